Background: an optimization exercise with open tools, aiming at small area and a short achievable clock period. Do not read the settings as production practice.
RTL that was checked went through simulation tests only; none was proved equivalent to the original.
Runs are listed by start time; runs that overlapped did not see each other's results, and the first one shown may already differ from the original design.
Not every run is shown, and edits may drop behaviour that the tests do not exercise.
No functional check of the RTL was part of runs 5 to 8, 17, 21, 27, 33, 35 and 39 to 41.
Power and IR drop assume default switching activity.

==> design.v <==
`timescale 1ns/1ps
module FloatingPoint_Multiplier_Complete (
    input wire         clk,
    input wire         rst,
    input  wire [15:0] a,
    input  wire [15:0] b,
    output reg  [15:0] result,
    output reg         overflow,
    output reg         underflow
);
    reg        s1_sign_res;
    reg signed [8:0]  s1_exp_res_biased;
    reg [21:0] s1_mant_prod;
    reg        s1_is_zero;  
    reg        s2_sign_res;
    reg signed [9:0]  s2_exp_res_biased;
    reg [21:0] s2_mant_prod_norm;
    reg        s2_is_zero;
    wire sign_a, sign_b;
    wire [4:0] exp_a, exp_b;
    wire [10:0] mant_a, mant_b;
    wire is_zero_a, is_zero_b;
    assign sign_a = a[15];
    assign exp_a  = a[14:10];
    assign mant_a = {exp_a != 0, a[9:0]};  
    assign is_zero_a = (exp_a == 0) && (a[9:0] == 0);
    assign sign_b = b[15];
    assign exp_b  = b[14:10];
    assign mant_b = {exp_b != 0, b[9:0]};
    assign is_zero_b = (exp_b == 0) && (b[9:0] == 0);
    always @(posedge clk or posedge rst) begin
        if (rst) begin
            s1_sign_res <= 1'b0;
            s1_exp_res_biased <= 9'b0;
            s1_mant_prod <= 22'b0;
            s1_is_zero <= 1'b0;
        end else begin
            s1_sign_res <= sign_a ^ sign_b;
            s1_exp_res_biased <= $signed({2'b0, exp_a}) + $signed({2'b0, exp_b}) - 9'd15;
            s1_mant_prod <= mant_a * mant_b;
            s1_is_zero <= is_zero_a | is_zero_b;
        end
    end
    always @(posedge clk or posedge rst) begin
        if (rst) begin
            s2_sign_res <= 1'b0;
            s2_exp_res_biased <= 10'b0;
            s2_mant_prod_norm <= 22'b0;
            s2_is_zero <= 1'b0;
        end else begin
            s2_is_zero <= s1_is_zero;
            s2_sign_res <= s1_sign_res;
            if (s1_mant_prod[21]) begin
                s2_mant_prod_norm <= s1_mant_prod >> 1;
                s2_exp_res_biased <= s1_exp_res_biased + 1;
            end else begin
                s2_mant_prod_norm <= s1_mant_prod;
                s2_exp_res_biased <= s1_exp_res_biased;
            end
        end
    end
    wire [11:0] mant_rounded;
    wire signed [10:0]  exp_final;
    wire        round_up;
    wire lsb        = s2_mant_prod_norm[10];  
    wire guard_bit  = s2_mant_prod_norm[9];
    wire round_bit  = s2_mant_prod_norm[8];
    wire sticky_bit = |(s2_mant_prod_norm[7:0]);
    wire round_if_greater_than_half = guard_bit & (round_bit | sticky_bit);
    wire round_if_tie_to_even       = guard_bit & ~(round_bit | sticky_bit) & lsb;
    assign round_up = round_if_greater_than_half | round_if_tie_to_even;
    assign mant_rounded = {1'b0, s2_mant_prod_norm[20:10]} + round_up;
    assign exp_final = s2_exp_res_biased + $signed({1'b0, mant_rounded[11]});
    always @(posedge clk or posedge rst) begin
        if (rst) begin
            result <= 16'b0;
            overflow <= 1'b0;
            underflow <= 1'b0;
        end else begin
            if (s2_is_zero) begin
                result <= 16'b0;
                overflow <= 1'b0;
                underflow <= 1'b0;
            end
            else if (exp_final >= 31) begin
                overflow <= 1'b1;
                underflow <= 1'b0;
                result <= 16'h7F80;  
            end
            else if (exp_final <= 0) begin
                overflow <= 1'b0;
                underflow <= 1'b1;
                result <= 16'b0;  
            end
            else begin
                overflow <= 1'b0;
                underflow <= 1'b0;
                result <= {s2_sign_res, exp_final[4:0], mant_rounded[11] ? 10'b0 : mant_rounded[9:0]};
            end
        end
    end
endmodule
==> run.sh <==
#!/bin/bash
# synth_recipe.tcl (not shown) runs the flow's synth.tcl, then flattens the netlist and writes it again
# the make line also repeats each setting of config.mk as NAME=value (left out here)
make -C /OpenROAD-flow-scripts/flow DESIGN_CONFIG=/design/flow/config.mk WORK_HOME=/design/flow/orfs CLKGATE_MAP_FILE= SYNTH_SCRIPT=/design/flow/synth_recipe.tcl finish
==> config.mk <==
export PLATFORM = sky130hd
export DESIGN_NAME = FloatingPoint_Multiplier_Complete
export DESIGN_NICKNAME = FloatingPoint_Multiplier_Complete
export VERILOG_FILES = /design/flow/design.v
export SDC_FILE = /design/flow/constraint.sdc
export NUM_CORES = 4
export LEC_CHECK = 0
export CAP_MARGIN = 20
export CORE_MARGIN = 2
export CORE_UTILIZATION = 40
export SLEW_MARGIN = 20
==> constraint.sdc <==
create_clock -name core_clock -period 7.5 [get_ports {clk}]
set_input_delay 1.5000 -clock core_clock [delete_from_list [all_inputs] [get_ports {clk}]]
set_output_delay 1.5000 -clock core_clock [all_outputs]
set_load 0.01 [all_outputs]
==> summary.md, run 1 <==
| Metric | Value |
|---|---|
| Status | no timing/DRC/antenna violations |
| Most frequent cells in the layout | 127 x inv_1, 81 x fa_1, 80 x dfrtp_1, 73 x ha_1, 69 x and2_1 |
| Fraction of layout cells with a size suffix above 1 | 7.918% |
| Pwr Density | approximately 360 nW/um^2 |
| Clock Path Buffers | 2 |
| Netlist Area Pre-Place | approximately 7400 sq um |
| Yosys reg bits | 80 |
| Highest clock rate | between 100 and 150 MHz |
| Syn-to-layout area delta | 14.26% |
| DRT Pass-1 Iters | 4 |
| DIE AREA | ~20000 sq um |
| CP max FO | 4 |
| # Post-CTS Setup Buffers | 0 |
| Post-Syn Instances | 737 |
| Antenna violations before repair | 0 |
| Post-route ant nets | 0 |
| Vias per inst | 4.895 |
| DP HPWL | approximately 11000 um |
| Core ar. | 18020 sq um |
| Number of enable flip-flop cells after synthesis | 0 |
| Die width | 140.0 um |
| Per-cell routed wire length | ~14 um |
| Max Cap Viol | 0 |
| Htree depth | 3 |
| Remaining global-route overflow | 0 |
| Clock Latency Late Sink | between 0.3 and 0.4 ns |
| Fillcell total | 1738 |
| FF/Latch Area | ~2000 sq um |
| Ys Warns | 1 |
| Clock-pin slew on the worst setup and hold paths | roughly 0.060 ns |
| Syn nets | between 900 and 1000 |
| Critical path class | in -> reg |
| Vias | around 5000 |
| Commonest non-fill, non-tap cell in the layout | inv_1 |
| Synth cell types | 56 |
| Die H | between 100 and 150 um |
| Setup TNS | 0 ns |
| CTS Root Cell | clkbuf_16 |
| Gr usage total | ~15% |
| Worst hold path class | reg -> reg |
| Fin Hold WS | around 0.36 ns |
| Row cnt | 49 |
| I/O Buffers | between 50 and 60 |
| Reg2reg path depth | 11 |
| Tcrit/Tclk final | between 90% and 100% |
| Initial Util | between 40% and 50% |
| CP Capture Type | flip-flop |
| DRC | 0 |
| Worst slew margin | between 30% and 40% |
| Leak Pwr | ~4.1 nW |
| RSZ-0062 raised after global routing | false |
| Final nets | 966 |
| Number of diodes | 0 |
| # IOs | 52 |
| Clock Sinks | 80 |
| Post-cts resize count | 0 |
| Hold violation count in the final report | 0 |
| Post-synthesis sequential area ratio | a little over a quarter |
| First-pass GRT wire length | around 25000 um |
| Ys flop type | dfrtp_1 |
| DRT iter0 DRCs | 106 |
| Critical Path RT | between 7 and 8 ns |
| FFs w/ async S/R, synth | 100.0% |
| Worst VDD drop | 196.1 uV |
| Number of CTS-inserted buffers | 9 |
| CTS Hold Bufs | 0 |
| Multi-input logic area | between 4000 and 5000 sq um |
| WHS Path Cells | 0 |
| Startpoint Class | input port |
| Clock skew | 0.006512 ns |
| CTS tree | built |
| Vias in the first global route | between 5000 and 6000 |
| Slew Limit Fails | 0 |
| Largest net degree at the start of global routing | between 80 and 90 |
| Worst slew pin tran | 0.9405 ns |
| CP Data Arrival Time | between 7 and 8 ns |
| Syn avg cell area | about 10 sq um |
| Tmin final | a little over 7 ns |
| Tot Pwr | just over 3 mW |
| Final setup fails | 0 |
| GPL Wtd Cong | just under 0.9 |
| Drt total wl | roughly 14000 um |
## registers in the layout, summed over array words and instances (netlist names), 7 cells and up
register,count
result,16
s1_exp_res_biased,7
s1_mant_prod,22
s2_exp_res_biased,8
s2_mant_prod_norm,21
## worst max-delay path, stage by stage
cell and delay [ns]:
clkdlybuf4s50_1 0.42, or4_1 0.63, nor2_1 0.27, nor2b_1 0.12
fa_1 0.55, inv_1 0.06, fa_1 0.53, inv_1 0.05
fa_1 0.50, fa_1 0.55, inv_1 0.06, fa_1 0.52
inv_1 0.04, ha_1 0.30, a21oi_1 0.13, o21ai_0 0.12
a221oi_1 0.30, o31a_1 0.30, mux2i_1 0.23, o2111ai_1 0.13
## through the flow
stage	area [sq um]	setup slack [ns]	utilization, %	cells
after floorplan	7396	0.6533	-	737
after global placement	8134	0.2091	45.13	996
after detailed placement	8134	0.06374	45.13	996
after CTS	8451	0.4075	46.88	1012
after global routing	8451	0.02030	46.88	1012
final	8451	0.3854	46.88	1012
## path summary, 6_finish.rpt
check                                           start                   end  slack, ns
worst max-delay path                            b[11]      s1_mant_prod[19]       0.39
worst min-delay path                      s1_sign_res           s2_sign_res       0.36
worst max register to register  s2_mant_prod_norm[12]            result[15]       4.57
worst min register to register            s1_sign_res           s2_sign_res       0.36
max in group asynchronous                         rst            result[13]       5.11
min in group asynchronous                         rst  s2_mant_prod_norm[3]       1.78
## cell usage after synthesis, drive strengths merged, types with 6 or more instances
| cell | instances | share of area [%] |
|---|---|---|
| nor4 | 6 | 0.71 |
| o21ai | 12 | 0.86 |
| xnor2 | 22 | 2.7 |
| a21o | 8 | 0.83 |
| ha | 73 | 12 |
| nand3 | 12 | 0.88 |
| and2 | 69 | 5.8 |
| a21oi | 23 | 1.6 |
| xor2 | 15 | 1.8 |
| nand2 | 60 | 3.0 |
| nand4 | 7 | 0.59 |
| inv | 128 | 6.5 |
| nand2b | 7 | 0.59 |
| clkbuf | 25 | 1.3 |
| mux2 | 21 | 3.2 |
| nor2b | 9 | 0.76 |
| fa | 81 | 22 |
| dfrtp | 80 | 27 |
| nor2 | 26 | 1.3 |
| and3 | 7 | 0.63 |
## power breakdown
part           internal [mW]  leakage, nW  switching (mW)
clock network          0.278        0.152           0.167
registers              0.620        0.949           0.108
logic                  0.864         2.98           0.980
## per-layer routing
layer,global-route usage [%],wire (um)
met3,1.675,403
met4,4.947,147
met1,19.94,6508
met2,26.50,6866
met5,0,0
## cells by family after synthesis
logic type	synth area share (%)
mux	3.333
simple gates	15.90
fa+ha+maj	34.28
buf+inv	7.816
xor+xnor	4.483
flops	27.07
compound gates	7.122
## layout make-up
cell class / count / area share [%]
flip-flops and latches: 80 / 23.69
clock buffers: 11 / 2.991
clock inverters: 5 / 0.7551
multi-input cells: 503 / 56.99
well taps: 229 / 3.391
repair buffers: 56 / 6.485
inverters: 128 / 5.700
==> run 2: too many edits to list; what changed since run 1 <==
design.v: 102 -> 573 lines; modules unchanged: 0
  FloatingPoint_Multiplier_Complete: edited, 101 -> 572 lines, shown in part
==> module FloatingPoint_Multiplier_Complete, changes in run 2, first 50 of 650 lines <==
@@ -7,95 +7,566 @@
     output reg         overflow,
     output reg         underflow
 );
-    reg        s1_sign_res;
-    reg signed [8:0]  s1_exp_res_biased;
-    reg [21:0] s1_mant_prod;
-    reg        s1_is_zero;  
-    reg        s2_sign_res;
-    reg signed [9:0]  s2_exp_res_biased;
-    reg [21:0] s2_mant_prod_norm;
-    reg        s2_is_zero;
-    wire sign_a, sign_b;
-    wire [4:0] exp_a, exp_b;
-    wire [10:0] mant_a, mant_b;
-    wire is_zero_a, is_zero_b;
-    assign sign_a = a[15];
-    assign exp_a  = a[14:10];
-    assign mant_a = {exp_a != 0, a[9:0]};  
-    assign is_zero_a = (exp_a == 0) && (a[9:0] == 0);
-    assign sign_b = b[15];
-    assign exp_b  = b[14:10];
-    assign mant_b = {exp_b != 0, b[9:0]};
-    assign is_zero_b = (exp_b == 0) && (b[9:0] == 0);
-    always @(posedge clk or posedge rst) begin
-        if (rst) begin
-            s1_sign_res <= 1'b0;
-            s1_exp_res_biased <= 9'b0;
-            s1_mant_prod <= 22'b0;
-            s1_is_zero <= 1'b0;
-        end else begin
-            s1_sign_res <= sign_a ^ sign_b;
-            s1_exp_res_biased <= $signed({2'b0, exp_a}) + $signed({2'b0, exp_b}) - 9'd15;
-            s1_mant_prod <= mant_a * mant_b;
-            s1_is_zero <= is_zero_a | is_zero_b;
-        end
+    wire es_g0 = a[10] & b[10];
+    wire es_p0 = a[10] ^ b[10];
+    wire es_g1 = a[11] & b[11];
+    wire es_p1 = a[11] ^ b[11];
+    wire es_g2 = a[12] & b[12];
+    wire es_p2 = a[12] ^ b[12];
+    wire es_g3 = a[13] & b[13];
+    wire es_p3 = a[13] ^ b[13];
+    wire es_g4 = a[14] & b[14];
+    wire es_p4 = a[14] ^ b[14];
+    wire es_G0_1 = es_g1 | (es_p1 & es_g0);
+    wire es_P0_1 = es_p1 & es_p0;
+    wire es_G0_2 = es_g2 | (es_p2 & es_g1);
+    wire es_P0_2 = es_p2 & es_p1;
--- a/config.mk
+++ b/config.mk
@@ -5,6 +5,7 @@
 export SDC_FILE = /design/flow/constraint.sdc
 export NUM_CORES = 4
 export LEC_CHECK = 0
+export ABC_CLOCK_PERIOD_IN_PS = 2500
 export CAP_MARGIN = 20
 export CORE_MARGIN = 2
 export CORE_UTILIZATION = 40
==> run 2 against run 1 <==
  * Register-to-register slack got worse by 1.2 ns
  * First-iteration DRC count rose by 55%
  * Design area shrank 7.2%
  * Critical path depth decreased by 9
  * Setup slack improved by 3.0 ns
  * Wire length is 1.5% higher
  * Final cell count is 3.9% lower
  * Via count decreased by 3.8%
  * Utilization is 0.26 points higher
  * Power increased by 0.46%
  * Sequential power shrank 9.3%
  * Clock-buffer cell count fell by 1
==> summary.md, run 2 <==
| Metric | Value |
|---|---|
| Status | no timing/DRC/antenna violations |
| Post-route ant nets | 0 (unchanged) |
| Die width | 134.8 um (-3.7%) |
| Largest regs | result x16, r2_a x13, r2_b x13 |
| Number of enable flip-flop cells after synthesis | 0 (unchanged) |
| Ys Warns | 1 (unchanged) |
| Switching pwr | 1.397 mW (+11%) |
| Core ar. | 16640 sq um (-7.7%) |
| CP Data Arrival Time | 4.35 ns (-2.96 ns) |
| Clock Sinks | 86 (+7.5%) |
| Vias per inst | 4.900 (+0.10%) |
| Netlist Area Pre-Place | 6843 sq um (-7.5%) |
| Commonest non-fill, non-tap cell in the layout | inv_1 |
| Vias | 4768 (-3.8%) |
| Row cnt | 47 (-4.1%) |
| # Post-CTS Setup Buffers | 0 (unchanged) |
| DP HPWL | 11330 um (+0.91%) |
| Post-synthesis sequential area ratio | 26.48% (-0.59 points) |
| Largest Register | result |
| Synth area leader | fa_1 |
| Worst slack, placed | 3.197 ns (+3.133 ns) |
| Clock share of power | 15.4% (+0.7 points) |
| R2r setup slk | 3.41 ns (-1.16 ns) |
| PnR worst setup slack | 3.407 ns (+3.022 ns) |
| Final nets | 906 (-6.2%) |
| Gr usage total | 16.87% (+1.7 points) |
| Int Pwr | 1.635 mW (-7.3%) |
| Ys flop type | dfxtp_1 |
| Hold violation count in the final report | 0 (unchanged) |
| Worst slew margin | 37.26% (-0.043 points) |
| Critical Path RT | 7.76 ns (+0.07 ns) |
| Clock Latency Late Sink | 0.35 ns (+0.02 ns) |
| Slew Limit Fails | 0 (unchanged) |
| Per-cell routed wire length | 14.53 um (+5.6%) |
| Die H | 134.8 um (-3.7%) |
| Post-Syn Instances | 712 (-3.4%) |
| Startpoint Class | flip-flop |
| Syn-to-layout area delta | 14.65% |
| Tcrit/Tclk final | 54.57% (-40 points) |
| Fraction of layout cells with a size suffix above 1 | 5.312% (-2.6 points) |
| Number of diodes | 0 (unchanged) |
| DRC | 0 (unchanged) |
| Tmin final | 4.093 ns (-3.022 ns) |
| First-pass GRT wire length | 24510 um (-0.51%) |
| # IOs | 52 (unchanged) |
| Htree depth | 3 (unchanged) |
| GPL Wtd Cong | 0.8691 (-1.1%) |
| Largest net degree at the start of global routing | 23 (-72%) |
| Number of CTS-inserted buffers | 9 (unchanged) |
| Share of the synthesized area in the top cell type | 24.28% (-2.8 points) |
| Sw Share | 46.09% (+4.5 points) |
| Worst slew pin tran | 0.9411 ns (+0.0006436 ns) |
| Syn nets | 870 (-5.9%) |
| RSZ-0062 raised after global routing | false |
| Final setup fails | 0 (unchanged) |
| Worst VDD drop | 192.7 uV (-1.7%) |
| Remaining global-route overflow | 0 (unchanged) |
| Synth cell types | 68 (+21%) |
| DRT iter0 DRCs | 164 (+55%) |
| FFs w/ async S/R, synth | 20.93% (-79 points) |
| Critical path class | reg -> reg |
| Post-cts resize count | 0 (unchanged) |
| Clock skew | 0.009126 ns (+0.002613 ns) |
| Comb pwr share | 62.8% (+1.7 points) |
| Synth area leaders | fa_1 24%, dfxtp_1 20%, ha_1 7.5% |
| CP max FO | 22 (+18) |
| Highest clock rate | 244.3 MHz (+74%) |
| CTS Root Cell | clkbuf_16 |
| Worst hold path class | reg -> reg |
| CP Capture Type | flip-flop |
| Vias in the first global route | 5199 (-3.2%) |
| Clock Path Buffers | 2 (unchanged) |
| Pwr Density | 386.5 nW/um^2 (+8.2%) |
| CTS Hold Bufs | 0 (unchanged) |
| Clock-pin slew on the worst setup and hold paths | 0.06 ns (about the same) |
| Yosys reg bits | 86 (+7.5%) |
| Initial Util | 41.12% (+0.086 points) |
| Max Cap Viol | 0 (unchanged) |
| Largest register FFs | 16 (-27%) |
| Drt total wl | 14140 um (+1.5%) |
| I/O Buffers | 51 (unchanged) |
| Antenna violations before repair | 0 (unchanged) |
| Sequential group share of total power | 21.8% (-2.3 points) |
| Most frequent cells in the layout | 110 x inv_1, 83 x fa_1, 68 x and2_1, 68 x dfxtp_1, 66 x nand2_1 |
| Top-count cell post-synth | inv_1 |
| Synth cell count leaders | 110 x inv_1, 83 x fa_1, 68 x and2_1, 68 x dfxtp_1, 66 x nand2_1 |
| Leak Pwr | 3.538 nW (-13%) |
| Setup TNS | 0 ns (unchanged) |
| DRT Pass-1 Iters | 4 (unchanged) |
| DIE AREA | 18170 sq um (-7.3%) |
| CTS tree | built |
| Syn avg cell area | 9.611 sq um (-4.2%) |
-- run 2: cell types whose count changed after synthesis, moves of 5 or more --
cell / change
mux2_2: -21
nand2_1: +6
inv_1: -18
nor3_1: +6
o21ai_0: +5
a211oi_1: +5
dfxtp_1: +68
dfrtp_1: -62
ha_1: -32
-- run 2: layer usage --
metal | vias to the layer above | global-route usage (%) | share of wire, %
met5 | - | 0 | 0
met2 | 83 | 28.34 | 48
met3 | 13 | 2.665 | 2.8
li1 | 2353 | - | -
met1 | 2319 | 22.68 | 48
met4 | 0 | 4.678 | 1.1
-- run 2: stage by stage --
stage                     util (%)  area, sq um  hold slack, ns  instances  power (mW)
after floorplan                  -         6843          0.3096        712       2.123
after global placement       45.19         7521          0.3132        957       2.538
after detailed placement     45.19         7521          0.3121        957       2.560
after CTS                    47.07         7834          0.3273        973       3.043
after global routing         47.14         7845          0.3525        973       3.320
final                        47.14         7845          0.3266        973       3.032
-- run 2: final cells by class --
class,count,area (sq um)
Fill cell,1536,8797
Tap cell,220,275.3
Multi-Input combinational cell,490,4522
Sequential cell,86,1812
Clock buffer,10,239.0
Clock inverter,6,73.82
Timing Repair Buffer,51,510.5
Inverter,110,412.9
-- run 2: kinds of logic (layout without fill, tap and decap cells) --
kind of cell             Yosys count  in the layout  share of synthesized area, %
AND/OR/NAND/NOR                  229            229                         17.92
buffers and inverters            136            177                         7.607
adder cells (fa/ha/maj)          124            124                         31.78
AO/OA/AOI/OAI                     97             97                         10.81
flip-flops                        86             86                         26.48
XOR/XNOR                          36             36                         4.827
multiplexers                       4              4                        0.5851
-- run 2: path summary, 6_finish.rpt --
check	cells after the start	to	from
max reg2reg	11	result[2]	r2_a[8]
max in group asynchronous	2	result[9]	rst
min in group asynchronous	2	result[13]	rst
max	11	result[2]	r2_a[8]
min	0	r2_zero	r1_zero
min reg2reg	0	r2_zero	r1_zero
-- run 2: power groups by stage --
stage          clock network, mW  logic [mW]  registers, mW
2_1_floorplan                  0        1.46          0.663
3_3_place_gp                   0        1.87          0.670
3_5_place_dp                   0        1.89          0.673
4_1_cts                    0.482        1.90          0.663
5_1_grt                    0.496        2.15          0.675
6_report                   0.466        1.90          0.661
-- run 2: critical path, stage by stage, from the launching register on --
cell and delay (ns):
dfxtp_1 0.34, inv_1 0.06, fa_1 0.45, and2b_1 0.25, o2111ai_2 0.23, a21oi_1 0.23, o21ai_0 0.11, a21oi_1 0.74
a41oi_4 0.29, a211o_1 0.49, or3_1 0.58, a211oi_2 0.22
==> run 3, diff against run 2 <==
--- a/config.mk
+++ b/config.mk
@@ -9,4 +9,5 @@
 export CAP_MARGIN = 20
 export CORE_MARGIN = 2
 export CORE_UTILIZATION = 40
+export SETUP_SLACK_MARGIN = 4.5
 export SLEW_MARGIN = 20
==> run 3 against run 2 <==
  * Power increased by 26%
  * Utilization rose by 7.2 points
  * Global-route usage increased by 2.5 points
  * Fmax grew 26%
  * Flip-flop and latch count unchanged
  * Critical endpoint is now result[3]
  * Critical path type unchanged
  * Largest power group unchanged
  * Highest routed layer unchanged
==> summary.md, run 3 <==
| Metric | Value |
|---|---|
| Final core utilization | 54.33% (+7.2 points) |
| Synth cell count leaders | 110 x inv_1, 83 x fa_1, 68 x and2_1, 68 x dfxtp_1, 66 x nand2_1 |
| DIE AREA | 18170 sq um (unchanged) |
| Number of enable flip-flop cells after synthesis | 0 (unchanged) |
| Pwr Density | 421.0 nW/um^2 (+8.9%) |
| Post-Syn Instances | 712 (unchanged) |
| CTS tree | built |
| Slew Limit Fails | 0 (unchanged) |
| Clock Latency Late Sink | 0.35 ns (about the same) |
| Critical path class | reg -> reg |
| Die width | 134.8 um (unchanged) |
| Ys flop type | dfxtp_1 |
| # IOs | 52 (unchanged) |
| Row cnt | 47 (unchanged) |
| Comb pwr share | 71.7% (+8.9 points) |
| Leak Pwr | 3.950 nW (+12%) |
| Hold path startpoint | r1_zero |
| Fraction of layout cells with a size suffix above 1 | 27.18% (+22 points) |
| Commonest non-fill, non-tap cell in the layout | inv_1 |
| Switching pwr | 1.767 mW (+26%) |
| I/O Buffers | 51 (unchanged) |
| Post-route ant nets | 0 (unchanged) |
| Largest register FFs | 16 (unchanged) |
| Clock-pin slew on the worst setup and hold paths | 0.07 ns (about the same) |
| Per-cell routed wire length | 16.18 um (+11%) |
| Met1 wire length | 7424 um (+8.3%) |
| DRT Pass-1 Iters | 5 (+1) |
| Sequential group share of total power | 17.3% (-4.5 points) |
| Setup TNS | 0 ns (unchanged) |
| Largest Register | result |
| Most frequent cells in the layout | 97 x inv_1, 70 x fa_1, 61 x and2_1, 61 x nand2_1, 53 x buf_4 |
| Final nets | 977 (+7.8%) |
| Syn nets | 870 (unchanged) |
| Hold violation count in the final report | 0 (unchanged) |
| CP startpoint | r2_a[8] |
| Die H | 134.8 um (unchanged) |
| GPL Wtd Cong | 0.9108 (+4.8%) |
| Worst slew pin tran | 0.6753 ns (-0.2658 ns) |
| Drt total wl | 16900 um (+19%) |
| Synth cell types | 68 (unchanged) |
| Top-count cell post-synth | inv_1 |
| Ys Warns | 1 (unchanged) |
| Syn-to-layout area delta | 32.13% |
| Post-synthesis sequential area ratio | 26.48% (unchanged) |
| Final setup fails | 0 (unchanged) |
| Fin Hold WS | 0.3277 ns (+0.001170 ns) |
| Netlist Area Pre-Place | 6843 sq um (unchanged) |
| Tcrit/Tclk final | 43.17% (-11 points) |
| DP HPWL | 11700 um (+3.2%) |
| Clock Path Buffers | 2 (unchanged) |
| DRT iter0 DRCs | 302 (+84%) |
| Worst slew margin | 54.93% (+18 points) |
| CTS Root Cell | clkbuf_16 |
| Largest regs | result x16, r2_a x13, r2_b x13 |
| Max Used Layer | met4 |
| Remaining global-route overflow | 0 (unchanged) |
| Clock skew | 0.007048 ns (-0.002078 ns) |
| Number of CTS-inserted buffers | 9 (unchanged) |
| Worst hold path class | reg -> reg |
| RSZ-0062 raised after global routing | true |
| Htree depth | 3 (unchanged) |
| Met2 Wirelength | 8423 um (+25%) |
| Tmin final | 3.238 ns (-0.8555 ns) |
| Reg-to-reg startpoint | r2_a[8] |
| Yosys reg bits | 86 (unchanged) |
| Critical Path RT | 7.76 ns (about the same) |
| First-pass GRT wire length | 27880 um (+14%) |
| Max Cap Viol | 0 (unchanged) |
| CP max FO | 8 (-64%) |
| Sw Share | 46.41% (+0.33 points) |
| CTS Hold Bufs | 0 (unchanged) |
| Worst VDD drop | 252.1 uV (+31%) |
| Synth area leaders | fa_1 24%, dfxtp_1 20%, ha_1 7.5% |
| Largest net degree at the start of global routing | 19 (-17%) |
| Antenna violations before repair | 0 (unchanged) |
| Number of diodes | 0 (unchanged) |
| CP Capture Type | flip-flop |
| Clock share of power | 11.0% (-4.4 points) |
| CP Data Arrival Time | 3.50 ns (-0.85 ns) |
| Vias per inst | 5.132 (+4.7%) |
| FFs w/ async S/R, synth | 20.93% (unchanged) |
| Highest clock rate | 308.9 MHz (+26%) |
| Syn avg cell area | 9.611 sq um (unchanged) |
| Share of the synthesized area in the top cell type | 24.28% (unchanged) |
| Clock Sinks | 86 (unchanged) |
| DRC | 0 (unchanged) |
| Gr usage total | 19.36% (+2.5 points) |
| Core ar. | 16640 sq um (unchanged) |
| Int Pwr | 2.040 mW (+25%) |
| Startpoint Class | flip-flop |
| WL met3 | 819 um (+110%) |
| Status | no timing/DRC/antenna violations |
| Synth area leader | fa_1 |
| Vias in the first global route | 5568 (+7.1%) |
| Initial Util | 41.12% (unchanged) |
| Vias | 5358 (+12%) |
## run 3: kinds of logic (layout without fill, tap and decap cells)
group,count (synthesis),after routing,share of synthesized area [%]
xor gates and xnor gates,36,36,4.827
adders and majority gates,124,124,31.78
buffers and inverters,136,246,7.607
DFF,86,86,26.48
muxes,4,4,0.5851
and+or+nand+nor,229,229,17.92
AOI/OAI and AO/OA,97,99,10.81
## run 3: final cells by class
class                   instances  area [sq um]
fillers                      1425          7601
multi-input cells             492          5105
flip-flops and latches         86          1887
repair buffers                120          1089
inverters                     110         412.9
well taps                     220         275.3
clock buffers                  10         229.0
clock inverters                 6         43.79
## run 3: critical path, stage by stage (launching register included)
cell and delay, ns:
dfxtp_1 0.31, ha_1 0.32, a211oi_4 0.26, buf_4 0.18
o21ai_4 0.09, a21oi_2 0.38, xor2_4 0.18, nor3_4 0.27
a41oi_4 0.19, a211o_4 0.37, or3_4 0.41, a211oi_2 0.17
## run 3: timing repair
action,in CTS,in global routing
endpoints found under the hold margin,0,0
gates resized for setup,122,49
gates cloned,2,0
pin swaps,31,25
setup endpoints to repair,29,30
buffers inserted,56,13
## run 3: path summary, 6_finish.rpt
kind / depth (start not counted) / end / slack [ns]
worst max-delay path: 11 / result[3] / 4.26
worst min-delay path: 0 / r2_zero / 0.33
worst max register to register: 11 / result[3] / 4.26
worst min register to register: 0 / r2_zero / 0.33
max in group asynchronous: 2 / underflow / 5.52
min in group asynchronous: 2 / result[15] / 1.55
## run 3: power by group through the flow
stage	clock [mW]	sequential (mW)	combinational, mW
2_1_floorplan	0	0.664	1.52
3_3_place_gp	0	0.670	1.93
3_5_place_dp	0	0.675	1.97
4_1_cts	0.430	0.657	2.44
5_1_grt	0.449	0.674	2.98
6_report	0.418	0.660	2.73
## run 3: per-stage QoR
stage | cell area, sq um | cells | worst slack [ns] | total power, mW
finish | 9041 | 1044 | 4.262 | 3.807
global route | 9041 | 1044 | 4.150 | 4.107
floorplan | 6989 | 712 | 4.262 | 2.186
global placement | 7614 | 957 | 3.490 | 2.599
detailed placement | 7614 | 957 | 3.377 | 2.643
CTS | 8760 | 1031 | 4.227 | 3.531
## run 3: metal layers
metal / track usage [%] / vias to the layer above
met1: 25.80 / 2660
li1: - / 2507
met4: 4.386 / 0
met5: 0 / -
met3: 3.866 / 26
met2: 32.66 / 165
==> run 4, diff against run 3 <==
==> flow/run.sh (new file) <==
#!/bin/bash
# Own layout flow: the standard flow (standard.sh) with two changes:
#  - synthesis runs Yosys's synth without its generic "abc -fast" pass
#    (-noabc), so the full adders written in the RTL reach extract_fa as
#    written instead of being remapped first; everything else in
#    synth_recipe.tcl (flatten, renames, registers) is unchanged;
#  - port buffers use the buffer cell named in flow/ports.txt.
# Each tool's output is in the ORFS logs under orfs/logs; make's own output
# goes to flow.log here.
set -euo pipefail
here=$(pwd)
first=$(head -n 1 synth_recipe.tcl)
if [[ "$first" != 'proc synth {args} { yosys synth -nofsm -noshare {*}$args }' ]]; then
  echo "unexpected first line of synth_recipe.tcl: $first" >&2
  exit 1
fi
{ echo 'proc synth {args} { yosys synth -nofsm -noshare -noabc {*}$args }'; tail -n +2 synth_recipe.tcl; } > own_synth.tcl
buf=$(tr -d ' \n' < flow/ports.txt)
sed -e "s#SYNTH_SCRIPT=[^ ]*#SYNTH_SCRIPT=$here/own_synth.tcl 'BUFFER_PORTS_ARGS=-buffer_cell $buf'#" standard.sh > own_standard.sh
grep -q own_synth.tcl own_standard.sh
bash own_standard.sh > flow.log 2>&1
==> flow/ports.txt (new file) <==
sky130_fd_sc_hd__buf_1
==> standard.sh (new file) <==
#!/bin/bash
# synth_recipe.tcl (not shown) runs the flow's synth.tcl, then flattens the netlist and writes it again
# the make line also repeats each setting of config.mk as NAME=value (left out here)
make -C /OpenROAD-flow-scripts/flow DESIGN_CONFIG=/design/flow/config.mk WORK_HOME=/design/flow/orfs CLKGATE_MAP_FILE= SYNTH_SCRIPT=/design/flow/synth_recipe.tcl "${@:-finish}"
removed: run.sh
==> run 4 against run 3 <==
  * Synthesized cell count is 15% lower
  * Clock-buffer cell count unchanged
  * Fmax is 5.2% higher
  * Combinational power is 23% lower
  * Final cell count decreased by 13%
  * Largest cell class unchanged
  * Highest routed layer unchanged
==> summary.md, run 4 <==
| Metric | Value |
|---|---|
| Per-cell routed wire length | 16.51 um (+2.0%) |
| Startpoint Class | flip-flop |
| CP Cell Sequence | and2_4 > fa_1 > fa_1 > fa_1 > ha_4 > a21oi_4 > xnor2_2 > nor4_4 > a21boi_2 |
| Reg2reg path depth | 9 (-2) |
| First-pass GRT wire length | 25050 um (-10%) |
| CP Data Arrival Time | 3.36 ns (-0.14 ns) |
| Fin area | 8083 sq um (-11%) |
| Post-DP Area | 6844 sq um (-10%) |
| Hold path startpoint | r1_sign |
| Synth area leaders | fa_1 26%, dfxtp_1 21%, and2_1 12% |
| Critical path's top delay family | adder cells |
| Leak Pwr | 3.311 nW (-16%) |
| Final setup fails | 0 (unchanged) |
| DRC | 0 (unchanged) |
| Remaining global-route overflow | 0 (unchanged) |
| Vias in the first global route | 5037 (-9.5%) |
| Pwr Density | 403.1 nW/um^2 (-4.3%) |
| Worst slack, placed | 3.974 ns (+0.5977 ns) |
| Clock Latency Late Sink | 0.35 ns (about the same) |
| Synth cell types | 58 (-15%) |
| Critical path class | reg -> reg |
| CP startpoint | r1_ma[2] |
| Most frequent cells in the layout | 114 x and2_1, 71 x fa_1, 51 x buf_1, 41 x dfxtp_1, 36 x buf_4 |
| GPL Wtd Cong | 0.8352 (-8.3%) |
| Ys flop type | dfxtp_1 |
| Largest stage delay, worst path | 0.55 ns (+0.14 ns) |
| Core ar. | 15830 sq um (-4.9%) |
| Synth area leader | fa_1 |
| Fillcell total | 1420 (-0.35%) |
| Synth cell count leaders | 124 x and2_1, 83 x fa_1, 68 x dfxtp_1 |
| Worst hold path class | reg -> reg |
| Tmin final | 3.077 ns (-0.1611 ns) |
| Top-count cell post-synth | and2_1 |
| Initial Util | 40.73% (-0.39 points) |
| Reg-to-reg startpoint | r1_ma[2] |
| Clock Path Buffers | 2 (unchanged) |
| Drt total wl | 14970 um (-11%) |
| Sequential group share of total power | 20.7% (+3.4 points) |
| PnR worst setup slack | 4.423 ns (+0.1611 ns) |
| FF/Latch Area | 1888 sq um (about the same) |
| Vias per inst | 5.098 (-0.66%) |
| Clock Sinks | 86 (unchanged) |
| Number of diodes | 0 (unchanged) |
| Max Cap Viol | 0 (unchanged) |
| Syn avg cell area | 10.64 sq um (+11%) |
| Number of CTS-inserted buffers | 9 (unchanged) |
| Largest register FFs | 16 (unchanged) |
| Clock share of power | 14.9% (+3.9 points) |
| I/O Buffers | 51 (unchanged) |
| Antenna violations before repair | 0 (unchanged) |
| Die width | 130.9 um (-2.9%) |
| Worst slew margin | 58.03% (+3.1 points) |
| CTS Hold Bufs | 0 (unchanged) |
| Tcrit/Tclk final | 41.02% (-2.1 points) |
| Setup TNS | 0 ns (unchanged) |
| DRT iter0 DRCs | 217 (-28%) |
| Row cnt | 46 (-2.1%) |
| Syn nets | 764 (-12%) |
| Hold violation count in the final report | 0 (unchanged) |
| CTS tree | built |
| Slowest cell on the critical path | fa_1 |
| Critical Path RT | 7.78 ns (+0.02 ns) |
| Largest Register | result |
| Post-route ant nets | 0 (unchanged) |
| Post-Syn Instances | 606 (-15%) |
| Worst VDD drop | 211.9 uV (-16%) |
| Yosys reg bits | 86 (unchanged) |
| Syn-to-layout area delta | 25.39% |
| Share of the synthesized area in the top cell type | 25.78% (+1.5 points) |
| DP HPWL | 10530 um (-10%) |
| Post-synthesis sequential area ratio | 28.11% (+1.6 points) |
| Status | no timing/DRC/antenna violations |
| Netlist Area Pre-Place | 6446 sq um (-5.8%) |
| Gr usage total | 19.01% (-0.35 points) |
| Worst slew pin tran | 0.6288 ns (-0.04645 ns) |
| CTS Root Cell | clkbuf_16 |
| Int Pwr | 1.870 mW (-8.3%) |
| CP max FO | 7 (-1) |
| Sw Share | 42.61% (-3.8 points) |
| DIE AREA | 17150 sq um (-5.6%) |
| # IOs | 52 (unchanged) |
| FFs w/ async S/R, synth | 20.93% (unchanged) |
| Htree depth | 3 (unchanged) |
| Largest net degree at the start of global routing | 19 (unchanged) |
| Commonest non-fill, non-tap cell in the layout | and2_1 |
| WP depth | 9 (-2) |
| Switching pwr | 1.388 mW (-21%) |
| Number of enable flip-flop cells after synthesis | 0 (unchanged) |
| Highest clock rate | 325.0 MHz (+5.2%) |
| Fraction of layout cells with a size suffix above 1 | 25.90% (-1.3 points) |
| Comb pwr share | 64.3% (-7.4 points) |
| Clock-pin slew on the worst setup and hold paths | 0.07 ns (about the same) |
| Final nets | 844 (-14%) |
| RSZ-0062 raised after global routing | true |
| DRT Pass-1 Iters | 4 (-1) |
| Ys Warns | 1 (unchanged) |
| Cell repeated most along the worst path | fa_1 |
| Vias | 4624 (-14%) |
| Die H | 130.9 um (-2.9%) |
| Clock skew | 0.009089 ns (+0.002041 ns) |
| Slew Limit Fails | 0 (unchanged) |
| CP Capture Type | flip-flop |
| CP bufs+invs | 0 (-1) |
| Largest regs | result x16, r2_a x13, r2_b x13 |
| WHS Path Cells | 0 (unchanged) |
| Multi-input logic area | 4985 sq um (-2.4%) |
[run 4: power groups by stage]
stage / Combinational [mW] / Sequential (mW) / Clock [mW]
2_1_floorplan: 1.28 / 0.659 / 0
3_3_place_gp: 1.58 / 0.665 / 0
3_5_place_dp: 1.59 / 0.667 / 0
4_1_cts: 1.91 / 0.664 / 0.496
5_1_grt: 2.33 / 0.692 / 0.520
6_report: 2.10 / 0.676 / 0.487
[run 4: path summary, 6_finish.rpt]
kind | slack [ns] | endpoint
worst min-delay path | 0.33 | r2_sign
max in group asynchronous | 5.90 | result[7]
worst max-delay path | 4.42 | r2_z0
worst max register to register | 4.42 | r2_z0
min in group asynchronous | 1.19 | result[10]
worst min register to register | 0.33 | r2_sign
[run 4: layout make-up]
class | instances | area share (%)
inverters | 13 | 0.6037
multi-input cells | 480 | 61.67
clock buffers | 10 | 3.096
well taps | 216 | 3.344
repair buffers | 96 | 7.028
flip-flops and latches | 86 | 23.36
clock inverters | 6 | 0.8978
[run 4: kinds of logic (layout without fill, tap and decap cells)]
family                     after synthesis  after routing  share of synthesized area, %
adders and majority gates              124            124                         33.73
muxes                                    3              3                        0.4852
DFF                                     86             86                         28.11
AOI/OAI and AO/OA                       91             91                         10.15
buffers and inverters                   40            125                         2.446
and+or+nand+nor                        222            222                         19.64
xor gates and xnor gates                40             40                         5.435
[run 4: routing by layer]
metal | global-route usage [%] | wire length (um) | vias up
met5 | 0 | 0 | -
met2 | 32.55 | 7428 | 116
met3 | 4.072 | 772 | 13
li1 | - | - | 2189
met4 | 6.008 | 196 | 0
met1 | 24.09 | 6575 | 2306
[run 4: what timing repair did]
action / CTS / global route
pin swaps: 32 / 21
setup buffers: 36 / 9
gates resized for setup: 98 / 40
endpoints found under the setup margin: 29 / 30
[run 4: per-stage QoR]
| stage | power, mW | hold WS (ns) | utilization, % | std cells |
|---|---|---|---|---|
| final | 3.258 | 0.3293 | 51.07 | 907 |
| after global routing | 3.540 | 0.3446 | 51.07 | 907 |
| after floorplan | 1.942 | 0.3096 | - | 606 |
| after global placement | 2.249 | 0.3168 | 43.24 | 846 |
| after detailed placement | 2.260 | 0.3179 | 43.24 | 846 |
| after CTS | 3.070 | 0.3341 | 49.53 | 898 |
[run 4: worst register-to-register path: cells and delay by family (launching register included)]
kind / cells / cell delay (ns)
DFF: 1 / 0.38
and+or+nand+nor: 2 / 0.46
AOI/OAI and AO/OA: 2 / 0.25
adders and majority gates: 4 / 1.77
xor gates and xnor gates: 1 / 0.14
==> run 5: too many edits to list; what changed since run 4 <==
design.v: 573 -> 608 lines; modules unchanged: 0
  FloatingPoint_Multiplier_Complete: edited, 572 -> 607 lines, shown in part
==> module FloatingPoint_Multiplier_Complete, changes in run 5, first 40 of 824 lines <==
@@ -37,229 +37,242 @@
     wire es_s2 = es_p2 ^ es_G0_1;
     wire es_s3 = es_p3 ^ es_G1_2;
     wire es_s4 = es_p4 ^ es_G1_3;
-    reg        r1_sign, r1_zero, r1_ha, r1_hb;
+    reg        r1_sign, r1_zero, r1_ha;
     reg  [5:0] r1_es;    
-    reg  [9:0] r1_ma, r1_mb;
+    reg  [9:0] r1_ma;
+    reg  [5:0] r1_one, r1_two;    
+    reg  [4:0] r1_neg;
+    wire [12:0] yb = {2'b00, b[14:10] != 5'd0, b[9:0]};
     always @(posedge clk) begin
         r1_sign <= a[15] ^ b[15];
         r1_zero <= (a[14:0] == 15'd0) | (b[14:0] == 15'd0);
         r1_es   <= {es_G2_4, es_s4, es_s3, es_s2, es_s1, es_p0};
         r1_ha   <= a[14:10] != 5'd0;
-        r1_hb   <= b[14:10] != 5'd0;
         r1_ma   <= a[9:0];
-        r1_mb   <= b[9:0];
+        r1_one[0] <= yb[0] ^ 1'b0;
+        r1_two[0] <= (yb[1] & ~yb[0] & ~1'b0) | (~yb[1] & yb[0] & 1'b0);
+        r1_neg[0] <= yb[1];
+        r1_one[1] <= yb[2] ^ yb[1];
+        r1_two[1] <= (yb[3] & ~yb[2] & ~yb[1]) | (~yb[3] & yb[2] & yb[1]);
+        r1_neg[1] <= yb[3];
+        r1_one[2] <= yb[4] ^ yb[3];
+        r1_two[2] <= (yb[5] & ~yb[4] & ~yb[3]) | (~yb[5] & yb[4] & yb[3]);
+        r1_neg[2] <= yb[5];
+        r1_one[3] <= yb[6] ^ yb[5];
+        r1_two[3] <= (yb[7] & ~yb[6] & ~yb[5]) | (~yb[7] & yb[6] & yb[5]);
+        r1_neg[3] <= yb[7];
+        r1_one[4] <= yb[8] ^ yb[7];
+        r1_two[4] <= (yb[9] & ~yb[8] & ~yb[7]) | (~yb[9] & yb[8] & yb[7]);
+        r1_neg[4] <= yb[9];
+        r1_one[5] <= yb[10] ^ yb[9];
+        r1_two[5] <= (yb[11] & ~yb[10] & ~yb[9]) | (~yb[11] & yb[10] & yb[9]);
     end
     wire [10:0] mx = {r1_ha, r1_ma};
-    wire [10:0] my = {r1_hb, r1_mb};
==> run 5 against run 4 <==
  * Still clean on timing, DRC and antenna
  * Design area shrank 0.48%
  * Wire length shrank 0.39%
  * Largest power group unchanged
  * Clock-buffer cell count is the same
  * Die area grew 3.0%
  * Combinational power grew 29%
  * Clock skew shrank 0.0029 ns
==> summary.md, run 5 <==
| Metric | Value |
|---|---|
| Largest regs | result x16, r2_a x12, r2_b x12 |
| Clock Path Buffers | 2 (unchanged) |
| DP HPWL | 10780 um (+2.4%) |
| I/O Buffers | 51 (unchanged) |
| Largest Register | result |
| Antenna violations before repair | 0 (unchanged) |
| # IOs | 52 (unchanged) |
| CTS tree | built |
| Setup TNS | 0 ns (unchanged) |
| Compound-cell area share of the yosys netlist | 16.30% (+6.1 points) |
| Gr usage total | 17.61% (-1.4 points) |
| PnR worst setup slack | 4.381 ns (-0.04279 ns) |
| Pwr Density | 480.0 nW/um^2 (+19%) |
| Max Cap Viol | 0 (unchanged) |
| Netlist Area Pre-Place | 6649 sq um (+3.1%) |
| Synth area leader | dfxtp_1 |
| Share of the synthesized area in the top cell type | 21.98% (-3.8 points) |
| Synth Area in Simple Gates | 12.23% (-7.4 points) |
| Number of enable flip-flop cells after synthesis | 0 (unchanged) |
| DRC | 0 (unchanged) |
| DRT iter0 DRCs | 280 (+29%) |
| CP Data Arrival Time | 3.38 ns (+0.02 ns) |
| Synth cell types | 69 (+19%) |
| Post-synthesis sequential area ratio | 28.75% (+0.65 points) |
| FF/Latch Area | 1999 sq um (+5.9%) |
| Critical path class | reg -> reg |
| Worst slew pin tran | 0.6803 ns (+0.05151 ns) |
| Initial Util | 40.52% (-0.20 points) |
| Startpoint Class | flip-flop |
| Row cnt | 47 (+2.2%) |
| CTS Hold Bufs | 0 (unchanged) |
| Worst slew margin | 54.49% (-3.5 points) |
| CP Capture Type | flip-flop |
| Post-Syn Instances | 673 (+11%) |
| Clock skew | 0.006213 ns (-0.002876 ns) |
| Final setup fails | 0 (unchanged) |
| Hold violation count in the final report | 0 (unchanged) |
| Post-route insts no fill | 955 (+5.3%) |
| CTS Root Cell | clkbuf_16 |
| First-pass GRT wire length | 25340 um (+1.1%) |
| Synth area leaders | dfxtp_1 22%, fa_1 14%, ha_1 10% |
| Core ar. | 16410 sq um (+3.7%) |
| Ys Warns | 1 (unchanged) |
| Status | no timing/DRC/antenna violations |
| Tmin final | 3.119 ns (+0.04279 ns) |
| Critical Path RT | 7.76 ns (-0.02 ns) |
| Final core utilization | 49.03% (-2.0 points) |
| Top-count cell post-synth | dfxtp_1 |
| Clock-pin slew on the worst setup and hold paths | 0.06 ns (about the same) |
| DRT Pass-1 Iters | 6 (+2) |
| Syn nets | 806 (+5.5%) |
| CP max FO | 8 (+1) |
| Tcrit/Tclk final | 41.59% (+0.57 points) |
| Per-cell routed wire length | 15.62 um (-5.4%) |
| Worst hold path class | reg -> reg |
| Yosys reg bits | 91 (+5.8%) |
| GPL Wtd Cong | 0.8287 (-0.78%) |
| Final nets | 864 (+2.4%) |
| Worst slack, placed | 3.579 ns (-0.3955 ns) |
| Leak Pwr | 3.201 nW (-3.3%) |
| DIE AREA | 17670 sq um (+3.0%) |
| Largest register FFs | 16 (unchanged) |
| Die width | 132.9 um (+1.5%) |
| Worst VDD drop | 214.4 uV (+1.2%) |
| Post-route ant nets | 0 (unchanged) |
| FFs w/ async S/R, synth | 19.78% (-1.2 points) |
| Met1 wire length | 6525 um (-0.76%) |
| Slew Limit Fails | 0 (unchanged) |
| Number of CTS-inserted buffers | 9 (unchanged) |
| Synth cell count leaders | 73 x dfxtp_1, 67 x xnor2_1, 54 x ha_1 |
| Htree depth | 3 (unchanged) |
| Largest net degree at the start of global routing | 19 (unchanged) |
| Tot Pwr | 3.861 mW (+18%) |
| Main combinational cell family by area after synthesis | adder cells |
| Syn-to-layout area delta | 20.98% |
| Post-Synth Adder-Cell Area | 23.71% (-10 points) |
| Vias per inst | 5.328 (+4.5%) |
| Die H | 132.9 um (+1.5%) |
| Multi-input logic area | 4882 sq um (-2.1%) |
| Vias | 5088 (+10%) |
| Remaining global-route overflow | 0 (unchanged) |
| Number of diodes | 0 (unchanged) |
| WL met3 | 788 um (+2.1%) |
| Most frequent cells in the layout | 63 x xnor2_1, 51 x buf_1, 47 x dfxtp_1, 44 x fa_1, 42 x a22oi_1 |
| Fillcell total | 1469 (+3.5%) |
| RSZ-0062 raised after global routing | true |
| Highest clock rate | 320.6 MHz (-1.4%) |
| Syn avg cell area | 9.879 sq um (-7.1%) |
| Commonest non-fill, non-tap cell in the layout | xnor2_1 |
| Drt total wl | 14910 um (-0.39%) |
| Fraction of layout cells with a size suffix above 1 | 21.22% (-4.7 points) |
| Xor/xnor share of the synthesized area | 13.27% (+7.8 points) |
| Clock Sinks | 91 (+5.8%) |
| Ys flop type | dfxtp_1 |
| Met2 Wirelength | 7324 um (-1.4%) |
| Clock Latency Late Sink | 0.35 ns (about the same) |
| Dpl cells | 904 (+6.9%) |
| Mux share of post-synthesis cell area | 0.7904% (+0.31 points) |
| Max Used Layer | met4 |
| Vias in the first global route | 5284 (+4.9%) |
run 5: changes by cell type in the layout (fill, tap and decap cells not counted), sizes merged, moves of 6 or more:
| cell | change |
|---|---|
| ha | +13 |
| xor2 | +16 |
| nand4 | +6 |
| xnor2 | +43 |
| inv | +26 |
| o21ai | +7 |
| buf | -10 |
| and2 | -119 |
| a22oi | +53 |
| a22o | +7 |
| nand2 | +23 |
| fa | -38 |
run 5: kinds of logic (layout without fill, tap and decap cells):
logic type | after synthesis | count (layout)
and+or+nand+nor | 149 | 149
xor gates and xnor gates | 99 | 99
adders and majority gates | 99 | 99
buffers and inverters | 81 | 142
muxes | 4 | 4
DFF | 91 | 91
AOI/OAI and AO/OA | 150 | 151
run 5: timing repair:
action | 4_1_cts | 5_1_grt
cloned | 1 | 0
setup buffers | 28 | 7
pin swaps | 31 | 34
setup endpoints to repair | 22 | 21
resized for setup | 85 | 40
run 5: area by class of cell:
type	instances	area share, %
Timing Repair Buffer	86	5.693
Sequential cell	91	24.86
Multi-Input combinational cell	502	60.69
Clock buffer	10	2.971
Inverter	41	1.913
Clock inverter	5	0.4511
Tap cell	220	3.422
run 5: metal layers:
layer	global-route usage [%]	up-vias
met3	4.215	32
met4	6.452	0
met1	21.58	2455
met5	0	-
met2	30.14	150
li1	-	2451
run 5: stage by stage:
stage	hold slack, ns	cell area, sq um
4_1_cts	0.3267	7805
5_1_grt	0.3464	8044
3_5_place_dp	0.3121	6947
6_report	0.3262	8044
3_3_place_gp	0.3136	6947
2_1_floorplan	0.3096	6679
run 5: path summary, 6_finish.rpt:
| kind | from | to | slack (ns) | depth (start not counted) |
|---|---|---|---|---|
| hold / removal | r1_zero | r2_zero | 0.33 | 0 |
| max in group asynchronous | rst | result[4] | 5.92 | 2 |
| setup reg to reg | r2_cin | result[6] | 4.38 | 10 |
| min in group asynchronous | rst | result[15] | 1.19 | 2 |
| setup / recovery | r2_cin | result[6] | 4.38 | 10 |
| hold reg to reg | r1_zero | r2_zero | 0.33 | 0 |
run 5: worst max-delay path: stages, from the launching register on:
cell and delay (ns):
dfxtp_4 0.37, fa_2 0.24, a211oi_4 0.09, or4_4 0.52, and4_1 0.16, or3_4 0.39
and2_4 0.18, a41o_4 0.29, mux2i_4 0.22, a211o_4 0.41, a211oi_2 0.16
run 5: power breakdown:
part	switching, mW	total [mW]	internal, mW
combinational	1.46	2.70	1.23
sequential	0.117	0.748	0.631
clock	0.183	0.416	0.233
==> run 6, diff against run 5 <==
--- a/design.v
+++ b/design.v
@@ -266,10 +266,6 @@
     wire lo_p6 = fc28 ^ fs29;
     wire lo_g7 = fc29 & fs30;
     wire lo_p7 = fc29 ^ fs30;
-    wire lo_g8 = fc30 & fs31;
-    wire lo_p8 = fc30 ^ fs31;
-    wire lo_g9 = fc31 & fs32;
-    wire lo_p9 = fc31 ^ fs32;
     wire lo_G0_1 = (bp0_1 & lo_g0);
     wire lo_P0_1 = bp0_1 & lo_p0;
     wire lo_G0_2 = lo_g2;
@@ -284,10 +280,6 @@
     wire lo_P0_6 = lo_p6 & lo_p5;
     wire lo_G0_7 = lo_g7 | (lo_p7 & lo_g6);
     wire lo_P0_7 = lo_p7 & lo_p6;
-    wire lo_G0_8 = lo_g8 | (lo_p8 & lo_g7);
-    wire lo_P0_8 = lo_p8 & lo_p7;
-    wire lo_G0_9 = lo_g9 | (lo_p9 & lo_g8);
-    wire lo_P0_9 = lo_p9 & lo_p8;
     wire lo_G1_2 = lo_G0_2 | (lo_P0_2 & lo_g0);
     wire lo_P1_2 = lo_P0_2 & lo_p0;
     wire lo_G1_3 = lo_G0_3 | (lo_P0_3 & lo_G0_1);
@@ -300,10 +292,6 @@
     wire lo_P1_6 = lo_P0_6 & lo_P0_4;
     wire lo_G1_7 = lo_G0_7 | (lo_P0_7 & lo_G0_5);
     wire lo_P1_7 = lo_P0_7 & lo_P0_5;
-    wire lo_G1_8 = lo_G0_8 | (lo_P0_8 & lo_G0_6);
-    wire lo_P1_8 = lo_P0_8 & lo_P0_6;
-    wire lo_G1_9 = lo_G0_9 | (lo_P0_9 & lo_G0_7);
-    wire lo_P1_9 = lo_P0_9 & lo_P0_7;
     wire lo_G2_4 = lo_G1_4 | (lo_P1_4 & lo_g0);
     wire lo_P2_4 = lo_P1_4 & lo_p0;
     wire lo_G2_5 = lo_G1_5 | (lo_P1_5 & lo_G0_1);
@@ -312,14 +300,6 @@
     wire lo_P2_6 = lo_P1_6 & lo_P1_2;
     wire lo_G2_7 = lo_G1_7 | (lo_P1_7 & lo_G1_3);
     wire lo_P2_7 = lo_P1_7 & lo_P1_3;
-    wire lo_G2_8 = lo_G1_8 | (lo_P1_8 & lo_G1_4);
-    wire lo_P2_8 = lo_P1_8 & lo_P1_4;
-    wire lo_G2_9 = lo_G1_9 | (lo_P1_9 & lo_G1_5);
-    wire lo_P2_9 = lo_P1_9 & lo_P1_5;
-    wire lo_G3_8 = lo_G2_8 | (lo_P2_8 & lo_g0);
-    wire lo_P3_8 = lo_P2_8 & lo_p0;
-    wire lo_G3_9 = lo_G2_9 | (lo_P2_9 & lo_G0_1);
-    wire lo_P3_9 = lo_P2_9 & lo_P0_1;
     wire lo_s1 = bp0_1 ^ lo_g0;
     wire lo_s2 = lo_p2 ^ lo_G0_1;
     wire lo_s3 = lo_p3 ^ lo_G1_2;
@@ -327,9 +307,7 @@
     wire lo_s5 = lo_p5 ^ lo_G2_4;
     wire lo_s6 = lo_p6 ^ lo_G2_5;
     wire lo_s7 = lo_p7 ^ lo_G2_6;
-    wire lo_s8 = lo_p8 ^ lo_G2_7;
-    wire lo_s9 = lo_p9 ^ lo_G3_8;
-    wire [9:0] nlo = {lo_s9, lo_s8, lo_s7, lo_s6, lo_s5, lo_s4, lo_s3, lo_s2, lo_s1, lo_p0};
+    wire [7:0] nlo = {lo_s7, lo_s6, lo_s5, lo_s4, lo_s3, lo_s2, lo_s1, lo_p0};
     wire zq0 = ~(r1_neg[0] ^ bp0_0);
     wire zq1 = ~(bp0_1 ^ (r1_neg[0] | bp0_0));
     wire zq2 = ~((bp1_0 ^ hs9) ^ bp0_1);
@@ -344,20 +322,22 @@
     wire z08 = zq0 & zq1 & zq2 & zq3 & zq4 & zq5 & zq6 & zq7 & zq8;    
     wire z19 = zr1 & zq2 & zq3 & zq4 & zq5 & zq6 & zq7 & zq8 & zq9;    
     wire [6:0] e2 = {1'b0, r1_es} - 7'd15;    
-    reg [21:10] r2_a;
-    reg [21:10] r2_b;
+    reg [21:8] r2_a;
+    reg [21:8] r2_b;
     reg        r2_cin;
     reg        r2_z0;
     reg        r2_z1;
-    reg        r2_n9;
     reg        r2_sign;
     reg        r2_zero;
     reg  [6:0] r2_e;
     always @(posedge clk) begin
-        r2_cin <= lo_G3_9;
+        r2_cin <= lo_G2_7;
         r2_z0 <= z08;
         r2_z1 <= z19;
-        r2_n9 <= nlo[9];
+        r2_a[8] <= fc30;
+        r2_b[8] <= fs31;
+        r2_a[9] <= fc31;
+        r2_b[9] <= fs32;
         r2_a[10] <= fc32;
         r2_b[10] <= fs33;
         r2_a[11] <= fc33;
@@ -386,30 +366,34 @@
         r2_zero <= r1_zero;
         r2_e <= e2;
     end
-    wire hi_g0 = r2_a[10] & r2_b[10];
-    wire hi_p0 = r2_a[10] ^ r2_b[10];
-    wire hi_g1 = r2_a[11] & r2_b[11];
-    wire hi_p1 = r2_a[11] ^ r2_b[11];
-    wire hi_g2 = r2_a[12] & r2_b[12];
-    wire hi_p2 = r2_a[12] ^ r2_b[12];
-    wire hi_g3 = r2_a[13] & r2_b[13];
-    wire hi_p3 = r2_a[13] ^ r2_b[13];
-    wire hi_g4 = r2_a[14] & r2_b[14];
-    wire hi_p4 = r2_a[14] ^ r2_b[14];
-    wire hi_g5 = r2_a[15] & r2_b[15];
-    wire hi_p5 = r2_a[15] ^ r2_b[15];
-    wire hi_g6 = r2_a[16] & r2_b[16];
-    wire hi_p6 = r2_a[16] ^ r2_b[16];
-    wire hi_g7 = r2_a[17] & r2_b[17];
-    wire hi_p7 = r2_a[17] ^ r2_b[17];
-    wire hi_g8 = r2_a[18] & r2_b[18];
-    wire hi_p8 = r2_a[18] ^ r2_b[18];
-    wire hi_g9 = r2_a[19] & r2_b[19];
-    wire hi_p9 = r2_a[19] ^ r2_b[19];
-    wire hi_g10 = r2_a[20] & r2_b[20];
-    wire hi_p10 = r2_a[20] ^ r2_b[20];
-    wire hi_g11 = r2_a[21] & r2_b[21];
-    wire hi_p11 = r2_a[21] ^ r2_b[21];
+    wire hi_g0 = r2_a[8] & r2_b[8];
+    wire hi_p0 = r2_a[8] ^ r2_b[8];
+    wire hi_g1 = r2_a[9] & r2_b[9];
+    wire hi_p1 = r2_a[9] ^ r2_b[9];
+    wire hi_g2 = r2_a[10] & r2_b[10];
+    wire hi_p2 = r2_a[10] ^ r2_b[10];
+    wire hi_g3 = r2_a[11] & r2_b[11];
+    wire hi_p3 = r2_a[11] ^ r2_b[11];
+    wire hi_g4 = r2_a[12] & r2_b[12];
+    wire hi_p4 = r2_a[12] ^ r2_b[12];
+    wire hi_g5 = r2_a[13] & r2_b[13];
+    wire hi_p5 = r2_a[13] ^ r2_b[13];
+    wire hi_g6 = r2_a[14] & r2_b[14];
+    wire hi_p6 = r2_a[14] ^ r2_b[14];
+    wire hi_g7 = r2_a[15] & r2_b[15];
+    wire hi_p7 = r2_a[15] ^ r2_b[15];
+    wire hi_g8 = r2_a[16] & r2_b[16];
+    wire hi_p8 = r2_a[16] ^ r2_b[16];
+    wire hi_g9 = r2_a[17] & r2_b[17];
+    wire hi_p9 = r2_a[17] ^ r2_b[17];
+    wire hi_g10 = r2_a[18] & r2_b[18];
+    wire hi_p10 = r2_a[18] ^ r2_b[18];
+    wire hi_g11 = r2_a[19] & r2_b[19];
+    wire hi_p11 = r2_a[19] ^ r2_b[19];
+    wire hi_g12 = r2_a[20] & r2_b[20];
+    wire hi_p12 = r2_a[20] ^ r2_b[20];
+    wire hi_g13 = r2_a[21] & r2_b[21];
+    wire hi_p13 = r2_a[21] ^ r2_b[21];
     wire hi_G0_1 = hi_g0 | (hi_p0 & r2_cin);
     wire hi_G0_2 = hi_g1 | (hi_p1 & hi_g0);
     wire hi_P0_2 = hi_p1 & hi_p0;
@@ -433,6 +417,10 @@
     wire hi_P0_11 = hi_p10 & hi_p9;
     wire hi_G0_12 = hi_g11 | (hi_p11 & hi_g10);
     wire hi_P0_12 = hi_p11 & hi_p10;
+    wire hi_G0_13 = hi_g12 | (hi_p12 & hi_g11);
+    wire hi_P0_13 = hi_p12 & hi_p11;
+    wire hi_G0_14 = hi_g13 | (hi_p13 & hi_g12);
+    wire hi_P0_14 = hi_p13 & hi_p12;
     wire hi_G1_2 = hi_G0_2 | (hi_P0_2 & r2_cin);
     wire hi_G1_3 = hi_G0_3 | (hi_P0_3 & hi_G0_1);
     wire hi_G1_4 = hi_G0_4 | (hi_P0_4 & hi_G0_2);
@@ -453,6 +441,10 @@
     wire hi_P1_11 = hi_P0_11 & hi_P0_9;
     wire hi_G1_12 = hi_G0_12 | (hi_P0_12 & hi_G0_10);
     wire hi_P1_12 = hi_P0_12 & hi_P0_10;
+    wire hi_G1_13 = hi_G0_13 | (hi_P0_13 & hi_G0_11);
+    wire hi_P1_13 = hi_P0_13 & hi_P0_11;
+    wire hi_G1_14 = hi_G0_14 | (hi_P0_14 & hi_G0_12);
+    wire hi_P1_14 = hi_P0_14 & hi_P0_12;
     wire hi_G2_4 = hi_G1_4 | (hi_P1_4 & r2_cin);
     wire hi_G2_5 = hi_G1_5 | (hi_P1_5 & hi_G0_1);
     wire hi_G2_6 = hi_G1_6 | (hi_P1_6 & hi_G1_2);
@@ -467,11 +459,17 @@
     wire hi_P2_11 = hi_P1_11 & hi_P1_7;
     wire hi_G2_12 = hi_G1_12 | (hi_P1_12 & hi_G1_8);
     wire hi_P2_12 = hi_P1_12 & hi_P1_8;
+    wire hi_G2_13 = hi_G1_13 | (hi_P1_13 & hi_G1_9);
+    wire hi_P2_13 = hi_P1_13 & hi_P1_9;
+    wire hi_G2_14 = hi_G1_14 | (hi_P1_14 & hi_G1_10);
+    wire hi_P2_14 = hi_P1_14 & hi_P1_10;
     wire hi_G3_8 = hi_G2_8 | (hi_P2_8 & r2_cin);
     wire hi_G3_9 = hi_G2_9 | (hi_P2_9 & hi_G0_1);
     wire hi_G3_10 = hi_G2_10 | (hi_P2_10 & hi_G1_2);
     wire hi_G3_11 = hi_G2_11 | (hi_P2_11 & hi_G1_3);
     wire hi_G3_12 = hi_G2_12 | (hi_P2_12 & hi_G2_4);
+    wire hi_G3_13 = hi_G2_13 | (hi_P2_13 & hi_G2_5);
+    wire hi_G3_14 = hi_G2_14 | (hi_P2_14 & hi_G2_6);
     wire hi_s0 = hi_p0 ^ r2_cin;
     wire hi_s1 = hi_p1 ^ hi_G0_1;
     wire hi_s2 = hi_p2 ^ hi_G1_2;
@@ -484,20 +482,22 @@
     wire hi_s9 = hi_p9 ^ hi_G3_9;
     wire hi_s10 = hi_p10 ^ hi_G3_10;
     wire hi_s11 = hi_p11 ^ hi_G3_11;
-    wire tie0 = r2_n9 & r2_z0;
-    wire tie1 = hi_s0 & r2_z1;
-    wire r0_a0_1 = hi_s0 & r2_n9;
-    wire r0_a0_2 = hi_s1 & hi_s0;
-    wire r0_a0_3 = hi_s2 & hi_s1;
-    wire r0_a0_4 = hi_s3 & hi_s2;
-    wire r0_a0_5 = hi_s4 & hi_s3;
-    wire r0_a0_6 = hi_s5 & hi_s4;
-    wire r0_a0_7 = hi_s6 & hi_s5;
-    wire r0_a0_8 = hi_s7 & hi_s6;
-    wire r0_a0_9 = hi_s8 & hi_s7;
-    wire r0_a0_10 = hi_s9 & hi_s8;
-    wire r0_a0_11 = hi_s10 & hi_s9;
-    wire r0_a1_2 = r0_a0_2 & r2_n9;
+    wire hi_s12 = hi_p12 ^ hi_G3_12;
+    wire hi_s13 = hi_p13 ^ hi_G3_13;
+    wire tie0 = hi_s1 & r2_z0;
+    wire tie1 = hi_s2 & r2_z1;
+    wire r0_a0_1 = hi_s2 & hi_s1;
+    wire r0_a0_2 = hi_s3 & hi_s2;
+    wire r0_a0_3 = hi_s4 & hi_s3;
+    wire r0_a0_4 = hi_s5 & hi_s4;
+    wire r0_a0_5 = hi_s6 & hi_s5;
+    wire r0_a0_6 = hi_s7 & hi_s6;
+    wire r0_a0_7 = hi_s8 & hi_s7;
+    wire r0_a0_8 = hi_s9 & hi_s8;
+    wire r0_a0_9 = hi_s10 & hi_s9;
+    wire r0_a0_10 = hi_s11 & hi_s10;
+    wire r0_a0_11 = hi_s12 & hi_s11;
+    wire r0_a1_2 = r0_a0_2 & hi_s1;
     wire r0_a1_3 = r0_a0_3 & r0_a0_1;
     wire r0_a1_4 = r0_a0_4 & r0_a0_2;
     wire r0_a1_5 = r0_a0_5 & r0_a0_3;
@@ -507,7 +507,7 @@
     wire r0_a1_9 = r0_a0_9 & r0_a0_7;
     wire r0_a1_10 = r0_a0_10 & r0_a0_8;
     wire r0_a1_11 = r0_a0_11 & r0_a0_9;
-    wire r0_a2_4 = r0_a1_4 & r2_n9;
+    wire r0_a2_4 = r0_a1_4 & hi_s1;
     wire r0_a2_5 = r0_a1_5 & r0_a0_1;
     wire r0_a2_6 = r0_a1_6 & r0_a1_2;
     wire r0_a2_7 = r0_a1_7 & r0_a1_3;
@@ -515,33 +515,33 @@
     wire r0_a2_9 = r0_a1_9 & r0_a1_5;
     wire r0_a2_10 = r0_a1_10 & r0_a1_6;
     wire r0_a2_11 = r0_a1_11 & r0_a1_7;
-    wire r0_a3_8 = r0_a2_8 & r2_n9;
+    wire r0_a3_8 = r0_a2_8 & hi_s1;
     wire r0_a3_9 = r0_a2_9 & r0_a0_1;
     wire r0_a3_10 = r0_a2_10 & r0_a1_2;
     wire r0_a3_11 = r0_a2_11 & r0_a1_3;
-    wire r0_0 = hi_s0 ^ r2_n9;
-    wire r0_1 = hi_s1 ^ r0_a0_1;
-    wire r0_2 = hi_s2 ^ r0_a1_2;
-    wire r0_3 = hi_s3 ^ r0_a1_3;
-    wire r0_4 = hi_s4 ^ r0_a2_4;
-    wire r0_5 = hi_s5 ^ r0_a2_5;
-    wire r0_6 = hi_s6 ^ r0_a2_6;
-    wire r0_7 = hi_s7 ^ r0_a2_7;
-    wire r0_8 = hi_s8 ^ r0_a3_8;
-    wire r0_9 = hi_s9 ^ r0_a3_9;
-    wire r0_10 = hi_s10 ^ r0_a3_10;
-    wire r0_top = hi_s11 | r0_a3_11;    
-    wire r1_a0_1 = hi_s1 & hi_s0;
-    wire r1_a0_2 = hi_s2 & hi_s1;
-    wire r1_a0_3 = hi_s3 & hi_s2;
-    wire r1_a0_4 = hi_s4 & hi_s3;
-    wire r1_a0_5 = hi_s5 & hi_s4;
-    wire r1_a0_6 = hi_s6 & hi_s5;
-    wire r1_a0_7 = hi_s7 & hi_s6;
-    wire r1_a0_8 = hi_s8 & hi_s7;
-    wire r1_a0_9 = hi_s9 & hi_s8;
-    wire r1_a0_10 = hi_s10 & hi_s9;
-    wire r1_a1_2 = r1_a0_2 & hi_s0;
+    wire r0_0 = hi_s2 ^ hi_s1;
+    wire r0_1 = hi_s3 ^ r0_a0_1;
+    wire r0_2 = hi_s4 ^ r0_a1_2;
+    wire r0_3 = hi_s5 ^ r0_a1_3;
+    wire r0_4 = hi_s6 ^ r0_a2_4;
+    wire r0_5 = hi_s7 ^ r0_a2_5;
+    wire r0_6 = hi_s8 ^ r0_a2_6;
+    wire r0_7 = hi_s9 ^ r0_a2_7;
+    wire r0_8 = hi_s10 ^ r0_a3_8;
+    wire r0_9 = hi_s11 ^ r0_a3_9;
+    wire r0_10 = hi_s12 ^ r0_a3_10;
+    wire r0_top = hi_s13 | r0_a3_11;    
+    wire r1_a0_1 = hi_s3 & hi_s2;
+    wire r1_a0_2 = hi_s4 & hi_s3;
+    wire r1_a0_3 = hi_s5 & hi_s4;
+    wire r1_a0_4 = hi_s6 & hi_s5;
+    wire r1_a0_5 = hi_s7 & hi_s6;
+    wire r1_a0_6 = hi_s8 & hi_s7;
+    wire r1_a0_7 = hi_s9 & hi_s8;
+    wire r1_a0_8 = hi_s10 & hi_s9;
+    wire r1_a0_9 = hi_s11 & hi_s10;
+    wire r1_a0_10 = hi_s12 & hi_s11;
+    wire r1_a1_2 = r1_a0_2 & hi_s2;
     wire r1_a1_3 = r1_a0_3 & r1_a0_1;
     wire r1_a1_4 = r1_a0_4 & r1_a0_2;
     wire r1_a1_5 = r1_a0_5 & r1_a0_3;
@@ -550,26 +550,26 @@
     wire r1_a1_8 = r1_a0_8 & r1_a0_6;
     wire r1_a1_9 = r1_a0_9 & r1_a0_7;
     wire r1_a1_10 = r1_a0_10 & r1_a0_8;
-    wire r1_a2_4 = r1_a1_4 & hi_s0;
+    wire r1_a2_4 = r1_a1_4 & hi_s2;
     wire r1_a2_5 = r1_a1_5 & r1_a0_1;
     wire r1_a2_6 = r1_a1_6 & r1_a1_2;
     wire r1_a2_7 = r1_a1_7 & r1_a1_3;
     wire r1_a2_8 = r1_a1_8 & r1_a1_4;
     wire r1_a2_9 = r1_a1_9 & r1_a1_5;
     wire r1_a2_10 = r1_a1_10 & r1_a1_6;
-    wire r1_a3_8 = r1_a2_8 & hi_s0;
+    wire r1_a3_8 = r1_a2_8 & hi_s2;
     wire r1_a3_9 = r1_a2_9 & r1_a0_1;
     wire r1_a3_10 = r1_a2_10 & r1_a1_2;
-    wire r1_0 = hi_s1 ^ hi_s0;
-    wire r1_1 = hi_s2 ^ r1_a0_1;
-    wire r1_2 = hi_s3 ^ r1_a1_2;
-    wire r1_3 = hi_s4 ^ r1_a1_3;
-    wire r1_4 = hi_s5 ^ r1_a2_4;
-    wire r1_5 = hi_s6 ^ r1_a2_5;
-    wire r1_6 = hi_s7 ^ r1_a2_6;
-    wire r1_7 = hi_s8 ^ r1_a2_7;
-    wire r1_8 = hi_s9 ^ r1_a3_8;
-    wire r1_9 = hi_s10 ^ r1_a3_9;
+    wire r1_0 = hi_s3 ^ hi_s2;
+    wire r1_1 = hi_s4 ^ r1_a0_1;
+    wire r1_2 = hi_s5 ^ r1_a1_2;
+    wire r1_3 = hi_s6 ^ r1_a1_3;
+    wire r1_4 = hi_s7 ^ r1_a2_4;
+    wire r1_5 = hi_s8 ^ r1_a2_5;
+    wire r1_6 = hi_s9 ^ r1_a2_6;
+    wire r1_7 = hi_s10 ^ r1_a2_7;
+    wire r1_8 = hi_s11 ^ r1_a3_8;
+    wire r1_9 = hi_s12 ^ r1_a3_9;
     wire [9:0] mant0 = {r0_9, r0_8, r0_7, r0_6, r0_5, r0_4, r0_3, r0_2, r0_1, r0_0} & ~{9'd0, tie0};
     wire [9:0] mant1 = {r1_9, r1_8, r1_7, r1_6, r1_5, r1_4, r1_3, r1_2, r1_1, r1_0} & ~{9'd0, tie1};
     wire [9:0] mant  = r0_top ? mant1 : mant0;
==> run 6 against run 5 <==
  * Highest routed layer unchanged
  * Sequential power up 2%
  * Still clean
  * Flip-flop and latch count up 3
  * Clock-buffer cell count up 1
  * First-iteration DRC count down 15%
==> summary.md, run 6 <==
| Metric | Value |
|---|---|
| Syn avg cell area | 10.00 sq um (+1.2%) |
| DRC | 0 (unchanged) |
| Tmin final | 3.087 ns (-0.03260 ns) |
| Synth area leaders | dfxtp_1 23%, fa_1 13%, ha_1 10% |
| Clock skew | 0.006910 ns (+0.0006973 ns) |
| Yosys reg bits | 94 (+3.3%) |
| Post-route ant nets | 0 (unchanged) |
| Final nets | 866 (+0.23%) |
| Pwr Density | 511.0 nW/um^2 (+6.5%) |
| CTS tree | built |
| Hold endpoint | r2_zero |
| Vias | 5003 (-1.7%) |
| DRT iter0 DRCs | 237 (-15%) |
| Setup TNS | 0 ns (unchanged) |
| DP HPWL | 10750 um (-0.27%) |
| Fillcell total | 1455 (-0.95%) |
| DIE AREA | 17620 sq um (-0.27%) |
| Ys flop type | dfxtp_1 |
| Startpoint Class | flip-flop |
| Top-count cell post-synth | dfxtp_1 |
| Synth area leader | dfxtp_1 |
| WHS Path Cells | 0 (unchanged) |
| Highest clock rate | 324.0 MHz (+1.1%) |
| Synth cell types | 59 (-14%) |
| Largest regs | result x16, r2_a x14, r2_b x14 |
| Initial Util | 40.41% (-0.11 points) |
| Hold violation count in the final report | 0 (unchanged) |
| CP max FO | 11 (+3) |
| Slew Limit Fails | 0 (unchanged) |
| Gr usage total | 17.12% (-0.49 points) |
| Largest Register | result |
| Reg2reg path depth | 11 (+1) |
| Reg-to-reg startpoint | r1_two[0] |
| Number of enable flip-flop cells after synthesis | 0 (unchanged) |
| Antenna violations before repair | 1 (+1) |
| # IOs | 52 (unchanged) |
| Fraction of layout cells with a size suffix above 1 | 22.84% (+1.6 points) |
| FFs w/ async S/R, synth | 19.15% (-0.63 points) |
| Number of CTS-inserted buffers | 9 (unchanged) |
| Worst VDD drop | 237.9 uV (+11%) |
| Ys Warns | 1 (unchanged) |
| Clock-pin slew on the worst setup and hold paths | 0.06 ns (about the same) |
| Hold path startpoint | r1_zero |
| Worst hold path class | reg -> reg |
| Status | no timing/DRC/antenna violations |
| Tcrit/Tclk final | 41.16% (-0.43 points) |
| Clock Path Buffers | 2 (unchanged) |
| Fin area | 8207 sq um (+2.0%) |
| Post-Syn Instances | 663 (-1.5%) |
| Vias in the first global route | 4927 (-6.8%) |
| Clock Sinks | 94 (+3.3%) |
| Syn nets | 794 (-1.5%) |
| CP Capture Type | flip-flop |
| Worst slew pin tran | 0.5928 ns (-0.08752 ns) |
| Number of diodes | 0 (unchanged) |
| Worst slew margin | 60.44% (+5.9 points) |
| Per-cell routed wire length | 15.43 um (-1.2%) |
| DRT Pass-1 Iters | 5 (-1) |
| RSZ-0062 raised after global routing | true |
| Largest register FFs | 16 (unchanged) |
| Vias per inst | 5.211 (-2.2%) |
| Leak Pwr | 3.273 nW (+2.3%) |
| I/O Buffers | 51 (unchanged) |
| Max Cap Viol | 0 (unchanged) |
| Critical path class | reg -> reg |
| R2r setup slk | 4.41 ns (+0.03 ns) |
| Slowest cell on the critical path | fa_1 |
| Netlist Area Pre-Place | 6630 sq um (-0.28%) |
| CP Data Arrival Time | 3.35 ns (-0.03 ns) |
| Reg-to-reg endpoint | r2_z1 |
| Syn-to-layout area delta | 23.78% |
| Drt total wl | 14820 um (-0.66%) |
| Post-DP Area | 7008 sq um (+0.88%) |
| Row cnt | 47 (unchanged) |
| CP Cell Sequence | a22oi_2 > xnor2_1 > ha_2 > fa_1 > fa_1 > inv_1 > ha_1 > xnor2_1 > nor4_1 > nand3_1 > nor4_2 |
| Critical Path RT | 7.76 ns (about the same) |
| Synth cell count leaders | 76 x dfxtp_1, 74 x xnor2_1, 54 x a22oi_1 |
| GPL Wtd Cong | 0.8499 (+2.6%) |
| Share of the synthesized area in the top cell type | 22.95% (+0.97 points) |
| Htree depth | 3 (unchanged) |
| Post-synthesis sequential area ratio | 29.74% (+0.99 points) |
| Remaining global-route overflow | 0 (unchanged) |
| Largest net degree at the start of global routing | 19 (unchanged) |
| Die width | 132.7 um (-0.14%) |
| Multi-input logic area | 4891 sq um (+0.18%) |
| Largest stage delay, worst path | 0.52 ns (about the same) |
| Most frequent cells in the layout | 69 x xnor2_1, 51 x buf_1, 48 x a22oi_1, 48 x dfxtp_1, 44 x fa_1 |
| Clock Latency Late Sink | 0.35 ns (about the same) |
| Die H | 132.7 um (-0.14%) |
| First-pass GRT wire length | 24540 um (-3.1%) |
| Commonest non-fill, non-tap cell in the layout | xnor2_1 |
| CTS Root Cell | clkbuf_16 |
| Core ar. | 16410 sq um (unchanged) |
| Final setup fails | 0 (unchanged) |
| FF/Latch Area | 2057 sq um (+2.9%) |
-- run 6: changes by cell type after synthesis, moves of 5 or more --
| cell | delta |
|---|---|
| nand2_1 | -11 |
| xnor2_1 | +7 |
| a21oi_1 | -6 |
| a211oi_2 | +5 |
| o21a_1 | +5 |
-- run 6: final cells by class --
cell class | instances | area share, %
multi-input combinational | 494 | 59.60
sequential | 94 | 25.06
tap | 220 | 3.354
timing repair buffer | 97 | 6.663
inverter | 39 | 1.784
clock buffer | 11 | 2.836
clock inverter | 5 | 0.7013
-- run 6: report_power, final --
part / switching [mW] / internal (mW) / total (mW)
clock: 0.188 / 0.260 / 0.447
combinational: 1.59 / 1.39 / 2.98
sequential: 0.111 / 0.653 / 0.764
-- run 6: how the worst max path moves through the flow --
| stage | slack, ns | from | to |
|---|---|---|---|
| detailed placement | 3.91 | r2_a[15] | result[9] |
| global route | 4.31 | r2_a[15] | result[1] |
| finish | 4.41 | r1_two[0] | r2_z1 |
| floorplan | 4.45 | r2_a[8] | result[5] |
| global placement | 4.01 | r2_a[13] | result[7] |
| CTS | 4.49 | r2_a[8] | result[5] |
-- run 6: metal layers --
layer	up-vias	GRT usage, %	part of all wire [%]	wire length [um]
li1	2474	-	-	-
met1	2382	22.13	45	6681
met2	129	29.30	50	7347
met3	18	2.950	3.9	574
met4	0	5.197	1.4	212
met5	-	0	0	0
-- run 6: critical path: cells and delay by family, from the launching register on --
family	cells	cell delay, ns
fa+ha+maj	4	1.45
simple gates	3	0.60
flops	1	0.39
xor+xnor	2	0.32
compound gates	1	0.19
buf+inv	1	0.05
-- run 6: through the flow --
step                      worst slack [ns]  std cells  power, mW  utilization (%)  hold slack, ns
after floorplan                      4.448        663      2.532                -          0.3096
after global placement               4.011        899      2.931            42.71          0.3130
after detailed placement             3.914        899      2.971            42.71          0.3121
after CTS                            4.494        942      3.953            48.08          0.3242
after global routing                 4.311        960      4.543            50.02          0.3376
final                                4.413        960      4.194            50.02          0.3256
-- run 6: logic make-up after synthesis --
| logic type | synth area share [%] |
|---|---|
| AOI/OAI and AO/OA | 16.95 |
| xor gates and xnor gates | 14.13 |
| adders and majority gates | 23.29 |
| buffers and inverters | 4.284 |
| DFF | 29.74 |
| muxes | 0.3020 |
| and+or+nand+nor | 11.30 |
-- run 6: timing repair --
item / CTS / global route
endpoints found under the hold margin: 0 / 0
resized for setup: 98 / 43
pin swaps: 26 / 25
hold buffers: 0 / 0
cloned: 1 / 1
setup endpoints to repair: 20 / 21
setup buffers: 26 / 17
## Run 7: large edit since run 6, in outline
design.v: 608 -> 588 lines; modules unchanged: 0
  FloatingPoint_Multiplier_Complete: edited, 607 -> 587 lines, shown in part
==> module FloatingPoint_Multiplier_Complete, changes in run 7, first 40 of 637 lines <==
@@ -40,235 +40,228 @@
     reg        r1_sign, r1_zero, r1_ha;
     reg  [5:0] r1_es;    
     reg  [9:0] r1_ma;
-    reg  [5:0] r1_one, r1_two;    
-    reg  [4:0] r1_neg;
-    wire [12:0] yb = {2'b00, b[14:10] != 5'd0, b[9:0]};
+    reg        r1_hb;
+    reg  [9:0] r1_mb;
     always @(posedge clk) begin
         r1_sign <= a[15] ^ b[15];
         r1_zero <= (a[14:0] == 15'd0) | (b[14:0] == 15'd0);
         r1_es   <= {es_G2_4, es_s4, es_s3, es_s2, es_s1, es_p0};
         r1_ha   <= a[14:10] != 5'd0;
         r1_ma   <= a[9:0];
-        r1_one[0] <= yb[0] ^ 1'b0;
-        r1_two[0] <= (yb[1] & ~yb[0] & ~1'b0) | (~yb[1] & yb[0] & 1'b0);
-        r1_neg[0] <= yb[1];
-        r1_one[1] <= yb[2] ^ yb[1];
-        r1_two[1] <= (yb[3] & ~yb[2] & ~yb[1]) | (~yb[3] & yb[2] & yb[1]);
-        r1_neg[1] <= yb[3];
-        r1_one[2] <= yb[4] ^ yb[3];
-        r1_two[2] <= (yb[5] & ~yb[4] & ~yb[3]) | (~yb[5] & yb[4] & yb[3]);
-        r1_neg[2] <= yb[5];
-        r1_one[3] <= yb[6] ^ yb[5];
-        r1_two[3] <= (yb[7] & ~yb[6] & ~yb[5]) | (~yb[7] & yb[6] & yb[5]);
-        r1_neg[3] <= yb[7];
-        r1_one[4] <= yb[8] ^ yb[7];
-        r1_two[4] <= (yb[9] & ~yb[8] & ~yb[7]) | (~yb[9] & yb[8] & yb[7]);
-        r1_neg[4] <= yb[9];
-        r1_one[5] <= yb[10] ^ yb[9];
-        r1_two[5] <= (yb[11] & ~yb[10] & ~yb[9]) | (~yb[11] & yb[10] & yb[9]);
+        r1_hb   <= b[14:10] != 5'd0;
+        r1_mb   <= b[9:0];
     end
     wire [10:0] mx = {r1_ha, r1_ma};
-    wire bp0_0 = ((r1_one[0] & mx[0])) ^ r1_neg[0];
-    wire bp0_1 = ((r1_one[0] & mx[1]) | (r1_two[0] & mx[0])) ^ r1_neg[0];
-    wire bp0_2 = ((r1_one[0] & mx[2]) | (r1_two[0] & mx[1])) ^ r1_neg[0];
-    wire bp0_3 = ((r1_one[0] & mx[3]) | (r1_two[0] & mx[2])) ^ r1_neg[0];
==> run 7 against run 6 <==
  * Combinational power down about 30%
  * Die area rose by 1.3%
  * Synthesized cell count fell by 2.9%
  * Utilization shrank 1.2 points
  * Global-route usage barely moved
  * Critical path type unchanged
==> summary.md, run 7 <==
| Metric | Value |
|---|---|
| Status | no timing/DRC/antenna violations |
| Ys flop type | dfxtp_1 |
| Clock Path Buffers | 2 (unchanged) |
| Worst hold path class | reg -> reg |
| RSZ-0062 raised after global routing | true |
| DRT Pass-1 Iters | 4 (-1) |
| Pwr Density | 393.7 nW/um^2 (-23%) |
| Reg-to-reg endpoint | r2_z0 |
| DP HPWL | 11100 um (+3.2%) |
| Post-route ant nets | 0 (unchanged) |
| R2r setup slk | 4.33 ns (-0.08 ns) |
| Htree depth | 3 (unchanged) |
| Clock skew | 0.005466 ns (-0.001444 ns) |
| Worst slew margin | 57.73% (-2.7 points) |
| Tmin final | 3.169 ns (+0.08240 ns) |
| Post-DP Area | 7064 sq um (+0.80%) |
| Top-count cell post-synth | and2_1 |
| I/O Buffers | 51 (unchanged) |
| Drt total wl | 14850 um (+0.20%) |
| Number of diodes | 0 (unchanged) |
| Remaining global-route overflow | 0 (unchanged) |
| Row cnt | 47 (unchanged) |
| Syn-to-layout area delta | 20.00% |
| Synth area leaders | fa_1 24%, dfxtp_1 20%, and2_1 11% |
| Number of enable flip-flop cells after synthesis | 0 (unchanged) |
| Final core utilization | 48.79% (-1.2 points) |
| Hold violation count in the final report | 0 (unchanged) |
| Slew Limit Fails | 0 (unchanged) |
| Reg2reg path depth | 10 (-1) |
| Syn nets | 809 (+1.9%) |
| Die width | 133.6 um (+0.65%) |
| Number of CTS-inserted buffers | 9 (unchanged) |
| Worst slew pin tran | 0.6334 ns (+0.04057 ns) |
| CTS Root Cell | clkbuf_16 |
| Post-Syn Instances | 644 (-2.9%) |
| Worst Setup EP | r2_z0 |
| Post-route insts no fill | 941 (-2.0%) |
| Antenna violations before repair | 0 (-1) |
| CTS tree | built |
| Netlist Area Pre-Place | 6719 sq um (+1.3%) |
| CTS Hold Bufs | 0 (unchanged) |
| Startpoint Class | flip-flop |
| Final nets | 881 (+1.7%) |
| Most frequent cells in the layout | 116 x and2_1, 68 x fa_1, 51 x buf_1, 46 x dfxtp_1, 39 x ha_1 |
| Tcrit/Tclk final | 42.25% (+1.1 points) |
| Yosys reg bits | 86 (-8.5%) |
| DRT iter0 DRCs | 170 (-28%) |
| Largest register FFs | 16 (unchanged) |
| Synth cell count leaders | 123 x and2_1, 81 x fa_1, 68 x dfxtp_1 |
| Syn avg cell area | 10.43 sq um (+4.3%) |
| Max Cap Viol | 0 (unchanged) |
| Clock-pin slew on the worst setup and hold paths | 0.06 ns (about the same) |
| Per-cell routed wire length | 15.78 um (+2.2%) |
| Reg-to-reg startpoint | r1_ma[0] |
| DIE AREA | 17850 sq um (+1.3%) |
| Largest Register | result |
| Synth cell types | 66 (+12%) |
| Die H | 133.6 um (+0.65%) |
| First-pass GRT wire length | 24310 um (-0.96%) |
| Post-synthesis sequential area ratio | 26.96% (-2.8 points) |
| Vias | 4764 (-4.8%) |
| Commonest non-fill, non-tap cell in the layout | and2_1 |
| Dpl cells | 883 (-1.8%) |
| CP Data Arrival Time | 3.44 ns (+0.09 ns) |
| Worst VDD drop | 178.0 uV (-25%) |
| WHS Path Cells | 0 (unchanged) |
| Initial Util | 40.66% (+0.25 points) |
| Leak Pwr | 3.379 nW (+3.2%) |
| Largest regs | result x16, r2_a x13, r2_b x13 |
| CP max FO | 7 (-4) |
| Critical path class | reg -> reg |
| Ys Warns | 1 (unchanged) |
| Final setup fails | 0 (unchanged) |
| CP startpoint | r1_ma[0] |
| Clock Latency Late Sink | 0.34 ns (about the same) |
| Highest clock rate | 315.5 MHz (-2.6%) |
| DRC | 0 (unchanged) |
| FFs w/ async S/R, synth | 20.93% (+1.8 points) |
| Critical Path RT | 7.77 ns (about the same) |
| Vias in the first global route | 4944 (+0.35%) |
| Largest net degree at the start of global routing | 19 (unchanged) |
| Core ar. | 16520 sq um (+0.72%) |
| Fin area | 8063 sq um (-1.8%) |
| Synth area leader | fa_1 |
| Vias per inst | 5.063 (-2.9%) |
| GPL Wtd Cong | 0.8438 (-0.72%) |
| Share of the synthesized area in the top cell type | 24.13% (+1.2 points) |
| Setup TNS | 0 ns (unchanged) |
| Fraction of layout cells with a size suffix above 1 | 20.67% (-2.2 points) |
| CP Capture Type | flip-flop |
| # IOs | 52 (unchanged) |
| Clock Sinks | 86 (-8.5%) |
| Gr usage total | 17.15% (+0.029 points) |
-- run 7: area by class of cell --
class | count | area (sq um)
Sequential cell | 86 | 1887
Inverter | 25 | 93.84
Tap cell | 220 | 275.3
Clock inverter | 4 | 30.03
Timing Repair Buffer | 93 | 521.8
Fill cell | 1520 | 8462
Multi-Input combinational cell | 501 | 4999
Clock buffer | 12 | 256.5
-- run 7: worst min-delay path by stage --
stage	startpoint	to	slack [ns]
2_1_floorplan	r1_sign	r2_sign	0.31
3_3_place_gp	r1_sign	r2_sign	0.32
3_5_place_dp	r1_sign	r2_sign	0.32
4_1_cts	r1_sign	r2_sign	0.34
5_1_grt	r1_sign	r2_sign	0.35
6_report	r1_sign	r2_sign	0.34
-- run 7: report_power, final --
group,switching (mW),internal [mW]
registers,0.0703,0.587
logic,1.15,0.949
clock network,0.180,0.243
-- run 7: kinds of logic after synthesis --
| kind of cell | count (synthesis) | share of synthesized area (%) |
|---|---|---|
| multiplexers | 2 | 0.2980 |
| buffers and inverters | 57 | 3.426 |
| adder cells (fa/ha/maj) | 131 | 33.45 |
| XOR/XNOR | 39 | 5.084 |
| AND/OR/NAND/NOR | 232 | 19.87 |
| AO/OA/AOI/OAI | 97 | 10.91 |
| flip-flops | 86 | 26.96 |
-- run 7: worst max-delay path: stages, from the launching register on --
cell     delay [ns]
dfxtp_4        0.37
and2_4         0.14
fa_1           0.51
fa_2           0.36
fa_1           0.46
fa_1           0.53
inv_2          0.05
ha_4           0.26
xor2_1         0.14
nand4_1        0.15
nor2_1         0.14
-- run 7: stage by stage --
| stage | setup slack, ns | power (mW) | hold slack (ns) |
|---|---|---|---|
| 6_report | 4.331 | 3.174 | 0.3413 |
| 5_1_grt | 4.208 | 3.443 | 0.3537 |
| 4_1_cts | 4.323 | 3.010 | 0.3437 |
| 3_5_place_dp | 3.871 | 2.365 | 0.3157 |
| 3_3_place_gp | 4.113 | 2.336 | 0.3214 |
| 2_1_floorplan | 4.359 | 2.005 | 0.3096 |
-- run 7: layer usage --
layer / track usage [%] / part of all wire (%) / vias to the layer above
met1: 22.61 / 46 / 2345
met5: 0 / 0 / -
met4: 4.255 / 1.1 / 0
li1: - / - / 2295
met3: 3.501 / 3.9 / 13
met2: 29.01 / 49 / 111
-- run 7: what timing repair did --
action                     CTS  global route
pin swaps                   27            24
setup endpoints to repair   31            28
gates resized for setup     63            50
hold endpoints to repair     0             0
setup buffers               34             8
==> run 8, diff against run 7 <==
--- a/design.v
+++ b/design.v
@@ -382,33 +382,34 @@
     wire hi_p11 = r2_a[19] ^ r2_b[19];
     wire hi_g12 = r2_a[20] & r2_b[20];
     wire hi_p12 = r2_a[20] ^ r2_b[20];
-    wire hi_G0_1 = hi_g0 | (hi_p0 & r2_cin);
-    wire hi_G0_2 = hi_g1 | (hi_p1 & hi_g0);
-    wire hi_P0_2 = hi_p1 & hi_p0;
-    wire hi_G0_3 = hi_g2 | (hi_p2 & hi_g1);
-    wire hi_P0_3 = hi_p2 & hi_p1;
-    wire hi_G0_4 = hi_g3 | (hi_p3 & hi_g2);
-    wire hi_P0_4 = hi_p3 & hi_p2;
-    wire hi_G0_5 = hi_g4 | (hi_p4 & hi_g3);
-    wire hi_P0_5 = hi_p4 & hi_p3;
-    wire hi_G0_6 = hi_g5 | (hi_p5 & hi_g4);
-    wire hi_P0_6 = hi_p5 & hi_p4;
-    wire hi_G0_7 = hi_g6 | (hi_p6 & hi_g5);
-    wire hi_P0_7 = hi_p6 & hi_p5;
-    wire hi_G0_8 = hi_g7 | (hi_p7 & hi_g6);
-    wire hi_P0_8 = hi_p7 & hi_p6;
-    wire hi_G0_9 = hi_g8 | (hi_p8 & hi_g7);
-    wire hi_P0_9 = hi_p8 & hi_p7;
-    wire hi_G0_10 = hi_g9 | (hi_p9 & hi_g8);
-    wire hi_P0_10 = hi_p9 & hi_p8;
-    wire hi_G0_11 = hi_g10 | (hi_p10 & hi_g9);
-    wire hi_P0_11 = hi_p10 & hi_p9;
-    wire hi_G0_12 = hi_g11 | (hi_p11 & hi_g10);
-    wire hi_P0_12 = hi_p11 & hi_p10;
-    wire hi_G0_13 = hi_g12 | (hi_p12 & hi_g11);
-    wire hi_P0_13 = hi_p12 & hi_p11;
-    wire hi_G1_2 = hi_G0_2 | (hi_P0_2 & r2_cin);
+    wire hi_G0_1 = hi_g1 | (hi_p1 & hi_g0);
+    wire hi_P0_1 = hi_p1 & hi_p0;
+    wire hi_G0_2 = hi_g2 | (hi_p2 & hi_g1);
+    wire hi_P0_2 = hi_p2 & hi_p1;
+    wire hi_G0_3 = hi_g3 | (hi_p3 & hi_g2);
+    wire hi_P0_3 = hi_p3 & hi_p2;
+    wire hi_G0_4 = hi_g4 | (hi_p4 & hi_g3);
+    wire hi_P0_4 = hi_p4 & hi_p3;
+    wire hi_G0_5 = hi_g5 | (hi_p5 & hi_g4);
+    wire hi_P0_5 = hi_p5 & hi_p4;
+    wire hi_G0_6 = hi_g6 | (hi_p6 & hi_g5);
+    wire hi_P0_6 = hi_p6 & hi_p5;
+    wire hi_G0_7 = hi_g7 | (hi_p7 & hi_g6);
+    wire hi_P0_7 = hi_p7 & hi_p6;
+    wire hi_G0_8 = hi_g8 | (hi_p8 & hi_g7);
+    wire hi_P0_8 = hi_p8 & hi_p7;
+    wire hi_G0_9 = hi_g9 | (hi_p9 & hi_g8);
+    wire hi_P0_9 = hi_p9 & hi_p8;
+    wire hi_G0_10 = hi_g10 | (hi_p10 & hi_g9);
+    wire hi_P0_10 = hi_p10 & hi_p9;
+    wire hi_G0_11 = hi_g11 | (hi_p11 & hi_g10);
+    wire hi_P0_11 = hi_p11 & hi_p10;
+    wire hi_G0_12 = hi_g12 | (hi_p12 & hi_g11);
+    wire hi_P0_12 = hi_p12 & hi_p11;
+    wire hi_G1_2 = hi_G0_2 | (hi_P0_2 & hi_g0);
+    wire hi_P1_2 = hi_P0_2 & hi_p0;
     wire hi_G1_3 = hi_G0_3 | (hi_P0_3 & hi_G0_1);
+    wire hi_P1_3 = hi_P0_3 & hi_P0_1;
     wire hi_G1_4 = hi_G0_4 | (hi_P0_4 & hi_G0_2);
     wire hi_P1_4 = hi_P0_4 & hi_P0_2;
     wire hi_G1_5 = hi_G0_5 | (hi_P0_5 & hi_G0_3);
@@ -427,12 +428,14 @@
     wire hi_P1_11 = hi_P0_11 & hi_P0_9;
     wire hi_G1_12 = hi_G0_12 | (hi_P0_12 & hi_G0_10);
     wire hi_P1_12 = hi_P0_12 & hi_P0_10;
-    wire hi_G1_13 = hi_G0_13 | (hi_P0_13 & hi_G0_11);
-    wire hi_P1_13 = hi_P0_13 & hi_P0_11;
-    wire hi_G2_4 = hi_G1_4 | (hi_P1_4 & r2_cin);
+    wire hi_G2_4 = hi_G1_4 | (hi_P1_4 & hi_g0);
+    wire hi_P2_4 = hi_P1_4 & hi_p0;
     wire hi_G2_5 = hi_G1_5 | (hi_P1_5 & hi_G0_1);
+    wire hi_P2_5 = hi_P1_5 & hi_P0_1;
     wire hi_G2_6 = hi_G1_6 | (hi_P1_6 & hi_G1_2);
+    wire hi_P2_6 = hi_P1_6 & hi_P1_2;
     wire hi_G2_7 = hi_G1_7 | (hi_P1_7 & hi_G1_3);
+    wire hi_P2_7 = hi_P1_7 & hi_P1_3;
     wire hi_G2_8 = hi_G1_8 | (hi_P1_8 & hi_G1_4);
     wire hi_P2_8 = hi_P1_8 & hi_P1_4;
     wire hi_G2_9 = hi_G1_9 | (hi_P1_9 & hi_G1_5);
@@ -443,27 +446,42 @@
     wire hi_P2_11 = hi_P1_11 & hi_P1_7;
     wire hi_G2_12 = hi_G1_12 | (hi_P1_12 & hi_G1_8);
     wire hi_P2_12 = hi_P1_12 & hi_P1_8;
-    wire hi_G2_13 = hi_G1_13 | (hi_P1_13 & hi_G1_9);
-    wire hi_P2_13 = hi_P1_13 & hi_P1_9;
-    wire hi_G3_8 = hi_G2_8 | (hi_P2_8 & r2_cin);
+    wire hi_G3_8 = hi_G2_8 | (hi_P2_8 & hi_g0);
+    wire hi_P3_8 = hi_P2_8 & hi_p0;
     wire hi_G3_9 = hi_G2_9 | (hi_P2_9 & hi_G0_1);
+    wire hi_P3_9 = hi_P2_9 & hi_P0_1;
     wire hi_G3_10 = hi_G2_10 | (hi_P2_10 & hi_G1_2);
+    wire hi_P3_10 = hi_P2_10 & hi_P1_2;
     wire hi_G3_11 = hi_G2_11 | (hi_P2_11 & hi_G1_3);
+    wire hi_P3_11 = hi_P2_11 & hi_P1_3;
     wire hi_G3_12 = hi_G2_12 | (hi_P2_12 & hi_G2_4);
-    wire hi_G3_13 = hi_G2_13 | (hi_P2_13 & hi_G2_5);
+    wire hi_P3_12 = hi_P2_12 & hi_P2_4;
     wire hi_s0 = hi_p0 ^ r2_cin;
-    wire hi_s1 = hi_p1 ^ hi_G0_1;
-    wire hi_s2 = hi_p2 ^ hi_G1_2;
-    wire hi_s3 = hi_p3 ^ hi_G1_3;
-    wire hi_s4 = hi_p4 ^ hi_G2_4;
-    wire hi_s5 = hi_p5 ^ hi_G2_5;
-    wire hi_s6 = hi_p6 ^ hi_G2_6;
-    wire hi_s7 = hi_p7 ^ hi_G2_7;
-    wire hi_s8 = hi_p8 ^ hi_G3_8;
-    wire hi_s9 = hi_p9 ^ hi_G3_9;
-    wire hi_s10 = hi_p10 ^ hi_G3_10;
-    wire hi_s11 = hi_p11 ^ hi_G3_11;
-    wire hi_s12 = hi_p12 ^ hi_G3_12;
+    wire hi_C1 = hi_g0 | (hi_p0 & r2_cin);
+    wire hi_s1 = hi_p1 ^ hi_C1;
+    wire hi_C2 = hi_G0_1 | (hi_P0_1 & r2_cin);
+    wire hi_s2 = hi_p2 ^ hi_C2;
+    wire hi_C3 = hi_G1_2 | (hi_P1_2 & r2_cin);
+    wire hi_s3 = hi_p3 ^ hi_C3;
+    wire hi_C4 = hi_G1_3 | (hi_P1_3 & r2_cin);
+    wire hi_s4 = hi_p4 ^ hi_C4;
+    wire hi_C5 = hi_G2_4 | (hi_P2_4 & r2_cin);
+    wire hi_s5 = hi_p5 ^ hi_C5;
+    wire hi_C6 = hi_G2_5 | (hi_P2_5 & r2_cin);
+    wire hi_s6 = hi_p6 ^ hi_C6;
+    wire hi_C7 = hi_G2_6 | (hi_P2_6 & r2_cin);
+    wire hi_s7 = hi_p7 ^ hi_C7;
+    wire hi_C8 = hi_G2_7 | (hi_P2_7 & r2_cin);
+    wire hi_s8 = hi_p8 ^ hi_C8;
+    wire hi_C9 = hi_G3_8 | (hi_P3_8 & r2_cin);
+    wire hi_s9 = hi_p9 ^ hi_C9;
+    wire hi_C10 = hi_G3_9 | (hi_P3_9 & r2_cin);
+    wire hi_s10 = hi_p10 ^ hi_C10;
+    wire hi_C11 = hi_G3_10 | (hi_P3_10 & r2_cin);
+    wire hi_s11 = hi_p11 ^ hi_C11;
+    wire hi_C12 = hi_G3_11 | (hi_P3_11 & r2_cin);
+    wire hi_s12 = hi_p12 ^ hi_C12;
+    wire hi_C13 = hi_G3_12 | (hi_P3_12 & r2_cin);
     wire tie0 = hi_s1 & r2_z0;
     wire tie1 = hi_s2 & r2_z1;
     wire r0_a0_1 = hi_s2 & hi_s1;
@@ -510,7 +528,7 @@
     wire r0_8 = hi_s10 ^ r0_a3_8;
     wire r0_9 = hi_s11 ^ r0_a3_9;
     wire r0_10 = hi_s12 ^ r0_a3_10;
-    wire r0_top = hi_G3_13 | r0_a3_11;    
+    wire r0_top = hi_C13 | r0_a3_11;    
     wire r1_a0_1 = hi_s3 & hi_s2;
     wire r1_a0_2 = hi_s4 & hi_s3;
     wire r1_a0_3 = hi_s5 & hi_s4;
@@ -562,27 +580,24 @@
     wire       ovf  = r0_top ? ovf1 : ovf0;
     wire       unf  = r0_top ? unf1 : unf0;
     wire [4:0] ef   = r0_top ? ef1 : ef0;
+    reg        r3_nz, r3_ovf, r3_unf;    
+    reg [15:0] r3_val;
     always @(posedge clk or posedge rst) begin
         if (rst) begin
-            result    <= 16'd0;
-            overflow  <= 1'b0;
-            underflow <= 1'b0;
-        end else if (r2_zero) begin
-            result    <= 16'd0;
-            overflow  <= 1'b0;
-            underflow <= 1'b0;
-        end else if (ovf) begin
-            result    <= 16'h7F80;
-            overflow  <= 1'b1;
-            underflow <= 1'b0;
-        end else if (unf) begin
-            result    <= 16'd0;
-            overflow  <= 1'b0;
-            underflow <= 1'b1;
+            r3_nz  <= 1'b0;
+            r3_ovf <= 1'b0;
+            r3_unf <= 1'b0;
+            r3_val <= 16'd0;
         end else begin
-            result    <= {r2_sign, ef, mant};
-            overflow  <= 1'b0;
-            underflow <= 1'b0;
+            r3_nz  <= ~r2_zero & ~ovf & ~unf;
+            r3_ovf <= ~r2_zero & ovf;
+            r3_unf <= ~r2_zero & ~ovf & unf;
+            r3_val <= {r2_sign, ef, mant};
         end
     end
+    always @(*) begin
+        result    = r3_nz ? r3_val : (r3_ovf ? 16'h7F80 : 16'd0);
+        overflow  = r3_ovf;
+        underflow = r3_unf;
+    end
 endmodule
==> run 8 against run 7 <==
  * Still clean
  * Via count fell by 4.3%
  * Final cell count fell by 1.2%
  * Clock power rose by 7.3%
  * Combinational power rose by 3%
  * Clock skew rose by 0.0024 ns
  * Highest routed layer unchanged
==> summary.md, run 8 <==
| Metric | Value |
|---|---|
| Worst slew margin | 57.84% (+0.11 points) |
| Number of enable flip-flop cells after synthesis | 0 (unchanged) |
| Fraction of layout cells with a size suffix above 1 | 20.85% (+0.18 points) |
| Remaining global-route overflow | 0 (unchanged) |
| Most used routing layer | met2 |
| Yosys reg bits | 87 (+1.2%) |
| Number of diodes | 0 (unchanged) |
| Netlist Area Pre-Place | 6616 sq um (-1.5%) |
| Highest clock rate | 313.7 MHz (-0.59%) |
| PnR worst setup slack | 4.312 ns (-0.01871 ns) |
| Vias per inst | 4.904 (-3.1%) |
| Ys flop type | dfxtp_1 |
| DRC | 0 (unchanged) |
| Largest net degree at the start of global routing | 20 (+1) |
| CTS tree | built |
| Largest Register | r3_val |
| FFs w/ async S/R, synth | 21.84% (+0.91 points) |
| Die width | 132.6 um (-0.74%) |
| CTS Root Cell | clkbuf_16 |
| Ys Warns | 1 (unchanged) |
| First-pass GRT wire length | 23360 um (-3.9%) |
| Critical Path RT | 7.73 ns (-0.04 ns) |
| GRT met3 Usage | 3.180% (-0.32 points) |
| Clock Latency Late Sink | 0.35 ns (about the same) |
| CP max FO | 4 (-3) |
| GPL Wtd Cong | 0.8152 (-3.4%) |
| Largest register FFs | 16 (unchanged) |
| Vias | 4561 (-4.3%) |
| Slew Limit Fails | 0 (unchanged) |
| Status | no timing/DRC/antenna violations |
| DRT iter0 DRCs | 204 (+20%) |
| DRT Pass-1 Iters | 4 (unchanged) |
| Syn nets | 800 (-1.1%) |
| Startpoint Class | flip-flop |
| Tmin final | 3.188 ns (+0.01871 ns) |
| Htree depth | 3 (unchanged) |
| Max Cap Viol | 0 (unchanged) |
| Die H | 132.6 um (-0.74%) |
| Post-Syn Instances | 635 (-1.4%) |
| Hold violation count in the final report | 0 (unchanged) |
| Pwr Density | 413.3 nW/um^2 (+5.0%) |
| Critical path class | reg -> reg |
| Share of the synthesized area in the top cell type | 24.51% (+0.37 points) |
| Synth cell types | 57 (-14%) |
| Worst VDD drop | 227.8 uV (+28%) |
| DIE AREA | 17590 sq um (-1.5%) |
| CP Capture Type | flip-flop |
| Final nets | 870 (-1.2%) |
| CP Data Arrival Time | 3.41 ns (-0.03 ns) |
| Largest regs | r3_val x16, r2_a x13, r2_b x13 |
| Met2 track demand over resource | 28.01% (-1.0 points) |
| Syn avg cell area | 10.42 sq um (-0.13%) |
| Clock Path Buffers | 2 (unchanged) |
| # IOs | 52 (unchanged) |
| Per-cell routed wire length | 15.10 um (-4.3%) |
| Number of CTS-inserted buffers | 9 (unchanged) |
| Row cnt | 47 (unchanged) |
| Final setup fails | 0 (unchanged) |
| Initial Util | 40.47% (-0.19 points) |
| Synth area leader | fa_1 |
| Gr usage total | 16.55% (-0.59 points) |
| Syn-to-layout area delta | 20.84% |
| Clock skew | 0.007897 ns (+0.002430 ns) |
| Top-count cell post-synth | and2_1 |
| Vias in the first global route | 4811 (-2.7%) |
| Clock-pin slew on the worst setup and hold paths | 0.06 ns (about the same) |
| Synth area leaders | fa_1 25%, dfxtp_1 21%, and2_1 12% |
| Antenna violations before repair | 0 (unchanged) |
| Commonest non-fill, non-tap cell in the layout | and2_1 |
| DP HPWL | 10290 um (-7.3%) |
| Worst slew pin tran | 0.6267 ns (-0.006701 ns) |
| Clock Sinks | 87 (+1.2%) |
| Post-route ant nets | 0 (unchanged) |
| Worst hold path class | reg -> reg |
| Post-synthesis sequential area ratio | 27.76% (+0.80 points) |
| Worst slack, placed | 3.839 ns (-0.03133 ns) |
| RSZ-0062 raised after global routing | true |
| Setup TNS | 0 ns (unchanged) |
| Most frequent cells in the layout | 119 x and2_1, 66 x fa_1, 51 x buf_1, 45 x dfxtp_1, 42 x nand2_1 |
| Core ar. | 16350 sq um (-1.1%) |
| Drt total wl | 14040 um (-5.4%) |
| Synth cell count leaders | 126 x and2_1, 81 x fa_1, 68 x dfxtp_1 |
| I/O Buffers | 51 (unchanged) |
| Leak Pwr | 3.331 nW (-1.4%) |
| Tcrit/Tclk final | 42.50% (+0.25 points) |
| M1 GR Usage | 21.40% (-1.2 points) |
==> run 8: cell types whose count changed after synthesis, moves of 6 or more <==
cell and delta:
and3_1 -6, xor2_1 -6, o21ai_0 -12, a21o_1 -7, nand2_1 +14, xnor2_1 +11
==> run 8: worst paths after layout <==
path,startpoint,end,slack [ns],depth (start not counted)
hold / removal,r2_sign,r3_val[15],0.33,0
hold reg to reg,r2_sign,r3_val[15],0.33,0
max in group asynchronous,rst,r3_nz,5.85,2
min in group asynchronous,rst,r3_val[15],1.20,2
setup / recovery,r1_ma[1],r2_b[11],4.31,7
setup reg to reg,r1_ma[1],r2_b[11],4.31,7
==> run 8: stage by stage <==
step	util, %	cell area [sq um]	cells	power, mW	hold WS (ns)
5_1_grt	48.91	7995	930	3.583	0.3430
3_3_place_gp	42.71	6982	875	2.317	0.3116
2_1_floorplan	-	6644	635	2.020	0.3096
6_report	48.91	7995	930	3.305	0.3322
3_5_place_dp	42.71	6982	875	2.356	0.3207
4_1_cts	46.68	7631	911	2.977	0.3359
==> run 8: power by group <==
part / switching, mW / internal (mW)
registers: 0.0820 / 0.609
clock network: 0.191 / 0.263
logic: 1.12 / 1.04
total: 1.39 / 1.91
==> run 8: final cells by class <==
| class | count | area, sq um |
|---|---|---|
| fillers | 1516 | 8353 |
| well taps | 220 | 275.3 |
| clock inverters | 6 | 75.07 |
| flip-flops and latches | 87 | 1897 |
| multi-input cells | 488 | 4890 |
| repair buffers | 89 | 516.7 |
| inverters | 30 | 112.6 |
| clock buffers | 10 | 229.0 |
==> run 8: cell families (layout without fill, tap and decap cells) <==
group	count (synthesis)	count (layout)	synth area share, %
buf+inv	61	135	3.574
flops	87	87	27.76
compound gates	72	73	7.886
fa+ha+maj	131	131	33.96
simple gates	236	236	20.29
xor+xnor	45	45	6.070
mux	3	3	0.4539
==> run 8: routing by layer <==
| layer | routed length (um) | vias to the layer above | part of all wire [%] |
|---|---|---|---|
| met5 | 0 | - | 0 |
| met4 | 328 | 0 | 2.3 |
| met3 | 502 | 27 | 3.6 |
| met2 | 6770 | 96 | 48 |
| met1 | 6443 | 2219 | 46 |
| li1 | - | 2219 | - |
==> run 8: timing repair <==
| action | CTS | global route |
|---|---|---|
| pin swaps | 19 | 39 |
| buffers inserted | 19 | 19 |
| hold buffers | 0 | 0 |
| cloned | 1 | 0 |
| gates resized for setup | 56 | 47 |
| setup endpoints to repair | 31 | 37 |
==> run 8: critical path, cell delays in order (launching register included) <==
cell and delay, ns:
dfxtp_4 0.36, buf_4 0.14, and2_1 0.16, fa_1 0.46, fa_1 0.52, fa_2 0.42, fa_2 0.59, fa_2 0.42
==> run 9, diff against run 8 <==
--- a/design.v
+++ b/design.v
@@ -38,15 +38,14 @@
     wire es_s2 = es_p2 ^ es_G0_1;
     wire es_s3 = es_p3 ^ es_G1_2;
     wire es_s4 = es_p4 ^ es_G1_3;
-    reg        r1_sign, r1_zero, r1_ha;
+    reg        r1_sign, r1_ha;
     reg  [5:0] r1_es;    
     reg  [9:0] r1_ma;
     reg        r1_hb;
     reg  [9:0] r1_mb;
     always @(posedge clk) begin
         r1_sign <= a[15] ^ b[15];
-        r1_zero <= (a[14:0] == 15'd0) | (b[14:0] == 15'd0);
-        r1_es   <= {es_G2_4, es_s4, es_s3, es_s2, es_s1, es_p0};
+        r1_es   <= ((a[14:0] == 15'd0) | (b[14:0] == 15'd0)) ? 6'h3f : {es_G2_4, es_s4, es_s3, es_s2, es_s1, es_p0};
         r1_ha   <= a[14:10] != 5'd0;
         r1_ma   <= a[9:0];
         r1_hb   <= b[14:10] != 5'd0;
@@ -313,15 +312,13 @@
     wire zr1 = ~((pp0_1 ^ pp1_0) ^ 1'b0);
     wire z08 = zq0 & zq1 & zq2 & zq3 & zq4 & zq5 & zq6 & zq7 & zq8;    
     wire z19 = zr1 & zq2 & zq3 & zq4 & zq5 & zq6 & zq7 & zq8 & zq9;    
-    wire [6:0] e2 = {1'b0, r1_es} - 7'd15;    
     reg [20:8] r2_a;
     reg [20:8] r2_b;
     reg        r2_cin;
     reg        r2_z0;
     reg        r2_z1;
     reg        r2_sign;
-    reg        r2_zero;
-    reg  [6:0] r2_e;
+    reg  [5:0] r2_es;
     always @(posedge clk) begin
         r2_cin <= lo_G2_7;
         r2_z0 <= z08;
@@ -353,8 +350,7 @@
         r2_a[20] <= pp10_10;
         r2_b[20] <= fc79;
         r2_sign <= r1_sign;
-        r2_zero <= r1_zero;
-        r2_e <= e2;
+        r2_es <= r1_es;
     end
     wire hi_g0 = r2_a[8] & r2_b[8];
     wire hi_p0 = r2_a[8] ^ r2_b[8];
@@ -571,12 +567,13 @@
     wire [9:0] mant0 = {r0_9, r0_8, r0_7, r0_6, r0_5, r0_4, r0_3, r0_2, r0_1, r0_0} & ~{9'd0, tie0};
     wire [9:0] mant1 = {r1_9, r1_8, r1_7, r1_6, r1_5, r1_4, r1_3, r1_2, r1_1, r1_0} & ~{9'd0, tie1};
     wire [9:0] mant  = r0_top ? mant1 : mant0;
-    wire       ovf0 = ~r2_e[6] & (r2_e[5:0] >= 6'd31);
-    wire       ovf1 = ~r2_e[6] & (r2_e[5:0] >= 6'd30);
-    wire       unf0 = r2_e[6] | (r2_e[5:0] == 6'd0);
-    wire       unf1 = r2_e[6];
-    wire [4:0] ef0  = r2_e[4:0];
-    wire [4:0] ef1  = r2_e[4:0] + 5'd1;
+    wire       r2_zero = &r2_es;
+    wire       ovf0 = r2_es >= 6'd46;
+    wire       ovf1 = r2_es >= 6'd45;
+    wire       unf0 = r2_es <= 6'd15;
+    wire       unf1 = r2_es <= 6'd14;
+    wire [4:0] ef0  = r2_es[4:0] + 5'd17;
+    wire [4:0] ef1  = r2_es[4:0] + 5'd18;
     wire       ovf  = r0_top ? ovf1 : ovf0;
     wire       unf  = r0_top ? unf1 : unf0;
     wire [4:0] ef   = r0_top ? ef1 : ef0;
--- a/config.mk
+++ b/config.mk
@@ -9,5 +9,5 @@
 export CAP_MARGIN = 20
 export CORE_MARGIN = 2
 export CORE_UTILIZATION = 40
-export SETUP_SLACK_MARGIN = 4.5
+export SETUP_SLACK_MARGIN = 3.5
 export SLEW_MARGIN = 20
==> run 9 against run 8 <==
  * Wire length decreased by 6.4%
  * Flip-flop and latch count decreased by 3
  * Final cell count fell by 5.2%
  * Global-route usage shrank 0.14 points
  * Clock power is 1% lower
  * Synthesized cell count fell by 1.3%
  * Critical endpoint is now r2_z1
==> summary.md, run 9 <==
| Metric | Value |
|---|---|
| Synth cell count leaders | 126 x and2_1, 81 x fa_1, 65 x dfxtp_1 |
| # IOs | 52 (unchanged) |
| Netlist Area Pre-Place | 6589 sq um (-0.42%) |
| Hold path startpoint | r1_es[2] |
| Slowest cell on the critical path | fa_1 |
| Highest clock rate | 287.7 MHz (-8.3%) |
| Clock Path Buffers | 2 (unchanged) |
| Clock-pin slew on the worst setup and hold paths | 0.06 ns (about the same) |
| Top-count cell post-synth | and2_1 |
| Max Used Layer | met4 |
| Status | no timing/DRC/antenna violations |
| Largest register FFs | 16 (unchanged) |
| Startpoint Class | flip-flop |
| Met2 Wirelength | 6353 um (-6.2%) |
| Gr usage total | 16.41% (-0.14 points) |
| Pwr Density | 368.9 nW/um^2 (-11%) |
| Per-cell routed wire length | 14.91 um (-1.3%) |
| DRT iter0 DRCs | 167 (-18%) |
| Syn nets | 793 (-0.88%) |
| Worst slew pin tran | 0.8370 ns (+0.2103 ns) |
| CP max FO | 11 (+7) |
| GPL Wtd Cong | 0.8818 (+8.2%) |
| Die H | 132.3 um (-0.20%) |
| Leak Pwr | 3.156 nW (-5.3%) |
| Critical Path RT | 7.76 ns (+0.03 ns) |
| Syn avg cell area | 10.51 sq um (+0.85%) |
| Cell repeated most along the worst path | fa_1 |
| Worst VDD drop | 172.4 uV (-24%) |
| Most frequent cells in the layout | 126 x and2_1, 81 x fa_1, 65 x dfxtp_1, 51 x ha_1, 51 x buf_1 |
| Core ar. | 16000 sq um (-2.1%) |
| Vias | 4353 (-4.6%) |
| Number of diodes | 0 (unchanged) |
| Post-Syn Instances | 627 (-1.3%) |
| CP Capture Type | flip-flop |
| Share of the synthesized area in the top cell type | 24.61% (+0.10 points) |
| Initial Util | 41.18% (+0.71 points) |
| Final setup fails | 0 (unchanged) |
| Critical path class | reg -> reg |
| Largest net degree at the start of global routing | 20 (unchanged) |
| Setup TNS | 0 ns (unchanged) |
| Post-route insts no fill | 882 (-5.2%) |
| Final core utilization | 45.25% (-3.7 points) |
| Worst slew margin | 43.90% (-14 points) |
| Largest stage delay, worst path | 0.52 ns (-0.07 ns) |
| Clock Latency Late Sink | 0.34 ns (about the same) |
| Antenna violations before repair | 0 (unchanged) |
| Vias per inst | 4.935 (+0.63%) |
| Synth area leaders | fa_1 25%, dfxtp_1 20%, and2_1 12% |
| CTS tree | built |
| Critical path's top delay family | adder cells |
| Fin Hold WS | 0.3264 ns (-0.005739 ns) |
| Synth cell types | 65 (+14%) |
| Number of enable flip-flop cells after synthesis | 0 (unchanged) |
| FFs w/ async S/R, synth | 22.62% (+0.78 points) |
| I/O Buffers | 51 (unchanged) |
| Post-cts resize count | 0 (-100%) |
| Reg-to-reg startpoint | r1_mb[6] |
| Post-route ant nets | 0 (unchanged) |
| WL met3 | 545 um (+8.6%) |
| Synth area leader | fa_1 |
| Largest Register | r3_val |
| Tmin final | 3.476 ns (+0.2881 ns) |
| Met1 wire length | 6090 um (-5.5%) |
| Post-synthesis sequential area ratio | 26.97% (-0.80 points) |
| DRC | 0 (unchanged) |
| Clock Sinks | 84 (-3.4%) |
| Syn-to-layout area delta | 9.894% |
| Worst hold path class | reg -> reg |
| Number of CTS-inserted buffers | 9 (unchanged) |
| Fraction of layout cells with a size suffix above 1 | 5.706% (-15 points) |
| Post-DP Area | 6923 sq um (-0.84%) |
| DIE AREA | 17520 sq um (-0.40%) |
| CP Data Arrival Time | 3.74 ns (+0.33 ns) |
| Yosys reg bits | 84 (-3.4%) |
| Ys flop type | dfxtp_1 |
| RSZ-0062 raised after global routing | false |
| Clock skew | 0.006323 ns (-0.001573 ns) |
| CP bufs+invs | 1 (unchanged) |
| Hold violation count in the final report | 0 (unchanged) |
| Htree depth | 3 (unchanged) |
| # Post-CTS Setup Buffers | 0 (-19) |
| Commonest non-fill, non-tap cell in the layout | and2_1 |
| Max Cap Viol | 0 (unchanged) |
| CTS Root Cell | clkbuf_16 |
| CTS Hold Bufs | 0 (unchanged) |
| CP startpoint | r1_mb[6] |
| Fin area | 7241 sq um (-9.4%) |
| Tcrit/Tclk final | 46.35% (+3.8 points) |
| Row cnt | 46 (-2.1%) |
| Drt total wl | 13150 um (-6.4%) |
| Dpl cells | 866 (-1.0%) |
| First-pass GRT wire length | 23120 um (-1.1%) |
| DRT Pass-1 Iters | 4 (unchanged) |
| Remaining global-route overflow | 0 (unchanged) |
| CP Cell Sequence | and2_1 > ha_1 > fa_1 > fa_1 > fa_1 > inv_1 > ha_1 > xnor2_1 > nor4_1 > nand4_1 > nor3_1 |
| Die width | 132.3 um (-0.20%) |
| Vias in the first global route | 4696 (-2.4%) |
| Final nets | 827 (-4.9%) |
| Largest regs | r3_val x16, r2_a x13, r2_b x13 |
| DP HPWL | 10590 um (+2.9%) |
| Slew Limit Fails | 0 (unchanged) |
| Ys Warns | 1 (unchanged) |
-- run 9: cell types whose count changed after synthesis, sizes merged, moves of 4 or more --
| cell | change |
|---|---|
| o21ai | +5 |
| nand3 | -7 |
| o21a | +4 |
| o211ai | -4 |
| nor2 | +5 |
| xor2 | -4 |
| xnor2 | -6 |
-- run 9: logic make-up after synthesis --
| group | synth area share, % |
|---|---|
| xor gates and xnor gates | 4.652 |
| adders and majority gates | 34.30 |
| AOI/OAI and AO/OA | 8.754 |
| and+or+nand+nor | 20.96 |
| buffers and inverters | 3.589 |
| DFF | 26.97 |
| muxes | 0.7786 |
-- run 9: worst register-to-register path, stage by stage, from the launching register on --
cell and delay (ns):
dfxtp_1 0.51, and2_1 0.18, ha_1 0.24, fa_1 0.39, fa_1 0.49, fa_1 0.52, inv_1 0.05, ha_1 0.29
xnor2_1 0.13, nor4_1 0.25, nand4_1 0.15, nor3_1 0.20
-- run 9: where the power goes --
part	switching, mW	internal (mW)	total (mW)
clock network	0.175	0.273	0.448
registers	0.0650	0.584	0.649
logic	0.892	0.682	1.57
-- run 9: layer usage --
layer / GRT usage, % / vias up
li1: - / 2113
met1: 21.01 / 2124
met2: 27.61 / 104
met3: 3.652 / 12
met4: 5.376 / 0
met5: 0 / -
-- run 9: cell type report --
class	count	area, sq um
repair buffers	51	191.4
well taps	216	270.3
multi-input cells	486	4576
clock inverters	3	26.28
fillers	1551	8760
flip-flops and latches	84	1777
inverters	29	108.9
clock buffers	13	291.5
-- run 9: path summary, 6_finish.rpt --
kind                             endpoint  slack [ns]  cells past startpoint
worst max-delay path                r2_z1        4.02                     11
worst min-delay path             r2_es[2]        0.33                      0
worst max register to register      r2_z1        4.02                     11
worst min register to register   r2_es[2]        0.33                      0
max in group asynchronous       r3_val[5]        5.85                      2
min in group asynchronous       r3_val[0]        1.23                      2
-- run 9: metrics by stage --
step / worst slack, ns / total power, mW
3_5_place_dp: 4.021 / 2.242
4_1_cts: 4.009 / 2.703
5_1_grt: 3.658 / 2.946
2_1_floorplan: 4.215 / 1.919
6_report: 4.024 / 2.671
3_3_place_gp: 4.110 / 2.214
==> run 10, diff against run 9 <==
--- a/config.mk
+++ b/config.mk
@@ -9,5 +9,5 @@
 export CAP_MARGIN = 20
 export CORE_MARGIN = 2
 export CORE_UTILIZATION = 40
-export SETUP_SLACK_MARGIN = 3.5
+export SETUP_SLACK_MARGIN = 0
 export SLEW_MARGIN = 20
==> run 10 against run 9 <==
  * Utilization unchanged
  * Combinational power hardly changed
  * Clock-buffer cell count did not move
  * Non-clock buffer count did not move
  * Synthesized cell count unchanged
  * Sequential share of layout area did not move
  * Sequential power hardly changed
  * Global-route usage unchanged
  * Flip-flop and latch count stayed put
  * First-iteration DRC count unchanged
  * Fmax is the same
  * Highest routed layer unchanged
==> summary.md, run 10 <==
| Metric | Value |
|---|---|
| Clock Path Buffers | 2 (unchanged) |
| Mux share of post-synthesis cell area | 0.7786% (unchanged) |
| CTS tree | built |
| Ys Warns | 1 (unchanged) |
| DRC | 0 (unchanged) |
| Setup TNS | 0 ns (unchanged) |
| Worst slew pin tran | 0.8370 ns (unchanged) |
| Core ar. | 16000 sq um (unchanged) |
| Row cnt | 46 (unchanged) |
| Worst VDD drop | 172.4 uV (unchanged) |
| CP max FO | 11 (unchanged) |
| Worst slew margin | 43.90% (unchanged) |
| Post-Synth Adder-Cell Area | 34.30% (unchanged) |
| Number of enable flip-flop cells after synthesis | 0 (unchanged) |
| # Post-CTS Setup Buffers | 0 (unchanged) |
| Die H | 132.3 um (unchanged) |
| I/O Buffers | 51 (unchanged) |
| Vias in the first global route | 4696 (unchanged) |
| Largest register FFs | 16 (unchanged) |
| CTS Root Cell | clkbuf_16 |
| Htree depth | 3 (unchanged) |
| Synth cell count leaders | 126 x and2_1, 81 x fa_1, 65 x dfxtp_1 |
| Final setup fails | 0 (unchanged) |
| RSZ-0062 raised after global routing | false |
| Clock Sinks | 84 (unchanged) |
| Highest clock rate | 287.7 MHz (unchanged) |
| Initial Util | 41.18% (unchanged) |
| Largest net degree at the start of global routing | 20 (unchanged) |
| Post-Syn Instances | 627 (unchanged) |
| Dpl cells | 866 (unchanged) |
| Vias per inst | 4.935 (unchanged) |
| Xor/xnor share of the synthesized area | 4.652% (unchanged) |
| Largest regs | r3_val x16, r2_a x13, r2_b x13 |
| Most frequent cells in the layout | 126 x and2_1, 81 x fa_1, 65 x dfxtp_1, 51 x ha_1, 51 x buf_1 |
| Worst hold path class | reg -> reg |
| Final nets | 827 (unchanged) |
| Pwr Density | 368.9 nW/um^2 (unchanged) |
| Fillcell total | 1551 (unchanged) |
| DP HPWL | 10590 um (unchanged) |
| Ys flop type | dfxtp_1 |
| # IOs | 52 (unchanged) |
| Commonest non-fill, non-tap cell in the layout | and2_1 |
| Synth area leader | fa_1 |
| CP Capture Type | flip-flop |
| Tcrit/Tclk final | 46.35% (unchanged) |
| Number of diodes | 0 (unchanged) |
| CTS Hold Bufs | 0 (unchanged) |
| Syn nets | 793 (unchanged) |
| Slew Limit Fails | 0 (unchanged) |
| Antenna violations before repair | 0 (unchanged) |
| DRT Pass-1 Iters | 4 (unchanged) |
| Top-count cell post-synth | and2_1 |
| Compound-cell area share of the yosys netlist | 8.754% (unchanged) |
| DRT iter0 DRCs | 167 (unchanged) |
| Main combinational cell family by area after synthesis | adder cells |
| Fraction of layout cells with a size suffix above 1 | 5.706% (unchanged) |
| Critical path class | reg -> reg |
| Syn-to-layout area delta | 9.894% (unchanged) |
| Max Cap Viol | 0 (unchanged) |
| CP Data Arrival Time | 3.74 ns (about the same) |
| Clock skew | 0.006323 ns (unchanged) |
| Die width | 132.3 um (unchanged) |
| Clock-pin slew on the worst setup and hold paths | 0.06 ns (about the same) |
| Post-route ant nets | 0 (unchanged) |
| Post-synthesis sequential area ratio | 26.97% (unchanged) |
| Gr usage total | 16.41% (unchanged) |
| Number of CTS-inserted buffers | 9 (unchanged) |
| Drt total wl | 13150 um (unchanged) |
| Vias | 4353 (unchanged) |
| FFs w/ async S/R, synth | 22.62% (unchanged) |
| Startpoint Class | flip-flop |
| Largest Register | r3_val |
| Critical Path RT | 7.76 ns (about the same) |
| First-pass GRT wire length | 23120 um (unchanged) |
| Tmin final | 3.476 ns (unchanged) |
| Remaining global-route overflow | 0 (unchanged) |
| Post-cts resize count | 0 (unchanged) |
| Netlist Area Pre-Place | 6589 sq um (unchanged) |
| Synth cell types | 65 (unchanged) |
| Yosys reg bits | 84 (unchanged) |
| Synth Area in Simple Gates | 20.96% (unchanged) |
| Synth area leaders | fa_1 25%, dfxtp_1 20%, and2_1 12% |
| Share of the synthesized area in the top cell type | 24.61% (unchanged) |
| GPL Wtd Cong | 0.8818 (unchanged) |
| Leak Pwr | 3.156 nW (unchanged) |
| Status | no timing/DRC/antenna violations |
| Hold violation count in the final report | 0 (unchanged) |
| Syn avg cell area | 10.51 sq um (unchanged) |
| DIE AREA | 17520 sq um (unchanged) |
| Post-route insts no fill | 882 (unchanged) |
| Per-cell routed wire length | 14.91 um (unchanged) |
| Clock Latency Late Sink | 0.34 ns (about the same) |
==> run 10: cell counts after synthesis <==
Identical to the previous run, type by type.
==> run 10: power by group <==
| group | internal (mW) | switching (mW) |
|---|---|---|
| Clock | 0.273 | 0.175 |
| Combinational | 0.682 | 0.892 |
| Sequential | 0.584 | 0.0650 |
| Total | 1.54 | 1.13 |
==> run 10: final cells by class <==
class / instances / area [sq um] / area share (%)
multi-input combinational: 486 / 4576 / 63.19
sequential: 84 / 1777 / 24.54
clock buffer: 13 / 291.5 / 4.026
tap: 216 / 270.3 / 3.733
timing repair buffer: 51 / 191.4 / 2.644
inverter: 29 / 108.9 / 1.503
clock inverter: 3 / 26.28 / 0.3629
==> run 10: per-layer routing <==
metal  part of all wire, %  GRT usage [%]  routed length, um  vias up
met5                     0              0                  0        -
met4                   1.2          5.376                158        0
met3                   4.1          3.652                545       12
met2                    48          27.61               6353      104
met1                    46          21.01               6090     2124
li1                      -              -                  -     2113
==> run 10: per-stage QoR <==
step | power [mW] | worst slack (ns) | hold slack, ns | cell area, sq um | util [%]
6_report | 2.671 | 4.024 | 0.3264 | 7241 | 45.25
3_5_place_dp | 2.242 | 4.021 | 0.3121 | 6923 | 43.27
4_1_cts | 2.703 | 4.009 | 0.3264 | 7241 | 45.25
5_1_grt | 2.946 | 3.658 | 0.3280 | 7241 | 45.25
2_1_floorplan | 1.919 | 4.215 | 0.3096 | 6589 | -
3_3_place_gp | 2.214 | 4.110 | 0.3147 | 6923 | 43.27
==> run 10: kinds of logic (layout without fill, tap and decap cells) <==
logic type	after synthesis	after routing
AND/OR/NAND/NOR	237	237
adder cells (fa/ha/maj)	132	132
flip-flops	84	84
AO/OA/AOI/OAI	77	77
buffers and inverters	57	96
XOR/XNOR	35	35
multiplexers	5	5
==> run 10: final timing paths <==
path	depth (start not counted)	slack (ns)	end	start
worst max-delay path	11	4.02	r2_z1	r1_mb[6]
worst min-delay path	0	0.33	r2_es[2]	r1_es[2]
worst max register to register	11	4.02	r2_z1	r1_mb[6]
worst min register to register	0	0.33	r2_es[2]	r1_es[2]
max in group asynchronous	2	5.85	r3_val[5]	rst
min in group asynchronous	2	1.23	r3_val[0]	rst
==> run 10: critical path: stages (launching register included) <==
cell and delay, ns:
dfxtp_1 0.51, and2_1 0.18, ha_1 0.24, fa_1 0.39, fa_1 0.49, fa_1 0.52, inv_1 0.05, ha_1 0.29
xnor2_1 0.13, nor4_1 0.25, nand4_1 0.15, nor3_1 0.20
==> run 11, diff against run 10 <==
--- a/config.mk
+++ b/config.mk
@@ -9,5 +9,5 @@
 export CAP_MARGIN = 20
 export CORE_MARGIN = 2
 export CORE_UTILIZATION = 40
-export SETUP_SLACK_MARGIN = 0
+export SETUP_SLACK_MARGIN = 5.0
 export SLEW_MARGIN = 20
==> run 11 against run 10 <==
  * Design area is 22% higher
  * Setup slack improved by 0.32 ns
  * Area after synthesis unchanged
  * Clock power is 3% higher
  * Final cell count is 7.9% higher
  * Sequential power rose by 2%
  * Wire length up 18%
  * Synthesized cell count stayed put
  * Flip-flop and latch count unchanged
  * Power is 32% higher
  * Clock skew about the same
  * Critical path type unchanged
  * Critical endpoint unchanged
==> summary.md, run 11 <==
| Metric | Value |
|---|---|
| CP Data Arrival Time | 3.44 ns (-0.30 ns) |
| CP Cell Sequence | and2_4 > fa_1 > fa_2 > fa_1 > fa_1 > inv_2 > ha_4 > xor2_1 > nand4_1 > nor3_2 |
| Per-cell routed wire length | 16.32 um (+9.5%) |
| Clock Latency Late Sink | 0.35 ns (about the same) |
| Clock Sinks | 84 (unchanged) |
| Post-synthesis sequential area ratio | 26.97% (unchanged) |
| Fin area | 8816 sq um (+22%) |
| R2r setup slk | 4.34 ns (+0.32 ns) |
| Worst slew pin tran | 0.6414 ns (-0.1955 ns) |
| Pwr Density | 400.0 nW/um^2 (+8.4%) |
| Slew Limit Fails | 0 (unchanged) |
| Startpoint Class | flip-flop |
| Syn nets | 793 (unchanged) |
| Reg2reg path depth | 10 (-1) |
| Post-Syn Instances | 627 (unchanged) |
| CP max FO | 2 (-9) |
| Number of CTS-inserted buffers | 9 (unchanged) |
| Max Cap Viol | 0 (unchanged) |
| Status | no timing/DRC/antenna violations |
| Fillcell total | 1365 (-12%) |
| Vias in the first global route | 5060 (+7.8%) |
| Slowest cell on the critical path | fa_1 |
| Post-DP Area | 7114 sq um (+2.8%) |
| Yosys reg bits | 84 (unchanged) |
| Critical path's top delay family | adder cells |
| Reg-to-reg endpoint | r2_z1 |
| Largest stage delay, worst path | 0.53 ns (about the same) |
| Post-route ant nets | 0 (unchanged) |
| I/O Buffers | 51 (unchanged) |
| Setup TNS | 0 ns (unchanged) |
| Synth cell count leaders | 126 x and2_1, 81 x fa_1, 65 x dfxtp_1 |
| Reg-to-reg startpoint | r1_mb[7] |
| Critical Path RT | 7.78 ns (+0.02 ns) |
| Drt total wl | 15540 um (+18%) |
| Die width | 132.3 um (unchanged) |
| Antenna violations before repair | 0 (unchanged) |
| # IOs | 52 (unchanged) |
| Tmin final | 3.156 ns (-0.3196 ns) |
| Worst slew margin | 56.87% (+13 points) |
| Number of enable flip-flop cells after synthesis | 0 (unchanged) |
| Core ar. | 16000 sq um (unchanged) |
| Htree depth | 3 (unchanged) |
| First-pass GRT wire length | 25160 um (+8.8%) |
| Syn avg cell area | 10.51 sq um (unchanged) |
| DRT Pass-1 Iters | 5 (+1) |
| Commonest non-fill, non-tap cell in the layout | and2_1 |
| Cell repeated most along the worst path | fa_1 |
| FF/Latch Area | 1861 sq um (+4.7%) |
| Multi-input logic area | 5296 sq um (+16%) |
| Top-count cell post-synth | and2_1 |
| CTS Root Cell | clkbuf_16 |
| Largest register FFs | 16 (unchanged) |
| Vias per inst | 4.972 (+0.73%) |
| WHS Path Cells | 0 (unchanged) |
| Syn-to-layout area delta | 33.80% |
| Hold violation count in the final report | 0 (unchanged) |
| CP bufs+invs | 1 (unchanged) |
| Remaining global-route overflow | 0 (unchanged) |
| Fraction of layout cells with a size suffix above 1 | 39.54% (+34 points) |
| Leak Pwr | 3.736 nW (+18%) |
| Worst VDD drop | 224.6 uV (+30%) |
| Highest clock rate | 316.8 MHz (+10%) |
| Clock skew | 0.006003 ns (-0.0003200 ns) |
| Netlist Area Pre-Place | 6589 sq um (unchanged) |
| CP Capture Type | flip-flop |
| Most frequent cells in the layout | 98 x and2_1, 45 x fa_1, 44 x buf_4, 37 x dfxtp_1, 36 x fa_2 |
| GPL Wtd Cong | 0.8741 (-0.87%) |
| Number of diodes | 0 (unchanged) |
| DRT iter0 DRCs | 231 (+38%) |
| Vias | 4733 (+8.7%) |
| Share of the synthesized area in the top cell type | 24.61% (unchanged) |
| Final setup fails | 0 (unchanged) |
| DP HPWL | 10930 um (+3.2%) |
| Synth cell types | 65 (unchanged) |
| Critical path class | reg -> reg |
| Initial Util | 41.18% (unchanged) |
| Final nets | 897 (+8.5%) |
| Dpl cells | 866 (unchanged) |
| Largest regs | r3_val x16, r2_a x13, r2_b x13 |
| Clock Path Buffers | 2 (unchanged) |
| Tcrit/Tclk final | 42.08% (-4.3 points) |
| Largest net degree at the start of global routing | 20 (unchanged) |
| Gr usage total | 18.17% (+1.8 points) |
| Largest Register | r3_val |
| Synth area leader | fa_1 |
| Row cnt | 46 (unchanged) |
| Post-route insts no fill | 952 (+7.9%) |
| Ys flop type | dfxtp_1 |
| Hold endpoint | r2_es[1] |
| Synth area leaders | fa_1 25%, dfxtp_1 20%, and2_1 12% |
| CTS tree | built |
| Fin Hold WS | 0.3266 ns (+0.0001330 ns) |
| Tot Pwr | 3.526 mW (+32%) |
| Die H | 132.3 um (unchanged) |
| DIE AREA | 17520 sq um (unchanged) |
| Hold path startpoint | r1_es[1] |
| DRC | 0 (unchanged) |
| Worst hold path class | reg -> reg |
| Clock-pin slew on the worst setup and hold paths | 0.07 ns (about the same) |
| RSZ-0062 raised after global routing | true |
| Ys Warns | 1 (unchanged) |
| FFs w/ async S/R, synth | 22.62% (unchanged) |
| CTS Hold Bufs | 0 (unchanged) |
## run 11: worst reg2reg max path, cell delays in order (launching register included)
cell	delay, ns
dfxtp_4	0.35
and2_4	0.16
fa_1	0.51
fa_2	0.36
fa_1	0.47
fa_1	0.53
inv_2	0.05
ha_4	0.26
xor2_1	0.14
nand4_1	0.15
nor3_2	0.13
## run 11: metrics by stage
step	setup slack, ns	util, %
2_1_floorplan	4.360	-
3_3_place_gp	4.223	44.46
3_5_place_dp	4.087	44.46
4_1_cts	4.344	52.00
5_1_grt	4.183	55.10
6_report	4.344	55.10
## run 11: where the power goes
group,internal [mW],total (mW),switching [mW]
clock,0.266,0.463,0.197
combinational,1.19,2.40,1.21
sequential,0.586,0.663,0.0776
total,2.04,3.53,1.48
## run 11: per-layer routing
metal | up-vias | part of all wire, % | routed length, um | global-route usage [%]
met5 | - | 0 | 0 | 0
met4 | 0 | 1.2 | 191 | 4.958
met2 | 92 | 52 | 8043 | 31.95
met3 | 16 | 2.6 | 400 | 3.691
met1 | 2367 | 44 | 6903 | 22.73
li1 | 2258 | - | - | -
## run 11: how the worst max path moves through the flow
stage,cells after the start,startpoint,end
after global placement,10,r1_ma[1],r2_z1
after global routing,10,r1_mb[6],r2_z1
after floorplan,11,r1_ma[2],r2_z1
after CTS,11,r1_mb[5],r2_z1
final,10,r1_mb[7],r2_z1
after detailed placement,10,r1_ma[1],r2_z1
## run 11: what timing repair did
action,in CTS,in global routing
gates resized for setup,144,93
setup buffers,51,17
endpoints found under the setup margin,57,62
gates cloned,2,0
pin swaps,42,47
## run 11: cells by family after synthesis
group	synth area share, %
buffers and inverters	3.589
xor gates and xnor gates	4.652
DFF	26.97
muxes	0.7786
adders and majority gates	34.30
AOI/OAI and AO/OA	8.754
and+or+nand+nor	20.96
## run 11: final cells by class
cell class | instances | share of cell area, %
well taps | 216 | 3.066
repair buffers | 121 | 10.93
flip-flops and latches | 84 | 21.10
clock inverters | 7 | 1.036
clock buffers | 9 | 2.555
multi-input cells | 486 | 60.08
inverters | 29 | 1.235
==> run 12, diff against run 11 <==
--- a/config.mk
+++ b/config.mk
@@ -9,5 +9,5 @@
 export CAP_MARGIN = 20
 export CORE_MARGIN = 2
 export CORE_UTILIZATION = 40
-export SETUP_SLACK_MARGIN = 5.0
+export SETUP_SLACK_MARGIN = 4.0
 export SLEW_MARGIN = 20
==> run 12 against run 11 <==
  * Hold slack hardly changed
  * Synthesized cell count is the same
  * Final cell count is 7.2% lower
  * Flip-flop and latch count unchanged
  * Via count shrank 8.0%
  * Utilization down 9.6 points
  * Critical path type unchanged
  * Largest power group unchanged
==> summary.md, run 12 <==
| Metric | Value |
|---|---|
| Worst slew margin | 55.40% (-1.5 points) |
| Yosys reg bits | 84 (unchanged) |
| Fin area | 7276 sq um (-17%) |
| Die width | 132.3 um (unchanged) |
| Number of CTS-inserted buffers | 9 (unchanged) |
| Number of enable flip-flop cells after synthesis | 0 (unchanged) |
| First-pass GRT wire length | 23120 um (-8.1%) |
| Vias in the first global route | 4696 (-7.2%) |
| I/O Buffers | 51 (unchanged) |
| Vias | 4353 (-8.0%) |
| Largest regs | r3_val x16, r2_a x13, r2_b x13 |
| Post-Syn Instances | 627 (unchanged) |
| Post-DP Area | 6923 sq um (-2.7%) |
| RSZ-0062 raised after global routing | true |
| Syn nets | 793 (unchanged) |
| Critical path class | reg -> reg |
| Fraction of layout cells with a size suffix above 1 | 7.196% (-32 points) |
| Worst slew pin tran | 0.6683 ns (+0.02685 ns) |
| Ys Warns | 1 (unchanged) |
| Worst VDD drop | 174.5 uV (-22%) |
| Post-synthesis sequential area ratio | 26.97% (unchanged) |
| Setup TNS | 0 ns (unchanged) |
| DIE AREA | 17520 sq um (unchanged) |
| FFs w/ async S/R, synth | 22.62% (unchanged) |
| Largest Register | r3_val |
| Tmin final | 3.368 ns (+0.2115 ns) |
| Syn-to-layout area delta | 10.43% |
| Htree depth | 3 (unchanged) |
| Most frequent cells in the layout | 126 x and2_1, 81 x fa_1, 59 x dfxtp_1, 51 x ha_1, 51 x buf_1 |
| Remaining global-route overflow | 0 (unchanged) |
| Highest clock rate | 296.9 MHz (-6.3%) |
| Initial Util | 41.18% (unchanged) |
| Worst slack, placed | 4.021 ns (-0.06647 ns) |
| Fillcell total | 1547 (+13%) |
| Pwr Density | 368.8 nW/um^2 (-7.8%) |
| Number of diodes | 0 (unchanged) |
| # IOs | 52 (unchanged) |
| Slew Limit Fails | 0 (unchanged) |
| Clock-pin slew on the worst setup and hold paths | 0.06 ns (about the same) |
| Drt total wl | 13190 um (-15%) |
| CTS Root Cell | clkbuf_16 |
| Clock Path Buffers | 2 (unchanged) |
| Max Cap Viol | 0 (unchanged) |
| CP startpoint | r1_mb[3] |
| Dpl cells | 866 (unchanged) |
| Ys flop type | dfxtp_1 |
| Reg-to-reg startpoint | r1_mb[3] |
| DRT iter0 DRCs | 157 (-32%) |
| Critical Path RT | 7.77 ns (about the same) |
| Synth cell types | 65 (unchanged) |
| Largest register FFs | 16 (unchanged) |
| Row cnt | 46 (unchanged) |
| Synth area leader | fa_1 |
| Per-cell routed wire length | 14.94 um (-8.5%) |
| CP max FO | 11 (+9) |
| Core ar. | 16000 sq um (unchanged) |
| DRC | 0 (unchanged) |
| Post-route ant nets | 0 (unchanged) |
| Top-count cell post-synth | and2_1 |
| Syn avg cell area | 10.51 sq um (unchanged) |
| Fin Hold WS | 0.3264 ns (-0.0001380 ns) |
| Post-route insts no fill | 883 (-7.2%) |
| Commonest non-fill, non-tap cell in the layout | and2_1 |
| Antenna violations before repair | 0 (unchanged) |
| CP Capture Type | flip-flop |
| Gr usage total | 16.41% (-1.8 points) |
| Largest net degree at the start of global routing | 20 (unchanged) |
| Vias per inst | 4.930 (-0.84%) |
| Netlist Area Pre-Place | 6589 sq um (unchanged) |
| Status | no timing/DRC/antenna violations |
| Synth area leaders | fa_1 25%, dfxtp_1 20%, and2_1 12% |
| Tcrit/Tclk final | 44.90% (+2.8 points) |
| CP Data Arrival Time | 3.64 ns (+0.20 ns) |
| R2r setup slk | 4.13 ns (-0.21 ns) |
| CTS tree | built |
| Die H | 132.3 um (unchanged) |
| Hold path startpoint | r1_es[2] |
| Hold violation count in the final report | 0 (unchanged) |
| DRT Pass-1 Iters | 4 (-1) |
| CTS Hold Bufs | 0 (unchanged) |
| Startpoint Class | flip-flop |
| Worst hold path class | reg -> reg |
| GPL Wtd Cong | 0.8818 (+0.88%) |
| Final setup fails | 0 (unchanged) |
| Synth cell count leaders | 126 x and2_1, 81 x fa_1, 65 x dfxtp_1 |
| DP HPWL | 10590 um (-3.1%) |
| Final nets | 828 (-7.7%) |
| Clock Latency Late Sink | 0.34 ns (about the same) |
| Clock Sinks | 84 (unchanged) |
| Share of the synthesized area in the top cell type | 24.61% (unchanged) |
| PnR worst setup slack | 4.132 ns (-0.2115 ns) |
| Clock skew | 0.006487 ns (+0.0004842 ns) |
| Leak Pwr | 3.163 nW (-15%) |
-- run 12: area by class of cell --
class                           count  area (sq um)  area share [%]
Multi-Input combinational cell    486          4596           63.16
Sequential cell                    84          1784           24.52
Clock buffer                       13         291.5           4.007
Tap cell                          216         270.3           3.715
Timing Repair Buffer               52         198.9           2.734
Inverter                           29         108.9           1.496
Clock inverter                      3         26.28          0.3611
-- run 12: per-layer routing --
layer  track usage [%]  up-vias  routed length [um]
met5                 0        -                   0
met4             5.376        0                 158
met3             3.652       12                 495
met2             27.61       97                6312
met1             21.01     2132                6225
li1                  -     2112                   -
-- run 12: cells by family (layout without fill, tap and decap cells) --
logic type / after synthesis / after routing / share of synthesized area, %
AOI/OAI and AO/OA: 77 / 77 / 8.754
xor gates and xnor gates: 35 / 35 / 4.652
adders and majority gates: 132 / 132 / 34.30
buffers and inverters: 57 / 97 / 3.589
DFF: 84 / 84 / 26.97
muxes: 5 / 5 / 0.7786
and+or+nand+nor: 237 / 237 / 20.96
-- run 12: report_power, final --
part           internal [mW]  switching (mW)
Sequential             0.585          0.0652
Clock                  0.273           0.176
Combinational          0.686           0.899
Total                   1.54            1.14
-- run 12: critical path, stage by stage, from the launching register on --
cell     delay (ns)
dfxtp_1        0.60
and2_1         0.22
fa_1           0.46
fa_1           0.46
fa_1           0.52
inv_1          0.05
ha_1           0.29
xnor2_1        0.14
nor4_2         0.20
nand4_1        0.16
nor3_2         0.18
-- run 12: worst paths after layout --
path / cells after the start / end
setup reg to reg: 10 / r2_z1
min in group asynchronous: 2 / r3_val[0]
max in group asynchronous: 2 / r3_val[5]
hold reg to reg: 0 / r2_es[2]
hold / removal: 0 / r2_es[2]
setup / recovery: 10 / r2_z1
-- run 12: repair_timing --
action                                  in CTS  in global routing
resized for setup                            0                 10
buffers inserted                             0                  1
endpoints found under the setup margin       0                  9
-- run 12: through the flow --
step	power [mW]	utilization [%]
3_5_place_dp	2.242	43.27
2_1_floorplan	1.919	-
3_3_place_gp	2.214	43.27
6_report	2.684	45.47
5_1_grt	2.955	45.47
4_1_cts	2.703	45.25
==> run 13: too many edits to list; what changed since run 12 <==
design.v: 600 -> 628 lines; modules unchanged: 0
  FloatingPoint_Multiplier_Complete: edited, 599 -> 627 lines, shown in part
==> module FloatingPoint_Multiplier_Complete, changes in run 13, first 37 of 654 lines <==
@@ -40,227 +40,234 @@
     reg        r1_sign, r1_ha;
     reg  [5:0] r1_es;    
     reg  [9:0] r1_ma;
-    reg        r1_hb;
-    reg  [9:0] r1_mb;
+    reg  [5:0] r1_one, r1_two;    
+    reg  [4:0] r1_neg;
+    wire [12:0] yb = {2'b00, b[14:10] != 5'd0, b[9:0]};
     always @(posedge clk) begin
         r1_sign <= a[15] ^ b[15];
         r1_es   <= ((a[14:0] == 15'd0) | (b[14:0] == 15'd0)) ? 6'h3f : {es_G2_4, es_s4, es_s3, es_s2, es_s1, es_p0};
         r1_ha   <= a[14:10] != 5'd0;
         r1_ma   <= a[9:0];
-        r1_hb   <= b[14:10] != 5'd0;
-        r1_mb   <= b[9:0];
+        r1_one[0] <= yb[0] ^ 1'b0;
+        r1_two[0] <= (yb[1] & ~yb[0] & ~1'b0) | (~yb[1] & yb[0] & 1'b0);
+        r1_neg[0] <= yb[1];
+        r1_one[1] <= yb[2] ^ yb[1];
+        r1_two[1] <= (yb[3] & ~yb[2] & ~yb[1]) | (~yb[3] & yb[2] & yb[1]);
+        r1_neg[1] <= yb[3];
+        r1_one[2] <= yb[4] ^ yb[3];
+        r1_two[2] <= (yb[5] & ~yb[4] & ~yb[3]) | (~yb[5] & yb[4] & yb[3]);
+        r1_neg[2] <= yb[5];
+        r1_one[3] <= yb[6] ^ yb[5];
+        r1_two[3] <= (yb[7] & ~yb[6] & ~yb[5]) | (~yb[7] & yb[6] & yb[5]);
+        r1_neg[3] <= yb[7];
+        r1_one[4] <= yb[8] ^ yb[7];
+        r1_two[4] <= (yb[9] & ~yb[8] & ~yb[7]) | (~yb[9] & yb[8] & yb[7]);
+        r1_neg[4] <= yb[9];
+        r1_one[5] <= yb[10] ^ yb[9];
+        r1_two[5] <= (yb[11] & ~yb[10] & ~yb[9]) | (~yb[11] & yb[10] & yb[9]);
     end
     wire [10:0] mx = {r1_ha, r1_ma};
-    wire [10:0] my = {r1_hb, r1_mb};
-    wire pp0_0 = mx[0] & my[0], pp0_1 = mx[0] & my[1], pp0_2 = mx[0] & my[2], pp0_3 = mx[0] & my[3], pp0_4 = mx[0] & my[4], pp0_5 = mx[0] & my[5], pp0_6 = mx[0] & my[6], pp0_7 = mx[0] & my[7], pp0_8 = mx[0] & my[8], pp0_9 = mx[0] & my[9], pp0_10 = mx[0] & my[10];
--- a/config.mk
+++ b/config.mk
@@ -8,6 +8,7 @@
 export ABC_CLOCK_PERIOD_IN_PS = 2500
 export CAP_MARGIN = 20
 export CORE_MARGIN = 2
-export CORE_UTILIZATION = 40
+export CORE_UTILIZATION = 55
+export CTS_BUF_LIST = sky130_fd_sc_hd__clkbuf_8
 export SETUP_SLACK_MARGIN = 4.0
 export SLEW_MARGIN = 20
==> run 13 against run 12 <==
  * Register-to-register slack better by 0.22 ns
  * Final cell count down 5.7%
  * Die area shrank 24%
  * Synthesized cell count increased by 4.3%
  * Critical path depth is the same
  * Flip-flop and latch count up 10
  * Design area decreased by 1.1%
  * Critical path type unchanged
  * Via count grew 9.3%
  * Sequential share of layout area increased by 3.0 points
  * Non-clock buffer count decreased by 1
  * Combinational power rose by 39%
==> summary.md, run 13 <==
| Metric | Value |
|---|---|
| GPL Wtd Cong | 0.8901 (+0.94%) |
| Vias | 4757 (+9.3%) |
| Final setup fails | 0 (unchanged) |
| Max Cap Viol | 0 (unchanged) |
| Critical path class | reg -> reg |
| Number of diodes | 0 (unchanged) |
| Synth area leaders | dfxtp_1 22%, fa_1 16%, xnor2_1 10% |
| Final nets | 824 (-0.48%) |
| Top-count cell post-synth | xnor2_1 |
| Ys Warns | 1 (unchanged) |
| CTS Hold Bufs | 0 (unchanged) |
| Leak Pwr | 2.965 nW (-6.2%) |
| Antenna violations before repair | 0 (unchanged) |
| Initial Util | 56.42% (+15 points) |
| Row cnt | 40 (-13%) |
| Remaining global-route overflow | 0 (unchanged) |
| Synth cell types | 66 (+1.5%) |
| DIE AREA | 13230 sq um (-24%) |
| FFs w/ async S/R, synth | 20.21% (-2.4 points) |
| RSZ-0062 raised after global routing | false |
| Per-cell routed wire length | 16.44 um (+10%) |
| Ys flop type | dfxtp_1 |
| DRT Pass-1 Iters | 7 (+3) |
| Worst hold path class | reg -> reg |
| Synth area leader | dfxtp_1 |
| Netlist Area Pre-Place | 6776 sq um (+2.8%) |
| Number of CTS-inserted buffers | 9 (unchanged) |
| Clock Path Buffers | 2 (unchanged) |
| I/O Buffers | 51 (unchanged) |
| Largest Register | r3_val |
| Drt total wl | 13690 um (+3.8%) |
| Final core utilization | 59.91% (+14 points) |
| Syn avg cell area | 10.36 sq um (-1.4%) |
| Post-Syn Instances | 654 (+4.3%) |
| Tmin final | 3.149 ns (-0.2191 ns) |
| Tcrit/Tclk final | 41.98% (-2.9 points) |
| Reg2reg path depth | 10 (unchanged) |
| Pwr Density | 459.5 nW/um^2 (+25%) |
| First-pass GRT wire length | 23160 um (+0.21%) |
| CP max FO | 14 (+3) |
| CTS Root Cell | clkbuf_8 |
| Clock skew | 0.007159 ns (+0.0006720 ns) |
| Htree depth | 3 (unchanged) |
| Share of the synthesized area in the top cell type | 22.16% (-2.5 points) |
| Post-route ant nets | 0 (unchanged) |
| Syn nets | 797 (+0.50%) |
| CP Capture Type | flip-flop |
| Most frequent cells in the layout | 78 x xnor2_1, 75 x dfxtp_1, 55 x nand2_1, 55 x fa_1 |
| Tot Pwr | 3.306 mW (+23%) |
| Synth cell count leaders | 78 x xnor2_1, 75 x dfxtp_1, 55 x fa_1, 55 x nand2_1 |
| Largest net degree at the start of global routing | 20 (unchanged) |
| Post-synthesis sequential area ratio | 29.17% (+2.2 points) |
| Vias in the first global route | 4678 (-0.38%) |
| WHS Path Cells | 0 (unchanged) |
| Post-cts resize count | 0 (unchanged) |
| Largest register FFs | 16 (unchanged) |
| Fraction of layout cells with a size suffix above 1 | 6.414% (-0.78 points) |
| DRT iter0 DRCs | 298 (+90%) |
| # IOs | 52 (unchanged) |
| Vias per inst | 5.711 (+16%) |
| Slew Limit Fails | 0 (unchanged) |
| Worst VDD drop | 186.7 uV (+7.0%) |
| DP HPWL | 10720 um (+1.3%) |
| Core ar. | 12010 sq um (-25%) |
| Worst slew pin tran | 0.9010 ns (+0.2327 ns) |
| Setup TNS | 0 ns (unchanged) |
| Highest clock rate | 317.6 MHz (+7.0%) |
| DRC | 0 (unchanged) |
| Die width | 115 um (-13%) |
| Largest regs | r3_val x16, r2_a x14, r2_b x14 |
| Startpoint Class | flip-flop |
| Status | no timing/DRC/antenna violations |
| # Post-CTS Setup Buffers | 0 (unchanged) |
| Critical Path RT | 7.77 ns (about the same) |
| Hold violation count in the final report | 0 (unchanged) |
| CP Data Arrival Time | 3.42 ns (-0.22 ns) |
| Clock-pin slew on the worst setup and hold paths | 0.10 ns (+0.04 ns) |
| Yosys reg bits | 94 (+12%) |
| CTS tree | built |
| Worst slew margin | 39.85% (-16 points) |
| Gr usage total | 22.43% (+6.0 points) |
| Die H | 115 um (-13%) |
| Clock Latency Late Sink | 0.38 ns (+0.04 ns) |
| Commonest non-fill, non-tap cell in the layout | xnor2_1 |
| Clock Sinks | 94 (+12%) |
| Number of enable flip-flop cells after synthesis | 0 (unchanged) |
| Syn-to-layout area delta | 6.185% |
## run 13: per-layer routing
| layer | vias up | share of wire, % | GRT usage, % |
|---|---|---|---|
| li1 | 2295 | - | - |
| met1 | 2336 | 47 | 31.66 |
| met4 | 0 | 1.2 | 7.711 |
| met5 | - | 0 | 0 |
| met3 | 10 | 4.0 | 2.530 |
| met2 | 116 | 48 | 36.12 |
## run 13: through the flow
step	setup slack, ns	area, sq um	std cells	hold slack [ns]
finish	4.351	7196	833	0.3323
global route	4.177	7196	833	0.3459
CTS	4.075	7193	833	0.3354
detailed placement	4.078	6997	817	0.3150
global placement	4.226	6997	817	0.3117
floorplan	4.566	6777	654	0.3096
## run 13: power breakdown
part	internal, mW	leakage [nW]	switching [mW]
registers	0.667	0.857	0.122
logic	0.935	2.01	1.25
clock network	0.130	0.0966	0.202
## run 13: layout make-up
| type | instances | area, sq um |
|---|---|---|
| tap | 147 | 183.9 |
| clock inverter | 7 | 72.57 |
| clock buffer | 9 | 123.9 |
| inverter | 37 | 138.9 |
| timing repair buffer | 51 | 191.4 |
| sequential | 94 | 1977 |
| fill | 1052 | 4816 |
| multi-input combinational | 488 | 4508 |
## run 13: worst max-delay path, stage by stage (launching register included)
cell      delay (ns)
dfxtp_1         0.31
ha_1            0.25
fa_1            0.47
a31oi_4         0.21
o21ai_2         0.12
a211oi_2        0.35
o21bai_4        0.12
xor2_2          0.19
nor2_2          0.52
o41ai_1         0.18
a211o_1         0.31
## run 13: cells by family (layout without fill, tap and decap cells)
family	count (synthesis)	in the layout	synth area share (%)
AND/OR/NAND/NOR	143	143	10.62
multiplexers	2	2	0.2954
buffers and inverters	72	104	4.339
flip-flops	94	94	29.17
AO/OA/AOI/OAI	127	127	14.86
XOR/XNOR	107	107	14.49
adder cells (fa/ha/maj)	109	109	26.22
## run 13: path summary, 6_finish.rpt
path | from | to | slack, ns
setup / recovery | r2_a[9] | r3_val[9] | 4.35
hold / removal | r1_es[1] | r2_es[1] | 0.33
setup reg to reg | r2_a[9] | r3_val[9] | 4.35
hold reg to reg | r1_es[1] | r2_es[1] | 0.33
max in group asynchronous | rst | r3_val[12] | 5.88
min in group asynchronous | rst | r3_val[0] | 1.18
==> run 14, diff against run 13 <==
--- a/config.mk
+++ b/config.mk
@@ -8,7 +8,6 @@
 export ABC_CLOCK_PERIOD_IN_PS = 2500
 export CAP_MARGIN = 20
 export CORE_MARGIN = 2
-export CORE_UTILIZATION = 55
-export CTS_BUF_LIST = sky130_fd_sc_hd__clkbuf_8
+export CORE_UTILIZATION = 40
 export SETUP_SLACK_MARGIN = 4.0
 export SLEW_MARGIN = 20
==> run 14 against run 13 <==
  * Still clean on timing, DRC and antenna
  * Utilization fell by 15 points
  * Wire length rose by 2.6%
  * Sequential share of layout area fell by 0.67 points
  * Die area rose by 36%
  * Largest power group unchanged
==> summary.md, run 14 <==
| Metric | Value |
|---|---|
| Clock Sinks | 94 (unchanged) |
| Vias per inst | 5.308 (-7.1%) |
| CP startpoint | r2_a[9] |
| Final nets | 824 (unchanged) |
| WHS Path Cells | 0 (unchanged) |
| DP HPWL | 11260 um (+5.0%) |
| Largest register FFs | 16 (unchanged) |
| Critical path class | reg -> reg |
| Worst slew margin | 38.07% (-1.8 points) |
| Hold violation count in the final report | 0 (unchanged) |
| Critical Path RT | 7.72 ns (-0.05 ns) |
| DIE AREA | 18000 sq um (+36%) |
| Die H | 134.2 um (+17%) |
| Post-synthesis sequential area ratio | 29.17% (unchanged) |
| Vias | 4798 (+0.86%) |
| Most frequent cells in the layout | 78 x xnor2_1, 75 x dfxtp_1, 55 x nand2_1, 55 x fa_1 |
| Final setup fails | 0 (unchanged) |
| DRC | 0 (unchanged) |
| Worst Setup EP | r3_val[9] |
| FFs w/ async S/R, synth | 20.21% (unchanged) |
| Status | no timing/DRC/antenna violations |
| Number of CTS-inserted buffers | 9 (unchanged) |
| Clock skew | 0.003525 ns (-0.003635 ns) |
| Number of enable flip-flop cells after synthesis | 0 (unchanged) |
| Per-cell routed wire length | 15.54 um (-5.5%) |
| DRT iter0 DRCs | 228 (-23%) |
| Yosys reg bits | 94 (unchanged) |
| Die width | 134.2 um (+17%) |
| Syn nets | 797 (unchanged) |
| Max Cap Viol | 0 (unchanged) |
| Pwr Density | 459.8 nW/um^2 (about the same) |
| Synth cell count leaders | 78 x xnor2_1, 75 x dfxtp_1, 55 x fa_1, 55 x nand2_1 |
| Commonest non-fill, non-tap cell in the layout | xnor2_1 |
| CTS tree | built |
| Ys Warns | 1 (unchanged) |
| CP Data Arrival Time | 3.40 ns (-0.02 ns) |
| Reg2reg path depth | 10 (unchanged) |
| PnR worst setup slack | 4.328 ns (-0.02343 ns) |
| Ys flop type | dfxtp_1 |
| I/O Buffers | 51 (unchanged) |
| Setup TNS | 0 ns (unchanged) |
| CTS Root Cell | clkbuf_16 |
| Top-count cell post-synth | xnor2_1 |
| Antenna violations before repair | 0 (unchanged) |
| CP max FO | 14 (unchanged) |
| Syn-to-layout area delta | 8.826% |
| Syn avg cell area | 10.36 sq um (unchanged) |
| Largest regs | r3_val x16, r2_a x14, r2_b x14 |
| Drt total wl | 14050 um (+2.6%) |
| Slew Limit Fails | 0 (unchanged) |
| Post-Syn Instances | 654 (unchanged) |
| Share of the synthesized area in the top cell type | 22.16% (unchanged) |
| R2r setup slk | 4.33 ns (-0.02 ns) |
| CP Capture Type | flip-flop |
| DRT Pass-1 Iters | 5 (-2) |
| Tcrit/Tclk final | 42.30% (+0.31 points) |
| # Post-CTS Setup Buffers | 0 (unchanged) |
| Htree depth | 3 (unchanged) |
| Clock Latency Late Sink | 0.34 ns (-0.04 ns) |
| Synth area leader | dfxtp_1 |
| Post-route ant nets | 0 (unchanged) |
| Largest net degree at the start of global routing | 20 (unchanged) |
| Worst VDD drop | 212.6 uV (+14%) |
| Worst slack, placed | 4.091 ns (+0.01332 ns) |
| # IOs | 52 (unchanged) |
| Leak Pwr | 3.005 nW (+1.3%) |
| Fin Hold WS | 0.3258 ns (-0.006495 ns) |
| Tmin final | 3.172 ns (+0.02343 ns) |
| Largest Register | r3_val |
| Reg-to-reg endpoint | r3_val[9] |
| Worst slew pin tran | 0.9277 ns (+0.02663 ns) |
| GPL Wtd Cong | 0.8665 (-2.7%) |
| Core ar. | 16580 sq um (+38%) |
| RSZ-0062 raised after global routing | false |
| Remaining global-route overflow | 0 (unchanged) |
| Row cnt | 47 (+18%) |
| Fraction of layout cells with a size suffix above 1 | 5.994% (-0.42 points) |
| Initial Util | 40.86% (-16 points) |
| Clock-pin slew on the worst setup and hold paths | 0.06 ns (-0.04 ns) |
| Startpoint Class | flip-flop |
| Clock Path Buffers | 2 (unchanged) |
| Vias in the first global route | 4930 (+5.4%) |
| Worst hold path class | reg -> reg |
| Gr usage total | 16.56% (-5.9 points) |
| Highest clock rate | 315.2 MHz (-0.74%) |
| Synth area leaders | dfxtp_1 22%, fa_1 16%, xnor2_1 10% |
| Number of diodes | 0 (unchanged) |
| First-pass GRT wire length | 23920 um (+3.2%) |
| Netlist Area Pre-Place | 6776 sq um (unchanged) |
| Reg-to-reg startpoint | r2_a[9] |
| Synth cell types | 66 (unchanged) |
==> run 14: worst min-delay path by stage <==
| stage | startpoint | endpoint | slack (ns) |
|---|---|---|---|
| after global routing | r1_es[0] | r2_es[0] | 0.33 |
| after floorplan | r1_es[0] | r2_es[0] | 0.31 |
| after CTS | r1_es[0] | r2_es[0] | 0.33 |
| final | r1_es[0] | r2_es[0] | 0.33 |
| after global placement | r1_es[1] | r2_es[1] | 0.32 |
| after detailed placement | r1_es[0] | r2_es[0] | 0.31 |
==> run 14: final cells by class <==
type / count / area, sq um
clock buffer: 12 / 267.8
timing repair buffer: 51 / 191.4
sequential: 94 / 1977
multi-input combinational: 488 / 4508
tap: 220 / 275.3
clock inverter: 2 / 16.27
fill: 1600 / 9209
inverter: 37 / 138.9
==> run 14: critical path: stages, from the launching register on <==
cell and delay (ns):
dfxtp_1 0.30, ha_1 0.26, fa_1 0.47, a31oi_4 0.21, o21ai_2 0.11, a211oi_2 0.35
o21bai_4 0.12, xor2_2 0.20, nor2_2 0.52, o41ai_1 0.19, a211o_1 0.32
==> run 14: layer usage <==
metal	GRT usage [%]	vias to the layer above	part of all wire [%]
met2	28.23	167	48
met5	0	-	0
met4	5.614	0	2.3
met3	4.346	26	5.8
met1	20.36	2309	43
li1	-	2296	-
==> run 14: cells by family (layout without fill, tap and decap cells) <==
logic type / count (synthesis) / in the layout / synth area share (%)
AND/OR/NAND/NOR: 143 / 143 / 10.62
flip-flops: 94 / 94 / 29.17
multiplexers: 2 / 2 / 0.2954
buffers and inverters: 72 / 102 / 4.339
AO/OA/AOI/OAI: 127 / 127 / 14.86
adder cells (fa/ha/maj): 109 / 109 / 26.22
XOR/XNOR: 107 / 107 / 14.49
==> run 14: timing repair <==
item	in CTS	in global routing
resized for setup	0	1
hold buffers	0	0
setup endpoints to repair	0	2
==> run 14: power by group <==
group          internal (mW)  total [mW]  switching, mW  leakage (nW)
logic                  0.932        2.17           1.24          2.01
clock network          0.250       0.427          0.177         0.136
registers              0.669       0.791          0.123         0.857
==> run 14: stage by stage <==
stage / util [%] / cells / power [mW] / cell area [sq um]
2_1_floorplan: - / 654 / 2.534 / 6777
5_1_grt: 44.47 / 904 / 3.714 / 7375
3_3_place_gp: 42.74 / 890 / 2.935 / 7088
4_1_cts: 44.45 / 904 / 3.417 / 7372
3_5_place_dp: 42.74 / 890 / 2.980 / 7088
6_report: 44.47 / 904 / 3.391 / 7375
==> run 15, diff against run 14 <==
--- a/config.mk
+++ b/config.mk
@@ -8,6 +8,7 @@
 export ABC_CLOCK_PERIOD_IN_PS = 2500
 export CAP_MARGIN = 20
 export CORE_MARGIN = 2
-export CORE_UTILIZATION = 40
-export SETUP_SLACK_MARGIN = 4.0
+export CORE_UTILIZATION = 55
+export CTS_BUF_LIST = sky130_fd_sc_hd__clkbuf_8
+export SETUP_SLACK_MARGIN = 3.5
 export SLEW_MARGIN = 20
==> run 15 against run 14 <==
  * Non-clock buffer count unchanged
  * Clock skew grew 0.0035 ns
  * Still clean
  * Combinational power about the same
  * Utilization grew 15 points
  * Final cell count down 7.9%
  * Largest power group unchanged
  * Synthesized cell count did not move
  * Sequential share of layout area is 0.68 points higher
  * Die area is 27% lower
  * Flip-flop and latch count unchanged
  * Largest cell class unchanged
  * Global-route usage rose by 5.9 points
  * Power fell by 2.6%
  * Hold slack gained 0.0067 ns
==> summary.md, run 15 <==
| Metric | Value |
|---|---|
| Leak Pwr | 2.965 nW (-1.3%) |
| Post-synthesis sequential area ratio | 29.17% (unchanged) |
| Largest stage delay, worst path | 0.78 ns (+0.26 ns) |
| CP startpoint | r2_a[9] |
| Critical path's top delay family | compound AO/OA/AOI/OAI gates |
| Syn-to-layout area delta | 6.148% |
| CP Capture Type | flip-flop |
| Yosys reg bits | 94 (unchanged) |
| Slew Limit Fails | 0 (unchanged) |
| Highest clock rate | 291.1 MHz (-7.7%) |
| First-pass GRT wire length | 23160 um (-3.1%) |
| Startpoint Class | flip-flop |
| Vias per inst | 5.711 (+7.6%) |
| Row cnt | 40 (-15%) |
| Htree depth | 3 (unchanged) |
| Fin Hold WS | 0.3325 ns (+0.006719 ns) |
| Antenna violations before repair | 0 (unchanged) |
| Post-cts resize count | 0 (unchanged) |
| Post-Syn Instances | 654 (unchanged) |
| Post-route insts no fill | 833 (-7.9%) |
| Dpl cells | 817 (-8.2%) |
| Largest regs | r3_val x16, r2_a x14, r2_b x14 |
| CP bufs+invs | 0 (unchanged) |
| R2r setup slk | 4.06 ns (-0.26 ns) |
| Clock-pin slew on the worst setup and hold paths | 0.10 ns (+0.04 ns) |
| CTS Root Cell | clkbuf_8 |
| Core ar. | 12010 sq um (-28%) |
| Syn nets | 797 (unchanged) |
| Synth area leaders | dfxtp_1 22%, fa_1 16%, xnor2_1 10% |
| Gr usage total | 22.43% (+5.9 points) |
| Vias in the first global route | 4678 (-5.1%) |
| DP HPWL | 10720 um (-4.8%) |
| Top-count cell post-synth | xnor2_1 |
| Setup TNS | 0 ns (unchanged) |
| Status | no timing/DRC/antenna violations |
| Clock Latency Late Sink | 0.38 ns (+0.04 ns) |
| Drt total wl | 13660 um (-2.8%) |
| Per-cell routed wire length | 16.39 um (+5.5%) |
| CTS tree | built |
| Max Cap Viol | 0 (unchanged) |
| Worst slew margin | 35.51% (-2.6 points) |
| I/O Buffers | 51 (unchanged) |
| DRT iter0 DRCs | 295 (+29%) |
| Worst hold path class | reg -> reg |
| Largest net degree at the start of global routing | 20 (unchanged) |
| Critical path class | reg -> reg |
| Commonest non-fill, non-tap cell in the layout | xnor2_1 |
| DIE AREA | 13230 sq um (-27%) |
| Netlist Area Pre-Place | 6776 sq um (unchanged) |
| Clock Path Buffers | 2 (unchanged) |
| Synth cell types | 66 (unchanged) |
| Post-route ant nets | 0 (unchanged) |
| Ys flop type | dfxtp_1 |
| RSZ-0062 raised after global routing | false |
| Number of enable flip-flop cells after synthesis | 0 (unchanged) |
| Clock skew | 0.007043 ns (+0.003519 ns) |
| CP Data Arrival Time | 3.71 ns (+0.31 ns) |
| Synth cell count leaders | 78 x xnor2_1, 75 x dfxtp_1, 55 x fa_1, 55 x nand2_1 |
| Ys Warns | 1 (unchanged) |
| Final setup fails | 0 (unchanged) |
| Fin area | 7193 sq um (-2.5%) |
| Synth area leader | dfxtp_1 |
| Final core utilization | 59.89% (+15 points) |
| Tcrit/Tclk final | 45.81% (+3.5 points) |
| GPL Wtd Cong | 0.8901 (+2.7%) |
| Critical Path RT | 7.77 ns (+0.05 ns) |
| Hold path startpoint | r1_es[1] |
| Slowest cell on the critical path | nor2_1 |
| Worst slew pin tran | 0.9638 ns (+0.03616 ns) |
| Largest Register | r3_val |
| Tot Pwr | 3.303 mW (-2.6%) |
| Remaining global-route overflow | 0 (unchanged) |
| Reg-to-reg startpoint | r2_a[9] |
| Post-DP Area | 6997 sq um (-1.3%) |
| Fraction of layout cells with a size suffix above 1 | 6.268% (+0.27 points) |
| # Post-CTS Setup Buffers | 0 (unchanged) |
| Share of the synthesized area in the top cell type | 22.16% (unchanged) |
| Hold violation count in the final report | 0 (unchanged) |
| Worst slack, placed | 4.078 ns (-0.01332 ns) |
| Syn avg cell area | 10.36 sq um (unchanged) |
| Initial Util | 56.42% (+16 points) |
| CP Cell Sequence | ha_1 > fa_1 > a31oi_4 > o21ai_2 > a211oi_2 > o21bai_4 > xor2_2 > nor2_1 > o41ai_1 > a211o_1 |
| Number of diodes | 0 (unchanged) |
| PnR worst setup slack | 4.064 ns (-0.2636 ns) |
| Tmin final | 3.436 ns (+0.2636 ns) |
| Vias | 4757 (-0.85%) |
| DRT Pass-1 Iters | 5 (unchanged) |
| Largest register FFs | 16 (unchanged) |
| Die width | 115 um (-14%) |
| Worst VDD drop | 186.3 uV (-12%) |
| FFs w/ async S/R, synth | 20.21% (unchanged) |
| Pwr Density | 459.1 nW/um^2 (-0.15%) |
| Die H | 115 um (-14%) |
| Most frequent cells in the layout | 78 x xnor2_1, 75 x dfxtp_1, 55 x nand2_1, 55 x fa_1 |
| Clock Sinks | 94 (unchanged) |
| Final nets | 824 (unchanged) |
| CTS Hold Bufs | 0 (unchanged) |
| DRC | 0 (unchanged) |
| # IOs | 52 (unchanged) |
| Number of CTS-inserted buffers | 9 (unchanged) |
| CP max FO | 14 (unchanged) |
-- run 15: worst paths after layout --
kind	endpoint	depth (start not counted)
max in group asynchronous	r3_val[12]	2
max reg2reg	r3_val[9]	10
min in group asynchronous	r3_val[0]	2
max	r3_val[9]	10
min	r2_es[1]	0
min reg2reg	r2_es[1]	0
-- run 15: worst reg2reg max path: stages, from the launching register on --
cell and delay [ns]:
dfxtp_1 0.31, ha_1 0.25, fa_1 0.47, a31oi_4 0.21, o21ai_2 0.12, a211oi_2 0.35, o21bai_4 0.12, xor2_2 0.19
nor2_1 0.78, o41ai_1 0.21, a211o_1 0.32
-- run 15: layout make-up --
cell class | instances | area [sq um]
multi-input cells | 488 | 4506
fillers | 1053 | 4818
inverters | 37 | 138.9
clock buffers | 9 | 123.9
clock inverters | 7 | 72.57
repair buffers | 51 | 191.4
well taps | 147 | 183.9
flip-flops and latches | 94 | 1977
-- run 15: cells by family (layout without fill, tap and decap cells) --
family / after synthesis / count (layout) / share of synthesized area (%)
and+or+nand+nor: 143 / 143 / 10.62
AOI/OAI and AO/OA: 127 / 127 / 14.86
adders and majority gates: 109 / 109 / 26.22
xor gates and xnor gates: 107 / 107 / 14.49
DFF: 94 / 94 / 29.17
buffers and inverters: 72 / 104 / 4.339
muxes: 2 / 2 / 0.2954
-- run 15: metal layers --
metal / vias up / wire [um] / global-route usage, %
met4: 0 / 158 / 7.711
met1: 2327 / 6415 / 31.66
li1: 2297 / - / -
met3: 10 / 558 / 2.530
met5: - / 0 / 0
met2: 123 / 6522 / 36.12
-- run 15: power by group --
part	internal [mW]	leakage, nW	switching (mW)
Combinational	0.934	2.01	1.25
Clock	0.130	0.0966	0.201
Sequential	0.667	0.857	0.121
==> run 16, diff against run 15 <==
--- a/config.mk
+++ b/config.mk
@@ -8,7 +8,7 @@
 export ABC_CLOCK_PERIOD_IN_PS = 2500
 export CAP_MARGIN = 20
 export CORE_MARGIN = 2
-export CORE_UTILIZATION = 55
+export CORE_UTILIZATION = 70
 export CTS_BUF_LIST = sky130_fd_sc_hd__clkbuf_8
-export SETUP_SLACK_MARGIN = 3.5
+export SETUP_SLACK_MARGIN = 4.0
 export SLEW_MARGIN = 20
==> run 16 against run 15 <==
  * Global-route usage increased by 5.3 points
  * Wire length down 2.0%
  * Still clean on timing, DRC and antenna
  * Sequential power about the same
  * Largest power group unchanged
  * Setup slack better by 0.34 ns
  * Final cell count fell by 2.2%
  * Non-clock buffer count unchanged
  * Via count up 1.5%
  * Critical endpoint unchanged
==> summary.md, run 16 <==
| Metric | Value |
|---|---|
| Status | no timing/DRC/antenna violations |
| Die width | 102.4 um (-11%) |
| Tot Pwr | 3.305 mW (about the same) |
| RSZ-0062 raised after global routing | false |
| Synth cell count leaders | 78 x xnor2_1, 75 x dfxtp_1, 55 x fa_1, 55 x nand2_1 |
| CTS tree | built |
| Number of diodes | 0 (unchanged) |
| Largest stage delay, worst path | 0.50 ns (-0.28 ns) |
| Slew Limit Fails | 0 (unchanged) |
| CP max FO | 14 (unchanged) |
| Post-Syn Instances | 654 (unchanged) |
| Top-count cell post-synth | xnor2_1 |
| Share of the synthesized area in the top cell type | 22.16% (unchanged) |
| Syn-to-layout area delta | 5.853% |
| Slowest cell on the critical path | nor2_2 |
| Antenna violations before repair | 0 (unchanged) |
| Synth area leaders | dfxtp_1 22%, fa_1 16%, xnor2_1 10% |
| DP HPWL | 10370 um (-3.3%) |
| Netlist Area Pre-Place | 6776 sq um (unchanged) |
| Largest net degree at the start of global routing | 20 (unchanged) |
| Hold violation count in the final report | 0 (unchanged) |
| Per-cell routed wire length | 16.42 um (+0.18%) |
| Final nets | 824 (unchanged) |
| FFs w/ async S/R, synth | 20.21% (unchanged) |
| Core ar. | 9328 sq um (-22%) |
| # IOs | 52 (unchanged) |
| Post-synthesis sequential area ratio | 29.17% (unchanged) |
| Die H | 102.4 um (-11%) |
| Final setup fails | 0 (unchanged) |
| Worst VDD drop | 275.8 uV (+48%) |
| FF/Latch Area | 1977 sq um (unchanged) |
| Ys flop type | dfxtp_1 |
| Syn avg cell area | 10.36 sq um (unchanged) |
| Yosys reg bits | 94 (unchanged) |
| Clock Sinks | 94 (unchanged) |
| Most frequent cells in the layout | 78 x xnor2_1, 75 x dfxtp_1, 55 x nand2_1, 55 x fa_1 |
| Gr usage total | 27.72% (+5.3 points) |
| Clock Path Buffers | 2 (unchanged) |
| Worst slew margin | 38.81% (+3.3 points) |
| Leak Pwr | 2.966 nW (about the same) |
| Multi-input logic area | 4508 sq um (about the same) |
| Clock skew | 0.01076 ns (+0.003712 ns) |
| DIE AREA | 10480 sq um (-21%) |
| Critical Path RT | 7.74 ns (-0.03 ns) |
| Row cnt | 35 (-13%) |
| Drt total wl | 13380 um (-2.0%) |
| Remaining global-route overflow | 0 (unchanged) |
| Pwr Density | 460.7 nW/um^2 (+0.35%) |
| Fin area | 7173 sq um (-0.28%) |
| CP bufs+invs | 0 (unchanged) |
| Commonest non-fill, non-tap cell in the layout | xnor2_1 |
| Clock-pin slew on the worst setup and hold paths | 0.11 ns (about the same) |
| I/O Buffers | 51 (unchanged) |
| Fraction of layout cells with a size suffix above 1 | 6.414% (+0.15 points) |
| Critical path's top delay family | compound AO/OA/AOI/OAI gates |
| Post-DP Area | 6974 sq um (-0.32%) |
| Clock Latency Late Sink | 0.36 ns (-0.02 ns) |
| Initial Util | 72.65% (+16 points) |
| Critical path class | reg -> reg |
| CP Cell Sequence | ha_1 > fa_1 > a31oi_4 > o21ai_2 > a211oi_2 > o21bai_4 > xor2_2 > nor2_2 > o41ai_1 > a211o_1 |
| Ys Warns | 1 (unchanged) |
| Vias | 4829 (+1.5%) |
| Syn nets | 797 (unchanged) |
| CP Data Arrival Time | 3.34 ns (-0.37 ns) |
| Number of CTS-inserted buffers | 9 (unchanged) |
| Worst slew pin tran | 0.9165 ns (-0.04728 ns) |
| Worst hold path class | reg -> reg |
| Synth cell types | 66 (unchanged) |
| Highest clock rate | 322.8 MHz (+11%) |
| Tcrit/Tclk final | 41.30% (-4.5 points) |
| Vias per inst | 5.925 (+3.8%) |
| Number of enable flip-flop cells after synthesis | 0 (unchanged) |
| Largest Register | r3_val |
| DRC | 0 (unchanged) |
| Setup TNS | 0 ns (unchanged) |
| DRT Pass-1 Iters | 5 (unchanged) |
| Fillcell total | 673 (-36%) |
| Post-route ant nets | 0 (unchanged) |
| First-pass GRT wire length | 22740 um (-1.8%) |
| Htree depth | 3 (unchanged) |
| Vias in the first global route | 4920 (+5.2%) |
| GPL Wtd Cong | 0.9093 (+2.2%) |
| Synth area leader | dfxtp_1 |
| Largest regs | r3_val x16, r2_a x14, r2_b x14 |
| DRT iter0 DRCs | 357 (+21%) |
| Largest register FFs | 16 (unchanged) |
| CP Capture Type | flip-flop |
| Startpoint Class | flip-flop |
| Tmin final | 3.098 ns (-0.3380 ns) |
| Max Cap Viol | 0 (unchanged) |
| CTS Root Cell | clkbuf_8 |
## run 16: cell type report
type | count | share of cell area [%]
inverters | 37 | 1.936
flip-flops and latches | 94 | 27.56
multi-input cells | 488 | 62.85
clock inverters | 7 | 1.012
clock buffers | 9 | 1.727
well taps | 129 | 2.250
repair buffers | 51 | 2.669
## run 16: power by group
part           internal [mW]  switching (mW)
Sequential             0.667           0.123
Clock                  0.131           0.199
Combinational          0.935            1.25
Total                   1.73            1.57
## run 16: worst paths after layout
check                      slack [ns]  cells after the start    endpoint  startpoint
max in group asynchronous        5.84                      2   r3_val[7]         rst
max reg2reg                      4.40                     10   r3_val[9]     r2_a[9]
min reg2reg                      0.34                      0  r3_val[15]     r2_sign
max                              4.40                     10   r3_val[9]     r2_a[9]
min in group asynchronous        1.21                      2  r3_val[15]         rst
min                              0.34                      0  r3_val[15]     r2_sign
## run 16: per-layer routing
metal  vias up  wire (um)  GRT usage (%)
met5         -          0              0
met4         0        184          7.487
met3        14        604          4.241
met2       139       6603          47.12
met1      2385       5991          37.32
li1       2291          -              -
## run 16: kinds of logic after synthesis
family                     count (synthesis)  share of synthesized area, %
adders and majority gates                109                         26.22
buffers and inverters                     72                         4.339
AOI/OAI and AO/OA                        127                         14.86
muxes                                      2                        0.2954
xor gates and xnor gates                 107                         14.49
and+or+nand+nor                          143                         10.62
DFF                                       94                         29.17
## run 16: through the flow
step	util, %	hold slack [ns]	setup slack (ns)	instances
after floorplan	-	0.3096	4.566	654
after global placement	74.77	0.3111	4.258	799
after detailed placement	74.77	0.3136	4.176	799
after CTS	76.87	0.3391	4.151	815
after global routing	76.90	0.3424	4.130	815
final	76.90	0.3366	4.402	815
## run 16: what timing repair did
action / in CTS / in global routing
buffers inserted: 0 / 0
endpoints found under the setup margin: 0 / 2
resized for setup: 0 / 1
hold buffers: 0 / 0
--- run 17: outline of the changes from run 16 ---
design.v: 628 -> 625 lines; modules unchanged: 0
  FloatingPoint_Multiplier_Complete: edited, 627 -> 624 lines, shown in part
==> module FloatingPoint_Multiplier_Complete, changes in run 17, first 46 of 317 lines <==
@@ -264,6 +264,8 @@
     wire lo_p6 = fc28 ^ fs29;
     wire lo_g7 = fc29 & fs30;
     wire lo_p7 = fc29 ^ fs30;
+    wire lo_g8 = fc30 & fs31;
+    wire lo_p8 = fc30 ^ fs31;
     wire lo_G0_1 = (bp0_1 & lo_g0);
     wire lo_P0_1 = bp0_1 & lo_p0;
     wire lo_G0_2 = lo_g2;
@@ -278,6 +280,8 @@
     wire lo_P0_6 = lo_p6 & lo_p5;
     wire lo_G0_7 = lo_g7 | (lo_p7 & lo_g6);
     wire lo_P0_7 = lo_p7 & lo_p6;
+    wire lo_G0_8 = lo_g8 | (lo_p8 & lo_g7);
+    wire lo_P0_8 = lo_p8 & lo_p7;
     wire lo_G1_2 = lo_G0_2 | (lo_P0_2 & lo_g0);
     wire lo_P1_2 = lo_P0_2 & lo_p0;
     wire lo_G1_3 = lo_G0_3 | (lo_P0_3 & lo_G0_1);
@@ -290,6 +294,8 @@
     wire lo_P1_6 = lo_P0_6 & lo_P0_4;
     wire lo_G1_7 = lo_G0_7 | (lo_P0_7 & lo_G0_5);
     wire lo_P1_7 = lo_P0_7 & lo_P0_5;
+    wire lo_G1_8 = lo_G0_8 | (lo_P0_8 & lo_G0_6);
+    wire lo_P1_8 = lo_P0_8 & lo_P0_6;
     wire lo_G2_4 = lo_G1_4 | (lo_P1_4 & lo_g0);
     wire lo_P2_4 = lo_P1_4 & lo_p0;
     wire lo_G2_5 = lo_G1_5 | (lo_P1_5 & lo_G0_1);
@@ -298,6 +304,10 @@
     wire lo_P2_6 = lo_P1_6 & lo_P1_2;
     wire lo_G2_7 = lo_G1_7 | (lo_P1_7 & lo_G1_3);
     wire lo_P2_7 = lo_P1_7 & lo_P1_3;
+    wire lo_G2_8 = lo_G1_8 | (lo_P1_8 & lo_G1_4);
+    wire lo_P2_8 = lo_P1_8 & lo_P1_4;
+    wire lo_G3_8 = lo_G2_8 | (lo_P2_8 & lo_g0);
+    wire lo_P3_8 = lo_P2_8 & lo_p0;
     wire lo_s1 = bp0_1 ^ lo_g0;
     wire lo_s2 = lo_p2 ^ lo_G0_1;
     wire lo_s3 = lo_p3 ^ lo_G1_2;
@@ -305,7 +315,8 @@
     wire lo_s5 = lo_p5 ^ lo_G2_4;
     wire lo_s6 = lo_p6 ^ lo_G2_5;
     wire lo_s7 = lo_p7 ^ lo_G2_6;
-    wire [7:0] nlo = {lo_s7, lo_s6, lo_s5, lo_s4, lo_s3, lo_s2, lo_s1, lo_p0};
+    wire lo_s8 = lo_p8 ^ lo_G2_7;
+    wire [8:0] nlo = {lo_s8, lo_s7, lo_s6, lo_s5, lo_s4, lo_s3, lo_s2, lo_s1, lo_p0};
     wire zq0 = ~(r1_neg[0] ^ bp0_0);
==> run 17 against run 16 <==
  * Still clean
  * Area after synthesis shrank 3.9%
  * Register-to-register slack lost 0.22 ns
  * Flip-flop and latch count shrank 2
  * Fmax shrank 6.7%
  * Largest power group unchanged
==> summary.md, run 17 <==
| Metric | Value |
|---|---|
| # IOs | 52 (unchanged) |
| Vias | 4701 (-2.7%) |
| # Post-CTS Setup Buffers | 0 (unchanged) |
| Post-Syn Instances | 632 (-3.4%) |
| Worst slew pin tran | 0.8942 ns (-0.02234 ns) |
| Comb pwr share | 63.6% (-2.5 points) |
| Final nets | 806 (-2.2%) |
| Clock share of power | 10.7% (+0.7 points) |
| Number of CTS-inserted buffers | 9 (unchanged) |
| Die width | 100.5 um (-1.9%) |
| Core ar. | 9153 sq um (-1.9%) |
| Final setup fails | 0 (unchanged) |
| Critical Path RT | 7.81 ns (+0.07 ns) |
| Tmin final | 3.320 ns (+0.2219 ns) |
| RSZ-0062 raised after global routing | false |
| Largest register FFs | 16 (unchanged) |
| Ys Warns | 1 (unchanged) |
| DRT iter0 DRCs | 275 (-23%) |
| Worst slack, placed | 4.012 ns (-0.1647 ns) |
| Top-count cell post-synth | xnor2_1 |
| Highest clock rate | 301.2 MHz (-6.7%) |
| Largest Register | r3_val |
| Status | no timing/DRC/antenna violations |
| Critical path class | reg -> reg |
| Pwr Density | 437.0 nW/um^2 (-5.2%) |
| First-pass GRT wire length | 22200 um (-2.4%) |
| Switching pwr | 1.425 mW (-9.4%) |
| Gr usage total | 28.13% (+0.41 points) |
| Clock Sinks | 92 (-2.1%) |
| Slew Limit Fails | 0 (unchanged) |
| Setup TNS | 0 ns (unchanged) |
| Clock skew | 0.01847 ns (+0.007711 ns) |
| Hold violation count in the final report | 0 (unchanged) |
| DP HPWL | 10040 um (-3.2%) |
| Clock Path Buffers | 2 (unchanged) |
| Clock-pin slew on the worst setup and hold paths | 0.10 ns (about the same) |
| Syn nets | 776 (-2.6%) |
| Synth area leaders | dfxtp_1 22%, fa_1 17%, ha_1 10% |
| Worst VDD drop | 274.6 uV (-0.42%) |
| Post-synthesis sequential area ratio | 29.73% (+0.56 points) |
| Synth cell types | 45 (-32%) |
| Remaining global-route overflow | 0 (unchanged) |
| Final core utilization | 75.58% (-1.3 points) |
| Sequential group share of total power | 25.7% (+1.8 points) |
| CP Capture Type | flip-flop |
| Initial Util | 71.17% (-1.5 points) |
| Post-route ant nets | 0 (unchanged) |
| Number of enable flip-flop cells after synthesis | 0 (unchanged) |
| Syn-to-layout area delta | 6.204% |
| Int Pwr | 1.599 mW (-7.8%) |
| FFs w/ async S/R, synth | 20.65% (+0.44 points) |
| Fraction of layout cells with a size suffix above 1 | 4.498% (-1.9 points) |
| Leak Pwr | 2.893 nW (-2.4%) |
| GPL Wtd Cong | 0.8703 (-4.3%) |
| Synth cell count leaders | 74 x xnor2_1, 73 x dfxtp_1, 56 x fa_1 |
| Max Cap Viol | 0 (unchanged) |
| Number of diodes | 0 (unchanged) |
| Fin area | 6918 sq um (-3.6%) |
| I/O Buffers | 51 (unchanged) |
| Largest net degree at the start of global routing | 22 (+10%) |
| DRT Pass-1 Iters | 5 (unchanged) |
| Yosys reg bits | 92 (-2.1%) |
| CTS Root Cell | clkbuf_8 |
| Syn avg cell area | 10.31 sq um (-0.53%) |
| Largest regs | r3_val x16, r2_a x13, r2_b x13 |
| Row cnt | 35 (unchanged) |
| Per-cell routed wire length | 16.60 um (+1.1%) |
| Startpoint Class | flip-flop |
| Netlist Area Pre-Place | 6514 sq um (-3.9%) |
| CTS tree | built |
| Sw Share | 47.12% (-0.43 points) |
| Drt total wl | 12910 um (-3.5%) |
| Post-route insts no fill | 778 (-4.5%) |
| Dpl cells | 762 (-4.6%) |
| Clock Latency Late Sink | 0.38 ns (+0.02 ns) |
| Vias in the first global route | 4912 (-0.16%) |
| Die H | 100.5 um (-1.9%) |
| Worst hold path class | reg -> reg |
| Tcrit/Tclk final | 44.26% (+3.0 points) |
| CP max FO | 10 (-4) |
| Tot Pwr | 3.023 mW (-8.5%) |
| Antenna violations before repair | 0 (unchanged) |
| Commonest non-fill, non-tap cell in the layout | xnor2_1 |
| Ys flop type | dfxtp_1 |
| PnR worst setup slack | 4.180 ns (-0.2219 ns) |
| Post-DP Area | 6723 sq um (-3.6%) |
| Vias per inst | 6.042 (+2.0%) |
| DRC | 0 (unchanged) |
| Most frequent cells in the layout | 74 x xnor2_1, 73 x dfxtp_1, 56 x fa_1, 54 x ha_1, 53 x a22oi_1 |
| Share of the synthesized area in the top cell type | 22.44% (+0.28 points) |
| DIE AREA | 10090 sq um (-3.7%) |
| Htree depth | 3 (unchanged) |
| Worst slew margin | 38.68% (-0.13 points) |
| Synth area leader | dfxtp_1 |
| CP Data Arrival Time | 3.63 ns (+0.29 ns) |
| Fin Hold WS | 0.3355 ns (-0.001043 ns) |
[run 17: cell types whose count changed after synthesis, moves of 4 or more]
cell and delta:
xor2_1 +6, nand2_1 -5, o21ai_0 +4, nor2_1 -4, xnor2_1 -4
[run 17: final timing paths]
kind	to	slack, ns	cells past startpoint	from
setup reg to reg	r3_val[9]	4.18	9	r2_a[10]
setup / recovery	r3_val[9]	4.18	9	r2_a[10]
hold reg to reg	r2_es[4]	0.34	0	r1_es[4]
min in group asynchronous	r3_val[15]	1.19	2	rst
hold / removal	r2_es[4]	0.34	0	r1_es[4]
max in group asynchronous	r3_val[12]	5.87	2	rst
[run 17: timing repair]
action	in CTS	in global routing
gates resized for setup	1	0
hold buffers	0	0
endpoints found under the setup margin	1	0
[run 17: logic make-up (layout without fill, tap and decap cells)]
| family | after synthesis | after routing | share of synthesized area [%] |
|---|---|---|---|
| AOI/OAI and AO/OA | 112 | 112 | 12.49 |
| xor gates and xnor gates | 107 | 107 | 14.85 |
| adders and majority gates | 110 | 110 | 27.58 |
| buffers and inverters | 70 | 105 | 4.053 |
| DFF | 92 | 92 | 29.73 |
| muxes | 6 | 6 | 0.9412 |
| and+or+nand+nor | 135 | 135 | 10.35 |
[run 17: area by class of cell]
class | instances | area, sq um
Tap cell | 111 | 138.9
Sequential cell | 92 | 1937
Inverter | 38 | 142.6
Fill cell | 670 | 2235
Clock buffer | 9 | 123.9
Clock inverter | 7 | 66.31
Timing Repair Buffer | 51 | 191.4
Multi-Input combinational cell | 470 | 4318
[run 17: power groups by stage]
stage                     combinational (mW)  clock [mW]  sequential, mW
final                                   1.92       0.323           0.777
after global routing                    2.17       0.352           0.797
after CTS                               1.93       0.332           0.776
after detailed placement                1.91           0           0.787
after global placement                  1.82           0           0.781
after floorplan                         1.53           0           0.733
[run 17: routing by layer]
metal / part of all wire [%] / routed length (um) / vias to the layer above / track usage (%)
met3: 5.5 / 709 / 21 / 5.340
met5: 0 / 0 / - / 0
met4: 1.8 / 228 / 0 / 10.33
li1: - / - / 2203 / -
met1: 42 / 5475 / 2329 / 35.67
met2: 50 / 6498 / 148 / 48.17
[run 17: critical path, stage by stage (launching register included)]
cell and delay (ns):
dfxtp_1 0.34, ha_1 0.21, fa_1 0.41, a211oi_2 0.42
nor2_1 0.13, xor2_2 0.38, nand4_1 0.23, or4_1 0.59
or4_1 0.43, nand4_1 0.12
==> run 18, diff against run 17 <==
==> design.v: back to that of run 13 <==
--- a/config.mk
+++ b/config.mk
@@ -10,5 +10,5 @@
 export CORE_MARGIN = 2
 export CORE_UTILIZATION = 70
 export CTS_BUF_LIST = sky130_fd_sc_hd__clkbuf_8
-export SETUP_SLACK_MARGIN = 4.0
+export SETUP_SLACK_MARGIN = 4.5
 export SLEW_MARGIN = 20
==> run 18 against run 17 <==
  * First-iteration DRC count up 19%
  * Clock-buffer cell count stayed put
  * Hold slack better by 0.0010 ns
  * Critical endpoint unchanged
  * Clock power up 2%
  * Utilization increased by 2.8 points
  * Die area grew 3.9%
  * Global-route usage decreased by 0.31 points
  * Fmax is 14% higher
==> summary.md, run 18 <==
| Metric | Value |
|---|---|
| Status | no timing/DRC/antenna violations |
| CTS tree | built |
| Startpoint Class | flip-flop |
| Highest clock rate | 343.7 MHz (+14%) |
| Slew Limit Fails | 0 (unchanged) |
| GPL Wtd Cong | 0.9093 (+4.5%) |
| Top-count cell post-synth | xnor2_1 |
| Htree depth | 3 (unchanged) |
| FFs w/ async S/R, synth | 20.21% (-0.44 points) |
| Final setup fails | 0 (unchanged) |
| Leak Pwr | 2.992 nW (+3.4%) |
| Core ar. | 9328 sq um (+1.9%) |
| Switching pwr | 1.617 mW (+14%) |
| CP Capture Type | flip-flop |
| I/O Buffers | 51 (unchanged) |
| Pwr Density | 466.9 nW/um^2 (+6.8%) |
| DRT iter0 DRCs | 327 (+19%) |
| DRC | 0 (unchanged) |
| CP Data Arrival Time | 3.16 ns (-0.47 ns) |
| Comb pwr share | 67.1% (+3.5 points) |
| Number of CTS-inserted buffers | 9 (unchanged) |
| Ys flop type | dfxtp_1 |
| Remaining global-route overflow | 0 (unchanged) |
| Post-synthesis sequential area ratio | 29.17% (-0.56 points) |
| Post-Syn Instances | 654 (+3.5%) |
| Critical path class | reg -> reg |
| DRT Pass-1 Iters | 6 (+1) |
| DIE AREA | 10480 sq um (+3.9%) |
| Largest Register | r3_val |
| Worst slew pin tran | 0.8790 ns (-0.01515 ns) |
| Slowest cell on the critical path | fa_1 |
| Clock skew | 0.009464 ns (-0.009002 ns) |
| Setup TNS | 0 ns (unchanged) |
| Syn avg cell area | 10.36 sq um (+0.53%) |
| Hold violation count in the final report | 0 (unchanged) |
| CTS Root Cell | clkbuf_8 |
| Final nets | 827 (+2.6%) |
| Fin area | 7308 sq um (+5.6%) |
| Initial Util | 72.65% (+1.5 points) |
| Syn nets | 797 (+2.7%) |
| Largest regs | r3_val x16, r2_a x14, r2_b x14 |
| Synth area leaders | dfxtp_1 22%, fa_1 16%, xnor2_1 10% |
| Fin Hold WS | 0.3365 ns (+0.001003 ns) |
| Largest register FFs | 16 (unchanged) |
| Number of enable flip-flop cells after synthesis | 0 (unchanged) |
| Yosys reg bits | 94 (+2.2%) |
| Per-cell routed wire length | 16.46 um (-0.84%) |
| Fraction of layout cells with a size suffix above 1 | 11.18% (+6.7 points) |
| CP Cell Sequence | ha_1 > fa_1 > a211oi_1 > o41ai_4 > xor2_1 > nand4_1 > nor2_2 > a211oi_2 > a211o_1 |
| Post-DP Area | 6974 sq um (+3.7%) |
| Max Cap Viol | 0 (unchanged) |
| Sequential group share of total power | 23.2% (-2.5 points) |
| Synth cell types | 66 (+47%) |
| Worst VDD drop | 291.3 uV (+6.1%) |
| Drt total wl | 13460 um (+4.3%) |
| CP max FO | 5 (-5) |
| Int Pwr | 1.795 mW (+12%) |
| Critical Path RT | 7.75 ns (-0.06 ns) |
| Largest net degree at the start of global routing | 20 (-9.1%) |
| Tcrit/Tclk final | 38.79% (-5.5 points) |
| Netlist Area Pre-Place | 6776 sq um (+4.0%) |
| Row cnt | 35 (unchanged) |
| Worst slew margin | 41.20% (+2.5 points) |
| Most frequent cells in the layout | 77 x xnor2_1, 56 x dfxtp_1, 54 x nand2_1, 54 x a22oi_1, 54 x fa_1 |
| Clock Latency Late Sink | 0.36 ns (-0.02 ns) |
| Tmin final | 2.909 ns (-0.4102 ns) |
| DP HPWL | 10370 um (+3.3%) |
| Ys Warns | 1 (unchanged) |
| Die width | 102.4 um (+1.9%) |
| First-pass GRT wire length | 22830 um (+2.8%) |
| RSZ-0062 raised after global routing | false |
| Post-route ant nets | 0 (unchanged) |
| Worst hold path class | reg -> reg |
| Die H | 102.4 um (+1.9%) |
| Vias | 4864 (+3.5%) |
| Vias per inst | 5.946 (-1.6%) |
| Antenna violations before repair | 0 (unchanged) |
| Clock Path Buffers | 2 (unchanged) |
| Synth area leader | dfxtp_1 |
| # IOs | 52 (unchanged) |
| Gr usage total | 27.82% (-0.31 points) |
| Commonest non-fill, non-tap cell in the layout | xnor2_1 |
| Vias in the first global route | 4939 (+0.55%) |
| Syn-to-layout area delta | 7.847% |
| Clock share of power | 9.7% (-1.0 points) |
| Clock-pin slew on the worst setup and hold paths | 0.11 ns (about the same) |
| Share of the synthesized area in the top cell type | 22.16% (-0.28 points) |
| Sw Share | 47.39% (+0.27 points) |
| Clock Sinks | 94 (+2.2%) |
| Number of diodes | 0 (unchanged) |
| Largest stage delay, worst path | 0.51 ns (-0.08 ns) |
| Synth cell count leaders | 78 x xnor2_1, 75 x dfxtp_1, 55 x fa_1, 55 x nand2_1 |
## run 18: changes by cell type in the layout (fill, tap and decap cells not counted), sizes merged, moves of 4 or more
cell | before | now
nand2 | 51 | 55
nor2 | 14 | 19
xor2 | 33 | 26
xnor2 | 74 | 81
## run 18: power groups by stage
stage               clock [mW]  combinational (mW)  sequential (mW)
global placement             0                2.10            0.795
detailed placement           0                2.16            0.802
global route             0.362                2.57            0.813
floorplan                    0                1.79            0.747
finish                   0.329                2.29            0.793
CTS                      0.339                2.19            0.791
## run 18: kinds of logic (layout without fill, tap and decap cells)
group / after synthesis / in the layout / synth area share [%]
compound gates: 127 / 127 / 14.86
simple gates: 143 / 143 / 10.62
mux: 2 / 2 / 0.2954
xor+xnor: 107 / 107 / 14.49
buf+inv: 72 / 107 / 4.339
flops: 94 / 94 / 29.17
fa+ha+maj: 109 / 109 / 26.22
## run 18: worst paths after layout
check / startpoint / to / slack, ns / cells past startpoint
max in group asynchronous: rst / r3_nz / 5.81 / 2
setup reg to reg: r2_a[13] / r3_val[9] / 4.59 / 9
setup / recovery: r2_a[13] / r3_val[9] / 4.59 / 9
min in group asynchronous: rst / r3_val[15] / 1.21 / 2
hold / removal: r2_sign / r3_val[15] / 0.34 / 0
hold reg to reg: r2_sign / r3_val[15] / 0.34 / 0
## run 18: per-stage QoR
stage	setup slack, ns	instances	total power, mW	util (%)
after floorplan	4.566	654	2.534	-
after global placement	4.258	799	2.893	74.77
after detailed placement	4.176	799	2.961	74.77
after CTS	4.504	815	3.316	77.04
after global routing	4.461	818	3.742	78.35
final	4.591	818	3.412	78.35
## run 18: worst max-delay path, delay by kind of cell, from the launching register on
family,cells,cell delay [ns]
AND/OR/NAND/NOR,2,0.51
adder cells (fa/ha/maj),2,0.73
XOR/XNOR,1,0.25
flip-flops,1,0.35
AO/OA/AOI/OAI,4,0.95
## run 18: routing by layer
metal / routed length [um] / global-route usage (%)
met5: 0 / 0
met4: 191 / 7.487
met3: 761 / 4.241
met2: 6638 / 47.52
met1: 5871 / 37.28
## run 18: repair_timing
action                     4_1_cts  5_1_grt
hold buffers                     0        0
hold endpoints to repair         0        0
gates cloned                     0        0
setup endpoints to repair       21       23
resized for setup                8       28
pin swaps                        0        5
setup buffers                    0        3
## run 18: final cells by class
cell class / count / area [sq um]
Clock buffer: 9 / 123.9
Clock inverter: 7 / 72.57
Fill cell: 636 / 2019
Inverter: 37 / 138.9
Multi-Input combinational cell: 488 / 4596
Sequential cell: 94 / 2002
Tap cell: 129 / 161.4
Timing Repair Buffer: 54 / 214.0
==> run 19, diff against run 18 <==
--- a/config.mk
+++ b/config.mk
@@ -10,5 +10,5 @@
 export CORE_MARGIN = 2
 export CORE_UTILIZATION = 70
 export CTS_BUF_LIST = sky130_fd_sc_hd__clkbuf_8
-export SETUP_SLACK_MARGIN = 4.5
+export SETUP_SLACK_MARGIN = 5.0
 export SLEW_MARGIN = 20
==> run 19 against run 18 <==
  * The run now fails in 5_1_grt
  * Synthesized cell count unchanged
  * Area after synthesis unchanged
==> summary.md, run 19 <==
| Metric | Value |
|---|---|
| Status | did not finish |
| Stop stage | 5_1_grt |
| Err | [ERROR GRT-0232] Routing congestion too high. Check the congestion heatmap in the GUI. |
| CTS Root Cell | clkbuf_8 |
| Worst slack, placed | 4.486 ns (+0.3101 ns) |
| Post-DP Area | 7032 sq um (+0.83%) |
| Syn avg cell area | 10.36 sq um (unchanged) |
| Largest net degree at the start of global routing | 20 |
| Remaining global-route overflow | roughly 310 |
| Clock Path Buffers | 2 (unchanged) |
| Post-synthesis sequential area ratio | 29.17% (unchanged) |
| Number of CTS-inserted buffers | 9 (unchanged) |
| Die H | 102.4 um (unchanged) |
| Crit. endpoint post-GRT repair | r3_val[9]$_DFF_PP0_/D |
| Ys flop type | dfxtp_1 |
| I/O Buffers | 51 (unchanged) |
| Synth area leader | dfxtp_1 |
| # IOs | 52 (unchanged) |
| GPL Wtd Cong | 0.9286 (+2.1%) |
| Share of the synthesized area in the top cell type | 22.16% (unchanged) |
| Initial Util | 72.65% (unchanged) |
| Synth cell types | 66 (unchanged) |
| Dpl cells | 799 (unchanged) |
| FFs w/ async S/R, synth | 20.21% (unchanged) |
| Ys Warns | 1 (unchanged) |
| CTS Hold Bufs | 0 (unchanged) |
| Synth area leaders | dfxtp_1 22%, fa_1 16%, xnor2_1 10% |
| Yosys reg bits | 94 (unchanged) |
| Number of enable flip-flop cells after synthesis | 0 (unchanged) |
| Die width | 102.4 um (unchanged) |
| DP HPWL | 10860 um (+4.7%) |
| Synth cell count leaders | 78 x xnor2_1, 75 x dfxtp_1, 55 x fa_1, 55 x nand2_1 |
| Gr usage total | around nine tenths |
| Top-count cell post-synth | xnor2_1 |
| Post-Syn Instances | 654 (unchanged) |
| Netlist Area Pre-Place | 6776 sq um (unchanged) |
| Worst End Pin Type | register data pin |
| Htree depth | 3 (unchanged) |
| Clock Sinks | 94 (unchanged) |
| Syn nets | 797 (unchanged) |
| Row cnt | 35 (unchanged) |
run 19: cell counts after synthesis:
No cell type changed its count.
run 19: worst min path at each step:
stage / endpoint / cells after the start / slack (ns)
global placement: r2_sign / 0 / 0.31
detailed placement: r2_es[1] / 0 / 0.31
CTS: r3_val[15] / 0 / 0.33
floorplan: r2_es[0] / 0 / 0.31
run 19: repair_timing:
| action | 4_1_cts |
|---|---|
| resized for setup | 156 |
| buffers inserted | 50 |
| hold endpoints to repair | 0 |
| pin swaps | 51 |
| endpoints found under the setup margin | 53 |
run 19: kinds of logic after synthesis:
family,synth area share (%)
simple gates,10.62
compound gates,14.86
fa+ha+maj,26.22
xor+xnor,14.49
flops,29.17
buf+inv,4.339
mux,0.2954
run 19: power groups by stage:
stage	sequential [mW]	combinational (mW)	clock (mW)
floorplan	0.748	1.82	0
global placement	0.795	2.12	0
detailed placement	0.804	2.22	0
CTS	0.798	2.87	0.346
run 19: routing by layer:
metal / track usage (%) / GRT overflow
met3: 70.73 / 2
met1: 84.64 / 2
met2: 107.0 / 210
met4: 98.36 / 93
met5: 25.48 / 0
==> run 20, diff against run 19 <==
--- a/config.mk
+++ b/config.mk
@@ -8,7 +8,7 @@
 export ABC_CLOCK_PERIOD_IN_PS = 2500
 export CAP_MARGIN = 20
 export CORE_MARGIN = 2
-export CORE_UTILIZATION = 70
+export CORE_UTILIZATION = 55
 export CTS_BUF_LIST = sky130_fd_sc_hd__clkbuf_8
 export SETUP_SLACK_MARGIN = 5.0
 export SLEW_MARGIN = 20
==> run 20 against run 19 <==
  * The run now finishes clean
  * Area after synthesis stayed put
  * Synthesized cell count stayed put
==> summary.md, run 20 <==
| Metric | Value |
|---|---|
| FFs w/ async S/R, synth | 20.21% (unchanged) |
| Critical path class | reg -> reg |
| Slew Limit Fails | 0 |
| Final nets | 890 |
| FF/Latch Area | ~2100 sq um |
| Fin Hold WS | around 0.34 ns |
| Syn nets | 797 (unchanged) |
| Ys flop type | dfxtp_1 |
| Post-synthesis sequential area ratio | 29.17% (unchanged) |
| Post-route insts no fill | between 800 and 900 |
| Die width | 115 um (+12%) |
| First-pass GRT wire length | approximately 26000 um |
| Remaining global-route overflow | 0 |
| CP Data Arrival Time | 3.05 ns |
| Critical Path RT | between 7 and 8 ns |
| GPL Wtd Cong | 0.9310 (+0.26%) |
| Met2 Wirelength | a little under 8000 um |
| Fin area | ~8700 sq um |
| Number of enable flip-flop cells after synthesis | 0 (unchanged) |
| Largest net degree at the start of global routing | 20 |
| Worst VDD drop | 253.0 uV |
| Max Used Layer | met4 |
| Synth cell count leaders | 78 x xnor2_1, 75 x dfxtp_1, 55 x fa_1, 55 x nand2_1 |
| Worst hold path class | reg -> reg |
| DIE AREA | between 10000 and 15000 sq um |
| CP max FO | 4 |
| DRC | 0 |
| Post-route ant nets | 0 |
| Tot Pwr | between 4 and 5 mW |
| Clock Latency Late Sink | between 0.3 and 0.4 ns |
| Pwr Density | a little over 500 nW/um^2 |
| Fillcell total | 880 |
| Mux share of post-synthesis cell area | 0.2954% (unchanged) |
| Tcrit/Tclk final | between 30% and 40% |
| Highest clock rate | between 300 and 400 MHz |
| DP HPWL | 10810 um (-0.42%) |
| Netlist Area Pre-Place | 6776 sq um (unchanged) |
| Met1 wire length | 7145 um |
| Top-count cell post-synth | xnor2_1 |
| RSZ-0062 raised after global routing | true |
| Multi-input logic area | around 5400 sq um |
| Synth area leader | dfxtp_1 |
| CP bufs+invs | 1 |
| DRT Pass-1 Iters | 5 |
| Syn-to-layout area delta | 28.79% |
| WL met3 | roughly 640 um |
| Max Cap Viol | 0 |
| Clock Sinks | 94 (unchanged) |
| CP Capture Type | flip-flop |
| Vias per inst | approximately 5.7 |
| Tmin final | between 2 and 3 ns |
| Post-Syn Instances | 654 (unchanged) |
| CP Cell Sequence | ha_4 > fa_2 > buf_4 > a2111oi_4 > o41ai_4 > xor2_1 > nand4_1 > nor2_2 > a211oi_2 > a211o_1 |
| Worst slew margin | a little over two fifths |
| PnR worst setup slack | roughly 4.7 ns |
| Vias | between 5000 and 6000 |
| Leak Pwr | between 3 and 4 nW |
| Startpoint Class | flip-flop |
| # IOs | 52 (unchanged) |
| Syn avg cell area | 10.36 sq um (unchanged) |
| Htree depth | 3 (unchanged) |
| Vias in the first global route | between 5000 and 6000 |
| Yosys reg bits | 94 (unchanged) |
| Die H | 115 um (+12%) |
| Hold violation count in the final report | 0 |
| Status | no timing/DRC/antenna violations |
| Largest stage delay, worst path | 0.39 ns |
| Setup TNS | 0 ns |
| Worst slack, placed | 4.478 ns (-0.008700 ns) |
| Clock-pin slew on the worst setup and hold paths | approximately 0.10 ns |
| Xor/xnor share of the synthesized area | 14.49% (unchanged) |
| Main combinational cell family by area after synthesis | adder cells |
| Synth Area in Simple Gates | 10.62% (unchanged) |
| Largest regs | r3_val x16, r2_a x14, r2_b x14 |
| Drt total wl | between 15000 and 20000 um |
| Dpl cells | 817 (+2.3%) |
| Post-Synth Adder-Cell Area | 26.22% (unchanged) |
| Final core utilization | approximately 73% |
| Row cnt | 40 (+14%) |
| Per-cell routed wire length | 17.61 um |
| Critical path's top delay family | compound AO/OA/AOI/OAI gates |
| Synth area leaders | dfxtp_1 22%, fa_1 16%, xnor2_1 10% |
| Fraction of layout cells with a size suffix above 1 | between 30% and 40% |
| Clock skew | ~0.013 ns |
| Gr usage total | between 20% and 30% |
| Commonest non-fill, non-tap cell in the layout | xnor2_1 |
| Post-DP Area | 7054 sq um (+0.32%) |
| Number of diodes | 0 |
| Synth cell types | 66 (unchanged) |
| I/O Buffers | 51 (unchanged) |
| Core ar. | ~12000 sq um |
| Initial Util | 56.42% (-16 points) |
| Largest Register | r3_val |
| CTS tree | built |
| Antenna violations before repair | 0 |
| Clock Path Buffers | 2 (unchanged) |
| Ys Warns | 1 (unchanged) |
| Share of the synthesized area in the top cell type | 22.16% (unchanged) |
| DRT iter0 DRCs | approximately 340 |
| Slowest cell on the critical path | fa_2 |
| Compound-cell area share of the yosys netlist | 14.86% (unchanged) |
| Worst slew pin tran | ~0.85 ns |
| Number of CTS-inserted buffers | 9 (unchanged) |
| CTS Root Cell | clkbuf_8 |
| Most frequent cells in the layout | 65 x xnor2_1, 58 x buf_4, 50 x nand2_1, 45 x fa_1 |
| Final setup fails | 0 |
| Largest register FFs | 16 |
-- run 20: cell counts after synthesis --
Identical to the previous run, type by type.
-- run 20: path summary, 6_finish.rpt --
kind,from,endpoint,slack [ns],depth (start not counted)
setup / recovery,r2_a[13],r3_val[9],4.73,10
hold / removal,r1_es[5],r2_es[5],0.34,0
setup reg to reg,r2_a[13],r3_val[9],4.73,10
hold reg to reg,r1_es[5],r2_es[5],0.34,0
max in group asynchronous,rst,r3_nz,5.81,2
min in group asynchronous,rst,r3_val[1],1.19,2
-- run 20: per-layer routing --
layer,track usage [%],up-vias
li1,-,2432
met1,34.44,2556
met2,40.16,143
met3,3.532,22
met4,8.434,0
met5,0,-
-- run 20: what timing repair did --
| item | CTS | global route |
|---|---|---|
| endpoints found under the hold margin | 0 | 0 |
| buffers inserted | 37 | 28 |
| pin swaps | 34 | 57 |
| hold buffers | 0 | 0 |
| cloned | 0 | 1 |
| endpoints found under the setup margin | 53 | 55 |
| gates resized for setup | 133 | 102 |
-- run 20: worst register-to-register path, delay by kind of cell (launching register included) --
family	cells	cell delay [ns]
buf+inv	1	0.17
simple gates	2	0.48
flops	1	0.37
xor+xnor	1	0.26
fa+ha+maj	2	0.55
compound gates	4	0.83
-- run 20: power breakdown --
| part | internal, mW | switching (mW) | leakage (nW) |
|---|---|---|---|
| combinational | 1.62 | 1.73 | 2.55 |
| clock | 0.163 | 0.201 | 0.107 |
| sequential | 0.679 | 0.135 | 0.866 |
-- run 20: area by class of cell --
cell class / instances / share of cell area (%)
Tap cell: 147 / 2.108
Clock inverter: 7 / 1.047
Timing Repair Buffer: 116 / 8.430
Multi-Input combinational cell: 489 / 61.46
Clock buffer: 9 / 1.419
Sequential cell: 94 / 23.94
Inverter: 37 / 1.591
-- run 20: cells by family after synthesis --
group | Yosys count
AOI/OAI and AO/OA | 127
xor gates and xnor gates | 107
adders and majority gates | 109
buffers and inverters | 72
DFF | 94
muxes | 2
and+or+nand+nor | 143
==> run 21, diff against run 20 <==
==> design.v: back to that of run 17 <==
--- a/config.mk
+++ b/config.mk
@@ -10,5 +10,5 @@
 export CORE_MARGIN = 2
 export CORE_UTILIZATION = 55
 export CTS_BUF_LIST = sky130_fd_sc_hd__clkbuf_8
-export SETUP_SLACK_MARGIN = 5.0
+export SETUP_SLACK_MARGIN = 4.5
 export SLEW_MARGIN = 20
==> run 21 against run 20 <==
  * Critical endpoint unchanged
  * Design area down 17%
  * First-iteration DRC count down 9.4%
  * Largest cell class unchanged
  * Sequential power down 4.3%
  * Sequential share of layout area up 3.1 points
==> summary.md, run 21 <==
| Metric | Value |
|---|---|
| Status | no timing/DRC/antenna violations |
| Pwr Density | 463.0 nW/um^2 (-11%) |
| CTS Root Cell | clkbuf_8 |
| Final nets | 818 (-8.1%) |
| FFs w/ async S/R, synth | 20.65% (+0.44 points) |
| GPL Wtd Cong | 0.8278 (-11%) |
| Post-Syn Instances | 632 (-3.4%) |
| Drt total wl | 13120 um (-17%) |
| Main combinational cell family by area after synthesis | adder cells |
| Netlist Area Pre-Place | 6514 sq um (-3.9%) |
| Leak Pwr | 3.003 nW (-15%) |
| Vias in the first global route | 4738 (-8.8%) |
| Clock Sinks | 92 (-2.1%) |
| Xor/xnor share of the synthesized area | 14.85% (+0.35 points) |
| CTS Hold Bufs | 0 (unchanged) |
| Core ar. | 11470 sq um (-4.5%) |
| Largest register FFs | 16 (unchanged) |
| Die H | 112.8 um (-1.9%) |
| Number of enable flip-flop cells after synthesis | 0 (unchanged) |
| I/O Buffers | 51 (unchanged) |
| Startpoint Class | flip-flop |
| Number of CTS-inserted buffers | 9 (unchanged) |
| Max Cap Viol | 0 (unchanged) |
| # IOs | 52 (unchanged) |
| Worst slew pin tran | 0.6969 ns (-0.1507 ns) |
| Setup TNS | 0 ns (unchanged) |
| Synth Area in Simple Gates | 10.35% (-0.26 points) |
| Yosys reg bits | 92 (-2.1%) |
| Tmin final | 3.022 ns (+0.2566 ns) |
| Highest clock rate | 330.9 MHz (-8.5%) |
| Compound-cell area share of the yosys netlist | 12.49% (-2.4 points) |
| Syn avg cell area | 10.31 sq um (-0.53%) |
| Largest net degree at the start of global routing | 22 (+10%) |
| Synth cell count leaders | 74 x xnor2_1, 73 x dfxtp_1, 56 x fa_1 |
| Post-synthesis sequential area ratio | 29.73% (+0.56 points) |
| Post-route ant nets | 0 (unchanged) |
| Share of the synthesized area in the top cell type | 22.44% (+0.28 points) |
| Post-Synth Adder-Cell Area | 27.58% (+1.4 points) |
| Largest regs | r3_val x16, r2_a x13, r2_b x13 |
| Per-cell routed wire length | 15.97 um (-9.3%) |
| Slew Limit Fails | 0 (unchanged) |
| CP max FO | 3 (-1) |
| Final setup fails | 0 (unchanged) |
| DIE AREA | 12730 sq um (-3.7%) |
| Critical Path RT | 7.82 ns (+0.04 ns) |
| Worst slew margin | 53.49% (+10 points) |
| Largest Register | r3_val |
| Row cnt | 39 (-2.5%) |
| Hold violation count in the final report | 0 (unchanged) |
| Synth cell types | 45 (-32%) |
| Tcrit/Tclk final | 40.29% (+3.4 points) |
| CP Capture Type | flip-flop |
| Htree depth | 3 (unchanged) |
| Mux share of post-synthesis cell area | 0.9412% (+0.65 points) |
| Ys flop type | dfxtp_1 |
| Synth area leader | dfxtp_1 |
| PnR worst setup slack | 4.478 ns (-0.2566 ns) |
| Gr usage total | 22.29% (-2.5 points) |
| Commonest non-fill, non-tap cell in the layout | xnor2_1 |
| Worst VDD drop | 431.2 uV (+70%) |
| Number of diodes | 0 (unchanged) |
| Vias | 4572 (-11%) |
| Die width | 112.8 um (-1.9%) |
| Antenna violations before repair | 0 (unchanged) |
| DP HPWL | 9913 um (-8.3%) |
| Ys Warns | 1 (unchanged) |
| Clock Latency Late Sink | 0.39 ns (about the same) |
| DRC | 0 (unchanged) |
| Fin Hold WS | 0.3314 ns (-0.004288 ns) |
| DRT iter0 DRCs | 310 (-9.4%) |
| Synth area leaders | dfxtp_1 22%, fa_1 17%, ha_1 10% |
| Fillcell total | 963 (+9.4%) |
| RSZ-0062 raised after global routing | true |
| First-pass GRT wire length | 22580 um (-12%) |
| Remaining global-route overflow | 0 (unchanged) |
| Top-count cell post-synth | xnor2_1 |
| Worst slack, placed | 4.236 ns (-0.2418 ns) |
| Worst hold path class | reg -> reg |
| DRT Pass-1 Iters | 4 (-1) |
| Most frequent cells in the layout | 73 x xnor2_1, 53 x a22oi_1, 53 x fa_1, 52 x ha_1, 52 x dfxtp_1 |
| Clock skew | 0.01475 ns (+0.001611 ns) |
| CP Data Arrival Time | 3.34 ns (+0.29 ns) |
| Syn nets | 776 (-2.6%) |
| Clock-pin slew on the worst setup and hold paths | 0.09 ns (about the same) |
| CTS tree | built |
| Critical path class | reg -> reg |
| Syn-to-layout area delta | 11.53% |
| Vias per inst | 5.562 (-3.0%) |
| Fraction of layout cells with a size suffix above 1 | 11.93% (-26 points) |
| Initial Util | 56.80% (+0.39 points) |
| Clock Path Buffers | 2 (unchanged) |
## run 21: changes by cell type after synthesis, sizes merged, moves of 3 or more
cell,previous run,this run
xor2,26,33
nand3b,0,3
and3,3,0
nor2,19,14
a21oi,15,12
o21bai,2,5
buf,9,6
mux2i,2,5
xnor2,81,74
nand2,55,51
nor3,10,7
## run 21: kinds of logic after synthesis
kind of cell | Yosys count
buffers and inverters | 70
muxes | 6
and+or+nand+nor | 135
xor gates and xnor gates | 107
DFF | 92
adders and majority gates | 110
AOI/OAI and AO/OA | 112
## run 21: layout make-up
cell class	count	area, sq um	area share [%]
Clock buffer	11	151.4	2.084
Clock inverter	5	83.83	1.154
Inverter	38	142.6	1.963
Multi-Input combinational cell	470	4462	61.42
Sequential cell	92	1964	27.04
Tap cell	143	178.9	2.463
Timing Repair Buffer	63	281.5	3.875
## run 21: repair_timing
item,4_1_cts,5_1_grt
endpoints found under the setup margin,17,18
buffers inserted,3,9
pin swaps,2,10
resized for setup,12,35
endpoints found under the hold margin,0,0
## run 21: path summary, 6_finish.rpt
| kind | slack [ns] | startpoint | endpoint | cells past startpoint |
|---|---|---|---|---|
| hold / removal | 0.33 | r1_es[4] | r2_es[4] | 0 |
| hold reg to reg | 0.33 | r1_es[4] | r2_es[4] | 0 |
| max in group asynchronous | 5.82 | rst | r3_nz | 2 |
| setup / recovery | 4.48 | r2_a[10] | r3_val[9] | 9 |
| setup reg to reg | 4.48 | r2_a[10] | r3_val[9] | 9 |
| min in group asynchronous | 1.19 | rst | r3_val[0] | 2 |
## run 21: report_power, final
group          switching [mW]  internal (mW)
Sequential              0.126          0.653
Clock                   0.181          0.208
Combinational            1.20          0.998
## run 21: stage by stage
stage | instance area, sq um | std cells | power (mW) | util (%)
floorplan | 6519 | 632 | 2.269 | -
global placement | 6768 | 794 | 2.642 | 59.02
detailed placement | 6768 | 794 | 2.672 | 59.02
CTS | 7077 | 813 | 3.181 | 61.71
global route | 7264 | 822 | 3.694 | 63.35
finish | 7264 | 822 | 3.363 | 63.35
## run 21: metal layers
metal / vias to the layer above / global-route usage [%] / part of all wire (%)
met2: 98 / 37.17 / 49
met3: 16 / 4.446 / 4.4
li1: 2214 / - / -
met4: 0 / 7.805 / 1.7
met1: 2244 / 29.13 / 45
met5: - / 0 / 0
## run 21: worst max-delay path: stages, from the launching register on
cell      delay [ns]
dfxtp_1         0.35
ha_1            0.21
fa_1            0.44
a211oi_4        0.34
o31ai_4         0.13
xor2_2          0.19
nand4_1         0.20
or4_4           0.58
or4_1           0.42
nand4_1         0.11
==> run 22, diff against run 21 <==
==> design.v: back to that of run 13 <==
==> run 22 against run 21 <==
  * Clock power fell by 15%
  * Area after synthesis rose by 4.0%
  * Combinational power rose by 3%
  * Via count rose by 3.8%
  * Design area rose by 0.84%
  * Fmax rose by 5.5%
  * Global-route usage rose by 0.14 points
  * Critical path type unchanged
  * Largest cell class unchanged
  * Largest power group unchanged
==> summary.md, run 22 <==
| Metric | Value |
|---|---|
| Status | no timing/DRC/antenna violations |
| Fin Hold WS | 0.3330 ns (+0.001580 ns) |
| Vias per inst | 5.654 (+1.7%) |
| GPL Wtd Cong | 0.8901 (+7.5%) |
| Tot Pwr | 3.391 mW (+0.84%) |
| CP Data Arrival Time | 3.17 ns (-0.17 ns) |
| Post-Syn Instances | 654 (+3.5%) |
| Clock Path Buffers | 2 (unchanged) |
| Commonest non-fill, non-tap cell in the layout | xnor2_1 |
| RSZ-0062 raised after global routing | false |
| Startpoint Class | flip-flop |
| CP max FO | 5 (+2) |
| Critical path's top delay family | adder cells |
| Clock-pin slew on the worst setup and hold paths | 0.10 ns (about the same) |
| FF/Latch Area | 1999 sq um (+1.8%) |
| Final setup fails | 0 (unchanged) |
| CTS tree | built |
| Largest regs | r3_val x16, r2_a x14, r2_b x14 |
| First-pass GRT wire length | 23160 um (+2.6%) |
| DRT Pass-1 Iters | 5 (+1) |
| Die H | 115 um (+1.9%) |
| Worst slew pin tran | 0.7428 ns (+0.04587 ns) |
| Post-synthesis sequential area ratio | 29.17% (-0.56 points) |
| Number of CTS-inserted buffers | 9 (unchanged) |
| Max Cap Viol | 0 (unchanged) |
| Largest register FFs | 16 (unchanged) |
| Vias | 4744 (+3.8%) |
| CTS Root Cell | clkbuf_8 |
| Number of diodes | 0 (unchanged) |
| Final nets | 830 (+1.5%) |
| Initial Util | 56.42% (-0.39 points) |
| Top-count cell post-synth | xnor2_1 |
| Worst VDD drop | 191.9 uV (-55%) |
| Netlist Area Pre-Place | 6776 sq um (+4.0%) |
| Vias in the first global route | 4678 (-1.3%) |
| DRT iter0 DRCs | 324 (+4.5%) |
| CP Cell Sequence | ha_1 > fa_1 > a31oi_1 > o21ai_1 > xor2_1 > nand4_2 > or3_4 > o221a_1 > a21oi_1 |
| Core ar. | 12010 sq um (+4.7%) |
| Row cnt | 40 (+2.6%) |
| Post-DP Area | 6997 sq um (+3.4%) |
| Leak Pwr | 3.004 nW (about the same) |
| CP Capture Type | flip-flop |
| Syn nets | 797 (+2.7%) |
| # IOs | 52 (unchanged) |
| Tcrit/Tclk final | 38.20% (-2.1 points) |
| Synth area leaders | dfxtp_1 22%, fa_1 16%, xnor2_1 10% |
| Slew Limit Fails | 0 (unchanged) |
| Synth area leader | dfxtp_1 |
| Critical path class | reg -> reg |
| Largest net degree at the start of global routing | 20 (-9.1%) |
| Clock Sinks | 94 (+2.2%) |
| CP bufs+invs | 0 (unchanged) |
| Syn-to-layout area delta | 8.106% |
| DRC | 0 (unchanged) |
| DP HPWL | 10720 um (+8.2%) |
| Per-cell routed wire length | 16.35 um (+2.4%) |
| Tmin final | 2.865 ns (-0.1569 ns) |
| DIE AREA | 13230 sq um (+3.9%) |
| Setup TNS | 0 ns (unchanged) |
| Multi-input logic area | 4571 sq um (+2.4%) |
| Clock Latency Late Sink | 0.37 ns (-0.02 ns) |
| Hold violation count in the final report | 0 (unchanged) |
| Worst slew margin | 50.42% (-3.1 points) |
| Post-route ant nets | 0 (unchanged) |
| Fin area | 7326 sq um (+0.84%) |
| Htree depth | 3 (unchanged) |
| Fraction of layout cells with a size suffix above 1 | 10.84% (-1.1 points) |
| I/O Buffers | 51 (unchanged) |
| Synth cell count leaders | 78 x xnor2_1, 75 x dfxtp_1, 55 x fa_1, 55 x nand2_1 |
| Remaining global-route overflow | 0 (unchanged) |
| Clock skew | 0.006815 ns (-0.007936 ns) |
| Largest Register | r3_val |
| Share of the synthesized area in the top cell type | 22.16% (-0.28 points) |
| Fillcell total | 1042 (+8.2%) |
| Gr usage total | 22.43% (+0.14 points) |
| CTS Hold Bufs | 0 (unchanged) |
| Number of enable flip-flop cells after synthesis | 0 (unchanged) |
| Worst hold path class | reg -> reg |
| Critical Path RT | 7.81 ns (about the same) |
| Pwr Density | 462.9 nW/um^2 (about the same) |
| Most frequent cells in the layout | 77 x xnor2_1, 58 x dfxtp_1, 54 x nand2_1, 54 x a22oi_1, 54 x fa_1 |
| FFs w/ async S/R, synth | 20.21% (-0.44 points) |
| Largest stage delay, worst path | 0.46 ns (-0.12 ns) |
| Yosys reg bits | 94 (+2.2%) |
| Ys Warns | 1 (unchanged) |
| Ys flop type | dfxtp_1 |
| Slowest cell on the critical path | fa_1 |
| Synth cell types | 66 (+47%) |
| Highest clock rate | 349.0 MHz (+5.5%) |
| Drt total wl | 13720 um (+4.5%) |
| Antenna violations before repair | 0 (unchanged) |
| Syn avg cell area | 10.36 sq um (+0.53%) |
| Die width | 115 um (+1.9%) |
run 22: worst reg2reg max path, cell delays in order (launching register included):
cell	delay, ns
dfxtp_1	0.34
ha_1	0.22
fa_1	0.46
a31oi_1	0.17
o21ai_1	0.13
xor2_1	0.46
nand4_2	0.26
or3_4	0.41
o221a_1	0.23
a21oi_1	0.12
run 22: layout make-up:
type                            instances  share of cell area, %
Inverter                               37                  1.896
Tap cell                              147                  2.511
Clock inverter                          7                 0.9906
Timing Repair Buffer                   57                  3.228
Clock buffer                            9                  1.691
Sequential cell                        94                  27.29
Multi-Input combinational cell        488                  62.39
run 22: repair_timing:
item	4_1_cts	5_1_grt
resized for setup	8	22
endpoints found under the setup margin	22	19
pin swaps	0	3
setup buffers	0	6
run 22: cells by family (layout without fill, tap and decap cells):
logic type | Yosys count | count (layout) | synth area share [%]
AO/OA/AOI/OAI | 127 | 127 | 14.86
AND/OR/NAND/NOR | 143 | 143 | 10.62
XOR/XNOR | 107 | 107 | 14.49
flip-flops | 94 | 94 | 29.17
adder cells (fa/ha/maj) | 109 | 109 | 26.22
multiplexers | 2 | 2 | 0.2954
buffers and inverters | 72 | 110 | 4.339
run 22: power breakdown:
group / internal, mW / switching, mW
clock network: 0.130 / 0.201
logic: 0.994 / 1.28
registers: 0.669 / 0.118
run 22: per-stage QoR:
stage	util, %	cells	setup slack, ns
6_report	60.99	839	4.635
5_1_grt	60.99	839	4.484
4_1_cts	60.02	833	4.501
3_5_place_dp	58.25	817	4.078
3_3_place_gp	58.25	817	4.226
2_1_floorplan	-	654	4.566
run 22: final timing paths:
check,startpoint,endpoint,slack (ns),depth (start not counted)
setup / recovery,r2_a[10],r3_val[6],4.63,9
hold / removal,r1_es[1],r2_es[1],0.33,0
setup reg to reg,r2_a[10],r3_val[6],4.63,9
hold reg to reg,r1_es[1],r2_es[1],0.33,0
max in group asynchronous,rst,r3_nz,5.82,2
min in group asynchronous,rst,r3_val[0],1.19,2
run 22: routing by layer:
layer	vias to the layer above	part of all wire, %	global-route usage (%)
met5	-	0	0
met4	0	1.2	7.711
met3	11	3.6	2.530
met2	99	48	36.08
met1	2329	47	31.69
li1	2305	-	-
==> run 23, diff against run 22 <==
--- a/config.mk
+++ b/config.mk
@@ -10,5 +10,5 @@
 export CORE_MARGIN = 2
 export CORE_UTILIZATION = 55
 export CTS_BUF_LIST = sky130_fd_sc_hd__clkbuf_8
-export SETUP_SLACK_MARGIN = 4.5
+export SETUP_SLACK_MARGIN = 4.7
 export SLEW_MARGIN = 20
==> run 23 against run 22 <==
  * Highest routed layer unchanged
  * Flip-flop and latch count is the same
  * Final cell count up 1.7%
  * Sequential share of layout area decreased by 0.69 points
  * Largest cell class unchanged
  * First-iteration DRC count increased by 20%
==> summary.md, run 23 <==
| Metric | Value |
|---|---|
| Status | no timing/DRC/antenna violations |
| Post-route ant nets | 0 (unchanged) |
| Leak Pwr | 3.126 nW (+4.0%) |
| Clock Latency Late Sink | 0.38 ns (about the same) |
| Drt total wl | 14290 um (+4.2%) |
| Largest stage delay, worst path | 0.45 ns (about the same) |
| Setup TNS | 0 ns (unchanged) |
| CTS Root Cell | clkbuf_8 |
| Final nets | 844 (+1.7%) |
| Slowest cell on the critical path | fa_2 |
| Post-synthesis sequential area ratio | 29.17% (unchanged) |
| Syn-to-layout area delta | 14.03% |
| CP max FO | 6 (+1) |
| CP bufs+invs | 0 (unchanged) |
| Top-count cell post-synth | xnor2_1 |
| Worst slack, placed | 4.071 ns (-0.006400 ns) |
| I/O Buffers | 51 (unchanged) |
| Hold path startpoint | r2_sign |
| Largest register FFs | 16 (unchanged) |
| GPL Wtd Cong | 0.9012 (+1.2%) |
| RSZ-0062 raised after global routing | true |
| Initial Util | 56.42% (unchanged) |
| Worst hold path class | reg -> reg |
| Fillcell total | 1005 (-3.6%) |
| Post-Syn Instances | 654 (unchanged) |
| WHS Path Cells | 0 (unchanged) |
| Max Cap Viol | 0 (unchanged) |
| Tmin final | 2.753 ns (-0.1125 ns) |
| Largest regs | r3_val x16, r2_a x14, r2_b x14 |
| Largest net degree at the start of global routing | 20 (unchanged) |
| Reg-to-reg endpoint | r3_val[6] |
| Synth area leader | dfxtp_1 |
| Fraction of layout cells with a size suffix above 1 | 17.85% (+7.0 points) |
| Slew Limit Fails | 0 (unchanged) |
| DRT Pass-1 Iters | 5 (unchanged) |
| Number of CTS-inserted buffers | 9 (unchanged) |
| Core ar. | 12010 sq um (unchanged) |
| Dpl cells | 817 (unchanged) |
| Commonest non-fill, non-tap cell in the layout | xnor2_1 |
| Critical path class | reg -> reg |
| Clock Path Buffers | 2 (unchanged) |
| Reg-to-reg startpoint | r2_b[9] |
| Most frequent cells in the layout | 76 x xnor2_1, 54 x nand2_1, 51 x fa_1, 50 x buf_1 |
| Antenna violations before repair | 0 (unchanged) |
| Critical path's top delay family | compound AO/OA/AOI/OAI gates |
| Pwr Density | 481.8 nW/um^2 (+4.1%) |
| Syn nets | 797 (unchanged) |
| R2r setup slk | 4.75 ns (+0.11 ns) |
| Die width | 115 um (unchanged) |
| Final setup fails | 0 (unchanged) |
| Hold violation count in the final report | 0 (unchanged) |
| Per-cell routed wire length | 16.75 um (+2.5%) |
| CP Data Arrival Time | 3.07 ns (-0.10 ns) |
| Vias | 4807 (+1.3%) |
| Worst VDD drop | 227.6 uV (+19%) |
| DRC | 0 (unchanged) |
| Netlist Area Pre-Place | 6776 sq um (unchanged) |
| Share of the synthesized area in the top cell type | 22.16% (unchanged) |
| Syn avg cell area | 10.36 sq um (unchanged) |
| Clock skew | 0.008337 ns (+0.001522 ns) |
| Row cnt | 40 (unchanged) |
| # IOs | 52 (unchanged) |
| DRT iter0 DRCs | 388 (+20%) |
| Post-route insts no fill | 853 (+1.7%) |
| Clock Sinks | 94 (unchanged) |
| Ys flop type | dfxtp_1 |
| Ys Warns | 1 (unchanged) |
| Hold endpoint | r3_val[15] |
| PnR worst setup slack | 4.747 ns (+0.1125 ns) |
| Reg2reg path depth | 10 (+1) |
| DIE AREA | 13230 sq um (unchanged) |
| Worst slew margin | 45.38% (-5.0 points) |
| Number of enable flip-flop cells after synthesis | 0 (unchanged) |
| Number of diodes | 0 (unchanged) |
| Vias in the first global route | 4811 (+2.8%) |
| Yosys reg bits | 94 (unchanged) |
| Remaining global-route overflow | 0 (unchanged) |
| DP HPWL | 10770 um (+0.40%) |
| Tcrit/Tclk final | 36.70% (-1.5 points) |
| Critical Path RT | 7.82 ns (about the same) |
| CP Capture Type | flip-flop |
| Htree depth | 3 (unchanged) |
| CTS Hold Bufs | 0 (unchanged) |
| CP Cell Sequence | ha_4 > fa_2 > a31oi_4 > o21ai_4 > a211oi_4 > o21bai_4 > xor2_4 > or3_4 > o221a_1 > a21oi_1 |
| Worst slew pin tran | 0.8166 ns (+0.07382 ns) |
| Highest clock rate | 363.3 MHz (+4.1%) |
| Vias per inst | 5.635 (-0.34%) |
| Final core utilization | 64.33% (+3.3 points) |
| First-pass GRT wire length | 23770 um (+2.6%) |
| Largest Register | r3_val |
| Clock-pin slew on the worst setup and hold paths | 0.10 ns (about the same) |
| FFs w/ async S/R, synth | 20.21% (unchanged) |
| Synth cell types | 66 (unchanged) |
| Gr usage total | 23.24% (+0.81 points) |
| Die H | 115 um (unchanged) |
| CTS tree | built |
| Synth cell count leaders | 78 x xnor2_1, 75 x dfxtp_1, 55 x fa_1, 55 x nand2_1 |
| Synth area leaders | dfxtp_1 22%, fa_1 16%, xnor2_1 10% |
| Startpoint Class | flip-flop |
==> run 23: cell counts after synthesis <==
No cell type changed its count.
==> run 23: how the worst max path moves through the flow <==
| stage | start | end | slack (ns) | cells after the start |
|---|---|---|---|---|
| 2_1_floorplan | r1_ma[4] | r2_z1c | 4.71 | 11 |
| 5_1_grt | r2_a[12] | r3_val[8] | 4.63 | 10 |
| 3_3_place_gp | r2_a[9] | r3_val[9] | 4.23 | 10 |
| 4_1_cts | r2_a[10] | r3_val[8] | 4.71 | 11 |
| 6_report | r2_b[9] | r3_val[6] | 4.75 | 10 |
| 3_5_place_dp | r2_a[9] | r3_val[9] | 4.07 | 10 |
==> run 23: where the power goes <==
group / internal, mW / switching (mW)
logic: 1.19 / 1.40
registers: 0.669 / 0.125
clock network: 0.132 / 0.204
total: 1.99 / 1.73
==> run 23: cells by family (layout without fill, tap and decap cells) <==
group                    after synthesis  after routing  share of synthesized area (%)
multiplexers                           2              2                         0.2954
AO/OA/AOI/OAI                        127            127                          14.86
buffers and inverters                 72            124                          4.339
AND/OR/NAND/NOR                      143            143                          10.62
XOR/XNOR                             107            107                          14.49
flip-flops                            94             94                          29.17
adder cells (fa/ha/maj)              109            109                          26.22
==> run 23: final cells by class <==
| cell class | count | area (sq um) | area share [%] |
|---|---|---|---|
| clock buffer | 9 | 123.9 | 1.603 |
| clock inverter | 7 | 75.07 | 0.9715 |
| inverter | 37 | 138.9 | 1.797 |
| multi-input combinational | 488 | 4785 | 61.92 |
| sequential | 94 | 2056 | 26.60 |
| tap | 147 | 183.9 | 2.380 |
| timing repair buffer | 71 | 365.4 | 4.728 |
==> run 23: what timing repair did <==
action                                 CTS  global route
endpoints found under the hold margin    0             0
pin swaps                                5            15
setup endpoints to repair               40            12
resized for setup                       42            54
buffers inserted                         6            14
==> run 23: routing by layer <==
layer / vias to the layer above / part of all wire, % / GRT usage (%)
met5: - / 0 / 0
met4: 0 / 1.5 / 8.353
met3: 14 / 3.5 / 2.741
met2: 83 / 48 / 37.06
met1: 2372 / 47 / 32.90
li1: 2338 / - / -
==> run 23: metrics by stage <==
| step | hold WS (ns) | instance area, sq um | total power, mW |
|---|---|---|---|
| after floorplan | 0.3096 | 6782 | 2.535 |
| after global placement | 0.3113 | 6997 | 2.945 |
| after detailed placement | 0.3135 | 6997 | 2.996 |
| after CTS | 0.3365 | 7415 | 3.519 |
| after global routing | 0.3453 | 7727 | 4.065 |
| final | 0.3335 | 7727 | 3.723 |
==> run 24, diff against run 23 <==
--- a/config.mk
+++ b/config.mk
@@ -5,10 +5,10 @@
 export SDC_FILE = /design/flow/constraint.sdc
 export NUM_CORES = 4
 export LEC_CHECK = 0
-export ABC_CLOCK_PERIOD_IN_PS = 2500
+export ABC_CLOCK_PERIOD_IN_PS = 1500
 export CAP_MARGIN = 20
 export CORE_MARGIN = 2
 export CORE_UTILIZATION = 55
 export CTS_BUF_LIST = sky130_fd_sc_hd__clkbuf_8
-export SETUP_SLACK_MARGIN = 4.7
+export SETUP_SLACK_MARGIN = 4.5
 export SLEW_MARGIN = 20
==> run 24 against run 23 <==
  * Global-route usage shrank 0.81 points
  * Final cell count shrank 1.6%
  * Clock skew down 0.0015 ns
  * Fmax decreased by 3.9%
  * Clock-buffer cell count stayed put
  * Wire length is 4.0% lower
  * Flip-flop and latch count unchanged
  * Design area fell by 5.2%
  * Largest cell class unchanged
  * Largest power group unchanged
==> summary.md, run 24 <==
| Metric | Value |
|---|---|
| Share of the synthesized area in the top cell type | 22.16% (unchanged) |
| Final nets | 830 (-1.7%) |
| Drt total wl | 13720 um (-4.0%) |
| Leak Pwr | 3.004 nW (-3.9%) |
| Worst slew pin tran | 0.7428 ns (-0.07382 ns) |
| Tcrit/Tclk final | 38.20% (+1.5 points) |
| Synth area leader | dfxtp_1 |
| Largest stage delay, worst path | 0.46 ns (about the same) |
| Yosys reg bits | 94 (unchanged) |
| GPL Wtd Cong | 0.8901 (-1.2%) |
| Dpl cells | 817 (unchanged) |
| Startpoint Class | flip-flop |
| Clock skew | 0.006815 ns (-0.001522 ns) |
| Vias in the first global route | 4678 (-2.8%) |
| DRT iter0 DRCs | 324 (-16%) |
| Ys Warns | 1 (unchanged) |
| Number of diodes | 0 (unchanged) |
| Clock-pin slew on the worst setup and hold paths | 0.10 ns (about the same) |
| Max Used Layer | met4 |
| Per-cell routed wire length | 16.35 um (-2.4%) |
| DRC | 0 (unchanged) |
| Most frequent cells in the layout | 77 x xnor2_1, 58 x dfxtp_1, 54 x nand2_1, 54 x a22oi_1, 54 x fa_1 |
| CP max FO | 5 (-1) |
| RSZ-0062 raised after global routing | false |
| Slowest cell on the critical path | fa_1 |
| Initial Util | 56.42% (unchanged) |
| R2r setup slk | 4.63 ns (-0.11 ns) |
| CTS Root Cell | clkbuf_8 |
| Slew Limit Fails | 0 (unchanged) |
| Synth cell types | 66 (unchanged) |
| Post-route insts no fill | 839 (-1.6%) |
| Final setup fails | 0 (unchanged) |
| Post-route ant nets | 0 (unchanged) |
| First-pass GRT wire length | 23160 um (-2.6%) |
| Ys flop type | dfxtp_1 |
| Syn nets | 797 (unchanged) |
| CP Capture Type | flip-flop |
| Largest net degree at the start of global routing | 20 (unchanged) |
| CTS Hold Bufs | 0 (unchanged) |
| Htree depth | 3 (unchanged) |
| WL met3 | 494 um (-0.40%) |
| Remaining global-route overflow | 0 (unchanged) |
| Critical Path RT | 7.81 ns (about the same) |
| Vias | 4744 (-1.3%) |
| FFs w/ async S/R, synth | 20.21% (unchanged) |
| Row cnt | 40 (unchanged) |
| DIE AREA | 13230 sq um (unchanged) |
| Tmin final | 2.865 ns (+0.1125 ns) |
| Commonest non-fill, non-tap cell in the layout | xnor2_1 |
| Die width | 115 um (unchanged) |
| Antenna violations before repair | 0 (unchanged) |
| Vias per inst | 5.654 (+0.34%) |
| Worst hold path class | reg -> reg |
| DP HPWL | 10720 um (-0.40%) |
| Largest register FFs | 16 (unchanged) |
| Gr usage total | 22.43% (-0.81 points) |
| Highest clock rate | 349.0 MHz (-3.9%) |
| DRT Pass-1 Iters | 5 (unchanged) |
| Largest Register | r3_val |
| Syn avg cell area | 10.36 sq um (unchanged) |
| CP Data Arrival Time | 3.17 ns (+0.10 ns) |
| Post-synthesis sequential area ratio | 29.17% (unchanged) |
| Clock Path Buffers | 2 (unchanged) |
| Top-count cell post-synth | xnor2_1 |
| Post-Syn Instances | 654 (unchanged) |
| Critical path class | reg -> reg |
| CTS tree | built |
| Netlist Area Pre-Place | 6776 sq um (unchanged) |
| Worst VDD drop | 191.9 uV (-16%) |
| Worst slew margin | 50.42% (+5.0 points) |
| Core ar. | 12010 sq um (unchanged) |
| Synth area leaders | dfxtp_1 22%, fa_1 16%, xnor2_1 10% |
| # IOs | 52 (unchanged) |
| Die H | 115 um (unchanged) |
| Syn-to-layout area delta | 8.106% |
| Synth cell count leaders | 78 x xnor2_1, 75 x dfxtp_1, 55 x fa_1, 55 x nand2_1 |
| Pwr Density | 462.9 nW/um^2 (-3.9%) |
| Largest regs | r3_val x16, r2_a x14, r2_b x14 |
| CP Cell Sequence | ha_1 > fa_1 > a31oi_1 > o21ai_1 > xor2_1 > nand4_2 > or3_4 > o221a_1 > a21oi_1 |
| Number of CTS-inserted buffers | 9 (unchanged) |
| I/O Buffers | 51 (unchanged) |
| Clock Latency Late Sink | 0.37 ns (about the same) |
| Number of enable flip-flop cells after synthesis | 0 (unchanged) |
| Fraction of layout cells with a size suffix above 1 | 10.84% (-7.0 points) |
| Status | no timing/DRC/antenna violations |
| Setup TNS | 0 ns (unchanged) |
| Met2 Wirelength | 6650 um (-3.6%) |
| Hold violation count in the final report | 0 (unchanged) |
| Clock Sinks | 94 (unchanged) |
| Met1 wire length | 6406 um (-4.0%) |
| Max Cap Viol | 0 (unchanged) |
==> run 24: per-layer routing <==
metal | vias up | track usage (%)
met5 | - | 0
met4 | 0 | 7.711
met3 | 11 | 2.530
met2 | 99 | 36.08
met1 | 2329 | 31.69
li1 | 2305 | -
==> run 24: cells by family after synthesis <==
family	count (synthesis)	synth area share [%]
AND/OR/NAND/NOR	143	10.62
multiplexers	2	0.2954
XOR/XNOR	107	14.49
flip-flops	94	29.17
adder cells (fa/ha/maj)	109	26.22
AO/OA/AOI/OAI	127	14.86
buffers and inverters	72	4.339
==> run 24: critical path, delay by kind of cell (launching register included) <==
family	cells	cell delay [ns]
adders and majority gates	2	0.68
AOI/OAI and AO/OA	4	0.65
and+or+nand+nor	2	0.67
xor gates and xnor gates	1	0.46
DFF	1	0.34
==> run 24: path summary, 6_finish.rpt <==
check	start	to	cells past startpoint
max	r2_a[10]	r3_val[6]	9
min	r1_es[1]	r2_es[1]	0
max reg2reg	r2_a[10]	r3_val[6]	9
min reg2reg	r1_es[1]	r2_es[1]	0
max in group asynchronous	rst	r3_nz	2
min in group asynchronous	rst	r3_val[0]	2
==> run 24: cell type report <==
cell class,count,area [sq um]
Clock buffer,9,123.9
Clock inverter,7,72.57
Fill cell,1042,4686
Inverter,37,138.9
Multi-Input combinational cell,488,4571
Sequential cell,94,1999
Tap cell,147,183.9
Timing Repair Buffer,57,236.5
==> run 24: report_power, final <==
group,total (mW),leakage (nW),switching (mW),internal [mW]
clock,0.331,0.0966,0.201,0.130
combinational,2.27,2.05,1.28,0.994
sequential,0.786,0.857,0.118,0.669
==> run 24: through the flow <==
step | util, % | power (mW) | hold slack (ns) | instance area (sq um) | worst slack (ns)
global placement | 58.25 | 2.944 | 0.3117 | 6997 | 4.226
finish | 60.99 | 3.391 | 0.3330 | 7326 | 4.635
global route | 60.99 | 3.731 | 0.3459 | 7326 | 4.484
floorplan | - | 2.534 | 0.3096 | 6777 | 4.566
CTS | 60.02 | 3.344 | 0.3354 | 7209 | 4.501
detailed placement | 58.25 | 2.989 | 0.3150 | 6997 | 4.078
==> run 24: timing repair <==
item / 4_1_cts / 5_1_grt
endpoints found under the setup margin: 22 / 19
gates resized for setup: 8 / 22
endpoints found under the hold margin: 0 / 0
pin swaps: 0 / 3
buffers inserted: 0 / 6
==> run 25, diff against run 24 <==
--- a/config.mk
+++ b/config.mk
@@ -5,7 +5,7 @@
 export SDC_FILE = /design/flow/constraint.sdc
 export NUM_CORES = 4
 export LEC_CHECK = 0
-export ABC_CLOCK_PERIOD_IN_PS = 1500
+export ABC_AREA = 1
 export CAP_MARGIN = 20
 export CORE_MARGIN = 2
 export CORE_UTILIZATION = 55
==> run 25 against run 24 <==
  * Global-route usage increased by 1.4 points
  * Clock power increased by 4%
  * Wire length increased by 17%
  * Synthesized cell count increased by 28%
  * Power about the same
  * Clock-buffer cell count unchanged
  * Critical path type unchanged
  * Critical endpoint is now r2_z1c
==> summary.md, run 25 <==
| Metric | Value |
|---|---|
| Clock Latency Late Sink | 0.38 ns (about the same) |
| Clock-pin slew on the worst setup and hold paths | 0.09 ns (about the same) |
| Antenna violations before repair | 0 (unchanged) |
| Die width | 117.3 um (+2.0%) |
| CP Capture Type | flip-flop |
| Comb pwr share | 67.3% (+0.3 points) |
| Number of diodes | 0 (unchanged) |
| Die H | 117.3 um (+2.0%) |
| Yosys reg bits | 94 (unchanged) |
| Post-synthesis sequential area ratio | 28.02% (-1.2 points) |
| Post-route ant nets | 0 (unchanged) |
| Top-count cell post-synth | nand2_1 |
| Vias per inst | 5.233 (-7.5%) |
| Switching pwr | 1.738 mW (+8.7%) |
| Most frequent cells in the layout | 140 x nand2_1, 116 x inv_1, 79 x xor2_1, 66 x dfxtp_1, 57 x o22ai_1 |
| Tmin final | 2.913 ns (+0.04838 ns) |
| CTS Root Cell | clkbuf_8 |
| Synth cell types | 43 (-35%) |
| Netlist Area Pre-Place | 7056 sq um (+4.1%) |
| Synth cell count leaders | 140 x nand2_1, 123 x inv_1, 79 x xor2_1 |
| FF/Latch Area | 1989 sq um (-0.50%) |
| Largest register FFs | 16 (unchanged) |
| CTS tree | built |
| Post-route insts no fill | 1092 (+30%) |
| Share of the synthesized area in the top cell type | 21.28% (-0.88 points) |
| Setup TNS | 0 ns (unchanged) |
| DRT iter0 DRCs | 414 (+28%) |
| DRT Pass-1 Iters | 5 (unchanged) |
| CP Data Arrival Time | 3.19 ns (+0.02 ns) |
| Tcrit/Tclk final | 38.85% (+0.65 points) |
| Worst slew pin tran | 0.6697 ns (-0.07308 ns) |
| DRC | 0 (unchanged) |
| Worst slew margin | 55.31% (+4.9 points) |
| Worst VDD drop | 217.0 uV (+13%) |
| Syn nets | 978 (+23%) |
| Critical path class | reg -> reg |
| Tot Pwr | 3.390 mW (about the same) |
| Slew Limit Fails | 0 (unchanged) |
| # IOs | 52 (unchanged) |
| Drt total wl | 16060 um (+17%) |
| Pwr Density | 427.0 nW/um^2 (-7.8%) |
| Initial Util | 56.14% (-0.28 points) |
| Multi-input logic area | 4499 sq um (-1.6%) |
| Fraction of layout cells with a size suffix above 1 | 12.07% (+1.2 points) |
| Per-cell routed wire length | 14.70 um (-10%) |
| Syn-to-layout area delta | 12.52% |
| Hold path startpoint | r1_es[5] |
| RSZ-0062 raised after global routing | true |
| First-pass GRT wire length | 24940 um (+7.7%) |
| DIE AREA | 13750 sq um (+4.0%) |
| Remaining global-route overflow | 0 (unchanged) |
| Ys flop type | dfxtp_1 |
| Clock Path Buffers | 2 (unchanged) |
| Commonest non-fill, non-tap cell in the layout | nand2_1 |
| I/O Buffers | 51 (unchanged) |
| CP startpoint | r1_ma[1] |
| Fillcell total | 1117 (+7.2%) |
| Synth area leaders | dfxtp_1 21%, fa_1 16%, xor2_1 9.8% |
| Largest net degree at the start of global routing | 20 (unchanged) |
| Row cnt | 41 (+2.5%) |
| Vias | 5714 (+20%) |
| Clock skew | 0.02001 ns (+0.01320 ns) |
| Hold violation count in the final report | 0 (unchanged) |
| Clock Sinks | 94 (unchanged) |
| Max Used Layer | met4 |
| Leak Pwr | 3.824 nW (+27%) |
| Htree depth | 3 (unchanged) |
| Vias in the first global route | 5241 (+12%) |
| GPL Wtd Cong | 0.9018 (+1.3%) |
| DP HPWL | 12890 um (+20%) |
| Met2 Wirelength | 7791 um (+17%) |
| Reg-to-reg startpoint | r1_ma[1] |
| Ys Warns | 1 (unchanged) |
| Sequential group share of total power | 22.6% (-0.6 points) |
| WL met3 | 626 um (+27%) |
| Clock share of power | 10.1% (+0.3 points) |
| CP max FO | 12 (+7) |
| Max Cap Viol | 0 (unchanged) |
| Highest clock rate | 343.2 MHz (-1.7%) |
| Gr usage total | 23.86% (+1.4 points) |
| Largest regs | r3_val x16, r2_a x14, r2_b x14 |
| Final nets | 1058 (+27%) |
| Syn avg cell area | 8.450 sq um (-18%) |
| Number of enable flip-flop cells after synthesis | 0 (unchanged) |
| Largest Register | r3_val |
| Startpoint Class | flip-flop |
| Core ar. | 12570 sq um (+4.6%) |
| Worst hold path class | reg -> reg |
| Post-Syn Instances | 835 (+28%) |
| Dpl cells | 1039 (+27%) |
| Number of CTS-inserted buffers | 9 (unchanged) |
| CTS Hold Bufs | 0 (unchanged) |
| Status | no timing/DRC/antenna violations |
| Met1 wire length | 7038 um (+9.9%) |
| Final core utilization | 63.17% (+2.2 points) |
| Critical Path RT | 7.77 ns (-0.04 ns) |
| Int Pwr | 1.652 mW (-7.8%) |
| Final setup fails | 0 (unchanged) |
| Sw Share | 51.27% (+4.1 points) |
| FFs w/ async S/R, synth | 20.21% (unchanged) |
| Synth area leader | dfxtp_1 |
run 25: power groups by stage:
stage / clock network [mW] / registers [mW] / logic [mW]
floorplan: 0 / 0.744 / 1.72
global placement: 0 / 0.781 / 2.19
detailed placement: 0 / 0.785 / 2.24
CTS: 0.353 / 0.775 / 2.25
global route: 0.373 / 0.787 / 2.59
finish: 0.343 / 0.767 / 2.28
run 25: repair_timing:
item	4_1_cts	5_1_grt
gates resized for setup	6	22
setup buffers	0	35
setup endpoints to repair	11	11
cloned	0	2
pin swaps	0	1
run 25: routing by layer:
| layer | up-vias | global-route usage [%] |
|---|---|---|
| met5 | - | 0 |
| met4 | 0 | 11.37 |
| met3 | 37 | 3.090 |
| met2 | 168 | 40.77 |
| met1 | 2680 | 30.01 |
| li1 | 2829 | - |
run 25: layout make-up:
cell class	instances	share of cell area, %
Multi-Input combinational cell	585	56.67
Sequential cell	94	25.06
Inverter	137	7.155
Timing Repair Buffer	86	5.721
Tap cell	172	2.711
Clock buffer	9	1.560
Clock inverter	7	0.9929
Timing Repair inverter	2	0.1261
run 25: worst paths after layout:
check,to,slack (ns),cells after the start
hold reg to reg,r2_es[5],0.33,0
max in group asynchronous,r3_nz,5.86,2
setup reg to reg,r2_z1c,4.59,11
hold / removal,r2_es[5],0.33,0
setup / recovery,r2_z1c,4.59,11
min in group asynchronous,r3_val[15],1.18,2
run 25: stage by stage:
stage	instance area (sq um)	hold slack (ns)	setup slack (ns)
2_1_floorplan	7056	0.3096	4.548
3_3_place_gp	7378	0.3110	4.485
3_5_place_dp	7378	0.3121	4.460
4_1_cts	7589	0.3329	4.513
5_1_grt	7939	0.3373	4.440
6_report	7939	0.3314	4.587
run 25: kinds of logic after synthesis:
kind of cell	after synthesis	synth area share, %
AOI/OAI and AO/OA	100	8.494
xor gates and xnor gates	92	11.53
adders and majority gates	109	25.18
buffers and inverters	156	8.477
DFF	94	28.02
muxes	2	0.3192
and+or+nand+nor	282	17.98
run 25: worst max-delay path, stage by stage (launching register included):
cell and delay (ns):
dfxtp_1 0.30, inv_1 0.32, o22ai_2 0.13, xor2_1 0.16
ha_1 0.30, fa_1 0.48, fa_1 0.54, inv_1 0.05
ha_1 0.18, xnor2_1 0.16, xor2_1 0.15, nor2_1 0.05
==> run 26, diff against run 25 <==
--- a/design.v
+++ b/design.v
@@ -612,14 +612,13 @@
             r3_nz  <= 1'b0;
             r3_ovf <= 1'b0;
             r3_unf <= 1'b0;
-            r3_val <= 16'd0;
         end else begin
             r3_nz  <= ~r2_zero & ~ovf & ~unf;
             r3_ovf <= ~r2_zero & ovf;
             r3_unf <= ~r2_zero & ~ovf & unf;
-            r3_val <= {r2_sign, ef, mant};
         end
     end
+    always @(posedge clk) r3_val <= {r2_sign, ef, mant};
     always @(*) begin
         result    = r3_nz ? r3_val : (r3_ovf ? 16'h7F80 : 16'd0);
         overflow  = r3_ovf;
--- a/config.mk
+++ b/config.mk
@@ -5,7 +5,7 @@
 export SDC_FILE = /design/flow/constraint.sdc
 export NUM_CORES = 4
 export LEC_CHECK = 0
-export ABC_AREA = 1
+export ABC_CLOCK_PERIOD_IN_PS = 2500
 export CAP_MARGIN = 20
 export CORE_MARGIN = 2
 export CORE_UTILIZATION = 55
==> run 26 against run 25 <==
  * Still clean on timing, DRC and antenna
  * Via count fell by 19%
  * Design area fell by 12%
  * Clock-buffer cell count did not move
  * Critical endpoint unchanged
==> summary.md, run 26 <==
| Metric | Value |
|---|---|
| Critical path's top delay family | adder cells |
| CTS tree | built |
| Number of CTS-inserted buffers | 9 (unchanged) |
| Post-synthesis sequential area ratio | 29.08% (+1.1 points) |
| CP max FO | 12 (unchanged) |
| WP depth | 10 (-1) |
| Per-cell routed wire length | 15.50 um (+5.5%) |
| Mux share of post-synthesis cell area | 0.6904% (+0.37 points) |
| Die width | 112.9 um (-3.7%) |
| Commonest non-fill, non-tap cell in the layout | xnor2_1 |
| Yosys reg bits | 94 (unchanged) |
| CP Cell Sequence | a22oi_1 > xnor2_1 > ha_1 > fa_1 > fa_1 > inv_1 > ha_1 > xor2_1 > xnor2_1 > nor2_1 |
| DRC | 0 (unchanged) |
| FFs w/ async S/R, synth | 3.191% (-17 points) |
| Core ar. | 11520 sq um (-8.4%) |
| R2r setup slk | 4.66 ns (+0.07 ns) |
| Worst slew margin | 50.61% (-4.7 points) |
| Max Cap Viol | 0 (unchanged) |
| Main combinational cell family by area after synthesis | adder cells |
| Largest register FFs | 16 (unchanged) |
| Clock-pin slew on the worst setup and hold paths | 0.10 ns (about the same) |
| DP HPWL | 9991 um (-23%) |
| Drt total wl | 12870 um (-20%) |
| Gr usage total | 22.12% (-1.7 points) |
| Worst VDD drop | 182.7 uV (-16%) |
| Clock skew | 0.01121 ns (-0.008799 ns) |
| Vias per inst | 5.583 (+6.7%) |
| Htree depth | 3 (unchanged) |
| Worst Setup EP | r2_z1c |
| Synth area leader | dfxtp_1 |
| Tcrit/Tclk final | 37.86% (-0.99 points) |
| Slowest cell on the critical path | dfxtp_1 |
| Reg-to-reg startpoint | r1_ma[5] |
| Vias | 4634 (-19%) |
| Leak Pwr | 2.905 nW (-24%) |
| Largest Register | r3_val |
| Largest stage delay, worst path | 0.61 ns (+0.07 ns) |
| Number of enable flip-flop cells after synthesis | 0 (unchanged) |
| I/O Buffers | 51 (unchanged) |
| Synth cell types | 51 (+19%) |
| Syn avg cell area | 10.02 sq um (+19%) |
| Critical path class | reg -> reg |
| Sequential group share of total power | 25.7% (+3.1 points) |
| Vias in the first global route | 4661 (-11%) |
| Post-Synth Adder-Cell Area | 27.23% (+2.1 points) |
| Ys Warns | 1 (unchanged) |
| Row cnt | 39 (-4.9%) |
| Int Pwr | 1.664 mW (+0.73%) |
| Pwr Density | 434.9 nW/um^2 (+1.8%) |
| Status | no timing/DRC/antenna violations |
| Share of the synthesized area in the top cell type | 27.92% (+6.6 points) |
| Most frequent cells in the layout | 78 x xnor2_1, 75 x dfxtp_1, 62 x nand2_1, 55 x fa_1, 54 x a22oi_1 |
| Ys flop type | dfxtp_1 |
| DRT iter0 DRCs | 264 (-36%) |
| Syn-to-layout area delta | 7.231% |
| Reg-to-reg endpoint | r2_z1c |
| Clock share of power | 10.2% (about the same) |
| DIE AREA | 12750 sq um (-7.3%) |
| CTS Root Cell | clkbuf_8 |
| Critical Path RT | 7.80 ns (+0.03 ns) |
| Final setup fails | 0 (unchanged) |
| Final nets | 825 (-22%) |
| First-pass GRT wire length | 22340 um (-10%) |
| DRT Pass-1 Iters | 16 (+11) |
| Clock Latency Late Sink | 0.39 ns (about the same) |
| Comb pwr share | 64.1% (-3.2 points) |
| Top-count cell post-synth | dfxtp_1 |
| Compound-cell area share of the yosys netlist | 13.14% (+4.6 points) |
| Die H | 112.9 um (-3.7%) |
| Tmin final | 2.840 ns (-0.07396 ns) |
| Remaining global-route overflow | 0 (unchanged) |
| WHS Path Cells | 0 (unchanged) |
| CP bufs+invs | 1 (-1) |
| Switching pwr | 1.378 mW (-21%) |
| Clock Sinks | 94 (unchanged) |
| Sw Share | 45.30% (-6.0 points) |
| RSZ-0062 raised after global routing | true |
| Setup TNS | 0 ns (unchanged) |
| GPL Wtd Cong | 0.8205 (-9.0%) |
| Post-Syn Instances | 651 (-22%) |
| Fraction of layout cells with a size suffix above 1 | 7.569% (-4.5 points) |
| Clock Path Buffers | 2 (unchanged) |
| Highest clock rate | 352.2 MHz (+2.6%) |
| Startpoint Class | flip-flop |
| Worst hold path class | reg -> reg |
| Number of diodes | 0 (unchanged) |
| Syn nets | 794 (-19%) |
| Synth area leaders | dfxtp_1 28%, fa_1 17%, xnor2_1 11% |
| CTS Hold Bufs | 0 (unchanged) |
| Post-route ant nets | 0 (unchanged) |
| Initial Util | 56.65% (+0.51 points) |
| Synth cell count leaders | 91 x dfxtp_1, 79 x xnor2_1, 62 x nand2_1 |
| CP Capture Type | flip-flop |
| Slew Limit Fails | 0 (unchanged) |
| Antenna violations before repair | 0 (unchanged) |
| Worst slew pin tran | 0.7398 ns (+0.07013 ns) |
| Largest regs | r3_val x16, r2_a x14, r2_b x14 |
| Netlist Area Pre-Place | 6524 sq um (-7.5%) |
| CP startpoint | r1_ma[5] |
| Hold violation count in the final report | 0 (unchanged) |
| Reg2reg path depth | 10 (-1) |
| # IOs | 52 (unchanged) |
| Post-DP Area | 6736 sq um (-8.7%) |
| CP Data Arrival Time | 3.14 ns (-0.05 ns) |
| Xor/xnor share of the synthesized area | 14.61% (+3.1 points) |
| Synth Area in Simple Gates | 10.82% (-7.2 points) |
| Largest net degree at the start of global routing | 31 (+55%) |
| Fin area | 6995 sq um (-12%) |
## run 26: cell families (layout without fill, tap and decap cells)
group                      count (synthesis)  after routing
AOI/OAI and AO/OA                        119            119
muxes                                      4              5
buffers and inverters                     71            106
xor gates and xnor gates                 108            108
and+or+nand+nor                          146            146
adders and majority gates                109            109
DFF                                       94             94
## run 26: power groups by stage
stage          clock [mW]  combinational, mW  sequential, mW
3_3_place_gp            0               1.85           0.796
2_1_floorplan           0               1.55           0.745
4_1_cts             0.324               1.90           0.789
3_5_place_dp            0               1.89           0.801
5_1_grt             0.346               2.23           0.804
6_report            0.312               1.95           0.782
## run 26: layout make-up
cell class / count / area, sq um
Multi-Input combinational cell: 487 / 4373
Sequential cell: 94 / 1918
Timing Repair Buffer: 55 / 221.5
Clock buffer: 9 / 123.9
Tap cell: 143 / 178.9
Clock inverter: 7 / 48.80
Inverter: 35 / 131.4
Fill cell: 1033 / 4521
## run 26: what timing repair did
action / in CTS / in global routing
setup buffers: 0 / 4
setup endpoints to repair: 10 / 14
pin swaps: 0 / 1
gates cloned: 0 / 1
resized for setup: 3 / 19
## run 26: per-layer routing
layer  GRT usage, %  part of all wire (%)  vias up
li1               -                     -     2260
met1          30.44                    48     2263
met2          35.18                    46       97
met3          4.124                   4.0       14
met4          8.049                   2.1        0
met5              0                     0        -
## run 26: stage by stage
stage	std cells	utilization, %	total power [mW]	setup WS [ns]	hold slack, ns
finish	830	60.75	3.042	4.660	0.3336
global route	830	60.75	3.383	4.465	0.3459
CTS	825	60.03	3.015	4.501	0.3341
detailed placement	809	58.50	2.689	4.478	0.3121
global placement	809	58.50	2.651	4.530	0.3105
floorplan	651	-	2.296	4.566	0.3096
## run 26: how the worst min path moves through the flow
stage / startpoint / to
finish: r1_es[5] / r2_es[5]
global route: r1_es[4] / r2_es[4]
CTS: r1_es[5] / r2_es[5]
global placement: r1_sign / r2_sign
detailed placement: r1_es[5] / r2_es[5]
floorplan: r1_es[0] / r2_es[0]
==> run 27, diff against run 26 <==
--- a/design.v
+++ b/design.v
@@ -20,20 +20,14 @@
     wire es_p4 = a[14] ^ b[14];
     wire es_G0_1 = es_g1 | (es_p1 & es_g0);
     wire es_P0_1 = es_p1 & es_p0;
-    wire es_G0_2 = es_g2 | (es_p2 & es_g1);
-    wire es_P0_2 = es_p2 & es_p1;
     wire es_G0_3 = es_g3 | (es_p3 & es_g2);
     wire es_P0_3 = es_p3 & es_p2;
-    wire es_G0_4 = es_g4 | (es_p4 & es_g3);
-    wire es_P0_4 = es_p4 & es_p3;
-    wire es_G1_2 = es_G0_2 | (es_P0_2 & es_g0);
-    wire es_P1_2 = es_P0_2 & es_p0;
+    wire es_G1_2 = es_g2 | (es_p2 & es_G0_1);
+    wire es_P1_2 = es_p2 & es_P0_1;
     wire es_G1_3 = es_G0_3 | (es_P0_3 & es_G0_1);
     wire es_P1_3 = es_P0_3 & es_P0_1;
-    wire es_G1_4 = es_G0_4 | (es_P0_4 & es_G0_2);
-    wire es_P1_4 = es_P0_4 & es_P0_2;
-    wire es_G2_4 = es_G1_4 | (es_P1_4 & es_g0);
-    wire es_P2_4 = es_P1_4 & es_p0;
+    wire es_G2_4 = es_g4 | (es_p4 & es_G1_3);
+    wire es_P2_4 = es_p4 & es_P1_3;
     wire es_s1 = es_p1 ^ es_g0;
     wire es_s2 = es_p2 ^ es_G0_1;
     wire es_s3 = es_p3 ^ es_G1_2;
@@ -267,36 +261,26 @@
     wire lo_p7 = fc29 ^ fs30;
     wire lo_G0_1 = (bp0_1 & lo_g0);
     wire lo_P0_1 = bp0_1 & lo_p0;
-    wire lo_G0_2 = lo_g2;
-    wire lo_P0_2 = lo_p2 & bp0_1;
     wire lo_G0_3 = lo_g3 | (lo_p3 & lo_g2);
     wire lo_P0_3 = lo_p3 & lo_p2;
-    wire lo_G0_4 = lo_g4 | (lo_p4 & lo_g3);
-    wire lo_P0_4 = lo_p4 & lo_p3;
     wire lo_G0_5 = lo_g5 | (lo_p5 & lo_g4);
     wire lo_P0_5 = lo_p5 & lo_p4;
-    wire lo_G0_6 = lo_g6 | (lo_p6 & lo_g5);
-    wire lo_P0_6 = lo_p6 & lo_p5;
     wire lo_G0_7 = lo_g7 | (lo_p7 & lo_g6);
     wire lo_P0_7 = lo_p7 & lo_p6;
-    wire lo_G1_2 = lo_G0_2 | (lo_P0_2 & lo_g0);
-    wire lo_P1_2 = lo_P0_2 & lo_p0;
+    wire lo_G1_2 = lo_g2 | (lo_p2 & lo_G0_1);
+    wire lo_P1_2 = lo_p2 & lo_P0_1;
     wire lo_G1_3 = lo_G0_3 | (lo_P0_3 & lo_G0_1);
     wire lo_P1_3 = lo_P0_3 & lo_P0_1;
-    wire lo_G1_4 = lo_G0_4 | (lo_P0_4 & lo_G0_2);
-    wire lo_P1_4 = lo_P0_4 & lo_P0_2;
-    wire lo_G1_5 = lo_G0_5 | (lo_P0_5 & lo_G0_3);
-    wire lo_P1_5 = lo_P0_5 & lo_P0_3;
-    wire lo_G1_6 = lo_G0_6 | (lo_P0_6 & lo_G0_4);
-    wire lo_P1_6 = lo_P0_6 & lo_P0_4;
+    wire lo_G1_6 = lo_g6 | (lo_p6 & lo_G0_5);
+    wire lo_P1_6 = lo_p6 & lo_P0_5;
     wire lo_G1_7 = lo_G0_7 | (lo_P0_7 & lo_G0_5);
     wire lo_P1_7 = lo_P0_7 & lo_P0_5;
-    wire lo_G2_4 = lo_G1_4 | (lo_P1_4 & lo_g0);
-    wire lo_P2_4 = lo_P1_4 & lo_p0;
-    wire lo_G2_5 = lo_G1_5 | (lo_P1_5 & lo_G0_1);
-    wire lo_P2_5 = lo_P1_5 & lo_P0_1;
-    wire lo_G2_6 = lo_G1_6 | (lo_P1_6 & lo_G1_2);
-    wire lo_P2_6 = lo_P1_6 & lo_P1_2;
+    wire lo_G2_4 = lo_g4 | (lo_p4 & lo_G1_3);
+    wire lo_P2_4 = lo_p4 & lo_P1_3;
+    wire lo_G2_5 = lo_G0_5 | (lo_P0_5 & lo_G1_3);
+    wire lo_P2_5 = lo_P0_5 & lo_P1_3;
+    wire lo_G2_6 = lo_G1_6 | (lo_P1_6 & lo_G1_3);
+    wire lo_P2_6 = lo_P1_6 & lo_P1_3;
     wire lo_G2_7 = lo_G1_7 | (lo_P1_7 & lo_G1_3);
     wire lo_P2_7 = lo_P1_7 & lo_P1_3;
     wire lo_s1 = bp0_1 ^ lo_g0;
@@ -396,86 +380,54 @@
     wire hi_p13 = r2_a[21] ^ r2_b[21];
     wire hi_G0_1 = hi_g1 | (hi_p1 & hi_g0);
     wire hi_P0_1 = hi_p1 & hi_p0;
-    wire hi_G0_2 = hi_g2 | (hi_p2 & hi_g1);
-    wire hi_P0_2 = hi_p2 & hi_p1;
     wire hi_G0_3 = hi_g3 | (hi_p3 & hi_g2);
     wire hi_P0_3 = hi_p3 & hi_p2;
-    wire hi_G0_4 = hi_g4 | (hi_p4 & hi_g3);
-    wire hi_P0_4 = hi_p4 & hi_p3;
     wire hi_G0_5 = hi_g5 | (hi_p5 & hi_g4);
     wire hi_P0_5 = hi_p5 & hi_p4;
-    wire hi_G0_6 = hi_g6 | (hi_p6 & hi_g5);
-    wire hi_P0_6 = hi_p6 & hi_p5;
     wire hi_G0_7 = hi_g7 | (hi_p7 & hi_g6);
     wire hi_P0_7 = hi_p7 & hi_p6;
-    wire hi_G0_8 = hi_g8 | (hi_p8 & hi_g7);
-    wire hi_P0_8 = hi_p8 & hi_p7;
     wire hi_G0_9 = hi_g9 | (hi_p9 & hi_g8);
     wire hi_P0_9 = hi_p9 & hi_p8;
-    wire hi_G0_10 = hi_g10 | (hi_p10 & hi_g9);
-    wire hi_P0_10 = hi_p10 & hi_p9;
     wire hi_G0_11 = hi_g11 | (hi_p11 & hi_g10);
     wire hi_P0_11 = hi_p11 & hi_p10;
-    wire hi_G0_12 = hi_g12 | (hi_p12 & hi_g11);
-    wire hi_P0_12 = hi_p12 & hi_p11;
     wire hi_G0_13 = hi_g13 | (hi_p13 & hi_g12);
     wire hi_P0_13 = hi_p13 & hi_p12;
-    wire hi_G1_2 = hi_G0_2 | (hi_P0_2 & hi_g0);
-    wire hi_P1_2 = hi_P0_2 & hi_p0;
+    wire hi_G1_2 = hi_g2 | (hi_p2 & hi_G0_1);
+    wire hi_P1_2 = hi_p2 & hi_P0_1;
     wire hi_G1_3 = hi_G0_3 | (hi_P0_3 & hi_G0_1);
     wire hi_P1_3 = hi_P0_3 & hi_P0_1;
-    wire hi_G1_4 = hi_G0_4 | (hi_P0_4 & hi_G0_2);
-    wire hi_P1_4 = hi_P0_4 & hi_P0_2;
-    wire hi_G1_5 = hi_G0_5 | (hi_P0_5 & hi_G0_3);
-    wire hi_P1_5 = hi_P0_5 & hi_P0_3;
-    wire hi_G1_6 = hi_G0_6 | (hi_P0_6 & hi_G0_4);
-    wire hi_P1_6 = hi_P0_6 & hi_P0_4;
+    wire hi_G1_6 = hi_g6 | (hi_p6 & hi_G0_5);
+    wire hi_P1_6 = hi_p6 & hi_P0_5;
     wire hi_G1_7 = hi_G0_7 | (hi_P0_7 & hi_G0_5);
     wire hi_P1_7 = hi_P0_7 & hi_P0_5;
-    wire hi_G1_8 = hi_G0_8 | (hi_P0_8 & hi_G0_6);
-    wire hi_P1_8 = hi_P0_8 & hi_P0_6;
-    wire hi_G1_9 = hi_G0_9 | (hi_P0_9 & hi_G0_7);
-    wire hi_P1_9 = hi_P0_9 & hi_P0_7;
-    wire hi_G1_10 = hi_G0_10 | (hi_P0_10 & hi_G0_8);
-    wire hi_P1_10 = hi_P0_10 & hi_P0_8;
+    wire hi_G1_10 = hi_g10 | (hi_p10 & hi_G0_9);
+    wire hi_P1_10 = hi_p10 & hi_P0_9;
     wire hi_G1_11 = hi_G0_11 | (hi_P0_11 & hi_G0_9);
     wire hi_P1_11 = hi_P0_11 & hi_P0_9;
-    wire hi_G1_12 = hi_G0_12 | (hi_P0_12 & hi_G0_10);
-    wire hi_P1_12 = hi_P0_12 & hi_P0_10;
-    wire hi_G1_13 = hi_G0_13 | (hi_P0_13 & hi_G0_11);
-    wire hi_P1_13 = hi_P0_13 & hi_P0_11;
-    wire hi_G2_4 = hi_G1_4 | (hi_P1_4 & hi_g0);
-    wire hi_P2_4 = hi_P1_4 & hi_p0;
-    wire hi_G2_5 = hi_G1_5 | (hi_P1_5 & hi_G0_1);
-    wire hi_P2_5 = hi_P1_5 & hi_P0_1;
-    wire hi_G2_6 = hi_G1_6 | (hi_P1_6 & hi_G1_2);
-    wire hi_P2_6 = hi_P1_6 & hi_P1_2;
+    wire hi_G2_4 = hi_g4 | (hi_p4 & hi_G1_3);
+    wire hi_P2_4 = hi_p4 & hi_P1_3;
+    wire hi_G2_5 = hi_G0_5 | (hi_P0_5 & hi_G1_3);
+    wire hi_P2_5 = hi_P0_5 & hi_P1_3;
+    wire hi_G2_6 = hi_G1_6 | (hi_P1_6 & hi_G1_3);
+    wire hi_P2_6 = hi_P1_6 & hi_P1_3;
     wire hi_G2_7 = hi_G1_7 | (hi_P1_7 & hi_G1_3);
     wire hi_P2_7 = hi_P1_7 & hi_P1_3;
-    wire hi_G2_8 = hi_G1_8 | (hi_P1_8 & hi_G1_4);
-    wire hi_P2_8 = hi_P1_8 & hi_P1_4;
-    wire hi_G2_9 = hi_G1_9 | (hi_P1_9 & hi_G1_5);
-    wire hi_P2_9 = hi_P1_9 & hi_P1_5;
-    wire hi_G2_10 = hi_G1_10 | (hi_P1_10 & hi_G1_6);
-    wire hi_P2_10 = hi_P1_10 & hi_P1_6;
-    wire hi_G2_11 = hi_G1_11 | (hi_P1_11 & hi_G1_7);
-    wire hi_P2_11 = hi_P1_11 & hi_P1_7;
-    wire hi_G2_12 = hi_G1_12 | (hi_P1_12 & hi_G1_8);
-    wire hi_P2_12 = hi_P1_12 & hi_P1_8;
-    wire hi_G2_13 = hi_G1_13 | (hi_P1_13 & hi_G1_9);
-    wire hi_P2_13 = hi_P1_13 & hi_P1_9;
-    wire hi_G3_8 = hi_G2_8 | (hi_P2_8 & hi_g0);
-    wire hi_P3_8 = hi_P2_8 & hi_p0;
-    wire hi_G3_9 = hi_G2_9 | (hi_P2_9 & hi_G0_1);
-    wire hi_P3_9 = hi_P2_9 & hi_P0_1;
-    wire hi_G3_10 = hi_G2_10 | (hi_P2_10 & hi_G1_2);
-    wire hi_P3_10 = hi_P2_10 & hi_P1_2;
-    wire hi_G3_11 = hi_G2_11 | (hi_P2_11 & hi_G1_3);
-    wire hi_P3_11 = hi_P2_11 & hi_P1_3;
-    wire hi_G3_12 = hi_G2_12 | (hi_P2_12 & hi_G2_4);
-    wire hi_P3_12 = hi_P2_12 & hi_P2_4;
-    wire hi_G3_13 = hi_G2_13 | (hi_P2_13 & hi_G2_5);
-    wire hi_P3_13 = hi_P2_13 & hi_P2_5;
+    wire hi_G2_12 = hi_g12 | (hi_p12 & hi_G1_11);
+    wire hi_P2_12 = hi_p12 & hi_P1_11;
+    wire hi_G2_13 = hi_G0_13 | (hi_P0_13 & hi_G1_11);
+    wire hi_P2_13 = hi_P0_13 & hi_P1_11;
+    wire hi_G3_8 = hi_g8 | (hi_p8 & hi_G2_7);
+    wire hi_P3_8 = hi_p8 & hi_P2_7;
+    wire hi_G3_9 = hi_G0_9 | (hi_P0_9 & hi_G2_7);
+    wire hi_P3_9 = hi_P0_9 & hi_P2_7;
+    wire hi_G3_10 = hi_G1_10 | (hi_P1_10 & hi_G2_7);
+    wire hi_P3_10 = hi_P1_10 & hi_P2_7;
+    wire hi_G3_11 = hi_G1_11 | (hi_P1_11 & hi_G2_7);
+    wire hi_P3_11 = hi_P1_11 & hi_P2_7;
+    wire hi_G3_12 = hi_G2_12 | (hi_P2_12 & hi_G2_7);
+    wire hi_P3_12 = hi_P2_12 & hi_P2_7;
+    wire hi_G3_13 = hi_G2_13 | (hi_P2_13 & hi_G2_7);
+    wire hi_P3_13 = hi_P2_13 & hi_P2_7;
     wire hi_s0 = hi_p0 ^ r2_cin;
     wire hi_C1 = hi_g0 | (hi_p0 & r2_cin);
     wire hi_s1 = hi_p1 ^ hi_C1;
@@ -507,38 +459,25 @@
     wire tie0 = hi_s1 & r2_zA & r2_zB & r2_z0c;
     wire tie1 = hi_s2 & r2_zA & r2_zB & r2_z1c;
     wire r0_a0_1 = hi_s2 & hi_s1;
-    wire r0_a0_2 = hi_s3 & hi_s2;
     wire r0_a0_3 = hi_s4 & hi_s3;
-    wire r0_a0_4 = hi_s5 & hi_s4;
     wire r0_a0_5 = hi_s6 & hi_s5;
-    wire r0_a0_6 = hi_s7 & hi_s6;
     wire r0_a0_7 = hi_s8 & hi_s7;
-    wire r0_a0_8 = hi_s9 & hi_s8;
     wire r0_a0_9 = hi_s10 & hi_s9;
-    wire r0_a0_10 = hi_s11 & hi_s10;
     wire r0_a0_11 = hi_s12 & hi_s11;
-    wire r0_a1_2 = r0_a0_2 & hi_s1;
+    wire r0_a1_2 = hi_s3 & r0_a0_1;
     wire r0_a1_3 = r0_a0_3 & r0_a0_1;
-    wire r0_a1_4 = r0_a0_4 & r0_a0_2;
-    wire r0_a1_5 = r0_a0_5 & r0_a0_3;
-    wire r0_a1_6 = r0_a0_6 & r0_a0_4;
+    wire r0_a1_6 = hi_s7 & r0_a0_5;
     wire r0_a1_7 = r0_a0_7 & r0_a0_5;
-    wire r0_a1_8 = r0_a0_8 & r0_a0_6;
-    wire r0_a1_9 = r0_a0_9 & r0_a0_7;
-    wire r0_a1_10 = r0_a0_10 & r0_a0_8;
+    wire r0_a1_10 = hi_s11 & r0_a0_9;
     wire r0_a1_11 = r0_a0_11 & r0_a0_9;
-    wire r0_a2_4 = r0_a1_4 & hi_s1;
-    wire r0_a2_5 = r0_a1_5 & r0_a0_1;
-    wire r0_a2_6 = r0_a1_6 & r0_a1_2;
+    wire r0_a2_4 = hi_s5 & r0_a1_3;
+    wire r0_a2_5 = r0_a0_5 & r0_a1_3;
+    wire r0_a2_6 = r0_a1_6 & r0_a1_3;
     wire r0_a2_7 = r0_a1_7 & r0_a1_3;
-    wire r0_a2_8 = r0_a1_8 & r0_a1_4;
-    wire r0_a2_9 = r0_a1_9 & r0_a1_5;
-    wire r0_a2_10 = r0_a1_10 & r0_a1_6;
-    wire r0_a2_11 = r0_a1_11 & r0_a1_7;
-    wire r0_a3_8 = r0_a2_8 & hi_s1;
-    wire r0_a3_9 = r0_a2_9 & r0_a0_1;
-    wire r0_a3_10 = r0_a2_10 & r0_a1_2;
-    wire r0_a3_11 = r0_a2_11 & r0_a1_3;
+    wire r0_a3_8 = hi_s9 & r0_a2_7;
+    wire r0_a3_9 = r0_a0_9 & r0_a2_7;
+    wire r0_a3_10 = r0_a1_10 & r0_a2_7;
+    wire r0_a3_11 = r0_a1_11 & r0_a2_7;
     wire r0_0 = hi_s2 ^ hi_s1;
     wire r0_1 = hi_s3 ^ r0_a0_1;
     wire r0_2 = hi_s4 ^ r0_a1_2;
@@ -554,34 +493,22 @@
     wire ones920 = ((r2_a[9] ^ r2_b[9]) ^ c9) & ((r2_a[9] & r2_b[9]) ^ (r2_a[10] ^ r2_b[10])) & ((r2_a[10] & r2_b[10]) ^ (r2_a[11] ^ r2_b[11])) & ((r2_a[11] & r2_b[11]) ^ (r2_a[12] ^ r2_b[12])) & ((r2_a[12] & r2_b[12]) ^ (r2_a[13] ^ r2_b[13])) & ((r2_a[13] & r2_b[13]) ^ (r2_a[14] ^ r2_b[14])) & ((r2_a[14] & r2_b[14]) ^ (r2_a[15] ^ r2_b[15])) & ((r2_a[15] & r2_b[15]) ^ (r2_a[16] ^ r2_b[16])) & ((r2_a[16] & r2_b[16]) ^ (r2_a[17] ^ r2_b[17])) & ((r2_a[17] & r2_b[17]) ^ (r2_a[18] ^ r2_b[18])) & ((r2_a[18] & r2_b[18]) ^ (r2_a[19] ^ r2_b[19])) & ((r2_a[19] & r2_b[19]) ^ (r2_a[20] ^ r2_b[20]));
     wire r0_top = hi_s13 | ones920;    
     wire r1_a0_1 = hi_s3 & hi_s2;
-    wire r1_a0_2 = hi_s4 & hi_s3;
     wire r1_a0_3 = hi_s5 & hi_s4;
-    wire r1_a0_4 = hi_s6 & hi_s5;
     wire r1_a0_5 = hi_s7 & hi_s6;
-    wire r1_a0_6 = hi_s8 & hi_s7;
     wire r1_a0_7 = hi_s9 & hi_s8;
-    wire r1_a0_8 = hi_s10 & hi_s9;
     wire r1_a0_9 = hi_s11 & hi_s10;
-    wire r1_a0_10 = hi_s12 & hi_s11;
-    wire r1_a1_2 = r1_a0_2 & hi_s2;
+    wire r1_a1_2 = hi_s4 & r1_a0_1;
     wire r1_a1_3 = r1_a0_3 & r1_a0_1;
-    wire r1_a1_4 = r1_a0_4 & r1_a0_2;
-    wire r1_a1_5 = r1_a0_5 & r1_a0_3;
-    wire r1_a1_6 = r1_a0_6 & r1_a0_4;
+    wire r1_a1_6 = hi_s8 & r1_a0_5;
     wire r1_a1_7 = r1_a0_7 & r1_a0_5;
-    wire r1_a1_8 = r1_a0_8 & r1_a0_6;
-    wire r1_a1_9 = r1_a0_9 & r1_a0_7;
-    wire r1_a1_10 = r1_a0_10 & r1_a0_8;
-    wire r1_a2_4 = r1_a1_4 & hi_s2;
-    wire r1_a2_5 = r1_a1_5 & r1_a0_1;
-    wire r1_a2_6 = r1_a1_6 & r1_a1_2;
+    wire r1_a1_10 = hi_s12 & r1_a0_9;
+    wire r1_a2_4 = hi_s6 & r1_a1_3;
+    wire r1_a2_5 = r1_a0_5 & r1_a1_3;
+    wire r1_a2_6 = r1_a1_6 & r1_a1_3;
     wire r1_a2_7 = r1_a1_7 & r1_a1_3;
-    wire r1_a2_8 = r1_a1_8 & r1_a1_4;
-    wire r1_a2_9 = r1_a1_9 & r1_a1_5;
-    wire r1_a2_10 = r1_a1_10 & r1_a1_6;
-    wire r1_a3_8 = r1_a2_8 & hi_s2;
-    wire r1_a3_9 = r1_a2_9 & r1_a0_1;
-    wire r1_a3_10 = r1_a2_10 & r1_a1_2;
+    wire r1_a3_8 = hi_s10 & r1_a2_7;
+    wire r1_a3_9 = r1_a0_9 & r1_a2_7;
+    wire r1_a3_10 = r1_a1_10 & r1_a2_7;
     wire r1_0 = hi_s3 ^ hi_s2;
     wire r1_1 = hi_s4 ^ r1_a0_1;
     wire r1_2 = hi_s5 ^ r1_a1_2;
==> run 27 against run 26 <==
  * Area after synthesis shrank 2.5%
  * Combinational power about the same
  * Synthesized cell count shrank 3.8%
  * Flip-flop and latch count unchanged
  * Hold slack improved by 0.00079 ns
  * Register-to-register slack got worse by 0.03 ns
  * Design area up 0.21%
  * Highest routed layer unchanged
==> summary.md, run 27 <==
| Metric | Value |
|---|---|
| CP Cell Sequence | ha_2 > fa_2 > and3_1 > a311o_2 > a31oi_1 > o21a_1 > mux2i_2 > buf_6 > or4b_1 > nand3_1 |
| Vias per inst | 5.469 (-2.1%) |
| Fraction of layout cells with a size suffix above 1 | 10.75% (+3.2 points) |
| Worst slew pin tran | 0.7447 ns (+0.004855 ns) |
| Largest Register | r3_val |
| Antenna violations before repair | 0 (unchanged) |
| Drt total wl | 12720 um (-1.2%) |
| CP Data Arrival Time | 3.20 ns (+0.06 ns) |
| Commonest non-fill, non-tap cell in the layout | xnor2_1 |
| Final nets | 808 (-2.1%) |
| DRC | 0 (unchanged) |
| Vias in the first global route | 4628 (-0.71%) |
| WHS Path Cells | 0 (unchanged) |
| Gr usage total | 22.05% (-0.071 points) |
| Syn avg cell area | 10.17 sq um (+1.4%) |
| Remaining global-route overflow | 0 (unchanged) |
| Fillcell total | 1013 (-1.9%) |
| Startpoint Class | flip-flop |
| Worst slew margin | 50.29% (-0.32 points) |
| Max Cap Viol | 0 (unchanged) |
| Critical path class | reg -> reg |
| Largest stage delay, worst path | 0.46 ns (-0.15 ns) |
| Top-count cell post-synth | dfxtp_1 |
| FFs w/ async S/R, synth | 3.191% (unchanged) |
| Post-route ant nets | 0 (unchanged) |
| Synth area leaders | dfxtp_1 29%, fa_1 16%, xnor2_1 12% |
| Post-Syn Instances | 626 (-3.8%) |
| R2r setup slk | 4.63 ns (-0.03 ns) |
| Number of CTS-inserted buffers | 9 (unchanged) |
| Yosys reg bits | 94 (unchanged) |
| Htree depth | 3 (unchanged) |
| Slowest cell on the critical path | a311o_2 |
| Clock Sinks | 94 (unchanged) |
| I/O Buffers | 51 (unchanged) |
| Synth cell types | 48 (-5.9%) |
| CTS Hold Bufs | 0 (unchanged) |
| DRT iter0 DRCs | 201 (-24%) |
| Clock Path Buffers | 2 (unchanged) |
| Die H | 111.6 um (-1.2%) |
| CP Capture Type | flip-flop |
| Syn nets | 769 (-3.1%) |
| Clock share of power | 10.5% (+0.3 points) |
| Reg-to-reg endpoint | r3_val[9] |
| Worst VDD drop | 347.3 uV (+90%) |
| GPL Wtd Cong | 0.7863 (-4.2%) |
| Clock Latency Late Sink | 0.38 ns (about the same) |
| DRT Pass-1 Iters | 5 (-11) |
| Slew Limit Fails | 0 (unchanged) |
| Netlist Area Pre-Place | 6364 sq um (-2.5%) |
| Hold violation count in the final report | 0 (unchanged) |
| RSZ-0062 raised after global routing | false |
| Synth area leader | dfxtp_1 |
| First-pass GRT wire length | 21890 um (-2.0%) |
| FF/Latch Area | 1921 sq um (+0.13%) |
| Number of enable flip-flop cells after synthesis | 0 (unchanged) |
| Synth cell count leaders | 91 x dfxtp_1, 84 x xnor2_1, 58 x ha_1 |
| Worst slack, placed | 4.222 ns (-0.2558 ns) |
| Clock-pin slew on the worst setup and hold paths | 0.10 ns (about the same) |
| Reg-to-reg startpoint | r2_a[10] |
| Per-cell routed wire length | 15.64 um (+0.87%) |
| Share of the synthesized area in the top cell type | 28.63% (+0.70 points) |
| Hold endpoint | r2_es[0] |
| Most frequent cells in the layout | 83 x xnor2_1, 73 x dfxtp_1, 55 x ha_1, 53 x a22oi_1, 51 x buf_1 |
| DP HPWL | 9771 um (-2.2%) |
| Tmin final | 2.874 ns (+0.03434 ns) |
| Worst hold path class | reg -> reg |
| # IOs | 52 (unchanged) |
| Hold path startpoint | r1_es[0] |
| Highest clock rate | 348.0 MHz (-1.2%) |
| PnR worst setup slack | 4.626 ns (-0.03434 ns) |
| Largest net degree at the start of global routing | 18 (-42%) |
| CTS Root Cell | clkbuf_8 |
| Sw Share | 42.79% (-2.5 points) |
| Syn-to-layout area delta | 10.17% |
| Multi-input logic area | 4285 sq um (-2.0%) |
| Setup TNS | 0 ns (unchanged) |
| Pwr Density | 430.4 nW/um^2 (-1.0%) |
| Post-synthesis sequential area ratio | 29.81% (+0.73 points) |
| Largest register FFs | 16 (unchanged) |
| Status | no timing/DRC/antenna violations |
| CP max FO | 7 (-5) |
| CTS tree | built |
| Vias | 4446 (-4.1%) |
| Ys flop type | dfxtp_1 |
| Tcrit/Tclk final | 38.32% (+0.46 points) |
| Row cnt | 39 (unchanged) |
| Largest regs | r3_val x16, r2_a x14, r2_b x14 |
| Number of diodes | 0 (unchanged) |
| Leak Pwr | 2.925 nW (+0.67%) |
| Int Pwr | 1.726 mW (+3.7%) |
| Die width | 111.6 um (-1.2%) |
| Switching pwr | 1.291 mW (-6.3%) |
| Initial Util | 55.97% (-0.68 points) |
| Core ar. | 11370 sq um (-1.3%) |
| Sequential group share of total power | 25.7% (about the same) |
| Final setup fails | 0 (unchanged) |
| Critical Path RT | 7.83 ns (+0.03 ns) |
| Comb pwr share | 63.8% (-0.3 points) |
| DIE AREA | 12450 sq um (-2.4%) |
| Reg2reg path depth | 10 (unchanged) |
| Clock skew | 0.009889 ns (-0.001324 ns) |
| Ys Warns | 1 (unchanged) |
run 27: cell types whose count changed in the layout (fill, tap and decap cells not counted), sizes merged, moves of 4 or more:
cell   change
buf        +9
ha         +4
nand2     -15
fa         -4
xnor2      +4
run 27: kinds of logic after synthesis:
group / count (synthesis) / share of synthesized area [%]
fa+ha+maj: 109 / 27.45
buf+inv: 73 / 4.384
xor+xnor: 112 / 15.53
mux: 6 / 1.003
simple gates: 127 / 9.713
compound gates: 105 / 12.11
flops: 94 / 29.81
run 27: timing repair:
| item | 4_1_cts | 5_1_grt |
|---|---|---|
| pin swaps | 2 | 7 |
| setup buffers | 1 | 10 |
| resized for setup | 7 | 24 |
| cloned | 1 | 0 |
| setup endpoints to repair | 14 | 19 |
run 27: through the flow:
stage / power, mW / cells / cell area, sq um / util [%] / hold WS, ns
5_1_grt: 3.360 / 813 / 7010 / 61.66 / 0.3397
3_5_place_dp: 2.553 / 785 / 6628 / 58.29 / 0.3121
4_1_cts: 2.922 / 803 / 6843 / 60.18 / 0.3355
6_report: 3.017 / 813 / 7010 / 61.66 / 0.3344
3_3_place_gp: 2.508 / 785 / 6628 / 58.29 / 0.3104
2_1_floorplan: 2.158 / 626 / 6386 / - / 0.3096
run 27: cell type report:
cell class | instances | share of cell area [%]
inverter | 37 | 1.981
clock buffer | 10 | 1.963
timing repair buffer | 64 | 4.319
multi-input combinational | 459 | 61.13
tap | 143 | 2.552
clock inverter | 6 | 0.6604
sequential | 94 | 27.40
run 27: worst max path at each step:
| stage | start | to | slack [ns] | depth (start not counted) |
|---|---|---|---|---|
| finish | r2_a[10] | r3_val[9] | 4.63 | 10 |
| global route | r2_a[10] | r3_val[9] | 4.49 | 10 |
| CTS | r1_neg[1] | r2_z1c | 4.51 | 9 |
| detailed placement | a[10] | r1_es[4] | 4.22 | 7 |
| global placement | a[10] | r1_es[4] | 4.27 | 7 |
| floorplan | a[10] | r1_es[4] | 4.42 | 6 |
run 27: worst max-delay path: cells and delay by family, from the launching register on:
kind	cells	cell delay, ns
AOI/OAI and AO/OA	3	0.83
and+or+nand+nor	3	0.71
adders and majority gates	2	0.56
DFF	1	0.31
muxes	1	0.25
buffers and inverters	1	0.16
run 27: routing by layer:
metal  wire length, um  global-route usage (%)  share of wire [%]  vias up
li1                  -                       -                  -     2173
met1              5681                   28.04                 45     2168
met2              6357                   38.25                 50       91
met3               489                   4.518                3.8       14
met4               187                   6.337                1.5        0
met5                 0                       0                  0        -
run 27: power groups by stage:
stage | registers (mW) | logic (mW) | clock network (mW)
global placement | 0.785 | 1.72 | 0
floorplan | 0.733 | 1.42 | 0
global route | 0.796 | 2.22 | 0.347
CTS | 0.777 | 1.82 | 0.329
detailed placement | 0.789 | 1.76 | 0
finish | 0.776 | 1.92 | 0.318
==> run 28, diff against run 27 <==
==> design.v: back to that of run 26 <==
--- a/config.mk
+++ b/config.mk
@@ -8,7 +8,7 @@
 export ABC_CLOCK_PERIOD_IN_PS = 2500
 export CAP_MARGIN = 20
 export CORE_MARGIN = 2
-export CORE_UTILIZATION = 55
+export CORE_UTILIZATION = 65
 export CTS_BUF_LIST = sky130_fd_sc_hd__clkbuf_8
 export SETUP_SLACK_MARGIN = 4.5
 export SLEW_MARGIN = 20
==> run 28 against run 27 <==
  * Critical endpoint is now result[8]
  * Combinational power is essentially flat
  * Clock skew rose by 0.0025 ns
  * Critical path type is now reg -> out
  * Power fell by 0.76%
  * Clock-buffer cell count unchanged
  * Area after synthesis up 2.5%
  * Fmax shrank 0.57%
  * Sequential power increased by 2%
  * Final cell count is 0.25% higher
  * Highest routed layer unchanged
  * Non-clock buffer count fell by 13
==> summary.md, run 28 <==
| Metric | Value |
|---|---|
| Status | no timing/DRC/antenna violations |
| Vias in the first global route | 4683 (+1.2%) |
| Fin area | 6930 sq um (-1.1%) |
| Compound-cell area share of the yosys netlist | 13.14% (+1.0 points) |
| Post-route insts no fill | 815 (+0.25%) |
| Clock Sinks | 94 (unchanged) |
| Post-route ant nets | 0 (unchanged) |
| CP max FO | 17 (+10) |
| Most frequent cells in the layout | 79 x xnor2_1, 75 x dfxtp_1, 62 x nand2_1, 55 x fa_1 |
| Synth area leader | dfxtp_1 |
| GPL Wtd Cong | 0.8940 (+14%) |
| R2r setup slk | 4.67 ns (+0.04 ns) |
| Worst VDD drop | 440.5 uV (+27%) |
| Ys flop type | dfxtp_1 |
| Largest stage delay, worst path | 0.51 ns (+0.05 ns) |
| Clock Path Buffers | 2 (unchanged) |
| Leak Pwr | 2.883 nW (-1.4%) |
| Number of enable flip-flop cells after synthesis | 0 (unchanged) |
| Ys Warns | 1 (unchanged) |
| Clock skew | 0.01237 ns (+0.002478 ns) |
| Number of CTS-inserted buffers | 9 (unchanged) |
| Core ar. | 9774 sq um (-14%) |
| Hold violation count in the final report | 0 (unchanged) |
| First-pass GRT wire length | 22090 um (+0.88%) |
| Antenna violations before repair | 0 (unchanged) |
| FFs w/ async S/R, synth | 3.191% (unchanged) |
| FF/Latch Area | 1918 sq um (-0.13%) |
| Highest clock rate | 346.0 MHz (-0.57%) |
| Vias per inst | 5.611 (+2.6%) |
| Drt total wl | 12640 um (-0.56%) |
| Slew Limit Fails | 0 (unchanged) |
| Fillcell total | 758 (-25%) |
| Tmin final | 2.890 ns (+0.01657 ns) |
| Clock-pin slew on the worst setup and hold paths | 0.09 ns (about the same) |
| Worst hold path class | reg -> reg |
| Dpl cells | 799 (+1.8%) |
| Pwr Density | 432.0 nW/um^2 (+0.39%) |
| Syn avg cell area | 10.02 sq um (-1.4%) |
| # IOs | 52 (unchanged) |
| DIE AREA | 10850 sq um (-13%) |
| Slowest cell on the critical path | dfrtp_2 |
| CP Cell Sequence | nand2b_2 > nand2_1 > buf_1 |
| CP Capture Type | primary output |
| Htree depth | 3 (unchanged) |
| Die H | 104.2 um (-6.6%) |
| DRT Pass-1 Iters | 6 (+1) |
| Multi-input logic area | 4340 sq um (+1.3%) |
| DRC | 0 (unchanged) |
| I/O Buffers | 51 (unchanged) |
| Largest net degree at the start of global routing | 31 (+13) |
| Tot Pwr | 2.994 mW (-0.76%) |
| Per-cell routed wire length | 15.51 um (-0.80%) |
| CTS Root Cell | clkbuf_8 |
| Synth Area in Simple Gates | 10.82% (+1.1 points) |
| Remaining global-route overflow | 0 (unchanged) |
| Post-Synth Adder-Cell Area | 27.23% (-0.21 points) |
| CP Data Arrival Time | 1.39 ns (-1.81 ns) |
| Startpoint Class | flip-flop |
| Largest Register | r3_val |
| Xor/xnor share of the synthesized area | 14.61% (-0.92 points) |
| Post-Syn Instances | 651 (+4.0%) |
| Share of the synthesized area in the top cell type | 27.92% (-0.70 points) |
| CTS Hold Bufs | 0 (unchanged) |
| Initial Util | 66.74% (+11 points) |
| Main combinational cell family by area after synthesis | adder cells |
| Final setup fails | 0 (unchanged) |
| Mux share of post-synthesis cell area | 0.6904% (-0.31 points) |
| Post-synthesis sequential area ratio | 29.08% (-0.73 points) |
| Post-DP Area | 6724 sq um (+1.5%) |
| DRT iter0 DRCs | 261 (+30%) |
| Yosys reg bits | 94 (unchanged) |
| Synth area leaders | dfxtp_1 28%, fa_1 17%, xnor2_1 11% |
| Number of diodes | 0 (unchanged) |
| Synth cell types | 51 (+6.3%) |
| Commonest non-fill, non-tap cell in the layout | xnor2_1 |
| Syn-to-layout area delta | 6.233% |
| Row cnt | 36 (-7.7%) |
| Largest regs | r3_val x16, r2_a x14, r2_b x14 |
| Tcrit/Tclk final | 38.54% (+0.22 points) |
| Max Cap Viol | 0 (unchanged) |
| Vias | 4573 (+2.9%) |
| DP HPWL | 9930 um (+1.6%) |
| Top-count cell post-synth | dfxtp_1 |
| Final core utilization | 70.90% (+9.2 points) |
| Gr usage total | 25.12% (+3.1 points) |
| Worst slew pin tran | 0.8495 ns (+0.1048 ns) |
| RSZ-0062 raised after global routing | true |
| Syn nets | 794 (+3.3%) |
| Netlist Area Pre-Place | 6524 sq um (+2.5%) |
| Fraction of layout cells with a size suffix above 1 | 6.305% (-4.4 points) |
| Clock Latency Late Sink | 0.37 ns (about the same) |
| CTS tree | built |
| Critical path class | reg -> out |
| Synth cell count leaders | 91 x dfxtp_1, 79 x xnor2_1, 62 x nand2_1 |
| Largest register FFs | 16 (unchanged) |
| Final nets | 820 (+1.5%) |
| Setup TNS | 0 ns (unchanged) |
| Worst slew margin | 42.96% (-7.3 points) |
| Die width | 104.2 um (-6.6%) |
| Critical Path RT | 6.00 ns (-1.83 ns) |
-- run 28: cell count changes after synthesis, moves of 4 or more --
| cell | before | now |
|---|---|---|
| ha_1 | 58 | 54 |
| o21ai_1 | 8 | 1 |
| o21ai_0 | 7 | 16 |
| fa_1 | 51 | 55 |
| nand2_1 | 47 | 62 |
| xnor2_1 | 84 | 79 |
-- run 28: power breakdown --
group / leakage (nW) / internal, mW / switching [mW]
Sequential: 0.803 / 0.667 / 0.121
Combinational: 1.98 / 0.844 / 1.04
Clock: 0.0964 / 0.133 / 0.188
Total: 2.88 / 1.64 / 1.35
-- run 28: repair_timing --
item | in CTS | in global routing
endpoints found under the setup margin | 10 | 11
buffers inserted | 0 | 0
gates resized for setup | 4 | 14
-- run 28: path summary, 6_finish.rpt --
kind,start,to,depth (start not counted)
hold reg to reg,r1_es[4],r2_es[4],0
min in group asynchronous,rst,r3_nz,2
setup / recovery,r3_nz,result[8],3
setup reg to reg,r1_ma[5],r2_z1c,10
hold / removal,r1_es[4],r2_es[4],0
max in group asynchronous,rst,r3_nz,2
-- run 28: final cells by class --
type | instances | share of cell area [%]
clock buffers | 10 | 1.986
clock inverters | 6 | 0.6499
inverters | 35 | 1.896
multi-input cells | 486 | 62.63
flip-flops and latches | 94 | 27.68
well taps | 133 | 2.401
repair buffers | 51 | 2.762
-- run 28: worst max-delay path: cells and delay by family, from the launching register on --
kind,cells,cell delay [ns]
and+or+nand+nor,2,0.37
DFF,1,0.51
buffers and inverters,1,0.15
-- run 28: per-stage QoR --
step	setup WS, ns	hold WS, ns
2_1_floorplan	4.566	0.3096
3_3_place_gp	4.542	0.3099
3_5_place_dp	4.489	0.3128
4_1_cts	4.548	0.3348
5_1_grt	4.490	0.3388
6_report	4.610	0.3339
-- run 28: cells by family after synthesis --
| kind of cell | count (synthesis) |
|---|---|
| flops | 94 |
| simple gates | 146 |
| buf+inv | 71 |
| mux | 4 |
| compound gates | 119 |
| xor+xnor | 108 |
| fa+ha+maj | 109 |
-- run 28: per-layer routing --
metal | vias up | part of all wire (%) | global-route usage [%]
li1 | 2248 | - | -
met1 | 2188 | 45 | 33.95
met2 | 126 | 48 | 42.15
met3 | 11 | 5.5 | 4.198
met4 | 0 | 0.97 | 6.660
met5 | - | 0 | 0
==> run 29, diff against run 28 <==
--- a/config.mk
+++ b/config.mk
@@ -8,7 +8,7 @@
 export ABC_CLOCK_PERIOD_IN_PS = 2500
 export CAP_MARGIN = 20
 export CORE_MARGIN = 2
-export CORE_UTILIZATION = 65
+export CORE_UTILIZATION = 55
 export CTS_BUF_LIST = sky130_fd_sc_hd__clkbuf_8
-export SETUP_SLACK_MARGIN = 4.5
+export SETUP_SLACK_MARGIN = 4.85
 export SLEW_MARGIN = 20
==> run 29 against run 28 <==
  * Clock-buffer cell count decreased by 1
  * Register-to-register slack better by 0.17 ns
  * Via count up 5.9%
  * Clock power about the same
  * Critical path type unchanged
  * Critical endpoint is now result[0]
  * Critical path depth did not move
  * Largest cell class unchanged
==> summary.md, run 29 <==
| Metric | Value |
|---|---|
| Worst slew margin | 59.39% (+16 points) |
| RSZ-0062 raised after global routing | true |
| Tmin final | 2.721 ns (-0.1696 ns) |
| CP Data Arrival Time | 1.22 ns (-0.17 ns) |
| Fillcell total | 944 (+25%) |
| DRC | 0 (unchanged) |
| Synth area leaders | dfxtp_1 28%, fa_1 17%, xnor2_1 11% |
| Worst hold path class | reg -> reg |
| Ys Warns | 1 (unchanged) |
| Final setup fails | 0 (unchanged) |
| Clock-pin slew on the worst setup and hold paths | 0.10 ns (about the same) |
| WL met3 | 651 um (-6.7%) |
| Critical Path RT | 6.00 ns (about the same) |
| DP HPWL | 10190 um (+2.6%) |
| Vias | 4842 (+5.9%) |
| Ys flop type | dfxtp_1 |
| Htree depth | 3 (unchanged) |
| CP Cell Sequence | buf_6 > and2_1 > clkbuf_2 |
| Die H | 112.9 um (+8.4%) |
| Fraction of layout cells with a size suffix above 1 | 22.44% (+16 points) |
| CTS Hold Bufs | 0 (unchanged) |
| Number of CTS-inserted buffers | 9 (unchanged) |
| Largest regs | r3_val x16, r2_a x14, r2_b x14 |
| Reg-to-reg endpoint | r2_z1c |
| Post-synthesis sequential area ratio | 29.08% (unchanged) |
| Slew Limit Fails | 0 (unchanged) |
| Drt total wl | 13830 um (+9.4%) |
| Gr usage total | 23.17% (-2.0 points) |
| PnR worst setup slack | 4.779 ns (+0.1696 ns) |
| DRT Pass-1 Iters | 17 (+11) |
| Synth cell count leaders | 91 x dfxtp_1, 79 x xnor2_1, 62 x nand2_1 |
| CTS Root Cell | clkbuf_8 |
| Post-route ant nets | 0 (unchanged) |
| Top-count cell post-synth | dfxtp_1 |
| Largest stage delay, worst path | 0.43 ns (-0.08 ns) |
| Remaining global-route overflow | 0 (unchanged) |
| Vias per inst | 5.657 (+0.81%) |
| Largest register FFs | 16 (unchanged) |
| Clock Latency Late Sink | 0.38 ns (about the same) |
| Reg-to-reg startpoint | r1_ma[4] |
| CTS tree | built |
| Hold violation count in the final report | 0 (unchanged) |
| Largest net degree at the start of global routing | 19 (-39%) |
| Most frequent cells in the layout | 71 x xnor2_1, 60 x nand2_1, 60 x dfxtp_1, 49 x fa_1, 45 x a22oi_1 |
| Initial Util | 56.65% (-10 points) |
| First-pass GRT wire length | 23440 um (+6.1%) |
| CP startpoint | r3_nz |
| Netlist Area Pre-Place | 6524 sq um (unchanged) |
| # IOs | 52 (unchanged) |
| Commonest non-fill, non-tap cell in the layout | xnor2_1 |
| Vias in the first global route | 4839 (+3.3%) |
| Multi-input logic area | 4676 sq um (+7.7%) |
| Per-cell routed wire length | 16.15 um (+4.1%) |
| Synth cell types | 51 (unchanged) |
| Slowest cell on the critical path | dfrtp_2 |
| Critical path class | reg -> out |
| Clock Path Buffers | 2 (unchanged) |
| Number of enable flip-flop cells after synthesis | 0 (unchanged) |
| Worst slack, placed | 4.472 ns (-0.01719 ns) |
| R2r setup slk | 4.84 ns (+0.17 ns) |
| GPL Wtd Cong | 0.8513 (-4.8%) |
| I/O Buffers | 51 (unchanged) |
| CP Capture Type | primary output |
| Syn nets | 794 (unchanged) |
| Startpoint Class | flip-flop |
| Status | no timing/DRC/antenna violations |
| Number of diodes | 0 (unchanged) |
| Syn-to-layout area delta | 16.63% |
| Max Cap Viol | 0 (unchanged) |
| Yosys reg bits | 94 (unchanged) |
| Worst Setup EP | result[0] |
| FFs w/ async S/R, synth | 3.191% (unchanged) |
| CP max FO | 12 (-5) |
| Syn avg cell area | 10.02 sq um (unchanged) |
| FF/Latch Area | 1987 sq um (+3.6%) |
| DIE AREA | 12750 sq um (+17%) |
| Clock Sinks | 94 (unchanged) |
| Worst VDD drop | 216.7 uV (-51%) |
| Final nets | 851 (+3.8%) |
| Highest clock rate | 367.5 MHz (+6.2%) |
| Synth area leader | dfxtp_1 |
| Pwr Density | 449.9 nW/um^2 (+4.1%) |
| Leak Pwr | 3.140 nW (+8.9%) |
| Reg2reg path depth | 10 (unchanged) |
| Row cnt | 39 (+8.3%) |
| DRT iter0 DRCs | 288 (+10%) |
| Tot Pwr | 3.423 mW (+14%) |
| Tcrit/Tclk final | 36.28% (-2.3 points) |
| Setup TNS | 0 ns (unchanged) |
| Die width | 112.9 um (+8.4%) |
| Post-Syn Instances | 651 (unchanged) |
| Fin Hold WS | 0.3328 ns (-0.001118 ns) |
| Core ar. | 11520 sq um (+18%) |
| Met2 Wirelength | 6607 um (+8.2%) |
| Clock skew | 0.007758 ns (-0.004609 ns) |
| Antenna violations before repair | 0 (unchanged) |
| Share of the synthesized area in the top cell type | 27.92% (unchanged) |
| Largest Register | r3_val |
| Max Used Layer | met4 |
| Worst slew pin tran | 0.6062 ns (-0.2433 ns) |
| Met1 wire length | 6357 um (+11%) |
run 29: cell counts after synthesis:
No cell type changed its count.
run 29: cell type report:
| type | count | area share [%] |
|---|---|---|
| multi-input cells | 487 | 61.45 |
| flip-flops and latches | 94 | 26.11 |
| clock inverters | 7 | 0.9045 |
| clock buffers | 9 | 1.628 |
| repair buffers | 81 | 5.821 |
| well taps | 143 | 2.352 |
| inverters | 35 | 1.727 |
run 29: timing repair:
| action | 4_1_cts | 5_1_grt |
|---|---|---|
| buffers inserted | 13 | 17 |
| cloned | 1 | 0 |
| gates resized for setup | 70 | 60 |
| setup endpoints to repair | 32 | 35 |
| pin swaps | 3 | 23 |
run 29: worst min path at each step:
stage	start	endpoint	slack, ns	depth (start not counted)
floorplan	r1_es[0]	r2_es[0]	0.31	0
global placement	r1_sign	r2_sign	0.31	0
detailed placement	r1_es[1]	r2_es[1]	0.31	0
CTS	r1_es[1]	r2_es[1]	0.34	0
global route	r1_es[0]	r2_es[0]	0.33	0
finish	r1_es[0]	r2_es[0]	0.33	0
run 29: critical path, delay by kind of cell, from the launching register on:
family | cells | cell delay, ns
flops | 1 | 0.43
buf+inv | 2 | 0.26
simple gates | 1 | 0.15
run 29: cells by family after synthesis:
kind of cell | after synthesis | share of synthesized area, %
muxes | 4 | 0.6904
DFF | 94 | 29.08
buffers and inverters | 71 | 4.430
AOI/OAI and AO/OA | 119 | 13.14
and+or+nand+nor | 146 | 10.82
xor gates and xnor gates | 108 | 14.61
adders and majority gates | 109 | 27.23
run 29: routing by layer:
| layer | vias up | track usage [%] |
|---|---|---|
| met5 | - | 0 |
| met4 | 0 | 7.154 |
| met3 | 19 | 3.910 |
| met2 | 133 | 37.99 |
| met1 | 2384 | 31.74 |
| li1 | 2306 | - |
run 29: report_power, final:
part	leakage [nW]	total [mW]	internal (mW)	switching, mW
Clock	0.0960	0.323	0.128	0.195
Sequential	0.810	0.795	0.668	0.127
Combinational	2.23	2.30	1.10	1.20
Total	3.14	3.42	1.90	1.52
run 29: per-stage QoR:
step                      instance area (sq um)  utilization, %  cells
after floorplan                            6561               -    651
after global placement                     6746           58.58    809
after detailed placement                   6746           58.58    809
after CTS                                  7237           62.84    839
after global routing                       7609           66.07    856
final                                      7609           66.07    856
==> run 30, diff against run 29 <==
--- a/config.mk
+++ b/config.mk
@@ -8,7 +8,7 @@
 export ABC_CLOCK_PERIOD_IN_PS = 2500
 export CAP_MARGIN = 20
 export CORE_MARGIN = 2
-export CORE_UTILIZATION = 55
+export CORE_UTILIZATION = 65
 export CTS_BUF_LIST = sky130_fd_sc_hd__clkbuf_8
-export SETUP_SLACK_MARGIN = 4.85
+export SETUP_SLACK_MARGIN = 4.7
 export SLEW_MARGIN = 20
==> run 30 against run 29 <==
  * Clock skew increased by 0.0030 ns
  * Synthesized cell count unchanged
  * Die area decreased by 15%
  * Area after synthesis unchanged
  * Combinational power decreased by 9.6%
  * Clock-buffer cell count increased by 1
  * Final cell count decreased by 3.0%
  * Sequential share of layout area increased by 1.1 points
  * Hold slack improved by 0.0017 ns
  * Sequential power decreased by 2%
  * Register-to-register slack got worse by 0.08 ns
  * Flip-flop and latch count unchanged
  * Largest cell class unchanged
  * Largest power group unchanged
  * Highest routed layer unchanged
==> summary.md, run 30 <==
| Metric | Value |
|---|---|
| Status | no timing/DRC/antenna violations |
| DIE AREA | 10850 sq um (-15%) |
| Post-route insts no fill | 830 (-3.0%) |
| Die H | 104.2 um (-7.7%) |
| Share of the synthesized area in the top cell type | 27.92% (unchanged) |
| Vias in the first global route | 4770 (-1.4%) |
| # IOs | 52 (unchanged) |
| Largest regs | r3_val x16, r2_a x14, r2_b x14 |
| Yosys reg bits | 94 (unchanged) |
| Antenna violations before repair | 0 (unchanged) |
| Largest net degree at the start of global routing | 31 (+12) |
| Pwr Density | 446.4 nW/um^2 (-0.77%) |
| Netlist Area Pre-Place | 6524 sq um (unchanged) |
| Clock Sinks | 94 (unchanged) |
| FFs w/ async S/R, synth | 3.191% (unchanged) |
| Worst hold path class | reg -> reg |
| CTS Hold Bufs | 0 (unchanged) |
| Max Cap Viol | 0 (unchanged) |
| Highest clock rate | 365.4 MHz (-0.58%) |
| Worst slew pin tran | 0.5407 ns (-0.06545 ns) |
| Top-count cell post-synth | dfxtp_1 |
| Number of CTS-inserted buffers | 9 (unchanged) |
| Most frequent cells in the layout | 75 x xnor2_1, 69 x dfxtp_1, 62 x nand2_1, 54 x fa_1, 52 x ha_1 |
| Post-route ant nets | 0 (unchanged) |
| CP Data Arrival Time | 3.05 ns (+1.83 ns) |
| CTS Root Cell | clkbuf_8 |
| Number of diodes | 0 (unchanged) |
| I/O Buffers | 51 (unchanged) |
| Clock Path Buffers | 2 (unchanged) |
| Remaining global-route overflow | 0 (unchanged) |
| Largest Register | r3_val |
| CTS tree | built |
| Tmin final | 2.737 ns (+0.01589 ns) |
| Worst VDD drop | 393.0 uV (+81%) |
| Vias per inst | 5.718 (+1.1%) |
| Number of enable flip-flop cells after synthesis | 0 (unchanged) |
| Slew Limit Fails | 0 (unchanged) |
| Initial Util | 66.74% (+10 points) |
| Critical path class | reg -> reg |
| Fraction of layout cells with a size suffix above 1 | 11.91% (-11 points) |
| Commonest non-fill, non-tap cell in the layout | xnor2_1 |
| CP Capture Type | flip-flop |
| Tcrit/Tclk final | 36.49% (+0.21 points) |
| Core ar. | 9774 sq um (-15%) |
| Post-synthesis sequential area ratio | 29.08% (unchanged) |
| Synth cell types | 51 (unchanged) |
| Hold violation count in the final report | 0 (unchanged) |
| Gr usage total | 25.67% (+2.5 points) |
| Largest register FFs | 16 (unchanged) |
| Die width | 104.2 um (-7.7%) |
| RSZ-0062 raised after global routing | true |
| Ys flop type | dfxtp_1 |
| Clock-pin slew on the worst setup and hold paths | 0.10 ns (about the same) |
| Worst slack, placed | 4.442 ns (-0.03012 ns) |
| Final nets | 835 (-1.9%) |
| Setup TNS | 0 ns (unchanged) |
| Clock skew | 0.01074 ns (+0.002983 ns) |
| Fillcell total | 727 (-23%) |
| Syn nets | 794 (unchanged) |
| Drt total wl | 13370 um (-3.3%) |
| CP max FO | 6 (-6) |
| Ys Warns | 1 (unchanged) |
| Worst slew margin | 63.78% (+4.4 points) |
| DRT iter0 DRCs | 299 (+3.8%) |
| Critical Path RT | 7.81 ns (+1.81 ns) |
| Post-Syn Instances | 651 (unchanged) |
| Synth area leader | dfxtp_1 |
| Syn avg cell area | 10.02 sq um (unchanged) |
| Per-cell routed wire length | 16.11 um (-0.30%) |
| PnR worst setup slack | 4.763 ns (-0.01589 ns) |
| DRC | 0 (unchanged) |
| Synth area leaders | dfxtp_1 28%, fa_1 17%, xnor2_1 11% |
| Startpoint Class | flip-flop |
| Clock Latency Late Sink | 0.37 ns (about the same) |
| Syn-to-layout area delta | 10.70% |
| Leak Pwr | 3.010 nW (-4.2%) |
| DP HPWL | 10030 um (-1.5%) |
| Vias | 4746 (-2.0%) |
| GPL Wtd Cong | 0.8659 (+1.7%) |
| Htree depth | 3 (unchanged) |
| Row cnt | 36 (-7.7%) |
| DRT Pass-1 Iters | 5 (-12) |
| Synth cell count leaders | 91 x dfxtp_1, 79 x xnor2_1, 62 x nand2_1 |
| Final setup fails | 0 (unchanged) |
| Dpl cells | 799 (-1.2%) |
| First-pass GRT wire length | 22430 um (-4.3%) |
-- run 30: cell counts after synthesis --
No cell type changed its count.
-- run 30: layout make-up --
class	instances	area, sq um	area share, %
multi-input combinational	488	4451	61.63
sequential	94	1968	27.25
timing repair buffer	64	295.3	4.089
tap	133	166.4	2.304
clock buffer	10	137.6	1.906
inverter	35	131.4	1.819
clock inverter	6	72.57	1.005
-- run 30: cell families after synthesis --
family                     Yosys count  share of synthesized area, %
buffers and inverters               71                         4.430
and+or+nand+nor                    146                         10.82
muxes                                4                        0.6904
AOI/OAI and AO/OA                  119                         13.14
adders and majority gates          109                         27.23
DFF                                 94                         29.08
xor gates and xnor gates           108                         14.61
-- run 30: what timing repair did --
item / 4_1_cts / 5_1_grt
pin swaps: 0 / 2
gates resized for setup: 20 / 42
gates cloned: 0 / 2
setup endpoints to repair: 23 / 20
hold endpoints to repair: 0 / 0
setup buffers: 2 / 11
-- run 30: final timing paths --
| path | slack, ns | end | from | cells after the start |
|---|---|---|---|---|
| max in group asynchronous | 6.42 | r3_nz | rst | 2 |
| worst max-delay path | 4.76 | r3_nz | r2_a[9] | 10 |
| worst min register to register | 0.33 | r2_es[2] | r1_es[2] | 0 |
| worst max register to register | 4.76 | r3_nz | r2_a[9] | 10 |
| worst min-delay path | 0.33 | r2_es[2] | r1_es[2] | 0 |
| min in group asynchronous | 0.94 | r3_nz | rst | 2 |
-- run 30: power by group --
group	total (mW)	switching, mW	internal [mW]
logic	2.08	1.14	0.944
registers	0.781	0.117	0.664
clock network	0.360	0.191	0.169
-- run 30: worst max-delay path: stages (launching register included) --
cell and delay (ns):
dfxtp_1 0.32, ha_1 0.27, fa_2 0.39, nor3_1 0.20, o21ai_1 0.16, nand2_1 0.17
o41a_1 0.23, mux2_4 0.36, and3_1 0.18, o31ai_2 0.24, nor2b_1 0.16
-- run 30: per-layer routing --
layer	wire (um)	global-route usage [%]
met1	6141	34.94
met3	659	5.075
met4	214	8.398
met2	6352	41.40
met5	0	0
-- run 30: stage by stage --
step / hold slack [ns] / power (mW) / utilization, % / cell area (sq um)
finish: 0.3344 / 3.224 / 73.89 / 7222
global route: 0.3423 / 3.528 / 73.89 / 7222
CTS: 0.3355 / 3.071 / 71.42 / 6980
detailed placement: 0.3121 / 2.682 / 68.79 / 6724
global placement: 0.3101 / 2.616 / 68.79 / 6724
floorplan: 0.3096 / 2.297 / - / 6529
==> run 31, diff against run 30 <==
--- a/config.mk
+++ b/config.mk
@@ -8,7 +8,7 @@
 export ABC_CLOCK_PERIOD_IN_PS = 2500
 export CAP_MARGIN = 20
 export CORE_MARGIN = 2
-export CORE_UTILIZATION = 65
+export CORE_UTILIZATION = 55
 export CTS_BUF_LIST = sky130_fd_sc_hd__clkbuf_8
 export SETUP_SLACK_MARGIN = 4.7
 export SLEW_MARGIN = 20
==> run 31 against run 30 <==
  * Hold slack got worse by 0.0016 ns
  * Wire length is 1.8% lower
  * Final cell count unchanged
  * Combinational power is 4% lower
  * Non-clock buffer count shrank 8
  * Area after synthesis unchanged
  * Flip-flop and latch count unchanged
  * First-iteration DRC count is 3.7% higher
  * Utilization down 12 points
  * Setup slack improved by 0.020 ns
==> summary.md, run 31 <==
| Metric | Value |
|---|---|
| Status | no timing/DRC/antenna violations |
| Vias in the first global route | 4589 (-3.8%) |
| Setup TNS | 0 ns (unchanged) |
| Synth area leader | dfxtp_1 |
| Pwr Density | 437.7 nW/um^2 (-2.0%) |
| CTS tree | built |
| Clock skew | 0.01108 ns (+0.0003385 ns) |
| Largest Register | r3_val |
| Vias | 4619 (-2.7%) |
| DP HPWL | 10060 um (+0.25%) |
| DIE AREA | 12750 sq um (+17%) |
| CP Data Arrival Time | 3.03 ns (-0.02 ns) |
| Per-cell routed wire length | 15.81 um (-1.8%) |
| Drt total wl | 13120 um (-1.8%) |
| Largest net degree at the start of global routing | 31 (unchanged) |
| Clock Path Buffers | 2 (unchanged) |
| Core ar. | 11520 sq um (+18%) |
| Max Cap Viol | 0 (unchanged) |
| Syn avg cell area | 10.02 sq um (unchanged) |
| Netlist Area Pre-Place | 6524 sq um (unchanged) |
| Die width | 112.9 um (+8.4%) |
| FFs w/ async S/R, synth | 3.191% (unchanged) |
| DRT iter0 DRCs | 310 (+3.7%) |
| Startpoint Class | flip-flop |
| Synth Area in Simple Gates | 10.82% (unchanged) |
| Compound-cell area share of the yosys netlist | 13.14% (unchanged) |
| Hold violation count in the final report | 0 (unchanged) |
| Critical Path RT | 7.81 ns (about the same) |
| Worst hold path class | reg -> reg |
| Clock-pin slew on the worst setup and hold paths | 0.09 ns (about the same) |
| Xor/xnor share of the synthesized area | 14.61% (unchanged) |
| Clock Latency Late Sink | 0.38 ns (about the same) |
| Share of the synthesized area in the top cell type | 27.92% (unchanged) |
| Tot Pwr | 3.127 mW (-3.0%) |
| Highest clock rate | 368.1 MHz (+0.73%) |
| Worst slew margin | 66.05% (+2.3 points) |
| Synth cell count leaders | 91 x dfxtp_1, 79 x xnor2_1, 62 x nand2_1 |
| Row cnt | 39 (+8.3%) |
| Synth area leaders | dfxtp_1 28%, fa_1 17%, xnor2_1 11% |
| GPL Wtd Cong | 0.8466 (-2.2%) |
| Top-count cell post-synth | dfxtp_1 |
| RSZ-0062 raised after global routing | true |
| DRC | 0 (unchanged) |
| Ys flop type | dfxtp_1 |
| Post-Syn Instances | 651 (unchanged) |
| First-pass GRT wire length | 22070 um (-1.6%) |
| Remaining global-route overflow | 0 (unchanged) |
| Largest register FFs | 16 (unchanged) |
| CP Capture Type | flip-flop |
| Syn nets | 794 (unchanged) |
| Htree depth | 3 (unchanged) |
| Fraction of layout cells with a size suffix above 1 | 9.898% (-2.0 points) |
| Number of enable flip-flop cells after synthesis | 0 (unchanged) |
| Tcrit/Tclk final | 36.22% (-0.27 points) |
| Tmin final | 2.717 ns (-0.01992 ns) |
| Most frequent cells in the layout | 76 x xnor2_1, 69 x dfxtp_1, 62 x nand2_1, 54 x fa_1, 54 x ha_1 |
| Syn-to-layout area delta | 9.494% |
| Number of CTS-inserted buffers | 9 (unchanged) |
| Worst slew pin tran | 0.5068 ns (-0.03396 ns) |
| Critical path class | reg -> reg |
| Worst VDD drop | 180.9 uV (-54%) |
| Number of diodes | 0 (unchanged) |
| Final core utilization | 62.03% (-12 points) |
| DRT Pass-1 Iters | 16 (+11) |
| Leak Pwr | 2.953 nW (-1.9%) |
| Mux share of post-synthesis cell area | 0.6904% (unchanged) |
| Ys Warns | 1 (unchanged) |
| Post-Synth Adder-Cell Area | 27.23% (unchanged) |
| Clock Sinks | 94 (unchanged) |
| Largest regs | r3_val x16, r2_a x14, r2_b x14 |
| Vias per inst | 5.565 (-2.7%) |
| Reg2reg path depth | 10 (unchanged) |
| Slew Limit Fails | 0 (unchanged) |
| Post-route ant nets | 0 (unchanged) |
| Die H | 112.9 um (+8.4%) |
| I/O Buffers | 51 (unchanged) |
| CTS Root Cell | clkbuf_8 |
| Gr usage total | 21.83% (-3.8 points) |
| Post-route insts no fill | 830 (unchanged) |
| Final nets | 826 (-1.1%) |
| Commonest non-fill, non-tap cell in the layout | xnor2_1 |
| # IOs | 52 (unchanged) |
| Dpl cells | 809 (+1.3%) |
| Final setup fails | 0 (unchanged) |
| Main combinational cell family by area after synthesis | adder cells |
| WHS Path Cells | 0 (unchanged) |
| Post-synthesis sequential area ratio | 29.08% (unchanged) |
| Antenna violations before repair | 0 (unchanged) |
| CTS Hold Bufs | 0 (unchanged) |
| Synth cell types | 51 (unchanged) |
| CP max FO | 8 (+2) |
| Yosys reg bits | 94 (unchanged) |
| Initial Util | 56.65% (-10 points) |
## run 31: cell counts after synthesis
Identical to the previous run, type by type.
## run 31: kinds of logic (layout without fill, tap and decap cells)
kind of cell | count (synthesis) | count (layout)
AOI/OAI and AO/OA | 119 | 119
xor gates and xnor gates | 108 | 108
and+or+nand+nor | 146 | 146
DFF | 94 | 94
buffers and inverters | 71 | 106
muxes | 4 | 5
adders and majority gates | 109 | 109
## run 31: through the flow
step,hold slack [ns],setup WS [ns],cell area [sq um]
2_1_floorplan,0.3096,4.712,6529
3_3_place_gp,0.3097,4.534,6736
3_5_place_dp,0.3121,4.451,6736
4_1_cts,0.3337,4.693,6960
5_1_grt,0.3382,4.680,7143
6_report,0.3328,4.783,7143
## run 31: path summary, 6_finish.rpt
kind                            startpoint       end  slack [ns]
worst min-delay path              r1_es[2]  r2_es[2]        0.33
min in group asynchronous              rst    r3_unf        0.94
worst max register to register    r2_a[11]     r3_nz        4.78
max in group asynchronous              rst     r3_nz        6.43
worst min register to register    r1_es[2]  r2_es[2]        0.33
worst max-delay path              r2_a[11]     r3_nz        4.78
## run 31: area by class of cell
type	count	area (sq um)
multi-input cells	487	4443
inverters	35	131.4
clock buffers	10	137.6
flip-flops and latches	94	1966
fillers	1006	4373
clock inverters	5	53.80
repair buffers	56	232.7
well taps	143	178.9
## run 31: repair_timing
| action | 4_1_cts | 5_1_grt |
|---|---|---|
| resized for setup | 19 | 40 |
| setup endpoints to repair | 20 | 19 |
| setup buffers | 1 | 4 |
| gates cloned | 0 | 1 |
| pin swaps | 0 | 3 |
## run 31: where the power goes
group | internal, mW | switching [mW] | leakage [nW]
Combinational | 0.911 | 1.09 | 2.04
Sequential | 0.664 | 0.122 | 0.809
Clock | 0.160 | 0.179 | 0.101
Total | 1.74 | 1.39 | 2.95
## run 31: per-layer routing
layer  routed length [um]  global-route usage, %  share of wire, %
met1                 6258                  29.62                48
met5                    0                      0                 0
met4                  310                  8.618               2.4
met2                 6039                  35.30                46
met3                  513                  3.535               3.9
## run 31: worst max-delay path: stages (launching register included)
cell,delay (ns)
dfxtp_1,0.33
ha_1,0.23
fa_1,0.45
a211oi_2,0.25
nor2_1,0.10
nand2_1,0.13
o41a_1,0.18
mux2_4,0.36
and3_1,0.21
o31ai_4,0.25
nor2b_1,0.16
==> run 32, diff against run 31 <==
--- a/config.mk
+++ b/config.mk
@@ -8,7 +8,9 @@
 export ABC_CLOCK_PERIOD_IN_PS = 2500
 export CAP_MARGIN = 20
 export CORE_MARGIN = 2
-export CORE_UTILIZATION = 55
+export CORE_UTILIZATION = 65
 export CTS_BUF_LIST = sky130_fd_sc_hd__clkbuf_8
+export CTS_CLUSTER_DIAMETER = 100
+export CTS_CLUSTER_SIZE = 25
 export SETUP_SLACK_MARGIN = 4.7
 export SLEW_MARGIN = 20
==> run 32 against run 31 <==
  * Utilization rose by 12 points
  * Synthesized cell count did not move
  * Clock-buffer cell count did not move
  * Largest cell class unchanged
==> summary.md, run 32 <==
| Metric | Value |
|---|---|
| Number of CTS-inserted buffers | 9 (unchanged) |
| Drt total wl | 13370 um (+1.9%) |
| Critical path class | reg -> reg |
| FFs w/ async S/R, synth | 3.191% (unchanged) |
| Leak Pwr | 3.010 nW (+1.9%) |
| Share of the synthesized area in the top cell type | 27.92% (unchanged) |
| Multi-input logic area | 4451 sq um (+0.17%) |
| Row cnt | 36 (-7.7%) |
| Post-route ant nets | 0 (unchanged) |
| Slew Limit Fails | 0 (unchanged) |
| Post-route insts no fill | 830 (unchanged) |
| Syn-to-layout area delta | 10.70% |
| Netlist Area Pre-Place | 6524 sq um (unchanged) |
| Worst slew margin | 63.78% (-2.3 points) |
| Startpoint Class | flip-flop |
| Max Cap Viol | 0 (unchanged) |
| Largest register FFs | 16 (unchanged) |
| # IOs | 52 (unchanged) |
| Largest Register | r3_val |
| Number of enable flip-flop cells after synthesis | 0 (unchanged) |
| Vias | 4746 (+2.7%) |
| CP Capture Type | flip-flop |
| RSZ-0062 raised after global routing | true |
| Die H | 104.2 um (-7.7%) |
| CTS Root Cell | clkbuf_8 |
| Top-count cell post-synth | dfxtp_1 |
| Final nets | 835 (+1.1%) |
| Pwr Density | 446.4 nW/um^2 (+2.0%) |
| Remaining global-route overflow | 0 (unchanged) |
| Setup TNS | 0 ns (unchanged) |
| Critical Path RT | 7.81 ns (about the same) |
| Post-synthesis sequential area ratio | 29.08% (unchanged) |
| DP HPWL | 10030 um (-0.25%) |
| Hold violation count in the final report | 0 (unchanged) |
| Worst hold path class | reg -> reg |
| DRC | 0 (unchanged) |
| Synth area leaders | dfxtp_1 28%, fa_1 17%, xnor2_1 11% |
| Status | no timing/DRC/antenna violations |
| Core ar. | 9774 sq um (-15%) |
| Tcrit/Tclk final | 36.49% (+0.27 points) |
| Clock Sinks | 94 (unchanged) |
| Clock-pin slew on the worst setup and hold paths | 0.10 ns (about the same) |
| Synth cell count leaders | 91 x dfxtp_1, 79 x xnor2_1, 62 x nand2_1 |
| Synth cell types | 51 (unchanged) |
| Tmin final | 2.737 ns (+0.01992 ns) |
| Highest clock rate | 365.4 MHz (-0.73%) |
| Largest regs | r3_val x16, r2_a x14, r2_b x14 |
| First-pass GRT wire length | 22430 um (+1.6%) |
| Clock Latency Late Sink | 0.37 ns (about the same) |
| Clock Path Buffers | 2 (unchanged) |
| Yosys reg bits | 94 (unchanged) |
| Die width | 104.2 um (-7.7%) |
| Vias in the first global route | 4770 (+3.9%) |
| Worst VDD drop | 393.0 uV (+120%) |
| Syn avg cell area | 10.02 sq um (unchanged) |
| Synth area leader | dfxtp_1 |
| Post-Syn Instances | 651 (unchanged) |
| GPL Wtd Cong | 0.8659 (+2.3%) |
| CTS tree | built |
| Vias per inst | 5.718 (+2.7%) |
| FF/Latch Area | 1968 sq um (+0.13%) |
| Per-cell routed wire length | 16.11 um (+1.9%) |
| CP Data Arrival Time | 3.05 ns (+0.02 ns) |
| Final setup fails | 0 (unchanged) |
| Fillcell total | 727 (-28%) |
| Most frequent cells in the layout | 75 x xnor2_1, 69 x dfxtp_1, 62 x nand2_1, 54 x fa_1, 52 x ha_1 |
| Gr usage total | 25.67% (+3.8 points) |
| CP max FO | 6 (-2) |
| Largest net degree at the start of global routing | 31 (unchanged) |
| Ys flop type | dfxtp_1 |
| DRT Pass-1 Iters | 5 (-11) |
| DIE AREA | 10850 sq um (-15%) |
| Htree depth | 3 (unchanged) |
| I/O Buffers | 51 (unchanged) |
| Dpl cells | 799 (-1.2%) |
| Clock skew | 0.01074 ns (-0.0003385 ns) |
| Ys Warns | 1 (unchanged) |
| Antenna violations before repair | 0 (unchanged) |
| Fraction of layout cells with a size suffix above 1 | 11.91% (+2.0 points) |
| Worst slew pin tran | 0.5407 ns (+0.03396 ns) |
| Initial Util | 66.74% (+10 points) |
| DRT iter0 DRCs | 299 (-3.5%) |
| Number of diodes | 0 (unchanged) |
| Syn nets | 794 (unchanged) |
| Commonest non-fill, non-tap cell in the layout | xnor2_1 |
run 32: cell counts after synthesis:
Identical to the previous run, type by type.
run 32: timing repair:
| item | CTS | global route |
|---|---|---|
| buffers inserted | 2 | 11 |
| gates cloned | 0 | 2 |
| hold buffers | 0 | 0 |
| gates resized for setup | 20 | 42 |
| pin swaps | 0 | 2 |
| endpoints found under the hold margin | 0 | 0 |
| setup endpoints to repair | 23 | 20 |
run 32: cells by family after synthesis:
| kind of cell | after synthesis | share of synthesized area (%) |
|---|---|---|
| adder cells (fa/ha/maj) | 109 | 27.23 |
| multiplexers | 4 | 0.6904 |
| flip-flops | 94 | 29.08 |
| buffers and inverters | 71 | 4.430 |
| AND/OR/NAND/NOR | 146 | 10.82 |
| AO/OA/AOI/OAI | 119 | 13.14 |
| XOR/XNOR | 108 | 14.61 |
run 32: final timing paths:
check | startpoint | endpoint | slack [ns] | cells past startpoint
setup / recovery | r2_a[9] | r3_nz | 4.76 | 10
min in group asynchronous | rst | r3_nz | 0.94 | 2
setup reg to reg | r2_a[9] | r3_nz | 4.76 | 10
hold / removal | r1_es[2] | r2_es[2] | 0.33 | 0
hold reg to reg | r1_es[2] | r2_es[2] | 0.33 | 0
max in group asynchronous | rst | r3_nz | 6.42 | 2
run 32: power by group:
part	internal (mW)	total, mW	leakage [nW]	switching [mW]
combinational	0.944	2.08	2.09	1.14
clock	0.169	0.360	0.110	0.191
sequential	0.664	0.781	0.809	0.117
total	1.78	3.22	3.01	1.45
run 32: critical path, stage by stage, from the launching register on:
cell	delay, ns
dfxtp_1	0.32
ha_1	0.27
fa_2	0.39
nor3_1	0.20
o21ai_1	0.16
nand2_1	0.17
o41a_1	0.23
mux2_4	0.36
and3_1	0.18
o31ai_2	0.24
nor2b_1	0.16
run 32: through the flow:
step	cell area, sq um	utilization [%]	power (mW)	setup WS (ns)	hold WS [ns]
6_report	7222	73.89	3.224	4.763	0.3344
5_1_grt	7222	73.89	3.528	4.647	0.3423
4_1_cts	6980	71.42	3.071	4.679	0.3355
3_5_place_dp	6724	68.79	2.682	4.442	0.3121
3_3_place_gp	6724	68.79	2.616	4.533	0.3101
2_1_floorplan	6529	-	2.297	4.712	0.3096
run 32: per-layer routing:
metal	global-route usage (%)	wire length, um
met5	0	0
met1	34.94	6141
met3	5.075	659
met4	8.398	214
met2	41.40	6352
run 32: area by class of cell:
cell class / instances / share of cell area [%]
inverters: 35 / 1.819
repair buffers: 64 / 4.089
clock inverters: 6 / 1.005
flip-flops and latches: 94 / 27.25
multi-input cells: 488 / 61.63
clock buffers: 10 / 1.906
well taps: 133 / 2.304
==> run 33, diff against run 32 <==
--- a/design.v
+++ b/design.v
@@ -552,7 +552,7 @@
     wire r0_10 = hi_s12 ^ r0_a3_10;
     wire c9 = (r2_a[8] & r2_b[8]) | ((r2_a[8] ^ r2_b[8]) & r2_cin);
     wire ones920 = ((r2_a[9] ^ r2_b[9]) ^ c9) & ((r2_a[9] & r2_b[9]) ^ (r2_a[10] ^ r2_b[10])) & ((r2_a[10] & r2_b[10]) ^ (r2_a[11] ^ r2_b[11])) & ((r2_a[11] & r2_b[11]) ^ (r2_a[12] ^ r2_b[12])) & ((r2_a[12] & r2_b[12]) ^ (r2_a[13] ^ r2_b[13])) & ((r2_a[13] & r2_b[13]) ^ (r2_a[14] ^ r2_b[14])) & ((r2_a[14] & r2_b[14]) ^ (r2_a[15] ^ r2_b[15])) & ((r2_a[15] & r2_b[15]) ^ (r2_a[16] ^ r2_b[16])) & ((r2_a[16] & r2_b[16]) ^ (r2_a[17] ^ r2_b[17])) & ((r2_a[17] & r2_b[17]) ^ (r2_a[18] ^ r2_b[18])) & ((r2_a[18] & r2_b[18]) ^ (r2_a[19] ^ r2_b[19])) & ((r2_a[19] & r2_b[19]) ^ (r2_a[20] ^ r2_b[20]));
-    wire r0_top = hi_s13 | ones920;    
+    wire r0_top = hi_C13 ? (~hi_p13 | ones920) : (hi_p13 | ones920);    
     wire r1_a0_1 = hi_s3 & hi_s2;
     wire r1_a0_2 = hi_s4 & hi_s3;
     wire r1_a0_3 = hi_s5 & hi_s4;
--- a/config.mk
+++ b/config.mk
@@ -8,9 +8,7 @@
 export ABC_CLOCK_PERIOD_IN_PS = 2500
 export CAP_MARGIN = 20
 export CORE_MARGIN = 2
-export CORE_UTILIZATION = 65
+export CORE_UTILIZATION = 55
 export CTS_BUF_LIST = sky130_fd_sc_hd__clkbuf_8
-export CTS_CLUSTER_DIAMETER = 100
-export CTS_CLUSTER_SIZE = 25
 export SETUP_SLACK_MARGIN = 4.7
 export SLEW_MARGIN = 20
==> run 33 against run 32 <==
  * Non-clock buffer count is 13 higher
  * Register-to-register slack worse by 0.03 ns
  * Critical path depth stayed put
  * Die area is 20% higher
  * Still clean
  * Sequential power is 2% higher
  * Hold slack hardly changed
  * Utilization is 9.1 points lower
  * Design area is 6.8% higher
==> summary.md, run 33 <==
| Metric | Value |
|---|---|
| Final setup fails | 0 (unchanged) |
| Antenna violations before repair | 0 (unchanged) |
| Synth area leader | dfxtp_1 |
| Post-route ant nets | 0 (unchanged) |
| Post-Syn Instances | 654 (+0.46%) |
| Worst hold path class | reg -> reg |
| Vias in the first global route | 4775 (+0.10%) |
| Post-synthesis sequential area ratio | 28.45% (-0.63 points) |
| Tot Pwr | 3.754 mW (+16%) |
| Worst VDD drop | 221.1 uV (-44%) |
| Post-DP Area | 6888 sq um (+2.4%) |
| Clock Latency Late Sink | 0.38 ns (about the same) |
| FFs w/ async S/R, synth | 3.191% (unchanged) |
| Ys Warns | 1 (unchanged) |
| PnR worst setup slack | 4.729 ns (-0.03405 ns) |
| First-pass GRT wire length | 23090 um (+2.9%) |
| Top-count cell post-synth | dfxtp_1 |
| Startpoint Class | flip-flop |
| Clock Path Buffers | 2 (unchanged) |
| Final nets | 850 (+1.8%) |
| DRT iter0 DRCs | 287 (-4.0%) |
| Worst slew pin tran | 0.9108 ns (+0.3701 ns) |
| Fin Hold WS | 0.3340 ns (-0.0003930 ns) |
| Largest register FFs | 16 (unchanged) |
| Syn avg cell area | 10.20 sq um (+1.7%) |
| Most frequent cells in the layout | 76 x xnor2_1, 63 x dfxtp_1, 54 x nand2_1, 51 x buf_1 |
| CTS Root Cell | clkbuf_8 |
| Netlist Area Pre-Place | 6668 sq um (+2.2%) |
| Commonest non-fill, non-tap cell in the layout | xnor2_1 |
| Core ar. | 11910 sq um (+22%) |
| Share of the synthesized area in the top cell type | 27.32% (-0.60 points) |
| Die width | 114.1 um (+9.5%) |
| CP Data Arrival Time | 3.09 ns (+0.04 ns) |
| GPL Wtd Cong | 0.9080 (+4.9%) |
| Largest regs | r3_val x16, r2_a x14, r2_b x14 |
| # IOs | 52 (unchanged) |
| Htree depth | 3 (unchanged) |
| Row cnt | 40 (+11%) |
| Clock-pin slew on the worst setup and hold paths | 0.09 ns (about the same) |
| Drt total wl | 14130 um (+5.7%) |
| CP max FO | 7 (+1) |
| CP Capture Type | flip-flop |
| Die H | 114.1 um (+9.5%) |
| Critical path class | reg -> reg |
| Hold violation count in the final report | 0 (unchanged) |
| Remaining global-route overflow | 0 (unchanged) |
| Syn nets | 797 (+0.38%) |
| Pwr Density | 486.5 nW/um^2 (+9.0%) |
| Ys flop type | dfxtp_1 |
| Worst slew margin | 39.07% (-25 points) |
| DRT Pass-1 Iters | 5 (unchanged) |
| Clock skew | 0.007932 ns (-0.002810 ns) |
| Max Cap Viol | 0 (unchanged) |
| Tcrit/Tclk final | 36.94% (+0.45 points) |
| Largest Register | r3_val |
| Status | no timing/DRC/antenna violations |
| Vias | 4873 (+2.7%) |
| Number of diodes | 0 (unchanged) |
| Clock Sinks | 94 (unchanged) |
| Setup TNS | 0 ns (unchanged) |
| Highest clock rate | 360.9 MHz (-1.2%) |
| DIE AREA | 13020 sq um (+20%) |
| DRC | 0 (unchanged) |
| Synth area leaders | dfxtp_1 27%, fa_1 17%, xnor2_1 10% |
| Post-route insts no fill | 859 (+3.5%) |
| Fin area | 7715 sq um (+6.8%) |
| Slew Limit Fails | 0 (unchanged) |
| CTS tree | built |
| Number of enable flip-flop cells after synthesis | 0 (unchanged) |
| Leak Pwr | 3.076 nW (+2.2%) |
| Tmin final | 2.771 ns (+0.03405 ns) |
| Yosys reg bits | 94 (unchanged) |
| Final core utilization | 64.77% (-9.1 points) |
| Largest net degree at the start of global routing | 18 (-42%) |
| Vias per inst | 5.673 (-0.79%) |
| RSZ-0062 raised after global routing | true |
| Worst slack, placed | 4.091 ns (-0.3506 ns) |
| Fraction of layout cells with a size suffix above 1 | 19.24% (+7.3 points) |
| CTS Hold Bufs | 0 (unchanged) |
| Per-cell routed wire length | 16.45 um (+2.2%) |
| Syn-to-layout area delta | 15.71% |
| Synth cell count leaders | 91 x dfxtp_1, 78 x xnor2_1, 55 x fa_1, 55 x nand2_1 |
| Initial Util | 55.98% (-11 points) |
| Dpl cells | 817 (+2.3%) |
| Gr usage total | 22.52% (-3.2 points) |
| Number of CTS-inserted buffers | 9 (unchanged) |
| Critical Path RT | 7.82 ns (about the same) |
| I/O Buffers | 51 (unchanged) |
| DP HPWL | 10540 um (+5.1%) |
| Synth cell types | 64 (+25%) |
==> run 33: power breakdown <==
part	leakage, nW	switching (mW)	total [mW]	internal (mW)
Sequential	0.810	0.123	0.795	0.672
Combinational	2.17	1.41	2.63	1.22
Clock	0.0914	0.193	0.328	0.135
Total	3.08	1.72	3.75	2.03
==> run 33: path summary, 6_finish.rpt <==
check	startpoint	depth (start not counted)	slack (ns)	to
worst max-delay path	r2_b[11]	10	4.73	r3_val[6]
max in group asynchronous	rst	2	6.43	r3_nz
worst min-delay path	r1_sign	0	0.33	r2_sign
worst min register to register	r1_sign	0	0.33	r2_sign
min in group asynchronous	rst	2	0.93	r3_unf
worst max register to register	r2_b[11]	10	4.73	r3_val[6]
==> run 33: worst max-delay path: stages (launching register included) <==
cell     delay (ns)
dfxtp_4        0.37
ha_4           0.16
fa_2           0.41
a31oi_4        0.20
o21ai_4        0.13
buf_12         0.15
xor2_4         0.22
nand4_1        0.28
or3_4          0.44
o221a_1        0.23
a21oi_2        0.11
==> run 33: routing by layer <==
| layer | GRT usage (%) | routed length [um] | vias up |
|---|---|---|---|
| met5 | 0 | 0 | - |
| met4 | 8.211 | 270 | 0 |
| met3 | 2.912 | 732 | 15 |
| met2 | 36.75 | 6815 | 135 |
| met1 | 30.94 | 6314 | 2369 |
| li1 | - | - | 2354 |
==> run 33: timing repair <==
| item | in CTS | in global routing |
|---|---|---|
| endpoints found under the setup margin | 40 | 13 |
| gates resized for setup | 41 | 65 |
| buffers inserted | 4 | 22 |
| pin swaps | 5 | 17 |
==> run 33: kinds of logic after synthesis <==
logic type	share of synthesized area (%)
compound gates	14.77
xor+xnor	14.73
fa+ha+maj	26.65
buf+inv	4.410
flops	28.45
mux	0.3003
simple gates	10.70
==> run 33: area by class of cell <==
type,count,area [sq um]
clock buffer,10,137.6
clock inverter,6,52.55
fill,993,4197
inverter,37,138.9
multi-input combinational,488,4802
sequential,94,1983
tap,147,183.9
timing repair buffer,77,416.7
==> run 34, diff against run 33 <==
--- a/design.v
+++ b/design.v
@@ -552,7 +552,7 @@
     wire r0_10 = hi_s12 ^ r0_a3_10;
     wire c9 = (r2_a[8] & r2_b[8]) | ((r2_a[8] ^ r2_b[8]) & r2_cin);
     wire ones920 = ((r2_a[9] ^ r2_b[9]) ^ c9) & ((r2_a[9] & r2_b[9]) ^ (r2_a[10] ^ r2_b[10])) & ((r2_a[10] & r2_b[10]) ^ (r2_a[11] ^ r2_b[11])) & ((r2_a[11] & r2_b[11]) ^ (r2_a[12] ^ r2_b[12])) & ((r2_a[12] & r2_b[12]) ^ (r2_a[13] ^ r2_b[13])) & ((r2_a[13] & r2_b[13]) ^ (r2_a[14] ^ r2_b[14])) & ((r2_a[14] & r2_b[14]) ^ (r2_a[15] ^ r2_b[15])) & ((r2_a[15] & r2_b[15]) ^ (r2_a[16] ^ r2_b[16])) & ((r2_a[16] & r2_b[16]) ^ (r2_a[17] ^ r2_b[17])) & ((r2_a[17] & r2_b[17]) ^ (r2_a[18] ^ r2_b[18])) & ((r2_a[18] & r2_b[18]) ^ (r2_a[19] ^ r2_b[19])) & ((r2_a[19] & r2_b[19]) ^ (r2_a[20] ^ r2_b[20]));
-    wire r0_top = hi_C13 ? (~hi_p13 | ones920) : (hi_p13 | ones920);    
+    wire r0_top = hi_s13 | ones920;    
     wire r1_a0_1 = hi_s3 & hi_s2;
     wire r1_a0_2 = hi_s4 & hi_s3;
     wire r1_a0_3 = hi_s5 & hi_s4;
--- a/config.mk
+++ b/config.mk
@@ -10,5 +10,6 @@
 export CORE_MARGIN = 2
 export CORE_UTILIZATION = 55
 export CTS_BUF_LIST = sky130_fd_sc_hd__clkbuf_8
+export PLACE_DENSITY_LB_ADDON = 0.2
 export SETUP_SLACK_MARGIN = 4.7
 export SLEW_MARGIN = 20
==> run 34 against run 33 <==
  * Highest routed layer unchanged
  * Largest cell class unchanged
  * Critical path type is now reg -> out
  * Setup slack gained 0.048 ns
  * Utilization shrank 2.5 points
  * Critical path depth shrank 7
  * Global-route usage shrank 1.8 points
  * Synthesized cell count shrank 0.46%
==> summary.md, run 34 <==
| Metric | Value |
|---|---|
| Post-Syn Instances | 651 (-0.46%) |
| Critical path's top delay family | flip-flops |
| CP Cell Sequence | buf_4 > and2_1 > buf_1 |
| Vias | 4621 (-5.2%) |
| Number of CTS-inserted buffers | 9 (unchanged) |
| Ys Warns | 1 (unchanged) |
| GPL Wtd Cong | 0.9297 (+2.4%) |
| Hold violation count in the final report | 0 (unchanged) |
| Met2 track demand over resource | 35.38% (-1.4 points) |
| I/O Buffers | 51 (unchanged) |
| Clock-pin slew on the worst setup and hold paths | 0.09 ns (about the same) |
| Remaining global-route overflow | 0 (unchanged) |
| DIE AREA | 12750 sq um (-2.1%) |
| Worst slew margin | 64.86% (+26 points) |
| Clock Path Buffers | 2 (unchanged) |
| Antenna violations before repair | 0 (unchanged) |
| DRT Pass-1 Iters | 16 (+11) |
| Most used routing layer | met2 |
| Compound-cell area share of the yosys netlist | 13.14% (-1.6 points) |
| Most frequent cells in the layout | 76 x xnor2_1, 69 x dfxtp_1, 62 x nand2_1, 54 x fa_1, 53 x ha_1 |
| Core ar. | 11520 sq um (-3.3%) |
| Clock Latency Late Sink | 0.37 ns (about the same) |
| Vias per inst | 5.534 (-2.4%) |
| Main combinational cell family by area after synthesis | adder cells |
| Max Cap Viol | 0 (unchanged) |
| Final setup fails | 0 (unchanged) |
| DRT iter0 DRCs | 228 (-21%) |
| Post-route ant nets | 0 (unchanged) |
| Tmin final | 2.723 ns (-0.04753 ns) |
| Clock skew | 0.01330 ns (+0.005367 ns) |
| Final core utilization | 62.27% (-2.5 points) |
| Vias in the first global route | 4516 (-5.4%) |
| Drt total wl | 12840 um (-9.1%) |
| Die H | 112.9 um (-1.0%) |
| Synth area leader | dfxtp_1 |
| Critical Path RT | 6.00 ns (-1.82 ns) |
| Largest Register | r3_val |
| Top-count cell post-synth | dfxtp_1 |
| Number of enable flip-flop cells after synthesis | 0 (unchanged) |
| First-pass GRT wire length | 21380 um (-7.4%) |
| Xor/xnor share of the synthesized area | 14.61% (-0.12 points) |
| Synth cell types | 51 (-20%) |
| M1 GR Usage | 26.72% (-4.2 points) |
| Worst slew pin tran | 0.5271 ns (-0.3838 ns) |
| Commonest non-fill, non-tap cell in the layout | xnor2_1 |
| Row cnt | 39 (-2.5%) |
| CP startpoint | r3_nz |
| # IOs | 52 (unchanged) |
| GRT met3 Usage | 3.107% (+0.19 points) |
| Mux share of post-synthesis cell area | 0.6904% (+0.39 points) |
| Fillcell total | 983 (-1.0%) |
| Die width | 112.9 um (-1.0%) |
| Number of diodes | 0 (unchanged) |
| FFs w/ async S/R, synth | 3.191% (unchanged) |
| Status | no timing/DRC/antenna violations |
| Htree depth | 3 (unchanged) |
| RSZ-0062 raised after global routing | true |
| Gr usage total | 20.68% (-1.8 points) |
| Syn-to-layout area delta | 9.916% |
| Post-Synth Adder-Cell Area | 27.23% (+0.59 points) |
| Syn nets | 794 (-0.38%) |
| Slowest cell on the critical path | dfrtp_2 |
| Tcrit/Tclk final | 36.31% (-0.63 points) |
| Netlist Area Pre-Place | 6524 sq um (-2.2%) |
| Largest net degree at the start of global routing | 31 (+13) |
| Clock Sinks | 94 (unchanged) |
| Highest clock rate | 367.2 MHz (+1.7%) |
| Synth area leaders | dfxtp_1 28%, fa_1 17%, xnor2_1 11% |
| CP max FO | 16 (+9) |
| Ys flop type | dfxtp_1 |
| Slew Limit Fails | 0 (unchanged) |
| Startpoint Class | flip-flop |
| Initial Util | 56.65% (+0.67 points) |
| Yosys reg bits | 94 (unchanged) |
| Setup TNS | 0 ns (unchanged) |
| CP Capture Type | primary output |
| CP Data Arrival Time | 1.22 ns (-1.87 ns) |
| Synth cell count leaders | 91 x dfxtp_1, 79 x xnor2_1, 62 x nand2_1 |
| Worst VDD drop | 176.4 uV (-20%) |
| DRC | 0 (unchanged) |
| Worst hold path class | reg -> reg |
| Syn avg cell area | 10.02 sq um (-1.7%) |
| Largest regs | r3_val x16, r2_a x14, r2_b x14 |
| Fraction of layout cells with a size suffix above 1 | 10.40% (-8.8 points) |
| CP bufs+invs | 2 (+1) |
| Share of the synthesized area in the top cell type | 27.92% (+0.60 points) |
| CTS tree | built |
| DP HPWL | 9844 um (-6.6%) |
| Leak Pwr | 2.984 nW (-3.0%) |
| Post-synthesis sequential area ratio | 29.08% (+0.63 points) |
| Pwr Density | 435.5 nW/um^2 (-10%) |
| Per-cell routed wire length | 15.38 um (-6.5%) |
| Largest register FFs | 16 (unchanged) |
| Synth Area in Simple Gates | 10.82% (+0.12 points) |
| Hold path startpoint | r2_sign |
| Reg-to-reg startpoint | r2_a[14] |
| Largest stage delay, worst path | 0.41 ns (-0.03 ns) |
| CTS Root Cell | clkbuf_8 |
| Final nets | 830 (-2.4%) |
| Critical path class | reg -> out |
-- run 34: cell types whose count changed after synthesis, moves of 3 or more --
cell / delta
nand2_1: +7
xor2_1: +5
and2_1: +4
nor2b_1: +3
nor4_1: -3
o211ai_1: +3
o21ai_0: +3
xor2_2: -3
-- run 34: worst register-to-register path, delay by kind of cell, from the launching register on --
kind / cells / cell delay (ns)
fa+ha+maj: 2 / 0.74
compound gates: 2 / 0.41
mux: 1 / 0.38
flops: 1 / 0.35
simple gates: 4 / 0.77
-- run 34: cell families (layout without fill, tap and decap cells) --
group / Yosys count / in the layout
AND/OR/NAND/NOR: 146 / 146
AO/OA/AOI/OAI: 119 / 119
multiplexers: 4 / 5
XOR/XNOR: 108 / 108
adder cells (fa/ha/maj): 109 / 109
buffers and inverters: 71 / 111
flip-flops: 94 / 94
-- run 34: path summary, 6_finish.rpt --
check	endpoint	slack [ns]	cells past startpoint
max	result[0]	4.78	3
min	r3_val[15]	0.33	0
max reg2reg	r3_nz	4.79	9
min reg2reg	r3_val[15]	0.33	0
max in group asynchronous	r3_nz	6.40	2
min in group asynchronous	r3_unf	0.96	2
-- run 34: routing by layer --
layer	part of all wire, %	routed length (um)	vias to the layer above
li1	-	-	2269
met1	44	5599	2181
met2	50	6480	151
met3	4.3	554	20
met4	1.6	210	0
met5	0	0	-
-- run 34: what timing repair did --
item | CTS | global route
setup buffers | 1 | 8
resized for setup | 17 | 36
pin swaps | 0 | 5
cloned | 0 | 1
setup endpoints to repair | 19 | 16
hold buffers | 0 | 0
-- run 34: metrics by stage --
step | instance area, sq um | hold slack (ns) | power (mW) | worst slack, ns | cells
2_1_floorplan | 6529 | 0.3096 | 2.297 | 4.712 | 651
3_3_place_gp | 6736 | 0.3113 | 2.588 | 4.556 | 809
3_5_place_dp | 6736 | 0.3121 | 2.650 | 4.426 | 809
4_1_cts | 6993 | 0.3351 | 3.042 | 4.661 | 826
5_1_grt | 7171 | 0.3424 | 3.432 | 4.681 | 835
6_report | 7171 | 0.3348 | 3.123 | 4.777 | 835
-- run 34: power by group --
group | leakage (nW) | switching (mW) | internal (mW)
registers | 0.808 | 0.118 | 0.665
clock network | 0.116 | 0.193 | 0.193
logic | 2.06 | 1.04 | 0.912
total | 2.98 | 1.35 | 1.77
-- run 34: cell type report --
cell class	count	area, sq um	share of cell area, %
flip-flops and latches	94	1961	27.34
well taps	143	178.9	2.495
clock inverters	7	102.6	1.431
clock buffers	9	123.9	1.727
repair buffers	60	261.5	3.647
multi-input cells	487	4412	61.52
inverters	35	131.4	1.832
==> run 35, diff against run 34 <==
--- a/design.v
+++ b/design.v
@@ -594,7 +594,7 @@
     wire r1_9 = hi_s12 ^ r1_a3_9;
     wire [9:0] mant0 = {r0_9, r0_8, r0_7, r0_6, r0_5, r0_4, r0_3, r0_2, r0_1, r0_0} & ~{9'd0, tie0};
     wire [9:0] mant1 = {r1_9, r1_8, r1_7, r1_6, r1_5, r1_4, r1_3, r1_2, r1_1, r1_0} & ~{9'd0, tie1};
-    wire [9:0] mant  = r0_top ? mant1 : mant0;
+    wire [9:0] mant  = hi_s13 ? mant1 : mant0;
     wire       r2_zero = &r2_es;
     wire       ovf0 = r2_es >= 6'd46;
     wire       ovf1 = r2_es >= 6'd45;
--- a/config.mk
+++ b/config.mk
@@ -10,6 +10,5 @@
 export CORE_MARGIN = 2
 export CORE_UTILIZATION = 55
 export CTS_BUF_LIST = sky130_fd_sc_hd__clkbuf_8
-export PLACE_DENSITY_LB_ADDON = 0.2
 export SETUP_SLACK_MARGIN = 4.7
 export SLEW_MARGIN = 20
==> run 35 against run 34 <==
  * Still clean
  * Global-route usage up 1.7 points
  * Combinational power grew 24%
  * Fmax barely moved
  * Sequential power rose by 1%
==> summary.md, run 35 <==
| Metric | Value |
|---|---|
| Met2 track demand over resource | 36.55% (+1.2 points) |
| Top-count cell post-synth | dfxtp_1 |
| M1 GR Usage | 29.77% (+3.0 points) |
| Number of enable flip-flop cells after synthesis | 0 (unchanged) |
| Leak Pwr | 3.036 nW (+1.7%) |
| Clock skew | 0.008978 ns (-0.004321 ns) |
| I/O Buffers | 51 (unchanged) |
| Largest Register | r3_val |
| Syn avg cell area | 10.24 sq um (+2.2%) |
| Gr usage total | 22.34% (+1.7 points) |
| Final core utilization | 64.59% (+2.3 points) |
| DP HPWL | 10010 um (+1.7%) |
| Remaining global-route overflow | 0 (unchanged) |
| Post-route insts no fill | 832 (-0.36%) |
| Worst VDD drop | 241.1 uV (+37%) |
| Max Cap Viol | 0 (unchanged) |
| Vias in the first global route | 4699 (+4.1%) |
| Highest clock rate | 367.5 MHz (about the same) |
| Final nets | 827 (-0.36%) |
| Synth area leader | dfxtp_1 |
| Worst hold path class | reg -> reg |
| Share of the synthesized area in the top cell type | 27.94% (about the same) |
| Largest net degree at the start of global routing | 18 (-42%) |
| Number of diodes | 0 (unchanged) |
| Drt total wl | 13070 um (+1.8%) |
| Clock Sinks | 94 (unchanged) |
| Tmin final | 2.721 ns (-0.001920 ns) |
| Per-cell routed wire length | 15.71 um (+2.1%) |
| Largest regs | r3_val x16, r2_a x14, r2_b x14 |
| Worst slew margin | 51.02% (-14 points) |
| Core ar. | 11520 sq um (unchanged) |
| Clock-pin slew on the worst setup and hold paths | 0.08 ns (about the same) |
| CTS tree | built |
| Most used routing layer | met2 |
| CTS Hold Bufs | 0 (unchanged) |
| Xor/xnor share of the synthesized area | 15.71% (+1.1 points) |
| Worst slew pin tran | 0.7295 ns (+0.2024 ns) |
| CP Data Arrival Time | 3.04 ns (+1.82 ns) |
| Initial Util | 56.63% (about the same) |
| Synth cell count leaders | 91 x dfxtp_1, 83 x xnor2_1, 55 x fa_1, 55 x nand2_1 |
| Hold violation count in the final report | 0 (unchanged) |
| GPL Wtd Cong | 0.8336 (-10%) |
| GRT met3 Usage | 5.463% (+2.4 points) |
| Post-Syn Instances | 637 (-2.2%) |
| Startpoint Class | flip-flop |
| DIE AREA | 12740 sq um (about the same) |
| Critical path class | reg -> reg |
| Syn-to-layout area delta | 14.06% |
| Compound-cell area share of the yosys netlist | 12.61% (-0.53 points) |
| RSZ-0062 raised after global routing | true |
| Die width | 112.9 um (about the same) |
| Tcrit/Tclk final | 36.29% (about the same) |
| Synth Area in Simple Gates | 10.28% (-0.53 points) |
| CTS Root Cell | clkbuf_8 |
| DRT iter0 DRCs | 237 (+3.9%) |
| Die H | 112.9 um (about the same) |
| Setup TNS | 0 ns (unchanged) |
| Ys Warns | 1 (unchanged) |
| Row cnt | 39 (unchanged) |
| Dpl cells | 798 (-1.4%) |
| # IOs | 52 (unchanged) |
| Post-synthesis sequential area ratio | 29.09% (about the same) |
| Slew Limit Fails | 0 (unchanged) |
| CP max FO | 4 (-12) |
| Status | no timing/DRC/antenna violations |
| Critical Path RT | 7.82 ns (+1.82 ns) |
| Most frequent cells in the layout | 80 x xnor2_1, 68 x dfxtp_1, 54 x nand2_1, 51 x fa_1, 51 x buf_1 |
| Fraction of layout cells with a size suffix above 1 | 15.67% (+5.3 points) |
| Netlist Area Pre-Place | 6521 sq um (about the same) |
| First-pass GRT wire length | 22690 um (+6.1%) |
| Synth cell types | 51 (unchanged) |
| Main combinational cell family by area after synthesis | adder cells |
| Largest register FFs | 16 (unchanged) |
| DRT Pass-1 Iters | 15 (-1) |
| Clock Path Buffers | 2 (unchanged) |
| Pwr Density | 479.5 nW/um^2 (+10%) |
| Vias | 4595 (-0.56%) |
| Post-Synth Adder-Cell Area | 27.24% (about the same) |
| Mux share of post-synthesis cell area | 0.9210% (+0.23 points) |
| Syn nets | 780 (-1.8%) |
| Fillcell total | 974 (-0.92%) |
| Number of CTS-inserted buffers | 9 (unchanged) |
| Yosys reg bits | 94 (unchanged) |
| CP Capture Type | flip-flop |
| FFs w/ async S/R, synth | 3.191% (unchanged) |
| Post-route ant nets | 0 (unchanged) |
| Synth area leaders | dfxtp_1 28%, fa_1 17%, xnor2_1 11% |
| Clock Latency Late Sink | 0.38 ns (about the same) |
| Antenna violations before repair | 0 (unchanged) |
| Final setup fails | 0 (unchanged) |
| DRC | 0 (unchanged) |
| Commonest non-fill, non-tap cell in the layout | xnor2_1 |
| Htree depth | 3 (unchanged) |
| Vias per inst | 5.523 (-0.20%) |
| Ys flop type | dfxtp_1 |
run 35: changes by cell type after synthesis, sizes merged, moves of 3 or more:
cell and change:
buf -4, xor2 -4, mux2i +3, xnor2 +7, nand2 -7, a31o +5, a31oi +3, a21oi -3
nor2b -4
run 35: where the power goes:
part | switching (mW) | internal [mW]
clock | 0.180 | 0.190
sequential | 0.124 | 0.668
combinational | 1.25 | 1.16
total | 1.55 | 2.02
run 35: path summary, 6_finish.rpt:
| check | startpoint | endpoint | slack, ns | cells past startpoint |
|---|---|---|---|---|
| setup / recovery | r2_a[10] | r3_val[9] | 4.78 | 11 |
| min in group asynchronous | rst | r3_unf | 0.94 | 2 |
| hold / removal | r1_sign | r2_sign | 0.33 | 0 |
| hold reg to reg | r1_sign | r2_sign | 0.33 | 0 |
| max in group asynchronous | rst | r3_nz | 6.42 | 2 |
| setup reg to reg | r2_a[10] | r3_val[9] | 4.78 | 11 |
run 35: critical path: stages, from the launching register on:
cell and delay [ns]:
dfxtp_1 0.34, ha_2 0.20, fa_2 0.43, a31oi_4 0.18, o21ai_4 0.12, buf_4 0.17, a41oi_4 0.29, xnor2_4 0.17
and2_4 0.17, inv_1 0.04, or4b_1 0.46, nand3_1 0.10
run 35: timing repair:
item,in CTS,in global routing
setup buffers,3,15
pin swaps,2,11
resized for setup,29,56
endpoints found under the setup margin,21,29
run 35: stage by stage:
step / total power, mW / setup slack [ns] / hold slack (ns) / cell area, sq um
3_5_place_dp: 2.811 / 4.446 / 0.3132 / 6756
6_report: 3.567 / 4.779 / 0.3311 / 7438
5_1_grt: 3.920 / 4.648 / 0.3411 / 7438
4_1_cts: 3.276 / 4.688 / 0.3344 / 7093
2_1_floorplan: 2.407 / 4.712 / 0.3096 / 6526
3_3_place_gp: 2.772 / 4.538 / 0.3105 / 6756
run 35: logic make-up after synthesis:
kind of cell,Yosys count
AOI/OAI and AO/OA,114
adders and majority gates,109
buffers and inverters,69
and+or+nand+nor,134
xor gates and xnor gates,111
DFF,94
muxes,6
run 35: final cells by class:
| class | instances | area (sq um) | area share, % |
|---|---|---|---|
| clock buffers | 9 | 123.9 | 1.665 |
| clock inverters | 7 | 100.1 | 1.346 |
| inverters | 36 | 135.1 | 1.817 |
| multi-input cells | 474 | 4601 | 61.85 |
| flip-flops and latches | 94 | 1969 | 26.48 |
| well taps | 143 | 178.9 | 2.405 |
| repair buffers | 69 | 330.3 | 4.441 |
run 35: layer usage:
layer | up-vias | share of wire (%)
met2 | 90 | 49
met1 | 2248 | 45
met5 | - | 0
met4 | 0 | 1.6
li1 | 2243 | -
met3 | 14 | 4.3
## Run 36: large edit since run 35, in outline
design.v: 627 -> 582 lines; modules unchanged: 0
  FloatingPoint_Multiplier_Complete: edited, 626 -> 581 lines, shown in part
==> module FloatingPoint_Multiplier_Complete as of run 36, first 49 of 581 lines <==
module FloatingPoint_Multiplier_Complete (
    input wire         clk,
    input wire         rst,
    input  wire [15:0] a,
    input  wire [15:0] b,
    output reg  [15:0] result,
    output reg         overflow,
    output reg         underflow
);
    wire es_g0 = a[10] & b[10];
    wire es_p0 = a[10] ^ b[10];
    wire es_g1 = a[11] & b[11];
    wire es_p1 = a[11] ^ b[11];
    wire es_g2 = a[12] & b[12];
    wire es_p2 = a[12] ^ b[12];
    wire es_g3 = a[13] & b[13];
    wire es_p3 = a[13] ^ b[13];
    wire es_g4 = a[14] & b[14];
    wire es_p4 = a[14] ^ b[14];
    wire es_G0_1 = es_g1 | (es_p1 & es_g0);
    wire es_P0_1 = es_p1 & es_p0;
    wire es_G0_2 = es_g2 | (es_p2 & es_g1);
    wire es_P0_2 = es_p2 & es_p1;
    wire es_G0_3 = es_g3 | (es_p3 & es_g2);
    wire es_P0_3 = es_p3 & es_p2;
    wire es_G0_4 = es_g4 | (es_p4 & es_g3);
    wire es_P0_4 = es_p4 & es_p3;
    wire es_G1_2 = es_G0_2 | (es_P0_2 & es_g0);
    wire es_P1_2 = es_P0_2 & es_p0;
    wire es_G1_3 = es_G0_3 | (es_P0_3 & es_G0_1);
    wire es_P1_3 = es_P0_3 & es_P0_1;
    wire es_G1_4 = es_G0_4 | (es_P0_4 & es_G0_2);
    wire es_P1_4 = es_P0_4 & es_P0_2;
    wire es_G2_4 = es_G1_4 | (es_P1_4 & es_g0);
    wire es_P2_4 = es_P1_4 & es_p0;
    wire es_s1 = es_p1 ^ es_g0;
    wire es_s2 = es_p2 ^ es_G0_1;
    wire es_s3 = es_p3 ^ es_G1_2;
    wire es_s4 = es_p4 ^ es_G1_3;
    reg        r1_sign, r1_ha;
    reg  [5:0] r1_es;    
    reg  [9:0] r1_ma;
    reg  [5:0] r1_one, r1_two;    
    reg  [4:0] r1_neg;
    wire [12:0] yb = {2'b00, b[14:10] != 5'd0, b[9:0]};
    always @(posedge clk) begin
        r1_sign <= a[15] ^ b[15];
        r1_es   <= ((a[14:0] == 15'd0) | (b[14:0] == 15'd0)) ? 6'h3f : {es_G2_4, es_s4, es_s3, es_s2, es_s1, es_p0};
        r1_ha   <= a[14:10] != 5'd0;
--- a/config.mk
+++ b/config.mk
@@ -10,5 +10,5 @@
 export CORE_MARGIN = 2
 export CORE_UTILIZATION = 55
 export CTS_BUF_LIST = sky130_fd_sc_hd__clkbuf_8
-export SETUP_SLACK_MARGIN = 4.7
+export SETUP_SLACK_MARGIN = 4.5
 export SLEW_MARGIN = 20
==> run 36 against run 35 <==
  * Synthesized cell count up 1.7%
  * Critical path depth decreased by 3
  * Clock power decreased by 7.3%
  * Still clean
  * Power fell by 21%
  * Combinational power is 29% lower
==> summary.md, run 36 <==
| Metric | Value |
|---|---|
| Largest Register | r3_val |
| Commonest non-fill, non-tap cell in the layout | dfxtp_1 |
| Clock Path Buffers | 2 (unchanged) |
| Number of enable flip-flop cells after synthesis | 0 (unchanged) |
| CP Capture Type | flip-flop |
| Startpoint Class | flip-flop |
| Status | no timing/DRC/antenna violations |
| Gr usage total | 21.71% (-0.63 points) |
| Setup TNS | 0 ns (unchanged) |
| Row cnt | 39 (unchanged) |
| Drt total wl | 12500 um (-4.4%) |
| Worst hold path class | reg -> reg |
| First-pass GRT wire length | 21900 um (-3.5%) |
| # IOs | 52 (unchanged) |
| Clock skew | 0.01145 ns (+0.002470 ns) |
| Netlist Area Pre-Place | 6336 sq um (-2.8%) |
| Max Cap Viol | 0 (unchanged) |
| Syn-to-layout area delta | 6.912% |
| Critical path's top delay family | compound AO/OA/AOI/OAI gates |
| Worst VDD drop | 264.6 uV (+9.8%) |
| Ys flop type | dfxtp_1 |
| Dpl cells | 806 (+1.0%) |
| CP bufs+invs | 0 (-2) |
| Worst slack, placed | 4.565 ns (+0.1186 ns) |
| Largest stage delay, worst path | 0.53 ns (+0.07 ns) |
| Vias in the first global route | 4673 (-0.55%) |
| DIE AREA | 12390 sq um (-2.7%) |
| Post-route ant nets | 0 (unchanged) |
| Post-DP Area | 6548 sq um (-3.1%) |
| DRT iter0 DRCs | 300 (+27%) |
| Slew Limit Fails | 0 (unchanged) |
| PnR worst setup slack | 4.645 ns (-0.1337 ns) |
| RSZ-0062 raised after global routing | true |
| DP HPWL | 9651 um (-3.6%) |
| Synth area leader | dfxtp_1 |
| Vias | 4621 (+0.57%) |
| Clock Sinks | 94 (unchanged) |
| Final nets | 806 (-2.5%) |
| GPL Wtd Cong | 0.8551 (+2.6%) |
| Clock Latency Late Sink | 0.38 ns (about the same) |
| Vias per inst | 5.608 (+1.5%) |
| DRC | 0 (unchanged) |
| Fraction of layout cells with a size suffix above 1 | 5.727% (-9.9 points) |
| Syn nets | 778 (-0.26%) |
| Post-Syn Instances | 648 (+1.7%) |
| Largest net degree at the start of global routing | 18 (unchanged) |
| Final core utilization | 59.84% (-4.8 points) |
| CTS Root Cell | clkbuf_8 |
| Post-synthesis sequential area ratio | 29.94% (+0.85 points) |
| Remaining global-route overflow | 0 (unchanged) |
| Antenna violations before repair | 0 (unchanged) |
| Largest register FFs | 16 (unchanged) |
| Number of CTS-inserted buffers | 9 (unchanged) |
| Clock-pin slew on the worst setup and hold paths | 0.09 ns (about the same) |
| Syn avg cell area | 9.778 sq um (-4.5%) |
| Pwr Density | 414.1 nW/um^2 (-14%) |
| Most frequent cells in the layout | 85 x dfxtp_1, 67 x xnor2_1, 54 x nand2_1, 54 x a22oi_1, 52 x ha_1 |
| Largest regs | r3_val x16, r2_a x14, r2_b x14 |
| Critical Path RT | 7.74 ns (-0.08 ns) |
| CP Data Arrival Time | 3.10 ns (+0.06 ns) |
| CTS tree | built |
| Htree depth | 3 (unchanged) |
| DRT Pass-1 Iters | 6 (-9) |
| Core ar. | 11320 sq um (-1.7%) |
| Per-cell routed wire length | 15.17 um (-3.4%) |
| I/O Buffers | 51 (unchanged) |
| Tmin final | 2.855 ns (+0.1337 ns) |
| Tot Pwr | 2.805 mW (-21%) |
| Post-route insts no fill | 824 (-0.96%) |
| Highest clock rate | 350.3 MHz (-4.7%) |
| Yosys reg bits | 94 (unchanged) |
| CP max FO | 15 (+11) |
| CP Cell Sequence | ha_1 > a21o_1 > a221o_1 > o211ai_2 > mux2i_1 > nor2_2 > mux2i_1 > o221ai_1 |
| Fin Hold WS | 0.3311 ns (-0.00009600 ns) |
| FFs w/ async S/R, synth | 3.191% (unchanged) |
| Worst slew margin | 51.89% (+0.87 points) |
| Top-count cell post-synth | dfxtp_1 |
| Die width | 111.3 um (-1.4%) |
| Fin area | 6774 sq um (-8.9%) |
| Critical path class | reg -> reg |
| Cell repeated most along the worst path | mux2i_1 |
| Initial Util | 55.97% (-0.66 points) |
| Hold violation count in the final report | 0 (unchanged) |
| Tcrit/Tclk final | 38.07% (+1.8 points) |
| Final setup fails | 0 (unchanged) |
| Leak Pwr | 2.843 nW (-6.3%) |
| Synth cell types | 59 (+16%) |
| Slowest cell on the critical path | nor2_2 |
| Synth area leaders | dfxtp_1 29%, fa_1 14%, ha_1 10% |
| Share of the synthesized area in the top cell type | 28.75% (+0.82 points) |
| Synth cell count leaders | 91 x dfxtp_1, 67 x xnor2_1, 54 x a22oi_1, 54 x nand2_1, 52 x ha_1 |
| Die H | 111.3 um (-1.4%) |
| Worst slew pin tran | 0.7207 ns (-0.008766 ns) |
| Ys Warns | 1 (unchanged) |
| Number of diodes | 0 (unchanged) |
## run 36: changes by cell type in the layout (fill, tap and decap cells not counted), sizes merged, moves of 5 or more
cell	delta
nor2	+5
buf	-16
o21ai	+7
nand4	-5
a31o	-5
or2	+5
fa	-11
o211ai	+5
xnor2	-20
a21oi	+5
## run 36: cells by family (layout without fill, tap and decap cells)
kind of cell | after synthesis | in the layout | synth area share [%]
flops | 94 | 94 | 29.94
buf+inv | 75 | 108 | 4.818
xor+xnor | 89 | 89 | 12.30
simple gates | 140 | 140 | 10.88
fa+ha+maj | 96 | 96 | 24.17
compound gates | 150 | 150 | 17.26
mux | 4 | 4 | 0.6319
## run 36: timing repair
action / 4_1_cts / 5_1_grt
endpoints found under the setup margin: 8 / 12
hold buffers: 0 / 0
gates resized for setup: 1 / 8
setup buffers: 0 / 2
## run 36: final timing paths
kind	from	end	slack, ns	cells after the start
max	r2_a[10]	r3_nz	4.64	8
min	r1_es[2]	r2_es[2]	0.33	0
max reg2reg	r2_a[10]	r3_nz	4.64	8
min reg2reg	r1_es[2]	r2_es[2]	0.33	0
max in group asynchronous	rst	r3_nz	6.38	2
min in group asynchronous	rst	r3_nz	0.96	2
## run 36: power breakdown
part / total, mW / switching, mW / internal (mW)
registers: 0.747 / 0.0848 / 0.662
logic: 1.71 / 0.980 / 0.735
clock network: 0.343 / 0.180 / 0.163
total: 2.81 / 1.25 / 1.56
## run 36: cell type report
cell class	count	area (sq um)
Sequential cell	94	1906
Fill cell	989	4547
Clock inverter	6	62.56
Clock buffer	10	137.6
Multi-Input combinational cell	479	4136
Tap cell	143	178.9
Inverter	39	146.4
Timing Repair Buffer	53	206.4
## run 36: worst register-to-register path: cells and delay by family, from the launching register on
family          cells  cell delay [ns]
simple gates        1             0.53
fa+ha+maj           1             0.39
mux                 2             0.42
flops               1             0.31
compound gates      4             1.09
## run 36: routing by layer
layer / track usage (%) / routed length [um] / vias to the layer above
li1: - / - / 2292
met1: 30.37 / 5858 / 2191
met2: 34.35 / 5871 / 116
met3: 2.885 / 491 / 22
met4: 8.807 / 275 / 0
met5: 0 / 0 / -
==> run 37, diff against run 36 <==
--- a/config.mk
+++ b/config.mk
@@ -10,5 +10,5 @@
 export CORE_MARGIN = 2
 export CORE_UTILIZATION = 55
 export CTS_BUF_LIST = sky130_fd_sc_hd__clkbuf_8
-export SETUP_SLACK_MARGIN = 4.5
+export SETUP_SLACK_MARGIN = 4.7
 export SLEW_MARGIN = 20
==> run 37 against run 36 <==
  * Largest power group unchanged
  * Critical endpoint is now result[0]
  * Critical path depth down 5
  * Largest cell class unchanged
  * Clock power up 3%
  * Die area unchanged
  * Fmax up 5.0%
  * Design area up 1.6%
  * Wire length up 0.22%
  * Global-route usage up 0.34 points
==> summary.md, run 37 <==
| Metric | Value |
|---|---|
| Most used routing layer | met2 |
| Clock Latency Late Sink | 0.38 ns (about the same) |
| Most frequent cells in the layout | 70 x dfxtp_1, 67 x xnor2_1, 54 x nand2_1, 52 x a22oi_1, 52 x ha_1 |
| I/O Buffers | 51 (unchanged) |
| CTS Root Cell | clkbuf_8 |
| Startpoint Class | flip-flop |
| Syn avg cell area | 9.778 sq um (unchanged) |
| Post-DP Area | 6548 sq um (unchanged) |
| DP HPWL | 9800 um (+1.5%) |
| Initial Util | 55.97% (unchanged) |
| Number of diodes | 0 (unchanged) |
| DIE AREA | 12390 sq um (unchanged) |
| Row cnt | 39 (unchanged) |
| Clock Path Buffers | 2 (unchanged) |
| # IOs | 52 (unchanged) |
| Worst slew pin tran | 0.7267 ns (+0.005969 ns) |
| Syn nets | 778 (unchanged) |
| DRT iter0 DRCs | 316 (+5.3%) |
| Synth cell types | 59 (unchanged) |
| Hold violation count in the final report | 0 (unchanged) |
| Pwr Density | 417.0 nW/um^2 (+0.71%) |
| Per-cell routed wire length | 15.20 um (+0.22%) |
| Critical path class | reg -> out |
| GPL Wtd Cong | 0.8530 (-0.25%) |
| Fraction of layout cells with a size suffix above 1 | 9.104% (+3.4 points) |
| Number of enable flip-flop cells after synthesis | 0 (unchanged) |
| Dpl cells | 806 (unchanged) |
| Vias per inst | 5.650 (+0.76%) |
| Tmin final | 2.719 ns (-0.1364 ns) |
| Synth cell count leaders | 91 x dfxtp_1, 67 x xnor2_1, 54 x a22oi_1, 54 x nand2_1, 52 x ha_1 |
| Slew Limit Fails | 0 (unchanged) |
| Commonest non-fill, non-tap cell in the layout | dfxtp_1 |
| FFs w/ async S/R, synth | 3.191% (unchanged) |
| DRT Pass-1 Iters | 5 (-1) |
| Worst VDD drop | 285.1 uV (+7.7%) |
| First-pass GRT wire length | 22260 um (+1.6%) |
| Final setup fails | 0 (unchanged) |
| Status | no timing/DRC/antenna violations |
| Drt total wl | 12530 um (+0.22%) |
| Syn-to-layout area delta | 8.570% |
| Largest register FFs | 16 (unchanged) |
| Setup TNS | 0 ns (unchanged) |
| GRT met3 Usage | 3.811% (+0.93 points) |
| Synth area leader | dfxtp_1 |
| CTS tree | built |
| Number of CTS-inserted buffers | 9 (unchanged) |
| Clock-pin slew on the worst setup and hold paths | 0.09 ns (about the same) |
| CP max FO | 16 (+1) |
| Post-route insts no fill | 824 (unchanged) |
| Worst slack, placed | 4.547 ns (-0.01756 ns) |
| Tcrit/Tclk final | 36.25% (-1.8 points) |
| Slowest cell on the critical path | dfrtp_2 |
| Htree depth | 3 (unchanged) |
| CTS Hold Bufs | 0 (unchanged) |
| Largest net degree at the start of global routing | 17 (-1) |
| Met2 track demand over resource | 36.26% (+1.9 points) |
| Final core utilization | 60.76% (+0.93 points) |
| Die H | 111.3 um (unchanged) |
| Gr usage total | 22.05% (+0.34 points) |
| Largest stage delay, worst path | 0.43 ns (-0.10 ns) |
| Max Cap Viol | 0 (unchanged) |
| CP Data Arrival Time | 1.22 ns (-1.88 ns) |
| Clock Sinks | 94 (unchanged) |
| Clock skew | 0.01369 ns (+0.002245 ns) |
| Fin area | 6879 sq um (+1.6%) |
| DRC | 0 (unchanged) |
| Post-route ant nets | 0 (unchanged) |
| Synth area leaders | dfxtp_1 29%, fa_1 14%, ha_1 10% |
| Vias in the first global route | 4712 (+0.83%) |
| Worst slew margin | 51.49% (-0.40 points) |
| Antenna violations before repair | 0 (unchanged) |
| Post-Syn Instances | 648 (unchanged) |
| Ys Warns | 1 (unchanged) |
| Worst hold path class | reg -> reg |
| Fin Hold WS | 0.3284 ns (-0.002606 ns) |
| Core ar. | 11320 sq um (unchanged) |
| Top-count cell post-synth | dfxtp_1 |
| Leak Pwr | 2.866 nW (+0.81%) |
| FF/Latch Area | 1934 sq um (+1.5%) |
| Multi-input logic area | 4190 sq um (+1.3%) |
| Largest regs | r3_val x16, r2_a x14, r2_b x14 |
| Yosys reg bits | 94 (unchanged) |
| Final nets | 806 (unchanged) |
| Tot Pwr | 2.869 mW (+2.3%) |
| RSZ-0062 raised after global routing | true |
| Remaining global-route overflow | 0 (unchanged) |
| Netlist Area Pre-Place | 6336 sq um (unchanged) |
| CP Cell Sequence | buf_12 > and2_1 > buf_1 |
| Share of the synthesized area in the top cell type | 28.75% (unchanged) |
| Fillcell total | 1004 (+1.5%) |
| Die width | 111.3 um (unchanged) |
| Critical Path RT | 6.00 ns (-1.74 ns) |
| Vias | 4656 (+0.76%) |
| M1 GR Usage | 29.53% (-0.85 points) |
| Post-synthesis sequential area ratio | 29.94% (unchanged) |
| PnR worst setup slack | 4.781 ns (+0.1364 ns) |
| CP Capture Type | primary output |
| Highest clock rate | 367.8 MHz (+5.0%) |
| Ys flop type | dfxtp_1 |
| Largest Register | r3_val |
==> run 37: cell counts after synthesis <==
No cell type changed its count.
==> run 37: cells by family after synthesis <==
group,after synthesis,synth area share (%)
AO/OA/AOI/OAI,150,17.26
AND/OR/NAND/NOR,140,10.88
adder cells (fa/ha/maj),96,24.17
flip-flops,94,29.94
XOR/XNOR,89,12.30
buffers and inverters,75,4.818
multiplexers,4,0.6319
==> run 37: path summary, 6_finish.rpt <==
path,from,end,slack (ns),cells after the start
max,r3_nz,result[0],4.78,3
max reg2reg,r1_ma[9],r2_b[11],4.84,5
min in group asynchronous,rst,r3_unf,0.94,2
min,r1_es[2],r2_es[2],0.33,0
min reg2reg,r1_es[2],r2_es[2],0.33,0
max in group asynchronous,rst,r3_nz,6.42,2
==> run 37: critical path, delay by kind of cell, from the launching register on <==
| family | cells | cell delay (ns) |
|---|---|---|
| buffers and inverters | 2 | 0.27 |
| AND/OR/NAND/NOR | 1 | 0.14 |
| flip-flops | 1 | 0.43 |
==> run 37: where the power goes <==
| group | total (mW) | switching, mW | internal, mW |
|---|---|---|---|
| Clock | 0.352 | 0.179 | 0.173 |
| Sequential | 0.748 | 0.0851 | 0.663 |
| Combinational | 1.77 | 1.00 | 0.766 |
==> run 37: cell type report <==
type                    count  area share (%)
multi-input cells         479           60.91
flip-flops and latches     94           28.12
repair buffers             53           3.183
well taps                 143           2.601
clock buffers              11           2.201
inverters                  39           2.128
clock inverters             5          0.8549
==> run 37: repair_timing <==
item,CTS,global route
pin swaps,0,1
gates resized for setup,10,28
hold endpoints to repair,0,0
setup endpoints to repair,24,19
buffers inserted,1,1
==> run 37: routing by layer <==
metal	up-vias	part of all wire, %
met5	-	0
met4	0	2.4
met3	28	3.6
met2	96	47
met1	2241	46
li1	2291	-
==> run 38, diff against run 37 <==
--- a/config.mk
+++ b/config.mk
@@ -10,5 +10,5 @@
 export CORE_MARGIN = 2
 export CORE_UTILIZATION = 55
 export CTS_BUF_LIST = sky130_fd_sc_hd__clkbuf_8
-export SETUP_SLACK_MARGIN = 4.7
+export SETUP_SLACK_MARGIN = 4.9
 export SLEW_MARGIN = 20
==> run 38 against run 37 <==
  * Synthesized cell count unchanged
  * Critical path depth is the same
  * Area after synthesis unchanged
  * Wire length increased by 7.7%
  * Register-to-register slack improved by 0.06 ns
  * Critical path type unchanged
  * Sequential power up 0.8%
  * Highest routed layer unchanged
  * Via count rose by 4.7%
  * Fmax increased by 0.18%
  * Die area is the same
  * Still clean on timing, DRC and antenna
  * Design area rose by 9.0%
  * Final cell count increased by 4.7%
  * Clock power barely moved
==> summary.md, run 38 <==
| Metric | Value |
|---|---|
| Pwr Density | 436.2 nW/um^2 (+4.6%) |
| DP HPWL | 9681 um (-1.2%) |
| Yosys reg bits | 94 (unchanged) |
| Ys Warns | 1 (unchanged) |
| Final setup fails | 0 (unchanged) |
| Highest clock rate | 368.5 MHz (+0.18%) |
| Slowest cell on the critical path | dfrtp_2 |
| Setup TNS | 0 ns (unchanged) |
| Most frequent cells in the layout | 65 x xnor2_1, 65 x dfxtp_1, 50 x nand2_1, 46 x a22oi_1, 43 x fa_1 |
| CTS Hold Bufs | 0 (unchanged) |
| First-pass GRT wire length | 21780 um (-2.1%) |
| Final nets | 845 (+4.8%) |
| Syn-to-layout area delta | 18.38% |
| Drt total wl | 13490 um (+7.7%) |
| Clock Latency Late Sink | 0.37 ns (about the same) |
| Syn avg cell area | 9.778 sq um (unchanged) |
| FFs w/ async S/R, synth | 3.191% (unchanged) |
| CP Capture Type | primary output |
| Number of diodes | 0 (unchanged) |
| Post-route insts no fill | 863 (+4.7%) |
| Antenna violations before repair | 0 (unchanged) |
| Post-Syn Instances | 648 (unchanged) |
| Largest regs | r3_val x16, r2_a x14, r2_b x14 |
| Vias per inst | 5.651 (about the same) |
| Largest stage delay, worst path | 0.45 ns (+0.02 ns) |
| CP Cell Sequence | buf_6 > and2_1 > clkbuf_2 |
| Tmin final | 2.714 ns (-0.004790 ns) |
| Critical path class | reg -> out |
| Clock Path Buffers | 2 (unchanged) |
| RSZ-0062 raised after global routing | true |
| CTS Root Cell | clkbuf_8 |
| DRT Pass-1 Iters | 6 (+1) |
| Fin area | 7501 sq um (+9.0%) |
| Post-DP Area | 6566 sq um (+0.29%) |
| DIE AREA | 12390 sq um (unchanged) |
| Syn nets | 778 (unchanged) |
| Worst slack, placed | 4.557 ns (+0.009700 ns) |
| CP Data Arrival Time | 1.21 ns (about the same) |
| I/O Buffers | 51 (unchanged) |
| Clock skew | 0.01240 ns (-0.001293 ns) |
| Share of the synthesized area in the top cell type | 28.75% (unchanged) |
| Gr usage total | 21.63% (-0.42 points) |
| Netlist Area Pre-Place | 6336 sq um (unchanged) |
| Remaining global-route overflow | 0 (unchanged) |
| Fin Hold WS | 0.3319 ns (+0.003457 ns) |
| Number of CTS-inserted buffers | 9 (unchanged) |
| Slew Limit Fails | 0 (unchanged) |
| Die width | 111.3 um (unchanged) |
| Worst hold path class | reg -> reg |
| Met1 wire length | 6074 um (+4.4%) |
| Fraction of layout cells with a size suffix above 1 | 21.94% (+13 points) |
| Core ar. | 11320 sq um (unchanged) |
| Die H | 111.3 um (unchanged) |
| Tot Pwr | 3.272 mW (+14%) |
| Met2 Wirelength | 6575 um (+11%) |
| Dpl cells | 806 (unchanged) |
| Clock-pin slew on the worst setup and hold paths | 0.09 ns (about the same) |
| Critical Path RT | 6.00 ns (about the same) |
| Top-count cell post-synth | dfxtp_1 |
| CP max FO | 8 (-8) |
| Htree depth | 3 (unchanged) |
| Worst slew pin tran | 0.6912 ns (-0.03550 ns) |
| Largest Register | r3_val |
| Synth cell count leaders | 91 x dfxtp_1, 67 x xnor2_1, 54 x a22oi_1, 54 x nand2_1, 52 x ha_1 |
| Max Used Layer | met4 |
| Leak Pwr | 3.142 nW (+9.6%) |
| Initial Util | 55.97% (unchanged) |
| Startpoint Class | flip-flop |
| Per-cell routed wire length | 15.63 um (+2.8%) |
| Hold violation count in the final report | 0 (unchanged) |
| PnR worst setup slack | 4.786 ns (+0.004790 ns) |
| Synth area leader | dfxtp_1 |
| CTS tree | built |
| Worst slew margin | 53.43% (+1.9 points) |
| Post-route ant nets | 0 (unchanged) |
| Number of enable flip-flop cells after synthesis | 0 (unchanged) |
| Vias in the first global route | 4597 (-2.4%) |
| Largest register FFs | 16 (unchanged) |
| WL met3 | 645 um (+41%) |
| Row cnt | 39 (unchanged) |
| # IOs | 52 (unchanged) |
| Worst VDD drop | 440.1 uV (+54%) |
| GPL Wtd Cong | 0.8531 (about the same) |
| Max Cap Viol | 0 (unchanged) |
| Vias | 4877 (+4.7%) |
| Status | no timing/DRC/antenna violations |
| DRC | 0 (unchanged) |
| DRT iter0 DRCs | 233 (-26%) |
| Final core utilization | 66.26% (+5.5 points) |
| Largest net degree at the start of global routing | 16 (-1) |
| CP bufs+invs | 2 (unchanged) |
| Post-synthesis sequential area ratio | 29.94% (unchanged) |
| Ys flop type | dfxtp_1 |
| Synth cell types | 59 (unchanged) |
| Synth area leaders | dfxtp_1 29%, fa_1 14%, ha_1 10% |
| Critical path's top delay family | flip-flops |
| Tcrit/Tclk final | 36.18% (-0.064 points) |
| Clock Sinks | 94 (unchanged) |
==> run 38: changes by cell type in the layout (fill, tap and decap cells not counted), moves of 6 or more <==
cell     previous run  this run
dfxtp_2            17         6
a22oi_2             2         8
buf_2               0         8
buf_4               1        34
ha_1               52        41
dfxtp_4             4        20
a22oi_1            52        46
ha_4                0         6
buf_1              51        36
buf_6               0         8
==> run 38: path summary, 6_finish.rpt <==
check,endpoint,start,depth (start not counted),slack (ns)
setup / recovery,result[5],r3_nz,3,4.79
hold / removal,r2_es[0],r1_es[0],0,0.33
setup reg to reg,r2_zB,r1_ma[5],9,4.90
hold reg to reg,r2_es[0],r1_es[0],0,0.33
max in group asynchronous,r3_nz,rst,2,6.40
min in group asynchronous,r3_unf,rst,2,0.96
==> run 38: cells by family (layout without fill, tap and decap cells) <==
family | after synthesis | in the layout | share of synthesized area [%]
muxes | 4 | 4 | 0.6319
buffers and inverters | 75 | 146 | 4.818
AOI/OAI and AO/OA | 150 | 150 | 17.26
adders and majority gates | 96 | 96 | 24.17
DFF | 94 | 94 | 29.94
and+or+nand+nor | 140 | 141 | 10.88
xor gates and xnor gates | 89 | 89 | 12.30
==> run 38: power by group <==
| group | switching [mW] | leakage (nW) | internal [mW] | total, mW |
|---|---|---|---|---|
| Clock | 0.180 | 0.112 | 0.173 | 0.353 |
| Sequential | 0.0918 | 0.810 | 0.662 | 0.754 |
| Combinational | 1.14 | 2.22 | 1.02 | 2.16 |
==> run 38: cell type report <==
cell class | count | area (sq um)
flip-flops and latches | 94 | 1981
inverters | 39 | 146.4
fillers | 926 | 3820
clock buffers | 11 | 151.4
repair buffers | 91 | 545.5
clock inverters | 5 | 56.30
multi-input cells | 480 | 4442
well taps | 143 | 178.9
==> run 38: routing by layer <==
| layer | GRT usage, % | up-vias |
|---|---|---|
| met5 | 0 | - |
| met4 | 7.160 | 0 |
| met3 | 3.103 | 15 |
| met2 | 35.04 | 129 |
| met1 | 30.16 | 2363 |
| li1 | - | 2370 |
==> run 38: what timing repair did <==
| item | in CTS | in global routing |
|---|---|---|
| setup buffers | 4 | 35 |
| pin swaps | 3 | 30 |
| resized for setup | 45 | 93 |
| setup endpoints to repair | 45 | 39 |
| cloned | 1 | 1 |
==> run 39, diff against run 38 <==
--- a/design.v
+++ b/design.v
@@ -561,21 +561,28 @@
     wire       unf  = r0_top ? unf1 : unf0;
     wire [4:0] ef   = r0_top ? ef1 : ef0;
     reg        r3_nz, r3_ovf, r3_unf;    
-    reg [15:0] r3_val;
+    reg        r3_s;                     
+    reg  [6:0] r3_lo;                    
+    reg  [7:0] r3_hi;                    
+    wire       nzn = ~r2_zero & ~ovf & ~unf;
     always @(posedge clk or posedge rst) begin
         if (rst) begin
             r3_nz  <= 1'b0;
             r3_ovf <= 1'b0;
             r3_unf <= 1'b0;
+            r3_s   <= 1'b0;
+            r3_lo  <= 7'd0;
         end else begin
-            r3_nz  <= ~r2_zero & ~ovf & ~unf;
+            r3_nz  <= nzn;
             r3_ovf <= ~r2_zero & ovf;
             r3_unf <= ~r2_zero & ~ovf & unf;
+            r3_s   <= nzn & r2_sign;
+            r3_lo  <= {7{nzn}} & mant[6:0];
         end
     end
-    always @(posedge clk) r3_val <= {r2_sign, ef, mant};
+    always @(posedge clk) r3_hi <= {ef, mant[9:7]};
     always @(*) begin
-        result    = r3_nz ? r3_val : (r3_ovf ? 16'h7F80 : 16'd0);
+        result    = {r3_s, r3_nz ? r3_hi : {8{r3_ovf}}, r3_lo};
         overflow  = r3_ovf;
         underflow = r3_unf;
     end
--- a/config.mk
+++ b/config.mk
@@ -10,5 +10,5 @@
 export CORE_MARGIN = 2
 export CORE_UTILIZATION = 55
 export CTS_BUF_LIST = sky130_fd_sc_hd__clkbuf_8
-export SETUP_SLACK_MARGIN = 4.9
+export SETUP_SLACK_MARGIN = 4.7
 export SLEW_MARGIN = 20
==> run 39 against run 38 <==
  * Fmax decreased by 0.38%
  * Highest routed layer unchanged
  * Sequential power fell by 0.7%
  * Largest cell class unchanged
  * Flip-flop and latch count stayed put
  * Utilization decreased by 3.4 points
  * Wire length decreased by 2.6%
  * Global-route usage is 1.1 points higher
  * Power shrank 7.5%
==> summary.md, run 39 <==
| Metric | Value |
|---|---|
| R2r setup slk | 4.78 ns (-0.12 ns) |
| Number of CTS-inserted buffers | 9 (unchanged) |
| WHS Path Cells | 0 (unchanged) |
| Clock-pin slew on the worst setup and hold paths | 0.09 ns (about the same) |
| Largest net degree at the start of global routing | 20 (+4) |
| Vias per inst | 5.693 (+0.74%) |
| CTS Hold Bufs | 0 (unchanged) |
| FFs w/ async S/R, synth | 11.70% (+8.5 points) |
| Mux share of post-synthesis cell area | 0.3954% (-0.24 points) |
| Post-DP Area | 6549 sq um (-0.27%) |
| Critical Path RT | 7.82 ns (+1.82 ns) |
| Worst slew margin | 50.61% (-2.8 points) |
| Max Cap Viol | 0 (unchanged) |
| Synth cell types | 61 (+3.4%) |
| Leak Pwr | 2.960 nW (-5.8%) |
| Post-synthesis sequential area ratio | 30.60% (+0.67 points) |
| DRT iter0 DRCs | 258 (+11%) |
| Sw Share | 43.28% (about the same) |
| Share of the synthesized area in the top cell type | 26.26% (-2.5 points) |
| Tot Pwr | 3.027 mW (-7.5%) |
| Clock share of power | 10.5% (-0.3 points) |
| Tcrit/Tclk final | 36.32% (+0.14 points) |
| DP HPWL | 9805 um (+1.3%) |
| Remaining global-route overflow | 0 (unchanged) |
| Syn avg cell area | 9.842 sq um (+0.66%) |
| Htree depth | 3 (unchanged) |
| Post-route ant nets | 0 (unchanged) |
| Pwr Density | 425.6 nW/um^2 (-2.4%) |
| RSZ-0062 raised after global routing | true |
| Fillcell total | 1000 (+8.0%) |
| Sequential group share of total power | 24.7% (+1.7 points) |
| Worst VDD drop | 309.0 uV (-30%) |
| Reg-to-reg startpoint | r2_a[10] |
| Hold violation count in the final report | 0 (unchanged) |
| Startpoint Class | flip-flop |
| Gr usage total | 22.69% (+1.1 points) |
| Ys flop type | dfxtp_1 |
| Worst slew pin tran | 0.7398 ns (+0.04865 ns) |
| Worst hold path class | reg -> reg |
| Number of enable flip-flop cells after synthesis | 0 (unchanged) |
| Synth Area in Simple Gates | 10.24% (-0.64 points) |
| Syn-to-layout area delta | 12.38% |
| Reg-to-reg endpoint | r3_hi[2] |
| Commonest non-fill, non-tap cell in the layout | xnor2_1 |
| Final nets | 812 (-3.9%) |
| Core ar. | 11320 sq um (unchanged) |
| Vias in the first global route | 4624 (+0.59%) |
| CTS Root Cell | clkbuf_8 |
| Post-route insts no fill | 830 (-3.8%) |
| Slew Limit Fails | 0 (unchanged) |
| Final core utilization | 62.82% (-3.4 points) |
| Antenna violations before repair | 0 (unchanged) |
| Comb pwr share | 64.8% (-1.4 points) |
| Number of diodes | 0 (unchanged) |
| Multi-input logic area | 4277 sq um (-3.7%) |
| Fin Hold WS | 0.3317 ns (-0.0001730 ns) |
| Final setup fails | 0 (unchanged) |
| Switching pwr | 1.310 mW (-7.5%) |
| Highest clock rate | 367.1 MHz (-0.38%) |
| Clock Sinks | 94 (unchanged) |
| Post-Syn Instances | 643 (-0.77%) |
| Hold path startpoint | r1_es[5] |
| Worst slack, placed | 4.428 ns (-0.1295 ns) |
| Per-cell routed wire length | 15.83 um (+1.3%) |
| Synth area leader | dfxtp_1 |
| Xor/xnor share of the synthesized area | 13.15% (+0.84 points) |
| Yosys reg bits | 94 (unchanged) |
| Synth area leaders | dfxtp_1 26%, fa_1 14%, ha_1 10% |
| Clock Latency Late Sink | 0.38 ns (about the same) |
| Clock Path Buffers | 2 (unchanged) |
| Status | no timing/DRC/antenna violations |
| Int Pwr | 1.717 mW (-7.5%) |
| Critical path class | reg -> reg |
| Vias | 4725 (-3.1%) |
| Main combinational cell family by area after synthesis | adder cells |
| First-pass GRT wire length | 22490 um (+3.2%) |
| Reg2reg path depth | 10 (+1) |
| Setup TNS | 0 ns (unchanged) |
| CTS tree | built |
| GPL Wtd Cong | 0.8315 (-2.5%) |
| Post-Synth Adder-Cell Area | 24.20% (+0.029 points) |
| Drt total wl | 13140 um (-2.6%) |
| Compound-cell area share of the yosys netlist | 16.43% (-0.83 points) |
| Syn nets | 773 (-0.64%) |
| Largest regs | r2_a x14, r2_b x14, r1_ma x10 |
| Tmin final | 2.724 ns (+0.01040 ns) |
| Fin area | 7112 sq um (-5.2%) |
| DRC | 0 (unchanged) |
| Synth cell count leaders | 83 x dfxtp_1, 74 x xnor2_1, 55 x a22oi_1 |
| PnR worst setup slack | 4.776 ns (-0.01040 ns) |
| Ys Warns | 1 (unchanged) |
| Die width | 111.3 um (about the same) |
| DRT Pass-1 Iters | 5 (-1) |
| CP Data Arrival Time | 3.04 ns (+1.83 ns) |
| Row cnt | 39 (unchanged) |
| # IOs | 52 (unchanged) |
| CP Capture Type | flip-flop |
| Initial Util | 55.90% (-0.066 points) |
| Netlist Area Pre-Place | 6329 sq um (-0.12%) |
| CP max FO | 8 (unchanged) |
| Fraction of layout cells with a size suffix above 1 | 13.25% (-8.7 points) |
| Top-count cell post-synth | dfxtp_1 |
| Most frequent cells in the layout | 71 x xnor2_1, 60 x dfxtp_1, 54 x a22oi_1, 51 x buf_1, 45 x inv_1 |
| Hold endpoint | r2_es[5] |
| I/O Buffers | 51 (unchanged) |
| FF/Latch Area | 1989 sq um (+0.44%) |
| DIE AREA | 12380 sq um (-0.11%) |
| Die H | 111.3 um (about the same) |
| Clock skew | 0.007632 ns (-0.004768 ns) |
| Dpl cells | 800 (-0.74%) |
-- run 39: layout make-up --
type                       instances  share of cell area [%]
multi-input combinational        468                   60.13
sequential                        94                   27.97
timing repair buffer              65                   4.451
tap                              143                   2.516
inverter                          44                   2.322
clock buffer                      11                   2.129
clock inverter                     5                  0.4750
-- run 39: per-layer routing --
metal  global-route usage, %  vias up  wire length, um
met5                       0        -                0
li1                        -     2289                -
met1                   30.83     2302             6021
met3                   3.554       17              528
met4                   7.819        0              229
met2                   37.07      117             6357
-- run 39: how the worst max path moves through the flow --
| stage | startpoint | endpoint | slack, ns | cells past startpoint |
|---|---|---|---|---|
| 2_1_floorplan | r1_neg[2] | r2_cin | 4.71 | 9 |
| 3_3_place_gp | r2_a[10] | r3_lo[0] | 4.54 | 9 |
| 3_5_place_dp | r2_a[10] | r3_lo[0] | 4.43 | 9 |
| 4_1_cts | r2_b[15] | r3_hi[2] | 4.65 | 9 |
| 5_1_grt | r2_a[10] | r3_lo[0] | 4.61 | 10 |
| 6_report | r2_a[10] | r3_hi[2] | 4.78 | 10 |
-- run 39: critical path, cell delays in order (launching register included) --
cell	delay, ns
dfxtp_1	0.37
ha_4	0.24
a21o_4	0.23
a221oi_4	0.36
a21oi_4	0.11
buf_6	0.14
mux2_4	0.31
nor4_4	0.32
xnor2_1	0.12
a311o_1	0.34
a21oi_2	0.11
-- run 39: power by group through the flow --
stage | clock network [mW] | registers (mW) | logic (mW)
CTS | 0.330 | 0.742 | 1.79
global route | 0.352 | 0.767 | 2.21
floorplan | 0 | 0.711 | 1.34
finish | 0.318 | 0.749 | 1.96
detailed placement | 0 | 0.750 | 1.63
global placement | 0 | 0.748 | 1.60
-- run 39: cell families after synthesis --
logic type      Yosys count
xor+xnor                 95
fa+ha+maj                96
compound gates          143
buf+inv                  81
simple gates            132
mux                       2
flops                    94
-- run 39: timing repair --
item,in CTS,in global routing
endpoints found under the hold margin,0,0
gates resized for setup,32,40
setup endpoints to repair,22,22
pin swaps,7,14
buffers inserted,6,8
cloned,0,0
==> run 40, diff against run 39 <==
--- a/design.v
+++ b/design.v
@@ -561,28 +561,28 @@
     wire       unf  = r0_top ? unf1 : unf0;
     wire [4:0] ef   = r0_top ? ef1 : ef0;
     reg        r3_nz, r3_ovf, r3_unf;    
-    reg        r3_s;                     
-    reg  [6:0] r3_lo;                    
-    reg  [7:0] r3_hi;                    
-    wire       nzn = ~r2_zero & ~ovf & ~unf;
+    reg [15:0] r3_val;
     always @(posedge clk or posedge rst) begin
         if (rst) begin
             r3_nz  <= 1'b0;
             r3_ovf <= 1'b0;
             r3_unf <= 1'b0;
-            r3_s   <= 1'b0;
-            r3_lo  <= 7'd0;
         end else begin
-            r3_nz  <= nzn;
+            r3_nz  <= ~r2_zero & ~ovf & ~unf;
             r3_ovf <= ~r2_zero & ovf;
             r3_unf <= ~r2_zero & ~ovf & unf;
-            r3_s   <= nzn & r2_sign;
-            r3_lo  <= {7{nzn}} & mant[6:0];
         end
     end
-    always @(posedge clk) r3_hi <= {ef, mant[9:7]};
+    always @(posedge clk) r3_val <= {r2_sign, ef, mant};
+    reg        r3_zn;    
+    always @(posedge clk or posedge rst) begin
+        if (rst) r3_zn <= 1'b1;
+        else     r3_zn <= r2_zero | ovf | unf;
+    end
     always @(*) begin
-        result    = {r3_s, r3_nz ? r3_hi : {8{r3_ovf}}, r3_lo};
+        result[15]   = r3_nz & r3_val[15];
+        result[14:7] = r3_zn ? {8{r3_ovf}} : r3_val[14:7];
+        result[6:0]  = {7{r3_nz}} & r3_val[6:0];
         overflow  = r3_ovf;
         underflow = r3_unf;
     end
==> run 40 against run 39 <==
  * Global-route usage decreased by 0.84 points
  * Final cell count decreased by 0.60%
  * Power decreased by 1.3%
  * Sequential power is 2% higher
  * Design area is 0.76% lower
  * Utilization grew 1.4 points
  * Largest power group unchanged
  * Highest routed layer unchanged
==> summary.md, run 40 <==
| Metric | Value |
|---|---|
| Post-Synth Adder-Cell Area | 24.45% (+0.25 points) |
| Die width | 110.7 um (-0.50%) |
| Antenna violations before repair | 0 (unchanged) |
| DIE AREA | 12260 sq um (-1.0%) |
| # IOs | 52 (unchanged) |
| Fillcell total | 942 (-5.8%) |
| Worst hold path class | reg -> reg |
| Pwr Density | 423.0 nW/um^2 (-0.59%) |
| WL met3 | 565 um (+7.0%) |
| Number of diodes | 0 (unchanged) |
| Post-DP Area | 6509 sq um (-0.61%) |
| Post-Syn Instances | 634 (-1.4%) |
| Mux share of post-synthesis cell area | 0.3995% (+0.0041 points) |
| CP max FO | 4 (-4) |
| DRT Pass-1 Iters | 5 (unchanged) |
| Setup TNS | 0 ns (unchanged) |
| Most frequent cells in the layout | 69 x xnor2_1, 69 x dfxtp_1, 51 x a22oi_1, 49 x inv_1, 48 x ha_1 |
| CP Capture Type | flip-flop |
| Largest register FFs | 16 |
| FFs w/ async S/R, synth | 4.211% (-7.5 points) |
| Dpl cells | 793 (-0.88%) |
| Met1 wire length | 5841 um (-3.0%) |
| Core ar. | 10980 sq um (-3.0%) |
| Tot Pwr | 2.986 mW (-1.3%) |
| Syn nets | 764 (-1.2%) |
| Number of CTS-inserted buffers | 9 (unchanged) |
| CTS tree | built |
| Worst slew pin tran | 0.9989 ns (+0.2591 ns) |
| Post-route ant nets | 0 (unchanged) |
| Status | no timing/DRC/antenna violations |
| Main combinational cell family by area after synthesis | adder cells |
| Slew Limit Fails | 0 (unchanged) |
| Critical Path RT | 7.82 ns (about the same) |
| DRT iter0 DRCs | 269 (+4.3%) |
| Ys flop type | dfxtp_1 |
| Synth cell types | 59 (-3.3%) |
| I/O Buffers | 51 (unchanged) |
| Vias per inst | 5.598 (-1.7%) |
| Synth cell count leaders | 91 x dfxtp_1, 72 x xnor2_1, 53 x a22oi_1 |
| Critical path class | reg -> reg |
| Fin area | 7058 sq um (-0.76%) |
| Worst slew margin | 32.93% (-18 points) |
| Final core utilization | 64.26% (+1.4 points) |
| Clock Sinks | 95 (+1.1%) |
| Startpoint Class | flip-flop |
| Largest net degree at the start of global routing | 23 (+15%) |
| Max Used Layer | met4 |
| Per-cell routed wire length | 15.36 um (-3.0%) |
| Drt total wl | 12670 um (-3.6%) |
| Clock skew | 0.01602 ns (+0.008393 ns) |
| CTS Root Cell | clkbuf_8 |
| Post-route insts no fill | 825 (-0.60%) |
| Row cnt | 38 (-2.6%) |
| Largest regs | r3_val x16, r2_a x14, r2_b x14 |
| Xor/xnor share of the synthesized area | 12.86% (-0.28 points) |
| Tmin final | 2.819 ns (+0.09432 ns) |
| DRC | 0 (unchanged) |
| CP Cell Sequence | ha_4 > a211o_1 > a21oi_4 > xnor2_2 > ha_2 > o2111ai_4 > nor4_4 > nand2_2 > mux2_4 > a211o_1 > a22oi_2 |
| RSZ-0062 raised after global routing | true |
| Initial Util | 57.03% (+1.1 points) |
| CTS Hold Bufs | 0 (unchanged) |
| Worst VDD drop | 370.9 uV (+20%) |
| Largest Register | r3_val |
| Clock-pin slew on the worst setup and hold paths | 0.11 ns (+0.02 ns) |
| Clock Latency Late Sink | 0.38 ns (about the same) |
| Tcrit/Tclk final | 37.58% (+1.3 points) |
| Synth area leaders | dfxtp_1 29%, fa_1 14%, ha_1 10% |
| DP HPWL | 9625 um (-1.8%) |
| CP Data Arrival Time | 3.14 ns (+0.10 ns) |
| GPL Wtd Cong | 0.8155 (-1.9%) |
| Synth area leader | dfxtp_1 |
| Compound-cell area share of the yosys netlist | 17.18% (+0.75 points) |
| Vias in the first global route | 4616 (-0.17%) |
| Max Cap Viol | 0 (unchanged) |
| First-pass GRT wire length | 21960 um (-2.3%) |
| R2r setup slk | 4.68 ns (-0.09 ns) |
| Met2 Wirelength | 6013 um (-5.4%) |
| Gr usage total | 21.84% (-0.84 points) |
| Vias | 4618 (-2.3%) |
| Largest stage delay, worst path | 0.38 ns (about the same) |
| Slowest cell on the critical path | a211o_1 |
| Hold violation count in the final report | 0 (unchanged) |
| Htree depth | 3 (unchanged) |
| Cell repeated most along the worst path | a211o_1 |
| Top-count cell post-synth | dfxtp_1 |
| Ys Warns | 1 (unchanged) |
| Fraction of layout cells with a size suffix above 1 | 15.18% (+1.9 points) |
| Post-synthesis sequential area ratio | 30.70% (+0.098 points) |
| Share of the synthesized area in the top cell type | 29.09% (+2.8 points) |
| Synth Area in Simple Gates | 9.409% (-0.83 points) |
| Die H | 110.7 um (-0.50%) |
| Syn avg cell area | 9.879 sq um (+0.38%) |
| Final setup fails | 0 (unchanged) |
| Netlist Area Pre-Place | 6264 sq um (-1.0%) |
| Syn-to-layout area delta | 12.68% |
| Final nets | 810 (-0.25%) |
| Clock Path Buffers | 2 (unchanged) |
| Number of enable flip-flop cells after synthesis | 0 (unchanged) |
| Remaining global-route overflow | 0 (unchanged) |
| Yosys reg bits | 95 (+1.1%) |
| Highest clock rate | 354.8 MHz (-3.3%) |
| Leak Pwr | 2.940 nW (-0.68%) |
## run 40: cell count changes after synthesis, sizes merged, moves of 4 or more
| cell | delta |
|---|---|
| nor2 | -11 |
| dfxtp | +8 |
| inv | +5 |
| clkbuf | -6 |
| dfrtp | -8 |
| a21oi | -4 |
| and2 | +7 |
| a211oi | -4 |
| o21ai | +15 |
## run 40: repair_timing
| item | 4_1_cts | 5_1_grt |
|---|---|---|
| buffers inserted | 8 | 6 |
| setup endpoints to repair | 21 | 19 |
| pin swaps | 18 | 6 |
| resized for setup | 49 | 30 |
| gates cloned | 0 | 2 |
## run 40: critical path: cells and delay by family (launching register included)
family,cells,cell delay [ns]
AOI/OAI and AO/OA,5,1.12
xor gates and xnor gates,1,0.14
adders and majority gates,2,0.46
DFF,1,0.34
muxes,1,0.30
and+or+nand+nor,2,0.39
## run 40: worst paths after layout
check	from	depth (start not counted)	endpoint
worst max-delay path	r2_b[8]	11	r3_val[9]
min in group asynchronous	rst	2	r3_unf
worst min-delay path	r1_es[1]	0	r2_es[1]
max in group asynchronous	rst	2	r3_zn
worst max register to register	r2_b[8]	11	r3_val[9]
worst min register to register	r1_es[1]	0	r2_es[1]
## run 40: final cells by class
type / count / area [sq um] / share of cell area, %
inverters: 49 / 183.9 / 2.606
multi-input cells: 457 / 4209 / 59.63
clock buffers: 9 / 123.9 / 1.755
repair buffers: 68 / 331.6 / 4.698
well taps: 140 / 175.2 / 2.482
flip-flops and latches: 95 / 1968 / 27.89
clock inverters: 7 / 66.31 / 0.9395
## run 40: power by group
| group | leakage [nW] | switching, mW | internal [mW] |
|---|---|---|---|
| registers | 0.818 | 0.0916 | 0.672 |
| clock network | 0.0892 | 0.197 | 0.127 |
| logic | 2.03 | 1.03 | 0.866 |
## run 40: cell families (layout without fill, tap and decap cells)
kind of cell / after synthesis / count (layout)
compound gates: 149 / 149
xor+xnor: 92 / 92
fa+ha+maj: 96 / 96
buf+inv: 82 / 133
flops: 95 / 95
mux: 2 / 2
simple gates: 118 / 118
## run 40: metrics by stage
stage | hold slack [ns] | setup WS [ns]
final | 0.3318 | 4.681
after global routing | 0.3382 | 4.544
after CTS | 0.3353 | 4.642
after detailed placement | 0.3132 | 4.200
after global placement | 0.3110 | 4.299
after floorplan | 0.3096 | 4.683
## run 40: per-layer routing
layer	up-vias	global-route usage (%)
met4	0	8.417
met2	117	36.07
met5	-	0
met3	19	3.226
met1	2225	29.13
li1	2257	-
==> run 41, diff against run 40 <==
--- a/config.mk
+++ b/config.mk
@@ -10,5 +10,5 @@
 export CORE_MARGIN = 2
 export CORE_UTILIZATION = 55
 export CTS_BUF_LIST = sky130_fd_sc_hd__clkbuf_8
-export SETUP_SLACK_MARGIN = 4.7
+export SETUP_SLACK_MARGIN = 4.8
 export SLEW_MARGIN = 20
==> run 41 against run 40 <==
  * Still clean
  * Critical path depth down 8
  * Sequential power about the same
  * Power rose by 5.5%
  * Global-route usage decreased by 0.053 points
  * Wire length up 2.9%
  * Clock power up 8.0%
  * Clock skew fell by 0.0025 ns
  * Die area did not move
  * Area after synthesis unchanged
  * Register-to-register slack gained 0.02 ns
  * Highest routed layer unchanged
==> summary.md, run 41 <==
| Metric | Value |
|---|---|
| Status | no timing/DRC/antenna violations |
| Commonest non-fill, non-tap cell in the layout | xnor2_1 |
| Critical Path RT | 6.00 ns (-1.82 ns) |
| Syn avg cell area | 9.879 sq um (unchanged) |
| Comb pwr share | 64.6% (+1.0 points) |
| Int Pwr | 1.781 mW (+7.0%) |
| GPL Wtd Cong | 0.8185 (+0.37%) |
| Vias in the first global route | 4566 (-1.1%) |
| Clock Sinks | 95 (unchanged) |
| Number of CTS-inserted buffers | 9 (unchanged) |
| DP HPWL | 9700 um (+0.78%) |
| Clock skew | 0.01348 ns (-0.002546 ns) |
| Hold violation count in the final report | 0 (unchanged) |
| Share of the synthesized area in the top cell type | 29.09% (unchanged) |
| Post-synthesis sequential area ratio | 30.70% (unchanged) |
| Post-route ant nets | 0 (unchanged) |
| Tcrit/Tclk final | 37.26% (-0.32 points) |
| Gr usage total | 21.79% (-0.053 points) |
| Largest register FFs | 16 (unchanged) |
| Worst slew margin | 45.16% (+12 points) |
| Number of diodes | 0 (unchanged) |
| Fin area | 7262 sq um (+2.9%) |
| Drt total wl | 13040 um (+2.9%) |
| # IOs | 52 (unchanged) |
| CP Capture Type | primary output |
| Htree depth | 3 (unchanged) |
| Switching pwr | 1.370 mW (+3.7%) |
| Largest regs | r3_val x16, r2_a x14, r2_b x14 |
| Netlist Area Pre-Place | 6264 sq um (unchanged) |
| CP Data Arrival Time | 1.29 ns (-1.85 ns) |
| Fraction of layout cells with a size suffix above 1 | 18.90% (+3.7 points) |
| Per-cell routed wire length | 15.65 um (+1.9%) |
| Syn nets | 764 (unchanged) |
| Pwr Density | 433.9 nW/um^2 (+2.6%) |
| Die width | 110.7 um (unchanged) |
| DRT Pass-1 Iters | 5 (unchanged) |
| Vias | 4631 (+0.28%) |
| CTS Root Cell | clkbuf_8 |
| Clock share of power | 11.1% (+0.3 points) |
| Synth Area in Simple Gates | 9.409% (unchanged) |
| Synth area leader | dfxtp_1 |
| Synth cell count leaders | 91 x dfxtp_1, 72 x xnor2_1, 53 x a22oi_1 |
| Worst VDD drop | 401.3 uV (+8.2%) |
| Tot Pwr | 3.151 mW (+5.5%) |
| Sw Share | 43.48% (-0.79 points) |
| Post-DP Area | 6511 sq um (about the same) |
| Core ar. | 10980 sq um (unchanged) |
| Post-Synth Adder-Cell Area | 24.45% (unchanged) |
| Initial Util | 57.03% (unchanged) |
| WHS Path Cells | 0 (unchanged) |
| Clock Latency Late Sink | 0.38 ns (about the same) |
| Clock Path Buffers | 2 (unchanged) |
| Top-count cell post-synth | dfxtp_1 |
| Post-Syn Instances | 634 (unchanged) |
| Clock-pin slew on the worst setup and hold paths | 0.10 ns (about the same) |
| RSZ-0062 raised after global routing | true |
| CTS tree | built |
| Multi-input logic area | 4292 sq um (+2.0%) |
| Number of enable flip-flop cells after synthesis | 0 (unchanged) |
| DRC | 0 (unchanged) |
| Final core utilization | 66.12% (+1.9 points) |
| Antenna violations before repair | 0 (unchanged) |
| Fin Hold WS | 0.3265 ns (-0.005267 ns) |
| Die H | 110.7 um (unchanged) |
| Largest Register | r3_val |
| Ys Warns | 1 (unchanged) |
| Tmin final | 2.794 ns (-0.02418 ns) |
| Max Cap Viol | 0 (unchanged) |
| Worst slew pin tran | 0.8167 ns (-0.1822 ns) |
| Fillcell total | 885 (-6.1%) |
| Startpoint Class | flip-flop |
| Critical path class | reg -> out |
| Yosys reg bits | 95 (unchanged) |
| Leak Pwr | 3.004 nW (+2.2%) |
| Sequential group share of total power | 24.3% (-1.3 points) |
| Largest net degree at the start of global routing | 23 (unchanged) |
| I/O Buffers | 51 (unchanged) |
| Final setup fails | 0 (unchanged) |
| DIE AREA | 12260 sq um (unchanged) |
| Mux share of post-synthesis cell area | 0.3995% (unchanged) |
| Most frequent cells in the layout | 69 x xnor2_1, 67 x dfxtp_1, 49 x inv_1, 48 x a22oi_1 |
| Syn-to-layout area delta | 15.94% |
| Final nets | 818 (+0.99%) |
| Worst hold path class | reg -> reg |
| Compound-cell area share of the yosys netlist | 17.18% (unchanged) |
| Synth area leaders | dfxtp_1 29%, fa_1 14%, ha_1 10% |
| Remaining global-route overflow | 0 (unchanged) |
| FFs w/ async S/R, synth | 4.211% (unchanged) |
| Slew Limit Fails | 0 (unchanged) |
| FF/Latch Area | 1999 sq um (+1.6%) |
| Ys flop type | dfxtp_1 |
| Xor/xnor share of the synthesized area | 12.86% (unchanged) |
| Synth cell types | 59 (unchanged) |
| CTS Hold Bufs | 0 (unchanged) |
| Setup TNS | 0 ns (unchanged) |
| CP max FO | 8 (+4) |
| Row cnt | 38 (unchanged) |
| First-pass GRT wire length | 21760 um (-0.91%) |
| Highest clock rate | 357.9 MHz (+0.87%) |
| Main combinational cell family by area after synthesis | adder cells |
| DRT iter0 DRCs | 304 (+13%) |
| Vias per inst | 5.559 (-0.68%) |
| Reg2reg path depth | 11 (unchanged) |
==> run 41: cell counts after synthesis <==
No cell type changed its count.
==> run 41: stage by stage <==
stage	std cells	setup slack, ns
3_3_place_gp	793	4.299
4_1_cts	819	4.646
5_1_grt	833	4.587
6_report	833	4.706
2_1_floorplan	634	4.683
3_5_place_dp	793	4.182
==> run 41: per-layer routing <==
layer  wire length (um)  up-vias  GRT usage [%]  share of wire (%)
met1               5990     2216          29.01                 46
li1                   -     2279              -                  -
met4                213        0          7.500                1.6
met2               6382      116          36.20                 49
met5                  0        -              0                  0
met3                452       20          3.609                3.5
==> run 41: layout make-up <==
type	instances	share of cell area, %
sequential	95	27.53
timing repair buffer	76	5.548
clock buffer	9	1.706
tap	140	2.412
multi-input combinational	457	59.10
clock inverter	7	1.172
inverter	49	2.533
==> run 41: worst paths after layout <==
check,from,slack (ns),to
worst min-delay path,r1_es[0],0.33,r2_es[0]
worst min register to register,r1_es[0],0.33,r2_es[0]
max in group asynchronous,rst,6.33,r3_zn
worst max-delay path,r3_zn,4.71,result[7]
min in group asynchronous,rst,0.94,r3_unf
worst max register to register,r2_a[8],4.71,r3_val[9]
==> run 41: power groups by stage <==
stage          logic (mW)  registers (mW)  clock network, mW
2_1_floorplan        1.33           0.723                  0
4_1_cts              1.83           0.766              0.363
6_report             2.04           0.766              0.349
3_5_place_dp         1.64           0.772                  0
3_3_place_gp         1.60           0.767                  0
5_1_grt              2.25           0.786              0.384
==> run 41: logic make-up (layout without fill, tap and decap cells) <==
logic type | count (synthesis) | count (layout)
fa+ha+maj | 96 | 96
flops | 95 | 95
simple gates | 118 | 118
compound gates | 149 | 149
xor+xnor | 92 | 92
buf+inv | 82 | 141
mux | 2 | 2
==> run 41: critical path: stages, from the launching register on <==
cell and delay, ns:
dfstp_2 0.58, buf_6 0.14, o21ai_1 0.06, buf_2 0.14
==> run 41: repair_timing <==
action | in CTS | in global routing
endpoints found under the setup margin | 36 | 21
pin swaps | 12 | 27
buffers inserted | 10 | 14
gates resized for setup | 56 | 58
==> run 42, diff against run 41 <==
--- a/design.v
+++ b/design.v
@@ -574,15 +574,8 @@
         end
     end
     always @(posedge clk) r3_val <= {r2_sign, ef, mant};
-    reg        r3_zn;    
-    always @(posedge clk or posedge rst) begin
-        if (rst) r3_zn <= 1'b1;
-        else     r3_zn <= r2_zero | ovf | unf;
-    end
     always @(*) begin
-        result[15]   = r3_nz & r3_val[15];
-        result[14:7] = r3_zn ? {8{r3_ovf}} : r3_val[14:7];
-        result[6:0]  = {7{r3_nz}} & r3_val[6:0];
+        result    = r3_nz ? r3_val : (r3_ovf ? 16'h7F80 : 16'd0);
         overflow  = r3_ovf;
         underflow = r3_unf;
     end
--- a/config.mk
+++ b/config.mk
@@ -10,5 +10,5 @@
 export CORE_MARGIN = 2
 export CORE_UTILIZATION = 55
 export CTS_BUF_LIST = sky130_fd_sc_hd__clkbuf_8
-export SETUP_SLACK_MARGIN = 4.8
+export SETUP_SLACK_MARGIN = 4.6
 export SLEW_MARGIN = 20
==> run 42 against run 41 <==
  * Clock-buffer cell count increased by 1
  * Hold slack improved by 0.0045 ns
  * Synthesized cell count increased by 2.2%
  * Critical endpoint is now r2_cin
  * Largest cell class unchanged
==> summary.md, run 42 <==
| Metric | Value |
|---|---|
| Most frequent cells in the layout | 81 x dfxtp_1, 67 x xnor2_1, 54 x nand2_1, 54 x a22oi_1, 52 x ha_1 |
| Clock Path Buffers | 2 (unchanged) |
| Clock-pin slew on the worst setup and hold paths | 0.09 ns (about the same) |
| Post-Syn Instances | 648 (+2.2%) |
| Syn avg cell area | 9.778 sq um (-1.0%) |
| Per-cell routed wire length | 15.12 um (-3.4%) |
| Synth cell types | 59 (unchanged) |
| Initial Util | 55.97% (-1.1 points) |
| Largest stage delay, worst path | 0.64 ns (+0.06 ns) |
| CP Cell Sequence | a22oi_1 > xnor2_1 > fa_1 > fa_1 > inv_1 > ha_1 > nor2b_1 > o21ai_0 > nand2b_1 |
| Max Cap Viol | 0 (unchanged) |
| Final setup fails | 0 (unchanged) |
| Sequential group share of total power | 26.6% (+2.3 points) |
| Critical path class | reg -> reg |
| Critical Path RT | 7.78 ns (+1.78 ns) |
| CP Data Arrival Time | 3.07 ns (+1.78 ns) |
| Syn nets | 778 (+1.8%) |
| Clock share of power | 12.2% (+1.1 points) |
| Core ar. | 11320 sq um (+3.1%) |
| Clock skew | 0.01162 ns (-0.001862 ns) |
| DP HPWL | 9651 um (-0.50%) |
| Vias per inst | 5.583 (+0.42%) |
| Synth area leaders | dfxtp_1 29%, fa_1 14%, ha_1 10% |
| CTS tree | built |
| Clock Latency Late Sink | 0.37 ns (about the same) |
| Antenna violations before repair | 0 (unchanged) |
| FF/Latch Area | 1911 sq um (-4.4%) |
| Yosys reg bits | 94 (-1.1%) |
| Worst hold path class | reg -> reg |
| Slowest cell on the critical path | dfxtp_1 |
| DIE AREA | 12390 sq um (+1.1%) |
| Worst slew margin | 51.82% (+6.7 points) |
| Hold violation count in the final report | 0 (unchanged) |
| Die width | 111.3 um (+0.56%) |
| Number of CTS-inserted buffers | 9 (unchanged) |
| Syn-to-layout area delta | 7.148% |
| Largest regs | r3_val x16, r2_a x14, r2_b x14 |
| Worst slew pin tran | 0.7217 ns (-0.09509 ns) |
| Clock Sinks | 94 (-1.1%) |
| WP depth | 9 (+6) |
| Largest register FFs | 16 (unchanged) |
| WHS Path Cells | 0 (unchanged) |
| Cell repeated most along the worst path | fa_1 |
| Drt total wl | 12460 um (-4.5%) |
| Pwr Density | 414.1 nW/um^2 (-4.6%) |
| Comb pwr share | 61.2% (-3.4 points) |
| Sw Share | 44.37% (+0.89 points) |
| Fin Hold WS | 0.3310 ns (+0.004529 ns) |
| CP max FO | 12 (+4) |
| Critical path's top delay family | adder cells |
| DRT iter0 DRCs | 292 (-3.9%) |
| Die H | 111.3 um (+0.56%) |
| Largest Register | r3_val |
| CTS Hold Bufs | 0 (unchanged) |
| Ys Warns | 1 (unchanged) |
| Tcrit/Tclk final | 37.32% (+0.061 points) |
| Vias | 4600 (-0.67%) |
| Remaining global-route overflow | 0 (unchanged) |
| CP bufs+invs | 1 (-1) |
| Tmin final | 2.799 ns (+0.004540 ns) |
| Htree depth | 3 (unchanged) |
| CTS Root Cell | clkbuf_8 |
| Share of the synthesized area in the top cell type | 28.75% (-0.33 points) |
| Number of enable flip-flop cells after synthesis | 0 (unchanged) |
| Worst VDD drop | 265.7 uV (-34%) |
| Largest net degree at the start of global routing | 16 (-30%) |
| Switching pwr | 1.248 mW (-8.9%) |
| GPL Wtd Cong | 0.8551 (+4.5%) |
| Fillcell total | 984 (+11%) |
| CP Capture Type | flip-flop |
| Slew Limit Fails | 0 (unchanged) |
| # IOs | 52 (unchanged) |
| Synth cell count leaders | 91 x dfxtp_1, 67 x xnor2_1, 54 x a22oi_1, 54 x nand2_1, 52 x ha_1 |
| Gr usage total | 21.65% (-0.14 points) |
| Final nets | 806 (-1.5%) |
| Tot Pwr | 2.811 mW (-11%) |
| Startpoint Class | flip-flop |
| Multi-input logic area | 4146 sq um (-3.4%) |
| FFs w/ async S/R, synth | 3.191% (-1.0 points) |
| RSZ-0062 raised after global routing | true |
| Top-count cell post-synth | dfxtp_1 |
| DRC | 0 (unchanged) |
| Fraction of layout cells with a size suffix above 1 | 6.461% (-12 points) |
| Ys flop type | dfxtp_1 |
| Highest clock rate | 357.3 MHz (-0.16%) |
| Reg2reg path depth | 9 (-2) |
| Netlist Area Pre-Place | 6336 sq um (+1.2%) |
| Row cnt | 39 (+2.6%) |
| Vias in the first global route | 4683 (+2.6%) |
| Status | no timing/DRC/antenna violations |
| DRT Pass-1 Iters | 5 (unchanged) |
| Post-synthesis sequential area ratio | 29.94% (-0.77 points) |
| Leak Pwr | 2.845 nW (-5.3%) |
| Commonest non-fill, non-tap cell in the layout | dfxtp_1 |
| Synth area leader | dfxtp_1 |
| Int Pwr | 1.564 mW (-12%) |
| Post-route ant nets | 0 (unchanged) |
| First-pass GRT wire length | 21850 um (+0.38%) |
| I/O Buffers | 51 (unchanged) |
| Setup TNS | 0 ns (unchanged) |
| Number of diodes | 0 (unchanged) |
## run 42: stage by stage
| step | worst slack, ns | area [sq um] | std cells | util [%] |
|---|---|---|---|---|
| after floorplan | 4.646 | 6336 | 648 | - |
| after global placement | 4.609 | 6548 | 806 | 57.84 |
| after detailed placement | 4.565 | 6548 | 806 | 57.84 |
| after CTS | 4.606 | 6768 | 824 | 59.78 |
| after global routing | 4.472 | 6789 | 824 | 59.97 |
| final | 4.701 | 6789 | 824 | 59.97 |
## run 42: worst paths after layout
check                      startpoint  endpoint  slack, ns
min reg2reg                  r1_es[2]  r2_es[2]       0.33
max reg2reg                  r1_ma[3]    r2_cin       4.70
min                          r1_es[2]  r2_es[2]       0.33
max                          r1_ma[3]    r2_cin       4.70
max in group asynchronous         rst     r3_nz       6.40
min in group asynchronous         rst    r3_unf       0.96
## run 42: cell families (layout without fill, tap and decap cells)
family | count (synthesis) | after routing | share of synthesized area, %
xor gates and xnor gates | 89 | 89 | 12.30
adders and majority gates | 96 | 96 | 24.17
AOI/OAI and AO/OA | 150 | 150 | 17.26
DFF | 94 | 94 | 29.94
muxes | 4 | 4 | 0.6319
and+or+nand+nor | 140 | 140 | 10.88
buffers and inverters | 75 | 108 | 4.818
## run 42: final cells by class
type	instances	area share [%]
timing repair buffer	53	3.041
clock buffer	10	2.027
inverter	39	2.156
tap	143	2.635
clock inverter	6	0.9215
sequential	94	28.14
multi-input combinational	479	61.08
## run 42: layer usage
metal  part of all wire [%]  GRT usage [%]  wire [um]  vias up
li1                       -              -          -     2287
met1                     47          30.09       5856     2172
met2                     47          34.47       5806      118
met3                    4.1          2.885        515       23
met4                    2.2          8.807        278        0
met5                      0              0          0        -
## run 42: timing repair
action | 4_1_cts | 5_1_grt
gates cloned | 0 | 0
gates resized for setup | 3 | 12
setup endpoints to repair | 10 | 9
buffers inserted | 2 | 0
## run 42: power by group through the flow
stage / clock network, mW / logic, mW / registers [mW]
floorplan: 0 / 1.42 / 0.714
finish: 0.342 / 1.72 / 0.747
global placement: 0 / 1.66 / 0.761
detailed placement: 0 / 1.70 / 0.764
CTS: 0.355 / 1.72 / 0.748
global route: 0.376 / 1.96 / 0.765
==> run 43, diff against run 42 <==
--- a/config.mk
+++ b/config.mk
@@ -8,7 +8,7 @@
 export ABC_CLOCK_PERIOD_IN_PS = 2500
 export CAP_MARGIN = 20
 export CORE_MARGIN = 2
-export CORE_UTILIZATION = 55
+export CORE_UTILIZATION = 65
 export CTS_BUF_LIST = sky130_fd_sc_hd__clkbuf_8
-export SETUP_SLACK_MARGIN = 4.6
+export SETUP_SLACK_MARGIN = 4.7
 export SLEW_MARGIN = 20
==> run 43 against run 42 <==
  * Still clean on timing, DRC and antenna
  * Setup slack better by 0.056 ns
  * Power up 3.7%
  * Critical path depth unchanged
  * Sequential share of layout area down 0.19 points
  * Flip-flop and latch count unchanged
  * Clock-buffer cell count unchanged
  * First-iteration DRC count down 12%
  * Sequential power about the same
  * Combinational power up 4%
  * Clock power up 11%
  * Die area down 15%
  * Design area up 1.3%
  * Critical path type unchanged
  * Largest cell class unchanged
  * Largest power group unchanged
==> summary.md, run 43 <==
| Metric | Value |
|---|---|
| Status | no timing/DRC/antenna violations |
| Clock Latency Late Sink | 0.37 ns (about the same) |
| Worst slew margin | 50.53% (-1.3 points) |
| Antenna violations before repair | 0 (unchanged) |
| Critical path's top delay family | adder cells |
| Post-Syn Instances | 648 (unchanged) |
| Vias per inst | 5.780 (+3.5%) |
| Slew Limit Fails | 0 (unchanged) |
| RSZ-0062 raised after global routing | true |
| Ys Warns | 1 (unchanged) |
| Switching pwr | 1.280 mW (+2.6%) |
| Clock Sinks | 94 (unchanged) |
| CP Cell Sequence | a22oi_1 > xnor2_1 > fa_1 > fa_1 > inv_1 > ha_1 > nor2b_1 > o21ai_0 > nand2b_1 |
| Synth cell count leaders | 91 x dfxtp_1, 67 x xnor2_1, 54 x a22oi_1, 54 x nand2_1, 52 x ha_1 |
| Worst hold path class | reg -> reg |
| Clock-pin slew on the worst setup and hold paths | 0.10 ns (about the same) |
| Tcrit/Tclk final | 36.58% (-0.74 points) |
| Drt total wl | 12370 um (-0.70%) |
| GRT met3 Usage | 4.136% (+1.3 points) |
| Critical path class | reg -> reg |
| DRT iter0 DRCs | 258 (-12%) |
| Clock skew | 0.009127 ns (-0.002490 ns) |
| CTS Hold Bufs | 0 (unchanged) |
| Pwr Density | 424.2 nW/um^2 (+2.4%) |
| Post-synthesis sequential area ratio | 29.94% (unchanged) |
| CP bufs+invs | 1 (unchanged) |
| Vias in the first global route | 4623 (-1.3%) |
| Die H | 102.7 um (-7.7%) |
| Initial Util | 66.04% (+10 points) |
| Per-cell routed wire length | 15.12 um (about the same) |
| Int Pwr | 1.636 mW (+4.6%) |
| Top-count cell post-synth | dfxtp_1 |
| Syn nets | 778 (unchanged) |
| Most used routing layer | met2 |
| Fillcell total | 776 (-21%) |
| Syn-to-layout area delta | 8.511% |
| CP max FO | 11 (-1) |
| Largest stage delay, worst path | 0.62 ns (-0.02 ns) |
| Largest register FFs | 16 (unchanged) |
| Gr usage total | 25.76% (+4.1 points) |
| Final setup fails | 0 (unchanged) |
| Netlist Area Pre-Place | 6336 sq um (unchanged) |
| Number of enable flip-flop cells after synthesis | 0 (unchanged) |
| Syn avg cell area | 9.778 sq um (unchanged) |
| Largest regs | r3_val x16, r2_a x14, r2_b x14 |
| Number of diodes | 0 (unchanged) |
| Highest clock rate | 364.5 MHz (+2.0%) |
| Comb pwr share | 61.2% (about the same) |
| Hold violation count in the final report | 0 (unchanged) |
| CP Capture Type | flip-flop |
| Leak Pwr | 2.890 nW (+1.6%) |
| Fin Hold WS | 0.3334 ns (+0.002327 ns) |
| Sequential group share of total power | 25.7% (-0.9 points) |
| Tmin final | 2.743 ns (-0.05576 ns) |
| Post-DP Area | 6535 sq um (-0.19%) |
| Yosys reg bits | 94 (unchanged) |
| Remaining global-route overflow | 0 (unchanged) |
| CP Data Arrival Time | 3.02 ns (-0.05 ns) |
| DRC | 0 (unchanged) |
| Row cnt | 36 (-7.7%) |
| Ys flop type | dfxtp_1 |
| Post-route ant nets | 0 (unchanged) |
| Startpoint Class | flip-flop |
| Vias | 4728 (+2.8%) |
| Clock share of power | 13.1% (+0.9 points) |
| Setup TNS | 0 ns (unchanged) |
| FFs w/ async S/R, synth | 3.191% (unchanged) |
| Met2 track demand over resource | 43.79% (+9.3 points) |
| Clock Path Buffers | 2 (unchanged) |
| Slowest cell on the critical path | dfxtp_1 |
| DIE AREA | 10550 sq um (-15%) |
| I/O Buffers | 51 (unchanged) |
| Worst slew pin tran | 0.7411 ns (+0.01943 ns) |
| GPL Wtd Cong | 0.8690 (+1.6%) |
| Largest Register | r3_val |
| DRT Pass-1 Iters | 5 (unchanged) |
| Worst VDD drop | 232.4 uV (-13%) |
| DP HPWL | 9401 um (-2.6%) |
| Dpl cells | 796 (-1.2%) |
| Max Cap Viol | 0 (unchanged) |
| Number of CTS-inserted buffers | 9 (unchanged) |
| CTS Root Cell | clkbuf_8 |
| Synth area leaders | dfxtp_1 29%, fa_1 14%, ha_1 10% |
| Final core utilization | 71.66% (+12 points) |
| Synth area leader | dfxtp_1 |
| Post-route insts no fill | 818 (-0.73%) |
| Synth cell types | 59 (unchanged) |
| Core ar. | 9594 sq um (-15%) |
| Fraction of layout cells with a size suffix above 1 | 8.905% (+2.4 points) |
| Die width | 102.7 um (-7.7%) |
| CTS tree | built |
| Most frequent cells in the layout | 72 x dfxtp_1, 67 x xnor2_1, 54 x nand2_1, 54 x a22oi_1, 52 x ha_1 |
| Share of the synthesized area in the top cell type | 28.75% (unchanged) |
| Critical Path RT | 7.78 ns (about the same) |
| # IOs | 52 (unchanged) |
| Cell repeated most along the worst path | fa_1 |
| Largest net degree at the start of global routing | 17 (+1) |
| Final nets | 810 (+0.50%) |
| Htree depth | 3 (unchanged) |
| Fin area | 6875 sq um (+1.3%) |
| M1 GR Usage | 34.03% (+3.9 points) |
| Sw Share | 43.89% (-0.49 points) |
| First-pass GRT wire length | 21260 um (-2.7%) |
| Commonest non-fill, non-tap cell in the layout | dfxtp_1 |
-- run 43: cell counts after synthesis --
Identical to the previous run, type by type.
-- run 43: cells by family (layout without fill, tap and decap cells) --
group	Yosys count	after routing	synth area share [%]
mux	4	4	0.6319
simple gates	140	140	10.88
xor+xnor	89	89	12.30
compound gates	150	150	17.26
flops	94	94	29.94
fa+ha+maj	96	96	24.17
buf+inv	75	112	4.818
-- run 43: cell type report --
type / count / area, sq um / share of cell area, %
Timing Repair Buffer: 57 / 241.5 / 3.512
Sequential cell: 94 / 1922 / 27.95
Clock inverter: 6 / 93.84 / 1.365
Tap cell: 133 / 166.4 / 2.420
Multi-Input combinational cell: 479 / 4168 / 60.62
Inverter: 39 / 146.4 / 2.129
Clock buffer: 10 / 137.6 / 2.002
-- run 43: power groups by stage --
stage                     registers, mW  clock network (mW)  logic [mW]
after detailed placement          0.765                   0        1.69
final                             0.750               0.381        1.79
after floorplan                   0.714                   0        1.42
after global placement            0.759                   0        1.64
after global routing              0.770               0.409        2.03
after CTS                         0.748               0.392        1.73
-- run 43: through the flow --
stage | setup slack (ns) | power (mW)
after floorplan | 4.711 | 2.135
after global placement | 4.612 | 2.397
after detailed placement | 4.556 | 2.454
after CTS | 4.702 | 2.866
after global routing | 4.617 | 3.205
final | 4.757 | 2.916
-- run 43: timing repair --
action	4_1_cts	5_1_grt
endpoints found under the hold margin	0	0
resized for setup	9	21
pin swaps	0	1
endpoints found under the setup margin	24	25
setup buffers	1	5
-- run 43: final timing paths --
check                          start  endpoint  depth (start not counted)  slack, ns
min in group asynchronous        rst    r3_unf                          2       0.95
hold / removal              r1_es[1]  r2_es[1]                          0       0.33
setup / recovery           r1_two[1]    r2_cin                          9       4.76
hold reg to reg             r1_es[1]  r2_es[1]                          0       0.33
max in group asynchronous        rst     r3_nz                          2       6.40
setup reg to reg           r1_two[1]    r2_cin                          9       4.76
-- run 43: worst reg2reg max path, cell delays in order, from the launching register on --
cell and delay, ns:
dfxtp_1 0.62, a22oi_1 0.16, xnor2_1 0.19, fa_1 0.51, fa_1 0.51, inv_1 0.05
ha_1 0.29, nor2b_1 0.13, o21ai_0 0.14, nand2b_1 0.07
-- run 43: routing by layer --
layer | share of wire [%] | vias to the layer above
met2 | 51 | 112
li1 | - | 2304
met4 | 1.5 | 0
met3 | 3.8 | 14
met5 | 0 | -
met1 | 44 | 2298
==> run 44, diff against run 43 <==
--- a/config.mk
+++ b/config.mk
@@ -8,7 +8,6 @@
 export ABC_CLOCK_PERIOD_IN_PS = 2500
 export CAP_MARGIN = 20
 export CORE_MARGIN = 2
-export CORE_UTILIZATION = 65
-export CTS_BUF_LIST = sky130_fd_sc_hd__clkbuf_8
+export CORE_UTILIZATION = 55
 export SETUP_SLACK_MARGIN = 4.7
 export SLEW_MARGIN = 20
==> run 44 against run 43 <==
  * Combinational power is 2% lower
  * Register-to-register slack improved by 0.05 ns
  * Area after synthesis stayed put
  * Flip-flop and latch count unchanged
  * Critical endpoint is now r3_val[9]
  * Largest power group unchanged
  * Utilization is 10 points lower
  * Still clean on timing, DRC and antenna
==> summary.md, run 44 <==
| Metric | Value |
|---|---|
| Post-route ant nets | 0 (unchanged) |
| Number of enable flip-flop cells after synthesis | 0 (unchanged) |
| Largest regs | r3_val x16, r2_a x14, r2_b x14 |
| RSZ-0062 raised after global routing | true |
| Status | no timing/DRC/antenna violations |
| Syn nets | 778 (unchanged) |
| Tmin final | 2.696 ns (-0.04736 ns) |
| Final setup fails | 0 (unchanged) |
| Leak Pwr | 2.903 nW (+0.45%) |
| Largest Register | r3_val |
| Hold violation count in the final report | 0 (unchanged) |
| WL met3 | 501 um (+6.8%) |
| Clock skew | 0.007376 ns (-0.001751 ns) |
| CP max FO | 8 (-3) |
| Clock Sinks | 94 (unchanged) |
| Synth area leader | dfxtp_1 |
| First-pass GRT wire length | 22390 um (+5.3%) |
| Critical Path RT | 7.79 ns (about the same) |
| Vias | 4703 (-0.53%) |
| Netlist Area Pre-Place | 6336 sq um (unchanged) |
| Largest net degree at the start of global routing | 17 (unchanged) |
| Slew Limit Fails | 0 (unchanged) |
| CTS tree | built |
| Critical path class | reg -> reg |
| Setup TNS | 0 ns (unchanged) |
| Pwr Density | 427.1 nW/um^2 (+0.69%) |
| Highest clock rate | 370.9 MHz (+1.8%) |
| Most frequent cells in the layout | 70 x dfxtp_1, 67 x xnor2_1, 54 x nand2_1, 53 x a22oi_1, 52 x ha_1 |
| Share of the synthesized area in the top cell type | 28.75% (unchanged) |
| CP Data Arrival Time | 2.98 ns (-0.04 ns) |
| Met2 Wirelength | 6058 um (-3.1%) |
| Die H | 111.3 um (+8.4%) |
| Syn avg cell area | 9.778 sq um (unchanged) |
| Gr usage total | 22.18% (-3.6 points) |
| Tot Pwr | 2.970 mW (+1.9%) |
| Ys Warns | 1 (unchanged) |
| Htree depth | 3 (unchanged) |
| DIE AREA | 12390 sq um (+17%) |
| Yosys reg bits | 94 (unchanged) |
| I/O Buffers | 51 (unchanged) |
| Row cnt | 39 (+8.3%) |
| Vias in the first global route | 4727 (+2.2%) |
| Clock-pin slew on the worst setup and hold paths | 0.06 ns (-0.04 ns) |
| # IOs | 52 (unchanged) |
| Core ar. | 11320 sq um (+18%) |
| Initial Util | 55.97% (-10 points) |
| Number of diodes | 0 (unchanged) |
| Clock Path Buffers | 2 (unchanged) |
| Drt total wl | 12620 um (+2.0%) |
| Remaining global-route overflow | 0 (unchanged) |
| Worst slew pin tran | 0.7339 ns (-0.007231 ns) |
| CTS Hold Bufs | 0 (unchanged) |
| Tcrit/Tclk final | 35.94% (-0.63 points) |
| Top-count cell post-synth | dfxtp_1 |
| Worst hold path class | reg -> reg |
| Synth cell types | 59 (unchanged) |
| Fillcell total | 989 (+27%) |
| Largest register FFs | 16 (unchanged) |
| FFs w/ async S/R, synth | 3.191% (unchanged) |
| Final nets | 806 (-0.49%) |
| Antenna violations before repair | 0 (unchanged) |
| Startpoint Class | flip-flop |
| Worst VDD drop | 288.1 uV (+24%) |
| Fraction of layout cells with a size suffix above 1 | 8.517% (-0.39 points) |
| Clock Latency Late Sink | 0.35 ns (-0.02 ns) |
| Synth area leaders | dfxtp_1 29%, fa_1 14%, ha_1 10% |
| Syn-to-layout area delta | 9.775% |
| Max Used Layer | met4 |
| DP HPWL | 9800 um (+4.2%) |
| Per-cell routed wire length | 15.31 um (+1.2%) |
| Vias per inst | 5.708 (-1.3%) |
| Synth cell count leaders | 91 x dfxtp_1, 67 x xnor2_1, 54 x a22oi_1, 54 x nand2_1, 52 x ha_1 |
| Worst slew margin | 51.01% (+0.48 points) |
| Ys flop type | dfxtp_1 |
| Post-Syn Instances | 648 (unchanged) |
| GPL Wtd Cong | 0.8530 (-1.8%) |
| DRT iter0 DRCs | 263 (+1.9%) |
| CP Capture Type | flip-flop |
| DRT Pass-1 Iters | 6 (+1) |
| Met1 wire length | 5757 um (+5.3%) |
| Die width | 111.3 um (+8.4%) |
| CTS Root Cell | clkbuf_16 |
| Commonest non-fill, non-tap cell in the layout | dfxtp_1 |
| DRC | 0 (unchanged) |
| Max Cap Viol | 0 (unchanged) |
| Post-synthesis sequential area ratio | 29.94% (unchanged) |
| Number of CTS-inserted buffers | 9 (unchanged) |
## run 44: final timing paths
| check | startpoint | slack [ns] | endpoint | depth (start not counted) |
|---|---|---|---|---|
| setup / recovery | r2_a[10] | 4.80 | r3_val[9] | 8 |
| hold / removal | r1_es[2] | 0.32 | r2_es[2] | 0 |
| setup reg to reg | r2_a[10] | 4.80 | r3_val[9] | 8 |
| hold reg to reg | r1_es[2] | 0.32 | r2_es[2] | 0 |
| max in group asynchronous | rst | 6.38 | r3_nz | 2 |
| min in group asynchronous | rst | 0.98 | r3_unf | 2 |
## run 44: worst max-delay path, stage by stage (launching register included)
cell,delay (ns)
dfxtp_1,0.30
ha_1,0.39
a21o_1,0.25
a221o_1,0.46
o221ai_1,0.31
xor2_2,0.17
or2_2,0.31
o311ai_1,0.27
o211a_1,0.18
## run 44: where the power goes
part / switching (mW) / total [mW] / internal [mW]
Combinational: 0.994 / 1.75 / 0.758
Sequential: 0.0853 / 0.749 / 0.664
Clock: 0.191 / 0.469 / 0.278
Total: 1.27 / 2.97 / 1.70
## run 44: through the flow
step | hold slack (ns) | std cells | util, % | area (sq um) | setup WS, ns
global route | 0.3275 | 824 | 61.44 | 6955 | 4.660
floorplan | 0.3096 | 648 | - | 6339 | 4.711
CTS | 0.3264 | 823 | 60.88 | 6892 | 4.625
global placement | 0.3098 | 806 | 57.84 | 6548 | 4.611
finish | 0.3226 | 824 | 61.44 | 6955 | 4.804
detailed placement | 0.3132 | 806 | 57.84 | 6548 | 4.547
## run 44: area by class of cell
type / instances / area [sq um] / share of cell area, %
Clock buffer: 12 / 256.5 / 3.688
Clock inverter: 4 / 55.05 / 0.7915
Inverter: 39 / 146.4 / 2.105
Multi-Input combinational cell: 479 / 4168 / 59.92
Sequential cell: 94 / 1932 / 27.77
Tap cell: 143 / 178.9 / 2.572
Timing Repair Buffer: 53 / 219.0 / 3.148
## run 44: routing by layer
layer | vias up | GRT usage [%]
li1 | 2292 | -
met1 | 2265 | 29.67
met2 | 122 | 36.50
met3 | 24 | 3.157
met4 | 0 | 9.053
met5 | - | 0
## run 44: cells by family after synthesis
| group | after synthesis | synth area share, % |
|---|---|---|
| xor+xnor | 89 | 12.30 |
| simple gates | 140 | 10.88 |
| mux | 4 | 0.6319 |
| buf+inv | 75 | 4.818 |
| compound gates | 150 | 17.26 |
| flops | 94 | 29.94 |
| fa+ha+maj | 96 | 24.17 |
## run 44: repair_timing
action / in CTS / in global routing
endpoints found under the setup margin: 23 / 27
pin swaps: 0 / 1
resized for setup: 9 / 24
buffers inserted: 1 / 1
==> run 45, diff against run 44 <==
--- a/config.mk
+++ b/config.mk
@@ -9,5 +9,6 @@
 export CAP_MARGIN = 20
 export CORE_MARGIN = 2
 export CORE_UTILIZATION = 55
+export CTS_BUF_LIST = sky130_fd_sc_hd__clkbuf_8 sky130_fd_sc_hd__clkbuf_16
 export SETUP_SLACK_MARGIN = 4.7
 export SLEW_MARGIN = 20
==> run 45 against run 44 <==
  * Flip-flop and latch count did not move
  * Via count fell by 0.17%
  * Combinational power barely moved
  * Largest cell class unchanged
  * Largest power group unchanged
  * Highest routed layer unchanged
==> summary.md, run 45 <==
| Metric | Value |
|---|---|
| Status | no timing/DRC/antenna violations |
| Post-Synth Adder-Cell Area | 24.17% (unchanged) |
| Die width | 111.3 um (unchanged) |
| Hold path startpoint | r1_es[2] |
| Highest clock rate | 370.9 MHz (about the same) |
| Syn-to-layout area delta | 9.775% (unchanged) |
| Largest register FFs | 16 (unchanged) |
| DRT Pass-1 Iters | 5 (-1) |
| Post-DP Area | 6548 sq um (unchanged) |
| Post-route ant nets | 0 (unchanged) |
| Netlist Area Pre-Place | 6336 sq um (unchanged) |
| Vias per inst | 5.698 (-0.17%) |
| Critical Path RT | 7.79 ns (about the same) |
| Setup TNS | 0 ns (unchanged) |
| Clock Latency Late Sink | 0.35 ns (about the same) |
| Largest regs | r3_val x16, r2_a x14, r2_b x14 |
| Worst slew margin | 49.77% (-1.2 points) |
| DRT iter0 DRCs | 268 (+1.9%) |
| Syn avg cell area | 9.778 sq um (unchanged) |
| Compound-cell area share of the yosys netlist | 17.26% (unchanged) |
| Syn nets | 778 (unchanged) |
| Post-Syn Instances | 648 (unchanged) |
| Final nets | 806 (unchanged) |
| Gr usage total | 22.18% (unchanged) |
| Remaining global-route overflow | 0 (unchanged) |
| Initial Util | 55.97% (unchanged) |
| CTS Hold Bufs | 0 (unchanged) |
| Number of diodes | 0 (unchanged) |
| Largest net degree at the start of global routing | 17 (unchanged) |
| Core ar. | 11320 sq um (unchanged) |
| Number of CTS-inserted buffers | 9 (unchanged) |
| Xor/xnor share of the synthesized area | 12.30% (unchanged) |
| Synth cell count leaders | 91 x dfxtp_1, 67 x xnor2_1, 54 x a22oi_1, 54 x nand2_1, 52 x ha_1 |
| Drt total wl | 12640 um (+0.16%) |
| Most frequent cells in the layout | 70 x dfxtp_1, 67 x xnor2_1, 54 x nand2_1, 53 x a22oi_1, 52 x ha_1 |
| FFs w/ async S/R, synth | 3.191% (unchanged) |
| GPL Wtd Cong | 0.8530 (unchanged) |
| Top-count cell post-synth | dfxtp_1 |
| Leak Pwr | 2.907 nW (+0.14%) |
| Per-cell routed wire length | 15.34 um (+0.16%) |
| Clock skew | 0.007133 ns (-0.0002425 ns) |
| Fraction of layout cells with a size suffix above 1 | 8.517% (unchanged) |
| Clock-pin slew on the worst setup and hold paths | 0.07 ns (about the same) |
| Largest Register | r3_val |
| Hold endpoint | r2_es[2] |
| Commonest non-fill, non-tap cell in the layout | dfxtp_1 |
| Slew Limit Fails | 0 (unchanged) |
| Fin area | 6955 sq um (unchanged) |
| DP HPWL | 9800 um (unchanged) |
| CP max FO | 8 (unchanged) |
| CTS Root Cell | clkbuf_16 |
| Htree depth | 3 (unchanged) |
| Worst hold path class | reg -> reg |
| CP Data Arrival Time | 2.99 ns (about the same) |
| Post-synthesis sequential area ratio | 29.94% (unchanged) |
| RSZ-0062 raised after global routing | true |
| DRC | 0 (unchanged) |
| R2r setup slk | 4.80 ns (about the same) |
| WHS Path Cells | 0 (unchanged) |
| Reg2reg path depth | 8 (unchanged) |
| Ys Warns | 1 (unchanged) |
| Hold violation count in the final report | 0 (unchanged) |
| CP Capture Type | flip-flop |
| Synth area leader | dfxtp_1 |
| Row cnt | 39 (unchanged) |
| Yosys reg bits | 94 (unchanged) |
| Vias | 4695 (-0.17%) |
| Synth cell types | 59 (unchanged) |
| Max Cap Viol | 0 (unchanged) |
| Number of enable flip-flop cells after synthesis | 0 (unchanged) |
| Ys flop type | dfxtp_1 |
| Die H | 111.3 um (unchanged) |
| Clock Path Buffers | 2 (unchanged) |
| Synth area leaders | dfxtp_1 29%, fa_1 14%, ha_1 10% |
| Critical path class | reg -> reg |
| Tcrit/Tclk final | 35.95% (about the same) |
| Worst VDD drop | 288.2 uV (about the same) |
| Main combinational cell family by area after synthesis | adder cells |
| Startpoint Class | flip-flop |
| Share of the synthesized area in the top cell type | 28.75% (unchanged) |
| Reg-to-reg endpoint | r3_val[9] |
| DIE AREA | 12390 sq um (unchanged) |
| CTS tree | built |
| # IOs | 52 (unchanged) |
| Final setup fails | 0 (unchanged) |
| Vias in the first global route | 4727 (unchanged) |
| Antenna violations before repair | 0 (unchanged) |
| Pwr Density | 427.0 nW/um^2 (about the same) |
| I/O Buffers | 51 (unchanged) |
| Reg-to-reg startpoint | r2_a[10] |
| Tmin final | 2.696 ns (+0.0001200 ns) |
| Worst slew pin tran | 0.7525 ns (+0.01864 ns) |
| Clock Sinks | 94 (unchanged) |
| Synth Area in Simple Gates | 10.88% (unchanged) |
| First-pass GRT wire length | 22390 um (unchanged) |
| Mux share of post-synthesis cell area | 0.6319% (unchanged) |
-- run 45: cell count changes in the layout (fill, tap and decap cells not counted), sizes merged --
| cell | before | now |
|---|---|---|
| inv | 40 | 41 |
| clkbuf | 12 | 11 |
-- run 45: worst max path at each step --
stage,cells after the start,to,slack [ns],startpoint
2_1_floorplan,9,r2_cin,4.71,r1_neg[2]
3_3_place_gp,7,r1_es[4],4.61,a[10]
3_5_place_dp,8,r2_zB,4.55,r1_neg[0]
4_1_cts,8,r3_nz,4.63,r2_a[10]
5_1_grt,8,r3_val[9],4.66,r2_a[10]
6_report,8,r3_val[9],4.80,r2_a[10]
-- run 45: cells by family after synthesis --
| kind of cell | count (synthesis) |
|---|---|
| buffers and inverters | 75 |
| AO/OA/AOI/OAI | 150 |
| flip-flops | 94 |
| adder cells (fa/ha/maj) | 96 |
| multiplexers | 4 |
| AND/OR/NAND/NOR | 140 |
| XOR/XNOR | 89 |
-- run 45: report_power, final --
part	internal [mW]	switching, mW	total, mW
Sequential	0.664	0.0856	0.750
Combinational	0.758	0.994	1.75
Clock	0.277	0.192	0.469
-- run 45: worst max-delay path, cell delays in order (launching register included) --
cell and delay [ns]:
dfxtp_1 0.30, ha_1 0.39, a21o_1 0.25, a221o_1 0.46, o221ai_1 0.31, xor2_2 0.17, or2_2 0.31, o311ai_1 0.27
o211a_1 0.18
-- run 45: layout make-up --
cell class                 instances  area (sq um)
fill                             989          4365
tap                              143         178.9
timing repair buffer              53         219.0
clock inverter                     5         58.81
sequential                        94          1932
clock buffer                      11         252.7
inverter                          39         146.4
multi-input combinational        479          4168
-- run 45: what timing repair did --
| item | in CTS | in global routing |
|---|---|---|
| cloned | 0 | 0 |
| resized for setup | 9 | 24 |
| setup endpoints to repair | 23 | 27 |
| pin swaps | 0 | 1 |
| buffers inserted | 1 | 1 |
-- run 45: per-layer routing --
metal  track usage [%]  vias up  share of wire [%]
li1                  -     2291                  -
met1             29.67     2254                 45
met2             36.50      125                 48
met3             3.157       25                4.4
met4             9.053        0                2.6
met5                 0        -                  0
-- run 45: through the flow --
| step | worst slack (ns) | hold WS [ns] | util, % | total power [mW] | std cells |
|---|---|---|---|---|---|
| 3_3_place_gp | 4.611 | 0.3098 | 57.84 | 2.418 | 806 |
| 2_1_floorplan | 4.711 | 0.3096 | - | 2.135 | 648 |
| 4_1_cts | 4.626 | 0.3262 | 60.88 | 2.964 | 823 |
| 3_5_place_dp | 4.547 | 0.3132 | 57.84 | 2.471 | 806 |
| 6_report | 4.804 | 0.3223 | 61.44 | 2.970 | 824 |
| 5_1_grt | 4.660 | 0.3272 | 61.44 | 3.281 | 824 |
==> run 46, diff against run 45 <==
--- a/config.mk
+++ b/config.mk
@@ -8,7 +8,7 @@
 export ABC_CLOCK_PERIOD_IN_PS = 2500
 export CAP_MARGIN = 20
 export CORE_MARGIN = 2
-export CORE_UTILIZATION = 55
-export CTS_BUF_LIST = sky130_fd_sc_hd__clkbuf_8 sky130_fd_sc_hd__clkbuf_16
+export CORE_UTILIZATION = 45
+export CTS_BUF_LIST = sky130_fd_sc_hd__clkbuf_8
 export SETUP_SLACK_MARGIN = 4.7
 export SLEW_MARGIN = 20
==> run 46 against run 45 <==
  * Largest power group unchanged
  * Utilization decreased by 11 points
  * Global-route usage decreased by 4.5 points
  * Die area increased by 21%
  * Non-clock buffer count increased by 4
  * Design area decreased by 0.27%
  * Combinational power increased by 2%
  * First-iteration DRC count decreased by 12%
  * Wire length decreased by 1.0%
  * Hold slack improved by 0.0067 ns
  * Flip-flop and latch count unchanged
  * Power decreased by 3.7%
==> summary.md, run 46 <==
| Metric | Value |
|---|---|
| Die width | 122.7 um (+10%) |
| FF/Latch Area | 1933 sq um (about the same) |
| Initial Util | 45.82% (-10 points) |
| Core ar. | 13830 sq um (+22%) |
| Ys Warns | 1 (unchanged) |
| Fin Hold WS | 0.3290 ns (+0.006681 ns) |
| Vias | 4518 (-3.8%) |
| Synth area leaders | dfxtp_1 29%, fa_1 14%, ha_1 10% |
| Fraction of layout cells with a size suffix above 1 | 9.635% (+1.1 points) |
| Largest Register | r3_val |
| Syn avg cell area | 9.778 sq um (unchanged) |
| Clock Latency Late Sink | 0.38 ns (+0.03 ns) |
| Antenna violations before repair | 0 (unchanged) |
| Startpoint Class | flip-flop |
| Final core utilization | 50.17% (-11 points) |
| # IOs | 52 (unchanged) |
| Number of diodes | 0 (unchanged) |
| GPL Wtd Cong | 0.8488 (-0.49%) |
| Max Used Layer | met4 |
| Ys flop type | dfxtp_1 |
| Top-count cell post-synth | dfxtp_1 |
| Hold path startpoint | r1_sign |
| Largest net degree at the start of global routing | 19 (+2) |
| Reg-to-reg endpoint | r2_zB |
| Clock Sinks | 94 (unchanged) |
| Post-Syn Instances | 648 (unchanged) |
| CP Data Arrival Time | 1.21 ns (-1.78 ns) |
| DRT Pass-1 Iters | 5 (unchanged) |
| Share of the synthesized area in the top cell type | 28.75% (unchanged) |
| CTS Root Cell | clkbuf_8 |
| Syn-to-layout area delta | 9.479% |
| Largest regs | r3_val x16, r2_a x14, r2_b x14 |
| Tot Pwr | 2.862 mW (-3.7%) |
| Htree depth | 3 (unchanged) |
| Number of enable flip-flop cells after synthesis | 0 (unchanged) |
| Yosys reg bits | 94 (unchanged) |
| First-pass GRT wire length | 20990 um (-6.3%) |
| Netlist Area Pre-Place | 6336 sq um (unchanged) |
| Remaining global-route overflow | 0 (unchanged) |
| FFs w/ async S/R, synth | 3.191% (unchanged) |
| Tcrit/Tclk final | 36.11% (+0.16 points) |
| Post-route ant nets | 0 (unchanged) |
| Hold endpoint | r2_sign |
| Max Cap Viol | 0 (unchanged) |
| Worst slew pin tran | 0.4823 ns (-0.2702 ns) |
| Post-route insts no fill | 865 (+5.0%) |
| WL met3 | 729 um (+31%) |
| RSZ-0062 raised after global routing | true |
| Drt total wl | 12510 um (-1.0%) |
| Vias in the first global route | 4312 (-8.8%) |
| Clock Path Buffers | 2 (unchanged) |
| Commonest non-fill, non-tap cell in the layout | dfxtp_1 |
| Row cnt | 43 (+10%) |
| Slew Limit Fails | 0 (unchanged) |
| Met2 Wirelength | 5690 um (-5.4%) |
| I/O Buffers | 51 (unchanged) |
| Gr usage total | 17.71% (-4.5 points) |
| Reg-to-reg startpoint | r1_neg[0] |
| Per-cell routed wire length | 14.46 um (-5.7%) |
| Highest clock rate | 369.3 MHz (-0.45%) |
| CTS Hold Bufs | 0 (unchanged) |
| Clock skew | 0.01617 ns (+0.009039 ns) |
| Synth area leader | dfxtp_1 |
| Met1 wire length | 5971 um (+4.0%) |
| R2r setup slk | 4.82 ns (+0.02 ns) |
| DIE AREA | 15050 sq um (+21%) |
| Multi-input logic area | 4174 sq um (+0.15%) |
| CP bufs+invs | 2 (+2) |
| Hold violation count in the final report | 0 (unchanged) |
| Most frequent cells in the layout | 69 x dfxtp_1, 67 x xnor2_1, 54 x nand2_1, 54 x a22oi_1, 51 x ha_1 |
| DP HPWL | 9666 um (-1.4%) |
| CP Capture Type | primary output |
| Tmin final | 2.708 ns (+0.01206 ns) |
| Leak Pwr | 2.870 nW (-1.3%) |
| Reg2reg path depth | 8 (unchanged) |
| Status | no timing/DRC/antenna violations |
| Largest stage delay, worst path | 0.41 ns (-0.05 ns) |
| Setup TNS | 0 ns (unchanged) |
| DRC | 0 (unchanged) |
| Dpl cells | 843 (+4.6%) |
| CP Cell Sequence | buf_6 > and2_1 > buf_1 |
| Largest register FFs | 16 (unchanged) |
| Die H | 122.7 um (+10%) |
| CP max FO | 16 (+8) |
| Worst slew margin | 67.81% (+18 points) |
| DRT iter0 DRCs | 237 (-12%) |
| Critical Path RT | 6.00 ns (-1.79 ns) |
| WHS Path Cells | 0 (unchanged) |
| Slowest cell on the critical path | dfrtp_2 |
| Clock-pin slew on the worst setup and hold paths | 0.09 ns (+0.02 ns) |
| Critical path class | reg -> out |
| Synth cell count leaders | 91 x dfxtp_1, 67 x xnor2_1, 54 x a22oi_1, 54 x nand2_1, 52 x ha_1 |
| Final setup fails | 0 (unchanged) |
| Synth cell types | 59 (unchanged) |
| Worst VDD drop | 163.7 uV (-43%) |
| Final nets | 810 (+0.50%) |
| Fillcell total | 1329 (+34%) |
| Number of CTS-inserted buffers | 9 (unchanged) |
| Pwr Density | 412.5 nW/um^2 (-3.4%) |
| Vias per inst | 5.223 (-8.3%) |
| Syn nets | 778 (unchanged) |
| Post-synthesis sequential area ratio | 29.94% (unchanged) |
| Worst hold path class | reg -> reg |
| CTS tree | built |
| Critical path's top delay family | flip-flops |
==> run 46: cell counts after synthesis <==
Identical to the previous run, type by type.
==> run 46: what timing repair did <==
action,4_1_cts,5_1_grt
buffers inserted,1,5
pin swaps,0,1
gates resized for setup,14,23
setup endpoints to repair,24,20
==> run 46: per-layer routing <==
layer  global-route usage [%]  vias to the layer above
met3                    4.647                        8
met5                        0                        -
met2                    27.38                      122
li1                         -                     2302
met1                    24.04                     2086
met4                    5.963                        0
==> run 46: where the power goes <==
part	leakage, nW	internal [mW]	switching, mW
clock network	0.0872	0.127	0.191
registers	0.805	0.663	0.0864
logic	1.98	0.802	0.991
==> run 46: worst max-delay path by stage <==
| stage | start | end | slack, ns | cells past startpoint |
|---|---|---|---|---|
| floorplan | r1_neg[2] | r2_cin | 4.71 | 9 |
| global placement | r1_neg[0] | r2_zB | 4.61 | 8 |
| detailed placement | r1_neg[0] | r2_zB | 4.51 | 8 |
| CTS | r3_nz | result[10] | 4.71 | 3 |
| global route | r1_ma[3] | r2_cin | 4.67 | 9 |
| finish | r3_nz | result[0] | 4.79 | 3 |
==> run 46: final cells by class <==
class / count / area share (%)
Sequential cell: 94 / 27.87
Timing Repair Buffer: 57 / 3.842
Tap cell: 180 / 3.247
Clock inverter: 7 / 0.9740
Multi-Input combinational cell: 479 / 60.17
Clock buffer: 9 / 1.786
Inverter: 39 / 2.110
==> run 46: worst reg2reg max path: stages, from the launching register on <==
cell and delay, ns:
dfxtp_2 0.63, xnor2_1 0.15, ha_1 0.21, fa_1 0.45, fa_1 0.52, inv_1 0.05, ha_1 0.29, xnor2_1 0.13
nor3_1 0.17
==> run 46: cell families (layout without fill, tap and decap cells) <==
family,count (synthesis),in the layout,synth area share [%]
AO/OA/AOI/OAI,150,150,17.26
XOR/XNOR,89,89,12.30
adder cells (fa/ha/maj),96,96,24.17
buffers and inverters,75,112,4.818
flip-flops,94,94,29.94
multiplexers,4,4,0.6319
AND/OR/NAND/NOR,140,140,10.88
==> run 46: stage by stage <==
stage	setup slack (ns)	area (sq um)
after floorplan	4.711	6339
after global placement	4.606	6594
after detailed placement	4.507	6594
after CTS	4.707	6817
after global routing	4.667	6937
final	4.792	6937
==> run 47, diff against run 46 <==
--- a/config.mk
+++ b/config.mk
@@ -8,7 +8,7 @@
 export ABC_CLOCK_PERIOD_IN_PS = 2500
 export CAP_MARGIN = 20
 export CORE_MARGIN = 2
-export CORE_UTILIZATION = 45
+export CORE_UTILIZATION = 50
 export CTS_BUF_LIST = sky130_fd_sc_hd__clkbuf_8
 export SETUP_SLACK_MARGIN = 4.7
 export SLEW_MARGIN = 20
==> run 47 against run 46 <==
  * Sequential share of layout area is 0.063 points higher
  * Area after synthesis unchanged
  * Critical path type unchanged
  * Fmax down 0.13%
  * Largest power group unchanged
  * Register-to-register slack about the same
  * Setup slack worse by 0.0034 ns
  * Clock-buffer cell count is 1 higher
  * Combinational power decreased by 2%
  * Wire length is 1.4% higher
  * Utilization is 5.3 points higher
  * Non-clock buffer count down 1
  * Final cell count is 1.0% lower
  * Power is 1.1% higher
==> summary.md, run 47 <==
| Metric | Value |
|---|---|
| Main combinational cell family by area after synthesis | adder cells |
| Hold endpoint | r2_es[1] |
| Number of CTS-inserted buffers | 9 (unchanged) |
| Xor/xnor share of the synthesized area | 12.30% (unchanged) |
| Compound-cell area share of the yosys netlist | 17.26% (unchanged) |
| Per-cell routed wire length | 14.82 um (+2.5%) |
| Syn avg cell area | 9.778 sq um (unchanged) |
| Fin Hold WS | 0.3324 ns (+0.003395 ns) |
| Critical Path RT | 6.00 ns (about the same) |
| Fraction of layout cells with a size suffix above 1 | 9.357% (-0.28 points) |
| Clock Sinks | 94 (unchanged) |
| FF/Latch Area | 1941 sq um (+0.39%) |
| Leak Pwr | 2.893 nW (+0.81%) |
| Vias | 4676 (+3.5%) |
| I/O Buffers | 51 (unchanged) |
| Syn-to-layout area delta | 9.656% |
| Hold path startpoint | r1_es[1] |
| CTS Hold Bufs | 0 (unchanged) |
| Final setup fails | 0 (unchanged) |
| Critical path class | reg -> out |
| Largest regs | r3_val x16, r2_a x14, r2_b x14 |
| Vias per inst | 5.463 (+4.6%) |
| Multi-input logic area | 4170 sq um (about the same) |
| Status | no timing/DRC/antenna violations |
| Tcrit/Tclk final | 36.15% (+0.046 points) |
| DP HPWL | 9766 um (+1.0%) |
| Final core utilization | 55.51% (+5.3 points) |
| FFs w/ async S/R, synth | 3.191% (unchanged) |
| RSZ-0062 raised after global routing | true |
| DIE AREA | 13590 sq um (-9.7%) |
| Worst slew margin | 51.38% (-16 points) |
| Mux share of post-synthesis cell area | 0.6319% (unchanged) |
| Commonest non-fill, non-tap cell in the layout | dfxtp_1 |
| Clock Latency Late Sink | 0.37 ns (about the same) |
| Vias in the first global route | 4503 (+4.4%) |
| Worst VDD drop | 180.5 uV (+10%) |
| CP Data Arrival Time | 1.21 ns (about the same) |
| Worst slew pin tran | 0.7283 ns (+0.2460 ns) |
| Antenna violations before repair | 0 (unchanged) |
| Setup TNS | 0 ns (unchanged) |
| WHS Path Cells | 0 (unchanged) |
| Tmin final | 2.711 ns (+0.003430 ns) |
| Yosys reg bits | 94 (unchanged) |
| Core ar. | 12520 sq um (-9.5%) |
| Remaining global-route overflow | 0 (unchanged) |
| Slew Limit Fails | 0 (unchanged) |
| Ys Warns | 1 (unchanged) |
| Reg-to-reg startpoint | r1_ma[8] |
| CTS Root Cell | clkbuf_8 |
| Post-Syn Instances | 648 (unchanged) |
| Pwr Density | 416.5 nW/um^2 (+0.96%) |
| First-pass GRT wire length | 21580 um (+2.8%) |
| CP Capture Type | primary output |
| GPL Wtd Cong | 0.8618 (+1.5%) |
| DRT iter0 DRCs | 301 (+27%) |
| # IOs | 52 (unchanged) |
| Most frequent cells in the layout | 71 x dfxtp_1, 67 x xnor2_1, 54 x nand2_1, 52 x a22oi_1, 52 x ha_1 |
| Syn nets | 778 (unchanged) |
| Gr usage total | 20.13% (+2.4 points) |
| Die H | 116.6 um (-5.0%) |
| Synth cell count leaders | 91 x dfxtp_1, 67 x xnor2_1, 54 x a22oi_1, 54 x nand2_1, 52 x ha_1 |
| Netlist Area Pre-Place | 6336 sq um (unchanged) |
| CP max FO | 12 (-4) |
| CTS tree | built |
| Synth area leader | dfxtp_1 |
| Largest register FFs | 16 (unchanged) |
| Worst hold path class | reg -> reg |
| Hold violation count in the final report | 0 (unchanged) |
| Row cnt | 41 (-4.7%) |
| DRT Pass-1 Iters | 5 (unchanged) |
| Largest net degree at the start of global routing | 18 (-1) |
| Synth cell types | 59 (unchanged) |
| Drt total wl | 12690 um (+1.4%) |
| Tot Pwr | 2.894 mW (+1.1%) |
| Post-DP Area | 6584 sq um (-0.15%) |
| Htree depth | 3 (unchanged) |
| Ys flop type | dfxtp_1 |
| Number of diodes | 0 (unchanged) |
| Clock skew | 0.009086 ns (-0.007086 ns) |
| Post-Synth Adder-Cell Area | 24.17% (unchanged) |
| Top-count cell post-synth | dfxtp_1 |
| Share of the synthesized area in the top cell type | 28.75% (unchanged) |
| Post-route insts no fill | 856 (-1.0%) |
| Highest clock rate | 368.8 MHz (-0.13%) |
| Synth Area in Simple Gates | 10.88% (unchanged) |
| Clock-pin slew on the worst setup and hold paths | 0.09 ns (about the same) |
| Final nets | 809 (-0.12%) |
| R2r setup slk | 4.81 ns (about the same) |
| Reg-to-reg endpoint | r2_zB |
| Fillcell total | 1142 (-14%) |
| DRC | 0 (unchanged) |
| PnR worst setup slack | 4.789 ns (-0.003430 ns) |
| Startpoint Class | flip-flop |
| Max Cap Viol | 0 (unchanged) |
| Reg2reg path depth | 7 (-1) |
| Worst slack, placed | 4.537 ns (+0.02939 ns) |
| Synth area leaders | dfxtp_1 29%, fa_1 14%, ha_1 10% |
| Die width | 116.6 um (-5.0%) |
| Initial Util | 50.62% (+4.8 points) |
| Post-route ant nets | 0 (unchanged) |
| Largest Register | r3_val |
| Dpl cells | 835 (-0.95%) |
| Clock Path Buffers | 2 (unchanged) |
| Post-synthesis sequential area ratio | 29.94% (unchanged) |
| Fin area | 6948 sq um (+0.16%) |
| Number of enable flip-flop cells after synthesis | 0 (unchanged) |
==> run 47: cell counts after synthesis <==
No cell type changed its count.
==> run 47: worst max-delay path by stage <==
stage | from | endpoint | slack (ns) | cells past startpoint
global placement | a[10] | r1_es[4] | 4.60 | 7
floorplan | r1_neg[2] | r2_cin | 4.71 | 9
global route | r2_a[10] | r3_val[9] | 4.66 | 8
detailed placement | r1_neg[0] | r2_zB | 4.54 | 8
finish | r3_nz | result[0] | 4.79 | 3
CTS | r2_a[10] | r3_val[9] | 4.63 | 8
==> run 47: what timing repair did <==
item,CTS,global route
endpoints found under the setup margin,23,23
endpoints found under the hold margin,0,0
setup buffers,2,3
resized for setup,16,24
pin swaps,0,1
==> run 47: critical path, cell delays in order (launching register included) <==
cell and delay [ns]:
dfrtp_2 0.43, buf_6 0.14, and2_1 0.15, buf_1 0.12
==> run 47: final cells by class <==
cell class	count	share of cell area [%]
inverters	39	2.107
flip-flops and latches	94	27.93
repair buffers	56	3.386
clock inverters	6	1.477
well taps	172	3.097
multi-input cells	479	60.02
clock buffers	10	1.981
==> run 47: power breakdown <==
group          switching, mW  internal [mW]  total, mW
logic                  0.993          0.761       1.75
registers             0.0852          0.662      0.748
clock network          0.189          0.203      0.392
total                   1.27           1.63       2.89
==> run 47: per-layer routing <==
layer  part of all wire (%)  global-route usage [%]  vias to the layer above
met2                     49                   33.18                       82
met4                    1.4                   5.098                        0
li1                       -                       -                     2297
met1                     46                   27.41                     2283
met5                      0                       0                        -
met3                    3.3                   3.944                       14
==> run 47: kinds of logic (layout without fill, tap and decap cells) <==
logic type	Yosys count	in the layout
simple gates	140	140
buf+inv	75	111
mux	4	4
xor+xnor	89	89
flops	94	94
compound gates	150	150
fa+ha+maj	96	96

## re-timing with driven ports
In the flow no input, the clock included, has a driving cell. The finished layouts below were timed again as built, in two steps. Step 1: set_driving_cell puts a clkbuf_16 on clk and a buf_2 on each other input, an assumption about the parent block. Step 2 times the ports against the registers' clock, not the clock port: input delays grow and output delays shrink by t, the midpoint of the rising clock arrivals with the driver on. a / b / c = ideal ports / drivers / drivers and shift; a / b = the first two.
| run | shift t [ns] | setup WS [ns] | worst setup path at the end | clock arrival spread, ns | worst slew at a driven data input, ns |
|---|---|---|---|---|---|
| run 1 | 0.364 | 0.385 / 0.398 / 0.034 | input to register | 0.007 / 0.007 | 0.05 |
| run 2 | 0.382 | 3.407 / 3.407 / 3.407 | register to register | 0.009 / 0.010 | 0.04 |
| run 3 | 0.393 | 4.262 / 4.262 / 4.262 | register to register | 0.008 / 0.008 | 0.04 |
| run 4 | 0.389 | 4.423 / 4.423 / 4.423 | register to register | 0.010 / 0.009 | 0.03 |
| run 5 | 0.381 | 4.381 / 4.381 / 4.381 | register to register | 0.006 / 0.006 | 0.04 |
| run 6 | 0.383 | 4.413 / 4.413 / 4.413 | register to register | 0.008 / 0.007 | 0.03 |
| run 7 | 0.378 | 4.331 / 4.331 / 4.331 | register to register | 0.007 / 0.007 | 0.04 |
| run 8 | 0.384 | 4.312 / 4.312 / 4.312 | register to register | 0.008 / 0.008 | 0.03 |
| run 9 | 0.381 | 4.024 / 4.024 / 4.024 | register to register | 0.006 / 0.006 | 0.03 |
| run 10 | 0.381 | 4.024 / 4.024 / 4.024 | register to register | 0.006 / 0.006 | 0.03 |
| run 11 | 0.389 | 4.344 / 4.344 / 4.344 | register to register | 0.007 / 0.006 | 0.05 |
| run 12 | 0.383 | 4.132 / 4.132 / 4.132 | register to register | 0.006 / 0.007 | 0.03 |
| run 13 | 0.410 | 4.351 / 4.351 / 4.351 | register to register | 0.008 / 0.008 | 0.03 |
| run 14 | 0.382 | 4.328 / 4.328 / 4.328 | register to register | 0.006 / 0.005 | 0.05 |
| run 15 | 0.408 | 4.064 / 4.064 / 4.064 | register to register | 0.008 / 0.008 | 0.03 |
| run 16 | 0.385 | 4.402 / 4.402 / 4.402 | register to register | 0.011 / 0.011 | 0.03 |
| run 17 | 0.402 | 4.180 / 4.180 / 4.180 | register to register | 0.020 / 0.020 | 0.03 |
| run 18 | 0.387 | 4.591 / 4.571 / 4.569 | input to register | 0.011 / 0.010 | 0.03 |
| run 20 | 0.411 | 4.735 / 4.730 / 4.694 | input to register | 0.014 / 0.014 | 0.03 |
| run 21 | 0.414 | 4.478 / 4.478 / 4.478 | register to register | 0.015 / 0.015 | 0.04 |
| run 22 | 0.407 | 4.635 / 4.635 / 4.588 | input to register | 0.007 / 0.008 | 0.03 |
| run 23 | 0.412 | 4.747 / 4.729 / 4.603 | input to register | 0.010 / 0.011 | 0.03 |
| run 24 | 0.407 | 4.635 / 4.635 / 4.588 | input to register | 0.007 / 0.008 | 0.03 |
| run 25 | 0.409 | 4.587 / 4.587 / 4.587 | register to register | 0.020 / 0.021 | 0.04 |
| run 26 | 0.418 | 4.660 / 4.660 / 4.584 | input to register | 0.014 / 0.014 | 0.03 |
| run 27 | 0.408 | 4.626 / 4.626 / 4.235 | input to register | 0.010 / 0.010 | 0.03 |
| run 28 | 0.396 | 4.610 / 4.576 / 4.583 | input to register | 0.012 / 0.012 | 0.03 |
| run 29 | 0.408 | 4.779 / 4.745 / 4.615 | input to register | 0.009 / 0.009 | 0.03 |
| run 30 | 0.404 | 4.763 / 4.746 / 4.573 | input to register | 0.011 / 0.011 | 0.03 |
| run 31 | 0.410 | 4.783 / 4.761 / 4.557 | input to register | 0.012 / 0.012 | 0.03 |
| run 32 | 0.404 | 4.763 / 4.746 / 4.573 | input to register | 0.011 / 0.011 | 0.03 |
| run 33 | 0.411 | 4.729 / 4.729 / 4.585 | input to register | 0.008 / 0.008 | 0.04 |
| run 34 | 0.392 | 4.777 / 4.745 / 4.551 | input to register | 0.013 / 0.013 | 0.03 |
| run 35 | 0.410 | 4.779 / 4.749 / 4.545 | input to register | 0.009 / 0.009 | 0.03 |
| run 36 | 0.403 | 4.645 / 4.645 / 4.578 | input to register | 0.011 / 0.012 | 0.03 |
| run 37 | 0.405 | 4.781 / 4.748 / 4.615 | input to register | 0.014 / 0.013 | 0.03 |
| run 38 | 0.403 | 4.786 / 4.752 / 4.701 | input to register | 0.012 / 0.012 | 0.03 |
| run 39 | 0.405 | 4.776 / 4.756 / 4.560 | input to register | 0.008 / 0.009 | 0.03 |
| run 40 | 0.408 | 4.681 / 4.657 / 4.590 | input to register | 0.016 / 0.016 | 0.03 |
| run 41 | 0.407 | 4.706 / 4.673 / 4.616 | input to register | 0.013 / 0.013 | 0.03 |
| run 42 | 0.403 | 4.701 / 4.689 / 4.570 | input to register | 0.012 / 0.012 | 0.03 |
| run 43 | 0.401 | 4.757 / 4.743 / 4.602 | input to register | 0.011 / 0.011 | 0.03 |
| run 44 | 0.380 | 4.804 / 4.784 / 4.608 | input to register | 0.007 / 0.008 | 0.03 |
| run 45 | 0.382 | 4.804 / 4.784 / 4.608 | input to register | 0.008 / 0.007 | 0.03 |
| run 46 | 0.407 | 4.792 / 4.755 / 4.582 | input to register | 0.018 / 0.018 | 0.03 |
| run 47 | 0.402 | 4.789 / 4.756 / 4.601 | input to register | 0.010 / 0.010 | 0.03 |
After both steps setup and hold are still met in every run listed. The setup slack of run 27, which loses most, moves by 0.000 ns with the drivers and by -0.391 ns with both steps.
